Context: an optimization exercise on an open-source flow, tuned for small area and a short achievable clock period. The choices shown serve that exercise and are no tape-out recipe. In this exercise RTL edits were held to simulation tests only and were not proved equivalent to the original. Order is by start time. A run may have started before the one above it ended, and the first run may already hold edits. Some runs may be left out. An edit can pass the tests and still lose a function that they never use. Power figures rest on the tool's default switching activity, not on a simulated workload.

[flow/config.mk]
export PLATFORM = sky130hd
export DESIGN_NAME = DCPU
export DESIGN_NICKNAME = DCPU
export VERILOG_FILES = /design/flow/design.v
export SDC_FILE = /design/flow/constraint.sdc
export NUM_CORES = 4
export LEC_CHECK = 0
export CAP_MARGIN = 20
export CORE_MARGIN = 2
export CORE_UTILIZATION = 40
export SLEW_MARGIN = 20
[flow/constraint.sdc]
create_clock -name core_clock -period 5.0 [get_ports {CLK}]
set_input_delay 1.0000 -clock core_clock [delete_from_list [all_inputs] [get_ports {CLK}]]
set_output_delay 1.0000 -clock core_clock [all_outputs]
set_load 0.01 [all_outputs]
[flow/design.v]
`timescale 1ns / 1ps
module ALU(
  input  wire[3:0]  OPC,   
  input  wire[15:0] IN1,   
  input  wire[15:0] IN2,   
  input  wire       ICF,   
  output wire[15:0] OUT,   
  output reg        OCF,   
  output wire       OZF,   
  output wire       ONF    
);
  reg [15:0] ROUT;
  wire[15:0] ShiftMark; assign ShiftMark = 16'hFFFF;
  assign OZF = (ROUT == 16'b0);
  assign ONF = (OPC[3]) ? (1'b0) : (ROUT[15]);
  assign OUT = (OPC==4'b0000) ? (16'b0) : (ROUT);  
  always @(*) case(OPC)
      4'b0000:begin  
                ROUT        = IN1-IN2;
                OCF         = 0;
              end
      4'b0001:begin  
                ROUT        = 0;
                OCF         = 0;
              end
      4'b0010:begin  
                {OCF,ROUT}  = IN1+IN2+ICF;
              end
      4'b0011:begin  
                ROUT        = 0;
                OCF         = 0;
              end
      4'b0100:begin  
                ROUT        = 0;
                OCF         = 0;
               end
      4'b0101:begin  
                ROUT        = IN1-IN2-ICF;
                OCF         = 0;
              end
      4'b0110:begin  
                {OCF,ROUT}  = IN1+1;
              end
      4'b0111:begin  
                ROUT        = IN2;
                OCF         = 0;
              end
      4'b1000:begin  
                ROUT        = 0;
                OCF         = 0;
              end
      4'b1001:begin  
                ROUT        = IN1^IN2;
                OCF         = 0;
              end
      4'b1010:begin  
                ROUT        = IN1&IN2;
                OCF         = 0;
              end
      4'b1011:begin  
                ROUT        = IN1|IN2;
                OCF         = 0;
              end
      4'b1100:begin  
                {OCF,ROUT}  = IN1 << IN2[3:0]; 
              end
      4'b1101:begin  
                {OCF,ROUT}  = IN1 <<< IN2[3:0];
              end
      4'b1110:begin  
                OCF         = 0;
                {ROUT,OCF}  = {IN1,OCF} >> IN2[3:0];
              end
      4'b1111:begin  
                OCF         = 0;
                if(IN1[15]) {ROUT,OCF}  = {ShiftMark,IN1,OCF} >>> IN2[3:0];
                else        {ROUT,OCF}  = {IN1,OCF} >>> IN2[3:0];
              end
  endcase
endmodule
`timescale 1ns / 1ps
module DCPU(
  input  wire       CLK,           
  input  wire       RST,           
  input  wire       EN,            
  input  wire       Start,         
  output wire[7:0]  InstMemAddr,   
  input  wire[15:0] Inst,          
  output wire[7:0]  DataMemAddr,   
  input  wire[15:0] DataIn,        
  output wire       DataMemWE,     
  output wire[15:0] DataOut        
);
  reg        state;
  reg        next_state;
  reg [7:0]  PC;       
  reg [15:0] GR[0:7];  
  reg [15:0] IDIR;     
  reg [15:0] EXIR;     
  reg [3:0]  EXOP;     
  reg [15:0] MRIR;     
  reg [15:0] WBIR;     
  reg [15:0] EXRA;     
  reg [15:0] EXRB;     
  reg [15:0] EXSD;     
  reg        EXCF;     
  reg [15:0] MRRC;     
  reg        MRCF;     
  reg        MRZF;     
  reg        MRNF;     
  reg        MRDW;     
  reg [15:0] MRSD;     
  reg [15:0] WBRC;     
  reg        PCSt;         
  wire       HazardEX;
  wire       HazardEXL;
  wire       HazardMR;
  wire       HazardMRL;
  wire       HazardWB;
  wire       HazardWBL;
  reg [1:0]  BrSt;         
  wire       HazardCtrl;
  wire[15:0] ALUOUT;
  wire       ALUOCF;
  wire       ALUOZF;
  wire       ALUONF;
  ALU        ALUM(.OPC(EXOP),    
                  .IN1(EXRA),    
                  .IN2(EXRB),    
                  .ICF(EXCF),    
                  .OUT(ALUOUT),  
                  .OCF(ALUOCF),  
                  .OZF(ALUOZF),  
                  .ONF(ALUONF)   
                  );
  assign HazardEX   = EXIR[15];
  assign HazardMR   = MRIR[15];
  assign HazardMRL  = (MRIR[14:11]==4'b0010);
  assign HazardWBX  = WBIR[15]|(WBIR[14:11]==4'b0010);
  assign HazardCtrl = (Inst[15:14]==2'b01)
                    | (Inst[15:11]==5'b00101||
                       Inst[15:11]==5'b00110||
                       Inst[15:11]==5'b00111);
  assign InstMemAddr = PC;
  assign DataMemAddr = MRRC[7:0];
  assign DataMemWE   = MRDW;
  assign DataOut     = MRSD;
  always @(posedge CLK, posedge RST) begin
    if(RST) state <= 1'b0;
    else    state <= next_state;
  end
  always @(*) begin
    case(state)
      1'b0:
        if(EN & Start) next_state <= 1'b1;
        else           next_state <= 1'b0;
      1'b1:
        if(!EN | WBIR[15:11]==5'b00001) next_state <= 1'b0;
        else                         next_state <= 1'b1;
    endcase
  end
  always @(posedge CLK, posedge RST) begin
    if(RST) begin
      IDIR <= 16'b0;   
      PC   <= 8'b0;    
      PCSt <= 1'b0;    
      BrSt <= 2'b0;    
    end
    else begin  
      if(state==1'b1) begin
        if(BrSt==2'b00) IDIR <= Inst;
        else            IDIR <= 16'b0;  
        case(BrSt)
          2'b00: BrSt <= ((HazardCtrl)?(2'b01):(2'b00));
          2'b01: BrSt <= 2'b10;
          2'b10: BrSt <= 2'b11;
          2'b11: BrSt <= 2'b00;
        endcase
        if((MRIR[15:11]==5'b00110)
        || (MRIR[15:11]==5'b00111)
        || (MRIR[15:11]==5'b01000  &&  MRZF)
        || (MRIR[15:11]==5'b01001 && ~MRZF)
        || (MRIR[15:11]==5'b01010  &&  MRNF)
        || (MRIR[15:11]==5'b01011 && ~MRNF)
        || (MRIR[15:11]==5'b01100  &&  MRCF)
        || (MRIR[15:11]==5'b01101 && ~MRCF)
        || (MRIR[15:11]==5'b01110  && ~MRNF)
        || (MRIR[15:11]==5'b01111  &&  MRNF)
        || (MRIR[15:11]==5'b00101  &&  MRZF))
        begin
          PC   <= MRRC[7:0];  
          PCSt <= 1'b0;       
        end
        else begin
          if((Inst==5'b00010)&(~PCSt)) begin
            PC   <= PC;      
            PCSt <= 1'b1;    
          end
          else begin
            if(BrSt==2'b00)
              PC <= PC + 1;  
            else
              PC <= PC;      
            PCSt <= 1'b0;    
          end
        end
      end
      else begin  
        IDIR <= IDIR;       
        PC   <= PC;         
        PCSt <= PCSt;       
        BrSt <= BrSt;       
      end
    end
  end
  always @(posedge CLK, posedge RST) begin
    if(RST) begin
      EXIR  <= 0;        
      EXRA  <= 0;        
      EXRB  <= 0;        
      EXSD  <= 0;        
      EXCF  <= 1'b0;     
      EXOP  <= 4'b0;     
    end
    else begin  
      if(state==1'b1) begin
        EXIR  <= IDIR;
        case(IDIR[15:14])
          2'b00:  begin
                    case(IDIR[13:11])
                      3'b100:   EXOP <= 5'b0000;
                      3'b110:   EXOP <= 5'b0111;
                      default:  EXOP <= 5'b0010;
                    endcase
                  end
          2'b01:  begin
                    EXOP <= 5'b0010;
                  end
          2'b10:  begin
                    if(IDIR[13:11]==3'b000 || IDIR[13:11]==3'b001)
                      EXOP <= 5'b0010;
                    else if(IDIR[13:11]==3'b011 || IDIR[13:11]==3'b100)
                      EXOP <= 5'b0101;
                    else
                      EXOP <= IDIR[14:11];
                  end
          2'b11:  begin
                    if(IDIR[13:11]==3'b000)
                      EXOP <= 5'b0111;
                    else
                      EXOP <= IDIR[14:11];
                  end
        endcase
        if(IDIR[15:11]==5'b10101||IDIR[15:11]==5'b10010)
          EXCF <= MRCF;
        else
          EXCF <= 0;
        if(IDIR[15:11]==5'b00011)
          if      (HazardEX &(IDIR[10:8]==EXIR[10:8])) EXSD <= ALUOUT;
          else if (HazardMR &(IDIR[10:8]==MRIR[10:8])) EXSD <= MRRC;
          else if (HazardMRL&(IDIR[10:8]==MRIR[10:8])) EXSD <= DataIn;
          else if (HazardWBX&(IDIR[10:8]==WBIR[10:8])) EXSD <= WBRC;
          else                                 EXSD <= GR[IDIR[10:8]];
        else
          EXSD <= 0;
        case(IDIR[15:11])
          5'b00010:  begin
                    if      (HazardEX &(IDIR[6:4]==EXIR[10:8])) EXRA <= ALUOUT;
                    else if (HazardMR &(IDIR[6:4]==MRIR[10:8])) EXRA <= MRRC;
                    else if (HazardMRL&(IDIR[6:4]==MRIR[10:8])) EXRA <= DataIn;
                    else if (HazardWBX&(IDIR[6:4]==WBIR[10:8])) EXRA <= WBRC;
                    else                                 EXRA <= GR[IDIR[6:4]];
                    EXRB <= IDIR[3:0];
                  end
          5'b00011: begin
                    if      (HazardEX &(IDIR[6:4]==EXIR[10:8])) EXRA <= ALUOUT;
                    else if (HazardMR &(IDIR[6:4]==MRIR[10:8])) EXRA <= MRRC;
                    else if (HazardMRL&(IDIR[6:4]==MRIR[10:8])) EXRA <= DataIn;
                    else if (HazardWBX&(IDIR[6:4]==WBIR[10:8])) EXRA <= WBRC;
                    else                                 EXRA <= GR[IDIR[6:4]];
                    EXRB <= IDIR[3:0];
                  end
          5'b00101:    begin
                    if      (HazardEX &(IDIR[10:8]==EXIR[10:8])) EXRA <= ALUOUT;
                    else if (HazardMR &(IDIR[10:8]==MRIR[10:8])) EXRA <= MRRC;
                    else if (HazardMRL&(IDIR[10:8]==MRIR[10:8])) EXRA <= DataIn;
                    else if (HazardWBX&(IDIR[10:8]==WBIR[10:8])) EXRA <= WBRC;
                    else                                 EXRA <= GR[IDIR[10:8]];
                    EXRB <= {IDIR[7:4],IDIR[3:0]};
                  end
          5'b00110:  begin
                    if      (HazardEX &(IDIR[10:8]==EXIR[10:8])) EXRA <= ALUOUT;
                    else if (HazardMR &(IDIR[10:8]==MRIR[10:8])) EXRA <= MRRC;
                    else if (HazardMRL&(IDIR[10:8]==MRIR[10:8])) EXRA <= DataIn;
                    else if (HazardWBX&(IDIR[10:8]==WBIR[10:8])) EXRA <= WBRC;
                    else                                 EXRA <= GR[IDIR[10:8]];
                    EXRB <= {IDIR[7:4],IDIR[3:0]};
                  end
          5'b00111:  begin
                    if      (HazardEX &(IDIR[10:8]==EXIR[10:8])) EXRA <= ALUOUT;
                    else if (HazardMR &(IDIR[10:8]==MRIR[10:8])) EXRA <= MRRC;
                    else if (HazardMRL&(IDIR[10:8]==MRIR[10:8])) EXRA <= DataIn;
                    else if (HazardWBX&(IDIR[10:8]==WBIR[10:8])) EXRA <= WBRC;
                    else                                 EXRA <= GR[IDIR[10:8]];
                    EXRB <= {IDIR[7:4],IDIR[3:0]};
                  end
          5'b01000:    begin
                    if      (HazardEX &(IDIR[10:8]==EXIR[10:8])) EXRA <= ALUOUT;
                    else if (HazardMR &(IDIR[10:8]==MRIR[10:8])) EXRA <= MRRC;
                    else if (HazardMRL&(IDIR[10:8]==MRIR[10:8])) EXRA <= DataIn;
                    else if (HazardWBX&(IDIR[10:8]==WBIR[10:8])) EXRA <= WBRC;
                    else                                 EXRA <= GR[IDIR[10:8]];
                    EXRB <= {IDIR[7:4],IDIR[3:0]};
                  end
          5'b01001:   begin
                    if      (HazardEX &(IDIR[10:8]==EXIR[10:8])) EXRA <= ALUOUT;
                    else if (HazardMR &(IDIR[10:8]==MRIR[10:8])) EXRA <= MRRC;
                    else if (HazardMRL&(IDIR[10:8]==MRIR[10:8])) EXRA <= DataIn;
                    else if (HazardWBX&(IDIR[10:8]==WBIR[10:8])) EXRA <= WBRC;
                    else                                 EXRA <= GR[IDIR[10:8]];
                    EXRB <= {IDIR[7:4],IDIR[3:0]};
                  end
          5'b01010:    begin
                    if      (HazardEX &(IDIR[10:8]==EXIR[10:8])) EXRA <= ALUOUT;
                    else if (HazardMR &(IDIR[10:8]==MRIR[10:8])) EXRA <= MRRC;
                    else if (HazardMRL&(IDIR[10:8]==MRIR[10:8])) EXRA <= DataIn;
                    else if (HazardWBX&(IDIR[10:8]==WBIR[10:8])) EXRA <= WBRC;
                    else                                 EXRA <= GR[IDIR[10:8]];
                    EXRB <= {IDIR[7:4],IDIR[3:0]};
                  end
          5'b01011:   begin
                    if      (HazardEX &(IDIR[10:8]==EXIR[10:8])) EXRA <= ALUOUT;
                    else if (HazardMR &(IDIR[10:8]==MRIR[10:8])) EXRA <= MRRC;
                    else if (HazardMRL&(IDIR[10:8]==MRIR[10:8])) EXRA <= DataIn;
                    else if (HazardWBX&(IDIR[10:8]==WBIR[10:8])) EXRA <= WBRC;
                    else                                 EXRA <= GR[IDIR[10:8]];
                    EXRB <= {IDIR[7:4],IDIR[3:0]};
                  end
          5'b01100:    begin
                    if      (HazardEX &(IDIR[10:8]==EXIR[10:8])) EXRA <= ALUOUT;
                    else if (HazardMR &(IDIR[10:8]==MRIR[10:8])) EXRA <= MRRC;
                    else if (HazardMRL&(IDIR[10:8]==MRIR[10:8])) EXRA <= DataIn;
                    else if (HazardWBX&(IDIR[10:8]==WBIR[10:8])) EXRA <= WBRC;
                    else                                 EXRA <= GR[IDIR[10:8]];
                    EXRB <= {IDIR[7:4],IDIR[3:0]};
                  end
          5'b01101:   begin
                    if      (HazardEX &(IDIR[10:8]==EXIR[10:8])) EXRA <= ALUOUT;
                    else if (HazardMR &(IDIR[10:8]==MRIR[10:8])) EXRA <= MRRC;
                    else if (HazardMRL&(IDIR[10:8]==MRIR[10:8])) EXRA <= DataIn;
                    else if (HazardWBX&(IDIR[10:8]==WBIR[10:8])) EXRA <= WBRC;
                    else                                 EXRA <= GR[IDIR[10:8]];
                    EXRB <= {IDIR[7:4],IDIR[3:0]};
                  end
          5'b01110:   begin
                    if      (HazardEX &(IDIR[10:8]==EXIR[10:8])) EXRA <= ALUOUT;
                    else if (HazardMR &(IDIR[10:8]==MRIR[10:8])) EXRA <= MRRC;
                    else if (HazardMRL&(IDIR[10:8]==MRIR[10:8])) EXRA <= DataIn;
                    else if (HazardWBX&(IDIR[10:8]==WBIR[10:8])) EXRA <= WBRC;
                    else                                 EXRA <= GR[IDIR[10:8]];
                    EXRB <= {IDIR[7:4],IDIR[3:0]};
                  end
          5'b01111:    begin
                    if      (HazardEX &(IDIR[10:8]==EXIR[10:8])) EXRA <= ALUOUT;
                    else if (HazardMR &(IDIR[10:8]==MRIR[10:8])) EXRA <= MRRC;
                    else if (HazardMRL&(IDIR[10:8]==MRIR[10:8])) EXRA <= DataIn;
                    else if (HazardWBX&(IDIR[10:8]==WBIR[10:8])) EXRA <= WBRC;
                    else                                 EXRA <= GR[IDIR[10:8]];
                    EXRB <= {IDIR[7:4],IDIR[3:0]};
                  end
          5'b10001:  begin
                    if      (HazardEX &(IDIR[10:8]==EXIR[10:8])) EXRA <= ALUOUT;
                    else if (HazardMR &(IDIR[10:8]==MRIR[10:8])) EXRA <= MRRC;
                    else if (HazardMRL&(IDIR[10:8]==MRIR[10:8])) EXRA <= DataIn;
                    else if (HazardWBX&(IDIR[10:8]==WBIR[10:8])) EXRA <= WBRC;
                    else                                 EXRA <= GR[IDIR[10:8]];
                    EXRB <= {IDIR[7:4],IDIR[3:0]};
                  end
          5'b10100:  begin
                    if      (HazardEX &(IDIR[10:8]==EXIR[10:8])) EXRA <= ALUOUT;
                    else if (HazardMR &(IDIR[10:8]==MRIR[10:8])) EXRA <= MRRC;
                    else if (HazardMRL&(IDIR[10:8]==MRIR[10:8])) EXRA <= DataIn;
                    else if (HazardWBX&(IDIR[10:8]==WBIR[10:8])) EXRA <= WBRC;
                    else                                 EXRA <= GR[IDIR[10:8]];
                    EXRB <= {IDIR[7:4],IDIR[3:0]};
                  end
          5'b10111:  begin
                    if      (HazardEX &(IDIR[10:8]==EXIR[10:8])) EXRA <= ALUOUT;
                    else if (HazardMR &(IDIR[10:8]==MRIR[10:8])) EXRA <= MRRC;
                    else if (HazardMRL&(IDIR[10:8]==MRIR[10:8])) EXRA <= DataIn;
                    else if (HazardWBX&(IDIR[10:8]==WBIR[10:8])) EXRA <= WBRC;
                    else                                 EXRA <= GR[IDIR[10:8]];
                    EXRB <= {IDIR[7:4],IDIR[3:0]};
                  end
          5'b11000:  begin
                    if      (HazardEX &(IDIR[10:8]==EXIR[10:8])) EXRA <= ALUOUT;
                    else if (HazardMR &(IDIR[10:8]==MRIR[10:8])) EXRA <= MRRC;
                    else if (HazardMRL&(IDIR[10:8]==MRIR[10:8])) EXRA <= DataIn;
                    else if (HazardWBX&(IDIR[10:8]==WBIR[10:8])) EXRA <= WBRC;
                    else                                 EXRA <= GR[IDIR[10:8]];
                    EXRB <= {IDIR[7:4],IDIR[3:0],8'b0};
                  end
          default:begin
                    if      (HazardEX &(IDIR[6:4]==EXIR[10:8])) EXRA <= ALUOUT;
                    else if (HazardMR &(IDIR[6:4]==MRIR[10:8])) EXRA <= MRRC;
                    else if (HazardMRL&(IDIR[6:4]==MRIR[10:8])) EXRA <= DataIn;
                    else if (HazardWBX&(IDIR[6:4]==WBIR[10:8])) EXRA <= WBRC;
                    else                                 EXRA <= GR[IDIR[6:4]];
                    if      (HazardEX &(IDIR[2:0]==EXIR[10:8])) EXRB <= ALUOUT;
                    else if (HazardMR &(IDIR[2:0]==MRIR[10:8])) EXRB <= MRRC;
                    else if (HazardMRL&(IDIR[2:0]==MRIR[10:8])) EXRB <= DataIn;
                    else if (HazardWBX&(IDIR[2:0]==WBIR[10:8])) EXRB <= WBRC;
                    else                                 EXRB <= GR[IDIR[2:0]];
                  end
        endcase
      end
      else begin  
        EXIR  <= EXIR;     
        EXRA  <= EXRA;     
        EXRB  <= EXRB;     
        EXSD  <= EXSD;     
        EXCF  <= EXCF;     
      end
    end
  end
  always @(posedge CLK, posedge RST) begin
    if(RST) begin
      MRIR  <= 0;          
      MRRC  <= 0;          
      MRCF  <= 1'b0;       
      MRZF  <= 1'b0;       
      MRNF  <= 1'b0;       
      MRDW  <= 1'b0;       
      MRSD  <= 0;          
    end
    else begin  
      if(state==1'b1) begin
        MRIR  <= EXIR;
        MRRC  <= ALUOUT;
        MRCF  <= ALUOCF;
        MRZF  <= ALUOZF;
        MRNF  <= ALUONF;
        MRDW  <= (EXIR[15:11]==5'b00011);
        MRSD  <= EXSD;
      end
      else begin  
        MRIR  <= MRIR;     
        MRRC  <= MRRC;     
        MRCF  <= MRCF;     
        MRZF  <= MRZF;     
        MRNF  <= MRNF;     
        MRDW  <= MRDW;     
        MRSD  <= MRSD;     
      end
    end
  end
  always @(posedge CLK, posedge RST) begin
    if(RST) begin
      WBIR  <= 0;          
      WBRC  <= 0;          
    end
    else begin  
      if(state==1'b1) begin
        WBIR  <= MRIR;
        if(MRIR[15:11]==5'b00010) WBRC <= DataIn;
        else                   WBRC <= MRRC;
      end
      else begin  
        WBIR  <= 0;        
        WBRC  <= 0;        
      end
    end
  end
  always @(posedge CLK, posedge RST) begin
    if(RST) begin
      GR[0] <= 0;          
      GR[1] <= 0;
      GR[2] <= 0;
      GR[3] <= 0;
      GR[4] <= 0;
      GR[5] <= 0;
      GR[6] <= 0;
      GR[7] <= 0;
    end
    else begin  
      if((state==1'b1) && ((WBIR[15:11]==5'b00010)|WBIR[15]))
      begin
        GR[0] <= (WBIR[10:8]==3'h0) ? (WBRC) : (GR[0]);
        GR[1] <= (WBIR[10:8]==3'h1) ? (WBRC) : (GR[1]);
        GR[2] <= (WBIR[10:8]==3'h2) ? (WBRC) : (GR[2]);
        GR[3] <= (WBIR[10:8]==3'h3) ? (WBRC) : (GR[3]);
        GR[4] <= (WBIR[10:8]==3'h4) ? (WBRC) : (GR[4]);
        GR[5] <= (WBIR[10:8]==3'h5) ? (WBRC) : (GR[5]);
        GR[6] <= (WBIR[10:8]==3'h6) ? (WBRC) : (GR[6]);
        GR[7] <= (WBIR[10:8]==3'h7) ? (WBRC) : (GR[7]);
      end
      else begin  
        GR[0] <= GR[0];    
        GR[1] <= GR[1];
        GR[2] <= GR[2];
        GR[3] <= GR[3];
        GR[4] <= GR[4];
        GR[5] <= GR[5];
        GR[6] <= GR[6];
        GR[7] <= GR[7];
      end
    end
  end
endmodule
[flow/run.sh]
#!/bin/bash
# synth_recipe.tcl (not shown) runs the flow's synth.tcl, then flattens the netlist and writes it again
# the make line also repeats each setting of config.mk as NAME=value (left out here)
make -C /OpenROAD-flow-scripts/flow DESIGN_CONFIG=/design/flow/config.mk WORK_HOME=/design/flow/orfs CLKGATE_MAP_FILE= SYNTH_SCRIPT=/design/flow/synth_recipe.tcl finish
==> metrics.md, run 1 <==
| Metric | Value |
|---|---|
| Antenna Violating Nets Remaining | 0 |
| Fmax | 215.8 MHz |
| Antenna violations before repair | 1 |
| R2R setup slack | 0.37 ns |
| Hold Slack | 0.5049 ns |
| Tmin final | 4.633 ns |
| Global Route met2 Usage | 0.4857 |
| Vias | 21580 |
| Leak pwr | 10.72 nW |
| GR Util met1 | 0.4000 |
| Vias in the first global route | 20760 |
| Dpl cell area | 0.02414 mm² |
| Final wirelength | 91.48 mm |
| Reg2reg path depth | 14 |
| DIE HEIGHT | 241.8 µm |
| Share of cells above drive strength 1 | 0.1807 |
| Fill cells | 5507 |
| Clk latency of the worst-skew pair | 0.56 ns |
| Global route overflow | 0 |
| Synthesized area | 0.02262 mm² |
| Hold Buf Count CTS | 0 |
| Die Wd | 241.8 µm |
| Post-synth EDFFs | 0 |
| Synth area leader | dfrtp_1 |
| Clock Skew | 0.01906 ns |
| Die area | 0.05847 mm² |
| Setup TNS | 0 ns |
| Area share of the largest cell type after synthesis | 0.3152 |
| Period utilization | 0.9267 |
| Routed WL per cell | 27.46 µm |
| Core Rows | 87 |
| Final hold vios | 0 |
| Critical Path Start Type | flop |
| RD Place Congestion | 1.015 |
| Crit. End Element | flop |
| Actual slew at the worst max-slew pin | 1.175 ns |
| Slew HR | 0.2145 |
| TritonRoute pass-1 iters | 8 |
| Hold endpoint | PCSt |
| CP delay by family, top | simple AND/OR/NAND/NOR gates |
| Crit path cell chain | inv_1 -> ha_1 -> inv_1 -> fa_1 -> nor2b_1 -> o31ai_1 -> xor2_1 -> or4_1 -> nand3b_1 -> mux2_1 -> nor4_1 -> a21oi_1 -> o21ai_1 -> o211ai_1 |
| Critical-path top delay cell | or4_1 |
| HPWL after DPL | 66.55 mm |
| CP Class | flop to flop |
| Synthesized netlist cell count | 2570 |
| Top cells by area, synth | dfrtp_1, mux2_2, mux4_2, a21oi_1, nand2_1 |
| Yosys reg bits | 285 |
| Final Cell Area | 0.02531 mm² |
| Routing usage on met3 | 0.04306 |
| Hold Crit Start | PCSt |
| Fraction of synthesis flops using an asynchronous set or reset pin | 1.000 |
| Top-count cell post-synth | dfrtp_1 |
| Top FF cell, synth | dfrtp_1 |
| Yosys warning count | 4 |
| CP most frequent cell | inv_1 |
| Pwr per Cell Area | 639.0 mW/mm² |
| Clock transition at the registers of the reported paths | 0.07 ns |
| DR DRC count | 0 |
| CTS tree | built |
| Area Overhead vs Synth | 11.88% |
| Max-Cap Viols | 0 |
| Initial Utilization | 0.4028 |
| # setup viols final | 0 |
| First-pass GRT wire length | 137.0 mm |
| IO Pins | 69 |
| CP required | 5.39 ns |
| Largest net degree at the start of global routing | 145 |
| Syn Nets | 2664 |
| Max FO, Critical Path | 10 |
| Clock tree buffer depth | 3 |
| GRT Util Overall | 0.3062 |
| Core Box Area | 0.05617 mm² |
| 1st-iter DRT viols | 2412 |
| Post-synth top cells | dfrtp_1, nand2_1, nor2_1, mux2_2, a21oi_1 |
| Net count, final | 2642 |
| # Post-CTS Setup Buffers | 0 |
| Syn_area_per_cell | 8.803 µm² |
| VDD IR-drop max | 0.3168 mV |
| Vias per cell | 6.479 |
| Utilization after layout | 0.4506 |
| Max stage delay on crit path | 0.70 ns |
| Hold Crit Class | flop to flop |
| Crit path buffers/inverters | 2 |
| Root buffer cell | clkbuf_16 |
| Slew Viols, Final | 0 |
| Worst r2r src | EXRA[0] |
| Sinks on Clock Net | 285 |
| RSZ-0062 raised after global routing | no |
| Port Buf Inserts | 68 |
| Post-synthesis sequential area ratio | 0.3152 |
| Crit Reg-Reg Endpoint | EXRB[10] |
| Synth cell types | 99 |
| CTS resizes | 0 |
| GRT busiest layer | met2 |
| Hold path cells | 1 |
| Outcome | timing/DRC/antenna clean |
| Arrival time at the worst endpoint | 5.03 ns |
| Max H-tree Level | 2 |
| Total CTS buffers | 35 |
[where the power goes]
part / leakage, nW / switching (mW) / internal (mW)
combinational: 6.33 / 6.25 / 3.73
sequential: 3.82 / 0.830 / 2.73
clock: 0.571 / 1.09 / 1.54
total: 10.7 / 8.17 / 8.00
[cells in the final DEF (no fill, tap or decap), drive strengths merged, types with 10 or more instances in the layout]
| master | count |
|---|---|
| inv | 88 |
| a22oi | 25 |
| nor2b | 30 |
| nand3b | 12 |
| nand3 | 75 |
| nor4 | 19 |
| a22o | 11 |
| nor3 | 58 |
| dfrtp | 285 |
| nand2 | 231 |
| xnor2 | 46 |
| a221oi | 42 |
| a2111oi | 11 |
| o22ai | 33 |
| ha | 55 |
| nor2 | 199 |
| a31oi | 34 |
| buf | 116 |
| o2bb2ai | 10 |
| clkinv | 11 |
| a21o | 15 |
| nand4 | 16 |
| mux4 | 59 |
| and2 | 19 |
| and3 | 19 |
| o21ai | 175 |
| clkdlybuf4s50 | 68 |
| a21oi | 189 |
| nand2b | 15 |
| mux2i | 72 |
| o211ai | 58 |
| clkbuf | 50 |
| xor2 | 23 |
| mux2 | 191 |
| a211oi | 51 |
[logic make-up (layout without fill, tap and decap cells)]
group / Yosys count / after routing / share of synthesized area
flops: 285 / 285 / 0.3152
simple gates: 743 / 743 / 0.1555
other cells: 0 / 1 / 0
mux: 322 / 322 / 0.1862
xor+xnor: 69 / 69 / 0.02671
buf+inv: 334 / 338 / 0.06133
fa+ha+maj: 58 / 58 / 0.03307
compound gates: 759 / 759 / 0.2220
[metrics by stage]
step           setup slack (ns)  power, mW  instances
3_3_place_gp             0.5875      13.20       3267
2_1_floorplan            0.2228      9.979       2570
4_1_cts                  0.4458      15.93       3330
5_1_grt                 0.06955      17.06       3331
3_5_place_dp             0.4797      13.23       3267
6_report                 0.3666      16.17       3331
[layout make-up]
class                   count  area (µm²)  area share
repair buffers            184        1589     0.06278
clock buffers              50        1023     0.04044
inverters                  91       345.3     0.01364
flip-flops and latches    285        7141      0.2821
clock inverters            13       142.6    0.005635
diodes                      1       2.502  0.00009887
well taps                 756       945.9     0.03737
multi-input cells        1951       14120      0.5579
[per-layer routing]
layer | up-vias | share of wire | routed length, µm
met5 | - | 0 | 0
met2 | 1193 | 0.45 | 41460
met3 | 270 | 0.075 | 6869
li1 | 9478 | - | -
met4 | 0 | 0.067 | 6105
met1 | 10640 | 0.40 | 37050
[worst max path at each step]
stage,start,to,slack (ns),cells after the start
after floorplan,RST,BrSt[0],0.22,1
after global placement,EXRA[0],EXSD[10],0.59,14
after detailed placement,EXRA[0],EXRB[10],0.48,14
after CTS,EXRA[0],EXSD[10],0.45,14
after global routing,EXRA[0],EXRB[10],0.07,14
final,EXRA[0],EXRB[10],0.37,14
[state kept, by name, summed over array words and instances, names as in the netlist, 2 cells and up]
| register | cells |
|---|---|
| MRIR | 8 |
| GR | 128 |
| WBRC | 16 |
| MRSD | 16 |
| EXOP | 4 |
| IDIR | 16 |
| WBIR | 8 |
| EXSD | 16 |
| MRRC | 16 |
| EXRB | 16 |
| EXRA | 16 |
| BrSt | 2 |
| PC | 8 |
| EXIR | 8 |
==> run 2, diff against run 1 <==
==> flow/design.v (replaced) <==
module ALU(
  input  wire[3:0]  OPC,
  input  wire[15:0] IN1,
  input  wire[15:0] IN2,
  input  wire       ICF,
  output wire[15:0] OUT,
  output wire       OCF
);
  wire [15:0] b   = IN2 ^ {16{OPC[1]}};
  wire [16:0] sum = {1'b0, IN1} + {1'b0, b} + {16'b0, ICF};
  wire [15:0] lx = IN1 ^ IN2;
  wire [15:0] la = IN1 & IN2;
  wire [3:0]  sa   = IN2[3:0];
  wire        left = ~OPC[1];
  wire [3:0]  k    = sa ^ {4{left}};
  wire [15:0] r1 = k[0] ? {IN1[0],   IN1[15:1]} : IN1;
  wire [15:0] r2 = k[1] ? {r1[1:0],  r1[15:2]}  : r1;
  wire [15:0] r3 = k[2] ? {r2[3:0],  r2[15:4]}  : r2;
  wire [15:0] r4 = k[3] ? {r3[7:0],  r3[15:8]}  : r3;
  wire        fill = OPC[0] & IN1[15];
  wire [15:0] t;    
  wire [15:0] sh;
  genvar j;
  generate
    for (j = 0; j < 16; j = j + 1) begin : g_sh
      assign t[j]  = (j >= sa);
      assign sh[j] = left ? (t[j] & r4[(j+1)%16])
                          : (t[15-j] ? r4[j] : fill);
    end
  endgenerate
  wire        snz = |sa;
  wire selSum = ~OPC[3] & ~OPC[2] & OPC[0];
  wire cEn    = ~OPC[3] & ~OPC[2] & ~OPC[1] & OPC[0];
  wire selX   = ~OPC[3] &  OPC[2] & ~OPC[0];
  wire selA   = ~OPC[3] &  OPC[2] & (OPC[1] | OPC[0]);
  wire selSh  =  OPC[3];
  assign OUT = ({16{selSum}} & sum[15:0])
             | ({16{selX}}   & lx)
             | ({16{selA}}   & la)
             | ({16{selSh}}  & sh);
  assign OCF = (cEn & sum[16])
             | (selSh & snz & (left ? r4[1] : r4[15]));
endmodule
module DCPU(
  input  wire       CLK,
  input  wire       RST,
  input  wire       EN,
  input  wire       Start,
  output wire[7:0]  InstMemAddr,
  input  wire[15:0] Inst,
  output wire[7:0]  DataMemAddr,
  input  wire[15:0] DataIn,
  output wire       DataMemWE,
  output wire[15:0] DataOut
);
  localparam [4:0] NOP  = 5'b00000, HALT = 5'b00001, LOAD = 5'b00010,
                   STORE= 5'b00011, CMP  = 5'b00100, BE   = 5'b00101,
                   JUMP = 5'b00110, JMPR = 5'b00111, BZ   = 5'b01000,
                   BNZ  = 5'b01001, BN   = 5'b01010, BNN  = 5'b01011,
                   BC   = 5'b01100, BNC  = 5'b01101, BB   = 5'b01110,
                   BS   = 5'b01111, ADD  = 5'b10000, ADDI = 5'b10001,
                   ADDC = 5'b10010, SUB  = 5'b10011, SUBI = 5'b10100,
                   SUBB = 5'b10101, INC  = 5'b10110, LDIL = 5'b10111,
                   LDIH = 5'b11000, XOR  = 5'b11001, AND  = 5'b11010,
                   OR   = 5'b11011, SLL  = 5'b11100, SLA  = 5'b11101,
                   SRL  = 5'b11110, SRA  = 5'b11111;
  localparam [3:0] A_ZERO = 4'b0000, A_ADD = 4'b0001, A_SUB = 4'b0011,
                   A_XOR  = 4'b0100, A_AND = 4'b0101, A_OR  = 4'b0110,
                   A_SLL  = 4'b1000, A_SRL = 4'b1010, A_SRA = 4'b1011;
  reg        state;           
  reg [7:0]  PC;
  reg        PCSt;
  reg [1:0]  BrSt;
  reg [15:0] IDIR;
  reg [4:0]  EXop;            
  reg [2:0]  EXrd;            
  reg [3:0]  EXOP;            
  reg        EXCF;            
  reg [15:0] EXRA, EXRB, EXSD;
  reg [4:0]  MRop;
  reg [2:0]  MRrd;
  reg [15:0] MRRC;
  reg        MRCF;
  reg        MRDW;
  reg [15:0] MRSD;
  reg        WBwe;            
  reg        WBhalt;          
  reg [2:0]  WBrd;
  reg [15:0] WBRC;
  reg [15:0] GR [0:7];
  wire [15:0] ALUOUT;
  wire        ALUOCF;
  ALU ALUM(.OPC(EXOP), .IN1(EXRA), .IN2(EXRB), .ICF(EXCF),
           .OUT(ALUOUT), .OCF(ALUOCF));
  assign InstMemAddr = PC;
  assign DataMemAddr = MRRC[7:0];
  assign DataMemWE   = MRDW;
  assign DataOut     = MRSD;
  wire run = state;
  always @(posedge CLK, posedge RST)
    if (RST) state <= 1'b0;
    else if (!state) state <= EN & Start;
    else             state <= EN & ~WBhalt;
  wire ctrlInst = (Inst[15:14] == 2'b01) | (Inst[15:11] == BE) |
                  (Inst[15:11] == JUMP)  | (Inst[15:11] == JMPR);
  wire mrZ = (MRRC == 16'b0);
  wire mrN = MRRC[15];
  wire take = (MRop == JUMP) | (MRop == JMPR) |
              (((MRop == BZ) | (MRop == BE)) &  mrZ) |
              ((MRop == BNZ) & ~mrZ) |
              (((MRop == BN) | (MRop == BS)) &  mrN) |
              (((MRop == BNN) | (MRop == BB)) & ~mrN) |
              ((MRop == BC)  &  MRCF) |
              ((MRop == BNC) & ~MRCF);
  wire stall = (Inst == 16'h0002) & ~PCSt;
  always @(posedge CLK, posedge RST)
    if (RST) begin
      IDIR <= 16'b0; PC <= 8'b0; PCSt <= 1'b0; BrSt <= 2'b0;
    end else if (run) begin
      IDIR <= (BrSt == 2'b00) ? Inst : 16'b0;
      BrSt <= (BrSt == 2'b00) ? {1'b0, ctrlInst} : BrSt + 2'b01;
      if (take) begin
        PC <= MRRC[7:0]; PCSt <= 1'b0;
      end else if (stall) begin
        PCSt <= 1'b1;
      end else begin
        if (BrSt == 2'b00) PC <= PC + 8'd1;
        PCSt <= 1'b0;
      end
    end
  wire [4:0] iop = IDIR[15:11];
  wire [2:0] r1  = IDIR[10:8];
  wire [2:0] r2  = IDIR[6:4];
  wire [2:0] r3  = IDIR[2:0];
  wire d_ls    = (iop == LOAD) | (iop == STORE);
  wire d_store = (iop == STORE);
  wire d_imm8  = (iop == BE) | (iop == JMPR) | (iop[4:3] == 2'b01) |
                 (iop == ADDI) | (iop == SUBI);
  wire d_ldi   = (iop == JUMP) | (iop == LDIL) | (iop == LDIH);
  wire d_inc   = (iop == INC);
  wire regA    = ~d_ldi;
  wire regB    = ~(d_ls | d_imm8 | d_ldi | d_inc);
  wire [2:0] iA = d_imm8  ? r1 : r2;
  wire [2:0] iB = d_store ? r1 : r3;
  wire hEX = EXop[4];
  wire hMR = MRop[4] | (MRop == LOAD);
  wire aEX = hEX & (iA == EXrd);
  wire aMR = hMR & (iA == MRrd);
  wire aWB = WBwe & (iA == WBrd);
  wire bEX = hEX & (iB == EXrd);
  wire bMR = hMR & (iB == MRrd);
  wire bWB = WBwe & (iB == WBrd);
  wire sAEX  = aEX;
  wire sAMRa = ~aEX & aMR &  MRop[4];
  wire sAMRl = ~aEX & aMR & ~MRop[4];
  wire sAWB  = ~aEX & ~aMR & aWB;
  wire sAGR  = ~aEX & ~aMR & ~aWB;
  wire sBEX  = bEX;
  wire sBMRa = ~bEX & bMR &  MRop[4];
  wire sBMRl = ~bEX & bMR & ~MRop[4];
  wire sBWB  = ~bEX & ~bMR & bWB;
  wire sBGR  = ~bEX & ~bMR & ~bWB;
  reg [15:0] grA, grB;
  integer n;
  always @(*) begin
    grA = 16'b0; grB = 16'b0;
    for (n = 0; n < 8; n = n + 1) begin
      grA = grA | ({16{sAGR & (iA == n)}} & GR[n]);
      grB = grB | ({16{sBGR & (iB == n)}} & GR[n]);
    end
  end
  wire [15:0] fwdA = ({16{sAEX}}  & ALUOUT) | ({16{sAMRa}} & MRRC) |
                     ({16{sAMRl}} & DataIn) | ({16{sAWB}}  & WBRC) | grA;
  wire [15:0] fwdB = ({16{sBEX}}  & ALUOUT) | ({16{sBMRa}} & MRRC) |
                     ({16{sBMRl}} & DataIn) | ({16{sBWB}}  & WBRC) | grB;
  wire [15:0] immB = d_ls               ? {12'b0, IDIR[3:0]} :
                     (iop == LDIH)      ? {IDIR[7:0], 8'b0}  :
                     (d_imm8 | d_ldi)   ? {8'b0, IDIR[7:0]}  : 16'b0;
  reg [3:0] dop;
  always @(*)
    case (iop)
      CMP:                    dop = A_ZERO;
      SUB, SUBI, SUBB:        dop = A_SUB;
      XOR:                    dop = A_XOR;
      AND:                    dop = A_AND;
      OR:                     dop = A_OR;
      SLL, SLA:               dop = A_SLL;
      SRL:                    dop = A_SRL;
      SRA:                    dop = A_SRA;
      default:                dop = A_ADD;
    endcase
  wire dcf = ((iop == ADDC) &  MRCF) | ((iop == SUBB) & ~MRCF) |
             (iop == SUB) | (iop == SUBI) | (iop == INC);
  always @(posedge CLK, posedge RST)
    if (RST) begin
      EXop <= 5'b0; EXrd <= 3'b0; EXOP <= A_ZERO; EXCF <= 1'b0;
      EXRA <= 16'b0; EXRB <= 16'b0; EXSD <= 16'b0;
    end else if (run) begin
      EXop <= iop;
      EXrd <= r1;
      EXOP <= dop;
      EXCF <= dcf;
      EXRA <= {16{regA}} & fwdA;
      EXRB <= ({16{regB}} & fwdB) | immB;
      EXSD <= {16{d_store}} & fwdB;
    end
  always @(posedge CLK, posedge RST)
    if (RST) begin
      MRop <= 5'b0; MRrd <= 3'b0; MRRC <= 16'b0; MRCF <= 1'b0;
      MRDW <= 1'b0; MRSD <= 16'b0;
    end else if (run) begin
      MRop <= EXop;
      MRrd <= EXrd;
      MRRC <= ALUOUT;
      MRCF <= ALUOCF;
      MRDW <= (EXop == STORE);
      MRSD <= EXSD;
    end
  always @(posedge CLK, posedge RST)
    if (RST) begin
      WBwe <= 1'b0; WBhalt <= 1'b0; WBrd <= 3'b0; WBRC <= 16'b0;
    end else begin
      WBwe   <= run & hMR;
      WBhalt <= run & (MRop == HALT);
      WBrd   <= MRrd;
      WBRC   <= (MRop == LOAD) ? DataIn : MRRC;
    end
  genvar g;
  generate
    for (g = 0; g < 8; g = g + 1) begin : g_gr
      always @(posedge CLK, posedge RST)
        if (RST)                              GR[g] <= 16'b0;
        else if (run & WBwe & (WBrd == g))    GR[g] <= WBRC;
    end
  endgenerate
endmodule
==> run 2 against run 1 <==
  * Still clean on timing, DRC and antenna
  * Sequential power is 11% higher
  * Sequential share of layout area is 4.4 points higher
  * Worst hold slack worse by 0.020 ns
  * Critical path type unchanged
  * Critical endpoint is now EXRB[1]
  * Largest cell class unchanged
  * Highest routed layer unchanged
==> metrics.md, run 2 <==
| Metric | Value |
|---|---|
| Outcome | timing/DRC/antenna clean |
| CTS tree | built |
| Period utilization | 0.9183 (-0.008359) |
| Clock tree buffer depth | 3 (unchanged) |
| Slew HR | 0.2088 (-0.005758) |
| RD Place Congestion | 0.9742 (-4.0%) |
| Most frequent cells in the layout | dfrtp_1, mux2_2, nand2_1 |
| GRT Util Overall | 0.3022 (-0.003998) |
| Vias per cell | 6.675 (+3.0%) |
| Post-synthesis sequential area ratio | 0.3697 (+0.05444) |
| Clock Skew | 0.01276 ns (-0.006305 ns) |
| Top-count cell post-synth | dfrtp_1 |
| Setup TNS | 0 ns (unchanged) |
| Fraction of synthesis flops using an asynchronous set or reset pin | 1.000 (unchanged) |
| Root buffer cell | clkbuf_16 |
| Area Overhead vs Synth | 13.68% |
| Hold Crit Class | flop to flop |
| Reg2reg path depth | 12 (-2) |
| HPWL after DPL | 54.83 mm (-18%) |
| Fmax | 217.8 MHz (+0.91%) |
| DR DRC count | 0 (unchanged) |
| First-pass GRT wire length | 113.0 mm (-17%) |
| Die Wd | 221.7 µm (-8.3%) |
| Commonest non-fill, non-tap cell in the layout | dfrtp_1 |
| Arrival time at the worst endpoint | 4.96 ns (-0.07 ns) |
| # setup viols final | 0 (unchanged) |
| CP Class | flop to flop |
| Tmin final | 4.592 ns (-0.04179 ns) |
| Area share of the largest cell type after synthesis | 0.3697 (+0.05444) |
| Final Total Pwr | 12.67 mW (-22%) |
| Global route overflow | 0 (unchanged) |
| Slew Viols, Final | 0 (unchanged) |
| Leak pwr | 8.865 nW (-17%) |
| Pwr per Cell Area | 588.2 mW/mm² (-7.9%) |
| Crit. End Element | flop |
| Top FF cell, synth | dfrtp_1 |
| Synthesized netlist cell count | 1977 (-23%) |
| TritonRoute pass-1 iters | 19 (+11) |
| Final wirelength | 75.52 mm (-17%) |
| Routed WL per cell | 28.80 µm (+4.9%) |
| Flop pwr share | 0.312 (+0.092) |
| Sw Pwr | 5.914 mW (-28%) |
| Die area | 0.04914 mm² (-16%) |
| Syn_area_per_cell | 9.587 µm² (+8.9%) |
| # Post-CTS Setup Buffers | 0 (unchanged) |
| Pre-CTS WS | 0.5890 ns (+0.1093 ns) |
| Antenna Violating Nets Remaining | 0 (unchanged) |
| Core Rows | 79 (-9.2%) |
| Cells after DPL | 2560 (-22%) |
| Largest register by flop count | GR |
| CTS resizes | 0 (unchanged) |
| Sw frac | 0.4666 (-0.03882) |
| Setup ws final | 0.4084 ns (+0.04179 ns) |
| VDD IR-drop max | 0.2738 mV (-14%) |
| CP required | 5.37 ns (-0.02 ns) |
| Final hold vios | 0 (unchanged) |
| Critical Path Start Type | flop |
| Largest net degree at the start of global routing | 116 (-20%) |
| Crit Reg-Reg Endpoint | EXRB[1] |
| Net count, final | 2060 (-22%) |
| Hold path cells | 1 (unchanged) |
| Antenna violations before repair | 0 (-1) |
| Max FO, Critical Path | 89 (+79) |
| Clock share of power | 0.207 (+0.044) |
| FF/Latch Area | 0.007017 mm² (-1.7%) |
| Yosys warning count | 2 (-2) |
| Synth area leader | dfrtp_1 |
| Multi-input gate area | 0.01103 mm² (-22%) |
| Yosys reg bits | 280 (-1.8%) |
| Total CTS buffers | 34 (-2.9%) |
| Fill cells | 4431 (-20%) |
| Core Box Area | 0.04665 mm² (-17%) |
| CP Launch Point | EXOP[1] |
| Clk latency of the worst-skew pair | 0.55 ns (about the same) |
| Actual slew at the worst max-slew pin | 1.183 ns (+0.007115 ns) |
| Post-synth EDFFs | 0 (unchanged) |
| Initial Utilization | 0.4062 (+0.003477) |
| Hold Slack | 0.4848 ns (-0.02012 ns) |
| Part of the power in combinational logic | 0.481 (-0.136) |
| Hold Buf Count CTS | 0 (unchanged) |
| Worst r2r src | EXOP[1] |
| Max-Cap Viols | 0 (unchanged) |
| Post-route insts no fill | 2622 (-21%) |
| Synthesized area | 0.01895 mm² (-16%) |
| Max H-tree Level | 2 (unchanged) |
| Hold Crit Start | EXSD[3] |
| Hold endpoint | EXSD[3] |
| Port Buf Inserts | 68 (unchanged) |
| Sinks on Clock Net | 280 (-1.8%) |
| Internal power | 6.761 mW (-15%) |
| Synth cell types | 91 (-8.1%) |
| RSZ-0062 raised after global routing | no |
| DIE HEIGHT | 221.7 µm (-8.3%) |
| Post-synth top cells | dfrtp_1, mux2_2, nand2_1, nor2_1, a21oi_1 |
| Vias in the first global route | 16630 (-20%) |
| 1st-iter DRT viols | 2369 (-1.8%) |
| Top cells by area, synth | dfrtp_1, mux2_2, nand2_1, a21oi_1, mux2i_1 |
| R2R setup slack | 0.41 ns (+0.04 ns) |
| IO Pins | 69 (unchanged) |
| Share of cells above drive strength 1 | 0.2046 (+0.02392) |
| Vias | 17500 (-19%) |
| Largest register FFs | 128 (unchanged) |
| Clock transition at the registers of the reported paths | 0.07 ns (about the same) |
| Syn Nets | 2048 (-23%) |
[run 2: per-stage QoR]
stage          area, µm²  utilization
2_1_floorplan      18960            -
3_3_place_gp       20340       0.4360
3_5_place_dp       20380       0.4368
4_1_cts            21540       0.4618
5_1_grt            21540       0.4618
6_report           21550       0.4618
[run 2: routing by layer]
layer  GRT usage  up-vias  wire, µm
met5           0        -         0
met4      0.1133        0      2883
met3     0.05606      176      6677
met2      0.4570     1010     33290
met1      0.4294     8756     32670
li1            -     7559         -
[run 2: worst max path at each step]
stage	cells after the start	to
after floorplan	18	EXRB[8]
after global placement	12	EXRB[1]
after detailed placement	12	EXRA[9]
after CTS	12	EXRA[9]
after global routing	12	EXRB[1]
final	12	EXRB[1]
[run 2: power groups by stage]
stage	sequential [mW]	combinational, mW	clock [mW]
after floorplan	3.25	4.22	0
after global routing	4.02	6.47	2.75
final	3.95	6.10	2.63
after detailed placement	3.94	5.91	0
after global placement	3.93	5.85	0
after CTS	3.91	5.94	2.66
[run 2: critical path: stages (launching register included)]
cell and delay [ns]:
dfrtp_4 0.57, buf_12 0.34, nor2b_1 0.63, a22oi_1 0.24, o21ai_0 0.21, nand2_1 0.22
a22o_1 0.25, a2111oi_1 0.87, buf_4 0.28, nand2_1 0.06, a211oi_1 0.33, buf_4 0.20
o221ai_1 0.14
[run 2: area by class of cell]
| type | count | share of cell area |
|---|---|---|
| clock inverter | 20 | 0.01208 |
| antenna | 1 | 0.0001161 |
| clock buffer | 41 | 0.04210 |
| tap | 607 | 0.03525 |
| sequential | 280 | 0.3256 |
| timing repair buffer | 159 | 0.06579 |
| multi-input combinational | 1475 | 0.5121 |
| inverter | 39 | 0.006968 |
[run 2: cell families after synthesis]
logic type,count (synthesis),synth area share
XOR/XNOR,44,0.02291
AND/OR/NAND/NOR,545,0.1482
buffers and inverters,222,0.05268
AO/OA/AOI/OAI,594,0.2254
flip-flops,280,0.3697
adder cells (fa/ha/maj),35,0.02390
multiplexers,257,0.1572
==> run 3, diff against run 2 <==
--- a/flow/config.mk
+++ b/flow/config.mk
@@ -5,6 +5,7 @@
 export SDC_FILE = /design/flow/constraint.sdc
 export NUM_CORES = 4
 export LEC_CHECK = 0
+export ABC_AREA = 1
 export CAP_MARGIN = 20
 export CORE_MARGIN = 2
 export CORE_UTILIZATION = 40
==> run 3 against run 2 <==
  * Still clean on timing, DRC and antenna
  * Clock-buffer cell count grew 9
  * Die area shrank 4.7%
  * Combinational power grew 21%
==> metrics.md, run 3 <==
| Metric | Value |
|---|---|
| Root buffer cell | clkbuf_16 |
| Actual slew at the worst max-slew pin | 1.180 ns (-0.002889 ns) |
| Clk latency of the worst-skew pair | 0.57 ns (+0.02 ns) |
| RD Place Congestion | 0.9681 (-0.63%) |
| Net count, final | 2716 (+32%) |
| Synthesized area | 0.01805 mm² (-4.8%) |
| Pwr per Cell Area | 672.5 mW/mm² (+14%) |
| Synth area leader | dfrtp_1 |
| Vias in the first global route | 17960 (+8.0%) |
| Post-synth EDFFs | 0 (unchanged) |
| Clock tree buffer depth | 3 (unchanged) |
| CTS resizes | 0 (unchanged) |
| Fill cells | 4577 (+3.3%) |
| Area share of the largest cell type after synthesis | 0.3881 (+0.01845) |
| Antenna Violating Nets Remaining | 0 (unchanged) |
| Vias per cell | 5.791 (-13%) |
| Period utilization | 0.7809 (-0.1374) |
| GRT Util Overall | 0.3022 (about the same) |
| Yosys warning count | 2 (unchanged) |
| CTS tree | built |
| Leak pwr | 9.768 nW (+10%) |
| Top-count cell post-synth | nand2_1 |
| Internal power | 6.540 mW (-3.3%) |
| # Post-CTS Setup Buffers | 0 (unchanged) |
| Synth cell types | 46 (-49%) |
| Antenna diodes | 0 (-1) |
| Core Rows | 77 (-2.5%) |
| Most frequent cells in the layout | nand2_1, nand3_1, dfrtp_1 |
| Initial Utilization | 0.4065 (about the same) |
| Share of cells above drive strength 1 | 0.05614 (-0.1484) |
| HPWL after DPL | 51.46 mm (-6.1%) |
| Commonest non-fill, non-tap cell in the layout | nand2_1 |
| Final hold vios | 0 (unchanged) |
| Largest register FFs | 128 (unchanged) |
| Synthesized netlist cell count | 2644 (+34%) |
| Max-Cap Viols | 0 (unchanged) |
| Hold Buf Count CTS | 0 (unchanged) |
| Global route overflow | 0 (unchanged) |
| Fraction of synthesis flops using an asynchronous set or reset pin | 1.000 (unchanged) |
| Port Buf Inserts | 68 (unchanged) |
| VDD IR-drop max | 0.3080 mV (+13%) |
| 1st-iter DRT viols | 2117 (-11%) |
| Syn_area_per_cell | 6.828 µm² (-29%) |
| TritonRoute pass-1 iters | 5 (-14) |
| Routed WL per cell | 21.73 µm (-25%) |
| Largest net degree at the start of global routing | 95 (-18%) |
| Slew HR | 0.2127 (+0.003992) |
| Compound-cell area share of the yosys netlist | 0.1096 (-0.1158) |
| Post-synth top cells | nand2_1, nand3_1, dfrtp_1, o21ai_0, nor2_1 |
| Vias | 18900 (+8.0%) |
| Post-synthesis sequential area ratio | 0.3881 (+0.01845) |
| Flop pwr share | 0.271 (-0.041) |
| # setup viols final | 0 (unchanged) |
| Setup TNS | 0 ns (unchanged) |
| IO Pins | 69 (unchanged) |
| Dpl cell area | 0.01917 mm² (-5.9%) |
| Adder-Cell Fraction of Synth Area | 0.02509 (+0.001193) |
| Crit. End Element | flop |
| Max H-tree Level | 2 (unchanged) |
| Final Cell Area | 0.02039 mm² (-5.3%) |
| Tmin final | 3.905 ns (-0.6870 ns) |
| RSZ-0062 raised after global routing | no |
| Part of the power in combinational logic | 0.537 (+0.056) |
| DIE HEIGHT | 216.4 µm (-2.4%) |
| Slew Viols, Final | 0 (unchanged) |
| Synth Area in XOR/XNOR | 0.01067 (-0.01223) |
| CP most frequent cell | nand2_1 |
| Post-synthesis mux area share | 0.0006238 (-0.1566) |
| Crit path buffers/inverters | 1 (-2) |
| Area Overhead vs Synth | 12.97% |
| Total CTS buffers | 35 (+2.9%) |
| Outcome | timing/DRC/antenna clean |
| Top FF cell, synth | dfrtp_1 |
| CP delay by family, top | simple AND/OR/NAND/NOR gates |
| Crit path cell chain | nor2_4 -> nand4_1 -> nand2_2 -> nand2_1 -> nand2_1 -> nor2_1 -> nand2_4 -> nand2_1 -> nor2_4 -> buf_4 -> nand3_1 -> o21ai_0 -> nor2_1 -> nand4_1 -> nand2_1 -> o21ai_1 |
| Largest family of logic cells by synthesized area | simple AND/OR/NAND/NOR gates |
| Yosys reg bits | 280 (unchanged) |
| First-pass GRT wire length | 108.5 mm (-4.0%) |
| Critical Path Start Type | flop |
| Sinks on Clock Net | 280 (unchanged) |
| Die Wd | 216.4 µm (-2.4%) |
| Clock share of power | 0.192 (-0.015) |
| Largest register by flop count | GR |
| Arrival time at the worst endpoint | 4.38 ns (-0.58 ns) |
| Clock Skew | 0.02824 ns (+0.01548 ns) |
| Top cells by area, synth | dfrtp_1, nand2_1, nand3_1, o21ai_0, nor2_1 |
| Clock transition at the registers of the reported paths | 0.06 ns (about the same) |
| Hold Crit Class | flop to flop |
| Die area | 0.04685 mm² (-4.7%) |
| Critical-path top delay cell | nor2_4 |
| Core Box Area | 0.04441 mm² (-4.8%) |
| CP required | 5.48 ns (+0.11 ns) |
| Simple-gate share of the synthesized area | 0.3813 (+0.2331) |
| Sw frac | 0.5231 (+0.05650) |
| Fmax | 256.1 MHz (+18%) |
| Max stage delay on crit path | 0.55 ns (-0.32 ns) |
| Sw Pwr | 7.174 mW (+21%) |
| Max FO, Critical Path | 45 (-49%) |
| Antenna violations before repair | 3 (+3) |
| Final wirelength | 70.94 mm (-6.1%) |
| Syn Nets | 2715 (+33%) |
| DR DRC count | 0 (unchanged) |
| CP Class | flop to flop |
==> run 3: worst paths after layout <==
path | from | end | slack (ns) | cells past startpoint
max | IDIR[14] | EXSD[9] | 1.10 | 16
min | MRrd[1] | WBrd[1] | 0.43 | 0
max reg2reg | IDIR[14] | EXSD[9] | 1.10 | 16
min reg2reg | MRrd[1] | WBrd[1] | 0.43 | 0
max in group asynchronous | RST | PC[2] | 3.25 | 3
min in group asynchronous | RST | GR[1][7] | 0.85 | 2
==> run 3: worst register-to-register path, delay by kind of cell, from the launching register on <==
kind                   cells  cell delay (ns)
DFF                        1             0.45
buffers and inverters      1             0.53
AOI/OAI and AO/OA          2             0.23
and+or+nand+nor           13             2.60
==> run 3: cell type report <==
cell class	instances	area [µm²]	area share
multi-input cells	2000	9580	0.4698
flip-flops and latches	280	7010	0.3437
repair buffers	113	1069	0.05239
clock buffers	50	972.2	0.04767
inverters	215	812.0	0.03982
well taps	592	740.7	0.03632
clock inverters	14	210.2	0.01031
==> run 3: power by group through the flow <==
stage / clock, mW / combinational (mW) / sequential, mW
floorplan: 0 / 4.98 / 3.41
global placement: 0 / 7.10 / 3.71
detailed placement: 0 / 7.13 / 3.72
CTS: 2.68 / 7.16 / 3.69
global route: 2.77 / 8.01 / 3.79
finish: 2.64 / 7.37 / 3.71
==> run 3: cell families (layout without fill, tap and decap cells) <==
family                     Yosys count  after routing
DFF                                280            280
and+or+nand+nor                   1563           1563
muxes                                1              1
buffers and inverters              364            392
AOI/OAI and AO/OA                  379            379
adders and majority gates           35             35
xor gates and xnor gates            22             22
==> run 3: metrics by stage <==
step | setup WS (ns) | power [mW] | hold WS [ns] | utilization | cells
2_1_floorplan | 0.2927 | 8.392 | 0.3744 | - | 2644
3_3_place_gp | 1.305 | 10.81 | 0.4229 | 0.4317 | 3199
3_5_place_dp | 1.237 | 10.85 | 0.4153 | 0.4317 | 3199
4_1_cts | 1.217 | 13.53 | 0.4232 | 0.4583 | 3263
5_1_grt | 0.7804 | 14.57 | 0.4324 | 0.4592 | 3264
6_report | 1.095 | 13.71 | 0.4272 | 0.4592 | 3264
==> run 3: metal layers <==
layer	track usage	part of all wire
met1	0.4117	0.43
met2	0.4628	0.44
met3	0.04996	0.080
met4	0.1568	0.053
met5	0	0.00018
==> run 4, diff against run 3 <==
--- a/flow/design.v
+++ b/flow/design.v
@@ -6,8 +6,7 @@
   output wire[15:0] OUT,
   output wire       OCF
 );
-  wire [15:0] b   = IN2 ^ {16{OPC[1]}};
-  wire [16:0] sum = {1'b0, IN1} + {1'b0, b} + {16'b0, ICF};
+  wire [16:0] sum = {1'b0, IN1} + {1'b0, IN2} + {16'b0, ICF};
   wire [15:0] lx = IN1 ^ IN2;
   wire [15:0] la = IN1 & IN2;
   wire [3:0]  sa   = IN2[3:0];
@@ -201,7 +200,7 @@
       EXOP <= dop;
       EXCF <= dcf;
       EXRA <= {16{regA}} & fwdA;
-      EXRB <= ({16{regB}} & fwdB) | immB;
+      EXRB <= (({16{regB}} & fwdB) | immB) ^ {16{dop == A_SUB}};
       EXSD <= {16{d_store}} & fwdB;
     end
   always @(posedge CLK, posedge RST)
--- a/flow/config.mk
+++ b/flow/config.mk
@@ -9,4 +9,5 @@
 export CAP_MARGIN = 20
 export CORE_MARGIN = 2
 export CORE_UTILIZATION = 40
+export SETUP_SLACK_MARGIN = 2
 export SLEW_MARGIN = 20
==> run 4 against run 3 <==
  * Design area up 12%
  * Die area up 0.30%
  * Sequential power down 5%
  * Setup slack better by 0.77 ns
  * Clock power about the same
  * Critical path type unchanged
  * Highest routed layer unchanged
  * Cell count up 5.7%
  * Total power up 7.6%
==> metrics.md, run 4 <==
| Metric | Value |
|---|---|
| Syn_area_per_cell | 6.674 µm² (-2.2%) |
| Vias per cell | 5.973 (+3.1%) |
| Fmax | 319.3 MHz (+25%) |
| VDD IR-drop max | 0.3557 mV (+15%) |
| Top-count cell post-synth | nand2_1 |
| IO Pins | 69 (unchanged) |
| Die Wd | 216.8 µm (+0.15%) |
| Global Route met2 Usage | 0.5326 (+0.06976) |
| Fraction of synthesis flops using an asynchronous set or reset pin | 1.000 (unchanged) |
| RD Place Congestion | 1.021 (+5.5%) |
| Share of cells above drive strength 1 | 0.1681 (+0.1119) |
| Arrival time at the worst endpoint | 3.61 ns (-0.77 ns) |
| 1st-iter DRT viols | 2651 (+25%) |
| GRT busiest layer | met2 |
| Pwr per Cell Area | 644.2 mW/mm² (-4.2%) |
| Period utilization | 0.6263 (-0.1546) |
| Clock Skew | 0.01906 ns (-0.009181 ns) |
| CP required | 5.48 ns (about the same) |
| Yosys reg bits | 280 (unchanged) |
| Commonest non-fill, non-tap cell in the layout | nand2_1 |
| CP most frequent cell | nand2_1 |
| Setup TNS | 0 ns (unchanged) |
| Post-synth EDFFs | 0 (unchanged) |
| # setup viols final | 0 (unchanged) |
| Synth area leader | dfrtp_1 |
| Final hold vios | 0 (unchanged) |
| Routed WL per cell | 24.43 µm (+12%) |
| Multi-input gate area | 0.01057 mm² (+10%) |
| Syn Nets | 2769 (+2.0%) |
| Reg2reg path depth | 14 (-2) |
| Hold endpoint | MRSD[15] |
| Area Overhead vs Synth | 26.52% |
| Actual slew at the worst max-slew pin | 1.216 ns (+0.03602 ns) |
| Routing usage on met3 | 0.06247 (+0.01251) |
| Crit. End Element | flop |
| Area share of the largest cell type after synthesis | 0.3870 (-0.001180) |
| Fill cells | 4375 (-4.4%) |
| R2R setup slack | 1.87 ns (+0.77 ns) |
| CP Class | flop to flop |
| Largest register FFs | 128 (unchanged) |
| Slew HR | 0.1887 (-0.02404) |
| Core Box Area | 0.04441 mm² (unchanged) |
| Vias in the first global route | 19390 (+7.9%) |
| Utilization after layout | 0.5158 (+0.05662) |
| Max stage delay on crit path | 0.56 ns (about the same) |
| Max-Cap Viols | 0 (unchanged) |
| Synthesized netlist cell count | 2713 (+2.6%) |
| Clock tree buffer depth | 3 (unchanged) |
| TritonRoute pass-1 iters | 6 (+1) |
| GR Util met1 | 0.4525 (+0.04079) |
| Worst r2r src | IDIR[11] |
| DIE HEIGHT | 216.8 µm (+0.15%) |
| Leak pwr | 10.70 nW (+9.5%) |
| Crit path cell chain | buf_4 -> clkinvlp_4 -> o211ai_1 -> buf_4 -> nand2_4 -> o21ai_2 -> nand2_1 -> nor2_4 -> nand4_1 -> nor2_1 -> nor3_1 -> nand3_1 -> nand2_1 -> nand2_1 |
| Final wirelength | 84.29 mm (+19%) |
| Port Buf Inserts | 68 (unchanged) |
| Antenna Violating Nets Remaining | 0 (unchanged) |
| Yosys warning count | 2 (unchanged) |
| Core Rows | 77 (unchanged) |
| Post-synthesis sequential area ratio | 0.3870 (-0.001180) |
| Synthesized area | 0.01811 mm² (+0.30%) |
| Max H-tree Level | 2 (unchanged) |
| First-pass GRT wire length | 121.8 mm (+12%) |
| Global route overflow | 0 (unchanged) |
| CTS tree | built |
| Initial Utilization | 0.4077 (+0.001240) |
| Net count, final | 2887 (+6.3%) |
| Total CTS buffers | 34 (-2.9%) |
| Tmin final | 3.131 ns (-0.7731 ns) |
| Clock transition at the registers of the reported paths | 0.06 ns (about the same) |
| Max FO, Critical Path | 15 (-67%) |
| Hold Crit Start | MRSD[15] |
| Root buffer cell | clkbuf_16 |
| Largest register by flop count | GR |
| RSZ-0062 raised after global routing | yes |
| GRT Util Overall | 0.3450 (+0.04279) |
| Vias | 20610 (+9.1%) |
| Clk latency of the worst-skew pair | 0.55 ns (-0.02 ns) |
| Hold path cells | 2 (+2) |
| Hold Buf Count CTS | 0 (unchanged) |
| Crit Reg-Reg Endpoint | EXRA[4] |
| Slew Viols, Final | 0 (unchanged) |
| Critical-path top delay cell | nor2_4 |
| Outcome | timing/DRC/antenna clean |
| Sinks on Clock Net | 280 (unchanged) |
| Most frequent cells in the layout | nand2_1, nand3_1, dfrtp_1 |
| Hold Crit Class | flop to flop |
| HPWL after DPL | 56.95 mm (+11%) |
| Largest net degree at the start of global routing | 99 (+4.2%) |
| Post-synth top cells | nand2_1, nand3_1, dfrtp_1, o21ai_0, nor2_1 |
| Critical Path Start Type | flop |
| Die area | 0.04699 mm² (+0.30%) |
| DR DRC count | 0 (unchanged) |
| FF/Latch Area | 0.007030 mm² (+0.29%) |
| Synth cell types | 48 (+4.3%) |
| Top FF cell, synth | dfrtp_1 |
| Top cells by area, synth | dfrtp_1, nand2_1, nand3_1, o21ai_0, nor2_1 |
| Antenna violations before repair | 4 (+1) |
==> run 4: cell types whose count changed in the layout (fill, tap and decap cells not counted), sizes merged, moves of 15 or more <==
cell,delta
a21oi,-24
buf,+110
ha,-15
nand2,+79
nand3,+36
nand4,-19
==> run 4: metal layers <==
metal	up-vias	share of wire
met5	-	0.00014
met4	2	0.074
met2	1258	0.44
li1	9255	-
met3	329	0.097
met1	9770	0.39
==> run 4: how the worst max path moves through the flow <==
stage | slack (ns) | from | to
after floorplan | 0.29 | RST | BrSt[0]
after global placement | 1.04 | EXRA[1] | EXRB[8]
after detailed placement | 1.02 | EXRA[1] | EXRB[8]
after CTS | 1.89 | EXRA[0] | EXRB[8]
after global routing | 1.70 | IDIR[11] | EXRA[10]
final | 1.87 | IDIR[11] | EXRA[4]
==> run 4: worst max-delay path: cells and delay by family (launching register included) <==
kind	cells	cell delay, ns
AND/OR/NAND/NOR	9	1.73
buffers and inverters	3	0.45
AO/OA/AOI/OAI	2	0.50
flip-flops	1	0.40
==> run 4: stage by stage <==
| stage | cells | hold slack (ns) | power [mW] | area [µm²] | setup slack, ns |
|---|---|---|---|---|---|
| after floorplan | 2713 | 0.4135 | 7.278 | 18110 | 0.2927 |
| after global placement | 3272 | 0.4620 | 9.496 | 19270 | 1.044 |
| after detailed placement | 3273 | 0.4634 | 9.515 | 19280 | 1.020 |
| after CTS | 3396 | 0.4819 | 13.27 | 21590 | 1.892 |
| after global routing | 3448 | 0.5096 | 15.37 | 22900 | 1.697 |
| final | 3451 | 0.4783 | 14.76 | 22910 | 1.869 |
==> run 4: layout make-up <==
cell class | instances | share of cell area
Antenna cell | 3 | 0.0003277
Tap cell | 592 | 0.03233
Multi-Input combinational cell | 2054 | 0.4614
Clock buffer | 44 | 0.04276
Timing Repair Buffer | 230 | 0.1085
Sequential cell | 280 | 0.3069
Clock inverter | 17 | 0.008575
Inverter | 231 | 0.03916
==> run 4: kinds of logic after synthesis <==
family | after synthesis | share of synthesized area
AO/OA/AOI/OAI | 362 | 0.1070
XOR/XNOR | 10 | 0.005252
adder cells (fa/ha/maj) | 20 | 0.01465
buffers and inverters | 380 | 0.08630
flip-flops | 280 | 0.3870
multiplexers | 2 | 0.001244
AND/OR/NAND/NOR | 1659 | 0.3986
==> run 4: report_power, final <==
group / switching (mW) / internal (mW)
registers: 0.775 / 2.76
logic: 5.53 / 3.06
clock network: 1.04 / 1.59
==> run 4: what timing repair did <==
| action | CTS | global route |
|---|---|---|
| buffers inserted | 55 | 39 |
| cloned | 7 | 13 |
| pin swaps | 46 | 113 |
| setup endpoints to repair | 59 | 54 |
| gates resized for setup | 140 | 177 |
==> run 5, diff against run 4 <==
--- a/flow/config.mk
+++ b/flow/config.mk
@@ -9,5 +9,5 @@
 export CAP_MARGIN = 20
 export CORE_MARGIN = 2
 export CORE_UTILIZATION = 40
-export SETUP_SLACK_MARGIN = 2
+export SETUP_SLACK_MARGIN = 3
 export SLEW_MARGIN = 20
==> run 5 against run 4 <==
  * Clock power down 3%
  * Die area unchanged
  * Still clean on timing, DRC and antenna
  * Highest routed layer unchanged
  * Critical path type unchanged
  * Critical path depth increased by 8
  * Clock-buffer cell count grew 6
==> metrics.md, run 5 <==
| Metric | Value |
|---|---|
| Outcome | timing/DRC/antenna clean |
| Area share of the largest cell type after synthesis | 0.3870 (unchanged) |
| Synthesized netlist cell count | 2713 (unchanged) |
| Syn Nets | 2769 (unchanged) |
| Vias per cell | 5.987 (+0.23%) |
| Commonest non-fill, non-tap cell in the layout | nand2_1 |
| Most frequent cells in the layout | nand2_1, nand3_1, dfrtp_1 |
| Max stage delay on crit path | 0.44 ns (-0.12 ns) |
| # setup viols final | 0 (unchanged) |
| RSZ-0062 raised after global routing | yes |
| Clock Skew | 0.02169 ns (+0.002636 ns) |
| Final hold vios | 0 (unchanged) |
| R2R setup slack | 1.90 ns (+0.03 ns) |
| Fraction of synthesis flops using an asynchronous set or reset pin | 1.000 (unchanged) |
| DIE HEIGHT | 216.8 µm (unchanged) |
| Vias in the first global route | 19620 (+1.2%) |
| CTS tree | built |
| Post-synthesis sequential area ratio | 0.3870 (unchanged) |
| IO Pins | 69 (unchanged) |
| Crit path cell chain | nor2_4 -> buf_12 -> nand3_4 -> nand2_4 -> nand2_4 -> nand2_2 -> nand2_2 -> nor2_2 -> nand2_2 -> nand2_4 -> nor2_4 -> buf_12 -> buf_12 -> clkbuf_16 -> nand3_4 -> nand2_2 -> nor2_2 -> nand4_1 -> nand2_1 -> nand3_1 -> nand3_1 -> nand2_1 |
| Root buffer cell | clkbuf_16 |
| Actual slew at the worst max-slew pin | 0.8828 ns (-0.3328 ns) |
| Leak pwr | 11.73 nW (+9.7%) |
| Sinks on Clock Net | 280 (unchanged) |
| DR DRC count | 0 (unchanged) |
| First-pass GRT wire length | 121.6 mm (-0.10%) |
| Core Rows | 77 (unchanged) |
| CP delay by family, top | simple AND/OR/NAND/NOR gates |
| Synthesized area | 0.01811 mm² (unchanged) |
| Reg2reg path depth | 22 (+8) |
| Slew Viols, Final | 0 (unchanged) |
| Crit path depth | 22 (+8) |
| Max H-tree Level | 2 (unchanged) |
| Crit. End Element | flop |
| Hold path cells | 0 (-2) |
| Top-count cell post-synth | nand2_1 |
| Setup TNS | 0 ns (unchanged) |
| Post-synth EDFFs | 0 (unchanged) |
| Antenna Violating Nets Remaining | 0 (unchanged) |
| Area Overhead vs Synth | 38.90% |
| Top FF cell, synth | dfrtp_1 |
| Clock transition at the registers of the reported paths | 0.06 ns (about the same) |
| Total CTS buffers | 35 (+2.9%) |
| Die area | 0.04699 mm² (unchanged) |
| Synth area leader | dfrtp_1 |
| Synth cell types | 48 (unchanged) |
| Yosys warning count | 2 (unchanged) |
| Global route overflow | 0 (unchanged) |
| VDD IR-drop max | 0.3440 mV (-3.3%) |
| Routed WL per cell | 23.45 µm (-4.0%) |
| Share of cells above drive strength 1 | 0.2825 (+0.1144) |
| GRT Util Overall | 0.3407 (-0.004267) |
| Crit path buffers/inverters | 4 (+1) |
| Antenna violations before repair | 1 (-3) |
| Slew HR | 0.4108 (+0.2221) |
| Yosys reg bits | 280 (unchanged) |
| HPWL after DPL | 54.82 mm (-3.7%) |
| Final Cell Area | 0.02515 mm² (+9.8%) |
| Pwr per Cell Area | 645.9 mW/mm² (+0.26%) |
| Critical Path Start Type | flop |
| Worst r2r src | IDIR[13] |
| Final wirelength | 82.79 mm (-1.8%) |
| Clock tree buffer depth | 3 (unchanged) |
| Largest register FFs | 128 (unchanged) |
| Top cells by area, synth | dfrtp_1, nand2_1, nand3_1, o21ai_0, nor2_1 |
| Initial Utilization | 0.4077 (unchanged) |
| Utilization after layout | 0.5663 (+0.05048) |
| Port Buf Inserts | 68 (unchanged) |
| CP Class | flop to flop |
| CP required | 5.44 ns (-0.04 ns) |
| CP most frequent cell | nand2_2 |
| RD Place Congestion | 0.9459 (-7.4%) |
| Fmax | 322.9 MHz (+1.1%) |
| Hold Crit Class | flop to flop |
| Hold Crit Start | MRrd[1] |
| Clk latency of the worst-skew pair | 0.57 ns (+0.02 ns) |
| Post-synth top cells | nand2_1, nand3_1, dfrtp_1, o21ai_0, nor2_1 |
| TritonRoute pass-1 iters | 6 (unchanged) |
| Period utilization | 0.6193 (-0.006998) |
| Vias | 21140 (+2.5%) |
| 1st-iter DRT viols | 2410 (-9.1%) |
| Largest net degree at the start of global routing | 85 (-14%) |
| Net count, final | 2970 (+2.9%) |
| Hold Buf Count CTS | 0 (unchanged) |
| Fill cells | 4159 (-4.9%) |
| Arrival time at the worst endpoint | 3.54 ns (-0.07 ns) |
| Core Box Area | 0.04441 mm² (unchanged) |
| Die Wd | 216.8 µm (unchanged) |
| Dpl cell area | 0.01941 mm² (+0.65%) |
| Critical-path top delay cell | dfrtp_2 |
| Max-Cap Viols | 0 (unchanged) |
| Largest register by flop count | GR |
| Syn_area_per_cell | 6.674 µm² (unchanged) |
| Max FO, Critical Path | 8 (-7) |
| CP Launch Point | IDIR[13] |
| Tmin final | 3.096 ns (-0.03499 ns) |
| Antenna diodes | 0 (-3) |
[run 5: power breakdown]
group / total [mW] / switching, mW / internal (mW) / leakage (nW)
clock: 2.55 / 1.07 / 1.48 / 0.552
combinational: 10.3 / 6.18 / 4.07 / 7.41
sequential: 3.44 / 0.669 / 2.77 / 3.78
total: 16.2 / 7.92 / 8.33 / 11.7
[run 5: worst reg2reg max path: cells and delay by family (launching register included)]
family,cells,cell delay [ns]
simple gates,18,1.97
buf+inv,4,0.56
flops,1,0.44
[run 5: final timing paths]
check                      endpoint
max in group asynchronous   EXRA[2]
hold / removal              WBrd[1]
setup / recovery            EXRB[3]
min in group asynchronous   WBRC[0]
hold reg to reg             WBrd[1]
setup reg to reg            EXRB[3]
[run 5: timing repair]
item / in CTS / in global routing
setup endpoints to repair: 374 / 191
endpoints found under the hold margin: 0 / 0
buffers inserted: 129 / 44
cloned: 19 / 11
pin swaps: 126 / 148
resized for setup: 560 / 236
[run 5: metrics by stage]
stage               total power [mW]  instances  hold WS, ns  setup slack (ns)
floorplan                      7.445       2713       0.4131            0.2927
global placement               9.387       3266       0.4678             1.217
detailed placement             9.453       3266       0.4694             1.085
CTS                            14.56       3475       0.4825             2.010
global route                   16.91       3530       0.5075             1.820
finish                         16.25       3530       0.4828             1.904
[run 5: layer usage]
| metal | part of all wire | global-route usage | up-vias | wire [µm] |
|---|---|---|---|---|
| li1 | - | - | 9431 | - |
| met1 | 0.41 | 0.4645 | 10170 | 33580 |
| met2 | 0.44 | 0.5280 | 1243 | 36760 |
| met3 | 0.094 | 0.05618 | 287 | 7757 |
| met4 | 0.055 | 0.1598 | 2 | 4579 |
| met5 | 0.0013 | 0.01667 | - | 104 |
[run 5: kinds of logic after synthesis]
kind of cell,share of synthesized area
AOI/OAI and AO/OA,0.1070
buffers and inverters,0.08630
DFF,0.3870
xor gates and xnor gates,0.005252
muxes,0.001244
and+or+nand+nor,0.3986
adders and majority gates,0.01465
[run 5: cell type report]
cell class	count	area, µm²	area share
well taps	592	740.7	0.02945
flip-flops and latches	280	7057	0.2806
multi-input cells	2059	11940	0.4746
inverters	231	910.9	0.03622
clock buffers	50	1023	0.04069
repair inverters	1	7.507	0.0002985
repair buffers	306	3374	0.1342
clock inverters	11	100.1	0.003980
==> run 6, diff against run 5 <==
--- a/flow/design.v
+++ b/flow/design.v
@@ -6,9 +6,24 @@
   output wire[15:0] OUT,
   output wire       OCF
 );
-  wire [16:0] sum = {1'b0, IN1} + {1'b0, IN2} + {16'b0, ICF};
   wire [15:0] lx = IN1 ^ IN2;
   wire [15:0] la = IN1 & IN2;
+  reg  [15:0] G, P, Gn, Pn;
+  integer i, l;
+  always @(*) begin
+    G = {la[15:1], la[0] | (lx[0] & ICF)};
+    P = lx;
+    for (l = 0; l < 4; l = l + 1) begin
+      Gn = G; Pn = P;
+      for (i = 0; i < 16; i = i + 1)
+        if (i >= (1 << l)) begin
+          Gn[i] = G[i] | (P[i] & G[i - (1 << l)]);
+          Pn[i] = P[i] & P[i - (1 << l)];
+        end
+      G = Gn; P = Pn;
+    end
+  end
+  wire [16:0] sum = {G[15], lx ^ {G[14:0], ICF}};
   wire [3:0]  sa   = IN2[3:0];
   wire        left = ~OPC[1];
   wire [3:0]  k    = sa ^ {4{left}};
@@ -112,6 +127,28 @@
               ((MRop == BC)  &  MRCF) |
               ((MRop == BNC) & ~MRCF);
   wire stall = (Inst == 16'h0002) & ~PCSt;
+  wire [15:0] nI   = (BrSt == 2'b00) ? Inst : 16'b0;
+  wire [4:0]  nop  = nI[15:11];
+  wire        nImm8 = (nop == BE) | (nop == JMPR) | (nop[4:3] == 2'b01) |
+                      (nop == ADDI) | (nop == SUBI);
+  wire [2:0]  nA   = nImm8 ? nI[10:8] : nI[6:4];
+  wire [2:0]  nB   = (nop == STORE) ? nI[10:8] : nI[2:0];
+  wire        wEX  = IDIR[15];
+  wire        wMR  = EXop[4] | (EXop == LOAD);
+  wire        wWB  = MRop[4] | (MRop == LOAD);
+  reg         fAEX, fAMR, fAWB, fBEX, fBMR, fBWB;
+  always @(posedge CLK, posedge RST)
+    if (RST) begin
+      fAEX <= 1'b0; fAMR <= 1'b0; fAWB <= 1'b0;
+      fBEX <= 1'b0; fBMR <= 1'b0; fBWB <= 1'b0;
+    end else if (run) begin
+      fAEX <= wEX & (nA == IDIR[10:8]);
+      fAMR <= wMR & (nA == EXrd);
+      fAWB <= wWB & (nA == MRrd);
+      fBEX <= wEX & (nB == IDIR[10:8]);
+      fBMR <= wMR & (nB == EXrd);
+      fBWB <= wWB & (nB == MRrd);
+    end
   always @(posedge CLK, posedge RST)
     if (RST) begin
       IDIR <= 16'b0; PC <= 8'b0; PCSt <= 1'b0; BrSt <= 2'b0;
@@ -141,24 +178,19 @@
   wire regB    = ~(d_ls | d_imm8 | d_ldi | d_inc);
   wire [2:0] iA = d_imm8  ? r1 : r2;
   wire [2:0] iB = d_store ? r1 : r3;
-  wire hEX = EXop[4];
-  wire hMR = MRop[4] | (MRop == LOAD);
-  wire aEX = hEX & (iA == EXrd);
-  wire aMR = hMR & (iA == MRrd);
-  wire aWB = WBwe & (iA == WBrd);
-  wire bEX = hEX & (iB == EXrd);
-  wire bMR = hMR & (iB == MRrd);
-  wire bWB = WBwe & (iB == WBrd);
-  wire sAEX  = aEX;
-  wire sAMRa = ~aEX & aMR &  MRop[4];
-  wire sAMRl = ~aEX & aMR & ~MRop[4];
-  wire sAWB  = ~aEX & ~aMR & aWB;
-  wire sAGR  = ~aEX & ~aMR & ~aWB;
-  wire sBEX  = bEX;
-  wire sBMRa = ~bEX & bMR &  MRop[4];
-  wire sBMRl = ~bEX & bMR & ~MRop[4];
-  wire sBWB  = ~bEX & ~bMR & bWB;
-  wire sBGR  = ~bEX & ~bMR & ~bWB;
+  wire regAu = regA;
+  wire wbA   = fAWB & WBwe;
+  wire wbB   = fBWB & WBwe;
+  wire sAEX  = regAu & fAEX;
+  wire sAMRa = regAu & ~fAEX & fAMR &  MRop[4];
+  wire sAMRl = regAu & ~fAEX & fAMR & ~MRop[4];
+  wire sAWB  = regAu & ~fAEX & ~fAMR & wbA;
+  wire sAGR  = regAu & ~fAEX & ~fAMR & ~wbA;
+  wire sBEX  = fBEX;
+  wire sBMRa = ~fBEX & fBMR &  MRop[4];
+  wire sBMRl = ~fBEX & fBMR & ~MRop[4];
+  wire sBWB  = ~fBEX & ~fBMR & wbB;
+  wire sBGR  = ~fBEX & ~fBMR & ~wbB;
   reg [15:0] grA, grB;
   integer n;
   always @(*) begin
@@ -199,7 +231,7 @@
       EXrd <= r1;
       EXOP <= dop;
       EXCF <= dcf;
-      EXRA <= {16{regA}} & fwdA;
+      EXRA <= fwdA;
       EXRB <= (({16{regB}} & fwdB) | immB) ^ {16{dop == A_SUB}};
       EXSD <= {16{d_store}} & fwdB;
     end
@@ -219,7 +251,7 @@
     if (RST) begin
       WBwe <= 1'b0; WBhalt <= 1'b0; WBrd <= 3'b0; WBRC <= 16'b0;
     end else begin
-      WBwe   <= run & hMR;
+      WBwe   <= run & wWB;
       WBhalt <= run & (MRop == HALT);
       WBrd   <= MRrd;
       WBRC   <= (MRop == LOAD) ? DataIn : MRRC;
--- a/flow/config.mk
+++ b/flow/config.mk
@@ -9,5 +9,4 @@
 export CAP_MARGIN = 20
 export CORE_MARGIN = 2
 export CORE_UTILIZATION = 40
-export SETUP_SLACK_MARGIN = 3
 export SLEW_MARGIN = 20
==> run 6 against run 5 <==
  * Clock power grew 7%
  * Core utilization shrank 11 points
  * Setup slack lost 0.60 ns
  * Still clean
  * Synthesized area shrank 3.4%
  * Cell count shrank 9.5%
  * First-iteration DRC count shrank 21%
  * Die area shrank 3.3%
  * Wire length shrank 20%
  * Critical path depth shrank 4
  * Synthesized cell count shrank 5.4%
  * Design area shrank 21%
  * Worst hold slack lost 0.062 ns
==> metrics.md, run 6 <==
| Metric | Value |
|---|---|
| Synth cell types | 56 (+17%) |
| Vias in the first global route | 16830 (-14%) |
| Arrival time at the worst endpoint | 4.12 ns (+0.58 ns) |
| Largest register by flop count | GR |
| Max H-tree Level | 2 (unchanged) |
| Clk latency of the worst-skew pair | 0.55 ns (-0.02 ns) |
| Post-synth EDFFs | 0 (unchanged) |
| Core Rows | 76 (-1.3%) |
| Crit. End Element | flop |
| TritonRoute pass-1 iters | 7 (+1) |
| Tmin final | 3.700 ns (+0.6038 ns) |
| Synth area leader | dfrtp_1 |
| Syn_area_per_cell | 6.816 µm² (+2.1%) |
| Fraction of synthesis flops using an asynchronous set or reset pin | 1.000 (unchanged) |
| Synthesized netlist cell count | 2567 (-5.4%) |
| Post-synthesis sequential area ratio | 0.4091 (+0.02211) |
| Yosys warning count | 3 (+1) |
| # setup viols final | 0 (unchanged) |
| Max-Cap Viols | 0 (unchanged) |
| Vias | 17870 (-15%) |
| Root buffer cell | clkbuf_16 |
| Clock tree buffer depth | 3 (unchanged) |
| # Post-CTS Setup Buffers | 0 (-100%) |
| Routed WL per cell | 20.82 µm (-11%) |
| Final Cell Area | 0.01984 mm² (-21%) |
| Yosys reg bits | 286 (+2.1%) |
| Die Wd | 213.1 µm (-1.7%) |
| Post-synth top cells | nand2_1, dfrtp_1, o21ai_0, nand3_1, inv_1 |
| Slew Viols, Final | 0 (unchanged) |
| Pwr per Cell Area | 578.6 mW/mm² (-10%) |
| Fill cells | 4490 (+8.0%) |
| Synthesized area | 0.01750 mm² (-3.4%) |
| Port Buf Inserts | 68 (unchanged) |
| Top FF cell, synth | dfrtp_1 |
| DIE HEIGHT | 213.1 µm (-1.7%) |
| Fmax | 270.3 MHz (-16%) |
| Max FO, Critical Path | 26 (+18) |
| Syn Nets | 2623 (-5.3%) |
| CP required | 5.42 ns (-0.02 ns) |
| Clock Skew | 0.02991 ns (+0.008219 ns) |
| Leak pwr | 9.383 nW (-20%) |
| CP Class | flop to flop |
| Hold Crit Class | flop to flop |
| Core Box Area | 0.04317 mm² (-2.8%) |
| Net count, final | 2641 (-11%) |
| VDD IR-drop max | 0.3375 mV (-1.9%) |
| First-pass GRT wire length | 100.2 mm (-18%) |
| Setup TNS | 0 ns (unchanged) |
| Area share of the largest cell type after synthesis | 0.4091 (+0.02211) |
| Outcome | timing/DRC/antenna clean |
| RSZ-0062 raised after global routing | no |
| DR DRC count | 0 (unchanged) |
| Antenna Violating Nets Remaining | 0 (unchanged) |
| Actual slew at the worst max-slew pin | 1.091 ns (+0.2080 ns) |
| RD Place Congestion | 0.9571 (+1.2%) |
| Clock transition at the registers of the reported paths | 0.06 ns (about the same) |
| CTS tree | built |
| Hold Buf Count CTS | 0 (unchanged) |
| Global route overflow | 0 (unchanged) |
| Critical Path Start Type | flop |
| Final wirelength | 66.53 mm (-20%) |
| Area Overhead vs Synth | 13.41% |
| Sinks on Clock Net | 286 (+2.1%) |
| Largest register FFs | 128 (unchanged) |
| Period utilization | 0.7401 (+0.1208) |
| GRT Util Overall | 0.2946 (-0.04608) |
| Largest net degree at the start of global routing | 97 (+14%) |
| Dpl cell area | 0.01861 mm² (-4.1%) |
| HPWL after DPL | 46.32 mm (-16%) |
| Top-count cell post-synth | nand2_1 |
| IO Pins | 69 (unchanged) |
| Final hold vios | 0 (unchanged) |
| Antenna diodes | 0 (unchanged) |
| Final Total Pwr | 11.48 mW (-29%) |
| 1st-iter DRT viols | 1910 (-21%) |
| Most frequent cells in the layout | nand2_1, dfrtp_1, o21ai_0 |
| Commonest non-fill, non-tap cell in the layout | nand2_1 |
| Vias per cell | 5.594 (-6.6%) |
| Total CTS buffers | 34 (-2.9%) |
| Initial Utilization | 0.4053 (-0.002439) |
| Utilization after layout | 0.4596 (-0.1067) |
| Antenna violations before repair | 0 (-1) |
| CTS resizes | 0 (-100%) |
| Share of cells above drive strength 1 | 0.05096 (-0.2315) |
| Die area | 0.04543 mm² (-3.3%) |
| Top cells by area, synth | dfrtp_1, nand2_1, o21ai_0, nand3_1, inv_1 |
| Slew HR | 0.2708 (-0.1401) |
==> run 6: critical path: stages (launching register included) <==
cell,delay (ns)
dfrtp_1,0.58
clkinv_1,0.37
buf_4,0.34
nand2_1,0.39
nand2_1,0.27
nand2_1,0.15
nand3_1,0.10
nand3_1,0.15
nand3_1,0.18
nand3_1,0.15
nand2_1,0.06
nand3_1,0.16
nand2_1,0.14
nand2_1,0.08
nand2_1,0.09
nand2_1,0.08
nand3_1,0.08
nand3_1,0.12
nand2_1,0.06
==> run 6: layout make-up <==
cell class	count	area, µm²	share of cell area
Tap cell	585	732.0	0.03689
Timing Repair Buffer	99	950.9	0.04793
Clock buffer	45	993.5	0.05007
Multi-Input combinational cell	1931	8899	0.4485
Sequential cell	286	7161	0.3609
Inverter	233	879.6	0.04433
Clock inverter	16	226.5	0.01141
==> run 6: per-layer routing <==
metal | global-route usage | share of wire | vias to the layer above
met5 | 0 | 0 | -
li1 | - | - | 8380
met4 | 0.1286 | 0.046 | 0
met1 | 0.4042 | 0.43 | 8474
met3 | 0.05677 | 0.087 | 156
met2 | 0.4532 | 0.43 | 864
==> run 6: path summary, 6_finish.rpt <==
check                      slack (ns)  depth (start not counted)    start  endpoint
setup reg to reg                 1.30                         18  EXOP[1]  EXRB[13]
min in group asynchronous        0.93                          2      RST  GR[3][5]
setup / recovery                 1.30                         18  EXOP[1]  EXRB[13]
hold reg to reg                  0.42                          0  MRrd[1]   WBrd[1]
max in group asynchronous        3.06                          3      RST   IDIR[0]
hold / removal                   0.42                          0  MRrd[1]   WBrd[1]
==> run 6: kinds of logic (layout without fill, tap and decap cells) <==
group,after synthesis,in the layout,synth area share
AOI/OAI and AO/OA,471,471,0.1485
buffers and inverters,350,393,0.08267
xor gates and xnor gates,15,15,0.007939
and+or+nand+nor,1425,1425,0.3366
adders and majority gates,20,20,0.01516
DFF,286,286,0.4091
==> run 6: metrics by stage <==
step / setup WS (ns) / hold WS, ns / instances
2_1_floorplan: 0.2088 / 0.3741 / 2567
3_3_place_gp: 1.459 / 0.4180 / 3133
3_5_place_dp: 1.403 / 0.4135 / 3133
4_1_cts: 1.400 / 0.4250 / 3194
5_1_grt: 1.011 / 0.4355 / 3195
6_report: 1.300 / 0.4209 / 3195
==> run 6: report_power, final <==
| part | total, mW | leakage, nW | switching, mW | internal (mW) |
|---|---|---|---|---|
| Sequential | 3.46 | 3.86 | 0.647 | 2.81 |
| Combinational | 5.30 | 4.92 | 3.81 | 1.49 |
| Clock | 2.72 | 0.603 | 1.05 | 1.67 |
==> run 7, diff against run 6 <==
--- a/flow/config.mk
+++ b/flow/config.mk
@@ -9,4 +9,5 @@
 export CAP_MARGIN = 20
 export CORE_MARGIN = 2
 export CORE_UTILIZATION = 40
+export SETUP_SLACK_MARGIN = 1.5
 export SLEW_MARGIN = 20
==> run 7 against run 6 <==
  * Still clean on timing, DRC and antenna
  * Total power is 0.85% higher
  * Non-clock buffer count rose by 11
  * Via count up 0.18%
  * Global-route usage about the same
  * Setup slack better by 0.31 ns
  * Critical path depth fell by 5
  * Cell count increased by 0.38%
  * Die area stayed put
  * Synthesized area is the same
  * Clock skew barely moved
  * Sequential share of layout area shrank 0.25 points
  * Synthesized cell count is the same
  * Critical endpoint is now EXRA[10]
==> metrics.md, run 7 <==
| Metric | Value |
|---|---|
| Outcome | timing/DRC/antenna clean |
| Top cells by area, synth | dfrtp_1, nand2_1, o21ai_0, nand3_1, inv_1 |
| Actual slew at the worst max-slew pin | 1.095 ns (+0.004656 ns) |
| Tmin final | 3.389 ns (-0.3108 ns) |
| Post-synth top cells | nand2_1, dfrtp_1, o21ai_0, nand3_1, inv_1 |
| Die area | 0.04543 mm² (unchanged) |
| Core Rows | 76 (unchanged) |
| Root buffer cell | clkbuf_16 |
| VDD IR-drop max | 0.3383 mV (+0.24%) |
| Max H-tree Level | 2 (unchanged) |
| Critical Path Start Type | flop |
| First-pass GRT wire length | 100.2 mm (about the same) |
| Synthesized area | 0.01750 mm² (unchanged) |
| Post-synthesis mux area share | 0 (unchanged) |
| Global route overflow | 0 (unchanged) |
| Final wirelength | 66.68 mm (+0.23%) |
| Sinks on Clock Net | 286 (unchanged) |
| Arrival time at the worst endpoint | 3.85 ns (-0.27 ns) |
| 1st-iter DRT viols | 1890 (-1.0%) |
| Final hold vios | 0 (unchanged) |
| Post-route insts no fill | 3207 (+0.38%) |
| Simple-gate share of the synthesized area | 0.3366 (unchanged) |
| DIE HEIGHT | 213.1 µm (unchanged) |
| Vias per cell | 5.584 (-0.19%) |
| Synthesized netlist cell count | 2567 (unchanged) |
| Area Overhead vs Synth | 14.24% |
| Pwr per Cell Area | 579.3 mW/mm² (+0.11%) |
| CTS tree | built |
| Net count, final | 2653 (+0.45%) |
| Reg2reg path depth | 13 (-5) |
| Setup ws final | 1.611 ns (+0.3108 ns) |
| Die Wd | 213.1 µm (unchanged) |
| RSZ-0062 raised after global routing | no |
| RD Place Congestion | 0.9571 (unchanged) |
| TritonRoute pass-1 iters | 6 (-1) |
| Synth cell types | 56 (unchanged) |
| Core Box Area | 0.04317 mm² (unchanged) |
| Largest family of logic cells by synthesized area | simple AND/OR/NAND/NOR gates |
| Largest register FFs | 128 (unchanged) |
| Hold Crit Class | flop to flop |
| CP required | 5.46 ns (+0.04 ns) |
| Max FO, Critical Path | 11 (-58%) |
| CP Class | flop to flop |
| Crit path buffers/inverters | 3 (+1) |
| Post-synth EDFFs | 0 (unchanged) |
| Antenna violations before repair | 0 (unchanged) |
| Fill cells | 4492 (+0.045%) |
| Synth area leader | dfrtp_1 |
| Clk latency of the worst-skew pair | 0.55 ns (about the same) |
| Slew HR | 0.2677 (-0.003112) |
| Antenna Violating Nets Remaining | 0 (unchanged) |
| # setup viols final | 0 (unchanged) |
| Max-Cap Viols | 0 (unchanged) |
| Pre-CTS WS | 1.403 ns (unchanged) |
| Initial Utilization | 0.4053 (unchanged) |
| Antenna diodes | 0 (unchanged) |
| Leak pwr | 9.404 nW (+0.23%) |
| R2R setup slack | 1.61 ns (+0.31 ns) |
| Clock tree buffer depth | 3 (unchanged) |
| Total CTS buffers | 34 (unchanged) |
| Yosys reg bits | 286 (unchanged) |
| Top-count cell post-synth | nand2_1 |
| GRT Util Overall | 0.2946 (about the same) |
| Commonest non-fill, non-tap cell in the layout | nand2_1 |
| Port Buf Inserts | 68 (unchanged) |
| Largest net degree at the start of global routing | 97 (unchanged) |
| Fraction of synthesis flops using an asynchronous set or reset pin | 1.000 (unchanged) |
| Max stage delay on crit path | 0.56 ns (-0.02 ns) |
| Crit. End Element | flop |
| Share of cells above drive strength 1 | 0.05950 (+0.008539) |
| Critical-path top delay cell | nor2_2 |
| Vias in the first global route | 16810 (-0.095%) |
| Synth Area in XOR/XNOR | 0.007938 (unchanged) |
| Period utilization | 0.6779 (-0.06216) |
| Adder-Cell Fraction of Synth Area | 0.01516 (unchanged) |
| Yosys warning count | 3 (unchanged) |
| Hold Buf Count CTS | 0 (unchanged) |
| Cells after DPL | 3133 (unchanged) |
| Crit Reg-Reg Endpoint | EXRA[10] |
| Vias | 17910 (+0.18%) |
| Hold path cells | 0 (unchanged) |
| CP delay by family, top | simple AND/OR/NAND/NOR gates |
| Clock transition at the registers of the reported paths | 0.06 ns (about the same) |
| Syn Nets | 2623 (unchanged) |
| Hold endpoint | WBrd[1] |
| Crit path cell chain | inv_1 -> nand2_1 -> nor2_1 -> buf_4 -> a31oi_2 -> nand3_1 -> nor2_2 -> clkinvlp_4 -> o211ai_1 -> a21oi_1 -> nand2_1 -> nor2_1 -> a21oi_1 |
| Hold Crit Start | MRrd[1] |
| Syn_area_per_cell | 6.816 µm² (unchanged) |
| Setup TNS | 0 ns (unchanged) |
| DR DRC count | 0 (unchanged) |
| Worst r2r src | IDIR[13] |
| Fmax | 295.0 MHz (+9.2%) |
| HPWL after DPL | 46.32 mm (unchanged) |
| Slew Viols, Final | 0 (unchanged) |
| Most frequent cells in the layout | nand2_1, dfrtp_1, o21ai_0 |
| Compound-cell area share of the yosys netlist | 0.1485 (unchanged) |
| Post-synthesis sequential area ratio | 0.4091 (unchanged) |
| IO Pins | 69 (unchanged) |
| Clock Skew | 0.03013 ns (+0.0002148 ns) |
| Top FF cell, synth | dfrtp_1 |
| Area share of the largest cell type after synthesis | 0.4091 (unchanged) |
| Largest register by flop count | GR |
| Routed WL per cell | 20.79 µm (-0.15%) |
-- run 7: cell count changes in the layout (fill, tap and decap cells not counted), moves of 2 or more --
| cell | previous run | this run |
|---|---|---|
| nand2_1 | 904 | 902 |
| clkinv_1 | 3 | 1 |
| clkinvlp_4 | 2 | 10 |
| inv_1 | 224 | 219 |
| dfrtp_2 | 0 | 2 |
| buf_4 | 27 | 36 |
| dfrtp_1 | 285 | 283 |
-- run 7: logic make-up (layout without fill, tap and decap cells) --
group / count (synthesis) / after routing
xor gates and xnor gates: 15 / 15
buffers and inverters: 350 / 405
DFF: 286 / 286
adders and majority gates: 20 / 20
and+or+nand+nor: 1425 / 1425
AOI/OAI and AO/OA: 471 / 471
-- run 7: area by class of cell --
| cell class | count | area (µm²) | share of cell area |
|---|---|---|---|
| Timing Repair inverter | 1 | 7.507 | 0.0003756 |
| Inverter | 233 | 905.9 | 0.04532 |
| Clock inverter | 16 | 226.5 | 0.01133 |
| Multi-Input combinational cell | 1931 | 8909 | 0.4457 |
| Tap cell | 585 | 732.0 | 0.03662 |
| Timing Repair Buffer | 110 | 1050 | 0.05252 |
| Sequential cell | 286 | 7163 | 0.3584 |
| Clock buffer | 45 | 993.5 | 0.04971 |
-- run 7: how the worst max path moves through the flow --
stage / depth (start not counted) / end / slack [ns] / startpoint
6_report: 13 / EXRA[10] / 1.61 / IDIR[13]
5_1_grt: 18 / EXRB[14] / 1.51 / EXRA[0]
4_1_cts: 18 / EXRB[4] / 1.54 / EXOP[1]
3_5_place_dp: 17 / EXRB[4] / 1.40 / EXOP[1]
3_3_place_gp: 17 / EXRB[4] / 1.46 / EXOP[1]
2_1_floorplan: 1 / BrSt[0] / 0.21 / RST
-- run 7: timing repair --
action,CTS,global route
pin swaps,0,0
gates resized for setup,3,12
endpoints found under the setup margin,13,43
setup buffers,0,11
cloned,0,1
-- run 7: layer usage --
layer / vias up / part of all wire / GRT usage
met4: 0 / 0.046 / 0.1284
met3: 166 / 0.089 / 0.05589
met1: 8476 / 0.43 / 0.4044
li1: 8411 / - / -
met2: 854 / 0.44 / 0.4534
met5: - / 0 / 0
-- run 7: through the flow --
| stage | hold WS, ns | util | power, mW | area (µm²) |
|---|---|---|---|---|
| 5_1_grt | 0.4355 | 0.4630 | 12.26 | 19990 |
| 3_5_place_dp | 0.4135 | 0.4312 | 8.635 | 18610 |
| 6_report | 0.4190 | 0.4630 | 11.58 | 19990 |
| 2_1_floorplan | 0.3741 | - | 6.784 | 17500 |
| 3_3_place_gp | 0.4180 | 0.4312 | 8.607 | 18610 |
| 4_1_cts | 0.4250 | 0.4596 | 11.39 | 19840 |
-- run 7: worst register-to-register path, stage by stage, from the launching register on --
cell and delay [ns]:
dfrtp_1 0.53, inv_1 0.11, nand2_1 0.13, nor2_1 0.06, buf_4 0.18, a31oi_2 0.27, nand3_1 0.18, nor2_2 0.56
clkinvlp_4 0.56, o211ai_1 0.31, a21oi_1 0.07, nand2_1 0.10, nor2_1 0.10, a21oi_1 0.14
-- run 7: report_power, final --
part           internal (mW)  total (mW)  switching (mW)
clock                   1.67        2.72            1.06
sequential              2.82        3.46           0.646
combinational           1.55        5.39            3.84
==> run 8, diff against run 7 <==
--- a/flow/design.v
+++ b/flow/design.v
@@ -136,12 +136,26 @@
   wire        wEX  = IDIR[15];
   wire        wMR  = EXop[4] | (EXop == LOAD);
   wire        wWB  = MRop[4] | (MRop == LOAD);
+  wire        nSt   = (nop == STORE);
+  wire        nLdi  = (nop == JUMP) | (nop == LDIL) | (nop == LDIH);
+  wire        nRegB = ~((nop == LOAD) | nSt | nImm8 | nLdi | (nop == INC));
   reg         fAEX, fAMR, fAWB, fBEX, fBMR, fBWB;
+  reg  [2:0]  IDa, IDb;       
+  reg         IDregA;         
+  reg         IDregB;         
+  reg         IDst;           
   always @(posedge CLK, posedge RST)
     if (RST) begin
       fAEX <= 1'b0; fAMR <= 1'b0; fAWB <= 1'b0;
       fBEX <= 1'b0; fBMR <= 1'b0; fBWB <= 1'b0;
-    end else if (run) begin
+      IDa <= 3'b0; IDb <= 3'b0;
+      IDregA <= 1'b1; IDregB <= 1'b1; IDst <= 1'b0;
+    end else if (run) begin
+      IDa    <= nA;
+      IDb    <= nB;
+      IDregA <= ~nLdi;
+      IDregB <= nRegB;
+      IDst   <= nSt;
       fAEX <= wEX & (nA == IDIR[10:8]);
       fAMR <= wMR & (nA == EXrd);
       fAWB <= wWB & (nA == MRrd);
@@ -174,11 +188,7 @@
                  (iop == ADDI) | (iop == SUBI);
   wire d_ldi   = (iop == JUMP) | (iop == LDIL) | (iop == LDIH);
   wire d_inc   = (iop == INC);
-  wire regA    = ~d_ldi;
-  wire regB    = ~(d_ls | d_imm8 | d_ldi | d_inc);
-  wire [2:0] iA = d_imm8  ? r1 : r2;
-  wire [2:0] iB = d_store ? r1 : r3;
-  wire regAu = regA;
+  wire regAu = IDregA;
   wire wbA   = fAWB & WBwe;
   wire wbB   = fBWB & WBwe;
   wire sAEX  = regAu & fAEX;
@@ -186,24 +196,25 @@
   wire sAMRl = regAu & ~fAEX & fAMR & ~MRop[4];
   wire sAWB  = regAu & ~fAEX & ~fAMR & wbA;
   wire sAGR  = regAu & ~fAEX & ~fAMR & ~wbA;
-  wire sBEX  = fBEX;
-  wire sBMRa = ~fBEX & fBMR &  MRop[4];
-  wire sBMRl = ~fBEX & fBMR & ~MRop[4];
-  wire sBWB  = ~fBEX & ~fBMR & wbB;
-  wire sBGR  = ~fBEX & ~fBMR & ~wbB;
+  wire regBu = 1'b1;
+  wire sBEX  = regBu & fBEX;
+  wire sBMRa = regBu & ~fBEX & fBMR &  MRop[4];
+  wire sBMRl = regBu & ~fBEX & fBMR & ~MRop[4];
+  wire sBWB  = regBu & ~fBEX & ~fBMR & wbB;
+  wire sBGR  = regBu & ~fBEX & ~fBMR & ~wbB;
   reg [15:0] grA, grB;
   integer n;
   always @(*) begin
     grA = 16'b0; grB = 16'b0;
     for (n = 0; n < 8; n = n + 1) begin
-      grA = grA | ({16{sAGR & (iA == n)}} & GR[n]);
-      grB = grB | ({16{sBGR & (iB == n)}} & GR[n]);
+      grA = grA | ({16{IDa == n}} & GR[n]);
+      grB = grB | ({16{IDb == n}} & GR[n]);
     end
   end
   wire [15:0] fwdA = ({16{sAEX}}  & ALUOUT) | ({16{sAMRa}} & MRRC) |
-                     ({16{sAMRl}} & DataIn) | ({16{sAWB}}  & WBRC) | grA;
+                     ({16{sAMRl}} & DataIn) | ({16{sAWB}}  & WBRC) | ({16{sAGR}} & grA);
   wire [15:0] fwdB = ({16{sBEX}}  & ALUOUT) | ({16{sBMRa}} & MRRC) |
-                     ({16{sBMRl}} & DataIn) | ({16{sBWB}}  & WBRC) | grB;
+                     ({16{sBMRl}} & DataIn) | ({16{sBWB}}  & WBRC) | ({16{sBGR}} & grB);
   wire [15:0] immB = d_ls               ? {12'b0, IDIR[3:0]} :
                      (iop == LDIH)      ? {IDIR[7:0], 8'b0}  :
                      (d_imm8 | d_ldi)   ? {8'b0, IDIR[7:0]}  : 16'b0;
@@ -232,8 +243,8 @@
       EXOP <= dop;
       EXCF <= dcf;
       EXRA <= fwdA;
-      EXRB <= (({16{regB}} & fwdB) | immB) ^ {16{dop == A_SUB}};
-      EXSD <= {16{d_store}} & fwdB;
+      EXRB <= (({16{IDregB}} & fwdB) | immB) ^ {16{dop == A_SUB}};
+      EXSD <= {16{IDst}} & fwdB;
     end
   always @(posedge CLK, posedge RST)
     if (RST) begin
==> run 8 against run 7 <==
  * Via count shrank 3.9%
  * Design area shrank 2.9%
  * Combinational power shrank 7.8%
  * Largest power group unchanged
==> metrics.md, run 8 <==
| Metric | Value |
|---|---|
| HPWL after DPL | 44.55 mm (-3.8%) |
| CP required | 5.42 ns (-0.04 ns) |
| First-pass GRT wire length | 97.02 mm (-3.1%) |
| Max stage delay on crit path | 0.57 ns (about the same) |
| Sinks on Clock Net | 295 (+3.1%) |
| Fraction of synthesis flops using an asynchronous set or reset pin | 1.000 (unchanged) |
| Tmin final | 3.390 ns (+0.0005000 ns) |
| Hold Crit Start | MRrd[2] |
| Most frequent cells in the layout | nand2_1, o21ai_0, dfrtp_1 |
| Largest register by flop count | GR |
| Post-synthesis sequential area ratio | 0.4294 (+0.02032) |
| Root buffer cell | clkbuf_16 |
| Final hold vios | 0 (unchanged) |
| DIE HEIGHT | 211.4 µm (-0.84%) |
| Syn_area_per_cell | 7.287 µm² (+6.9%) |
| Top cells by area, synth | dfrtp_1, nand2_1, o21ai_0, nand3_1, inv_1 |
| Area share of the largest cell type after synthesis | 0.4263 (+0.01727) |
| Final wirelength | 62.98 mm (-5.6%) |
| Synthesized area | 0.01720 mm² (-1.7%) |
| Slew HR | 0.3060 (+0.03834) |
| Share of cells above drive strength 1 | 0.04188 (-0.01762) |
| Clock Skew | 0.01815 ns (-0.01197 ns) |
| Period utilization | 0.6780 (about the same) |
| Port Buf Inserts | 68 (unchanged) |
| CTS tree | built |
| # setup viols final | 0 (unchanged) |
| Max-Cap Viols | 0 (unchanged) |
| Syn Nets | 2416 (-7.9%) |
| Net count, final | 2417 (-8.9%) |
| Antenna Violating Nets Remaining | 0 (unchanged) |
| Post-synth top cells | nand2_1, o21ai_0, dfrtp_1, nand3_1, inv_1 |
| Max FO, Critical Path | 10 (-1) |
| Largest register FFs | 128 (unchanged) |
| CP Class | flop to flop |
| Antenna violations before repair | 0 (unchanged) |
| Clk latency of the worst-skew pair | 0.54 ns (about the same) |
| Clock tree buffer depth | 3 (unchanged) |
| Hold Slack | 0.4139 ns (-0.005096 ns) |
| Commonest non-fill, non-tap cell in the layout | nand2_1 |
| CP Launch Point | IDb[2] |
| Pwr per Cell Area | 574.8 mW/mm² (-0.77%) |
| TritonRoute pass-1 iters | 8 (+2) |
| Initial Utilization | 0.4073 (+0.002002) |
| Critical Path Start Type | flop |
| Synth area leader | dfrtp_1 |
| Global route overflow | 0 (unchanged) |
| Hold Crit Class | flop to flop |
| Top-count cell post-synth | nand2_1 |
| RSZ-0062 raised after global routing | no |
| Leak pwr | 8.812 nW (-6.3%) |
| IO Pins | 69 (unchanged) |
| Vias per cell | 5.881 (+5.3%) |
| Slew Viols, Final | 0 (unchanged) |
| Die area | 0.04467 mm² (-1.7%) |
| Max H-tree Level | 2 (unchanged) |
| Fill cells | 4310 (-4.1%) |
| Die Wd | 211.4 µm (-0.84%) |
| Critical-path top delay cell | clkinv_1 |
| Area Overhead vs Synth | 12.83% |
| Crit path cell chain | nand3_1 -> clkinv_1 -> a221oi_1 -> a21oi_1 -> nor3_1 -> nand2_1 -> nand2_1 -> nand3_1 -> nand3_1 -> nand2_1 |
| Outcome | timing/DRC/antenna clean |
| DR DRC count | 0 (unchanged) |
| Vias in the first global route | 16380 (-2.6%) |
| 1st-iter DRT viols | 1910 (+1.1%) |
| Post-synth EDFFs | 0 (unchanged) |
| Clock transition at the registers of the reported paths | 0.06 ns (about the same) |
| Routed WL per cell | 21.52 µm (+3.5%) |
| Top FF cell, synth | dfrtp_1 |
| Antenna diodes | 0 (unchanged) |
| VDD IR-drop max | 0.2799 mV (-17%) |
| Yosys warning count | 3 (unchanged) |
| GRT Util Overall | 0.2831 (-0.01140) |
| Actual slew at the worst max-slew pin | 1.033 ns (-0.06238 ns) |
| Arrival time at the worst endpoint | 3.81 ns (-0.04 ns) |
| Synth cell types | 51 (-8.9%) |
| Synthesized netlist cell count | 2360 (-8.1%) |
| Largest net degree at the start of global routing | 116 (+20%) |
| Yosys reg bits | 295 (+3.1%) |
| Core Box Area | 0.04223 mm² (-2.2%) |
| Crit. End Element | flop |
| Fmax | 295.0 MHz (about the same) |
| Total CTS buffers | 35 (+2.9%) |
| Vias | 17210 (-3.9%) |
| Core Rows | 75 (-1.3%) |
| RD Place Congestion | 1.015 (+6.0%) |
| Setup TNS | 0 ns (unchanged) |
| Worst r2r src | IDb[2] |
==> run 8: cell types whose count changed in the layout (fill, tap and decap cells not counted), sizes merged, moves of 19 or more <==
cell	change
a221oi	+37
buf	-24
inv	+26
nand2	-262
nor2	-108
nor3	+27
o21ai	+19
o22ai	+25
==> run 8: what timing repair did <==
action,4_1_cts,5_1_grt
buffers inserted,0,0
endpoints found under the setup margin,0,30
resized for setup,0,5
hold buffers,0,0
==> run 8: power by group <==
group	leakage [nW]	switching (mW)	total [mW]	internal, mW
clock network	0.582	1.07	2.62	1.55
logic	4.26	3.48	4.97	1.49
registers	3.97	0.636	3.56	2.93
==> run 8: routing by layer <==
layer	vias up	routed length, µm	GRT usage
li1	7974	-	-
met3	179	5302	0.04347
met2	863	26900	0.4171
met1	8198	27340	0.4052
met4	0	3430	0.1404
met5	-	0	0
==> run 8: worst max-delay path: cells and delay by family (launching register included) <==
kind	cells	cell delay, ns
buffers and inverters	1	0.57
AND/OR/NAND/NOR	7	1.55
flip-flops	1	0.54
AO/OA/AOI/OAI	2	0.61
==> run 8: cell families (layout without fill, tap and decap cells) <==
logic type | count (synthesis) | after routing | share of synthesized area
buf+inv | 375 | 403 | 0.08643
flops | 295 | 295 | 0.4294
fa+ha+maj | 20 | 20 | 0.01542
simple gates | 1074 | 1074 | 0.2618
compound gates | 578 | 578 | 0.1962
xor+xnor | 18 | 18 | 0.01070
==> run 8: worst paths after layout <==
path / end / slack [ns] / cells past startpoint
min in group asynchronous: GR[2][4] / 0.91 / 2
setup / recovery: EXRB[13] / 1.61 / 10
hold reg to reg: WBrd[2] / 0.41 / 0
setup reg to reg: EXRB[13] / 1.61 / 10
max in group asynchronous: state / 2.94 / 3
hold / removal: WBrd[2] / 0.41 / 0
==> run 8: area by class of cell <==
type / count / area [µm²] / area share
repair buffers: 85 / 853.3 / 0.04397
flip-flops and latches: 295 / 7391 / 0.3809
clock inverters: 10 / 96.34 / 0.004965
clock buffers: 54 / 1080 / 0.05565
multi-input cells: 1690 / 8349 / 0.4303
inverters: 254 / 960.9 / 0.04952
well taps: 539 / 674.4 / 0.03475
==> run 8: through the flow <==
stage	cells	util	power, mW	instance area [µm²]	setup slack [ns]
finish	2927	0.4595	11.15	19400	1.610
CTS	2927	0.4591	11.04	19390	1.526
global route	2927	0.4595	11.85	19400	1.511
global placement	2862	0.4304	8.358	18170	1.320
floorplan	2360	-	6.717	17200	0.08451
detailed placement	2863	0.4313	8.407	18210	1.400
==> run 9, diff against run 8 <==
--- a/flow/config.mk
+++ b/flow/config.mk
@@ -9,5 +9,5 @@
 export CAP_MARGIN = 20
 export CORE_MARGIN = 2
 export CORE_UTILIZATION = 40
-export SETUP_SLACK_MARGIN = 1.5
+export SETUP_SLACK_MARGIN = 2.5
 export SLEW_MARGIN = 20
==> run 9 against run 8 <==
  * Still clean
  * Sequential share of layout area shrank 4.5 points
  * First-iteration DRC count is 8.0% higher
  * Wire length increased by 7.2%
  * Maximum frequency is 31% higher
  * Critical path depth up 7
  * Cell count rose by 3.4%
  * Critical path type unchanged
  * Highest routed layer unchanged
==> metrics.md, run 9 <==
| Metric | Value |
|---|---|
| Post-synth EDFFs | 0 (unchanged) |
| Post-synthesis sequential area ratio | 0.4294 (unchanged) |
| Slew Viols, Final | 0 (unchanged) |
| Fmax | 387.7 MHz (+31%) |
| Die area | 0.04467 mm² (unchanged) |
| Hold Buf Count CTS | 0 (unchanged) |
| Post-synth top cells | nand2_1, o21ai_0, dfrtp_1, nand3_1, inv_1 |
| Antenna Violating Nets Remaining | 0 (unchanged) |
| Outcome | timing/DRC/antenna clean |
| Port Buf Inserts | 68 (unchanged) |
| Simple-gate share of the synthesized area | 0.2618 (unchanged) |
| Dpl cell area | 0.01825 mm² (+0.22%) |
| Period utilization | 0.5159 (-0.1621) |
| Routed WL per cell | 22.30 µm (+3.7%) |
| Core Rows | 75 (unchanged) |
| Fraction of synthesis flops using an asynchronous set or reset pin | 1.000 (unchanged) |
| Hold Crit Start | MRrd[2] |
| Largest register FFs | 128 (unchanged) |
| Core Box Area | 0.04223 mm² (unchanged) |
| GRT Util Overall | 0.2969 (+0.01375) |
| VDD IR-drop max | 0.2688 mV (-4.0%) |
| Worst r2r src | EXCF |
| Clk latency of the worst-skew pair | 0.54 ns (about the same) |
| Top FF cell, synth | dfrtp_1 |
| RSZ-0062 raised after global routing | yes |
| Leak pwr | 9.774 nW (+11%) |
| Hold Crit Class | flop to flop |
| Largest net degree at the start of global routing | 97 (-16%) |
| Actual slew at the worst max-slew pin | 0.9279 ns (-0.1051 ns) |
| RD Place Congestion | 0.9819 (-3.2%) |
| Vias in the first global route | 17070 (+4.2%) |
| Final hold vios | 0 (unchanged) |
| Slew HR | 0.3799 (+0.07390) |
| R2R setup slack | 2.42 ns (+0.81 ns) |
| Area Overhead vs Synth | 28.30% |
| Arrival time at the worst endpoint | 3.01 ns (-0.80 ns) |
| Clock Skew | 0.01704 ns (-0.001110 ns) |
| Clock transition at the registers of the reported paths | 0.06 ns (about the same) |
| Largest family of logic cells by synthesized area | simple AND/OR/NAND/NOR gates |
| CP Class | flop to flop |
| Setup TNS | 0 ns (unchanged) |
| First-pass GRT wire length | 102.0 mm (+5.1%) |
| Clock tree buffer depth | 3 (unchanged) |
| Syn Nets | 2416 (unchanged) |
| Max FO, Critical Path | 2 (-8) |
| Most frequent cells in the layout | nand2_1, o21ai_0, dfrtp_1 |
| Crit. End Element | flop |
| Compound-cell area share of the yosys netlist | 0.1962 (unchanged) |
| Final Cell Area | 0.02206 mm² (+14%) |
| Net count, final | 2519 (+4.2%) |
| Synth cell types | 51 (unchanged) |
| Utilization after layout | 0.5225 (+0.06299) |
| Max H-tree Level | 2 (unchanged) |
| Sinks on Clock Net | 295 (unchanged) |
| Synth area leader | dfrtp_1 |
| DR DRC count | 0 (unchanged) |
| Vias | 17890 (+4.0%) |
| Share of cells above drive strength 1 | 0.2108 (+0.1689) |
| Yosys warning count | 3 (unchanged) |
| Die Wd | 211.4 µm (unchanged) |
| # setup viols final | 0 (unchanged) |
| 1st-iter DRT viols | 2062 (+8.0%) |
| HPWL after DPL | 45.79 mm (+2.8%) |
| Hold endpoint | WBrd[2] |
| Final Total Pwr | 12.95 mW (+16%) |
| Total CTS buffers | 34 (-2.9%) |
| Antenna violations before repair | 0 (unchanged) |
| CTS tree | built |
| DIE HEIGHT | 211.4 µm (unchanged) |
| Crit Reg-Reg Endpoint | EXRB[4] |
| Root buffer cell | clkbuf_16 |
| Synthesized netlist cell count | 2360 (unchanged) |
| Reg2reg path depth | 17 (+7) |
| Max-Cap Viols | 0 (unchanged) |
| Pwr per Cell Area | 587.0 mW/mm² (+2.1%) |
| Yosys reg bits | 295 (unchanged) |
| Post-synthesis mux area share | 0 (unchanged) |
| Largest register by flop count | GR |
| Synth Area in XOR/XNOR | 0.01069 (unchanged) |
| Final wirelength | 67.49 mm (+7.2%) |
| CP required | 5.43 ns (about the same) |
| Syn_area_per_cell | 7.287 µm² (unchanged) |
| Initial Utilization | 0.4073 (unchanged) |
| Area share of the largest cell type after synthesis | 0.4263 (unchanged) |
| Adder-Cell Fraction of Synth Area | 0.01542 (unchanged) |
| Critical Path Start Type | flop |
| Global route overflow | 0 (unchanged) |
| IO Pins | 69 (unchanged) |
| Top-count cell post-synth | nand2_1 |
| Commonest non-fill, non-tap cell in the layout | nand2_1 |
| TritonRoute pass-1 iters | 6 (-2) |
| Synthesized area | 0.01720 mm² (unchanged) |
| Vias per cell | 5.913 (+0.55%) |
| Top cells by area, synth | dfrtp_1, nand2_1, o21ai_0, nand3_1, inv_1 |
| Hold path cells | 0 (unchanged) |
| Tmin final | 2.579 ns (-0.8107 ns) |
-- run 9: cell counts after synthesis --
Identical to the previous run, type by type.
-- run 9: stage by stage --
stage	hold slack [ns]	instances	worst slack, ns
floorplan	0.3741	2360	0.08451
global placement	0.3917	2864	1.370
detailed placement	0.3952	2868	1.363
CTS	0.4086	2976	2.396
global route	0.4238	3025	2.308
finish	0.4088	3026	2.421
-- run 9: worst max-delay path by stage --
stage	from	endpoint	slack, ns	depth (start not counted)
after floorplan	RST	BrSt[0]	0.08	1
after global placement	Inst[14]	fAWB	1.37	10
after detailed placement	Inst[13]	fAWB	1.36	10
after CTS	IDb[1]	EXRB[2]	2.40	13
after global routing	EXCF	EXRB[12]	2.31	20
final	EXCF	EXRB[4]	2.42	17
-- run 9: layout make-up --
cell class                 instances  area (µm²)
fill                            4018       20160
multi-input combinational       1694       10060
sequential                       295        7420
timing repair buffer             184        1758
inverter                         254        1037
clock buffer                      50        1012
tap                              539       674.4
clock inverter                     9       101.3
antenna                            1       2.502
-- run 9: power breakdown --
group / total [mW] / switching, mW / internal [mW]
registers: 3.62 / 0.681 / 2.94
clock network: 2.54 / 1.07 / 1.47
logic: 6.79 / 4.38 / 2.41
total: 13.0 / 6.13 / 6.82
-- run 9: worst max-delay path: stages (launching register included) --
cell	delay, ns
dfrtp_2	0.45
fa_2	0.42
inv_2	0.07
fa_2	0.22
o21ai_2	0.08
buf_4	0.14
buf_6	0.11
xor2_1	0.13
o221ai_1	0.19
inv_1	0.09
nand2_2	0.08
nand2_2	0.06
nand2_4	0.10
nand2_2	0.06
nand2_1	0.09
nand2_1	0.06
nand3_2	0.06
nand2_1	0.05
-- run 9: logic make-up after synthesis --
family | Yosys count
AOI/OAI and AO/OA | 578
buffers and inverters | 375
xor gates and xnor gates | 18
adders and majority gates | 20
DFF | 295
and+or+nand+nor | 1074
-- run 9: repair_timing --
action / 4_1_cts / 5_1_grt
resized for setup: 141 / 327
endpoints found under the setup margin: 100 / 70
endpoints found under the hold margin: 0 / 0
buffers inserted: 46 / 48
pin swaps: 16 / 87
cloned: 3 / 1
-- run 9: routing by layer --
layer | up-vias | GRT usage | wire (µm)
li1 | 8190 | - | -
met1 | 8622 | 0.4280 | 29360
met2 | 881 | 0.4416 | 29030
met3 | 201 | 0.04228 | 5488
met4 | 0 | 0.1355 | 3605
met5 | - | 0 | 0
==> run 10, diff against run 9 <==
--- a/flow/config.mk
+++ b/flow/config.mk
@@ -9,5 +9,5 @@
 export CAP_MARGIN = 20
 export CORE_MARGIN = 2
 export CORE_UTILIZATION = 40
-export SETUP_SLACK_MARGIN = 2.5
+export SETUP_SLACK_MARGIN = 3.0
 export SLEW_MARGIN = 20
==> run 10 against run 9 <==
  * Combinational power grew 19%
  * Maximum frequency shrank 1.2%
  * Die area is the same
  * Clock skew shrank 0.0053 ns
  * Worst hold slack lost 0.012 ns
==> metrics.md, run 10 <==
| Metric | Value |
|---|---|
| Hold Crit Start | MRrd[2] |
| Routed WL per cell | 22.16 µm (-0.65%) |
| Post-synthesis sequential area ratio | 0.4294 (unchanged) |
| Die Wd | 211.4 µm (unchanged) |
| Vias per cell | 5.932 (+0.31%) |
| Hold Slack | 0.3967 ns (-0.01204 ns) |
| DIE HEIGHT | 211.4 µm (unchanged) |
| Core Rows | 75 (unchanged) |
| Largest net degree at the start of global routing | 102 (+5.2%) |
| Die area | 0.04467 mm² (unchanged) |
| Most frequent cells in the layout | nand2_1, dfrtp_1, o21ai_0 |
| Final wirelength | 69.09 mm (+2.4%) |
| Fmax | 383.2 MHz (-1.2%) |
| Syn Nets | 2416 (unchanged) |
| Final hold vios | 0 (unchanged) |
| Leak pwr | 10.66 nW (+9.0%) |
| Tmin final | 2.609 ns (+0.03016 ns) |
| Global route overflow | 0 (unchanged) |
| Outcome | timing/DRC/antenna clean |
| Initial Utilization | 0.4073 (unchanged) |
| Net count, final | 2618 (+3.9%) |
| Top cells by area, synth | dfrtp_1, nand2_1, o21ai_0, nand3_1, inv_1 |
| Crit. End Element | flop |
| Antenna violations before repair | 0 (unchanged) |
| Worst r2r src | EXRB[0] |
| TritonRoute pass-1 iters | 5 (-1) |
| Post-synth EDFFs | 0 (unchanged) |
| Vias in the first global route | 17620 (+3.2%) |
| Yosys reg bits | 295 (unchanged) |
| RSZ-0062 raised after global routing | yes |
| IO Pins | 69 (unchanged) |
| CP Launch Point | EXRB[0] |
| Syn_area_per_cell | 7.287 µm² (unchanged) |
| Top FF cell, synth | dfrtp_1 |
| Synthesized netlist cell count | 2360 (unchanged) |
| Period utilization | 0.5219 (+0.006032) |
| CP required | 5.44 ns (about the same) |
| Area share of the largest cell type after synthesis | 0.4263 (unchanged) |
| GRT Util Overall | 0.3025 (+0.005639) |
| Critical Path Start Type | flop |
| Top-count cell post-synth | nand2_1 |
| Slew HR | 0.1766 (-0.2033) |
| Core Box Area | 0.04223 mm² (unchanged) |
| Area Overhead vs Synth | 38.32% |
| VDD IR-drop max | 0.2900 mV (+7.9%) |
| Clock transition at the registers of the reported paths | 0.06 ns (about the same) |
| Share of cells above drive strength 1 | 0.3090 (+0.09825) |
| Total CTS buffers | 35 (+2.9%) |
| Clk latency of the worst-skew pair | 0.55 ns (about the same) |
| Setup ws final | 2.391 ns (-0.03016 ns) |
| Clock Skew | 0.01176 ns (-0.005284 ns) |
| Synth cell types | 51 (unchanged) |
| Commonest non-fill, non-tap cell in the layout | nand2_1 |
| Hold Buf Count CTS | 0 (unchanged) |
| Arrival time at the worst endpoint | 3.05 ns (+0.04 ns) |
| Slew Viols, Final | 0 (unchanged) |
| First-pass GRT wire length | 103.5 mm (+1.5%) |
| DR DRC count | 0 (unchanged) |
| Largest register by flop count | GR |
| 1st-iter DRT viols | 1805 (-12%) |
| HPWL after DPL | 44.72 mm (-2.3%) |
| Max H-tree Level | 2 (unchanged) |
| CP Class | flop to flop |
| Max FO, Critical Path | 3 (+1) |
| Clock tree buffer depth | 3 (unchanged) |
| Vias | 18500 (+3.4%) |
| Setup TNS | 0 ns (unchanged) |
| Pre-CTS WS | 1.533 ns (+0.1698 ns) |
| Fill cells | 3846 (-4.3%) |
| Synthesized area | 0.01720 mm² (unchanged) |
| Actual slew at the worst max-slew pin | 1.234 ns (+0.3059 ns) |
| Antenna Violating Nets Remaining | 0 (unchanged) |
| Pwr per Cell Area | 594.1 mW/mm² (+1.2%) |
| Synth area leader | dfrtp_1 |
| Utilization after layout | 0.5633 (+0.04080) |
| Antenna diodes | 0 (-1) |
| Hold Crit Class | flop to flop |
| # setup viols final | 0 (unchanged) |
| Port Buf Inserts | 68 (unchanged) |
| Root buffer cell | clkbuf_16 |
| Fraction of synthesis flops using an asynchronous set or reset pin | 1.000 (unchanged) |
| Max-Cap Viols | 0 (unchanged) |
| Final Total Pwr | 14.13 mW (+9.1%) |
| Largest register FFs | 128 (unchanged) |
| Sinks on Clock Net | 295 (unchanged) |
| RD Place Congestion | 0.9947 (+1.3%) |
| Yosys warning count | 3 (unchanged) |
| Post-synth top cells | nand2_1, o21ai_0, dfrtp_1, nand3_1, inv_1 |
| CTS tree | built |
## run 10: cell counts after synthesis
No cell type changed its count.
## run 10: metrics by stage
| stage | area, µm² | cells |
|---|---|---|
| global route | 23790 | 3118 |
| finish | 23790 | 3118 |
| detailed placement | 18420 | 2871 |
| CTS | 22250 | 3062 |
| floorplan | 17340 | 2360 |
| global placement | 18370 | 2868 |
## run 10: power breakdown
group | internal, mW | switching [mW]
Clock | 1.44 | 1.03
Combinational | 3.11 | 4.95
Sequential | 2.95 | 0.663
Total | 7.50 | 6.64
## run 10: layer usage
layer  wire length (µm)  part of all wire  track usage
met2              30550              0.44       0.4568
met1              28810              0.42       0.4195
met4               3712             0.054       0.1489
met3               6013             0.087      0.05355
met5                  0                 0            0
## run 10: logic make-up (layout without fill, tap and decap cells)
group,count (synthesis),count (layout),synth area share
xor+xnor,18,18,0.01070
flops,295,295,0.4294
compound gates,578,578,0.1962
buf+inv,375,593,0.08643
fa+ha+maj,20,20,0.01542
simple gates,1074,1075,0.2618
## run 10: area by class of cell
class / instances / area, µm² / area share
sequential: 295 / 7430 / 0.3123
clock buffer: 49 / 1008 / 0.04239
timing repair inverter: 2 / 13.76 / 0.0005786
tap: 539 / 674.4 / 0.02835
timing repair buffer: 283 / 2695 / 0.1133
inverter: 254 / 1099 / 0.04618
clock inverter: 5 / 56.30 / 0.002367
multi-input combinational: 1691 / 10810 / 0.4545
## run 10: repair_timing
action                                  CTS  global route
resized for setup                       609           265
pin swaps                                63            70
hold endpoints to repair                  0             0
endpoints found under the setup margin  305           273
cloned                                    4             3
buffers inserted                        133            53
## run 10: worst paths after layout
kind	slack [ns]	depth (start not counted)	endpoint
worst max-delay path	2.39	17	EXRB[14]
worst min-delay path	0.40	0	WBrd[2]
worst max register to register	2.39	17	EXRB[14]
worst min register to register	0.40	0	WBrd[2]
max in group asynchronous	3.25	3	EXRB[3]
min in group asynchronous	1.07	2	GR[2][10]
## run 10: worst max-delay path, cell delays in order (launching register included)
cell and delay [ns]:
dfrtp_2 0.43, fa_2 0.25, inv_2 0.05, fa_2 0.42, o21ai_2 0.18, nand2_1 0.08
nand2_2 0.12, nand3_2 0.09, a21oi_2 0.15, nor2_1 0.07, nor2_1 0.13, nand2_2 0.10
nand2_2 0.07, nand2_2 0.06, nand2_2 0.09, nand3_2 0.07, nand3_2 0.09, nand2_1 0.05
==> run 11, diff against run 10 <==
--- a/flow/design.v
+++ b/flow/design.v
@@ -140,7 +140,7 @@
   wire        nLdi  = (nop == JUMP) | (nop == LDIL) | (nop == LDIH);
   wire        nRegB = ~((nop == LOAD) | nSt | nImm8 | nLdi | (nop == INC));
   reg         fAEX, fAMR, fAWB, fBEX, fBMR, fBWB;
-  reg  [2:0]  IDa, IDb;       
+  reg  [7:0]  IDa, IDb;       
   reg         IDregA;         
   reg         IDregB;         
   reg         IDst;           
@@ -148,11 +148,11 @@
     if (RST) begin
       fAEX <= 1'b0; fAMR <= 1'b0; fAWB <= 1'b0;
       fBEX <= 1'b0; fBMR <= 1'b0; fBWB <= 1'b0;
-      IDa <= 3'b0; IDb <= 3'b0;
+      IDa <= 8'b1; IDb <= 8'b1;
       IDregA <= 1'b1; IDregB <= 1'b1; IDst <= 1'b0;
     end else if (run) begin
-      IDa    <= nA;
-      IDb    <= nB;
+      IDa    <= 8'b1 << nA;
+      IDb    <= 8'b1 << nB;
       IDregA <= ~nLdi;
       IDregB <= nRegB;
       IDst   <= nSt;
@@ -207,8 +207,8 @@
   always @(*) begin
     grA = 16'b0; grB = 16'b0;
     for (n = 0; n < 8; n = n + 1) begin
-      grA = grA | ({16{IDa == n}} & GR[n]);
-      grB = grB | ({16{IDb == n}} & GR[n]);
+      grA = grA | ({16{IDa[n]}} & GR[n]);
+      grB = grB | ({16{IDb[n]}} & GR[n]);
     end
   end
   wire [15:0] fwdA = ({16{sAEX}}  & ALUOUT) | ({16{sAMRa}} & MRRC) |
--- a/flow/config.mk
+++ b/flow/config.mk
@@ -9,5 +9,5 @@
 export CAP_MARGIN = 20
 export CORE_MARGIN = 2
 export CORE_UTILIZATION = 40
-export SETUP_SLACK_MARGIN = 3.0
+export SETUP_SLACK_MARGIN = 2.5
 export SLEW_MARGIN = 20
==> run 11 against run 10 <==
  * Cell count down 3.5%
  * Global-route usage shrank 2.0 points
  * Sequential share of layout area is 5.3 points higher
  * Wire length fell by 7.0%
  * Register-to-register slack worse by 0.03 ns
  * Clock-buffer cell count up 3
  * Worst hold slack better by 0.014 ns
  * Non-clock buffer count decreased by 139
  * Critical path depth shrank 2
  * Largest power group unchanged
==> metrics.md, run 11 <==
| Metric | Value |
|---|---|
| Outcome | timing/DRC/antenna clean |
| Routed WL per cell | 21.34 µm (-3.7%) |
| Arrival time at the worst endpoint | 3.06 ns (about the same) |
| Fmax | 378.3 MHz (-1.3%) |
| Dpl cell area | 0.01841 mm² (about the same) |
| Routing usage on met3 | 0.04162 (-0.01193) |
| Pwr per Cell Area | 563.9 mW/mm² (-5.1%) |
| CP Class | flop to flop |
| Slew HR | 0.2899 (+0.1133) |
| Total CTS buffers | 36 (+2.9%) |
| CTS tree | built |
| Vias in the first global route | 16820 (-4.5%) |
| IO Pins | 69 (unchanged) |
| Slew Viols, Final | 0 (unchanged) |
| Yosys warning count | 3 (unchanged) |
| HPWL after DPL | 43.14 mm (-3.5%) |
| Share of cells above drive strength 1 | 0.1394 (-0.1696) |
| Crit path depth | 15 (-2) |
| Initial Utilization | 0.4048 (-0.002472) |
| Clk latency of the worst-skew pair | 0.54 ns (about the same) |
| Final Cell Area | 0.02101 mm² (-12%) |
| Root buffer cell | clkbuf_16 |
| Max H-tree Level | 2 (unchanged) |
| Post-synth top cells | nand2_1, dfrtp_1, o21ai_0, nand3_1, inv_1 |
| Antenna violations before repair | 0 (unchanged) |
| Vias | 17630 (-4.7%) |
| Post-synth EDFFs | 0 (unchanged) |
| Max FO, Critical Path | 3 (unchanged) |
| Crit Reg-Reg Endpoint | EXSD[14] |
| GR Util met1 | 0.4011 (-0.01839) |
| Crit. End Element | flop |
| Critical-path top delay cell | dfrtp_1 |
| FF/Latch Area | 0.007671 mm² (+3.3%) |
| Tmin final | 2.644 ns (+0.03423 ns) |
| Vias per cell | 5.857 (-1.3%) |
| Largest net degree at the start of global routing | 116 (+14%) |
| Final wirelength | 64.22 mm (-7.0%) |
| Area Overhead vs Synth | 20.47% |
| Clock Skew | 0.01877 ns (+0.007012 ns) |
| Synth area leader | dfrtp_1 |
| CP required | 5.41 ns (-0.03 ns) |
| Post-synthesis sequential area ratio | 0.4380 (+0.008610) |
| Synth cell types | 51 (unchanged) |
| Hold path cells | 0 (unchanged) |
| Hold Slack | 0.4109 ns (+0.01416 ns) |
| Fill cells | 4174 (+8.5%) |
| Die Wd | 212.8 µm (+0.68%) |
| Critical Path Start Type | flop |
| Reg2reg path depth | 15 (-2) |
| Clock transition at the registers of the reported paths | 0.06 ns (about the same) |
| GRT busiest layer | met2 |
| Yosys reg bits | 305 (+3.4%) |
| Hold Buf Count CTS | 0 (unchanged) |
| Area share of the largest cell type after synthesis | 0.4320 (+0.005638) |
| RSZ-0062 raised after global routing | yes |
| # setup viols final | 0 (unchanged) |
| Global Route met2 Usage | 0.4324 (-0.02440) |
| Antenna Violating Nets Remaining | 0 (unchanged) |
| Largest register FFs | 128 (unchanged) |
| Multi-input gate area | 0.009315 mm² (-14%) |
| Core Box Area | 0.04308 mm² (+2.0%) |
| Commonest non-fill, non-tap cell in the layout | nand2_1 |
| Max-Cap Viols | 0 (unchanged) |
| TritonRoute pass-1 iters | 5 (unchanged) |
| Die area | 0.04528 mm² (+1.4%) |
| RD Place Congestion | 0.9639 (-3.1%) |
| DR DRC count | 0 (unchanged) |
| Hold endpoint | WBrd[1] |
| Leak pwr | 9.554 nW (-10%) |
| Period utilization | 0.5287 (+0.006846) |
| VDD IR-drop max | 0.2317 mV (-20%) |
| Synthesized netlist cell count | 2353 (-0.30%) |
| First-pass GRT wire length | 98.09 mm (-5.3%) |
| Crit path cell chain | fa_2 -> inv_2 -> fa_2 -> o21ai_2 -> nand2_1 -> nand2_2 -> nand3_4 -> a21oi_2 -> nor2_1 -> nor2_1 -> nand2_2 -> nand2_2 -> nand2_4 -> buf_4 -> a22o_1 |
| Hold Crit Class | flop to flop |
| Core Rows | 76 (+1.3%) |
| GRT Util Overall | 0.2828 (-0.01975) |
| Actual slew at the worst max-slew pin | 1.057 ns (-0.1767 ns) |
| Port Buf Inserts | 68 (unchanged) |
| Most frequent cells in the layout | nand2_1, dfrtp_1, o21ai_0 |
| Syn_area_per_cell | 7.410 µm² (+1.7%) |
| R2R setup slack | 2.36 ns (-0.03 ns) |
| Worst r2r src | EXCF |
| Hold Crit Start | MRrd[1] |
| Global route overflow | 0 (unchanged) |
| Fraction of synthesis flops using an asynchronous set or reset pin | 1.000 (unchanged) |
| Syn Nets | 2409 (-0.29%) |
| Top FF cell, synth | dfrtp_1 |
| Final hold vios | 0 (unchanged) |
| Sinks on Clock Net | 305 (+3.4%) |
| Net count, final | 2455 (-6.2%) |
| CP delay by family, top | simple AND/OR/NAND/NOR gates |
| 1st-iter DRT viols | 1698 (-5.9%) |
| CP most frequent cell | nand2_2 |
| Crit path buffers/inverters | 2 (+1) |
| Top cells by area, synth | dfrtp_1, nand2_1, o21ai_0, nand3_1, inv_1 |
| Synthesized area | 0.01744 mm² (+1.4%) |
| DIE HEIGHT | 212.8 µm (+0.68%) |
| Clock tree buffer depth | 3 (unchanged) |
| Max stage delay on crit path | 0.42 ns (about the same) |
| Top-count cell post-synth | nand2_1 |
| Largest register by flop count | GR |
-- run 11: cell count changes in the layout (fill, tap and decap cells not counted), moves of 28 or more --
cell             delta
nand2_4            -28
nand3_4            -39
buf_6              -43
buf_4              -92
clkdlybuf4s50_1    +28
o21ai_2            -28
nand2_1           +160
a22o_1             +33
nand3_2            -50
nand2_2            -34
nand3_1            +81
inv_1              -34
-- run 11: repair_timing --
item / 4_1_cts / 5_1_grt
setup buffers: 38 / 19
pin swaps: 18 / 41
gates cloned: 2 / 3
gates resized for setup: 140 / 118
endpoints found under the setup margin: 104 / 63
-- run 11: area by class of cell --
cell class	count	share of cell area
Sequential cell	305	0.3652
Tap cell	585	0.03484
Multi-Input combinational cell	1726	0.4434
Clock inverter	11	0.006075
Timing Repair Buffer	144	0.06552
Clock buffer	52	0.04962
Antenna cell	1	0.0001191
Timing Repair inverter	1	0.0004169
Inverter	185	0.03478
-- run 11: how the worst max path moves through the flow --
stage                  from        to  slack, ns
finish                 EXCF  EXSD[14]       2.36
floorplan               RST   BrSt[0]      -0.05
global route           EXCF  EXRB[14]       2.22
CTS                    EXCF  EXRB[14]       2.41
detailed placement  EXOP[1]   EXRB[0]       1.52
global placement    EXRB[0]  EXRB[14]       1.52
-- run 11: cell families (layout without fill, tap and decap cells) --
group / after synthesis / in the layout / share of synthesized area
flip-flops: 305 / 305 / 0.4380
AND/OR/NAND/NOR: 1152 / 1154 / 0.2750
AO/OA/AOI/OAI: 534 / 534 / 0.1859
adder cells (fa/ha/maj): 20 / 20 / 0.01521
XOR/XNOR: 18 / 18 / 0.01055
buffers and inverters: 324 / 393 / 0.07527
other: 0 / 1 / 0
-- run 11: routing by layer --
layer  up-vias  wire length, µm  part of all wire
li1       8079                -                 -
met1      8496            27690              0.43
met2       888            28320              0.44
met3       166             5425             0.084
met4         0             2777             0.043
met5         -                0                 0
-- run 11: power by group --
| group | total (mW) | switching [mW] | internal [mW] |
|---|---|---|---|
| registers | 3.97 | 0.880 | 3.09 |
| clock network | 2.64 | 1.08 | 1.56 |
| logic | 5.23 | 3.36 | 1.88 |
| total | 11.8 | 5.32 | 6.53 |
-- run 11: stage by stage --
stage | utilization | power (mW) | TNS, ns | worst slack (ns) | cells
after floorplan | - | 6.621 | -16.17 | -0.05372 | 2353
final | 0.4877 | 11.85 | 0 | 2.356 | 3010
after global routing | 0.4876 | 12.49 | 0 | 2.223 | 3009
after CTS | 0.4726 | 11.30 | 0 | 2.406 | 2987
after global placement | 0.4274 | 8.196 | 0 | 1.517 | 2884
after detailed placement | 0.4274 | 8.232 | 0 | 1.518 | 2884
==> run 12, diff against run 11 <==
--- a/flow/design.v
+++ b/flow/design.v
@@ -11,7 +11,7 @@
   reg  [15:0] G, P, Gn, Pn;
   integer i, l;
   always @(*) begin
-    G = {la[15:1], la[0] | (lx[0] & ICF)};
+    G = la;
     P = lx;
     for (l = 0; l < 4; l = l + 1) begin
       Gn = G; Pn = P;
@@ -23,7 +23,8 @@
       G = Gn; P = Pn;
     end
   end
-  wire [16:0] sum = {G[15], lx ^ {G[14:0], ICF}};
+  wire [15:0] cc = G | (P & {16{ICF}});    
+  wire [16:0] sum = {cc[15], lx ^ {cc[14:0], ICF}};
   wire [3:0]  sa   = IN2[3:0];
   wire        left = ~OPC[1];
   wire [3:0]  k    = sa ^ {4{left}};
==> run 12 against run 11 <==
  * Worst hold slack better by 0.0099 ns
  * Global-route usage is 0.73 points higher
  * Wire length is 4.6% higher
  * Synthesized cell count is 2.2% higher
  * Via count is 2.5% higher
  * Clock-buffer cell count is 4 lower
  * First-iteration DRC count is 14% higher
  * Clock skew is 0.0026 ns lower
  * Non-clock buffer count is 17 higher
  * Clock power is 7% lower
  * Critical path depth is 2 higher
  * Synthesized area is 0.98% higher
  * Critical path type unchanged
==> metrics.md, run 12 <==
| Metric | Value |
|---|---|
| Vias in the first global route | 16930 (+0.65%) |
| Clock share of power | 0.205 (-0.018) |
| Hold Crit Class | flop to flop |
| Hold Crit Start | MRrd[0] |
| HPWL after DPL | 45.39 mm (+5.2%) |
| Adder-Cell Fraction of Synth Area | 0.01464 (-0.0005744) |
| Fmax | 392.0 MHz (+3.6%) |
| Final hold vios | 0 (unchanged) |
| RSZ-0062 raised after global routing | yes |
| DIE HEIGHT | 213.8 µm (+0.48%) |
| Post-synth top cells | nand2_1, dfrtp_1, o21ai_0, nand3_1, inv_1 |
| Hold Buf Count CTS | 0 (unchanged) |
| Slew Viols, Final | 0 (unchanged) |
| Root buffer cell | clkbuf_16 |
| Share of cells above drive strength 1 | 0.1676 (+0.02816) |
| Syn Nets | 2461 (+2.2%) |
| Synth area leader | dfrtp_1 |
| CP Class | flop to flop |
| Synthesized area | 0.01761 mm² (+0.98%) |
| Internal power | 6.470 mW (-0.90%) |
| Yosys warning count | 3 (unchanged) |
| R2R setup slack | 2.45 ns (+0.09 ns) |
| Total CTS buffers | 34 (-5.6%) |
| IO Pins | 69 (unchanged) |
| Utilization after layout | 0.5007 (+0.01304) |
| Largest register FFs | 128 (unchanged) |
| Leak pwr | 9.853 nW (+3.1%) |
| Die Wd | 213.8 µm (+0.48%) |
| Crit. End Element | flop |
| Worst r2r src | EXOP[1] |
| Post-synthesis mux area share | 0 (unchanged) |
| Port Buf Inserts | 68 (unchanged) |
| Largest net degree at the start of global routing | 94 (-19%) |
| Net count, final | 2527 (+2.9%) |
| Max FO, Critical Path | 8 (+5) |
| Clock Skew | 0.01622 ns (-0.002553 ns) |
| Syn_area_per_cell | 7.321 µm² (-1.2%) |
| Routed WL per cell | 21.81 µm (+2.2%) |
| Hold path cells | 0 (unchanged) |
| Arrival time at the worst endpoint | 3.01 ns (-0.05 ns) |
| Flop pwr share | 0.324 (-0.011) |
| Post-synthesis sequential area ratio | 0.4337 (-0.004264) |
| # setup viols final | 0 (unchanged) |
| TritonRoute pass-1 iters | 6 (+1) |
| Synth cell types | 49 (-3.9%) |
| Commonest non-fill, non-tap cell in the layout | nand2_1 |
| Max H-tree Level | 2 (unchanged) |
| VDD IR-drop max | 0.2867 mV (+24%) |
| Tmin final | 2.551 ns (-0.09277 ns) |
| Slew HR | 0.3005 (+0.01066) |
| CTS tree | built |
| Sinks on Clock Net | 305 (unchanged) |
| Yosys reg bits | 305 (unchanged) |
| Largest family of logic cells by synthesized area | simple AND/OR/NAND/NOR gates |
| GRT Util Overall | 0.2901 (+0.007302) |
| Most frequent cells in the layout | nand2_1, o21ai_0, dfrtp_1 |
| Post-synth EDFFs | 0 (unchanged) |
| Hold endpoint | WBrd[0] |
| Simple-gate share of the synthesized area | 0.2718 (-0.003246) |
| Largest register by flop count | GR |
| Synth Area in XOR/XNOR | 0.009877 (-0.0006712) |
| Clock tree buffer depth | 3 (unchanged) |
| RD Place Congestion | 0.9649 (+0.10%) |
| Core Rows | 76 (unchanged) |
| Reg2reg path depth | 17 (+2) |
| 1st-iter DRT viols | 1941 (+14%) |
| Die area | 0.04571 mm² (+0.97%) |
| Vias per cell | 5.864 (+0.13%) |
| Compound-cell area share of the yosys netlist | 0.1916 (+0.005722) |
| Global route overflow | 0 (unchanged) |
| Final Total Pwr | 12.02 mW (+1.5%) |
| Final wirelength | 67.18 mm (+4.6%) |
| Crit Reg-Reg Endpoint | EXRB[9] |
| Actual slew at the worst max-slew pin | 1.046 ns (-0.01098 ns) |
| First-pass GRT wire length | 100.7 mm (+2.6%) |
| Vias | 18060 (+2.5%) |
| DR DRC count | 0 (unchanged) |
| Pwr per Cell Area | 554.8 mW/mm² (-1.6%) |
| Sw frac | 0.4616 (+0.01280) |
| Area share of the largest cell type after synthesis | 0.4278 (-0.004205) |
| Clk latency of the worst-skew pair | 0.52 ns (-0.02 ns) |
| Sw Pwr | 5.548 mW (+4.3%) |
| Critical Path Start Type | flop |
| Part of the power in combinational logic | 0.471 (+0.029) |
| Area Overhead vs Synth | 23.03% |
| Initial Utilization | 0.4070 (+0.002183) |
| Period utilization | 0.5102 (-0.01855) |
| Antenna violations before repair | 2 (+2) |
| Top cells by area, synth | dfrtp_1, nand2_1, o21ai_0, nand3_1, inv_1 |
| Antenna Violating Nets Remaining | 0 (unchanged) |
| Top-count cell post-synth | nand2_1 |
| Clock transition at the registers of the reported paths | 0.06 ns (about the same) |
| Synthesized netlist cell count | 2405 (+2.2%) |
| Outcome | timing/DRC/antenna clean |
| CP required | 5.46 ns (+0.05 ns) |
| Fraction of synthesis flops using an asynchronous set or reset pin | 1.000 (unchanged) |
| Core Box Area | 0.04327 mm² (+0.44%) |
| Top FF cell, synth | dfrtp_1 |
| Max-Cap Viols | 0 (unchanged) |
==> run 12: how the worst max path moves through the flow <==
stage / start / end / slack, ns / cells after the start
finish: EXOP[1] / EXRB[9] / 2.45 / 17
floorplan: RST / BrSt[0] / -0.05 / 1
global route: EXOP[1] / EXRB[8] / 2.32 / 16
global placement: Inst[11] / fBMR / 1.32 / 10
detailed placement: Inst[11] / fBMR / 1.27 / 10
CTS: EXRB[0] / EXRB[1] / 2.42 / 18
==> run 12: power by group through the flow <==
stage          logic (mW)  registers [mW]  clock network, mW
2_1_floorplan        3.17            3.38                  0
3_3_place_gp         4.25            3.88                  0
3_5_place_dp         4.26            3.88                  0
4_1_cts              4.81            3.86               2.50
5_1_grt              6.14            3.95               2.60
6_report             5.66            3.90               2.46
==> run 12: worst max-delay path: stages, from the launching register on <==
cell and delay (ns):
dfrtp_4 0.53, buf_12 0.17, xor2_4 0.25, buf_8 0.19, clkinv_8 0.09, nand3_2 0.12, nand3_1 0.15, nand3_1 0.12
nand2_1 0.07, nand3_1 0.14, nand2_2 0.08, nand2_1 0.08, nand2_2 0.09, nand2_2 0.10, nand2_1 0.07, nand2_1 0.06
nand3_1 0.08, nand2_1 0.10
==> run 12: cells by family after synthesis <==
logic type / after synthesis
AND/OR/NAND/NOR: 1151
AO/OA/AOI/OAI: 568
buffers and inverters: 342
flip-flops: 305
adder cells (fa/ha/maj): 20
XOR/XNOR: 19
==> run 12: layer usage <==
metal	track usage	share of wire	up-vias
li1	-	-	8288
met4	0.1094	0.039	0
met2	0.4429	0.45	860
met1	0.4096	0.43	8762
met5	0	0	-
met3	0.05360	0.086	152
==> run 12: layout make-up <==
cell class	instances	area, µm²
Inverter	208	829.5
Timing Repair Buffer	161	1539
Sequential cell	305	7687
Antenna cell	1	2.502
Clock inverter	11	111.4
Tap cell	585	732.0
Clock buffer	48	954.7
Fill cell	4217	21600
Multi-Input combinational cell	1759	9792
Timing Repair inverter	2	15.01
==> run 12: repair_timing <==
item	4_1_cts	5_1_grt
pin swaps	13	55
cloned	1	2
resized for setup	149	191
buffers inserted	35	38
endpoints found under the setup margin	103	65
==> run 12: through the flow <==
step	cell area (µm²)	instances	TNS, ns	hold WS [ns]	setup slack [ns]
floorplan	17610	2405	-16.17	0.3690	-0.05372
global placement	18620	2942	0	0.4288	1.318
detailed placement	18660	2944	0	0.4219	1.270
CTS	20580	3039	0	0.4261	2.419
global route	21660	3079	0	0.4311	2.317
finish	21660	3080	0	0.4208	2.449
==> run 13, diff against run 12 <==
--- a/flow/config.mk
+++ b/flow/config.mk
@@ -9,5 +9,6 @@
 export CAP_MARGIN = 20
 export CORE_MARGIN = 2
 export CORE_UTILIZATION = 40
-export SETUP_SLACK_MARGIN = 2.5
+export SETUP_SLACK_MARGIN = 2.7
 export SLEW_MARGIN = 20
+export TNS_END_PERCENT = 0
==> run 13 against run 12 <==
  * Still clean on timing, DRC and antenna
  * Clock power barely moved
  * Flip-flop and latch count did not move
  * First-iteration DRC count shrank 1.9%
  * Clock skew rose by 0.0043 ns
  * Total power grew 3.0%
  * Synthesized area unchanged
  * Setup slack improved by 0.014 ns
  * Die area did not move
  * Critical path type is now flop to primary output
  * Largest cell class unchanged
  * Largest power group unchanged
==> metrics.md, run 13 <==
| Metric | Value |
|---|---|
| Outcome | timing/DRC/antenna clean |
| Core Box Area | 0.04327 mm² (unchanged) |
| Max-Cap Viols | 0 (unchanged) |
| Clock transition at the registers of the reported paths | 0.06 ns (about the same) |
| Antenna violations before repair | 1 (-1) |
| Final wirelength | 67.66 mm (+0.70%) |
| Cells after DPL | 2944 (unchanged) |
| Yosys warning count | 3 (unchanged) |
| Fmax | 394.1 MHz (+0.54%) |
| Root buffer cell | clkbuf_16 |
| Synthesized netlist cell count | 2405 (unchanged) |
| Sinks on Clock Net | 305 (unchanged) |
| Fill cells | 4167 (-1.2%) |
| Post-synth EDFFs | 0 (unchanged) |
| VDD IR-drop max | 0.2851 mV (-0.55%) |
| Leak pwr | 9.894 nW (+0.42%) |
| Synth area leader | dfrtp_1 |
| Antenna Violating Nets Remaining | 0 (unchanged) |
| Clock tree buffer depth | 3 (unchanged) |
| Core Rows | 76 (unchanged) |
| Vias in the first global route | 16940 (+0.030%) |
| Simple-gate share of the synthesized area | 0.2718 (unchanged) |
| Area share of the largest cell type after synthesis | 0.4278 (unchanged) |
| Post-synthesis mux area share | 0 (unchanged) |
| Compound-cell area share of the yosys netlist | 0.1916 (unchanged) |
| Max H-tree Level | 2 (unchanged) |
| Total CTS buffers | 34 (unchanged) |
| # setup viols final | 0 (unchanged) |
| Largest net degree at the start of global routing | 94 (unchanged) |
| Period utilization | 0.5074 (-0.002754) |
| GRT Util Overall | 0.2903 (about the same) |
| CP Launch Point | MRRC[5] |
| RSZ-0062 raised after global routing | yes |
| Synth Area in XOR/XNOR | 0.009877 (unchanged) |
| Vias per cell | 5.916 (+0.88%) |
| Slew HR | 0.3174 (+0.01682) |
| Top-count cell post-synth | nand2_1 |
| Worst r2r src | EXOP[1] |
| Post-synthesis sequential area ratio | 0.4337 (unchanged) |
| CP delay by family, top | buffers and inverters |
| Share of cells above drive strength 1 | 0.1865 (+0.01895) |
| Commonest non-fill, non-tap cell in the layout | nand2_1 |
| Largest family of logic cells by synthesized area | simple AND/OR/NAND/NOR gates |
| Clock Skew | 0.02052 ns (+0.004305 ns) |
| Die Wd | 213.8 µm (unchanged) |
| Largest register by flop count | GR |
| DR DRC count | 0 (unchanged) |
| Pwr per Cell Area | 562.4 mW/mm² (+1.4%) |
| Initial Utilization | 0.4070 (unchanged) |
| Final hold vios | 0 (unchanged) |
| Vias | 18240 (+0.97%) |
| Max FO, Critical Path | 4 (-4) |
| Synthesized area | 0.01761 mm² (unchanged) |
| Max stage delay on crit path | 0.57 ns (+0.04 ns) |
| Port Buf Inserts | 68 (unchanged) |
| Final Cell Area | 0.02200 mm² (+1.6%) |
| Syn_area_per_cell | 7.321 µm² (unchanged) |
| Clk latency of the worst-skew pair | 0.53 ns (about the same) |
| RD Place Congestion | 0.9649 (unchanged) |
| R2R setup slack | 2.47 ns (+0.02 ns) |
| DIE HEIGHT | 213.8 µm (unchanged) |
| Crit path cell chain | clkdlybuf4s50_1 |
| HPWL after DPL | 45.39 mm (unchanged) |
| Critical-path top delay cell | clkdlybuf4s50_1 |
| Tmin final | 2.537 ns (-0.01377 ns) |
| Fraction of synthesis flops using an asynchronous set or reset pin | 1.000 (unchanged) |
| CP Class | flop to primary output |
| Crit path buffers/inverters | 1 (-2) |
| Utilization after layout | 0.5086 (+0.007866) |
| Adder-Cell Fraction of Synth Area | 0.01464 (unchanged) |
| Routed WL per cell | 21.94 µm (+0.60%) |
| CP required | 4.00 ns (-1.46 ns) |
| CTS tree | built |
| Setup TNS | 0 ns (unchanged) |
| Largest register FFs | 128 (unchanged) |
| IO Pins | 69 (unchanged) |
| Most frequent cells in the layout | nand2_1, o21ai_0, dfrtp_1 |
| Top cells by area, synth | dfrtp_1, nand2_1, o21ai_0, nand3_1, inv_1 |
| Crit. End Element | primary output |
| Top FF cell, synth | dfrtp_1 |
| Die area | 0.04571 mm² (unchanged) |
| Net count, final | 2531 (+0.16%) |
| Setup ws final | 2.463 ns (+0.01377 ns) |
| Post-synth top cells | nand2_1, dfrtp_1, o21ai_0, nand3_1, inv_1 |
| Antenna diodes | 0 (-1) |
| Hold Crit Start | MRrd[0] |
| Arrival time at the worst endpoint | 1.54 ns (-1.47 ns) |
| Final Total Pwr | 12.37 mW (+3.0%) |
| Critical Path Start Type | flop |
| Pre-CTS WS | 1.270 ns (unchanged) |
| Post-route insts no fill | 3083 (+0.097%) |
| TritonRoute pass-1 iters | 6 (unchanged) |
| Syn Nets | 2461 (unchanged) |
| 1st-iter DRT viols | 1905 (-1.9%) |
| Hold Slack | 0.4230 ns (+0.002147 ns) |
| Slew Viols, Final | 0 (unchanged) |
| Dpl cell area | 0.01866 mm² (unchanged) |
| First-pass GRT wire length | 100.7 mm (about the same) |
| Synth cell types | 49 (unchanged) |
| Actual slew at the worst max-slew pin | 1.021 ns (-0.02515 ns) |
| Hold Crit Class | flop to flop |
| Area Overhead vs Synth | 24.96% |
| Global route overflow | 0 (unchanged) |
| Yosys reg bits | 305 (unchanged) |
run 13: routing by layer:
metal,routed length [µm],up-vias,GRT usage
met3,6304,180,0.05668
met5,13,-,0
li1,-,8293,-
met2,30250,981,0.4450
met1,28310,8782,0.4066
met4,2785,2,0.1094
run 13: logic make-up after synthesis:
group / count (synthesis)
AND/OR/NAND/NOR: 1151
XOR/XNOR: 19
AO/OA/AOI/OAI: 568
adder cells (fa/ha/maj): 20
buffers and inverters: 342
flip-flops: 305
run 13: power by group:
part           internal, mW  switching [mW]  total (mW)  leakage (nW)
Clock                  1.44            1.03        2.46         0.525
Combinational          2.16            3.84        6.00          5.30
Sequential             3.02           0.888        3.91          4.07
run 13: path summary, 6_finish.rpt:
kind,endpoint,cells past startpoint
max,DataMemAddr[5],1
min,WBrd[0],0
max reg2reg,EXSD[0],14
min reg2reg,WBrd[0],0
max in group asynchronous,EXRA[0],3
min in group asynchronous,GR[7][12],2
run 13: area by class of cell:
type	instances	area [µm²]	share of cell area
clock buffer	48	954.7	0.04339
clock inverter	11	111.4	0.005061
inverter	208	829.5	0.03770
multi-input combinational	1759	10090	0.4584
sequential	305	7684	0.3492
tap	585	732.0	0.03327
timing repair buffer	165	1590	0.07227
timing repair inverter	2	15.01	0.0006824
run 13: worst register-to-register path, cell delays in order (launching register included):
cell and delay [ns]:
dfrtp_4 0.53, buf_12 0.17, xor2_4 0.30, buf_8 0.21
clkinv_8 0.12, nand3_4 0.12, nand3_4 0.11, nand3_1 0.10
nand2_1 0.06, nand3_2 0.08, nand2_4 0.08, nand2_2 0.11
nand2_4 0.07, buf_4 0.15, a22o_1 0.18
run 13: repair_timing:
| item | CTS | global route |
|---|---|---|
| setup buffers | 31 | 45 |
| hold buffers | 0 | 0 |
| pin swaps | 11 | 76 |
| resized for setup | 128 | 266 |
| endpoints found under the setup margin | 128 | 130 |
| gates cloned | 1 | 3 |
==> run 14, diff against run 13 <==
--- a/flow/config.mk
+++ b/flow/config.mk
@@ -8,7 +8,6 @@
 export ABC_AREA = 1
 export CAP_MARGIN = 20
 export CORE_MARGIN = 2
-export CORE_UTILIZATION = 40
-export SETUP_SLACK_MARGIN = 2.7
+export CORE_UTILIZATION = 60
+export SETUP_SLACK_MARGIN = 2.5
 export SLEW_MARGIN = 20
-export TNS_END_PERCENT = 0
==> run 14 against run 13 <==
  * Synthesized area did not move
  * Flip-flop and latch count did not move
  * Die area fell by 33%
  * Combinational power fell by 3.7%
  * Wire length fell by 3.3%
  * Clock-buffer cell count did not move
  * Largest power group unchanged
  * Sequential share of layout area rose by 0.81 points
  * Largest cell class unchanged
==> metrics.md, run 14 <==
| Metric | Value |
|---|---|
| Commonest non-fill, non-tap cell in the layout | nand2_1 |
| Max FO, Critical Path | 10 (+6) |
| Post-synthesis sequential area ratio | 0.4337 (unchanged) |
| Crit path depth | 17 (+16) |
| Largest register FFs | 128 (unchanged) |
| Share of cells above drive strength 1 | 0.1796 (-0.006959) |
| DR top layer | met4 |
| Vias in the first global route | 17420 (+2.8%) |
| Top FF cell, synth | dfrtp_1 |
| Synth area leader | dfrtp_1 |
| 1st-iter DRT viols | 2959 (+55%) |
| Global route overflow | 0 (unchanged) |
| Total CTS buffers | 34 (unchanged) |
| Yosys warning count | 3 (unchanged) |
| First-pass GRT wire length | 97.01 mm (-3.7%) |
| Syn_area_per_cell | 7.321 µm² (unchanged) |
| Final Cell Area | 0.02152 mm² (-2.2%) |
| Dpl cell area | 0.01829 mm² (-2.0%) |
| Top-count cell post-synth | nand2_1 |
| Actual slew at the worst max-slew pin | 1.006 ns (-0.01459 ns) |
| Final hold vios | 0 (unchanged) |
| DR DRC count | 0 (unchanged) |
| Leak pwr | 9.886 nW (about the same) |
| Largest net degree at the start of global routing | 125 (+33%) |
| Critical-path top delay cell | dfrtp_4 |
| Antenna violations before repair | 2 (+1) |
| Post-synth EDFFs | 0 (unchanged) |
| Core Rows | 62 (-18%) |
| Final wirelength | 65.42 mm (-3.3%) |
| Arrival time at the worst endpoint | 3.06 ns (+1.52 ns) |
| Clk latency of the worst-skew pair | 0.53 ns (about the same) |
| Net count, final | 2520 (-0.43%) |
| RD Place Congestion | 1.039 (+7.7%) |
| Antenna diodes | 0 (unchanged) |
| Syn Nets | 2461 (unchanged) |
| Initial Utilization | 0.6118 (+0.2048) |
| CP delay by family, top | simple AND/OR/NAND/NOR gates |
| Outcome | timing/DRC/antenna clean |
| Max stage delay on crit path | 0.55 ns (-0.02 ns) |
| Yosys reg bits | 305 (unchanged) |
| Slew HR | 0.3291 (+0.01176) |
| VDD IR-drop max | 0.3322 mV (+16%) |
| Post-route insts no fill | 2873 (-6.8%) |
| Max H-tree Level | 2 (unchanged) |
| Tmin final | 2.637 ns (+0.09982 ns) |
| Slew Viols, Final | 0 (unchanged) |
| Area Overhead vs Synth | 22.23% |
| Clock tree buffer depth | 3 (unchanged) |
| Antenna Violating Nets Remaining | 0 (unchanged) |
| Top cells by area, synth | dfrtp_1, nand2_1, o21ai_0, nand3_1, inv_1 |
| Vias per cell | 6.625 (+12%) |
| IO Pins | 69 (unchanged) |
| Vias | 19030 (+4.4%) |
| Crit. End Element | flop |
| Synthesized area | 0.01761 mm² (unchanged) |
| CP most frequent cell | nand3_1 |
| Routed WL per cell | 22.77 µm (+3.8%) |
| HPWL after DPL | 41.96 mm (-7.5%) |
| Port Buf Inserts | 68 (unchanged) |
| Die area | 0.03073 mm² (-33%) |
| Met2 routed WL | 28.05 mm (-7.3%) |
| Synth cell types | 49 (unchanged) |
| Crit path cell chain | buf_12 -> nand2_4 -> nand2_1 -> nand2_1 -> nand3_1 -> nand3_1 -> nand3_1 -> nand3_1 -> nand2_1 -> nand3_1 -> nand2_2 -> nand2_1 -> nand2_2 -> nand2_1 -> nand3_1 -> nand3_1 -> nand2_1 |
| Sinks on Clock Net | 305 (unchanged) |
| DIE HEIGHT | 175.3 µm (-18%) |
| Fmax | 379.2 MHz (-3.8%) |
| Hold path cells | 0 (unchanged) |
| M1 wire length | 24.77 mm (-12%) |
| CTS tree | built |
| Clock Skew | 0.02053 ns (+0.000003300 ns) |
| GRT Util Overall | 0.4042 (+0.1139) |
| Hold Crit Class | flop to flop |
| Root buffer cell | clkbuf_16 |
| Hold Slack | 0.4531 ns (+0.03008 ns) |
| TritonRoute pass-1 iters | 6 (unchanged) |
| CP Class | flop to flop |
| # setup viols final | 0 (unchanged) |
| Hold Buf Count CTS | 0 (unchanged) |
| Crit path buffers/inverters | 1 (unchanged) |
| WL met3 | 8.659 mm (+37%) |
| Cells after DPL | 2733 (-7.2%) |
| CP required | 5.42 ns (+1.42 ns) |
| RSZ-0062 raised after global routing | yes |
| Synthesized netlist cell count | 2405 (unchanged) |
| Core Box Area | 0.02878 mm² (-33%) |
| Period utilization | 0.5274 (+0.01996) |
| Max-Cap Viols | 0 (unchanged) |
| Largest register by flop count | GR |
| Clock transition at the registers of the reported paths | 0.06 ns (about the same) |
| Critical Path Start Type | flop |
| Most frequent cells in the layout | nand2_1, o21ai_0, dfrtp_1 |
| Die Wd | 175.3 µm (-18%) |
| Reg2reg path depth | 17 (+3) |
| Fraction of synthesis flops using an asynchronous set or reset pin | 1.000 (unchanged) |
| Area share of the largest cell type after synthesis | 0.4278 (unchanged) |
| Post-synth top cells | nand2_1, dfrtp_1, o21ai_0, nand3_1, inv_1 |
| Pwr per Cell Area | 569.0 mW/mm² (+1.2%) |
-- run 14: cell counts after synthesis --
No cell type changed its count.
-- run 14: path summary, 6_finish.rpt --
kind                          from         to  slack, ns
min                        MRrd[2]    WBrd[2]       0.45
min in group asynchronous      RST  GR[2][10]       0.88
max in group asynchronous      RST       fBEX       2.98
max reg2reg                EXOP[1]    EXRB[3]       2.36
min reg2reg                MRrd[2]    WBrd[2]       0.45
max                        EXOP[1]    EXRB[3]       2.36
-- run 14: cell families after synthesis --
logic type	share of synthesized area
AO/OA/AOI/OAI	0.1916
XOR/XNOR	0.009877
adder cells (fa/ha/maj)	0.01464
AND/OR/NAND/NOR	0.2718
buffers and inverters	0.07831
flip-flops	0.4337
-- run 14: metrics by stage --
| stage | setup slack [ns] | util | power (mW) | TNS [ns] |
|---|---|---|---|---|
| after floorplan | -0.05372 | - | 6.546 | -16.17 |
| after global routing | 2.269 | 0.7478 | 12.79 | 0 |
| after detailed placement | 1.312 | 0.6355 | 8.022 | 0 |
| final | 2.363 | 0.7478 | 12.24 | 0 |
| after CTS | 2.409 | 0.6996 | 10.98 | 0 |
| after global placement | 1.319 | 0.6349 | 7.956 | 0 |
-- run 14: cell type report --
| class | count | area [µm²] |
|---|---|---|
| clock buffer | 48 | 1005 |
| clock inverter | 13 | 116.4 |
| fill | 2147 | 7258 |
| inverter | 208 | 840.8 |
| timing repair buffer | 154 | 1500 |
| timing repair inverter | 3 | 26.28 |
| multi-input combinational | 1758 | 9863 |
| tap | 384 | 480.5 |
| sequential | 305 | 7690 |
-- run 14: repair_timing --
item / in CTS / in global routing
gates cloned: 1 / 3
endpoints found under the setup margin: 164 / 128
buffers inserted: 33 / 42
pin swaps: 9 / 63
gates resized for setup: 142 / 249
-- run 14: layer usage --
metal	vias up	track usage
met5	-	0
met1	8927	0.5716
met2	1530	0.5845
met4	0	0.1983
li1	8266	-
met3	310	0.09784
-- run 14: power by group --
| part | internal [mW] | leakage [nW] | switching, mW |
|---|---|---|---|
| Combinational | 2.04 | 5.26 | 3.74 |
| Clock | 1.47 | 0.563 | 1.07 |
| Sequential | 3.03 | 4.06 | 0.900 |
==> run 15, diff against run 14 <==
--- a/flow/design.v
+++ b/flow/design.v
@@ -208,8 +208,8 @@
   always @(*) begin
     grA = 16'b0; grB = 16'b0;
     for (n = 0; n < 8; n = n + 1) begin
-      grA = grA | ({16{IDa[n]}} & GR[n]);
-      grB = grB | ({16{IDb[n]}} & GR[n]);
+      grA = grA | ({16{IDa[n] & GRV[n]}} & GR[n]);
+      grB = grB | ({16{IDb[n] & GRV[n]}} & GR[n]);
     end
   end
   wire [15:0] fwdA = ({16{sAEX}}  & ALUOUT) | ({16{sAMRa}} & MRRC) |
@@ -236,44 +236,57 @@
              (iop == SUB) | (iop == SUBI) | (iop == INC);
   always @(posedge CLK, posedge RST)
     if (RST) begin
-      EXop <= 5'b0; EXrd <= 3'b0; EXOP <= A_ZERO; EXCF <= 1'b0;
-      EXRA <= 16'b0; EXRB <= 16'b0; EXSD <= 16'b0;
-    end else if (run) begin
+      EXop <= 5'b0; EXOP <= A_ZERO; EXCF <= 1'b0; EXSD <= 16'b0;
+      EXRA <= 16'b0; EXRB <= 16'b0;
+    end else if (run) begin
+      EXRA <= fwdA;
+      EXRB <= (({16{IDregB}} & fwdB) | immB) ^ {16{dop == A_SUB}};
       EXop <= iop;
-      EXrd <= r1;
       EXOP <= dop;
       EXCF <= dcf;
-      EXRA <= fwdA;
-      EXRB <= (({16{IDregB}} & fwdB) | immB) ^ {16{dop == A_SUB}};
       EXSD <= {16{IDst}} & fwdB;
     end
-  always @(posedge CLK, posedge RST)
-    if (RST) begin
-      MRop <= 5'b0; MRrd <= 3'b0; MRRC <= 16'b0; MRCF <= 1'b0;
+  always @(posedge CLK)
+    if (run) begin
+      EXrd <= r1;
+    end
+  always @(posedge CLK, posedge RST)
+    if (RST) begin
+      MRop <= 5'b0; MRRC[7:0] <= 8'b0; MRCF <= 1'b0;
       MRDW <= 1'b0; MRSD <= 16'b0;
     end else if (run) begin
       MRop <= EXop;
-      MRrd <= EXrd;
-      MRRC <= ALUOUT;
+      MRRC[7:0] <= ALUOUT[7:0];
       MRCF <= ALUOCF;
       MRDW <= (EXop == STORE);
       MRSD <= EXSD;
     end
-  always @(posedge CLK, posedge RST)
-    if (RST) begin
-      WBwe <= 1'b0; WBhalt <= 1'b0; WBrd <= 3'b0; WBRC <= 16'b0;
+  always @(posedge CLK)
+    if (run) begin
+      MRrd <= EXrd;
+      MRRC[15:8] <= ALUOUT[15:8];
+    end
+  always @(posedge CLK, posedge RST)
+    if (RST) begin
+      WBwe <= 1'b0; WBhalt <= 1'b0;
     end else begin
       WBwe   <= run & wWB;
       WBhalt <= run & (MRop == HALT);
-      WBrd   <= MRrd;
-      WBRC   <= (MRop == LOAD) ? DataIn : MRRC;
-    end
+    end
+  always @(posedge CLK) begin
+    WBrd <= MRrd;
+    WBRC <= (MRop == LOAD) ? DataIn : MRRC;
+  end
+  reg [7:0] GRV;
   genvar g;
   generate
     for (g = 0; g < 8; g = g + 1) begin : g_gr
+      wire wr = run & WBwe & (WBrd == g);
+      always @(posedge CLK)
+        if (wr) GR[g] <= WBRC;
       always @(posedge CLK, posedge RST)
-        if (RST)                              GR[g] <= 16'b0;
-        else if (run & WBwe & (WBrd == g))    GR[g] <= WBRC;
+        if (RST)     GRV[g] <= 1'b0;
+        else if (wr) GRV[g] <= 1'b1;
     end
   endgenerate
 endmodule
==> flow/flow/run.sh (new file) <==
#!/bin/bash
set -euo pipefail
W=$PWD
exec > "$W/run_sh.log" 2>&1
{
  head -n 1 "$W/synth_recipe.tcl"
  cat <<'EOT'
proc abc {args} {
  set i [lsearch -exact $args -script]
  if {$i >= 0} { lset args [expr {$i + 1}] $::env(MY_ABC_SCRIPT) }
  yosys abc {*}$args
}
EOT
  tail -n +2 "$W/synth_recipe.tcl"
} > "$W/my_synth.tcl"
sed "s#SYNTH_SCRIPT=[^ ]*#SYNTH_SCRIPT=$W/my_synth.tcl#" "$W/standard.sh" > "$W/my_standard.sh"
grep -q "SYNTH_SCRIPT=$W/my_synth.tcl" "$W/my_standard.sh"
export MY_ABC_SCRIPT="$W/flow/abc.script"
bash "$W/my_standard.sh" > "$W/make.log" 2>&1
==> flow/flow/abc.script (new file) <==
&get -n
&st
&dch
&nf -R 1000
&put
topo
stime -c
buffer -c
upsize -c
dnsize -c
==> flow/standard.sh (new file) <==
#!/bin/bash
# synth_recipe.tcl (not shown) runs the flow's synth.tcl, then flattens the netlist and writes it again
# the make line also repeats each setting of config.mk as NAME=value (left out here)
make -C /OpenROAD-flow-scripts/flow DESIGN_CONFIG=/design/flow/config.mk WORK_HOME=/design/flow/orfs CLKGATE_MAP_FILE= SYNTH_SCRIPT=/design/flow/synth_recipe.tcl "${@:-finish}"
--- a/flow/config.mk
+++ b/flow/config.mk
@@ -8,6 +8,6 @@
 export ABC_AREA = 1
 export CAP_MARGIN = 20
 export CORE_MARGIN = 2
-export CORE_UTILIZATION = 60
+export CORE_UTILIZATION = 40
 export SETUP_SLACK_MARGIN = 2.5
 export SLEW_MARGIN = 20
removed: flow/run.sh
==> run 15 against run 14 <==
  * Cell count down 22%
  * Largest cell class is now registers
  * Design area down 3.2%
  * Synthesized cell count down 35%
  * Critical endpoint is now EXRB[0]
  * Critical path type unchanged
==> metrics.md, run 15 <==
| Metric | Value |
|---|---|
| Outcome | timing/DRC/antenna clean |
| # setup viols final | 0 (unchanged) |
| Area share of the largest cell type after synthesis | 0.2648 (-0.1630) |
| CP required | 5.40 ns (-0.02 ns) |
| Yosys reg bits | 313 (+2.6%) |
| Slew HR | 0.3254 (-0.003690) |
| CP Class | flop to flop |
| Leak pwr | 7.785 nW (-21%) |
| HPWL after DPL | 35.23 mm (-16%) |
| Hold endpoint | MRDW |
| GRT Util Overall | 0.2593 (-0.1450) |
| Total CTS buffers | 35 (+2.9%) |
| Largest register by flop count | GR |
| Actual slew at the worst max-slew pin | 1.012 ns (+0.005535 ns) |
| Sinks on Clock Net | 313 (+2.6%) |
| Reg2reg path depth | 16 (-1) |
| Dpl cell area | 0.01736 mm² (-5.1%) |
| Synth area leader | edfxtp_1 |
| VDD IR-drop max | 0.3535 mV (+6.4%) |
| Commonest non-fill, non-tap cell in the layout | nand2_1 |
| Yosys warning count | 3 (unchanged) |
| Synthesized area | 0.01610 mm² (-8.5%) |
| Final hold vios | 0 (unchanged) |
| Pwr per Cell Area | 621.3 mW/mm² (+9.2%) |
| Synthesized netlist cell count | 1556 (-35%) |
| Global route overflow | 0 (unchanged) |
| Routed WL per cell | 24.53 µm (+7.7%) |
| Hold Crit Start | EXop[4] |
| TritonRoute pass-1 iters | 7 (+1) |
| Final wirelength | 55.14 mm (-16%) |
| Fill cells | 3454 (+61%) |
| Vias per cell | 6.264 (-5.4%) |
| Period utilization | 0.6624 (+0.1350) |
| Critical Path Start Type | flop |
| Crit. End Element | flop |
| Crit Reg-Reg Endpoint | EXRB[0] |
| Antenna diodes | 0 (unchanged) |
| Top-count cell post-synth | nand2_1 |
| Root buffer cell | clkbuf_16 |
| DIE HEIGHT | 204.7 µm (+17%) |
| Max FO, Critical Path | 5 (-5) |
| R2R setup slack | 1.69 ns (-0.68 ns) |
| FF/Latch Area | 0.008484 mm² (+10%) |
| Fraction of synthesis flops using an asynchronous set or reset pin | 0.4856 (-0.5144) |
| Area Overhead vs Synth | 29.34% |
| Post-synthesis sequential area ratio | 0.5249 (+0.09116) |
| Port Buf Inserts | 68 (unchanged) |
| Synth cell types | 71 (+45%) |
| Hold Slack | 0.4404 ns (-0.01264 ns) |
| Die Wd | 204.7 µm (+17%) |
| Tmin final | 3.312 ns (+0.6751 ns) |
| RD Place Congestion | 0.9649 (-7.2%) |
| Initial Utilization | 0.4053 (-0.2065) |
| 1st-iter DRT viols | 1665 (-44%) |
| Clock transition at the registers of the reported paths | 0.06 ns (about the same) |
| Largest register FFs | 128 (unchanged) |
| Multi-input gate area | 0.008346 mm² (-15%) |
| Syn Nets | 1611 (-35%) |
| Hold Crit Class | flop to flop |
| Core Rows | 73 (+18%) |
| Net count, final | 1752 (-30%) |
| Hold path cells | 1 (+1) |
| Antenna violations before repair | 1 (-1) |
| Final Cell Area | 0.02083 mm² (-3.2%) |
| DR DRC count | 0 (unchanged) |
| Die area | 0.04188 mm² (+36%) |
| Hold Buf Count CTS | 0 (unchanged) |
| Core Box Area | 0.03973 mm² (+38%) |
| First-pass GRT wire length | 82.66 mm (-15%) |
| Clk latency of the worst-skew pair | 0.54 ns (about the same) |
| Fmax | 301.9 MHz (-20%) |
| Post-synth top cells | nand2_1, dfrtp_1, edfxtp_1, nor2_1, a21oi_1 |
| Clock tree buffer depth | 3 (unchanged) |
| Largest net degree at the start of global routing | 60 (-52%) |
| Slew Viols, Final | 0 (unchanged) |
| Post-synth EDFFs | 142 (+142) |
| Clock Skew | 0.01764 ns (-0.002892 ns) |
| Max-Cap Viols | 0 (unchanged) |
| Vias in the first global route | 13630 (-22%) |
| Max H-tree Level | 2 (unchanged) |
| IO Pins | 69 (unchanged) |
| Most frequent cells in the layout | nand2_1, edfxtp_1, dfrtp_1 |
| Worst r2r src | EXOP[1] |
| Antenna Violating Nets Remaining | 0 (unchanged) |
| Top FF cell, synth | dfrtp_1 |
| Syn_area_per_cell | 10.35 µm² (+41%) |
| Arrival time at the worst endpoint | 3.71 ns (+0.65 ns) |
| CTS tree | built |
| Vias | 14080 (-26%) |
| RSZ-0062 raised after global routing | yes |
| Setup TNS | 0 ns (unchanged) |
| Share of cells above drive strength 1 | 0.2972 (+0.1176) |
| Top cells by area, synth | edfxtp_1, dfrtp_1, a21oi_1, a222oi_1, nand2_1 |
-- run 15: where the power goes --
group          internal [mW]  switching, mW
clock                   1.56           1.09
sequential              3.34          0.750
combinational           2.82           3.38
-- run 15: cell families (layout without fill, tap and decap cells) --
family	count (synthesis)	after routing	share of synthesized area
AND/OR/NAND/NOR	463	463	0.1294
multiplexers	68	68	0.04599
AO/OA/AOI/OAI	504	504	0.2209
XOR/XNOR	43	43	0.02548
adder cells (fa/ha/maj)	19	19	0.01523
flip-flops	313	313	0.5249
buffers and inverters	146	313	0.03815
-- run 15: worst max-delay path by stage --
stage / startpoint / end / slack, ns / depth (start not counted)
final: EXOP[1] / EXRB[0] / 1.69 / 16
after global routing: EXRB[1] / EXRB[0] / 1.57 / 16
after CTS: EXOP[1] / EXRB[0] / 1.82 / 17
after detailed placement: EXRB[2] / EXRB[11] / 1.07 / 14
after global placement: EXRB[0] / EXRB[7] / 1.09 / 14
after floorplan: RST / BrSt[0] / 2.09 / 1
-- run 15: final cells by class --
| cell class | instances | area share |
|---|---|---|
| Clock buffer | 45 | 0.04535 |
| Clock inverter | 18 | 0.01045 |
| Inverter | 26 | 0.004866 |
| Multi-Input combinational cell | 1097 | 0.4007 |
| Sequential cell | 313 | 0.4073 |
| Tap cell | 525 | 0.03154 |
| Timing Repair Buffer | 224 | 0.09978 |
-- run 15: metrics by stage --
| stage | cells | worst slack, ns | utilization | power (mW) |
|---|---|---|---|---|
| floorplan | 1556 | 2.086 | - | 6.745 |
| global placement | 2066 | 1.086 | 0.4369 | 8.163 |
| detailed placement | 2066 | 1.069 | 0.4369 | 8.203 |
| CTS | 2214 | 1.819 | 0.5061 | 12.10 |
| global route | 2248 | 1.568 | 0.5242 | 13.51 |
| finish | 2248 | 1.688 | 0.5242 | 12.94 |
-- run 15: repair_timing --
item	CTS	global route
endpoints found under the setup margin	243	88
pin swaps	74	86
setup buffers	85	34
gates resized for setup	224	110
hold endpoints to repair	0	0
-- run 15: layer usage --
| layer | vias up | global-route usage | wire length [µm] |
|---|---|---|---|
| met5 | - | 0 | 0 |
| li1 | 6235 | - | - |
| met1 | 6981 | 0.3646 | 23340 |
| met4 | 0 | 0.1071 | 2423 |
| met3 | 134 | 0.03850 | 4516 |
| met2 | 732 | 0.4008 | 24860 |
-- run 15: critical path: stages, from the launching register on --
cell and delay, ns:
dfrtp_2 0.49, xnor2_4 0.22, buf_6 0.16, buf_8 0.15, mux2_4 0.34, o21ai_2 0.17, nor2_1 0.08, a21oi_2 0.19
o211ai_1 0.13, nand2_1 0.14, nor2_4 0.07, a211oi_2 0.16, buf_4 0.18, o211a_4 0.22, a2bb2oi_2 0.15, xor2_1 0.21
a21oi_1 0.11
==> run 16, diff against run 15 <==
==> flow/run.sh (new file) <==
#!/bin/bash
# synth_recipe.tcl (not shown) runs the flow's synth.tcl, then flattens the netlist and writes it again
# the make line also repeats each setting of config.mk as NAME=value (left out here)
make -C /OpenROAD-flow-scripts/flow DESIGN_CONFIG=/design/flow/config.mk WORK_HOME=/design/flow/orfs CLKGATE_MAP_FILE= SYNTH_SCRIPT=/design/flow/synth_recipe.tcl finish
removed: flow/flow/run.sh
removed: flow/flow/abc.script
removed: flow/standard.sh
==> run 16 against run 15 <==
  * Register-to-register slack better by 0.72 ns
  * Wire length rose by 16%
  * Non-clock buffer count fell by 75
  * Critical path depth down 5
  * Cell count up 25%
  * Worst hold slack lost 0.062 ns
  * Core utilization fell by 2.0 points
  * Clock-buffer cell count rose by 7
  * Die area up 6.3%
  * Maximum frequency grew 28%
  * Design area grew 2.1%
  * Critical path type unchanged
  * Largest power group unchanged
==> metrics.md, run 16 <==
| Metric | Value |
|---|---|
| Commonest non-fill, non-tap cell in the layout | nand2_1 |
| Synth Area in XOR/XNOR | 0.009633 (-0.01585) |
| Hold Crit Class | flop to flop |
| Synth cell types | 53 (-25%) |
| DIE HEIGHT | 211.0 µm (+3.1%) |
| Antenna diodes | 0 (unchanged) |
| Fraction of synthesis flops using an asynchronous set or reset pin | 0.4856 (unchanged) |
| Largest register by flop count | GR |
| Slew Viols, Final | 0 (unchanged) |
| Syn Nets | 2193 (+36%) |
| Yosys reg bits | 313 (unchanged) |
| CP delay by family, top | compound AO/OA/AOI/OAI gates |
| Synthesized area | 0.01715 mm² (+6.5%) |
| Tmin final | 2.590 ns (-0.7215 ns) |
| GRT Util Overall | 0.2830 (+0.02371) |
| Hold Buf Count CTS | 0 (unchanged) |
| Largest register FFs | 128 (unchanged) |
| Final hold vios | 0 (unchanged) |
| CTS tree | built |
| RSZ-0062 raised after global routing | yes |
| Port Buf Inserts | 68 (unchanged) |
| Setup TNS | 0 ns (unchanged) |
| Largest family of logic cells by synthesized area | simple AND/OR/NAND/NOR gates |
| Yosys warning count | 3 (unchanged) |
| Critical-path top delay cell | dfrtp_2 |
| Multi-input gate area | 0.008424 mm² (+0.94%) |
| 1st-iter DRT viols | 1877 (+13%) |
| Max stage delay on crit path | 0.48 ns (about the same) |
| Outcome | timing/DRC/antenna clean |
| Post-synthesis mux area share | 0 (-0.04599) |
| Pwr per Cell Area | 519.0 mW/mm² (-16%) |
| Area share of the largest cell type after synthesis | 0.2487 (-0.01608) |
| Slew HR | 0.3483 (+0.02285) |
| Fmax | 386.0 MHz (+28%) |
| Max-Cap Viols | 0 (unchanged) |
| Period utilization | 0.5181 (-0.1443) |
| Crit. End Element | flop |
| FF/Latch Area | 0.008499 mm² (+0.18%) |
| CP most frequent cell | nand2_1 |
| Arrival time at the worst endpoint | 3.01 ns (-0.70 ns) |
| Initial Utilization | 0.4069 (+0.001597) |
| Leak pwr | 9.090 nW (+17%) |
| Post-synth EDFFs | 142 (unchanged) |
| Post-synth top cells | nand2_1, inv_1, nand3_1, o21ai_0, dfrtp_1 |
| Vias per cell | 5.956 (-4.9%) |
| Crit path buffers/inverters | 2 (-1) |
| Root buffer cell | clkbuf_16 |
| Actual slew at the worst max-slew pin | 0.9701 ns (-0.04174 ns) |
| Simple-gate share of the synthesized area | 0.2422 (+0.1128) |
| Utilization after layout | 0.5046 (-0.01967) |
| Post-synthesis sequential area ratio | 0.4930 (-0.03187) |
| First-pass GRT wire length | 95.34 mm (+15%) |
| Critical Path Start Type | flop |
| Max H-tree Level | 2 (unchanged) |
| Final Cell Area | 0.02126 mm² (+2.1%) |
| Area Overhead vs Synth | 23.99% |
| RD Place Congestion | 0.9947 (+3.1%) |
| Synth area leader | edfxtp_1 |
| Adder-Cell Fraction of Synth Area | 0.01430 (-0.0009246) |
| Core Rows | 75 (+2.7%) |
| Syn_area_per_cell | 8.019 µm² (-23%) |
| HPWL after DPL | 43.65 mm (+24%) |
| Core Box Area | 0.04213 mm² (+6.0%) |
| Antenna Violating Nets Remaining | 0 (unchanged) |
| Die area | 0.04454 mm² (+6.3%) |
| DR DRC count | 0 (unchanged) |
| Clock tree buffer depth | 3 (unchanged) |
| # setup viols final | 0 (unchanged) |
| Largest net degree at the start of global routing | 153 (+160%) |
| CP Class | flop to flop |
| Vias | 16670 (+18%) |
| VDD IR-drop max | 0.2535 mV (-28%) |
| Fill cells | 3916 (+13%) |
| Most frequent cells in the layout | nand2_1, inv_1, nand3_1 |
| Top FF cell, synth | dfrtp_1 |
| Die Wd | 211.0 µm (+3.1%) |
| Crit path cell chain | buf_12 -> o21ai_4 -> clkinv_2 -> a221oi_2 -> nand2_1 -> nand2_1 -> nand2_2 -> nand2_1 -> nand3_1 -> nand3_1 -> nand2_1 |
| Sinks on Clock Net | 313 (unchanged) |
| Pre-CTS WS | 1.515 ns (+0.4451 ns) |
| Vias in the first global route | 15780 (+16%) |
| Max FO, Critical Path | 9 (+4) |
| TritonRoute pass-1 iters | 6 (-1) |
| Antenna violations before repair | 0 (-1) |
| Share of cells above drive strength 1 | 0.1721 (-0.1250) |
| Dpl cell area | 0.01825 mm² (+5.1%) |
| Top cells by area, synth | edfxtp_1, dfrtp_1, nand2_1, nand3_1, inv_1 |
| CP required | 5.42 ns (+0.02 ns) |
| Synthesized netlist cell count | 2138 (+37%) |
| Compound-cell area share of the yosys netlist | 0.1588 (-0.06209) |
| Net count, final | 2289 (+31%) |
| IO Pins | 69 (unchanged) |
| Setup ws final | 2.410 ns (+0.7215 ns) |
| Global route overflow | 0 (unchanged) |
| Routed WL per cell | 22.91 µm (-6.6%) |
| Total CTS buffers | 35 (unchanged) |
| Clock transition at the registers of the reported paths | 0.07 ns (about the same) |
| Top-count cell post-synth | nand2_1 |
| Final wirelength | 64.13 mm (+16%) |
| Clk latency of the worst-skew pair | 0.54 ns (about the same) |
| Clock Skew | 0.02302 ns (+0.005390 ns) |
-- run 16: stage by stage --
step / hold WS [ns] / std cells / total power [mW]
3_5_place_dp: 0.3696 / 2672 / 7.275
2_1_floorplan: 0.3480 / 2138 / 5.929
6_report: 0.3781 / 2799 / 11.03
4_1_cts: 0.3833 / 2768 / 10.33
5_1_grt: 0.3994 / 2799 / 11.58
3_3_place_gp: 0.3628 / 2672 / 7.280
-- run 16: kinds of logic (layout without fill, tap and decap cells) --
logic type      count (synthesis)  in the layout
simple gates                  989            989
buf+inv                       356            477
fa+ha+maj                      19             19
flops                         313            313
compound gates                443            444
xor+xnor                       18             18
-- run 16: final timing paths --
path | endpoint | slack (ns) | from | depth (start not counted)
max in group asynchronous | fBEX | 3.19 | RST | 3
hold reg to reg | WBrd[2] | 0.38 | MRrd[2] | 0
setup reg to reg | EXRB[0] | 2.41 | EXOP[1] | 11
setup / recovery | EXRB[0] | 2.41 | EXOP[1] | 11
hold / removal | WBrd[2] | 0.38 | MRrd[2] | 0
min in group asynchronous | BrSt[0] | 1.03 | RST | 3
-- run 16: final cells by class --
| class | count | share of cell area |
|---|---|---|
| Clock inverter | 11 | 0.007180 |
| Timing Repair Buffer | 149 | 0.06827 |
| Tap cell | 539 | 0.03172 |
| Sequential cell | 313 | 0.3998 |
| Timing Repair inverter | 1 | 0.0002943 |
| Clock buffer | 52 | 0.04755 |
| Inverter | 264 | 0.04891 |
| Multi-Input combinational cell | 1470 | 0.3963 |
-- run 16: power by group --
| group | internal, mW | total, mW | switching (mW) |
|---|---|---|---|
| Sequential | 3.18 | 3.81 | 0.632 |
| Clock | 1.57 | 2.66 | 1.09 |
| Combinational | 1.63 | 4.57 | 2.93 |
-- run 16: timing repair --
action,CTS,global route
gates cloned,1,3
endpoints found under the setup margin,243,93
pin swaps,9,25
setup buffers,32,28
gates resized for setup,141,192
-- run 16: worst reg2reg max path, delay by kind of cell, from the launching register on --
kind / cells / cell delay, ns
AND/OR/NAND/NOR: 7 / 0.75
flip-flops: 1 / 0.48
AO/OA/AOI/OAI: 2 / 0.76
buffers and inverters: 2 / 0.47
-- run 16: per-layer routing --
| metal | part of all wire | global-route usage |
|---|---|---|
| met4 | 0.045 | 0.1204 |
| met5 | 0 | 0 |
| met2 | 0.45 | 0.4314 |
| met1 | 0.42 | 0.3975 |
| met3 | 0.092 | 0.04936 |
==> run 17, diff against run 16 <==
--- a/flow/design.v
+++ b/flow/design.v
@@ -219,6 +219,18 @@
   wire [15:0] immB = d_ls               ? {12'b0, IDIR[3:0]} :
                      (iop == LDIH)      ? {IDIR[7:0], 8'b0}  :
                      (d_imm8 | d_ldi)   ? {8'b0, IDIR[7:0]}  : 16'b0;
+  always @(*)
+    case (EXop)
+      CMP:                    EXOP = A_ZERO;
+      SUB, SUBI, SUBB:        EXOP = A_SUB;
+      XOR:                    EXOP = A_XOR;
+      AND:                    EXOP = A_AND;
+      OR:                     EXOP = A_OR;
+      SLL, SLA:               EXOP = A_SLL;
+      SRL:                    EXOP = A_SRL;
+      SRA:                    EXOP = A_SRA;
+      default:                EXOP = A_ADD;
+    endcase
   reg [3:0] dop;
   always @(*)
     case (iop)
@@ -236,13 +248,12 @@
              (iop == SUB) | (iop == SUBI) | (iop == INC);
   always @(posedge CLK, posedge RST)
     if (RST) begin
-      EXop <= 5'b0; EXOP <= A_ZERO; EXCF <= 1'b0; EXSD <= 16'b0;
+      EXop <= 5'b0; EXCF <= 1'b0; EXSD <= 16'b0;
       EXRA <= 16'b0; EXRB <= 16'b0;
     end else if (run) begin
       EXRA <= fwdA;
       EXRB <= (({16{IDregB}} & fwdB) | immB) ^ {16{dop == A_SUB}};
       EXop <= iop;
-      EXOP <= dop;
       EXCF <= dcf;
       EXSD <= {16{IDst}} & fwdB;
     end
==> run 17 against run 16 <==
  * Still clean on timing, DRC and antenna
  * Maximum frequency is 11% lower
  * Worst hold slack better by 0.074 ns
  * Synthesized area is 0.80% lower
  * Cell count is 1.3% higher
  * Clock-buffer cell count is 1 higher
  * First-iteration DRC count is 2.8% lower
  * Core utilization is 2.7 points higher
  * Critical endpoint is now EXRB[6]
  * Largest cell class is now multi-input combinational cells
==> metrics.md, run 17 <==
| Metric | Value |
|---|---|
| Yosys reg bits | 309 (-1.3%) |
| Core Rows | 75 (unchanged) |
| Largest net degree at the start of global routing | 129 (-16%) |
| DIE HEIGHT | 210.2 µm (-0.39%) |
| Synthesized area | 0.01701 mm² (-0.80%) |
| Antenna violations before repair | 0 (unchanged) |
| Setup TNS | 0 ns (unchanged) |
| Core Box Area | 0.04195 mm² (-0.45%) |
| HPWL after DPL | 43.30 mm (-0.79%) |
| Sw Pwr | 5.093 mW (+9.5%) |
| Yosys warning count | 3 (unchanged) |
| Cells after DPL | 2643 (-1.1%) |
| Port Buf Inserts | 68 (unchanged) |
| Global route overflow | 0 (unchanged) |
| Largest register FFs | 128 (unchanged) |
| Part of the power in combinational logic | 0.456 (+0.042) |
| Net count, final | 2323 (+1.5%) |
| Fill cells | 3724 (-4.9%) |
| Hold endpoint | WBrd[0] |
| Initial Utilization | 0.4055 (-0.001431) |
| Synth area leader | edfxtp_1 |
| Met2 routed WL | 28.22 mm (-1.2%) |
| Worst r2r src | IDb[4] |
| Most frequent cells in the layout | nand2_1, inv_1, o21ai_0 |
| Vias | 16830 (+0.98%) |
| Critical-path top delay cell | nor3_1 |
| Max stage delay on crit path | 0.57 ns (+0.09 ns) |
| Slew Viols, Final | 0 (unchanged) |
| Fraction of synthesis flops using an asynchronous set or reset pin | 0.4790 (-0.006659) |
| Slew HR | 0.3981 (+0.04983) |
| Outcome | timing/DRC/antenna clean |
| Routed WL per cell | 23.15 µm (+1.0%) |
| Antenna diodes | 0 (unchanged) |
| Synthesized netlist cell count | 2103 (-1.6%) |
| Max H-tree Level | 2 (unchanged) |
| Max FO, Critical Path | 10 (+1) |
| Hold Buf Count CTS | 0 (unchanged) |
| TritonRoute pass-1 iters | 6 (unchanged) |
| Commonest non-fill, non-tap cell in the layout | nand2_1 |
| Tmin final | 2.897 ns (+0.3070 ns) |
| DR DRC count | 0 (unchanged) |
| Clock transition at the registers of the reported paths | 0.06 ns (about the same) |
| First-pass GRT wire length | 97.18 mm (+1.9%) |
| Clock tree buffer depth | 3 (unchanged) |
| Clock Skew | 0.03149 ns (+0.008470 ns) |
| Sinks on Clock Net | 309 (-1.3%) |
| CP Class | flop to flop |
| RSZ-0062 raised after global routing | yes |
| Die Wd | 210.2 µm (-0.39%) |
| Post-synth top cells | nand2_1, inv_1, nand3_1, o21ai_0, dfrtp_1 |
| Hold Crit Class | flop to flop |
| DR top layer | met4 |
| Period utilization | 0.5795 (+0.06139) |
| Post-synthesis sequential area ratio | 0.4911 (-0.001932) |
| M1 wire length | 28.23 mm (+5.5%) |
| Hold path cells | 0 (unchanged) |
| Pre-CTS WS | 1.334 ns (-0.1811 ns) |
| FF/Latch Area | 0.008393 mm² (-1.3%) |
| Flop pwr share | 0.316 (-0.030) |
| Total CTS buffers | 37 (+5.7%) |
| Crit. End Element | flop |
| CP required | 5.44 ns (+0.02 ns) |
| IO Pins | 69 (unchanged) |
| Arrival time at the worst endpoint | 3.34 ns (+0.33 ns) |
| Hold Crit Start | MRrd[0] |
| RD Place Congestion | 0.9679 (-2.7%) |
| Top FF cell, synth | dfrtp_1 |
| Clk latency of the worst-skew pair | 0.57 ns (+0.03 ns) |
| Syn Nets | 2159 (-1.6%) |
| Top-count cell post-synth | nand2_1 |
| Critical Path Start Type | flop |
| Final wirelength | 65.62 mm (+2.3%) |
| WL met3 | 6.198 mm (+5.1%) |
| Crit Reg-Reg Endpoint | EXRB[6] |
| Post-route insts no fill | 2835 (+1.3%) |
| Post-synth EDFFs | 142 (unchanged) |
| Syn_area_per_cell | 8.088 µm² (+0.86%) |
| Sw frac | 0.4255 (+0.003900) |
| Synth cell types | 56 (+5.7%) |
| GRT Util Overall | 0.2914 (+0.008466) |
| Internal power | 6.876 mW (+7.8%) |
| VDD IR-drop max | 0.3283 mV (+30%) |
| CTS tree | built |
| R2R setup slack | 2.10 ns (-0.31 ns) |
| Setup ws final | 2.103 ns (-0.3070 ns) |
| 1st-iter DRT viols | 1825 (-2.8%) |
| Crit path cell chain | nand2_1 -> clkinv_2 -> a221oi_1 -> a21oi_1 -> nor3_1 -> nand2_2 -> nand2_2 -> nand3_1 -> nand3_1 -> nand2_1 |
| Area Overhead vs Synth | 31.20% |
| # setup viols final | 0 (unchanged) |
| Final hold vios | 0 (unchanged) |
| Largest register by flop count | GR |
| Root buffer cell | clkbuf_16 |
| Antenna Violating Nets Remaining | 0 (unchanged) |
| Die area | 0.04419 mm² (-0.78%) |
| Share of cells above drive strength 1 | 0.2413 (+0.06917) |
| Final Cell Area | 0.02232 mm² (+5.0%) |
| Vias in the first global route | 16080 (+1.9%) |
| Fmax | 345.1 MHz (-11%) |
| Top cells by area, synth | edfxtp_1, dfrtp_1, nand2_1, nand3_1, o21ai_0 |
| Utilization after layout | 0.5320 (+0.02743) |
| Actual slew at the worst max-slew pin | 0.9018 ns (-0.06828 ns) |
| Pwr per Cell Area | 536.4 mW/mm² (+3.4%) |
| Max-Cap Viols | 0 (unchanged) |
| Leak pwr | 9.515 nW (+4.7%) |
| Area share of the largest cell type after synthesis | 0.2507 (+0.001994) |
| Vias per cell | 5.938 (-0.30%) |
| Multi-input gate area | 0.009065 mm² (+7.6%) |
| Clock share of power | 0.229 (-0.012) |
| Reg2reg path depth | 10 (-1) |
| Dpl cell area | 0.01813 mm² (-0.67%) |
## run 17: cell count changes after synthesis, sizes merged, moves of 8 or more
cell	change
o22ai	+18
a31oi	-9
o221ai	-11
a221oi	-9
o21ai	+13
a21oi	-8
o2111ai	+8
nand4	-9
nand3	-29
a32oi	+14
inv	-10
## run 17: final cells by class
cell class                      count  area share
Clock inverter                     15    0.006897
Timing Repair Buffer              205     0.08657
Inverter                          257     0.04530
Tap cell                          539     0.03022
Sequential cell                   309      0.3761
Timing Repair inverter              1   0.0003364
Clock buffer                       53     0.04833
Multi-Input combinational cell   1456      0.4062
## run 17: cell families after synthesis
group                    count (synthesis)  share of synthesized area
buffers and inverters                  341                    0.07982
AND/OR/NAND/NOR                        955                     0.2378
adder cells (fa/ha/maj)                 20                    0.01515
AO/OA/AOI/OAI                          456                     0.1643
XOR/XNOR                                22                    0.01177
flip-flops                             309                     0.4911
## run 17: per-stage QoR
stage / hold slack (ns) / total power, mW
6_report: 0.4524 / 11.97
3_5_place_dp: 0.4389 / 7.213
2_1_floorplan: 0.4090 / 5.913
4_1_cts: 0.4536 / 11.15
3_3_place_gp: 0.4431 / 7.210
5_1_grt: 0.4683 / 12.51
## run 17: metal layers
metal	GRT usage	vias up
li1	-	7562
met1	0.4222	8137
met2	0.4309	949
met3	0.04976	185
met4	0.1230	0
met5	0	-
## run 17: power by group through the flow
stage	Combinational (mW)	Sequential [mW]	Clock, mW
floorplan	2.44	3.48	0
global placement	3.41	3.80	0
detailed placement	3.41	3.80	0
CTS	4.64	3.75	2.76
global route	5.81	3.82	2.88
finish	5.45	3.78	2.74
## run 17: what timing repair did
action / 4_1_cts / 5_1_grt
cloned: 5 / 1
endpoints found under the hold margin: 0 / 0
pin swaps: 60 / 60
resized for setup: 320 / 154
setup endpoints to repair: 109 / 101
buffers inserted: 80 / 38
## run 17: worst max-delay path by stage
stage / start / to / cells past startpoint
after floorplan: RST / BrSt[0] / 1
after global placement: EXop[2] / EXRB[0] / 18
after detailed placement: EXop[2] / EXRB[0] / 18
after CTS: EXop[1] / EXRB[11] / 21
after global routing: EXop[1] / EXRB[10] / 22
final: IDb[4] / EXRB[6] / 10
## run 17: worst max-delay path, delay by kind of cell (launching register included)
kind                   cells  cell delay, ns
buffers and inverters      1            0.37
and+or+nand+nor            7            1.50
AOI/OAI and AO/OA          2            0.50
DFF                        1            0.40
==> run 18, diff against run 17 <==
==> flow/design.v: back to that of run 12 <==
--- a/flow/config.mk
+++ b/flow/config.mk
@@ -6,8 +6,8 @@
 export NUM_CORES = 4
 export LEC_CHECK = 0
 export ABC_AREA = 1
-export CAP_MARGIN = 20
+export CAP_MARGIN = 0
 export CORE_MARGIN = 2
 export CORE_UTILIZATION = 40
 export SETUP_SLACK_MARGIN = 2.5
-export SLEW_MARGIN = 20
+export SLEW_MARGIN = 0
==> run 18 against run 17 <==
  * Still clean on timing, DRC and antenna
  * Clock skew fell by 0.0095 ns
  * Clock-buffer cell count shrank 1
  * Wire length increased by 1.8%
  * Die area is 3.5% higher
  * Worst hold slack worse by 0.013 ns
  * Synthesized cell count rose by 14%
  * Critical endpoint is now EXRB[15]
  * Largest cell class unchanged
==> metrics.md, run 18 <==
| Metric | Value |
|---|---|
| GR Util met1 | 0.4106 (-0.01161) |
| CP Class | flop to flop |
| GRT Util Overall | 0.2883 (-0.003136) |
| Pre-CTS WS | 1.295 ns (-0.03855 ns) |
| Die Wd | 213.8 µm (+1.7%) |
| Commonest non-fill, non-tap cell in the layout | nand2_1 |
| Clock Skew | 0.02198 ns (-0.009518 ns) |
| Vias per cell | 5.802 (-2.3%) |
| Worst r2r src | EXRB[0] |
| Largest register FFs | 128 (unchanged) |
| Antenna violations before repair | 3 (+3) |
| Initial Utilization | 0.4070 (+0.001481) |
| Period utilization | 0.5115 (-0.06800) |
| Vias in the first global route | 16720 (+4.0%) |
| Max-Cap Viols | 0 (unchanged) |
| Yosys warning count | 3 (unchanged) |
| Hold Crit Class | flop to flop |
| Global route overflow | 0 (unchanged) |
| Top cells by area, synth | dfrtp_1, nand2_1, o21ai_0, nand3_1, inv_1 |
| Clock tree buffer depth | 3 (unchanged) |
| Dpl cell area | 0.01862 mm² (+2.7%) |
| Fmax | 391.0 MHz (+13%) |
| Final wirelength | 66.81 mm (+1.8%) |
| Yosys reg bits | 305 (-1.3%) |
| Hold Buf Count CTS | 0 (unchanged) |
| CP Launch Point | EXRB[0] |
| Hold Crit Start | MRrd[0] |
| RD Place Congestion | 0.9649 (-0.31%) |
| Area Overhead vs Synth | 24.59% |
| Synthesized area | 0.01761 mm² (+3.5%) |
| Final Cell Area | 0.02194 mm² (-1.7%) |
| Max H-tree Level | 2 (unchanged) |
| Core Box Area | 0.04327 mm² (+3.1%) |
| First-pass GRT wire length | 99.82 mm (+2.7%) |
| RSZ-0062 raised after global routing | yes |
| Largest register by flop count | GR |
| Slew HR | 0.1780 (-0.2201) |
| Synth cell types | 49 (-13%) |
| Post-synth EDFFs | 0 (-100%) |
| Slew Viols, Final | 0 (unchanged) |
| Crit Reg-Reg Endpoint | EXRB[15] |
| Clk latency of the worst-skew pair | 0.54 ns (-0.03 ns) |
| Total CTS buffers | 35 (-5.4%) |
| Share of cells above drive strength 1 | 0.1827 (-0.05860) |
| Actual slew at the worst max-slew pin | 1.230 ns (+0.3282 ns) |
| Port Buf Inserts | 68 (unchanged) |
| Antenna diodes | 0 (unchanged) |
| CTS tree | built |
| Global Route met2 Usage | 0.4339 (+0.003025) |
| DIE HEIGHT | 213.8 µm (+1.7%) |
| DR DRC count | 0 (unchanged) |
| Area share of the largest cell type after synthesis | 0.4278 (+0.1771) |
| Final Total Pwr | 12.27 mW (+2.5%) |
| Routed WL per cell | 21.69 µm (-6.3%) |
| Vias | 17880 (+6.2%) |
| Sinks on Clock Net | 305 (-1.3%) |
| CP required | 5.42 ns (-0.02 ns) |
| Tmin final | 2.557 ns (-0.3400 ns) |
| Critical-path top delay cell | dfrtp_4 |
| Clock transition at the registers of the reported paths | 0.06 ns (about the same) |
| GRT busiest layer | met2 |
| # setup viols final | 0 (unchanged) |
| Net count, final | 2528 (+8.8%) |
| Leak pwr | 9.973 nW (+4.8%) |
| Core Rows | 76 (+1.3%) |
| IO Pins | 69 (unchanged) |
| Max stage delay on crit path | 0.58 ns (about the same) |
| CP most frequent cell | nand2_1 |
| Top FF cell, synth | dfrtp_1 |
| Syn Nets | 2461 (+14%) |
| Post-synth top cells | nand2_1, dfrtp_1, o21ai_0, nand3_1, inv_1 |
| Fraction of synthesis flops using an asynchronous set or reset pin | 1.000 (+0.5210) |
| Pwr per Cell Area | 559.4 mW/mm² (+4.3%) |
| Hold endpoint | WBrd[0] |
| Synth area leader | dfrtp_1 |
| Hold path cells | 0 (unchanged) |
| Syn_area_per_cell | 7.321 µm² (-9.5%) |
| HPWL after DPL | 45.20 mm (+4.4%) |
| Post-route insts no fill | 3081 (+8.7%) |
| Reg2reg path depth | 18 (+8) |
| Synthesized netlist cell count | 2405 (+14%) |
| Antenna Violating Nets Remaining | 0 (unchanged) |
| Setup ws final | 2.443 ns (+0.3400 ns) |
| Outcome | timing/DRC/antenna clean |
| Crit path cell chain | ha_4 -> inv_4 -> nor2_4 -> buf_6 -> nand2_4 -> nand3b_1 -> nand4_1 -> nand3_1 -> nand2_1 -> inv_1 -> nand2_2 -> nand2_2 -> nand2_4 -> nand2_2 -> nand2_1 -> nand2_1 -> nand3_1 -> nand2_1 |
| Cells after DPL | 2942 (+11%) |
| 1st-iter DRT viols | 2008 (+10%) |
| Arrival time at the worst endpoint | 2.97 ns (-0.37 ns) |
| TritonRoute pass-1 iters | 6 (unchanged) |
| Largest net degree at the start of global routing | 94 (-27%) |
| CP delay by family, top | simple AND/OR/NAND/NOR gates |
| Hold Slack | 0.4394 ns (-0.01308 ns) |
| Die area | 0.04571 mm² (+3.5%) |
| Root buffer cell | clkbuf_16 |
| Post-synthesis sequential area ratio | 0.4337 (-0.05736) |
| Crit. End Element | flop |
| Routing usage on met3 | 0.04643 (-0.003335) |
| R2R setup slack | 2.44 ns (+0.34 ns) |
| Critical Path Start Type | flop |
| VDD IR-drop max | 0.2588 mV (-21%) |
| Most frequent cells in the layout | nand2_1, o21ai_0, dfrtp_1 |
| Top-count cell post-synth | nand2_1 |
| Max FO, Critical Path | 5 (-5) |
| Final hold vios | 0 (unchanged) |
| Crit path buffers/inverters | 3 (+2) |
## run 18: timing repair
| item | 4_1_cts | 5_1_grt |
|---|---|---|
| endpoints found under the setup margin | 105 | 61 |
| setup buffers | 40 | 35 |
| pin swaps | 17 | 73 |
| resized for setup | 160 | 247 |
| gates cloned | 1 | 2 |
## run 18: cells by family (layout without fill, tap and decap cells)
group | count (synthesis) | in the layout | synth area share
buf+inv | 342 | 432 | 0.07831
simple gates | 1151 | 1152 | 0.2718
xor+xnor | 19 | 19 | 0.009877
compound gates | 568 | 568 | 0.1916
flops | 305 | 305 | 0.4337
fa+ha+maj | 20 | 20 | 0.01464
## run 18: how the worst max path moves through the flow
stage	endpoint	slack (ns)	depth (start not counted)
2_1_floorplan	BrSt[0]	-0.05	1
3_3_place_gp	fBMR	1.32	10
3_5_place_dp	fBMR	1.29	10
4_1_cts	EXRB[1]	2.45	17
5_1_grt	EXRB[15]	2.36	18
6_report	EXRB[15]	2.44	18
## run 18: area by class of cell
| type | instances | area, µm² |
|---|---|---|
| inverters | 208 | 838.3 |
| clock inverters | 9 | 85.08 |
| flip-flops and latches | 305 | 7689 |
| repair inverters | 2 | 15.01 |
| repair buffers | 161 | 1520 |
| multi-input cells | 1759 | 10030 |
| well taps | 585 | 732.0 |
| fillers | 4196 | 21330 |
| clock buffers | 52 | 1031 |
## run 18: stage by stage
stage	TNS (ns)	util
after floorplan	-16.17	-
after global placement	0	0.4303
after detailed placement	0	0.4303
after CTS	0	0.4781
after global routing	0	0.5070
final	0	0.5070
## run 18: where the power goes
group | internal [mW] | total, mW | switching (mW) | leakage [nW]
clock network | 1.48 | 2.53 | 1.05 | 0.554
registers | 3.03 | 3.90 | 0.875 | 4.07
logic | 2.10 | 5.84 | 3.74 | 5.35
## run 18: metal layers
metal / vias to the layer above / part of all wire
met4: 2 / 0.043
li1: 8283 / -
met5: - / 0.00019
met2: 834 / 0.44
met3: 166 / 0.077
met1: 8591 / 0.44
==> run 19, diff against run 18 <==
--- a/flow/design.v
+++ b/flow/design.v
@@ -92,6 +92,8 @@
   reg [3:0]  EXOP;            
   reg        EXCF;            
   reg [15:0] EXRA, EXRB, EXSD;
+  reg        EXfA, EXfB, EXfS;
+  reg        EXsub;           
   reg [4:0]  MRop;
   reg [2:0]  MRrd;
   reg [15:0] MRRC;
@@ -105,7 +107,9 @@
   reg [15:0] GR [0:7];
   wire [15:0] ALUOUT;
   wire        ALUOCF;
-  ALU ALUM(.OPC(EXOP), .IN1(EXRA), .IN2(EXRB), .ICF(EXCF),
+  wire [15:0] aluA = EXfA ? MRRC : EXRA;
+  wire [15:0] aluB = EXfB ? (MRRC ^ {16{EXsub}}) : EXRB;
+  ALU ALUM(.OPC(EXOP), .IN1(aluA), .IN2(aluB), .ICF(EXCF),
            .OUT(ALUOUT), .OCF(ALUOCF));
   assign InstMemAddr = PC;
   assign DataMemAddr = MRRC[7:0];
@@ -212,9 +216,9 @@
       grB = grB | ({16{IDb[n]}} & GR[n]);
     end
   end
-  wire [15:0] fwdA = ({16{sAEX}}  & ALUOUT) | ({16{sAMRa}} & MRRC) |
+  wire [15:0] fwdA = ({16{sAMRa}} & MRRC) |
                      ({16{sAMRl}} & DataIn) | ({16{sAWB}}  & WBRC) | ({16{sAGR}} & grA);
-  wire [15:0] fwdB = ({16{sBEX}}  & ALUOUT) | ({16{sBMRa}} & MRRC) |
+  wire [15:0] fwdB = ({16{sBMRa}} & MRRC) |
                      ({16{sBMRl}} & DataIn) | ({16{sBWB}}  & WBRC) | ({16{sBGR}} & grB);
   wire [15:0] immB = d_ls               ? {12'b0, IDIR[3:0]} :
                      (iop == LDIH)      ? {IDIR[7:0], 8'b0}  :
@@ -238,12 +242,17 @@
     if (RST) begin
       EXop <= 5'b0; EXrd <= 3'b0; EXOP <= A_ZERO; EXCF <= 1'b0;
       EXRA <= 16'b0; EXRB <= 16'b0; EXSD <= 16'b0;
+      EXfA <= 1'b0; EXfB <= 1'b0; EXfS <= 1'b0; EXsub <= 1'b0;
     end else if (run) begin
       EXop <= iop;
       EXrd <= r1;
       EXOP <= dop;
       EXCF <= dcf;
       EXRA <= fwdA;
+      EXfA <= sAEX;
+      EXfB <= sBEX & IDregB;
+      EXfS <= sBEX & IDst;
+      EXsub <= (dop == A_SUB);
       EXRB <= (({16{IDregB}} & fwdB) | immB) ^ {16{dop == A_SUB}};
       EXSD <= {16{IDst}} & fwdB;
     end
@@ -257,7 +266,7 @@
       MRRC <= ALUOUT;
       MRCF <= ALUOCF;
       MRDW <= (EXop == STORE);
-      MRSD <= EXSD;
+      MRSD <= EXfS ? MRRC : EXSD;
     end
   always @(posedge CLK, posedge RST)
     if (RST) begin
--- a/flow/config.mk
+++ b/flow/config.mk
@@ -6,8 +6,8 @@
 export NUM_CORES = 4
 export LEC_CHECK = 0
 export ABC_AREA = 1
-export CAP_MARGIN = 0
+export CAP_MARGIN = 20
 export CORE_MARGIN = 2
 export CORE_UTILIZATION = 40
 export SETUP_SLACK_MARGIN = 2.5
-export SLEW_MARGIN = 0
+export SLEW_MARGIN = 20
==> run 19 against run 18 <==
  * Still clean
  * Maximum frequency shrank 8.3%
  * Critical path depth shrank 2
  * Die area grew 3.3%
  * Design area grew 5.8%
  * Global-route usage grew 1.1 points
  * Sequential share of layout area shrank 1.6 points
  * Combinational power grew 21%
  * Synthesized area grew 3.3%
  * Critical endpoint is now MRRC[8]
  * Highest routed layer unchanged
==> metrics.md, run 19 <==
| Metric | Value |
|---|---|
| Outcome | timing/DRC/antenna clean |
| DIE HEIGHT | 217.3 µm (+1.6%) |
| FF/Latch Area | 0.007762 mm² (+0.96%) |
| Critical-path top delay cell | dfrtp_4 |
| First-pass GRT wire length | 108.4 mm (+8.6%) |
| HPWL after DPL | 48.61 mm (+7.6%) |
| Largest register by flop count | GR |
| Post-route insts no fill | 3218 (+4.4%) |
| Cells after DPL | 3034 (+3.1%) |
| Final hold vios | 0 (unchanged) |
| RSZ-0062 raised after global routing | yes |
| Sinks on Clock Net | 309 (+1.3%) |
| CP most frequent cell | nand2_2 |
| Actual slew at the worst max-slew pin | 0.9809 ns (-0.2491 ns) |
| Leak pwr | 10.29 nW (+3.2%) |
| CP Class | flop to flop |
| Core Box Area | 0.04519 mm² (+4.4%) |
| Crit. End Element | flop |
| Crit path buffers/inverters | 3 (unchanged) |
| Fill cells | 4273 (+1.8%) |
| Hold Buf Count CTS | 0 (unchanged) |
| Synth area leader | dfrtp_1 |
| Largest register FFs | 128 (unchanged) |
| Largest net degree at the start of global routing | 85 (-9.6%) |
| Critical Path Start Type | flop |
| Most frequent cells in the layout | nand2_1, o21ai_0, dfrtp_1 |
| Antenna violations before repair | 1 (-2) |
| CP delay by family, top | compound AO/OA/AOI/OAI gates |
| Area Overhead vs Synth | 27.59% |
| Multi-input gate area | 0.01058 mm² (+5.5%) |
| Setup TNS | 0 ns (unchanged) |
| GRT Util Overall | 0.2998 (+0.01148) |
| Vias | 18960 (+6.1%) |
| Die area | 0.04721 mm² (+3.3%) |
| VDD IR-drop max | 0.3444 mV (+33%) |
| Top FF cell, synth | dfrtp_1 |
| Fmax | 358.5 MHz (-8.3%) |
| Fraction of synthesis flops using an asynchronous set or reset pin | 1.000 (unchanged) |
| Area share of the largest cell type after synthesis | 0.4194 (-0.008324) |
| CTS tree | built |
| Post-synth top cells | nand2_1, o21ai_0, dfrtp_1, inv_1, nand3_1 |
| Total CTS buffers | 37 (+5.7%) |
| CP required | 5.43 ns (about the same) |
| Core Rows | 78 (+2.6%) |
| Root buffer cell | clkbuf_16 |
| Port Buf Inserts | 68 (unchanged) |
| Vias per cell | 5.892 (+1.5%) |
| Clock tree buffer depth | 3 (unchanged) |
| Syn_area_per_cell | 7.352 µm² (+0.42%) |
| Arrival time at the worst endpoint | 3.22 ns (+0.25 ns) |
| Synthesized netlist cell count | 2475 (+2.9%) |
| Net count, final | 2651 (+4.9%) |
| Syn Nets | 2531 (+2.8%) |
| Max stage delay on crit path | 0.51 ns (-0.07 ns) |
| Yosys warning count | 3 (unchanged) |
| DR DRC count | 0 (unchanged) |
| Antenna diodes | 0 (unchanged) |
| Clock transition at the registers of the reported paths | 0.06 ns (about the same) |
| Global route overflow | 0 (unchanged) |
| Routed WL per cell | 22.50 µm (+3.8%) |
| Tmin final | 2.789 ns (+0.2318 ns) |
| Slew HR | 0.3460 (+0.1680) |
| Max H-tree Level | 2 (unchanged) |
| Pwr per Cell Area | 586.8 mW/mm² (+4.9%) |
| Share of cells above drive strength 1 | 0.2009 (+0.01822) |
| Synth cell types | 53 (+8.2%) |
| TritonRoute pass-1 iters | 7 (+1) |
| Initial Utilization | 0.4027 (-0.004272) |
| Vias in the first global route | 18050 (+7.9%) |
| Die Wd | 217.3 µm (+1.6%) |
| Yosys reg bits | 309 (+1.3%) |
| IO Pins | 69 (unchanged) |
| Clk latency of the worst-skew pair | 0.57 ns (+0.03 ns) |
| Post-synthesis sequential area ratio | 0.4252 (-0.008517) |
| Clock Skew | 0.01713 ns (-0.004850 ns) |
| RD Place Congestion | 0.9848 (+2.1%) |
| Antenna Violating Nets Remaining | 0 (unchanged) |
| Hold Crit Class | flop to flop |
| Final wirelength | 72.40 mm (+8.4%) |
| Max FO, Critical Path | 4 (-1) |
| Hold Slack | 0.4592 ns (+0.01988 ns) |
| Period utilization | 0.5578 (+0.04635) |
| Top-count cell post-synth | nand2_1 |
| # setup viols final | 0 (unchanged) |
| Crit path cell chain | buf_12 -> buf_6 -> or2_4 -> nand2_8 -> inv_6 -> ha_4 -> nand2_2 -> nand2_2 -> nand2_2 -> nand2_4 -> nand2_2 -> o211ai_1 -> o31ai_1 -> o21ai_2 -> a21oi_2 -> a21oi_1 |
| 1st-iter DRT viols | 1980 (-1.4%) |
| Commonest non-fill, non-tap cell in the layout | nand2_1 |
| Synthesized area | 0.01820 mm² (+3.3%) |
| Post-synth EDFFs | 0 (unchanged) |
| Slew Viols, Final | 0 (unchanged) |
| Max-Cap Viols | 0 (unchanged) |
| Top cells by area, synth | dfrtp_1, nand2_1, o21ai_0, nand3_1, inv_1 |
run 19: cells by family after synthesis:
kind of cell	synth area share
and+or+nand+nor	0.2563
AOI/OAI and AO/OA	0.2018
buffers and inverters	0.07777
DFF	0.4252
xor gates and xnor gates	0.02475
adders and majority gates	0.01417
run 19: area by class of cell:
cell class	count	area share
clock buffers	52	0.04489
clock inverters	10	0.006467
inverters	213	0.03697
multi-input cells	1817	0.4556
flip-flops and latches	309	0.3343
well taps	600	0.03233
repair buffers	217	0.08935
run 19: timing repair:
| action | CTS | global route |
|---|---|---|
| endpoints found under the hold margin | 0 | 0 |
| gates resized for setup | 247 | 204 |
| cloned | 3 | 1 |
| endpoints found under the setup margin | 187 | 146 |
| setup buffers | 79 | 39 |
| pin swaps | 73 | 60 |
run 19: per-stage QoR:
stage	power (mW)	area (µm²)	setup WS, ns	utilization
floorplan	6.966	18200	-0.1097	-
global placement	8.732	19290	1.626	0.4268
global route	14.35	23220	2.166	0.5138
finish	13.62	23220	2.211	0.5138
CTS	12.57	22020	2.277	0.4874
detailed placement	8.757	19310	1.569	0.4274
run 19: metal layers:
layer  global-route usage  routed length [µm]
met4               0.1233                3119
met2               0.4471               31350
met5                    0                  13
met3              0.06136                6859
met1               0.4236               31050
run 19: worst paths after layout:
path	start	endpoint	slack [ns]	cells after the start
max in group asynchronous	RST	IDb[2]	2.98	3
setup / recovery	EXfB	MRRC[8]	2.21	16
hold reg to reg	MRrd[2]	WBrd[2]	0.46	0
hold / removal	MRrd[2]	WBrd[2]	0.46	0
setup reg to reg	EXfB	MRRC[8]	2.21	16
min in group asynchronous	RST	GR[5][0]	0.90	2
run 19: power breakdown:
| part | internal (mW) | total [mW] | switching, mW |
|---|---|---|---|
| clock network | 1.61 | 2.76 | 1.15 |
| registers | 3.07 | 3.80 | 0.724 |
| logic | 2.58 | 7.07 | 4.49 |
| total | 7.26 | 13.6 | 6.36 |
==> run 20, diff against run 19 <==
--- a/flow/design.v
+++ b/flow/design.v
@@ -92,8 +92,6 @@
   reg [3:0]  EXOP;            
   reg        EXCF;            
   reg [15:0] EXRA, EXRB, EXSD;
-  reg        EXfA, EXfB, EXfS;
-  reg        EXsub;           
   reg [4:0]  MRop;
   reg [2:0]  MRrd;
   reg [15:0] MRRC;
@@ -107,9 +105,7 @@
   reg [15:0] GR [0:7];
   wire [15:0] ALUOUT;
   wire        ALUOCF;
-  wire [15:0] aluA = EXfA ? MRRC : EXRA;
-  wire [15:0] aluB = EXfB ? (MRRC ^ {16{EXsub}}) : EXRB;
-  ALU ALUM(.OPC(EXOP), .IN1(aluA), .IN2(aluB), .ICF(EXCF),
+  ALU ALUM(.OPC(EXOP), .IN1(EXRA), .IN2(EXRB), .ICF(EXCF),
            .OUT(ALUOUT), .OCF(ALUOCF));
   assign InstMemAddr = PC;
   assign DataMemAddr = MRRC[7:0];
@@ -216,9 +212,9 @@
       grB = grB | ({16{IDb[n]}} & GR[n]);
     end
   end
-  wire [15:0] fwdA = ({16{sAMRa}} & MRRC) |
+  wire [15:0] fwdA = ({16{sAEX}}  & ALUOUT) | ({16{sAMRa}} & MRRC) |
                      ({16{sAMRl}} & DataIn) | ({16{sAWB}}  & WBRC) | ({16{sAGR}} & grA);
-  wire [15:0] fwdB = ({16{sBMRa}} & MRRC) |
+  wire [15:0] oB   = ({16{sBMRa}} & MRRC) |
                      ({16{sBMRl}} & DataIn) | ({16{sBWB}}  & WBRC) | ({16{sBGR}} & grB);
   wire [15:0] immB = d_ls               ? {12'b0, IDIR[3:0]} :
                      (iop == LDIH)      ? {IDIR[7:0], 8'b0}  :
@@ -236,25 +232,23 @@
       SRA:                    dop = A_SRA;
       default:                dop = A_ADD;
     endcase
+  wire dsub = (dop == A_SUB);
+  wire bEXr = sBEX & IDregB;     
   wire dcf = ((iop == ADDC) &  MRCF) | ((iop == SUBB) & ~MRCF) |
              (iop == SUB) | (iop == SUBI) | (iop == INC);
   always @(posedge CLK, posedge RST)
     if (RST) begin
       EXop <= 5'b0; EXrd <= 3'b0; EXOP <= A_ZERO; EXCF <= 1'b0;
       EXRA <= 16'b0; EXRB <= 16'b0; EXSD <= 16'b0;
-      EXfA <= 1'b0; EXfB <= 1'b0; EXfS <= 1'b0; EXsub <= 1'b0;
     end else if (run) begin
       EXop <= iop;
       EXrd <= r1;
       EXOP <= dop;
       EXCF <= dcf;
       EXRA <= fwdA;
-      EXfA <= sAEX;
-      EXfB <= sBEX & IDregB;
-      EXfS <= sBEX & IDst;
-      EXsub <= (dop == A_SUB);
-      EXRB <= (({16{IDregB}} & fwdB) | immB) ^ {16{dop == A_SUB}};
-      EXSD <= {16{IDst}} & fwdB;
+      EXRB <= ({16{bEXr}} & (ALUOUT ^ {16{dsub}})) |
+              ({16{~bEXr}} & ((({16{IDregB}} & oB) | immB) ^ {16{dsub}}));
+      EXSD <= ({16{sBEX & IDst}} & ALUOUT) | ({16{IDst}} & oB);
     end
   always @(posedge CLK, posedge RST)
     if (RST) begin
@@ -266,7 +260,7 @@
       MRRC <= ALUOUT;
       MRCF <= ALUOCF;
       MRDW <= (EXop == STORE);
-      MRSD <= EXfS ? MRRC : EXSD;
+      MRSD <= EXSD;
     end
   always @(posedge CLK, posedge RST)
     if (RST) begin
==> run 20 against run 19 <==
  * Clock skew down 0.0022 ns
  * Clock-buffer cell count rose by 1
  * Sequential power grew 5%
  * Maximum frequency increased by 14%
  * Wire length decreased by 6.8%
  * Critical endpoint is now DataOut[13]
  * Largest cell class unchanged
  * Largest power group unchanged
==> metrics.md, run 20 <==
| Metric | Value |
|---|---|
| R2R setup slack | 2.61 ns (+0.40 ns) |
| First-pass GRT wire length | 103.1 mm (-4.9%) |
| Slew HR | 0.3350 (-0.01108) |
| Actual slew at the worst max-slew pin | 0.9975 ns (+0.01661 ns) |
| Pwr per Cell Area | 566.7 mW/mm² (-3.4%) |
| CP delay by family, top | buffers and inverters |
| Clock tree buffer depth | 3 (unchanged) |
| Antenna violations before repair | 0 (-1) |
| Synth area leader | dfrtp_1 |
| Post-synth EDFFs | 0 (unchanged) |
| Dpl cell area | 0.01896 mm² (-1.8%) |
| Crit Reg-Reg Endpoint | EXRB[7] |
| Slew Viols, Final | 0 (unchanged) |
| RD Place Congestion | 0.9573 (-2.8%) |
| Outcome | timing/DRC/antenna clean |
| Final Total Pwr | 12.09 mW (-11%) |
| Utilization after layout | 0.4823 (-0.03154) |
| Hold endpoint | WBrd[1] |
| Synth cell types | 51 (-3.8%) |
| Core Box Area | 0.04422 mm² (-2.1%) |
| Crit. End Element | primary output |
| Die area | 0.04646 mm² (-1.6%) |
| Antenna diodes | 0 (unchanged) |
| Crit path buffers/inverters | 1 (-2) |
| DR DRC count | 0 (unchanged) |
| Synthesized netlist cell count | 2499 (+0.97%) |
| DIE HEIGHT | 215.6 µm (-0.80%) |
| Worst r2r src | EXRB[1] |
| Pre-CTS WS | 1.741 ns (+0.1718 ns) |
| Reg2reg path depth | 17 (+1) |
| Leak pwr | 9.699 nW (-5.7%) |
| Top-count cell post-synth | nand2_1 |
| Fmax | 407.8 MHz (+14%) |
| Vias | 18270 (-3.6%) |
| Final hold vios | 0 (unchanged) |
| GRT Util Overall | 0.2866 (-0.01322) |
| Yosys reg bits | 305 (-1.3%) |
| Antenna Violating Nets Remaining | 0 (unchanged) |
| Initial Utilization | 0.4048 (+0.002136) |
| RSZ-0062 raised after global routing | yes |
| CP Class | flop to primary output |
| Commonest non-fill, non-tap cell in the layout | nand2_1 |
| Port Buf Inserts | 68 (unchanged) |
| Synthesized area | 0.01790 mm² (-1.6%) |
| Crit path cell chain | clkdlybuf4s50_1 |
| Syn Nets | 2555 (+0.95%) |
| Max FO, Critical Path | 2 (-2) |
| Setup ws final | 2.548 ns (+0.3369 ns) |
| Final Cell Area | 0.02133 mm² (-8.1%) |
| Fraction of synthesis flops using an asynchronous set or reset pin | 1.000 (unchanged) |
| Core Rows | 77 (-1.3%) |
| Post-synthesis sequential area ratio | 0.4266 (+0.001393) |
| Hold Slack | 0.4616 ns (+0.002371 ns) |
| Critical-path top delay cell | clkdlybuf4s50_1 |
| Period utilization | 0.4905 (-0.06737) |
| Area share of the largest cell type after synthesis | 0.4207 (+0.001298) |
| Setup TNS | 0 ns (unchanged) |
| Die Wd | 215.6 µm (-0.80%) |
| Max stage delay on crit path | 0.55 ns (+0.04 ns) |
| Vias in the first global route | 17330 (-4.0%) |
| Arrival time at the worst endpoint | 1.45 ns (-1.77 ns) |
| Critical Path Start Type | flop |
| Final wirelength | 67.48 mm (-6.8%) |
| Routed WL per cell | 21.29 µm (-5.4%) |
| Post-synth top cells | nand2_1, dfrtp_1, o21ai_0, nand3_1, inv_1 |
| Largest register by flop count | GR |
| IO Pins | 69 (unchanged) |
| # setup viols final | 0 (unchanged) |
| Total CTS buffers | 36 (-2.7%) |
| Post-route insts no fill | 3170 (-1.5%) |
| Sinks on Clock Net | 305 (-1.3%) |
| Area Overhead vs Synth | 19.13% |
| Clock transition at the registers of the reported paths | 0.06 ns (about the same) |
| Top FF cell, synth | dfrtp_1 |
| Tmin final | 2.452 ns (-0.3369 ns) |
| Hold path cells | 0 (unchanged) |
| Max H-tree Level | 2 (unchanged) |
| Global route overflow | 0 (unchanged) |
| TritonRoute pass-1 iters | 8 (+1) |
| Max-Cap Viols | 0 (unchanged) |
| Largest register FFs | 128 (unchanged) |
| VDD IR-drop max | 0.3319 mV (-3.6%) |
| 1st-iter DRT viols | 2223 (+12%) |
| Net count, final | 2607 (-1.7%) |
| Syn_area_per_cell | 7.164 µm² (-2.6%) |
| CP required | 4.00 ns (-1.43 ns) |
| Vias per cell | 5.763 (-2.2%) |
| Root buffer cell | clkbuf_16 |
| Cells after DPL | 3050 (+0.53%) |
| Clk latency of the worst-skew pair | 0.54 ns (-0.03 ns) |
| Hold Buf Count CTS | 0 (unchanged) |
| Top cells by area, synth | dfrtp_1, nand2_1, o21ai_0, nand3_1, inv_1 |
| Yosys warning count | 3 (unchanged) |
| Hold Crit Start | MRrd[1] |
| HPWL after DPL | 46.65 mm (-4.0%) |
| Largest net degree at the start of global routing | 69 (-19%) |
| Share of cells above drive strength 1 | 0.1117 (-0.08920) |
| Hold Crit Class | flop to flop |
| CTS tree | built |
| Most frequent cells in the layout | nand2_1, dfrtp_1, o21ai_0 |
| Clock Skew | 0.01497 ns (-0.002160 ns) |
-- run 20: layout make-up --
type / instances / area (µm²)
well taps: 592 / 740.7
clock buffers: 53 / 1055
flip-flops and latches: 305 / 7680
clock inverters: 12 / 120.1
repair buffers: 145 / 1426
inverters: 221 / 877.1
fillers: 4397 / 22890
multi-input cells: 1842 / 9428
-- run 20: power breakdown --
group | internal, mW | switching (mW)
clock | 1.53 | 1.11
combinational | 1.91 | 3.55
sequential | 3.09 | 0.905
total | 6.52 | 5.56
-- run 20: timing repair --
item                       in CTS  in global routing
gates resized for setup        91                 99
buffers inserted               26                 28
pin swaps                       9                 22
cloned                          0                  1
setup endpoints to repair     107                 91
-- run 20: worst max path at each step --
stage | start | to | depth (start not counted)
3_5_place_dp | Inst[14] | fBEX | 8
6_report | MRSD[13] | DataOut[13] | 1
5_1_grt | Inst[11] | fAWB | 8
4_1_cts | EXRA[5] | EXSD[6] | 12
3_3_place_gp | Inst[14] | fBEX | 8
2_1_floorplan | RST | BrSt[0] | 1
-- run 20: cell families (layout without fill, tap and decap cells) --
kind of cell / after synthesis / after routing / share of synthesized area
compound gates: 555 / 555 / 0.1777
buf+inv: 353 / 431 / 0.07940
flops: 305 / 305 / 0.4266
xor+xnor: 17 / 17 / 0.01146
simple gates: 1249 / 1250 / 0.2904
fa+ha+maj: 20 / 20 / 0.01440
-- run 20: worst register-to-register path, stage by stage (launching register included) --
cell and delay [ns]:
dfrtp_1 0.40, buf_12 0.17, ha_4 0.26, nand2_1 0.08
inv_1 0.07, nand2_1 0.09, nor2_2 0.06, nor2_4 0.15
o21ai_2 0.10, or2_2 0.28, nand3_1 0.07, nand3_1 0.10
inv_1 0.10, nand3_1 0.10, nand2_1 0.09, nand2_1 0.05
nand3_1 0.06, nand2_1 0.07
-- run 20: per-layer routing --
metal / up-vias / track usage / wire, µm
li1: 8471 / - / -
met1: 8683 / 0.4043 / 28950
met5: - / 0 / 0
met4: 0 / 0.1131 / 2688
met3: 160 / 0.04299 / 6070
met2: 956 / 0.4430 / 29760
==> run 21, diff against run 20 <==
--- a/flow/design.v
+++ b/flow/design.v
@@ -214,7 +214,7 @@
   end
   wire [15:0] fwdA = ({16{sAEX}}  & ALUOUT) | ({16{sAMRa}} & MRRC) |
                      ({16{sAMRl}} & DataIn) | ({16{sAWB}}  & WBRC) | ({16{sAGR}} & grA);
-  wire [15:0] oB   = ({16{sBMRa}} & MRRC) |
+  wire [15:0] fwdB = ({16{sBEX}}  & ALUOUT) | ({16{sBMRa}} & MRRC) |
                      ({16{sBMRl}} & DataIn) | ({16{sBWB}}  & WBRC) | ({16{sBGR}} & grB);
   wire [15:0] immB = d_ls               ? {12'b0, IDIR[3:0]} :
                      (iop == LDIH)      ? {IDIR[7:0], 8'b0}  :
@@ -232,8 +232,6 @@
       SRA:                    dop = A_SRA;
       default:                dop = A_ADD;
     endcase
-  wire dsub = (dop == A_SUB);
-  wire bEXr = sBEX & IDregB;     
   wire dcf = ((iop == ADDC) &  MRCF) | ((iop == SUBB) & ~MRCF) |
              (iop == SUB) | (iop == SUBI) | (iop == INC);
   always @(posedge CLK, posedge RST)
@@ -246,9 +244,8 @@
       EXOP <= dop;
       EXCF <= dcf;
       EXRA <= fwdA;
-      EXRB <= ({16{bEXr}} & (ALUOUT ^ {16{dsub}})) |
-              ({16{~bEXr}} & ((({16{IDregB}} & oB) | immB) ^ {16{dsub}}));
-      EXSD <= ({16{sBEX & IDst}} & ALUOUT) | ({16{IDst}} & oB);
+      EXRB <= (({16{IDregB}} & fwdB) | immB) ^ {16{dop == A_SUB}};
+      EXSD <= {16{IDst}} & fwdB;
     end
   always @(posedge CLK, posedge RST)
     if (RST) begin
--- a/flow/config.mk
+++ b/flow/config.mk
@@ -9,5 +9,5 @@
 export CAP_MARGIN = 20
 export CORE_MARGIN = 2
 export CORE_UTILIZATION = 40
-export SETUP_SLACK_MARGIN = 2.5
+export SETUP_SLACK_MARGIN = 2.7
 export SLEW_MARGIN = 20
==> run 21 against run 20 <==
  * Worst hold slack worse by 0.060 ns
  * Largest power group unchanged
  * Still clean
  * Register-to-register slack lost 0.15 ns
  * Clock-buffer cell count shrank 4
  * Critical path type is now flop to flop
  * Combinational power is 27% higher
  * Highest routed layer unchanged
==> metrics.md, run 21 <==
| Metric | Value |
|---|---|
| Arrival time at the worst endpoint | 2.97 ns (+1.52 ns) |
| RD Place Congestion | 0.9735 (+1.7%) |
| Most frequent cells in the layout | nand2_1, o21ai_0, dfrtp_1 |
| Pwr per Cell Area | 576.0 mW/mm² (+1.6%) |
| RSZ-0062 raised after global routing | yes |
| Max-Cap Viols | 0 (unchanged) |
| DR DRC count | 0 (unchanged) |
| Fill cells | 4025 (-8.5%) |
| TritonRoute pass-1 iters | 6 (-2) |
| Routed WL per cell | 22.20 µm (+4.3%) |
| CP most frequent cell | nand2_1 |
| Core Rows | 76 (-1.3%) |
| Commonest non-fill, non-tap cell in the layout | nand2_1 |
| GRT Util Overall | 0.2993 (+0.01275) |
| HPWL after DPL | 45.05 mm (-3.4%) |
| Clk latency of the worst-skew pair | 0.55 ns (about the same) |
| CP required | 5.42 ns (+1.42 ns) |
| Share of cells above drive strength 1 | 0.2385 (+0.1268) |
| Critical Path Start Type | flop |
| Initial Utilization | 0.4070 (+0.002137) |
| Sinks on Clock Net | 305 (unchanged) |
| Die Wd | 213.8 µm (-0.81%) |
| Fmax | 393.1 MHz (-3.6%) |
| Max stage delay on crit path | 0.53 ns (-0.02 ns) |
| Final Total Pwr | 13.36 mW (+11%) |
| Utilization after layout | 0.5361 (+0.05387) |
| Crit. End Element | flop |
| Syn_area_per_cell | 7.321 µm² (+2.2%) |
| Global route overflow | 0 (unchanged) |
| Die area | 0.04571 mm² (-1.6%) |
| Tmin final | 2.544 ns (+0.09120 ns) |
| Slew Viols, Final | 0 (unchanged) |
| # setup viols final | 0 (unchanged) |
| CP Class | flop to flop |
| Fraction of synthesis flops using an asynchronous set or reset pin | 1.000 (unchanged) |
| CP delay by family, top | simple AND/OR/NAND/NOR gates |
| Post-synth top cells | nand2_1, dfrtp_1, o21ai_0, nand3_1, inv_1 |
| 1st-iter DRT viols | 2012 (-9.5%) |
| CP Launch Point | EXOP[1] |
| Max H-tree Level | 2 (unchanged) |
| Outcome | timing/DRC/antenna clean |
| Crit path buffers/inverters | 4 (+3) |
| Root buffer cell | clkbuf_16 |
| Antenna Violating Nets Remaining | 0 (unchanged) |
| Top-count cell post-synth | nand2_1 |
| DIE HEIGHT | 213.8 µm (-0.81%) |
| Critical-path top delay cell | dfrtp_4 |
| Largest register FFs | 128 (unchanged) |
| Largest register by flop count | GR |
| Synthesized area | 0.01761 mm² (-1.6%) |
| Hold Crit Class | flop to flop |
| Post-synth EDFFs | 0 (unchanged) |
| Core Box Area | 0.04327 mm² (-2.2%) |
| Cells after DPL | 2942 (-3.5%) |
| Synthesized netlist cell count | 2405 (-3.8%) |
| Port Buf Inserts | 68 (unchanged) |
| Leak pwr | 10.47 nW (+8.0%) |
| Worst r2r src | EXOP[1] |
| Synth area leader | dfrtp_1 |
| Clock transition at the registers of the reported paths | 0.06 ns (about the same) |
| Hold Buf Count CTS | 0 (unchanged) |
| Post-synthesis sequential area ratio | 0.4337 (+0.007124) |
| Clock tree buffer depth | 3 (unchanged) |
| Area Overhead vs Synth | 31.74% |
| Clock Skew | 0.03410 ns (+0.01914 ns) |
| Hold Crit Start | MRrd[0] |
| CTS tree | built |
| Crit path cell chain | buf_8 -> xor2_4 -> buf_12 -> buf_16 -> clkinv_16 -> nand3_4 -> nand3_4 -> nand3_1 -> nand2_1 -> nand3_2 -> nand2_4 -> nand2_1 -> nand2_2 -> nand2_2 -> nand2_1 -> nand2_1 -> nand3_1 -> nand2_1 |
| Top FF cell, synth | dfrtp_1 |
| IO Pins | 69 (unchanged) |
| Final wirelength | 69.61 mm (+3.2%) |
| Vias in the first global route | 17660 (+1.9%) |
| First-pass GRT wire length | 104.2 mm (+1.1%) |
| Hold Slack | 0.4019 ns (-0.05967 ns) |
| Max FO, Critical Path | 8 (+6) |
| Actual slew at the worst max-slew pin | 1.028 ns (+0.03059 ns) |
| Synth cell types | 49 (-3.9%) |
| Vias per cell | 5.950 (+3.2%) |
| Yosys warning count | 3 (unchanged) |
| Slew HR | 0.3146 (-0.02040) |
| Area share of the largest cell type after synthesis | 0.4278 (+0.007026) |
| Yosys reg bits | 305 (unchanged) |
| Syn Nets | 2461 (-3.7%) |
| Antenna violations before repair | 1 (+1) |
| Final hold vios | 0 (unchanged) |
| Post-route insts no fill | 3135 (-1.1%) |
| Top cells by area, synth | dfrtp_1, nand2_1, o21ai_0, nand3_1, inv_1 |
| Vias | 18650 (+2.1%) |
| Total CTS buffers | 35 (-2.8%) |
| Net count, final | 2580 (-1.0%) |
| R2R setup slack | 2.46 ns (-0.15 ns) |
| VDD IR-drop max | 0.3335 mV (+0.49%) |
| Largest net degree at the start of global routing | 101 (+46%) |
| Period utilization | 0.5087 (+0.01824) |
run 21: cells by family (layout without fill, tap and decap cells):
logic type,Yosys count,in the layout,share of synthesized area
xor+xnor,19,19,0.009877
fa+ha+maj,20,20,0.01464
buf+inv,342,484,0.07831
compound gates,568,568,0.1916
simple gates,1151,1153,0.2718
flops,305,305,0.4337
other cells,0,1,0
run 21: power by group:
| part | total (mW) | leakage, nW | internal (mW) | switching (mW) |
|---|---|---|---|---|
| registers | 3.89 | 4.07 | 3.02 | 0.866 |
| clock network | 2.55 | 0.566 | 1.48 | 1.07 |
| logic | 6.92 | 5.84 | 2.61 | 4.31 |
run 21: through the flow:
| step | area, µm² | TNS (ns) | setup WS, ns |
|---|---|---|---|
| final | 23200 | 0 | 2.456 |
| after global routing | 23200 | 0 | 2.358 |
| after CTS | 22030 | 0 | 2.454 |
| after detailed placement | 18620 | 0 | 1.433 |
| after global placement | 18620 | 0 | 1.453 |
| after floorplan | 17620 | -16.17 | -0.05372 |
run 21: final timing paths:
check / to / cells after the start
worst max-delay path: EXRB[6] / 18
worst min-delay path: WBrd[0] / 0
worst max register to register: EXRB[6] / 18
worst min register to register: WBrd[0] / 0
max in group asynchronous: fBEX / 3
min in group asynchronous: GR[0][6] / 2
run 21: what timing repair did:
action / 4_1_cts / 5_1_grt
pin swaps: 69 / 103
buffers inserted: 89 / 33
hold endpoints to repair: 0 / 0
endpoints found under the setup margin: 198 / 144
gates resized for setup: 387 / 210
cloned: 7 / 1
run 21: metal layers:
layer,routed length (µm),GRT usage,vias to the layer above
met3,5792,0.05082,222
met4,3575,0.1480,0
met2,31070,0.4597,945
li1,-,-,8410
met5,0,0,-
met1,29170,0.4095,9077
run 21: cell type report:
type | count | area [µm²] | area share
repair buffers | 210 | 2007 | 0.08652
clock buffers | 49 | 1020 | 0.04396
inverters | 208 | 858.3 | 0.03700
flip-flops and latches | 305 | 7690 | 0.3315
multi-input cells | 1760 | 10720 | 0.4622
diodes | 1 | 2.502 | 0.0001079
well taps | 585 | 732.0 | 0.03155
clock inverters | 13 | 108.9 | 0.004693
repair inverters | 4 | 57.56 | 0.002481
==> run 22, diff against run 21 <==
--- a/flow/design.v
+++ b/flow/design.v
@@ -214,7 +214,7 @@
   end
   wire [15:0] fwdA = ({16{sAEX}}  & ALUOUT) | ({16{sAMRa}} & MRRC) |
                      ({16{sAMRl}} & DataIn) | ({16{sAWB}}  & WBRC) | ({16{sAGR}} & grA);
-  wire [15:0] fwdB = ({16{sBEX}}  & ALUOUT) | ({16{sBMRa}} & MRRC) |
+  wire [15:0] oB   = ({16{sBMRa}} & MRRC) |
                      ({16{sBMRl}} & DataIn) | ({16{sBWB}}  & WBRC) | ({16{sBGR}} & grB);
   wire [15:0] immB = d_ls               ? {12'b0, IDIR[3:0]} :
                      (iop == LDIH)      ? {IDIR[7:0], 8'b0}  :
@@ -232,6 +232,8 @@
       SRA:                    dop = A_SRA;
       default:                dop = A_ADD;
     endcase
+  wire dsub = (dop == A_SUB);
+  wire bEXr = sBEX & IDregB;     
   wire dcf = ((iop == ADDC) &  MRCF) | ((iop == SUBB) & ~MRCF) |
              (iop == SUB) | (iop == SUBI) | (iop == INC);
   always @(posedge CLK, posedge RST)
@@ -244,8 +246,9 @@
       EXOP <= dop;
       EXCF <= dcf;
       EXRA <= fwdA;
-      EXRB <= (({16{IDregB}} & fwdB) | immB) ^ {16{dop == A_SUB}};
-      EXSD <= {16{IDst}} & fwdB;
+      EXRB <= ({16{bEXr}} & (ALUOUT ^ {16{dsub}})) |
+              ({16{~bEXr}} & ((({16{IDregB}} & oB) | immB) ^ {16{dsub}}));
+      EXSD <= ({16{sBEX & IDst}} & ALUOUT) | ({16{IDst}} & oB);
     end
   always @(posedge CLK, posedge RST)
     if (RST) begin
--- a/flow/config.mk
+++ b/flow/config.mk
@@ -9,5 +9,5 @@
 export CAP_MARGIN = 20
 export CORE_MARGIN = 2
 export CORE_UTILIZATION = 40
-export SETUP_SLACK_MARGIN = 2.7
+export SETUP_SLACK_MARGIN = 2.3
 export SLEW_MARGIN = 20
==> run 22 against run 21 <==
  * Still clean on timing, DRC and antenna
  * Synthesized cell count increased by 3.9%
  * Core utilization shrank 6.8 points
  * Combinational power is 27% lower
  * Total power is 13% lower
  * Flip-flop and latch count stayed put
  * Design area down 11%
  * Worst hold slack better by 0.058 ns
  * Largest power group unchanged
==> metrics.md, run 22 <==
| Metric | Value |
|---|---|
| Largest register by flop count | GR |
| RD Place Congestion | 0.9573 (-1.7%) |
| Commonest non-fill, non-tap cell in the layout | nand2_1 |
| CP Class | flop to primary output |
| Max FO, Critical Path | 4 (-4) |
| Vias per cell | 5.756 (-3.3%) |
| Multi-input gate area | 0.009109 mm² (-15%) |
| Clock Skew | 0.01738 ns (-0.01673 ns) |
| GRT Util Overall | 0.2834 (-0.01586) |
| Post-synthesis sequential area ratio | 0.4266 (-0.007124) |
| Core Box Area | 0.04422 mm² (+2.2%) |
| IO Pins | 69 (unchanged) |
| Hold Buf Count CTS | 0 (unchanged) |
| Area share of the largest cell type after synthesis | 0.4207 (-0.007026) |
| Final Total Pwr | 11.69 mW (-13%) |
| Antenna Violating Nets Remaining | 0 (unchanged) |
| Top FF cell, synth | dfrtp_1 |
| Post-synth top cells | nand2_1, dfrtp_1, o21ai_0, nand3_1, inv_1 |
| Fill cells | 4454 (+11%) |
| Syn Nets | 2555 (+3.8%) |
| Largest net degree at the start of global routing | 69 (-32%) |
| Die Wd | 215.6 µm (+0.82%) |
| Total CTS buffers | 36 (+2.9%) |
| CP required | 4.00 ns (-1.42 ns) |
| Outcome | timing/DRC/antenna clean |
| Synthesized netlist cell count | 2499 (+3.9%) |
| Tmin final | 2.638 ns (+0.09471 ns) |
| Synthesized area | 0.01790 mm² (+1.7%) |
| DR DRC count | 0 (unchanged) |
| HPWL after DPL | 46.65 mm (+3.5%) |
| Utilization after layout | 0.4686 (-0.06757) |
| Crit path buffers/inverters | 1 (-3) |
| DIE HEIGHT | 215.6 µm (+0.82%) |
| Clk latency of the worst-skew pair | 0.54 ns (about the same) |
| Actual slew at the worst max-slew pin | 0.9753 ns (-0.05288 ns) |
| Sinks on Clock Net | 305 (unchanged) |
| Crit path cell chain | clkdlybuf4s50_1 |
| Final hold vios | 0 (unchanged) |
| Pwr per Cell Area | 564.0 mW/mm² (-2.1%) |
| Net count, final | 2582 (+0.078%) |
| Hold Slack | 0.4600 ns (+0.05808 ns) |
| Leak pwr | 9.434 nW (-9.9%) |
| CP delay by family, top | buffers and inverters |
| Share of cells above drive strength 1 | 0.07834 (-0.1602) |
| Top cells by area, synth | dfrtp_1, nand2_1, o21ai_0, nand3_1, inv_1 |
| # setup viols final | 0 (unchanged) |
| Post-route insts no fill | 3145 (+0.32%) |
| Clock tree buffer depth | 3 (unchanged) |
| VDD IR-drop max | 0.3410 mV (+2.3%) |
| Global route overflow | 0 (unchanged) |
| TritonRoute pass-1 iters | 9 (+3) |
| Slew HR | 0.3498 (+0.03526) |
| Largest register FFs | 128 (unchanged) |
| Antenna diodes | 0 (-1) |
| Post-synth EDFFs | 0 (unchanged) |
| CTS tree | built |
| Max-Cap Viols | 0 (unchanged) |
| Crit. End Element | primary output |
| Vias in the first global route | 17160 (-2.8%) |
| Hold Crit Class | flop to flop |
| Root buffer cell | clkbuf_16 |
| Synth cell types | 51 (+4.1%) |
| Most frequent cells in the layout | nand2_1, dfrtp_1, o21ai_0 |
| Yosys reg bits | 305 (unchanged) |
| Period utilization | 0.5277 (+0.01894) |
| Area Overhead vs Synth | 15.75% |
| 1st-iter DRT viols | 2270 (+13%) |
| Cells after DPL | 3050 (+3.7%) |
| Max stage delay on crit path | 0.60 ns (+0.07 ns) |
| Vias | 18100 (-3.0%) |
| Die area | 0.04646 mm² (+1.6%) |
| Port Buf Inserts | 68 (unchanged) |
| Core Rows | 77 (+1.3%) |
| Critical-path top delay cell | clkdlybuf4s50_1 |
| Fraction of synthesis flops using an asynchronous set or reset pin | 1.000 (unchanged) |
| FF/Latch Area | 0.007659 mm² (-0.41%) |
| Routed WL per cell | 21.29 µm (-4.1%) |
| Arrival time at the worst endpoint | 1.64 ns (-1.33 ns) |
| Antenna violations before repair | 0 (-1) |
| Final wirelength | 66.95 mm (-3.8%) |
| Initial Utilization | 0.4048 (-0.002137) |
| Max H-tree Level | 2 (unchanged) |
| Top-count cell post-synth | nand2_1 |
| Critical Path Start Type | flop |
| Clock transition at the registers of the reported paths | 0.06 ns (about the same) |
| Yosys warning count | 3 (unchanged) |
| First-pass GRT wire length | 102.1 mm (-2.0%) |
| Fmax | 379.0 MHz (-3.6%) |
| Syn_area_per_cell | 7.164 µm² (-2.2%) |
| RSZ-0062 raised after global routing | yes |
| Synth area leader | dfrtp_1 |
| Setup TNS | 0 ns (unchanged) |
| R2R setup slack | 2.37 ns (-0.09 ns) |
| Slew Viols, Final | 0 (unchanged) |
-- run 22: cell types whose count changed in the layout (fill, tap and decap cells not counted), sizes merged, moves of 21 or more --
| cell | delta |
|---|---|
| nand2 | +75 |
| dlygate4sd2 | -29 |
| nor3 | -28 |
| buf | -89 |
| nor2 | +21 |
| clkdlybuf4s50 | +38 |
| a22o | -25 |
-- run 22: metal layers --
layer	share of wire	up-vias	wire length (µm)	GRT usage
li1	-	8396	-	-
met1	0.44	8655	29270	0.4013
met2	0.44	898	29560	0.4382
met3	0.082	153	5498	0.04031
met4	0.039	0	2619	0.1122
met5	0	-	0	0
-- run 22: kinds of logic (layout without fill, tap and decap cells) --
family,count (synthesis),in the layout,share of synthesized area
simple gates,1249,1250,0.2904
compound gates,555,555,0.1777
buf+inv,353,406,0.07940
flops,305,305,0.4266
fa+ha+maj,20,20,0.01440
xor+xnor,17,17,0.01146
-- run 22: worst paths after layout --
kind	startpoint	endpoint	cells past startpoint
max	MRRC[6]	DataMemAddr[6]	1
min	MRrd[1]	WBrd[1]	0
max reg2reg	EXRA[0]	EXSD[6]	12
min reg2reg	MRrd[1]	WBrd[1]	0
max in group asynchronous	RST	GR[4][2]	3
min in group asynchronous	RST	GR[0][9]	2
-- run 22: repair_timing --
action / in CTS / in global routing
cloned: 0 / 1
setup buffers: 6 / 23
pin swaps: 3 / 9
endpoints found under the setup margin: 69 / 94
resized for setup: 21 / 63
-- run 22: area by class of cell --
class | count | area share
clock buffer | 53 | 0.05090
timing repair buffer | 120 | 0.05682
sequential | 305 | 0.3696
inverter | 221 | 0.04154
clock inverter | 12 | 0.005797
tap | 592 | 0.03575
multi-input combinational | 1842 | 0.4396
-- run 22: per-stage QoR --
stage	worst slack, ns	area (µm²)
finish	2.362	20720
floorplan	-0.05372	17910
global placement	1.776	18940
detailed placement	1.741	18960
global route	2.228	20720
CTS	2.262	20270
-- run 22: power breakdown --
part	switching (mW)	internal [mW]
sequential	0.890	3.08
clock	1.11	1.53
combinational	3.42	1.66
total	5.42	6.27
==> run 23, diff against run 22 <==
--- a/flow/design.v
+++ b/flow/design.v
@@ -208,8 +208,8 @@
   always @(*) begin
     grA = 16'b0; grB = 16'b0;
     for (n = 0; n < 8; n = n + 1) begin
-      grA = grA | ({16{IDa[n]}} & GR[n]);
-      grB = grB | ({16{IDb[n]}} & GR[n]);
+      grA = grA | ({16{IDa[n] & GRV[n]}} & GR[n]);
+      grB = grB | ({16{IDb[n] & GRV[n]}} & GR[n]);
     end
   end
   wire [15:0] fwdA = ({16{sAEX}}  & ALUOUT) | ({16{sAMRa}} & MRRC) |
@@ -271,12 +271,16 @@
       WBrd   <= MRrd;
       WBRC   <= (MRop == LOAD) ? DataIn : MRRC;
     end
+  reg [7:0] GRV;
   genvar g;
   generate
     for (g = 0; g < 8; g = g + 1) begin : g_gr
+      wire wr = run & WBwe & (WBrd == g);
+      always @(posedge CLK)
+        if (wr) GR[g] <= WBRC;
       always @(posedge CLK, posedge RST)
-        if (RST)                              GR[g] <= 16'b0;
-        else if (run & WBwe & (WBrd == g))    GR[g] <= WBRC;
+        if (RST)     GRV[g] <= 1'b0;
+        else if (wr) GRV[g] <= 1'b1;
     end
   endgenerate
 endmodule
--- a/flow/config.mk
+++ b/flow/config.mk
@@ -9,5 +9,5 @@
 export CAP_MARGIN = 20
 export CORE_MARGIN = 2
 export CORE_UTILIZATION = 40
-export SETUP_SLACK_MARGIN = 2.3
+export SETUP_SLACK_MARGIN = 2.5
 export SLEW_MARGIN = 20
==> run 23 against run 22 <==
  * Critical endpoint is now DataMemAddr[3]
  * Total power grew 5.5%
  * Clock power is 4% lower
  * Sequential share of layout area is 2.6 points higher
  * Wire length down 1.4%
  * Sequential power increased by 2%
  * Clock skew grew 0.0049 ns
  * Maximum frequency increased by 6.1%
  * Critical path depth unchanged
  * Clock-buffer cell count is 2 lower
  * Highest routed layer unchanged
==> metrics.md, run 23 <==
| Metric | Value |
|---|---|
| Outcome | timing/DRC/antenna clean |
| # setup viols final | 0 (unchanged) |
| Clock tree buffer depth | 3 (unchanged) |
| Vias in the first global route | 16340 (-4.8%) |
| Net count, final | 2472 (-4.3%) |
| Clock Skew | 0.02225 ns (+0.004872 ns) |
| Syn_area_per_cell | 7.669 µm² (+7.1%) |
| Pwr per Cell Area | 572.1 mW/mm² (+1.4%) |
| Synthesized area | 0.01774 mm² (-0.92%) |
| Top FF cell, synth | dfrtp_1 |
| Max stage delay on crit path | 0.55 ns (-0.05 ns) |
| Most frequent cells in the layout | nand2_1, nand3_1, inv_1 |
| Commonest non-fill, non-tap cell in the layout | nand2_1 |
| Largest net degree at the start of global routing | 86 (+25%) |
| Die Wd | 214.6 µm (-0.45%) |
| Max FO, Critical Path | 2 (-2) |
| Fraction of synthesis flops using an asynchronous set or reset pin | 0.5911 (-0.4089) |
| VDD IR-drop max | 0.2456 mV (-28%) |
| Area Overhead vs Synth | 21.46% |
| Slew HR | 0.3374 (-0.01241) |
| Hold Buf Count CTS | 0 (unchanged) |
| Antenna diodes | 0 (unchanged) |
| Initial Utilization | 0.4029 (-0.001951) |
| RD Place Congestion | 0.9960 (+4.0%) |
| CP Class | flop to primary output |
| Post-synthesis sequential area ratio | 0.4780 (+0.05134) |
| Worst r2r src | IDa[2] |
| Utilization after layout | 0.4893 (+0.02075) |
| Syn Nets | 2369 (-7.3%) |
| Vias | 17690 (-2.3%) |
| Global route overflow | 0 (unchanged) |
| First-pass GRT wire length | 97.79 mm (-4.3%) |
| Final hold vios | 0 (unchanged) |
| Port Buf Inserts | 68 (unchanged) |
| CP delay by family, top | buffers and inverters |
| Crit path depth | 1 (unchanged) |
| Top cells by area, synth | dfrtp_1, edfxtp_1, nand2_1, nand3_1, o21ai_0 |
| Hold Crit Start | MRrd[2] |
| Final wirelength | 66.02 mm (-1.4%) |
| CP required | 4.00 ns (about the same) |
| Hold path cells | 0 (unchanged) |
| RSZ-0062 raised after global routing | yes |
| Critical-path top delay cell | clkdlybuf4s50_1 |
| Met2 routed WL | 28.97 mm (-2.0%) |
| Root buffer cell | clkbuf_16 |
| Max H-tree Level | 2 (unchanged) |
| Share of cells above drive strength 1 | 0.1316 (+0.05322) |
| R2R setup slack | 2.53 ns (+0.16 ns) |
| Routed WL per cell | 21.78 µm (+2.3%) |
| HPWL after DPL | 45.05 mm (-3.4%) |
| Hold Crit Class | flop to flop |
| Area share of the largest cell type after synthesis | 0.2553 (-0.1654) |
| Final Cell Area | 0.02154 mm² (+4.0%) |
| Dpl cell area | 0.01893 mm² (-0.16%) |
| Leak pwr | 9.386 nW (-0.51%) |
| Post-synth top cells | nand2_1, nand3_1, inv_1, o21ai_0, dfrtp_1 |
| Clock transition at the registers of the reported paths | 0.06 ns (about the same) |
| Die area | 0.04605 mm² (-0.90%) |
| Arrival time at the worst endpoint | 1.49 ns (-0.15 ns) |
| Tmin final | 2.487 ns (-0.1509 ns) |
| DR DRC count | 0 (unchanged) |
| Post-synth EDFFs | 128 (+128) |
| Core Rows | 77 (unchanged) |
| Total CTS buffers | 35 (-2.8%) |
| WL met3 | 6.341 mm (+15%) |
| Crit path cell chain | clkdlybuf4s50_1 |
| Hold endpoint | WBrd[2] |
| Crit. End Element | primary output |
| Actual slew at the worst max-slew pin | 0.9918 ns (+0.01652 ns) |
| 1st-iter DRT viols | 2125 (-6.4%) |
| Vias per cell | 5.833 (+1.3%) |
| Fill cells | 4291 (-3.7%) |
| Slew Viols, Final | 0 (unchanged) |
| Clk latency of the worst-skew pair | 0.53 ns (about the same) |
| TritonRoute pass-1 iters | 6 (-3) |
| Top-count cell post-synth | nand2_1 |
| Yosys warning count | 3 (unchanged) |
| Synth area leader | dfrtp_1 |
| Largest register by flop count | GR |
| Max-Cap Viols | 0 (unchanged) |
| GRT Util Overall | 0.2763 (-0.007112) |
| DR top layer | met4 |
| Antenna violations before repair | 0 (unchanged) |
| IO Pins | 69 (unchanged) |
| Critical Path Start Type | flop |
| Crit path buffers/inverters | 1 (unchanged) |
| Sinks on Clock Net | 313 (+2.6%) |
| M1 wire length | 27.71 mm (-5.3%) |
| Hold Slack | 0.4312 ns (-0.02882 ns) |
| Synthesized netlist cell count | 2313 (-7.4%) |
| Core Box Area | 0.04403 mm² (-0.44%) |
| Period utilization | 0.4975 (-0.03019) |
| Largest register FFs | 128 (unchanged) |
| Final Total Pwr | 12.32 mW (+5.5%) |
| Setup TNS | 0 ns (unchanged) |
| Synth cell types | 46 (-9.8%) |
| CTS tree | built |
| Fmax | 402.0 MHz (+6.1%) |
| DIE HEIGHT | 214.6 µm (-0.45%) |
| Yosys reg bits | 313 (+2.6%) |
| Reg2reg path depth | 6 (-6) |
| Antenna Violating Nets Remaining | 0 (unchanged) |
| Crit Reg-Reg Endpoint | EXRA[15] |
[run 23: cell count changes after synthesis, moves of 21 or more]
cell / delta
a221oi_1: -21
clkbuf_1: -36
dfrtp_1: -120
edfxtp_1: +128
inv_1: +51
nand2_1: -143
nand3_1: +28
o21ai_0: -74
[run 23: routing by layer]
layer,vias up,global-route usage
met4,0,0.1220
li1,8014,-
met2,994,0.4218
met5,-,0
met1,8494,0.3881
met3,183,0.04482
[run 23: power by group]
group	switching, mW	internal, mW	leakage, nW
logic	3.77	1.97	5.28
registers	0.772	3.28	3.56
clock network	1.06	1.48	0.538
total	5.60	6.73	9.39
[run 23: area by class of cell]
cell class	count	area, µm²	share of cell area
timing repair buffer	159	1513	0.07021
timing repair inverter	1	8.758	0.0004065
tap	592	740.7	0.03438
multi-input combinational	1632	8578	0.3982
sequential	313	8519	0.3954
inverter	274	1085	0.05035
clock inverter	10	103.9	0.004820
clock buffer	51	996.0	0.04623
[run 23: what timing repair did]
item                                    CTS  global route
pin swaps                                 7            19
resized for setup                       101           129
endpoints found under the setup margin  107            90
gates cloned                              0             2
setup buffers                            26            46
[run 23: stage by stage]
stage / setup WS (ns) / cells
after floorplan: 1.625 / 2313
after global placement: 1.638 / 2897
after detailed placement: 1.578 / 2897
after CTS: 2.454 / 2984
after global routing: 2.456 / 3032
final: 2.513 / 3032
[run 23: worst max-delay path by stage]
stage / startpoint / endpoint / slack, ns
after floorplan: RST / BrSt[0] / 1.62
after global placement: Inst[14] / fBWB / 1.64
after CTS: EXRA[9] / EXSD[12] / 2.45
after global routing: EXRB[3] / EXRB[10] / 2.46
after detailed placement: Inst[14] / fBWB / 1.58
final: MRRC[3] / DataMemAddr[3] / 2.51
[run 23: logic make-up after synthesis]
group,share of synthesized area
adders and majority gates,0.01453
and+or+nand+nor,0.2697
buffers and inverters,0.08168
AOI/OAI and AO/OA,0.1478
xor gates and xnor gates,0.008324
DFF,0.4780
==> run 24, diff against run 23 <==
--- a/flow/design.v
+++ b/flow/design.v
@@ -208,8 +208,8 @@
   always @(*) begin
     grA = 16'b0; grB = 16'b0;
     for (n = 0; n < 8; n = n + 1) begin
-      grA = grA | ({16{IDa[n] & GRV[n]}} & GR[n]);
-      grB = grB | ({16{IDb[n] & GRV[n]}} & GR[n]);
+      grA = grA | ({16{IDa[n]}} & GR[n]);
+      grB = grB | ({16{IDb[n]}} & GR[n]);
     end
   end
   wire [15:0] fwdA = ({16{sAEX}}  & ALUOUT) | ({16{sAMRa}} & MRRC) |
@@ -271,16 +271,12 @@
       WBrd   <= MRrd;
       WBRC   <= (MRop == LOAD) ? DataIn : MRRC;
     end
-  reg [7:0] GRV;
   genvar g;
   generate
     for (g = 0; g < 8; g = g + 1) begin : g_gr
-      wire wr = run & WBwe & (WBrd == g);
-      always @(posedge CLK)
-        if (wr) GR[g] <= WBRC;
       always @(posedge CLK, posedge RST)
-        if (RST)     GRV[g] <= 1'b0;
-        else if (wr) GRV[g] <= 1'b1;
+        if (RST)                              GR[g] <= 16'b0;
+        else if (run & WBwe & (WBrd == g))    GR[g] <= WBRC;
     end
   endgenerate
 endmodule
--- a/flow/config.mk
+++ b/flow/config.mk
@@ -9,5 +9,5 @@
 export CAP_MARGIN = 20
 export CORE_MARGIN = 2
 export CORE_UTILIZATION = 40
-export SETUP_SLACK_MARGIN = 2.5
+export SETUP_SLACK_MARGIN = 2.4
 export SLEW_MARGIN = 20
==> run 24 against run 23 <==
  * Register-to-register slack got worse by 0.05 ns
  * Worst hold slack improved by 0.032 ns
  * Clock-buffer cell count rose by 2
  * Core utilization shrank 1.4 points
==> metrics.md, run 24 <==
| Metric | Value |
|---|---|
| RD Place Congestion | 0.9573 (-3.9%) |
| Area Overhead vs Synth | 17.49% |
| Arrival time at the worst endpoint | 1.56 ns (+0.07 ns) |
| Final wirelength | 67.16 mm (+1.7%) |
| Slew Viols, Final | 0 (unchanged) |
| Crit. End Element | primary output |
| TritonRoute pass-1 iters | 6 (unchanged) |
| Critical-path top delay cell | clkdlybuf4s50_1 |
| Most frequent cells in the layout | nand2_1, dfrtp_1, o21ai_0 |
| HPWL after DPL | 46.65 mm (+3.5%) |
| Vias in the first global route | 17220 (+5.4%) |
| Antenna violations before repair | 0 (unchanged) |
| VDD IR-drop max | 0.3399 mV (+38%) |
| Top FF cell, synth | dfrtp_1 |
| Clk latency of the worst-skew pair | 0.54 ns (about the same) |
| Root buffer cell | clkbuf_16 |
| Max-Cap Viols | 0 (unchanged) |
| Largest net degree at the start of global routing | 69 (-20%) |
| Core Rows | 77 (unchanged) |
| Actual slew at the worst max-slew pin | 0.9690 ns (-0.02278 ns) |
| Post-synth EDFFs | 0 (-100%) |
| Total CTS buffers | 36 (+2.9%) |
| 1st-iter DRT viols | 2388 (+12%) |
| Setup ws final | 2.443 ns (-0.06919 ns) |
| Share of cells above drive strength 1 | 0.09516 (-0.03639) |
| Critical Path Start Type | flop |
| Outcome | timing/DRC/antenna clean |
| Crit path buffers/inverters | 1 (unchanged) |
| CP delay by family, top | buffers and inverters |
| Max FO, Critical Path | 5 (+3) |
| First-pass GRT wire length | 102.3 mm (+4.6%) |
| Antenna diodes | 0 (unchanged) |
| Yosys reg bits | 305 (-2.6%) |
| Die area | 0.04646 mm² (+0.91%) |
| Synthesized netlist cell count | 2499 (+8.0%) |
| Tmin final | 2.557 ns (+0.06919 ns) |
| Top cells by area, synth | dfrtp_1, nand2_1, o21ai_0, nand3_1, inv_1 |
| Max stage delay on crit path | 0.57 ns (+0.02 ns) |
| Hold Buf Count CTS | 0 (unchanged) |
| Commonest non-fill, non-tap cell in the layout | nand2_1 |
| Net count, final | 2593 (+4.9%) |
| Fill cells | 4409 (+2.7%) |
| Fmax | 391.2 MHz (-2.7%) |
| Port Buf Inserts | 68 (unchanged) |
| Max H-tree Level | 2 (unchanged) |
| Initial Utilization | 0.4048 (+0.001951) |
| Area share of the largest cell type after synthesis | 0.4207 (+0.1654) |
| Hold Crit Class | flop to flop |
| Synth area leader | dfrtp_1 |
| Antenna Violating Nets Remaining | 0 (unchanged) |
| Period utilization | 0.5113 (+0.01384) |
| Core Box Area | 0.04422 mm² (+0.44%) |
| Slew HR | 0.3540 (+0.01658) |
| Pwr per Cell Area | 567.7 mW/mm² (-0.77%) |
| Synthesized area | 0.01790 mm² (+0.92%) |
| # setup viols final | 0 (unchanged) |
| Largest register by flop count | GR |
| Sinks on Clock Net | 305 (-2.6%) |
| Pre-CTS WS | 1.741 ns (+0.1628 ns) |
| Setup TNS | 0 ns (unchanged) |
| Fraction of synthesis flops using an asynchronous set or reset pin | 1.000 (+0.4089) |
| Vias per cell | 5.760 (-1.2%) |
| Leak pwr | 9.491 nW (+1.1%) |
| CP Class | flop to primary output |
| Vias | 18180 (+2.8%) |
| Largest register FFs | 128 (unchanged) |
| DIE HEIGHT | 215.6 µm (+0.45%) |
| GRT Util Overall | 0.2840 (+0.007700) |
| Syn Nets | 2555 (+7.9%) |
| RSZ-0062 raised after global routing | yes |
| Global route overflow | 0 (unchanged) |
| CTS tree | built |
| Yosys warning count | 3 (unchanged) |
| Clock tree buffer depth | 3 (unchanged) |
| Post-synth top cells | nand2_1, dfrtp_1, o21ai_0, nand3_1, inv_1 |
| Top-count cell post-synth | nand2_1 |
| Clock transition at the registers of the reported paths | 0.06 ns (about the same) |
| Syn_area_per_cell | 7.164 µm² (-6.6%) |
| Die Wd | 215.6 µm (+0.45%) |
| Crit path cell chain | clkdlybuf4s50_1 |
| DR DRC count | 0 (unchanged) |
| IO Pins | 69 (unchanged) |
| Clock Skew | 0.01527 ns (-0.006984 ns) |
| Post-synthesis sequential area ratio | 0.4266 (-0.05134) |
| CP required | 4.00 ns (about the same) |
| Synth cell types | 51 (+11%) |
| Routed WL per cell | 21.28 µm (-2.3%) |
| Hold Slack | 0.4632 ns (+0.03198 ns) |
| Final hold vios | 0 (unchanged) |
[run 24: cell count changes after synthesis, sizes merged, moves of 9 or more]
cell | previous run | this run
a211oi | 0 | 11
clkbuf | 60 | 96
o21ai | 213 | 292
a221oi | 6 | 27
a21oi | 91 | 103
inv | 268 | 220
edfxtp | 128 | 0
dfrtp | 181 | 301
o2111ai | 25 | 7
o22ai | 54 | 45
nand2 | 686 | 832
nand3 | 279 | 253
nor2 | 120 | 105
[run 24: power by group]
part | total [mW] | internal [mW] | switching (mW)
combinational | 5.30 | 1.83 | 3.47
sequential | 4.00 | 3.08 | 0.917
clock | 2.64 | 1.53 | 1.11
[run 24: final cells by class]
cell class,instances,area [µm²],area share
well taps,592,740.7,0.03522
inverters,221,873.3,0.04152
clock buffers,53,1055,0.05015
repair buffers,132,1295,0.06157
clock inverters,12,120.1,0.005711
multi-input cells,1841,9280,0.4412
flip-flops and latches,305,7670,0.3646
[run 24: cell families (layout without fill, tap and decap cells)]
group,Yosys count,count (layout),synth area share
xor+xnor,17,17,0.01146
flops,305,305,0.4266
compound gates,555,555,0.1777
buf+inv,353,418,0.07940
simple gates,1249,1249,0.2904
fa+ha+maj,20,20,0.01440
[run 24: repair_timing]
item	in CTS	in global routing
setup endpoints to repair	88	98
gates resized for setup	41	90
pin swaps	5	12
endpoints found under the hold margin	0	0
setup buffers	15	26
[run 24: stage by stage]
step,cells,cell area [µm²],power (mW),util
final,3156,21030,11.94,0.4757
after global routing,3156,21030,12.66,0.4757
after CTS,3130,20410,11.42,0.4616
after detailed placement,3050,18960,8.611,0.4289
after global placement,3049,18940,8.610,0.4284
after floorplan,2499,17910,6.868,-
[run 24: worst paths after layout]
| check | slack [ns] | start | depth (start not counted) | end |
|---|---|---|---|---|
| worst max register to register | 2.48 | IDregA | 6 | EXRA[3] |
| worst min register to register | 0.46 | MRrd[1] | 0 | WBrd[1] |
| max in group asynchronous | 2.93 | RST | 3 | GR[4][2] |
| worst min-delay path | 0.46 | MRrd[1] | 0 | WBrd[1] |
| worst max-delay path | 2.44 | MRRC[5] | 1 | DataMemAddr[5] |
| min in group asynchronous | 0.99 | RST | 2 | GR[0][9] |
[run 24: metal layers]
layer	part of all wire	up-vias	GRT usage
li1	-	8425	-
met1	0.43	8688	0.3995
met2	0.44	910	0.4392
met3	0.084	157	0.04510
met4	0.038	0	0.1110
met5	0	-	0
==> run 25, diff against run 24 <==
--- a/flow/config.mk
+++ b/flow/config.mk
@@ -9,5 +9,5 @@
 export CAP_MARGIN = 20
 export CORE_MARGIN = 2
 export CORE_UTILIZATION = 40
-export SETUP_SLACK_MARGIN = 2.4
+export SETUP_SLACK_MARGIN = 2.6
 export SLEW_MARGIN = 20
==> run 25 against run 24 <==
  * Maximum frequency increased by 8.5%
  * Design area increased by 3.7%
  * Register-to-register slack improved by 0.16 ns
  * Core utilization increased by 1.7 points
  * Via count increased by 1.9%
  * Wire length increased by 1.8%
  * Critical endpoint is now EXRA[3]
  * Largest power group unchanged
  * Highest routed layer unchanged
==> metrics.md, run 25 <==
| Metric | Value |
|---|---|
| Max FO, Critical Path | 16 (+11) |
| Routed WL per cell | 21.39 µm (+0.53%) |
| Fraction of synthesis flops using an asynchronous set or reset pin | 1.000 (unchanged) |
| Yosys warning count | 3 (unchanged) |
| Total CTS buffers | 36 (unchanged) |
| CTS tree | built |
| Synthesized area | 0.01790 mm² (unchanged) |
| Port Buf Inserts | 68 (unchanged) |
| Max-Cap Viols | 0 (unchanged) |
| Outcome | timing/DRC/antenna clean |
| Utilization after layout | 0.4931 (+0.01746) |
| Fill cells | 4348 (-1.4%) |
| Die area | 0.04646 mm² (unchanged) |
| Final Cell Area | 0.02181 mm² (+3.7%) |
| Synthesized netlist cell count | 2499 (unchanged) |
| Dpl cell area | 0.01896 mm² (unchanged) |
| Post-synth EDFFs | 0 (unchanged) |
| Worst r2r src | IDregA |
| Largest register FFs | 128 (unchanged) |
| Post-synth top cells | nand2_1, dfrtp_1, o21ai_0, nand3_1, inv_1 |
| 1st-iter DRT viols | 2327 (-2.6%) |
| Cells after DPL | 3050 (unchanged) |
| Actual slew at the worst max-slew pin | 0.9508 ns (-0.01821 ns) |
| Top FF cell, synth | dfrtp_1 |
| Antenna diodes | 0 (unchanged) |
| Fmax | 424.4 MHz (+8.5%) |
| Net count, final | 2633 (+1.5%) |
| GRT Util Overall | 0.2894 (+0.005354) |
| CP Class | flop to flop |
| Leak pwr | 9.939 nW (+4.7%) |
| Hold Crit Class | flop to flop |
| Area share of the largest cell type after synthesis | 0.4207 (unchanged) |
| Yosys reg bits | 305 (unchanged) |
| Largest register by flop count | GR |
| Final hold vios | 0 (unchanged) |
| Tmin final | 2.356 ns (-0.2004 ns) |
| Antenna violations before repair | 0 (unchanged) |
| Arrival time at the worst endpoint | 2.80 ns (+1.24 ns) |
| TritonRoute pass-1 iters | 7 (+1) |
| Sinks on Clock Net | 305 (unchanged) |
| Syn Nets | 2555 (unchanged) |
| Slew HR | 0.3661 (+0.01214) |
| Clock tree buffer depth | 3 (unchanged) |
| HPWL after DPL | 46.65 mm (unchanged) |
| Pre-CTS WS | 1.741 ns (unchanged) |
| Commonest non-fill, non-tap cell in the layout | nand2_1 |
| Core Box Area | 0.04422 mm² (unchanged) |
| Period utilization | 0.4712 (-0.04008) |
| First-pass GRT wire length | 104.1 mm (+1.8%) |
| Critical Path Start Type | flop |
| Final wirelength | 68.37 mm (+1.8%) |
| Antenna Violating Nets Remaining | 0 (unchanged) |
| Vias in the first global route | 17410 (+1.1%) |
| Share of cells above drive strength 1 | 0.1421 (+0.04693) |
| VDD IR-drop max | 0.3321 mV (-2.3%) |
| Final Total Pwr | 12.43 mW (+4.1%) |
| Pwr per Cell Area | 570.0 mW/mm² (+0.41%) |
| Top-count cell post-synth | nand2_1 |
| Setup ws final | 2.644 ns (+0.2004 ns) |
| Core Rows | 77 (unchanged) |
| Max H-tree Level | 2 (unchanged) |
| Synth cell types | 51 (unchanged) |
| Vias per cell | 5.794 (+0.58%) |
| Top cells by area, synth | dfrtp_1, nand2_1, o21ai_0, nand3_1, inv_1 |
| RSZ-0062 raised after global routing | yes |
| Area Overhead vs Synth | 21.81% |
| Hold Crit Start | MRrd[1] |
| Post-route insts no fill | 3196 (+1.3%) |
| Crit. End Element | flop |
| Global route overflow | 0 (unchanged) |
| Clock Skew | 0.01529 ns (+0.00002080 ns) |
| Most frequent cells in the layout | nand2_1, dfrtp_1, o21ai_0 |
| Initial Utilization | 0.4048 (unchanged) |
| Vias | 18520 (+1.9%) |
| # setup viols final | 0 (unchanged) |
| CP required | 5.45 ns (+1.45 ns) |
| Slew Viols, Final | 0 (unchanged) |
| RD Place Congestion | 0.9573 (unchanged) |
| CP Launch Point | IDregA |
| Post-synthesis sequential area ratio | 0.4266 (unchanged) |
| Synth area leader | dfrtp_1 |
| Hold Slack | 0.4683 ns (+0.005085 ns) |
| Syn_area_per_cell | 7.164 µm² (unchanged) |
| Clock transition at the registers of the reported paths | 0.06 ns (about the same) |
| Clk latency of the worst-skew pair | 0.54 ns (about the same) |
| Largest net degree at the start of global routing | 69 (unchanged) |
| Root buffer cell | clkbuf_16 |
| Setup TNS | 0 ns (unchanged) |
| Die Wd | 215.6 µm (unchanged) |
| DIE HEIGHT | 215.6 µm (unchanged) |
| DR DRC count | 0 (unchanged) |
| IO Pins | 69 (unchanged) |
==> run 25: timing repair <==
| action | CTS | global route |
|---|---|---|
| resized for setup | 152 | 136 |
| setup buffers | 36 | 42 |
| hold buffers | 0 | 0 |
| endpoints found under the setup margin | 128 | 90 |
| pin swaps | 17 | 30 |
| gates cloned | 1 | 2 |
==> run 25: kinds of logic after synthesis <==
group / count (synthesis) / synth area share
and+or+nand+nor: 1249 / 0.2904
adders and majority gates: 20 / 0.01440
AOI/OAI and AO/OA: 555 / 0.1777
DFF: 305 / 0.4266
xor gates and xnor gates: 17 / 0.01146
buffers and inverters: 353 / 0.07940
==> run 25: final cells by class <==
class	count	area (µm²)	share of cell area
Clock buffer	53	1055	0.04837
Clock inverter	12	120.1	0.005508
Inverter	221	884.6	0.04057
Multi-Input combinational cell	1842	9672	0.4435
Sequential cell	305	7695	0.3529
Tap cell	592	740.7	0.03397
Timing Repair Buffer	170	1633	0.07488
Timing Repair inverter	1	6.256	0.0002869
==> run 25: critical path, cell delays in order, from the launching register on <==
cell and delay, ns:
dfstp_2 0.52, inv_1 0.06, nor3_1 0.41, nand2_2 0.45, a21oi_1 0.51, a2111oi_0 0.16
a21oi_1 0.15
==> run 25: worst paths after layout <==
kind                       endpoint  slack (ns)  cells after the start
max reg2reg                 EXRA[3]        2.64                      6
max in group asynchronous  GR[4][2]        2.94                      3
max                         EXRA[3]        2.64                      6
min in group asynchronous  GR[0][9]        0.99                      2
min                         WBrd[1]        0.47                      0
min reg2reg                 WBrd[1]        0.47                      0
==> run 25: where the power goes <==
part           total (mW)  switching, mW  internal, mW
sequential           3.98          0.882          3.09
combinational        5.82           3.76          2.06
clock                2.63           1.11          1.53
total                12.4           5.75          6.68
==> run 25: routing by layer <==
layer  global-route usage  share of wire  vias to the layer above
met3              0.04313          0.092                      159
met5                    0              0                        -
met2               0.4465           0.44                      974
met4               0.1131          0.040                        0
met1               0.4097           0.42                     8873
li1                     -              -                     8512
==> run 26, diff against run 25 <==
--- a/flow/config.mk
+++ b/flow/config.mk
@@ -9,5 +9,5 @@
 export CAP_MARGIN = 20
 export CORE_MARGIN = 2
 export CORE_UTILIZATION = 40
-export SETUP_SLACK_MARGIN = 2.6
+export SETUP_SLACK_MARGIN = 2.7
 export SLEW_MARGIN = 20
==> run 26 against run 25 <==
  * Via count increased by 2.5%
  * Register-to-register slack got worse by 0.14 ns
  * Critical path depth decreased by 2
  * Flip-flop and latch count unchanged
  * Global-route usage increased by 1.5 points
  * Cell count decreased by 0.25%
  * Wire length increased by 6.1%
  * Core utilization increased by 2.0 points
  * Clock power decreased by 2%
  * Combinational power increased by 22%
  * Setup slack got worse by 0.14 ns
  * Critical endpoint unchanged
  * Highest routed layer is now met5
==> metrics.md, run 26 <==
| Metric | Value |
|---|---|
| Outcome | timing/DRC/antenna clean |
| Largest family of logic cells by synthesized area | simple AND/OR/NAND/NOR gates |
| Share of cells above drive strength 1 | 0.2076 (+0.06554) |
| Vias in the first global route | 18040 (+3.6%) |
| Crit. End Element | flop |
| Clock tree buffer depth | 3 (unchanged) |
| Synth Area in XOR/XNOR | 0.01146 (unchanged) |
| Syn_area_per_cell | 7.164 µm² (unchanged) |
| Initial Utilization | 0.4048 (unchanged) |
| Sw frac | 0.4826 (+0.02024) |
| Cells after DPL | 3047 (-0.098%) |
| Syn Nets | 2555 (unchanged) |
| Top FF cell, synth | dfrtp_1 |
| Tmin final | 2.498 ns (+0.1416 ns) |
| Crit Reg-Reg Endpoint | EXRA[3] |
| Pwr per Cell Area | 603.4 mW/mm² (+5.9%) |
| Commonest non-fill, non-tap cell in the layout | nand2_1 |
| Core Box Area | 0.04422 mm² (unchanged) |
| Synthesized area | 0.01790 mm² (unchanged) |
| Top cells by area, synth | dfrtp_1, nand2_1, o21ai_0, nand3_1, inv_1 |
| CP required | 5.37 ns (-0.08 ns) |
| Synthesized netlist cell count | 2499 (unchanged) |
| Post-synthesis sequential area ratio | 0.4266 (unchanged) |
| Hold Buf Count CTS | 0 (unchanged) |
| Reg2reg path depth | 4 (-2) |
| 1st-iter DRT viols | 2302 (-1.1%) |
| Worst r2r src | IDa[5] |
| Largest net degree at the start of global routing | 89 (+29%) |
| Clock Skew | 0.02698 ns (+0.01169 ns) |
| Top-count cell post-synth | nand2_1 |
| VDD IR-drop max | 0.2812 mV (-15%) |
| Slew Viols, Final | 0 (unchanged) |
| Compound-cell area share of the yosys netlist | 0.1777 (unchanged) |
| Hold endpoint | WBrd[1] |
| Yosys warning count | 3 (unchanged) |
| Max H-tree Level | 2 (unchanged) |
| Period utilization | 0.4995 (+0.02832) |
| Sinks on Clock Net | 305 (unchanged) |
| Slew HR | 0.3161 (-0.05005) |
| Vias per cell | 5.951 (+2.7%) |
| Hold Crit Class | flop to flop |
| Flop pwr share | 0.292 (-0.028) |
| Post-synthesis mux area share | 0 (unchanged) |
| CP Launch Point | IDa[5] |
| Hold path cells | 0 (unchanged) |
| Clk latency of the worst-skew pair | 0.55 ns (about the same) |
| CP most frequent cell | a21oi_1 |
| Most frequent cells in the layout | nand2_1, dfrtp_1, o21ai_0 |
| R2R setup slack | 2.50 ns (-0.14 ns) |
| Largest register by flop count | GR |
| Clock share of power | 0.188 (-0.024) |
| Utilization after layout | 0.5131 (+0.01995) |
| Synth area leader | dfrtp_1 |
| Port Buf Inserts | 68 (unchanged) |
| Max stage delay on crit path | 0.78 ns (+0.26 ns) |
| Adder-Cell Fraction of Synth Area | 0.01440 (unchanged) |
| Max-Cap Viols | 0 (unchanged) |
| Internal power | 7.084 mW (+6.0%) |
| Antenna Violating Nets Remaining | 0 (unchanged) |
| Post-synth top cells | nand2_1, dfrtp_1, o21ai_0, nand3_1, inv_1 |
| Die Wd | 215.6 µm (unchanged) |
| Vias | 18970 (+2.5%) |
| # setup viols final | 0 (unchanged) |
| Die area | 0.04646 mm² (unchanged) |
| Final wirelength | 72.57 mm (+6.1%) |
| RSZ-0062 raised after global routing | yes |
| HPWL after DPL | 48.31 mm (+3.6%) |
| DIE HEIGHT | 215.6 µm (unchanged) |
| TritonRoute pass-1 iters | 9 (+2) |
| Crit path cell chain | a221oi_1 -> a21oi_1 -> a2111oi_1 -> a21oi_1 |
| Leak pwr | 10.17 nW (+2.3%) |
| Critical-path top delay cell | a2111oi_1 |
| Hold Crit Start | MRrd[1] |
| Max FO, Critical Path | 16 (unchanged) |
| Synth cell types | 51 (unchanged) |
| Critical Path Start Type | flop |
| DR DRC count | 0 (unchanged) |
| Core Rows | 77 (unchanged) |
| CP delay by family, top | compound AO/OA/AOI/OAI gates |
| Antenna violations before repair | 1 (+1) |
| Part of the power in combinational logic | 0.520 (+0.052) |
| Largest register FFs | 128 (unchanged) |
| GRT Util Overall | 0.3042 (+0.01477) |
| Post-synth EDFFs | 0 (unchanged) |
| CP Class | flop to flop |
| Root buffer cell | clkbuf_16 |
| Clock transition at the registers of the reported paths | 0.06 ns (about the same) |
| Area share of the largest cell type after synthesis | 0.4207 (unchanged) |
| Area Overhead vs Synth | 26.73% |
| First-pass GRT wire length | 109.4 mm (+5.0%) |
| Actual slew at the worst max-slew pin | 1.026 ns (+0.07508 ns) |
| Crit path buffers/inverters | 0 (-1) |
| Final hold vios | 0 (unchanged) |
| CTS tree | built |
| Total CTS buffers | 34 (-5.6%) |
| Routed WL per cell | 22.76 µm (+6.4%) |
| Simple-gate share of the synthesized area | 0.2904 (unchanged) |
| Antenna diodes | 0 (unchanged) |
| RD Place Congestion | 1.032 (+7.8%) |
| Net count, final | 2628 (-0.19%) |
| Post-route insts no fill | 3188 (-0.25%) |
| Yosys reg bits | 305 (unchanged) |
| Arrival time at the worst endpoint | 2.87 ns (+0.07 ns) |
| Fraction of synthesis flops using an asynchronous set or reset pin | 1.000 (unchanged) |
| Sw Pwr | 6.607 mW (+15%) |
| IO Pins | 69 (unchanged) |
| Fmax | 400.4 MHz (-5.7%) |
| Global route overflow | 0 (unchanged) |
-- run 26: worst max path at each step --
stage	end	slack, ns	cells after the start
4_1_cts	EXRB[4]	2.60	14
6_report	EXRA[3]	2.50	4
5_1_grt	EXRB[0]	2.50	16
3_3_place_gp	EXRB[4]	1.63	14
2_1_floorplan	BrSt[0]	-0.05	1
3_5_place_dp	EXRB[4]	1.59	14
-- run 26: logic make-up (layout without fill, tap and decap cells) --
family / after synthesis / after routing
adders and majority gates: 20 / 20
DFF: 305 / 305
AOI/OAI and AO/OA: 555 / 555
and+or+nand+nor: 1249 / 1251
xor gates and xnor gates: 17 / 17
buffers and inverters: 353 / 448
-- run 26: final cells by class --
| cell class | count | area [µm²] |
|---|---|---|
| flip-flops and latches | 305 | 7701 |
| repair inverters | 1 | 8.758 |
| clock inverters | 9 | 113.9 |
| repair buffers | 166 | 1562 |
| inverters | 221 | 889.6 |
| well taps | 592 | 740.7 |
| multi-input cells | 1843 | 10670 |
| fillers | 4254 | 21530 |
| clock buffers | 51 | 1006 |
-- run 26: repair_timing --
action,4_1_cts,5_1_grt
gates cloned,4,0
endpoints found under the hold margin,0,0
gates resized for setup,320,214
setup buffers,58,19
endpoints found under the setup margin,196,123
pin swaps,62,62
-- run 26: power by group through the flow --
| stage | logic, mW | registers [mW] | clock network, mW |
|---|---|---|---|
| floorplan | 3.39 | 3.48 | 0 |
| global placement | 4.91 | 4.01 | 0 |
| detailed placement | 4.94 | 4.01 | 0 |
| CTS | 6.12 | 3.96 | 2.59 |
| global route | 7.62 | 4.07 | 2.69 |
| finish | 7.12 | 4.00 | 2.57 |
-- run 26: metrics by stage --
stage                     hold WS [ns]  total power [mW]  cell area (µm²)  setup TNS [ns]  setup WS [ns]
after CTS                       0.4361             12.68            21710               0          2.596
after floorplan                 0.3744             6.873            17910          -16.17       -0.05372
after detailed placement        0.4226             8.951            18950               0          1.593
after global routing            0.4499             14.38            22690               0          2.505
after global placement          0.4291             8.918            18940               0          1.634
final                           0.4261             13.69            22690               0          2.502
-- run 26: routing by layer --
metal / track usage / wire length [µm] / up-vias
li1: - / - / 8520
met1: 0.4289 / 30550 / 9159
met2: 0.4578 / 31500 / 1057
met3: 0.05356 / 6986 / 234
met4: 0.1345 / 3519 / 2
met5: 0 / 13 / -
==> run 27, diff against run 26 <==
--- a/flow/config.mk
+++ b/flow/config.mk
@@ -9,5 +9,5 @@
 export CAP_MARGIN = 20
 export CORE_MARGIN = 2
 export CORE_UTILIZATION = 40
-export SETUP_SLACK_MARGIN = 2.7
+export SETUP_SLACK_MARGIN = 2.8
 export SLEW_MARGIN = 20
==> run 27 against run 26 <==
  * Still clean
  * Synthesized area unchanged
  * Clock power increased by 4%
  * Core utilization increased by 1.2 points
  * Die area unchanged
  * Global-route usage increased by 0.20 points
  * Cell count increased by 1.3%
  * Non-clock buffer count increased by 37
  * Critical path depth increased by 11
  * Sequential power about the same
  * Critical path type unchanged
  * Largest power group unchanged
==> metrics.md, run 27 <==
| Metric | Value |
|---|---|
| Outcome | timing/DRC/antenna clean |
| Syn Nets | 2555 (unchanged) |
| Max-Cap Viols | 0 (unchanged) |
| Sinks on Clock Net | 305 (unchanged) |
| Period utilization | 0.4884 (-0.01110) |
| Yosys reg bits | 305 (unchanged) |
| CP Class | flop to flop |
| Post-synthesis sequential area ratio | 0.4266 (unchanged) |
| Clock transition at the registers of the reported paths | 0.06 ns (about the same) |
| Net count, final | 2667 (+1.5%) |
| First-pass GRT wire length | 109.8 mm (+0.38%) |
| Clk latency of the worst-skew pair | 0.54 ns (about the same) |
| Share of cells above drive strength 1 | 0.2351 (+0.02749) |
| Synth area leader | dfrtp_1 |
| # setup viols final | 0 (unchanged) |
| Port Buf Inserts | 68 (unchanged) |
| Crit. End Element | flop |
| Vias per cell | 5.930 (-0.35%) |
| Post-synth EDFFs | 0 (unchanged) |
| HPWL after DPL | 46.95 mm (-2.8%) |
| Core Rows | 77 (unchanged) |
| Arrival time at the worst endpoint | 2.85 ns (-0.02 ns) |
| 1st-iter DRT viols | 2321 (+0.83%) |
| Fraction of synthesis flops using an asynchronous set or reset pin | 1.000 (unchanged) |
| Critical Path Start Type | flop |
| Slew HR | 0.3328 (+0.01667) |
| Routed WL per cell | 22.37 µm (-1.7%) |
| Die Wd | 215.6 µm (unchanged) |
| Tmin final | 2.442 ns (-0.05548 ns) |
| Actual slew at the worst max-slew pin | 1.001 ns (-0.02501 ns) |
| Most frequent cells in the layout | nand2_1, dfrtp_1, o21ai_0 |
| Synth cell types | 51 (unchanged) |
| DIE HEIGHT | 215.6 µm (unchanged) |
| Vias | 19150 (+0.93%) |
| Met2 routed WL | 31.23 mm (-0.86%) |
| Core Box Area | 0.04422 mm² (unchanged) |
| Antenna violations before repair | 0 (-1) |
| Clock tree buffer depth | 3 (unchanged) |
| Antenna Violating Nets Remaining | 0 (unchanged) |
| Clock Skew | 0.02189 ns (-0.005093 ns) |
| Global route overflow | 0 (unchanged) |
| Final Cell Area | 0.02323 mm² (+2.4%) |
| Vias in the first global route | 18300 (+1.4%) |
| IO Pins | 69 (unchanged) |
| DR top layer | met4 |
| Slew Viols, Final | 0 (unchanged) |
| Top FF cell, synth | dfrtp_1 |
| GRT Util Overall | 0.3062 (+0.002040) |
| Area share of the largest cell type after synthesis | 0.4207 (unchanged) |
| Synthesized area | 0.01790 mm² (unchanged) |
| Die area | 0.04646 mm² (unchanged) |
| Syn_area_per_cell | 7.164 µm² (unchanged) |
| Hold Buf Count CTS | 0 (unchanged) |
| Leak pwr | 10.42 nW (+2.5%) |
| Setup TNS | 0 ns (unchanged) |
| Total CTS buffers | 35 (+2.9%) |
| Initial Utilization | 0.4048 (unchanged) |
| M1 wire length | 30.17 mm (-1.2%) |
| Top-count cell post-synth | nand2_1 |
| Hold Crit Class | flop to flop |
| RSZ-0062 raised after global routing | yes |
| WL met3 | 6.974 mm (-0.17%) |
| Largest register FFs | 128 (unchanged) |
| TritonRoute pass-1 iters | 7 (-2) |
| Final Total Pwr | 13.61 mW (-0.60%) |
| Fmax | 409.5 MHz (+2.3%) |
| DR DRC count | 0 (unchanged) |
| Final hold vios | 0 (unchanged) |
| Pwr per Cell Area | 585.8 mW/mm² (-2.9%) |
| Post-synth top cells | nand2_1, dfrtp_1, o21ai_0, nand3_1, inv_1 |
| Top cells by area, synth | dfrtp_1, nand2_1, o21ai_0, nand3_1, inv_1 |
| Dpl cell area | 0.01898 mm² (+0.15%) |
| RD Place Congestion | 0.9997 (-3.1%) |
| Max FO, Critical Path | 8 (-8) |
| Synthesized netlist cell count | 2499 (unchanged) |
| Yosys warning count | 3 (unchanged) |
| Final wirelength | 72.24 mm (-0.46%) |
| Antenna diodes | 0 (unchanged) |
| CTS tree | built |
| Max H-tree Level | 2 (unchanged) |
| Root buffer cell | clkbuf_16 |
| Utilization after layout | 0.5253 (+0.01222) |
| Largest register by flop count | GR |
| Commonest non-fill, non-tap cell in the layout | nand2_1 |
| VDD IR-drop max | 0.3035 mV (+7.9%) |
| Area Overhead vs Synth | 29.75% |
| CP required | 5.41 ns (+0.04 ns) |
| Largest net degree at the start of global routing | 75 (-16%) |
==> run 27: through the flow <==
step / cells / setup slack (ns) / hold slack (ns)
final: 3229 / 2.558 / 0.4615
after floorplan: 2499 / -0.05372 / 0.3744
after detailed placement: 3048 / 1.703 / 0.4449
after CTS: 3201 / 2.593 / 0.4574
after global placement: 3048 / 1.762 / 0.4357
after global routing: 3229 / 2.480 / 0.4677
==> run 27: cell families (layout without fill, tap and decap cells) <==
group | count (synthesis) | in the layout | synth area share
fa+ha+maj | 20 | 20 | 0.01440
flops | 305 | 305 | 0.4266
simple gates | 1249 | 1251 | 0.2904
compound gates | 555 | 555 | 0.1777
xor+xnor | 17 | 17 | 0.01146
buf+inv | 353 | 489 | 0.07940
==> run 27: where the power goes <==
group          total (mW)  switching (mW)  internal [mW]
sequential           3.98           0.889           3.09
combinational        6.97            4.46           2.51
clock                2.66            1.07           1.58
total                13.6            6.42           7.19
==> run 27: worst paths after layout <==
check | start | endpoint | slack, ns | cells after the start
max in group asynchronous | RST | GR[0][0] | 3.10 | 3
setup reg to reg | EXRB[1] | EXRB[8] | 2.56 | 15
hold / removal | MRrd[1] | WBrd[1] | 0.46 | 0
hold reg to reg | MRrd[1] | WBrd[1] | 0.46 | 0
setup / recovery | EXRB[1] | EXRB[8] | 2.56 | 15
min in group asynchronous | RST | GR[6][11] | 0.95 | 2
==> run 27: layout make-up <==
| class | count | area (µm²) |
|---|---|---|
| inverters | 221 | 887.1 |
| repair buffers | 203 | 1933 |
| flip-flops and latches | 305 | 7699 |
| clock inverters | 11 | 127.6 |
| clock buffers | 52 | 1061 |
| fillers | 4113 | 20990 |
| well taps | 592 | 740.7 |
| repair inverters | 2 | 13.76 |
| multi-input cells | 1843 | 10770 |
==> run 27: what timing repair did <==
| action | in CTS | in global routing |
|---|---|---|
| pin swaps | 92 | 43 |
| gates resized for setup | 499 | 119 |
| endpoints found under the hold margin | 0 | 0 |
| setup buffers | 85 | 26 |
| gates cloned | 5 | 2 |
| setup endpoints to repair | 163 | 178 |
==> run 27: per-layer routing <==
layer | vias to the layer above | track usage
li1 | 8620 | -
met1 | 9172 | 0.4310
met2 | 1110 | 0.4606
met3 | 246 | 0.05018
met4 | 0 | 0.1444
met5 | - | 0
==> run 27: critical path, stage by stage, from the launching register on <==
cell     delay, ns
dfrtp_4       0.54
buf_8         0.16
buf_12        0.12
xnor2_4       0.19
buf_12        0.17
nand3_2       0.11
nand3_2       0.13
nand3_2       0.12
nand3_1       0.11
nand2_1       0.08
nand2_2       0.10
nand3_1       0.17
nand2_1       0.10
nand2_1       0.05
nand3_1       0.09
nand2_1       0.06
==> run 28, diff against run 27 <==
--- a/flow/config.mk
+++ b/flow/config.mk
@@ -9,5 +9,6 @@
 export CAP_MARGIN = 20
 export CORE_MARGIN = 2
 export CORE_UTILIZATION = 40
-export SETUP_SLACK_MARGIN = 2.8
+export PLACE_DENSITY = 0.75
+export SETUP_SLACK_MARGIN = 2.6
 export SLEW_MARGIN = 20
==> run 28 against run 27 <==
  * Core utilization down 3.6 points
  * Register-to-register slack better by 0.04 ns
  * Sequential power about the same
  * Synthesized cell count unchanged
  * Sequential share of layout area up 2.3 points
  * Synthesized area unchanged
  * Critical path type unchanged
  * Critical endpoint is now EXSD[0]
==> metrics.md, run 28 <==
| Metric | Value |
|---|---|
| Initial Utilization | 0.4048 (unchanged) |
| IO Pins | 69 (unchanged) |
| RSZ-0062 raised after global routing | yes |
| WL met3 | 6.879 mm (-1.4%) |
| Clock tree buffer depth | 3 (unchanged) |
| Worst r2r src | EXRB[0] |
| Yosys reg bits | 305 (unchanged) |
| Pre-CTS WS | 1.748 ns (+0.04463 ns) |
| Post-synth EDFFs | 0 (unchanged) |
| Share of cells above drive strength 1 | 0.1450 (-0.09015) |
| Met2 routed WL | 29.91 mm (-4.2%) |
| Top FF cell, synth | dfrtp_1 |
| Syn Nets | 2555 (unchanged) |
| Vias | 18790 (-1.9%) |
| Critical Path Start Type | flop |
| Actual slew at the worst max-slew pin | 1.002 ns (+0.001197 ns) |
| Fill cells | 4233 (+2.9%) |
| 1st-iter DRT viols | 2551 (+9.9%) |
| Post-synthesis sequential area ratio | 0.4266 (unchanged) |
| DIE HEIGHT | 215.6 µm (unchanged) |
| GRT Util Overall | 0.2812 (-0.02497) |
| Largest register by flop count | GR |
| DR DRC count | 0 (unchanged) |
| M1 wire length | 27.10 mm (-10%) |
| Area share of the largest cell type after synthesis | 0.4207 (unchanged) |
| Period utilization | 0.4806 (-0.007822) |
| Setup ws final | 2.597 ns (+0.03911 ns) |
| Global route overflow | 0 (unchanged) |
| CP Launch Point | EXRB[0] |
| Pwr per Cell Area | 592.6 mW/mm² (+1.1%) |
| Clk latency of the worst-skew pair | 0.58 ns (+0.04 ns) |
| RD Place Congestion | 0.9974 (-0.23%) |
| Sinks on Clock Net | 305 (unchanged) |
| DR top layer | met4 |
| VDD IR-drop max | 0.3304 mV (+8.8%) |
| CP required | 5.44 ns (+0.03 ns) |
| Area Overhead vs Synth | 20.95% |
| Yosys warning count | 3 (unchanged) |
| Top-count cell post-synth | nand2_1 |
| Core Rows | 77 (unchanged) |
| Synth area leader | dfrtp_1 |
| Synthesized area | 0.01790 mm² (unchanged) |
| Most frequent cells in the layout | nand2_1, dfrtp_1, o21ai_0 |
| Max H-tree Level | 1 (-1) |
| Core Box Area | 0.04422 mm² (unchanged) |
| # setup viols final | 0 (unchanged) |
| Vias in the first global route | 17580 (-3.9%) |
| Antenna Violating Nets Remaining | 0 (unchanged) |
| TritonRoute pass-1 iters | 6 (-1) |
| Die Wd | 215.6 µm (unchanged) |
| Commonest non-fill, non-tap cell in the layout | nand2_1 |
| Crit. End Element | flop |
| Syn_area_per_cell | 7.164 µm² (unchanged) |
| CP Class | flop to flop |
| Top cells by area, synth | dfrtp_1, nand2_1, o21ai_0, nand3_1, inv_1 |
| Post-synth top cells | nand2_1, dfrtp_1, o21ai_0, nand3_1, inv_1 |
| Root buffer cell | clkbuf_16 |
| Max FO, Critical Path | 8 (unchanged) |
| Slew HR | 0.3320 (-0.0007980) |
| Routed WL per cell | 21.45 µm (-4.1%) |
| Slew Viols, Final | 0 (unchanged) |
| CTS tree | built |
| First-pass GRT wire length | 102.8 mm (-6.3%) |
| Hold Buf Count CTS | 0 (unchanged) |
| Hold Crit Class | flop to flop |
| Outcome | timing/DRC/antenna clean |
| Final Total Pwr | 12.83 mW (-5.7%) |
| Vias per cell | 5.936 (+0.10%) |
| Fraction of synthesis flops using an asynchronous set or reset pin | 1.000 (unchanged) |
| Clock transition at the registers of the reported paths | 0.06 ns (about the same) |
| HPWL after DPL | 46.09 mm (-1.8%) |
| Hold Crit Start | MRrd[1] |
| Hold Slack | 0.4511 ns (-0.01031 ns) |
| Antenna violations before repair | 0 (unchanged) |
| Largest net degree at the start of global routing | 120 (+60%) |
| Die area | 0.04646 mm² (unchanged) |
| Final wirelength | 67.88 mm (-6.0%) |
| Leak pwr | 9.832 nW (-5.7%) |
| Final hold vios | 0 (unchanged) |
| Fmax | 416.1 MHz (+1.6%) |
| Max-Cap Viols | 0 (unchanged) |
| Net count, final | 2605 (-2.3%) |
| Antenna diodes | 0 (unchanged) |
| Arrival time at the worst endpoint | 2.84 ns (about the same) |
| Largest register FFs | 128 (unchanged) |
| Clock Skew | 0.01433 ns (-0.007564 ns) |
| Synth cell types | 51 (unchanged) |
| Port Buf Inserts | 68 (unchanged) |
| Total CTS buffers | 31 (-11%) |
| Synthesized netlist cell count | 2499 (unchanged) |
| Tmin final | 2.403 ns (-0.03911 ns) |
-- run 28: layout make-up --
cell class	count	area [µm²]	area share
clock inverters	12	135.1	0.006241
clock buffers	45	908.4	0.04195
inverters	221	889.6	0.04109
repair buffers	146	1416	0.06541
multi-input cells	1843	9871	0.4559
well taps	592	740.7	0.03421
repair inverters	1	6.256	0.0002889
flip-flops and latches	305	7685	0.3549
-- run 28: power by group --
group	internal (mW)	switching [mW]
clock	1.41	1.01
sequential	3.09	0.907
combinational	2.20	4.22
-- run 28: what timing repair did --
action	CTS	global route
setup buffers	22	43
endpoints found under the setup margin	143	88
resized for setup	138	187
pin swaps	6	31
cloned	2	2
-- run 28: worst paths after layout --
| path | endpoint | slack, ns | cells after the start |
|---|---|---|---|
| hold / removal | WBrd[1] | 0.45 | 0 |
| min in group asynchronous | GR[4][12] | 0.93 | 2 |
| max in group asynchronous | MRRC[3] | 2.95 | 3 |
| setup reg to reg | EXSD[0] | 2.60 | 14 |
| hold reg to reg | WBrd[1] | 0.45 | 0 |
| setup / recovery | EXSD[0] | 2.60 | 14 |
-- run 28: layer usage --
metal  global-route usage  vias to the layer above
met2               0.4298                     1146
met1               0.3861                     8948
li1                     -                     8456
met5                    0                        -
met3              0.04144                      238
met4               0.1508                        0
-- run 28: worst max-delay path: stages, from the launching register on --
cell	delay, ns
dfrtp_2	0.46
buf_12	0.16
clkinvlp_4	0.12
nand2_4	0.15
nand2_4	0.10
nand2_1	0.10
nand3_1	0.11
nand2_1	0.08
nand2_1	0.09
nand3_1	0.14
nand3_1	0.11
nand3_2	0.10
nand2_4	0.11
a21oi_1	0.30
o21ai_1	0.10
-- run 28: stage by stage --
stage	setup TNS [ns]	instance area, µm²	utilization	instances
floorplan	-16.17	17910	-	2499
global placement	0	18870	0.4267	3039
detailed placement	0	18870	0.4267	3039
CTS	0	20520	0.4640	3120
global route	0	21650	0.4896	3165
finish	0	21650	0.4896	3165
-- run 28: logic make-up after synthesis --
logic type               Yosys count  share of synthesized area
AO/OA/AOI/OAI                    555                     0.1777
adder cells (fa/ha/maj)           20                    0.01440
buffers and inverters            353                    0.07940
XOR/XNOR                          17                    0.01146
flip-flops                       305                     0.4266
AND/OR/NAND/NOR                 1249                     0.2904
==> run 29, diff against run 28 <==
--- a/flow/config.mk
+++ b/flow/config.mk
@@ -9,6 +9,6 @@
 export CAP_MARGIN = 20
 export CORE_MARGIN = 2
 export CORE_UTILIZATION = 40
-export PLACE_DENSITY = 0.75
+export PLACE_DENSITY = 0.45
 export SETUP_SLACK_MARGIN = 2.6
 export SLEW_MARGIN = 20
==> run 29 against run 28 <==
  * Combinational power is 3.7% lower
  * Cell count is 1.4% higher
  * Core utilization is 1.3 points higher
  * Via count is 1.5% lower
  * Clock-buffer cell count is 9 higher
  * Design area is 2.7% higher
  * Die area stayed put
  * Wire length is 8.6% higher
==> metrics.md, run 29 <==
| Metric | Value |
|---|---|
| Outcome | timing/DRC/antenna clean |
| Yosys warning count | 3 (unchanged) |
| Arrival time at the worst endpoint | 2.79 ns (-0.05 ns) |
| Vias in the first global route | 17190 (-2.2%) |
| Antenna violations before repair | 2 (+2) |
| Slew HR | 0.2471 (-0.08486) |
| Top FF cell, synth | dfrtp_1 |
| Final Total Pwr | 12.97 mW (+1.1%) |
| Hold Crit Class | flop to flop |
| Leak pwr | 10.13 nW (+3.0%) |
| Post-synth EDFFs | 0 (unchanged) |
| Crit path cell chain | buf_12 -> buf_4 -> xor2_4 -> buf_12 -> nand3_1 -> nand3_1 -> nand3_1 -> nand3_1 -> nand2_1 -> nand3_1 -> nand2_1 -> a21oi_1 -> o21ai_0 |
| TritonRoute pass-1 iters | 5 (-1) |
| # setup viols final | 0 (unchanged) |
| Fraction of synthesis flops using an asynchronous set or reset pin | 1.000 (unchanged) |
| DR DRC count | 0 (unchanged) |
| Largest net degree at the start of global routing | 150 (+25%) |
| Final Cell Area | 0.02223 mm² (+2.7%) |
| Core Rows | 77 (unchanged) |
| Fmax | 418.3 MHz (+0.53%) |
| Final hold vios | 0 (unchanged) |
| Largest register FFs | 128 (unchanged) |
| Clk latency of the worst-skew pair | 0.56 ns (-0.02 ns) |
| Hold Crit Start | MRrd[1] |
| Die Wd | 215.6 µm (unchanged) |
| Pwr per Cell Area | 583.6 mW/mm² (-1.5%) |
| Core Box Area | 0.04422 mm² (unchanged) |
| GRT Util Overall | 0.3093 (+0.02808) |
| Area share of the largest cell type after synthesis | 0.4207 (unchanged) |
| DIE HEIGHT | 215.6 µm (unchanged) |
| CP most frequent cell | nand3_1 |
| Dpl cell area | 0.01892 mm² (+0.24%) |
| Actual slew at the worst max-slew pin | 1.129 ns (+0.1273 ns) |
| Net count, final | 2647 (+1.6%) |
| Max stage delay on crit path | 0.39 ns (-0.07 ns) |
| Hold Buf Count CTS | 0 (unchanged) |
| Hold path cells | 0 (unchanged) |
| Share of cells above drive strength 1 | 0.1747 (+0.02973) |
| Root buffer cell | clkbuf_16 |
| Sinks on Clock Net | 305 (unchanged) |
| Top cells by area, synth | dfrtp_1, nand2_1, o21ai_0, nand3_1, inv_1 |
| Critical-path top delay cell | dfrtp_1 |
| 1st-iter DRT viols | 1912 (-25%) |
| Fill cells | 4400 (+3.9%) |
| Critical Path Start Type | flop |
| Antenna Violating Nets Remaining | 0 (unchanged) |
| Total CTS buffers | 38 (+23%) |
| Max-Cap Viols | 0 (unchanged) |
| Syn_area_per_cell | 7.164 µm² (unchanged) |
| Crit. End Element | flop |
| Hold endpoint | WBrd[1] |
| Slew Viols, Final | 0 (unchanged) |
| Clock tree buffer depth | 3 (unchanged) |
| Max H-tree Level | 2 (+1) |
| Synth cell types | 51 (unchanged) |
| Synthesized area | 0.01790 mm² (unchanged) |
| IO Pins | 69 (unchanged) |
| Initial Utilization | 0.4048 (unchanged) |
| Clock transition at the registers of the reported paths | 0.06 ns (about the same) |
| Commonest non-fill, non-tap cell in the layout | nand2_1 |
| Routed WL per cell | 22.99 µm (+7.2%) |
| Utilization after layout | 0.5026 (+0.01302) |
| VDD IR-drop max | 0.3188 mV (-3.5%) |
| Clock Skew | 0.01993 ns (+0.005606 ns) |
| Synthesized netlist cell count | 2499 (unchanged) |
| CP required | 5.40 ns (-0.04 ns) |
| Vias | 18510 (-1.5%) |
| Setup ws final | 2.610 ns (+0.01268 ns) |
| Crit Reg-Reg Endpoint | EXSD[6] |
| Setup TNS | 0 ns (unchanged) |
| First-pass GRT wire length | 109.0 mm (+6.0%) |
| Syn Nets | 2555 (unchanged) |
| Top-count cell post-synth | nand2_1 |
| Most frequent cells in the layout | nand2_1, dfrtp_1, o21ai_0 |
| Global route overflow | 0 (unchanged) |
| Port Buf Inserts | 68 (unchanged) |
| RD Place Congestion | 0.9498 (-4.8%) |
| Pre-CTS WS | 1.707 ns (-0.04136 ns) |
| Max FO, Critical Path | 16 (+8) |
| Post-synth top cells | nand2_1, dfrtp_1, o21ai_0, nand3_1, inv_1 |
| Reg2reg path depth | 13 (-1) |
| Post-synthesis sequential area ratio | 0.4266 (unchanged) |
| HPWL after DPL | 49.69 mm (+7.8%) |
| RSZ-0062 raised after global routing | yes |
| Final wirelength | 73.75 mm (+8.6%) |
| Worst r2r src | EXRB[1] |
| CP Class | flop to flop |
| Period utilization | 0.4781 (-0.002536) |
| Die area | 0.04646 mm² (unchanged) |
| Area Overhead vs Synth | 24.16% |
| CTS tree | built |
| Antenna diodes | 0 (unchanged) |
| R2R setup slack | 2.61 ns (about the same) |
| CP Launch Point | EXRB[1] |
| Vias per cell | 5.768 (-2.8%) |
| Synth area leader | dfrtp_1 |
| Largest register by flop count | GR |
| Tmin final | 2.390 ns (-0.01268 ns) |
| Yosys reg bits | 305 (unchanged) |
==> run 29: cell counts after synthesis <==
No cell type changed its count.
==> run 29: how the worst max path moves through the flow <==
stage                    end  cells past startpoint
floorplan            BrSt[0]                      1
global placement     EXSD[2]                     12
detailed placement   EXSD[2]                     12
CTS                  EXSD[0]                      7
global route        EXRB[11]                     16
finish               EXSD[6]                     13
==> run 29: stage by stage <==
| step | hold WS [ns] | cells |
|---|---|---|
| final | 0.4415 | 3208 |
| after global routing | 0.4650 | 3208 |
| after CTS | 0.4425 | 3172 |
| after detailed placement | 0.4218 | 3047 |
| after global placement | 0.4318 | 3047 |
| after floorplan | 0.3744 | 2499 |
==> run 29: power by group <==
part           internal, mW  switching [mW]
Sequential             3.09           0.954
Clock                  1.64            1.11
Combinational          2.15            4.03
==> run 29: cell families (layout without fill, tap and decap cells) <==
kind of cell,Yosys count,after routing,synth area share
XOR/XNOR,17,17,0.01146
flip-flops,305,305,0.4266
AO/OA/AOI/OAI,555,555,0.1777
buffers and inverters,353,468,0.07940
adder cells (fa/ha/maj),20,20,0.01440
AND/OR/NAND/NOR,1249,1251,0.2904
==> run 29: worst max-delay path, delay by kind of cell, from the launching register on <==
family	cells	cell delay (ns)
compound gates	2	0.26
xor+xnor	1	0.20
buf+inv	3	0.51
flops	1	0.39
simple gates	7	0.85
==> run 29: cell type report <==
class | count | area (µm²) | area share
multi-input cells | 1843 | 10030 | 0.4514
flip-flops and latches | 305 | 7690 | 0.3460
repair buffers | 181 | 1659 | 0.07464
clock buffers | 54 | 1071 | 0.04818
inverters | 221 | 880.8 | 0.03963
well taps | 592 | 740.7 | 0.03332
clock inverters | 11 | 143.9 | 0.006473
repair inverters | 1 | 7.507 | 0.0003377
==> run 29: layer usage <==
layer  part of all wire  GRT usage  wire [µm]  vias to the layer above
met5                  0          0          0                        -
met4              0.025    0.09011       1850                        0
met3              0.074    0.04538       5457                      103
met2               0.44     0.4662      32600                      823
met1               0.46     0.4596      33840                     9030
li1                   -          -          -                     8549
==> run 29: timing repair <==
item                       in CTS  in global routing
resized for setup             174                202
pin swaps                      26                 68
setup endpoints to repair     128                 88
cloned                          4                  0
buffers inserted               56                 36
==> run 30, diff against run 29 <==
--- a/flow/config.mk
+++ b/flow/config.mk
@@ -5,10 +5,9 @@
 export SDC_FILE = /design/flow/constraint.sdc
 export NUM_CORES = 4
 export LEC_CHECK = 0
-export ABC_AREA = 1
+export ABC_AREA = 0
 export CAP_MARGIN = 20
 export CORE_MARGIN = 2
 export CORE_UTILIZATION = 40
-export PLACE_DENSITY = 0.45
 export SETUP_SLACK_MARGIN = 2.6
 export SLEW_MARGIN = 20
==> run 30 against run 29 <==
  * Cell count fell by 18%
  * Clock-buffer cell count decreased by 9
  * Critical path depth decreased by 2
  * Setup slack got worse by 0.54 ns
  * Synthesized cell count fell by 24%
  * Maximum frequency decreased by 18%
  * Worst hold slack improved by 0.061 ns
  * Via count decreased by 3.9%
  * Critical endpoint is now EXRB[8]
  * Non-clock buffer count rose by 60
==> metrics.md, run 30 <==
| Metric | Value |
|---|---|
| Clock transition at the registers of the reported paths | 0.06 ns (about the same) |
| Actual slew at the worst max-slew pin | 1.130 ns (+0.001013 ns) |
| Fill cells | 4126 (-6.2%) |
| Yosys warning count | 3 (unchanged) |
| Crit Reg-Reg Endpoint | EXRB[8] |
| Synthesized netlist cell count | 1905 (-24%) |
| Largest net degree at the start of global routing | 110 (-27%) |
| WL met3 | 6.483 mm (+19%) |
| Post-synth EDFFs | 0 (unchanged) |
| Post-synth top cells | dfrtp_1, mux2_2, clkbuf_1, nor2_1, nand2_1 |
| Multi-input gate area | 0.01156 mm² (+15%) |
| Clock tree buffer depth | 3 (unchanged) |
| DIE HEIGHT | 220.7 µm (+2.4%) |
| Syn Nets | 1961 (-23%) |
| Largest register FFs | 128 (unchanged) |
| RD Place Congestion | 0.9807 (+3.3%) |
| Synthesized area | 0.01878 mm² (+4.9%) |
| Slew HR | 0.2431 (-0.003977) |
| Slew Viols, Final | 0 (unchanged) |
| Most frequent cells in the layout | dfrtp_1, mux2_2, buf_4 |
| Hold Slack | 0.5020 ns (+0.06051 ns) |
| Share of cells above drive strength 1 | 0.3276 (+0.1529) |
| Area Overhead vs Synth | 25.99% |
| Top FF cell, synth | dfrtp_1 |
| Pre-CTS WS | 1.385 ns (-0.3221 ns) |
| # setup viols final | 0 (unchanged) |
| Pwr per Cell Area | 618.5 mW/mm² (+6.0%) |
| Antenna Violating Nets Remaining | 0 (unchanged) |
| HPWL after DPL | 45.61 mm (-8.2%) |
| Vias | 17790 (-3.9%) |
| Synth area leader | dfrtp_1 |
| Arrival time at the worst endpoint | 3.34 ns (+0.55 ns) |
| IO Pins | 69 (unchanged) |
| CTS tree | built |
| CP Class | flop to flop |
| Largest register by flop count | GR |
| Commonest non-fill, non-tap cell in the layout | dfrtp_1 |
| Net count, final | 2053 (-22%) |
| Yosys reg bits | 305 (unchanged) |
| Max-Cap Viols | 0 (unchanged) |
| Met2 routed WL | 32.97 mm (+1.1%) |
| Final hold vios | 0 (unchanged) |
| Routed WL per cell | 27.63 µm (+20%) |
| Hold Crit Start | MRSD[13] |
| Die area | 0.04869 mm² (+4.8%) |
| Crit. End Element | flop |
| TritonRoute pass-1 iters | 7 (+2) |
| DR DRC count | 0 (unchanged) |
| Critical Path Start Type | flop |
| Outcome | timing/DRC/antenna clean |
| 1st-iter DRT viols | 2233 (+17%) |
| Fraction of synthesis flops using an asynchronous set or reset pin | 1.000 (unchanged) |
| Port Buf Inserts | 68 (unchanged) |
| Root buffer cell | clkbuf_16 |
| Vias in the first global route | 17030 (-0.94%) |
| Vias per cell | 6.762 (+17%) |
| Period utilization | 0.5852 (+0.1071) |
| R2R setup slack | 2.07 ns (-0.54 ns) |
| Synth cell types | 93 (+82%) |
| Hold Buf Count CTS | 0 (unchanged) |
| Hold path cells | 1 (+1) |
| VDD IR-drop max | 0.3397 mV (+6.6%) |
| GRT Util Overall | 0.2916 (-0.01767) |
| Die Wd | 220.7 µm (+2.4%) |
| Initial Utilization | 0.4042 (-0.0006581) |
| Worst r2r src | EXOP[1] |
| Clk latency of the worst-skew pair | 0.58 ns (+0.02 ns) |
| Total CTS buffers | 36 (-5.3%) |
| Reg2reg path depth | 11 (-2) |
| Fmax | 341.7 MHz (-18%) |
| Sinks on Clock Net | 305 (unchanged) |
| Top cells by area, synth | dfrtp_1, mux2_2, a22oi_1, mux2i_1, clkbuf_1 |
| Top-count cell post-synth | dfrtp_1 |
| Hold endpoint | MRSD[13] |
| First-pass GRT wire length | 107.8 mm (-1.1%) |
| Tmin final | 2.926 ns (+0.5357 ns) |
| DR top layer | met5 |
| Final Cell Area | 0.02366 mm² (+6.4%) |
| Post-synthesis sequential area ratio | 0.4067 (-0.01987) |
| Global route overflow | 0 (unchanged) |
| Final wirelength | 72.66 mm (-1.5%) |
| Max H-tree Level | 2 (unchanged) |
| M1 wire length | 28.88 mm (-15%) |
| Clock Skew | 0.02817 ns (+0.008235 ns) |
| Area share of the largest cell type after synthesis | 0.4011 (-0.01960) |
| Setup ws final | 2.074 ns (-0.5357 ns) |
| Core Box Area | 0.04646 mm² (+5.1%) |
| Leak pwr | 9.646 nW (-4.7%) |
| CP required | 5.41 ns (about the same) |
| Core Rows | 79 (+2.6%) |
| Hold Crit Class | flop to flop |
| Antenna violations before repair | 3 (+1) |
| Syn_area_per_cell | 9.857 µm² (+38%) |
| Max FO, Critical Path | 11 (-5) |
| Dpl cell area | 0.01989 mm² (+5.1%) |
| RSZ-0062 raised after global routing | yes |
| FF/Latch Area | 0.007695 mm² (about the same) |
| Final Total Pwr | 14.63 mW (+13%) |
[run 30: cell types whose count changed after synthesis, sizes merged, moves of 31 or more]
cell    change
inv       -181
nand4      -31
nand2     -714
clkbuf     +36
nand3     -221
mux2i      +57
a22oi     +105
mux2      +192
o22ai      -31
nor2b      +31
o21ai     -200
[run 30: area by class of cell]
cell class | instances | share of cell area
clock buffer | 45 | 0.04162
multi-input combinational | 1373 | 0.4886
sequential | 305 | 0.3253
antenna | 2 | 0.0002116
timing repair buffer | 241 | 0.09636
tap | 607 | 0.03210
inverter | 40 | 0.007034
clock inverter | 17 | 0.008779
[run 30: timing repair]
action	4_1_cts	5_1_grt
gates cloned	1	3
setup endpoints to repair	161	126
pin swaps	76	66
resized for setup	267	106
buffers inserted	105	33
[run 30: worst max-delay path by stage]
stage,start,to
after floorplan,RST,BrSt[0]
after global placement,Inst[13],fAWB
after detailed placement,Inst[13],fAWB
after CTS,EXOP[1],EXRB[1]
after global routing,EXOP[1],MRRC[9]
final,EXOP[1],EXRB[8]
[run 30: worst max-delay path: stages, from the launching register on]
cell	delay [ns]
dfrtp_4	0.50
buf_4	0.18
buf_12	0.15
or2_1	0.21
mux4_2	0.49
a21boi_4	0.22
buf_6	0.14
o31ai_2	0.06
o221ai_2	0.33
a31oi_2	0.18
xnor2_2	0.22
a21oi_2	0.07
[run 30: metal layers]
| layer | vias to the layer above | GRT usage |
|---|---|---|
| li1 | 7493 | - |
| met1 | 8882 | 0.3889 |
| met2 | 1106 | 0.4531 |
| met3 | 300 | 0.05924 |
| met4 | 4 | 0.1407 |
| met5 | - | 0 |
[run 30: cells by family after synthesis]
kind of cell	count (synthesis)	synth area share
and+or+nand+nor	431	0.1123
DFF	305	0.4067
xor gates and xnor gates	31	0.01486
adders and majority gates	20	0.01373
muxes	255	0.1531
AOI/OAI and AO/OA	636	0.2490
buffers and inverters	227	0.05031
[run 30: per-stage QoR]
stage | cells | setup TNS (ns) | utilization
floorplan | 1905 | -16.17 | -
global placement | 2424 | 0 | 0.4281
detailed placement | 2424 | 0 | 0.4281
CTS | 2592 | 0 | 0.4931
global route | 2629 | 0 | 0.5092
finish | 2630 | 0 | 0.5092
[run 30: report_power, final]
| group | total, mW | internal, mW | switching, mW |
|---|---|---|---|
| Sequential | 4.50 | 3.18 | 1.32 |
| Combinational | 7.42 | 3.40 | 4.01 |
| Clock | 2.71 | 1.57 | 1.14 |
==> run 31, diff against run 30 <==
--- a/flow/config.mk
+++ b/flow/config.mk
@@ -5,9 +5,9 @@
 export SDC_FILE = /design/flow/constraint.sdc
 export NUM_CORES = 4
 export LEC_CHECK = 0
-export ABC_AREA = 0
+export ABC_AREA = 1
 export CAP_MARGIN = 20
 export CORE_MARGIN = 2
-export CORE_UTILIZATION = 40
+export CORE_UTILIZATION = 50
 export SETUP_SLACK_MARGIN = 2.6
 export SLEW_MARGIN = 20
==> run 31 against run 30 <==
  * Wire length down 6.2%
  * Die area shrank 23%
  * Largest power group unchanged
  * Setup slack improved by 0.55 ns
  * Non-clock buffer count shrank 90
  * Design area down 9.0%
==> metrics.md, run 31 <==
| Metric | Value |
|---|---|
| Outcome | timing/DRC/antenna clean |
| CP most frequent cell | nand2_1 |
| Largest register FFs | 128 (unchanged) |
| Setup ws final | 2.623 ns (+0.5495 ns) |
| Die Wd | 193.2 µm (-12%) |
| DR DRC count | 0 (unchanged) |
| Yosys reg bits | 305 (unchanged) |
| Crit path depth | 15 (+4) |
| Most frequent cells in the layout | nand2_1, o21ai_0, dfrtp_1 |
| Commonest non-fill, non-tap cell in the layout | nand2_1 |
| RD Place Congestion | 0.9558 (-2.5%) |
| TritonRoute pass-1 iters | 7 (unchanged) |
| Period utilization | 0.4753 (-0.1099) |
| Global route overflow | 0 (unchanged) |
| Cells after DPL | 2916 (+20%) |
| RSZ-0062 raised after global routing | yes |
| Largest net degree at the start of global routing | 105 (-4.5%) |
| Antenna diodes | 0 (-2) |
| IO Pins | 69 (unchanged) |
| Arrival time at the worst endpoint | 2.77 ns (-0.57 ns) |
| Reg2reg path depth | 15 (+4) |
| Pre-CTS WS | 1.744 ns (+0.3598 ns) |
| CTS tree | built |
| Setup TNS | 0 ns (unchanged) |
| Fill cells | 3304 (-20%) |
| Syn_area_per_cell | 7.164 µm² (-27%) |
| Top-count cell post-synth | nand2_1 |
| Initial Utilization | 0.5058 (+0.1016) |
| Total CTS buffers | 36 (unchanged) |
| Core Rows | 69 (-13%) |
| Synthesized area | 0.01790 mm² (-4.7%) |
| Routed WL per cell | 22.37 µm (-19%) |
| Syn Nets | 2555 (+30%) |
| Post-synth top cells | nand2_1, dfrtp_1, o21ai_0, nand3_1, inv_1 |
| Fraction of synthesis flops using an asynchronous set or reset pin | 1.000 (unchanged) |
| Synth area leader | dfrtp_1 |
| CP required | 5.40 ns (about the same) |
| Slew HR | 0.3157 (+0.07261) |
| Hold Buf Count CTS | 0 (unchanged) |
| Core Box Area | 0.03540 mm² (-24%) |
| Largest register by flop count | GR |
| CP Launch Point | EXRB[0] |
| Root buffer cell | clkbuf_16 |
| Synth cell types | 51 (-45%) |
| Sinks on Clock Net | 305 (unchanged) |
| Final wirelength | 68.18 mm (-6.2%) |
| Crit Reg-Reg Endpoint | EXSD[11] |
| Share of cells above drive strength 1 | 0.1516 (-0.1760) |
| Top FF cell, synth | dfrtp_1 |
| Worst r2r src | EXRB[0] |
| Antenna Violating Nets Remaining | 0 (unchanged) |
| First-pass GRT wire length | 103.2 mm (-4.2%) |
| Tmin final | 2.377 ns (-0.5495 ns) |
| Area share of the largest cell type after synthesis | 0.4207 (+0.01960) |
| HPWL after DPL | 46.81 mm (+2.6%) |
| Pwr per Cell Area | 579.5 mW/mm² (-6.3%) |
| CP delay by family, top | simple AND/OR/NAND/NOR gates |
| CP Class | flop to flop |
| R2R setup slack | 2.62 ns (+0.55 ns) |
| Final hold vios | 0 (unchanged) |
| Vias per cell | 6.100 (-9.8%) |
| Vias | 18590 (+4.5%) |
| Critical Path Start Type | flop |
| Fmax | 420.8 MHz (+23%) |
| Clk latency of the worst-skew pair | 0.56 ns (-0.02 ns) |
| Die area | 0.03733 mm² (-23%) |
| Slew Viols, Final | 0 (unchanged) |
| Max H-tree Level | 2 (unchanged) |
| Max FO, Critical Path | 8 (-3) |
| Vias in the first global route | 17330 (+1.8%) |
| Post-synth EDFFs | 0 (unchanged) |
| Synthesized netlist cell count | 2499 (+31%) |
| Max-Cap Viols | 0 (unchanged) |
| Clock tree buffer depth | 3 (unchanged) |
| GRT Util Overall | 0.3565 (+0.06484) |
| VDD IR-drop max | 0.4231 mV (+25%) |
| Port Buf Inserts | 68 (unchanged) |
| Leak pwr | 9.869 nW (+2.3%) |
| Yosys warning count | 3 (unchanged) |
| Max stage delay on crit path | 0.54 ns (+0.04 ns) |
| DIE HEIGHT | 193.2 µm (-12%) |
| Crit path cell chain | ha_4 -> buf_6 -> nand2_4 -> nor2_4 -> nor2_4 -> o21ai_4 -> nand2_2 -> nand2_1 -> nand2_1 -> nand3_1 -> nand2_1 -> inv_2 -> nand2_4 -> a21oi_4 -> o21ai_1 |
| Actual slew at the worst max-slew pin | 1.026 ns (-0.1040 ns) |
| Clock Skew | 0.02266 ns (-0.005507 ns) |
| Crit path buffers/inverters | 2 (-1) |
| 1st-iter DRT viols | 2027 (-9.2%) |
| # setup viols final | 0 (unchanged) |
| Post-route insts no fill | 3047 (+16%) |
| Post-synthesis sequential area ratio | 0.4266 (+0.01987) |
| Crit. End Element | flop |
| Antenna violations before repair | 1 (-2) |
| Top cells by area, synth | dfrtp_1, nand2_1, o21ai_0, nand3_1, inv_1 |
| Area Overhead vs Synth | 20.21% |
| Clock transition at the registers of the reported paths | 0.06 ns (about the same) |
| Critical Path End | EXSD[11] |
| Net count, final | 2616 (+27%) |
| Hold Crit Class | flop to flop |
| Critical-path top delay cell | dfrtp_2 |
## run 31: final cells by class
type / count / area [µm²] / share of cell area
timing repair inverter: 2 / 13.76 / 0.0006396
multi-input combinational: 1843 / 9772 / 0.4541
sequential: 305 / 7707 / 0.3582
tap: 461 / 576.8 / 0.02680
clock inverter: 9 / 83.83 / 0.003896
timing repair buffer: 151 / 1386 / 0.06442
clock buffer: 55 / 1105 / 0.05134
inverter: 221 / 874.6 / 0.04064
## run 31: kinds of logic (layout without fill, tap and decap cells)
group,count (synthesis),in the layout,share of synthesized area
DFF,305,305,0.4266
AOI/OAI and AO/OA,555,555,0.1777
xor gates and xnor gates,17,17,0.01146
buffers and inverters,353,438,0.07940
and+or+nand+nor,1249,1251,0.2904
adders and majority gates,20,20,0.01440
## run 31: what timing repair did
item | 4_1_cts | 5_1_grt
endpoints found under the setup margin | 126 | 89
resized for setup | 127 | 189
pin swaps | 10 | 53
setup buffers | 29 | 33
gates cloned | 1 | 4
## run 31: worst min path at each step
stage	startpoint	endpoint	slack (ns)	cells past startpoint
floorplan	MRrd[1]	WBrd[1]	0.37	0
global placement	MRrd[1]	WBrd[1]	0.42	0
detailed placement	MRrd[1]	WBrd[1]	0.40	0
CTS	MRrd[1]	WBrd[1]	0.43	0
global route	MRrd[1]	WBrd[1]	0.43	0
finish	MRrd[1]	WBrd[1]	0.42	0
## run 31: power breakdown
group / internal (mW) / leakage, nW / switching [mW]
clock network: 1.58 / 0.587 / 1.08
logic: 1.99 / 5.26 / 3.77
registers: 3.10 / 4.02 / 0.961
## run 31: metal layers
layer	up-vias	global-route usage	wire length [µm]
met3	189	0.06555	6858
met1	8876	0.5075	28060
met5	-	0	0
met4	0	0.1493	3179
li1	8494	-	-
met2	1027	0.5360	30080
## run 31: stage by stage
step / util / cell area, µm² / power [mW] / hold WS [ns]
global route: 0.6080 / 21520 / 13.14 / 0.4312
detailed placement: 0.5298 / 18750 / 8.623 / 0.4040
CTS: 0.5803 / 20540 / 11.66 / 0.4263
global placement: 0.5298 / 18750 / 8.577 / 0.4206
finish: 0.6080 / 21520 / 12.47 / 0.4204
floorplan: - / 17910 / 6.868 / 0.3744
==> run 32, diff against run 31 <==
--- a/flow/design.v
+++ b/flow/design.v
@@ -141,7 +141,7 @@
   wire        nLdi  = (nop == JUMP) | (nop == LDIL) | (nop == LDIH);
   wire        nRegB = ~((nop == LOAD) | nSt | nImm8 | nLdi | (nop == INC));
   reg         fAEX, fAMR, fAWB, fBEX, fBMR, fBWB;
-  reg  [7:0]  IDa, IDb;       
+  reg  [2:0]  IDa, IDb;       
   reg         IDregA;         
   reg         IDregB;         
   reg         IDst;           
@@ -149,11 +149,11 @@
     if (RST) begin
       fAEX <= 1'b0; fAMR <= 1'b0; fAWB <= 1'b0;
       fBEX <= 1'b0; fBMR <= 1'b0; fBWB <= 1'b0;
-      IDa <= 8'b1; IDb <= 8'b1;
+      IDa <= 3'b0; IDb <= 3'b0;
       IDregA <= 1'b1; IDregB <= 1'b1; IDst <= 1'b0;
     end else if (run) begin
-      IDa    <= 8'b1 << nA;
-      IDb    <= 8'b1 << nB;
+      IDa    <= nA;
+      IDb    <= nB;
       IDregA <= ~nLdi;
       IDregB <= nRegB;
       IDst   <= nSt;
@@ -208,8 +208,8 @@
   always @(*) begin
     grA = 16'b0; grB = 16'b0;
     for (n = 0; n < 8; n = n + 1) begin
-      grA = grA | ({16{IDa[n]}} & GR[n]);
-      grB = grB | ({16{IDb[n]}} & GR[n]);
+      grA = grA | ({16{IDa == n}} & GR[n]);
+      grB = grB | ({16{IDb == n}} & GR[n]);
     end
   end
   wire [15:0] fwdA = ({16{sAEX}}  & ALUOUT) | ({16{sAMRa}} & MRRC) |
--- a/flow/config.mk
+++ b/flow/config.mk
@@ -8,6 +8,6 @@
 export ABC_AREA = 1
 export CAP_MARGIN = 20
 export CORE_MARGIN = 2
-export CORE_UTILIZATION = 50
+export CORE_UTILIZATION = 40
 export SETUP_SLACK_MARGIN = 2.6
 export SLEW_MARGIN = 20
==> run 32 against run 31 <==
  * Flip-flop and latch count down 10
  * Combinational power is 14% higher
  * Clock power hardly changed
  * Sequential share of layout area fell by 2.1 points
  * Wire length grew 1.6%
  * Clock-buffer cell count shrank 1
  * Cell count grew 5.7%
  * Synthesized area decreased by 1.2%
  * Critical path type unchanged
  * Critical endpoint is now EXRA[0]
==> metrics.md, run 32 <==
| Metric | Value |
|---|---|
| Outcome | timing/DRC/antenna clean |
| Core Rows | 77 (+12%) |
| Yosys reg bits | 295 (-3.3%) |
| Top cells by area, synth | dfrtp_1, nand2_1, nand3_1, o21ai_0, inv_1 |
| CTS tree | built |
| Most frequent cells in the layout | nand2_1, dfrtp_1, o21ai_0 |
| Area share of the largest cell type after synthesis | 0.4146 (-0.006111) |
| Clk latency of the worst-skew pair | 0.53 ns (-0.03 ns) |
| Final wirelength | 69.26 mm (+1.6%) |
| TritonRoute pass-1 iters | 8 (+1) |
| Area Overhead vs Synth | 24.40% |
| 1st-iter DRT viols | 2103 (+3.7%) |
| Largest register FFs | 128 (unchanged) |
| Total CTS buffers | 34 (-5.6%) |
| Synthesized area | 0.01768 mm² (-1.2%) |
| Hold Buf Count CTS | 0 (unchanged) |
| Top-count cell post-synth | nand2_1 |
| Share of cells above drive strength 1 | 0.1632 (+0.01159) |
| Sw Pwr | 6.078 mW (+4.6%) |
| Setup TNS | 0 ns (unchanged) |
| Fraction of synthesis flops using an asynchronous set or reset pin | 1.000 (unchanged) |
| Crit Reg-Reg Endpoint | EXRA[0] |
| Reg2reg path depth | 9 (-6) |
| Antenna Violating Nets Remaining | 0 (unchanged) |
| Clock Skew | 0.01170 ns (-0.01096 ns) |
| Post-synthesis sequential area ratio | 0.4176 (-0.009010) |
| DR DRC count | 0 (unchanged) |
| Port Buf Inserts | 68 (unchanged) |
| Largest net degree at the start of global routing | 118 (+12%) |
| Core Box Area | 0.04393 mm² (+24%) |
| Post-synth top cells | nand2_1, dfrtp_1, nand3_1, inv_1, o21ai_0 |
| Sinks on Clock Net | 295 (-3.3%) |
| Antenna violations before repair | 0 (-1) |
| Max stage delay on crit path | 0.56 ns (+0.02 ns) |
| Slew HR | 0.4368 (+0.1211) |
| CP Class | flop to flop |
| Post-synth EDFFs | 0 (unchanged) |
| Flop pwr share | 0.276 (-0.050) |
| Critical-path top delay cell | dfrtp_1 |
| Commonest non-fill, non-tap cell in the layout | nand2_1 |
| Hold Crit Class | flop to flop |
| Period utilization | 0.4937 (+0.01838) |
| Slew Viols, Final | 0 (unchanged) |
| Synth cell types | 50 (-2.0%) |
| Hold Crit Start | MRrd[0] |
| Root buffer cell | clkbuf_16 |
| R2R setup slack | 2.53 ns (-0.09 ns) |
| Largest register by flop count | GR |
| Worst r2r src | IDa[1] |
| Synth area leader | dfrtp_1 |
| Max-Cap Viols | 0 (unchanged) |
| Crit. End Element | flop |
| Part of the power in combinational logic | 0.516 (+0.054) |
| Vias in the first global route | 17710 (+2.2%) |
| Crit path cell chain | nor2_1 -> nand2_2 -> inv_1 -> nand2_1 -> o21ai_0 -> a21oi_1 -> a31oi_1 -> a211oi_1 -> a31oi_1 |
| Hold path cells | 0 (unchanged) |
| Syn Nets | 2558 (+0.12%) |
| RSZ-0062 raised after global routing | yes |
| GRT Util Overall | 0.2908 (-0.06569) |
| Vias per cell | 5.881 (-3.6%) |
| Syn_area_per_cell | 7.068 µm² (-1.3%) |
| Max FO, Critical Path | 13 (+5) |
| Pwr per Cell Area | 581.5 mW/mm² (+0.35%) |
| Net count, final | 2660 (+1.7%) |
| Hold Slack | 0.4364 ns (+0.01604 ns) |
| Fmax | 405.1 MHz (-3.7%) |
| HPWL after DPL | 46.57 mm (-0.51%) |
| # setup viols final | 0 (unchanged) |
| Internal power | 6.714 mW (+0.80%) |
| Actual slew at the worst max-slew pin | 0.8439 ns (-0.1825 ns) |
| Vias | 18940 (+1.9%) |
| Antenna diodes | 0 (unchanged) |
| Global route overflow | 0 (unchanged) |
| RD Place Congestion | 1.072 (+12%) |
| Initial Utilization | 0.4025 (-0.1032) |
| Synthesized netlist cell count | 2502 (+0.12%) |
| Clock share of power | 0.209 (-0.004) |
| Leak pwr | 9.877 nW (about the same) |
| Sw frac | 0.4751 (+0.009264) |
| Yosys warning count | 3 (unchanged) |
| Clock tree buffer depth | 3 (unchanged) |
| Final hold vios | 0 (unchanged) |
| IO Pins | 69 (unchanged) |
| Tmin final | 2.469 ns (+0.09189 ns) |
| Die area | 0.04591 mm² (+23%) |
| Top FF cell, synth | dfrtp_1 |
| Max H-tree Level | 2 (unchanged) |
| VDD IR-drop max | 0.2893 mV (-32%) |
| Arrival time at the worst endpoint | 2.85 ns (+0.08 ns) |
| Hold endpoint | WBrd[0] |
| Critical Path Start Type | flop |
| Routed WL per cell | 21.50 µm (-3.9%) |
| Clock transition at the registers of the reported paths | 0.06 ns (about the same) |
| CP required | 5.38 ns (-0.02 ns) |
| First-pass GRT wire length | 104.2 mm (+0.94%) |
| CP most frequent cell | a31oi_1 |
| Die Wd | 214.3 µm (+11%) |
| DIE HEIGHT | 214.3 µm (+11%) |
-- run 32: changes by cell type after synthesis, sizes merged, moves of 10 or more --
cell | previous run | this run
clkbuf | 96 | 74
nand3 | 253 | 283
nand2 | 832 | 705
o22ai | 45 | 70
a22oi | 4 | 16
nor2 | 105 | 124
a22o | 13 | 1
inv | 220 | 281
nor3 | 12 | 27
a21oi | 103 | 126
a31oi | 24 | 14
buf | 36 | 49
-- run 32: final cells by class --
cell class              count  area (µm²)
well taps                 592       740.7
clock inverters             7       85.08
repair buffers            185        1702
flip-flops and latches    295        7425
clock buffers              54        1120
fillers                  4367       21930
repair inverters            1       6.256
multi-input cells        1802        9767
inverters                 285        1154
-- run 32: worst max-delay path by stage --
stage / from / endpoint / slack [ns] / cells after the start
after floorplan: RST / BrSt[0] / 0.08 / 1
after detailed placement: Inst[14] / fBMR / 1.67 / 8
after global routing: IDb[2] / EXRB[13] / 2.50 / 16
final: IDa[1] / EXRA[0] / 2.53 / 9
after global placement: Inst[14] / fBMR / 1.62 / 8
after CTS: EXRA[8] / EXSD[15] / 2.55 / 14
-- run 32: metal layers --
layer  wire length (µm)  part of all wire  track usage  up-vias
li1                   -                 -            -     8586
met1              28870              0.42       0.4013     8994
met2              29800              0.43       0.4385     1135
met3               6693             0.097      0.05050      228
met4               3893             0.056       0.1502        0
met5                  0                 0            0        -
-- run 32: what timing repair did --
item                       in CTS  in global routing
pin swaps                       6                 46
setup endpoints to repair     165                 76
buffers inserted               51                 43
gates resized for setup       162                179
gates cloned                    2                  3
-- run 32: kinds of logic (layout without fill, tap and decap cells) --
| family | Yosys count | in the layout | share of synthesized area |
|---|---|---|---|
| and+or+nand+nor | 1181 | 1183 | 0.2807 |
| AOI/OAI and AO/OA | 578 | 579 | 0.1845 |
| buffers and inverters | 408 | 532 | 0.09234 |
| DFF | 295 | 295 | 0.4176 |
| adders and majority gates | 20 | 20 | 0.01458 |
| xor gates and xnor gates | 20 | 20 | 0.01033 |
-- run 32: power groups by stage --
stage / Combinational (mW) / Clock [mW] / Sequential, mW
floorplan: 3.60 / 0 / 3.22
CTS: 5.68 / 2.69 / 3.49
detailed placement: 5.13 / 0 / 3.52
global placement: 5.13 / 0 / 3.51
global route: 7.13 / 2.79 / 3.58
finish: 6.59 / 2.67 / 3.52
-- run 32: metrics by stage --
| step | utilization | area, µm² | worst slack [ns] | cells | power [mW] |
|---|---|---|---|---|---|
| 2_1_floorplan | - | 17690 | 0.08451 | 2502 | 6.826 |
| 3_3_place_gp | 0.4269 | 18750 | 1.620 | 3061 | 8.649 |
| 3_5_place_dp | 0.4269 | 18760 | 1.668 | 3061 | 8.656 |
| 4_1_cts | 0.4753 | 20880 | 2.548 | 3175 | 11.86 |
| 5_1_grt | 0.5007 | 22000 | 2.499 | 3221 | 13.50 |
| 6_report | 0.5007 | 22000 | 2.531 | 3221 | 12.79 |
-- run 32: critical path: cells and delay by family, from the launching register on --
family / cells / cell delay (ns)
AO/OA/AOI/OAI: 5 / 0.90
buffers and inverters: 1 / 0.25
AND/OR/NAND/NOR: 3 / 0.61
flip-flops: 1 / 0.56
==> run 33, diff against run 32 <==
--- a/flow/design.v
+++ b/flow/design.v
@@ -141,7 +141,7 @@
   wire        nLdi  = (nop == JUMP) | (nop == LDIL) | (nop == LDIH);
   wire        nRegB = ~((nop == LOAD) | nSt | nImm8 | nLdi | (nop == INC));
   reg         fAEX, fAMR, fAWB, fBEX, fBMR, fBWB;
-  reg  [2:0]  IDa, IDb;       
+  reg  [7:0]  IDa, IDb;       
   reg         IDregA;         
   reg         IDregB;         
   reg         IDst;           
@@ -149,11 +149,11 @@
     if (RST) begin
       fAEX <= 1'b0; fAMR <= 1'b0; fAWB <= 1'b0;
       fBEX <= 1'b0; fBMR <= 1'b0; fBWB <= 1'b0;
-      IDa <= 3'b0; IDb <= 3'b0;
+      IDa <= 8'b1; IDb <= 8'b1;
       IDregA <= 1'b1; IDregB <= 1'b1; IDst <= 1'b0;
     end else if (run) begin
-      IDa    <= nA;
-      IDb    <= nB;
+      IDa    <= 8'b1 << nA;
+      IDb    <= 8'b1 << nB;
       IDregA <= ~nLdi;
       IDregB <= nRegB;
       IDst   <= nSt;
@@ -208,8 +208,8 @@
   always @(*) begin
     grA = 16'b0; grB = 16'b0;
     for (n = 0; n < 8; n = n + 1) begin
-      grA = grA | ({16{IDa == n}} & GR[n]);
-      grB = grB | ({16{IDb == n}} & GR[n]);
+      grA = grA | ({16{IDa[n]}} & GR[n]);
+      grB = grB | ({16{IDb[n]}} & GR[n]);
     end
   end
   wire [15:0] fwdA = ({16{sAEX}}  & ALUOUT) | ({16{sAMRa}} & MRRC) |
--- a/flow/config.mk
+++ b/flow/config.mk
@@ -11,3 +11,4 @@
 export CORE_UTILIZATION = 40
 export SETUP_SLACK_MARGIN = 2.6
 export SLEW_MARGIN = 20
+export TNS_END_PERCENT = 50
==> run 33 against run 32 <==
  * Still clean on timing, DRC and antenna
  * Sequential power increased by 13%
  * Via count decreased by 2.2%
  * First-iteration DRC count increased by 4.4%
  * Design area decreased by 0.80%
  * Synthesized area increased by 1.2%
  * Largest cell class unchanged
  * Wire length decreased by 1.2%
  * Clock power decreased by 1%
  * Total power decreased by 3.1%
  * Register-to-register slack improved by 0.05 ns
  * Die area increased by 1.2%
  * Critical path depth decreased by 8
  * Core utilization decreased by 0.73 points
==> metrics.md, run 33 <==
| Metric | Value |
|---|---|
| Outcome | timing/DRC/antenna clean |
| Total CTS buffers | 36 (+5.9%) |
| Slew Viols, Final | 0 (unchanged) |
| Share of cells above drive strength 1 | 0.1382 (-0.02494) |
| Critical-path top delay cell | clkdlybuf4s50_1 |
| Net count, final | 2626 (-1.3%) |
| Clock transition at the registers of the reported paths | 0.07 ns (about the same) |
| Top FF cell, synth | dfrtp_1 |
| GRT Util Overall | 0.2888 (-0.002002) |
| Leak pwr | 9.861 nW (-0.16%) |
| Die Wd | 215.6 µm (+0.61%) |
| Vias in the first global route | 17370 (-1.9%) |
| Critical Path Start Type | flop |
| Root buffer cell | clkbuf_16 |
| Post-route insts no fill | 3189 (-0.99%) |
| Post-synth EDFFs | 0 (unchanged) |
| Syn Nets | 2555 (-0.12%) |
| DIE HEIGHT | 215.6 µm (+0.61%) |
| Core Box Area | 0.04422 mm² (+0.66%) |
| Largest register FFs | 128 (unchanged) |
| # setup viols final | 0 (unchanged) |
| RD Place Congestion | 0.9573 (-11%) |
| Synthesized area | 0.01790 mm² (+1.2%) |
| Max FO, Critical Path | 4 (-9) |
| Sw frac | 0.4623 (-0.01284) |
| Clock Skew | 0.01963 ns (+0.007926 ns) |
| Actual slew at the worst max-slew pin | 0.9857 ns (+0.1418 ns) |
| Post-synthesis sequential area ratio | 0.4266 (+0.009010) |
| Slew HR | 0.3429 (-0.09393) |
| IO Pins | 69 (unchanged) |
| Crit path cell chain | clkdlybuf4s50_1 |
| Internal power | 6.664 mW (-0.75%) |
| Setup TNS | 0 ns (unchanged) |
| Crit. End Element | primary output |
| Routed WL per cell | 21.45 µm (-0.23%) |
| Pwr per Cell Area | 567.9 mW/mm² (-2.3%) |
| HPWL after DPL | 46.65 mm (+0.16%) |
| First-pass GRT wire length | 103.9 mm (-0.28%) |
| Largest net degree at the start of global routing | 69 (-42%) |
| Port Buf Inserts | 68 (unchanged) |
| Vias | 18520 (-2.2%) |
| Max H-tree Level | 2 (unchanged) |
| CTS tree | built |
| Final hold vios | 0 (unchanged) |
| Top cells by area, synth | dfrtp_1, nand2_1, o21ai_0, nand3_1, inv_1 |
| Period utilization | 0.5068 (+0.01309) |
| Area Overhead vs Synth | 21.90% |
| Final Total Pwr | 12.39 mW (-3.1%) |
| Antenna Violating Nets Remaining | 0 (unchanged) |
| Crit path depth | 1 (-8) |
| Max stage delay on crit path | 0.57 ns (about the same) |
| Tmin final | 2.534 ns (+0.06547 ns) |
| Hold Slack | 0.4609 ns (+0.02451 ns) |
| Cells after DPL | 3050 (-0.36%) |
| Clk latency of the worst-skew pair | 0.54 ns (about the same) |
| Die area | 0.04646 mm² (+1.2%) |
| Syn_area_per_cell | 7.164 µm² (+1.4%) |
| RSZ-0062 raised after global routing | yes |
| Hold Buf Count CTS | 0 (unchanged) |
| Global route overflow | 0 (unchanged) |
| Antenna diodes | 0 (unchanged) |
| Part of the power in combinational logic | 0.467 (-0.049) |
| Synthesized netlist cell count | 2499 (-0.12%) |
| Area share of the largest cell type after synthesis | 0.4207 (+0.006111) |
| 1st-iter DRT viols | 2196 (+4.4%) |
| Clock share of power | 0.213 (+0.004) |
| Arrival time at the worst endpoint | 1.53 ns (-1.32 ns) |
| VDD IR-drop max | 0.3348 mV (+16%) |
| Top-count cell post-synth | nand2_1 |
| Reg2reg path depth | 6 (-3) |
| TritonRoute pass-1 iters | 6 (-2) |
| CP delay by family, top | buffers and inverters |
| Sinks on Clock Net | 305 (+3.4%) |
| Max-Cap Viols | 0 (unchanged) |
| Largest register by flop count | GR |
| Crit path buffers/inverters | 1 (unchanged) |
| Yosys reg bits | 305 (+3.4%) |
| Final wirelength | 68.41 mm (-1.2%) |
| Vias per cell | 5.808 (-1.2%) |
| CP Class | flop to primary output |
| Core Rows | 77 (unchanged) |
| Fill cells | 4322 (-1.0%) |
| Flop pwr share | 0.321 (+0.045) |
| Fraction of synthesis flops using an asynchronous set or reset pin | 1.000 (unchanged) |
| Sw Pwr | 5.729 mW (-5.7%) |
| Synth area leader | dfrtp_1 |
| Clock tree buffer depth | 3 (unchanged) |
| Fmax | 394.6 MHz (-2.6%) |
| Commonest non-fill, non-tap cell in the layout | nand2_1 |
| Utilization after layout | 0.4935 (-0.007262) |
| Most frequent cells in the layout | nand2_1, dfrtp_1, o21ai_0 |
| Hold Crit Class | flop to flop |
| Hold path cells | 0 (unchanged) |
| Synth cell types | 51 (+2.0%) |
| Initial Utilization | 0.4048 (+0.002321) |
| Yosys warning count | 3 (unchanged) |
| Antenna violations before repair | 0 (unchanged) |
| CP required | 4.00 ns (-1.38 ns) |
| DR DRC count | 0 (unchanged) |
| Post-synth top cells | nand2_1, dfrtp_1, o21ai_0, nand3_1, inv_1 |
## run 33: cell count changes in the layout (fill, tap and decap cells not counted), sizes merged, moves of 15 or more
cell | previous run | this run
nand2 | 707 | 833
clkdlybuf4s50 | 30 | 56
inv | 268 | 214
nor2 | 124 | 105
buf | 116 | 94
o22ai | 70 | 45
dlygate4sd2 | 37 | 1
nand3 | 283 | 253
nor3 | 27 | 12
a21oi | 127 | 103
## run 33: area by class of cell
class	instances	area, µm²	area share
Sequential cell	305	7696	0.3527
Timing Repair inverter	1	6.256	0.0002867
Tap cell	592	740.7	0.03394
Inverter	221	877.1	0.04019
Clock buffer	53	1055	0.04833
Timing Repair Buffer	163	1619	0.07419
Multi-Input combinational cell	1842	9708	0.4449
Clock inverter	12	120.1	0.005504
## run 33: routing by layer
metal | GRT usage | routed length (µm)
met5 | 0 | 0
met3 | 0.04299 | 6003
met4 | 0.1126 | 2648
met1 | 0.4090 | 29300
met2 | 0.4455 | 30460
## run 33: stage by stage
stage          cell area, µm²  setup slack [ns]
5_1_grt                 21820             2.455
3_5_place_dp            18960             1.741
4_1_cts                 20890             2.451
6_report                21820             2.466
3_3_place_gp            18940             1.776
2_1_floorplan           17910          -0.05372
## run 33: path summary, 6_finish.rpt
check	start	to	slack [ns]
worst max-delay path	PC[6]	InstMemAddr[6]	2.47
max in group asynchronous	RST	GR[4][2]	2.94
worst min-delay path	MRrd[1]	WBrd[1]	0.46
worst min register to register	MRrd[1]	WBrd[1]	0.46
min in group asynchronous	RST	GR[0][9]	0.99
worst max register to register	IDregA	EXRA[3]	2.58
## run 33: logic make-up (layout without fill, tap and decap cells)
kind of cell / Yosys count / in the layout / share of synthesized area
compound gates: 555 / 555 / 0.1777
xor+xnor: 17 / 17 / 0.01146
fa+ha+maj: 20 / 20 / 0.01440
buf+inv: 353 / 450 / 0.07940
flops: 305 / 305 / 0.4266
simple gates: 1249 / 1250 / 0.2904
## run 33: timing repair
action,in CTS,in global routing
gates resized for setup,116,138
gates cloned,1,2
pin swaps,16,22
buffers inserted,31,40
endpoints found under the setup margin,128,124
## run 33: power by group through the flow
stage | sequential, mW | clock (mW) | combinational [mW]
2_1_floorplan | 3.48 | 0 | 3.39
3_3_place_gp | 3.97 | 0 | 4.64
3_5_place_dp | 3.98 | 0 | 4.63
4_1_cts | 3.96 | 2.66 | 5.11
5_1_grt | 4.04 | 2.77 | 6.30
6_report | 3.97 | 2.63 | 5.79

==> what the ideal ports hide <==
No port has a modelled driver above. Below, the same layouts with a new extraction and two added sets of constraints. Step 1: set_driving_cell puts a clkbuf_16 on CLK and a buf_2 on each other input, an assumption about the parent block. Step 2 moves the port delays by t, midway between the first and last clock arrival at a register: inputs arrive t later, outputs are due t later. That takes back most of the time a late clock gives input paths. Slacks: ideal ports / drivers / drivers and shift; pairs: ideal ports / drivers.
run	shift t [ns]	slack for setup (ns)	slew at the worst register clock pin (ns)
run 1	0.608	0.367 / 0.367 / 0.367	0.07 / 0.07
run 2	0.601	0.408 / 0.408 / 0.408	0.07 / 0.07
run 3	0.617	1.095 / 1.095 / 1.095	0.06 / 0.06
run 4	0.594	1.869 / 1.869 / 1.869	0.06 / 0.06
run 5	0.620	1.904 / 1.904 / 1.904	0.07 / 0.07
run 6	0.589	1.300 / 1.300 / 1.300	0.07 / 0.07
run 7	0.591	1.611 / 1.611 / 1.611	0.07 / 0.07
run 8	0.585	1.610 / 1.610 / 1.376	0.06 / 0.06
run 9	0.591	2.421 / 2.421 / 2.098	0.07 / 0.07
run 10	0.596	2.391 / 2.391 / 2.248	0.06 / 0.06
run 11	0.589	2.356 / 2.356 / 2.128	0.06 / 0.06
run 12	0.571	2.449 / 2.449 / 2.055	0.06 / 0.06
run 13	0.570	2.463 / 2.408 / 1.939	0.06 / 0.06
run 14	0.577	2.363 / 2.363 / 2.061	0.06 / 0.06
run 15	0.587	1.688 / 1.688 / 1.688	0.06 / 0.06
run 16	0.589	2.410 / 2.410 / 2.003	0.07 / 0.07
run 17	0.609	2.103 / 2.103 / 2.051	0.06 / 0.06
run 18	0.587	2.443 / 2.443 / 2.027	0.07 / 0.07
run 19	0.619	2.211 / 2.211 / 1.928	0.07 / 0.07
run 20	0.583	2.548 / 2.494 / 2.052	0.07 / 0.07
run 21	0.589	2.456 / 2.456 / 2.072	0.06 / 0.06
run 22	0.583	2.362 / 2.309 / 1.879	0.07 / 0.07
run 23	0.579	2.513 / 2.456 / 2.066	0.06 / 0.06
run 24	0.584	2.443 / 2.390 / 1.995	0.07 / 0.07
run 25	0.583	2.644 / 2.628 / 2.290	0.07 / 0.07
run 26	0.585	2.502 / 2.502 / 2.121	0.07 / 0.07
run 27	0.587	2.558 / 2.558 / 2.271	0.07 / 0.07
run 28	0.623	2.597 / 2.564 / 2.085	0.07 / 0.07
run 29	0.604	2.610 / 2.610 / 2.044	0.06 / 0.06
run 30	0.617	2.074 / 2.074 / 1.794	0.07 / 0.07
run 31	0.603	2.623 / 2.612 / 2.193	0.06 / 0.06
run 32	0.578	2.531 / 2.531 / 2.179	0.07 / 0.07
run 33	0.583	2.466 / 2.411 / 2.259	0.07 / 0.07
After both steps every run listed still meets setup and hold. For run 29, which loses most, drivers alone change the setup slack by 0.000 ns; drivers and shift together by -0.566 ns.
